Background: an optimization exercise with open tools, aiming at small area. Do not read the settings as production practice. Function was checked by simulation only, so behaviour that the tests miss may differ from the original. Runs are listed by start time; runs that overlapped did not see each other's results, and the first one shown may already differ from the original design. The series may have gaps, and a smaller design here may also do less where the tests do not look. The flow treats the clock pin as an ideal source, which a real chip does not have. Power and IR drop assume default switching activity.

==> design/flow/design.v <==
`timescale 1ns/1ps
module latency #(
	parameter	LAT		= 2,
	parameter	DSIZE	= 1
)(
	input					clk,
	input					rst_n,
	input [DSIZE-1:0]		d,
	output[DSIZE-1:0]		q
);
reg	[DSIZE-1:0]		ltc		[LAT-1:0];
always@(posedge clk,negedge rst_n)begin:GEN_LAT
integer II;
	if(~rst_n)begin
		for(II=0;II<LAT;II=II+1)
			ltc[II]		<= {DSIZE{1'b0}};
	end else begin
		ltc[0]	<= d;
		for(II=1;II<LAT;II=II+1)
			ltc[II]		<= ltc[II-1];
end end
assign	q	= ltc[LAT-1];
endmodule
`timescale 1ns/1ps
module RGB_YCbCr #(
	parameter	DSIZE	= 16,
	parameter	MSIZE	= 12
)(
	input				clock  		,
	input				invsync     ,
	input				inhsync     ,
	input				inde        ,
	input [DSIZE-1:0]	inR         ,
	input [DSIZE-1:0]	inG         ,
	input [DSIZE-1:0]	inB         ,
	output				outvsync	,
	output				outhsync    ,
	output				outde       ,
	output[DSIZE-1:0]	outY        ,
	output[DSIZE-1:0]	outCb       ,
	output[DSIZE-1:0]	outCr
);
localparam [MSIZE-1:0]	  	M00p0_257		= 0.257 * 2**MSIZE,
							M10n0_148		= 0.148 * 2**MSIZE,
							M20p0_439       = 0.439 * 2**MSIZE;
localparam [MSIZE-1:0]		M01p0_504		= 0.504 * 2**MSIZE,
							M11n0_291		= 0.291 * 2**MSIZE,
							M21n0_368		= 0.368 * 2**MSIZE;
localparam [MSIZE-1:0]		M20p0_098		= 0.098 * 2**MSIZE,
							M21p0_439		= 0.439 * 2**MSIZE,
							M22n0_071		= 0.071 * 2**MSIZE;
reg [DSIZE+MSIZE-1:0]	Rxp0_257,Rxn0_148,Rxp0_439;
always@(posedge clock)begin
	Rxp0_257	<= inR * M00p0_257;
	Rxn0_148	<= inR * M10n0_148;
	Rxp0_439	<= inR * M20p0_439;
end
reg [DSIZE+MSIZE-1:0]	Gxp0_504,Gxn0_291,Gxn0_368;
always@(posedge clock)begin
	Gxp0_504	<= inG * M01p0_504;
	Gxn0_291	<= inG * M11n0_291;
	Gxn0_368	<= inG * M21n0_368;
end
reg [DSIZE+MSIZE-1:0]	Bxp0_098,Bxp0_439,Bxn0_071;
always@(posedge clock)begin
	Bxp0_098	<= inB * M20p0_098;
	Bxp0_439	<= inB * M21p0_439;
	Bxn0_071	<= inB * M22n0_071;
end
reg [DSIZE-1:0]	Rxp0_257__Gxp0_504;
reg [DSIZE-1:0]	Rxn0_148__Gxn0_291;
reg [DSIZE-1:0]	Gxn0_368__Bxn0_071;
reg [DSIZE-1:0]	Bxp0_098__16;
reg [DSIZE-1:0]	Bxp0_439__128;
reg [DSIZE-1:0]	Rxp0_439__128;
always@(posedge clock)begin
	Rxp0_257__Gxp0_504	<= Rxp0_257[DSIZE+MSIZE-1-:DSIZE] + Gxp0_504[DSIZE+MSIZE-1-:DSIZE];
	Rxn0_148__Gxn0_291	<= Rxn0_148[DSIZE+MSIZE-1-:DSIZE] + Gxn0_291[DSIZE+MSIZE-1-:DSIZE];
	Gxn0_368__Bxn0_071	<= Gxn0_368[DSIZE+MSIZE-1-:DSIZE] + Bxn0_071[DSIZE+MSIZE-1-:DSIZE];
	Bxp0_098__16		<= Bxp0_098[DSIZE+MSIZE-1-:DSIZE] + (2**DSIZE)/16;
	Bxp0_439__128		<= Bxp0_439[DSIZE+MSIZE-1-:DSIZE] + (2**DSIZE)/2;
	Rxp0_439__128		<= Rxp0_439[DSIZE+MSIZE-1-:DSIZE] + (2**DSIZE)/2;
end
reg [DSIZE-1:0]	Rxp0_257__Gxp0_504___Bxp0_098__16;
reg [DSIZE-1:0]	Rxn0_148__Gxn0_291___Bxp0_439__128;
reg [DSIZE-1:0]	Gxn0_368__Bxn0_071___Rxp0_439__128;
always@(posedge clock)begin
	Rxp0_257__Gxp0_504___Bxp0_098__16	<= Rxp0_257__Gxp0_504 	+ Bxp0_098__16;
	Rxn0_148__Gxn0_291___Bxp0_439__128	<= Bxp0_439__128		- Rxn0_148__Gxn0_291;
	Gxn0_368__Bxn0_071___Rxp0_439__128	<= Rxp0_439__128		- Gxn0_368__Bxn0_071;
end    
assign	outY  		=  Rxp0_257__Gxp0_504___Bxp0_098__16; 
assign	outCb       =  Rxn0_148__Gxn0_291___Bxp0_439__128;
assign	outCr       =  Gxn0_368__Bxn0_071___Rxp0_439__128; 
latency #(
	.LAT		(3),
	.DSIZE		(3)
)lat_sync(
	.clk		(clock						),
	.rst_n		(1'b1						),
	.d			({invsync,inhsync,inde}		),
	.q			({outvsync,outhsync,outde}	)
);
endmodule
==> design/flow/run.sh <==
#!/bin/bash
# synth_recipe.tcl (not shown) runs the flow's synth.tcl, then flattens the netlist and writes it again
# the make line also repeats each setting of config.mk as NAME=value (left out here)
make -C /OpenROAD-flow-scripts/flow DESIGN_CONFIG=/design/flow/config.mk WORK_HOME=/design/flow/orfs CLKGATE_MAP_FILE= SYNTH_SCRIPT=/design/flow/synth_recipe.tcl finish
==> design/flow/config.mk <==
export PLATFORM = sky130hd
export DESIGN_NAME = RGB_YCbCr
export DESIGN_NICKNAME = RGB_YCbCr
export VERILOG_FILES = /design/flow/design.v
export SDC_FILE = /design/flow/constraint.sdc
export NUM_CORES = 4
export LEC_CHECK = 0
export CAP_MARGIN = 20
export CORE_MARGIN = 2
export CORE_UTILIZATION = 40
export SLEW_MARGIN = 20
==> design/flow/constraint.sdc <==
create_clock -name core_clock -period 7.0 [get_ports {clock}]
set_input_delay 1.4000 -clock core_clock [delete_from_list [all_inputs] [get_ports {clock}]]
set_output_delay 1.4000 -clock core_clock [all_outputs]
set_load 0.01 [all_outputs]
==> results of run 1 <==
==> cell type report <==
class	instances	area, sq um	area share, %
Sequential cell	280	5610	18.5
Tap cell	864	1080	3.56
Inverter	549	2060	6.79
Multi-Input combinational cell	1854	19000	62.6
Timing Repair Buffer	150	1380	4.55
Clock inverter	18	293	0.964
Antenna cell	1	2.50	0.00824
Clock buffer	43	935	3.08
==> worst max-delay path by stage <==
stage,start,to,slack [ps],cells after the start
after global routing,inG[2],Gxn0_368[21],420,20
final,inG[0],Gxn0_368[26],700,19
after detailed placement,inG[2],Gxn0_368[21],160,20
after floorplan,inG[2],Gxn0_368[21],910,19
after global placement,inG[2],Gxn0_368[21],160,20
after CTS,inG[2],Gxn0_368[21],730,20
==> placed cells by master (no fill, tap or decap), types with 7 or more instances in the layout <==
master	instances
a211o_1	8
a211oi_1	13
a21boi_0	11
a21o_1	49
a21oi_1	103
a31oi_1	18
and2_1	12
and3_1	15
buf_4	48
clkbuf_16	34
clkdlybuf4s50_1	102
dfxtp_1	280
fa_1	244
ha_1	647
inv_1	549
nand2_1	73
nand2b_1	10
nand3_1	28
nand4_1	8
nor2_1	148
nor2b_1	32
nor3_1	51
o21a_1	29
o21ai_0	55
o21ai_1	11
o21bai_1	11
o31a_1	7
or3_1	16
xnor2_1	133
xor2_1	40
==> power groups by stage <==
stage / combinational, uW / sequential [uW] / clock (uW)
after floorplan: 6480 / 2780 / 0
after global placement: 8990 / 2840 / 0
after detailed placement: 9110 / 2840 / 0
after CTS: 9210 / 2820 / 1930
after global routing: 10300 / 2880 / 1990
final: 9090 / 2800 / 1870
==> layer usage <==
layer / track usage [%] / vias up / share of wire (%)
met5: 0 / - / 0
met4: 4.12 / 0 / 2.2
met3: 2.13 / 66 / 3.5
met2: 28.5 / 294 / 44
met1: 25.0 / 8677 / 50
li1: - / 9291 / -
==> per-stage QoR <==
step	total power, uW	area [sq um]	setup slack (ps)	utilization (%)
2_1_floorplan	9260	26700	911	-
3_3_place_gp	11800	29100	165	44.2
3_5_place_dp	11900	29100	156	44.2
4_1_cts	14000	30400	732	46.1
5_1_grt	15200	30400	419	46.1
6_report	13800	30400	704	46.1
==> cell families (layout without fill, tap and decap cells) <==
kind of cell | Yosys count | count (layout) | share of synthesized area, %
muxes | 1 | 1 | 0.0375
and+or+nand+nor | 414 | 414 | 7.36
adders and majority gates | 891 | 891 | 48.7
xor gates and xnor gates | 173 | 173 | 5.68
AOI/OAI and AO/OA | 375 | 375 | 9.49
DFF | 280 | 280 | 21.0
other | 0 | 1 | 0
buffers and inverters | 552 | 760 | 7.77
==> state kept, by name, summed over array words and instances (netlist names) <==
signal	flops
Rxp0_257__Gxp0_504___Bxp0_098__16	16
Rxn0_148__Gxn0_291	16
lat_sync.ltc	9
Bxn0_071	13
Rxp0_257	15
Rxn0_148__Gxn0_291___Bxp0_439__128	16
Bxp0_439__128	15
Bxp0_098	13
Bxp0_439	15
Rxp0_439	15
Rxp0_257__Gxp0_504	16
Rxn0_148	14
Gxn0_368	15
Rxp0_439__128	15
Gxn0_291	15
Bxp0_098__16	14
Gxn0_368__Bxn0_071___Rxp0_439__128	16
Gxn0_368__Bxn0_071	16
Gxp0_504	16
==> worst reg2reg max path: cells and delay by family (launching register included) <==
| kind | cells | cell delay [ps] |
|---|---|---|
| xor gates and xnor gates | 1 | 460 |
| buffers and inverters | 1 | 50 |
| AOI/OAI and AO/OA | 6 | 1460 |
| and+or+nand+nor | 2 | 240 |
| DFF | 1 | 320 |
| adders and majority gates | 2 | 560 |
==> Yosys cell counts (all sizes together), types with 13 or more instances <==
library cell / n
xnor2: 133
a21o: 49
a21oi: 105
dfxtp: 280
ha: 647
and3: 15
o21a: 29
a31oi: 18
nor2b: 32
inv: 549
a21boi: 13
nand3: 28
o21ai: 66
nand2: 73
nor2: 148
fa: 244
a211oi: 14
xor2: 40
or3: 16
nor3: 51
==> impl_metrics.csv, run 1 <==
group,metric,value,unit
finish,stdcell_count,3759,
critical_path,rr_startpoint,"Rxp0_257[12]",
place,gp_congestion,0.900,
logic_synthesis,netlist_area,26700,sq um
detailed_routing,drc,0,
place,port_buffers,102,
detailed_routing,first_pass_iters,5,
sta,fmax,0.159,GHz
min_path,min-delay-path-class,"register to register",
grt,grt_pass1_wl,98.9,mm
clocking,cts_resized,0,
clocking,cts_tree,"yes",
logic_synthesis,ys_seq_area_share,21.0,%
power_and_ir_drop,p_switching,6090,uW
critical_path,crit_type,"primary input to register",
power_and_ir_drop,power_frac_seq,20.3,%
die,initial_utilization,40.5,%
power_and_ir_drop,leakagePower,0.0158,uW
sta,maxSlewViolCount,0,
critical_path,critPathTopFamily,"adder cells",
detailed_routing,wire_per_inst,15.7,microns
critical_path,reg2reg_slack,3730,ps
die,die-width,262,microns
sta,period_needed,6300,ps
clocking,cts.sinks,280,
clocking,cts_setup_buffers,0,
logic_synthesis,synth_top_area_share,30.3,%
critical_path,crit_slowest_cell,"clkdlybuf4s50_1",
die,core_area,65900,sq um
sta,holdWs,303,ps
grt,grt_max_degree,15,
run,max_cap_viol_count,0,
outcome,status,"timing/DRC/antenna clean",
die,ios,103,
power_and_ir_drop,internal-power,7670,uW
clocking,clock_latency,560,ps
min_path,min_to,"lat_sync.ltc[1][2]",
detailed_routing,vias,18300,
critical_path,worst-path-max-fanout,8,
clocking,clockBufferDepth,3,
die,row_count,94,
sta,tightest_slew,728,ps
min_path,worstHoldPathCells,0,
logic_synthesis,synthArstFlopShare,0,%
finish,fill_cells,6137,
critical_path,rr_endpoint,"Rxp0_257__Gxp0_504[14]",
detailed_routing,wl,59.0,mm
sta,rsz0062_at_grt,"false",
sta,finalClockSkew,28.9,ps
logic_synthesis,syn_nets,3629,
power_and_ir_drop,swShare,44.3,%
logic_synthesis,synthTopCellsByArea,"ha_1, dfxtp_1, fa_1",
clocking,cts-root-buf,"clkbuf_16",
detailed_routing,ant_nets,0,
grt,antenna_found_initial,2,
die,die_h,262,microns
grt,grt_pass1_vias,19400,
critical_path,crit_path_end_kind,"register",
critical_path,cp.buffers_inverters,3,
logic_synthesis,synth_top_area_cell,"ha_1",
grt,grt_overflow,0,
logic_synthesis,yosysWarnings,12,
place,place_hpwl,51.0,mm
critical_path,worstSetupStartpointType,"primary input",
detailed_routing,via_per_inst,4.88,
clocking,cts_hold_buf,0,
logic_synthesis,synth_cell_types,70,
logic_synthesis,netlist_instances,2686,
power_and_ir_drop,power_frac_clock,13.6,%
clocking,path_clk_slew,60,ps
finish,area_growth,13.8,%
critical_path,arrival,6760,ps
detailed_routing,drt-initial-drc-count,788,
clocking,cts_max_level,2,
grt,grtUsageTotal,17.6,%
sta,period_share,89.9,%
sta,slew_headroom,51.2,%
logic_synthesis,avgSynthCellArea,9.93,sq um
logic_synthesis,synth_ff_type,"dfxtp_1",
critical_path,worst_r2r_path_depth,12,
place,placedCellCount,3697,
finish,num-nets-final,3812,
sta,setup_tns,0,ps
clocking,numCtsBuffers,34,
sta,hold_violations,0,
logic_synthesis,synth_edf_count,0,
critical_path,slowest_delay,630,ps
die,die_area,68800,sq um
sta,setup_violations,0,
logic_synthesis,ys_seq_elements,280,
critical_path,crit_chain,"clkdlybuf4s50_1 -> ha_1 -> xor2_1 -> ha_1 -> fa_1 -> inv_1 -> fa_1 -> fa_1 -> inv_1 -> ha_1 -> o21ai_0 -> a32o_2 -> a311oi_2 -> a311o_2 -> a221oi_4 -> o41ai_2 -> nor4_1 -> nor3_1 -> xnor2_1",
finish,drive_above_1_share,4.53,%
min_path,min_from,"lat_sync.ltc[0][2]",
power_and_ir_drop,peakVddDrop,0.242,mV
critical_path,worstPathRequired,7470,ps
power_and_ir_drop,power_density,453,nW/um^2
power_and_ir_drop,power_frac_comb,66.1,%
==> inputs of run 2 (changes only) <==
==> design/flow/design.v (replaced) <==
`timescale 1ns/1ps
module latency #(
	parameter	LAT		= 2,
	parameter	DSIZE	= 1
)(
	input					clk,
	input					rst_n,
	input [DSIZE-1:0]		d,
	output[DSIZE-1:0]		q
);
reg	[DSIZE-1:0]		ltc		[LAT-1:0];
always@(posedge clk,negedge rst_n)begin:GEN_LAT
integer II;
	if(~rst_n)begin
		for(II=0;II<LAT;II=II+1)
			ltc[II]		<= {DSIZE{1'b0}};
	end else begin
		ltc[0]	<= d;
		for(II=1;II<LAT;II=II+1)
			ltc[II]		<= ltc[II-1];
end end
assign	q	= ltc[LAT-1];
endmodule
`timescale 1ns/1ps
module RGB_YCbCr #(
	parameter	DSIZE	= 16,
	parameter	MSIZE	= 12
)(
	input				clock,
	input				invsync,
	input				inhsync,
	input				inde,
	input [DSIZE-1:0]	inR,
	input [DSIZE-1:0]	inG,
	input [DSIZE-1:0]	inB,
	output				outvsync,
	output				outhsync,
	output				outde,
	output[DSIZE-1:0]	outY,
	output[DSIZE-1:0]	outCb,
	output[DSIZE-1:0]	outCr
);
reg [15:0] q1R, q1G, q1B;
reg r1_1;
reg r1_2;
reg r1_3;
reg r1_4;
reg r1_5;
reg r1_6;
reg r1_7;
reg r1_8;
reg r1_9;
reg r1_10;
reg r1_11;
reg r1_12;
reg r2_13;
reg r2_14;
reg r2_15;
reg r2_16;
reg r2_17;
reg r2_18;
reg r2_19;
reg r2_20;
reg r2_21;
reg r2_22;
reg r2_23;
reg r2_24;
reg r2_25;
reg r2_26;
reg r2_27;
reg r2_28;
reg r2_29;
reg r2_30;
reg r2_31;
reg r2_32;
reg r2_33;
reg r2_34;
reg r2_35;
reg r2_36;
reg r2_37;
reg r2_38;
reg r2_39;
reg r2_40;
reg r2_41;
reg r2_42;
reg r2_43;
reg r2_44;
reg r2_45;
reg r2_46;
reg r2_47;
reg r2_48;
reg r2_49;
reg r2_50;
reg r2_51;
reg r2_52;
reg r2_53;
reg r2_54;
reg r2_55;
reg r2_56;
reg r2_57;
reg r2_58;
reg r2_59;
reg r2_60;
reg r2_61;
reg r2_62;
reg r2_63;
reg r2_64;
reg r2_65;
reg r2_66;
reg r2_67;
reg r2_68;
reg r2_69;
reg r2_70;
reg r2_71;
reg r2_72;
reg r2_73;
reg r2_74;
reg r2_75;
reg r2_76;
reg r2_77;
reg r2_78;
reg r2_79;
reg r3_80;
reg r3_81;
reg r3_82;
reg r3_83;
reg r3_84;
reg r3_85;
reg r3_86;
reg r3_87;
reg r3_88;
reg r3_89;
reg r3_90;
reg r3_91;
reg r3_92;
reg r3_93;
reg r3_94;
reg r3_95;
reg r3_96;
reg r3_97;
reg r3_98;
reg r3_99;
reg r3_100;
reg r3_101;
reg r3_102;
reg r3_103;
reg r3_104;
reg r3_105;
reg r3_106;
reg r3_107;
reg r3_108;
reg r3_109;
reg r3_110;
reg r3_111;
reg r3_112;
reg r3_113;
reg r3_114;
reg r3_115;
reg r3_116;
reg r3_117;
reg r3_118;
reg r3_119;
reg r3_120;
reg r3_121;
reg r3_122;
reg r3_123;
reg r3_124;
reg r3_125;
reg r3_126;
reg r3_127;
wire c1;
wire c2;
wire c3;
wire s4;
wire c5;
wire c6;
wire s7;
wire c8;
wire c9;
wire s10;
wire c11;
wire c12;
wire s13;
wire c14;
wire c15;
wire s16;
wire c17;
wire c18;
wire s19;
wire c20;
wire s21;
wire c22;
wire c23;
wire s24;
wire c25;
wire s26;
wire c27;
wire c28;
wire c29;
wire c30;
wire c31;
wire c32;
wire s33;
wire c34;
wire c35;
wire s36;
wire c37;
wire c38;
wire s39;
wire c40;
wire s41;
wire c42;
wire c43;
wire s44;
wire c45;
wire s46;
wire c47;
wire c48;
wire s49;
wire c50;
wire s51;
wire c52;
wire c53;
wire c54;
wire c55;
wire c56;
wire c57;
wire c58;
wire c59;
wire c60;
wire s61;
wire c62;
wire c63;
wire s64;
wire c65;
wire c66;
wire s67;
wire c68;
wire c69;
wire s70;
wire c71;
wire s72;
wire c73;
wire c74;
wire c75;
wire c76;
wire c77;
wire c78;
wire s79;
wire c80;
wire c81;
wire s82;
wire c83;
wire c84;
wire s85;
wire c86;
wire c87;
wire s88;
wire c89;
wire c90;
wire s91;
wire c92;
wire s93;
wire c94;
wire c95;
wire s96;
wire c97;
wire s98;
wire c99;
wire c100;
wire s101;
wire c102;
wire s103;
wire c104;
wire c105;
wire c106;
wire c107;
wire s108;
wire c109;
wire c110;
wire s111;
wire c112;
wire c113;
wire s114;
wire c115;
wire c116;
wire s117;
wire c118;
wire s119;
wire c120;
wire c121;
wire s122;
wire c123;
wire s124;
wire c125;
wire c126;
wire c127;
wire c128;
wire c129;
wire c130;
wire c131;
wire c132;
wire c133;
wire s134;
wire c135;
wire c136;
wire s137;
wire c138;
wire c139;
wire s140;
wire c141;
wire c142;
wire s143;
wire c144;
wire s145;
wire c146;
wire c147;
wire c148;
wire c149;
wire c150;
wire c151;
wire c152;
wire s153;
wire c154;
wire c155;
wire s156;
wire c157;
wire c158;
wire s159;
wire c160;
wire c161;
wire s162;
wire c163;
wire c164;
wire s165;
wire c166;
wire s167;
wire c168;
wire c169;
wire s170;
wire c171;
wire s172;
wire c173;
wire c174;
wire s175;
wire c176;
wire s177;
wire c178;
wire s179;
wire c180;
wire c181;
wire c182;
wire c183;
wire c184;
wire c185;
wire c186;
wire s187;
wire c188;
wire c189;
wire s190;
wire c191;
wire c192;
wire s193;
wire c194;
wire c195;
wire s196;
wire c197;
wire s198;
wire c199;
wire c200;
wire s201;
wire c202;
wire s203;
wire c204;
wire c205;
wire s206;
wire c207;
wire s208;
wire c209;
wire c210;
wire s211;
wire c212;
wire s213;
wire c214;
wire c215;
wire s216;
wire c217;
wire s218;
wire c219;
wire s220;
wire c221;
wire s222;
wire c223;
wire s224;
wire c225;
wire s226;
wire c227;
wire s228;
wire c229;
wire s230;
wire c231;
wire s232;
wire c233;
wire s234;
wire c235;
wire s236;
wire c237;
wire s238;
wire c239;
wire s240;
wire c241;
wire s242;
wire c243;
wire s244;
wire c245;
wire s246;
wire c247;
wire s248;
wire c249;
wire s250;
wire c251;
wire s252;
wire c253;
wire s254;
wire c255;
wire s256;
wire c257;
wire s258;
wire c259;
wire s260;
wire c261;
wire s262;
wire c263;
wire s264;
wire c265;
wire s266;
wire c267;
wire s268;
wire c269;
wire s270;
wire c271;
wire s272;
wire c273;
wire s274;
wire c275;
wire s276;
wire c277;
wire s278;
wire c279;
wire s280;
wire c281;
wire s282;
wire c283;
wire s284;
wire c285;
wire s286;
wire c287;
wire s288;
wire c289;
wire s290;
wire c291;
wire s292;
wire c293;
wire s294;
wire c295;
wire s296;
wire c297;
wire s298;
wire c299;
wire s300;
wire c301;
wire s302;
wire c303;
wire s304;
wire c305;
wire s306;
wire c307;
wire s308;
wire c309;
wire s310;
wire c311;
wire s312;
wire c313;
wire s314;
wire c315;
wire s316;
wire c317;
wire s318;
wire c319;
wire s320;
wire c321;
wire s322;
wire c323;
wire s324;
wire c325;
wire s326;
wire c327;
wire s328;
wire c329;
wire s330;
wire c331;
wire s332;
wire c333;
wire s334;
wire c335;
wire s336;
wire c337;
wire s338;
wire c339;
wire s340;
wire c341;
wire s342;
wire c343;
wire s344;
wire c345;
wire s346;
wire c347;
wire s348;
wire c349;
wire s350;
wire c351;
wire s352;
wire c353;
wire s354;
wire c355;
wire s356;
wire c357;
wire s358;
wire c359;
wire s360;
wire c361;
wire s362;
wire c363;
wire s364;
wire c365;
wire s366;
wire c367;
wire s368;
wire c369;
wire s370;
wire c371;
wire s372;
wire c373;
wire s374;
wire c375;
wire s376;
wire c377;
wire s378;
wire c379;
wire s380;
wire c381;
wire s382;
wire c383;
wire s384;
wire c385;
wire s386;
wire c387;
wire s388;
wire c389;
wire s390;
wire c391;
wire s392;
wire c393;
wire s394;
wire c395;
wire s396;
wire c397;
wire s398;
wire c399;
wire s400;
wire c401;
wire s402;
wire c403;
wire s404;
wire c405;
wire s406;
wire c407;
wire s408;
wire c409;
wire s410;
wire c411;
wire s412;
wire c413;
wire s414;
wire c415;
wire s416;
wire c417;
wire s418;
wire c419;
wire s420;
wire c421;
wire s422;
wire c423;
wire s424;
wire c425;
wire s426;
wire c427;
wire s428;
wire c429;
wire s430;
wire c431;
wire s432;
wire c433;
wire s434;
wire c435;
wire s436;
wire c437;
wire s438;
wire c439;
wire s440;
wire c441;
wire s442;
wire c443;
wire s444;
wire c445;
wire s446;
wire c447;
wire s448;
wire c449;
wire s450;
wire c451;
wire s452;
wire c453;
wire s454;
wire c455;
wire s456;
wire c457;
wire s458;
wire c459;
wire s460;
wire c461;
wire s462;
wire c463;
wire s464;
wire c465;
wire s466;
wire c467;
wire s468;
wire c469;
wire s470;
wire c471;
wire s472;
wire c473;
wire s474;
wire c475;
wire s476;
wire c477;
wire s478;
wire c479;
wire s480;
wire c481;
wire s482;
wire c483;
wire s484;
wire c485;
wire s486;
wire c487;
wire s488;
wire c489;
wire s490;
wire c491;
wire s492;
wire c493;
wire s494;
wire c495;
wire s496;
wire c497;
wire s498;
wire c499;
wire s500;
wire c501;
wire s502;
wire c503;
wire s504;
wire c505;
wire s506;
wire c507;
wire s508;
wire c509;
wire s510;
wire c511;
wire s512;
wire c513;
wire s514;
wire c515;
wire s516;
wire c517;
wire s518;
wire c519;
wire s520;
wire c521;
wire s522;
wire c523;
wire s524;
wire c525;
wire s526;
wire c527;
wire s528;
wire c529;
wire s530;
wire c531;
wire s532;
wire c533;
wire s534;
wire c535;
wire s536;
wire c537;
wire s538;
wire c539;
wire s540;
wire c541;
wire s542;
wire c543;
wire s544;
wire c545;
wire s546;
wire c547;
wire s548;
wire c549;
wire s550;
wire c551;
wire s552;
wire c553;
wire s554;
wire c555;
wire s556;
wire c557;
wire s558;
wire c559;
wire s560;
wire c561;
wire s562;
wire c563;
wire s564;
wire c565;
wire s566;
wire c567;
wire s568;
wire c569;
wire s570;
wire c571;
wire s572;
wire c573;
wire s574;
wire c575;
wire s576;
wire c577;
wire s578;
wire c579;
wire s580;
wire c581;
wire s582;
wire c583;
wire s584;
wire c585;
wire s586;
wire c587;
wire s588;
wire c589;
wire s590;
wire c591;
wire s592;
wire c593;
wire s594;
wire c595;
wire s596;
wire c597;
wire s598;
wire c599;
wire s600;
wire c601;
wire s602;
wire c603;
wire s604;
wire c605;
wire s606;
wire c607;
wire s608;
wire c609;
wire s610;
wire c611;
wire s612;
wire c613;
wire s614;
wire c615;
wire s616;
wire c617;
wire s618;
wire c619;
wire s620;
wire c621;
wire s622;
wire c623;
wire s624;
wire c625;
wire s626;
wire c627;
wire s628;
wire c629;
wire s630;
wire c631;
wire s632;
wire c633;
wire s634;
wire c635;
wire s636;
wire c637;
wire s638;
wire c639;
wire s640;
wire c641;
wire s642;
wire c643;
wire s644;
wire c645;
wire s646;
wire c647;
wire s648;
wire c649;
wire s650;
wire c651;
wire s652;
wire c653;
wire s654;
wire c655;
wire s656;
wire c657;
wire s658;
wire c659;
wire s660;
wire c661;
wire s662;
wire c663;
wire s664;
wire c665;
wire s666;
wire c667;
wire s668;
wire c669;
wire s670;
wire c671;
wire s672;
wire c673;
wire s674;
wire c675;
wire s676;
wire c677;
wire s678;
wire c679;
wire s680;
wire c681;
wire s682;
wire c683;
wire s684;
wire c685;
wire s686;
wire c687;
wire s688;
wire c689;
wire s690;
wire c691;
wire s692;
wire c693;
wire s694;
wire c695;
wire s696;
wire c697;
wire s698;
wire c699;
wire s700;
wire c701;
wire s702;
wire c703;
wire s704;
wire c705;
wire s706;
wire c707;
wire s708;
wire c709;
wire s710;
wire c711;
wire s712;
wire c713;
wire s714;
wire c715;
wire s716;
wire c717;
wire s718;
wire c719;
wire s720;
wire c721;
wire s722;
wire c723;
wire s724;
wire c725;
wire s726;
wire c727;
wire s728;
wire c729;
wire s730;
wire c731;
wire s732;
wire c733;
wire s734;
wire c735;
wire s736;
wire c737;
wire s738;
wire c739;
wire s740;
wire c741;
wire s742;
wire c743;
wire s744;
wire c745;
wire s746;
wire c747;
wire s748;
wire c749;
wire s750;
wire c751;
wire s752;
wire c753;
wire s754;
wire c755;
wire s756;
wire c757;
wire s758;
wire c759;
wire s760;
wire c761;
wire s762;
wire c763;
wire s764;
wire c765;
wire s766;
wire c767;
wire s768;
wire c769;
wire s770;
wire c771;
wire s772;
wire c773;
wire s774;
wire c775;
wire s776;
wire c777;
wire s778;
wire c779;
wire s780;
wire c781;
wire s782;
wire c783;
wire s784;
wire c785;
wire s786;
wire c787;
wire s788;
wire c789;
wire s790;
wire c791;
wire s792;
wire c793;
wire s794;
wire c795;
wire s796;
wire c797;
wire s798;
wire c799;
wire s800;
wire c801;
wire s802;
wire c803;
wire s804;
wire c805;
wire s806;
wire c807;
wire s808;
wire c809;
wire s810;
wire c811;
wire s812;
wire c813;
wire s814;
wire c815;
wire s816;
wire c817;
wire s818;
wire c819;
wire s820;
wire c821;
wire s822;
wire c823;
wire s824;
wire c825;
wire s826;
wire c827;
wire s828;
wire c829;
wire s830;
wire c831;
wire s832;
wire c833;
wire s834;
wire c835;
wire s836;
wire c837;
wire s838;
wire c839;
wire s840;
wire c841;
wire s842;
wire c843;
wire s844;
wire c845;
wire s846;
wire c847;
wire s848;
wire c849;
wire s850;
wire c851;
wire s852;
wire c853;
wire s854;
wire c855;
wire s856;
wire c857;
wire s858;
wire c859;
wire s860;
wire c861;
wire s862;
wire c863;
wire s864;
wire c865;
wire s866;
wire c867;
wire s868;
wire c869;
wire s870;
wire c871;
wire s872;
wire c873;
wire s874;
wire c875;
wire s876;
wire c877;
wire s878;
wire c879;
wire s880;
wire c881;
wire s882;
wire c883;
wire s884;
wire c885;
wire s886;
wire c887;
wire s888;
wire c889;
wire s890;
wire c891;
wire s892;
wire c893;
wire s894;
wire c895;
wire s896;
wire c897;
wire s898;
wire c899;
wire s900;
wire c901;
wire s902;
wire s903;
wire c904;
wire s905;
wire c906;
wire s907;
wire c908;
wire s909;
wire c910;
wire s911;
wire c912;
wire s913;
wire c914;
wire s915;
assign c1 = (1'b1 & inR[2]) | (1'b1 & ~inR[0]) | (inR[2] & ~inR[0]);
assign c2 = (inR[3] & ~inR[1]) | (inR[3] & c1) | (~inR[1] & c1);
assign c3 = (inR[4] & ~inR[2]) | (inR[4] & c2) | (~inR[2] & c2);
assign s4 = inR[5] ^ inR[0] ^ ~inR[3];
assign c5 = (inR[5] & inR[0]) | (inR[5] & ~inR[3]) | (inR[0] & ~inR[3]);
assign c6 = s4 & c3;
assign s7 = inR[6] ^ inR[1] ^ ~inR[4];
assign c8 = (inR[6] & inR[1]) | (inR[6] & ~inR[4]) | (inR[1] & ~inR[4]);
assign c9 = (c5 & s7) | (c5 & c6) | (s7 & c6);
assign s10 = inR[7] ^ inR[2] ^ ~inR[5];
assign c11 = (inR[7] & inR[2]) | (inR[7] & ~inR[5]) | (inR[2] & ~inR[5]);
assign c12 = (c8 & s10) | (c8 & c9) | (s10 & c9);
assign s13 = inR[8] ^ inR[3] ^ ~inR[6];
assign c14 = (inR[8] & inR[3]) | (inR[8] & ~inR[6]) | (inR[3] & ~inR[6]);
assign c15 = (c11 & s13) | (c11 & c12) | (s13 & c12);
assign s16 = inR[9] ^ inR[4] ^ ~inR[7];
assign c17 = (inR[9] & inR[4]) | (inR[9] & ~inR[7]) | (inR[4] & ~inR[7]);
assign c18 = (c14 & s16) | (c14 & c15) | (s16 & c15);
assign s19 = inR[10] ^ inR[5] ^ inR[0];
assign c20 = (inR[10] & inR[5]) | (inR[10] & inR[0]) | (inR[5] & inR[0]);
assign s21 = ~inR[8] ^ c17 ^ s19;
assign c22 = (~inR[8] & c17) | (~inR[8] & s19) | (c17 & s19);
assign c23 = s21 & c18;
assign s24 = inR[11] ^ inR[6] ^ inR[1];
assign c25 = (inR[11] & inR[6]) | (inR[11] & inR[1]) | (inR[6] & inR[1]);
assign s26 = ~inR[9] ^ c20 ^ s24;
assign c27 = (~inR[9] & c20) | (~inR[9] & s24) | (c20 & s24);
assign c28 = (c22 & s26) | (c22 & c23) | (s26 & c23);
assign c29 = inG[7] & inG[0];
assign c30 = inB[4] & inB[0];
assign c31 = (inB[5] & inB[1]) | (inB[5] & c30) | (inB[1] & c30);
assign c32 = (inB[6] & inB[2]) | (inB[6] & c31) | (inB[2] & c31);
assign s33 = 1'b1 ^ inB[7] ^ inB[3];
assign c34 = (1'b1 & inB[7]) | (1'b1 & inB[3]) | (inB[7] & inB[3]);
assign c35 = (~inB[0] & s33) | (~inB[0] & c32) | (s33 & c32);
assign s36 = inB[8] ^ inB[4] ^ ~inB[1];
assign c37 = (inB[8] & inB[4]) | (inB[8] & ~inB[1]) | (inB[4] & ~inB[1]);
assign c38 = (c34 & s36) | (c34 & c35) | (s36 & c35);
assign s39 = inB[9] ^ inB[5] ^ inB[0];
assign c40 = (inB[9] & inB[5]) | (inB[9] & inB[0]) | (inB[5] & inB[0]);
assign s41 = ~inB[2] ^ c37 ^ s39;
assign c42 = (~inB[2] & c37) | (~inB[2] & s39) | (c37 & s39);
assign c43 = s41 & c38;
assign s44 = inB[10] ^ inB[6] ^ inB[1];
assign c45 = (inB[10] & inB[6]) | (inB[10] & inB[1]) | (inB[6] & inB[1]);
assign s46 = ~inB[3] ^ c40 ^ s44;
assign c47 = (~inB[3] & c40) | (~inB[3] & s44) | (c40 & s44);
assign c48 = (c42 & s46) | (c42 & c43) | (s46 & c43);
assign s49 = inB[11] ^ inB[7] ^ inB[2];
assign c50 = (inB[11] & inB[7]) | (inB[11] & inB[2]) | (inB[7] & inB[2]);
assign s51 = ~inB[4] ^ c45 ^ s49;
assign c52 = (~inB[4] & c45) | (~inB[4] & s49) | (c45 & s49);
assign c53 = (c47 & s51) | (c47 & c48) | (s51 & c48);
assign c54 = 1'b1 & ~inB[0];
assign c55 = ~inB[1] & c54;
assign c56 = (inB[0] & ~inB[2]) | (inB[0] & c55) | (~inB[2] & c55);
assign c57 = (inB[1] & ~inB[3]) | (inB[1] & c56) | (~inB[3] & c56);
assign c58 = (inB[2] & ~inB[4]) | (inB[2] & c57) | (~inB[4] & c57);
assign c59 = (inB[3] & ~inB[5]) | (inB[3] & c58) | (~inB[5] & c58);
assign c60 = (inB[4] & ~inB[6]) | (inB[4] & c59) | (~inB[6] & c59);
assign s61 = 1'b1 ^ inB[5] ^ ~inB[7];
assign c62 = (1'b1 & inB[5]) | (1'b1 & ~inB[7]) | (inB[5] & ~inB[7]);
assign c63 = (~inB[0] & s61) | (~inB[0] & c60) | (s61 & c60);
assign s64 = ~inB[6] ^ inB[8] ^ inB[1];
assign c65 = (~inB[6] & inB[8]) | (~inB[6] & inB[1]) | (inB[8] & inB[1]);
assign c66 = (c62 & ~s64) | (c62 & c63) | (~s64 & c63);
assign s67 = ~inB[7] ^ inB[9] ^ inB[2];
assign c68 = (~inB[7] & inB[9]) | (~inB[7] & inB[2]) | (inB[9] & inB[2]);
assign c69 = (c65 & s67) | (c65 & ~c66) | (s67 & ~c66);
assign s70 = inB[8] ^ inB[0] ^ ~inB[10];
assign c71 = (inB[8] & inB[0]) | (inB[8] & ~inB[10]) | (inB[0] & ~inB[10]);
assign s72 = inB[3] ^ c68 ^ ~s70;
assign c73 = (inB[3] & c68) | (inB[3] & ~s70) | (c68 & ~s70);
assign c74 = ~s72 & ~c69;
assign c75 = 1'b1 & inR[0];
assign c76 = (1'b1 & inR[1]) | (1'b1 & c75) | (inR[1] & c75);
assign c77 = (1'b1 & inR[2]) | (1'b1 & c76) | (inR[2] & c76);
assign c78 = (1'b1 & inR[3]) | (1'b1 & c77) | (inR[3] & c77);
assign s79 = 1'b1 ^ inR[4] ^ inR[0];
assign c80 = (1'b1 & inR[4]) | (1'b1 & inR[0]) | (inR[4] & inR[0]);
assign c81 = s79 & c78;
assign s82 = 1'b1 ^ inR[5] ^ inR[1];
assign c83 = (1'b1 & inR[5]) | (1'b1 & inR[1]) | (inR[5] & inR[1]);
assign c84 = (c80 & s82) | (c80 & c81) | (s82 & c81);
assign s85 = inR[6] ^ inR[2] ^ ~inR[0];
assign c86 = (inR[6] & inR[2]) | (inR[6] & ~inR[0]) | (inR[2] & ~inR[0]);
assign c87 = (c83 & s85) | (c83 & c84) | (s85 & c84);
assign s88 = inR[7] ^ inR[3] ^ ~inR[1];
assign c89 = (inR[7] & inR[3]) | (inR[7] & ~inR[1]) | (inR[3] & ~inR[1]);
assign c90 = (c86 & s88) | (c86 & c87) | (s88 & c87);
assign s91 = 1'b1 ^ inR[8] ^ inR[4];
assign c92 = (1'b1 & inR[8]) | (1'b1 & inR[4]) | (inR[8] & inR[4]);
assign s93 = inR[2] ^ inR[0] ^ ~c89;
assign c94 = (inR[2] & inR[0]) | (inR[2] & ~c89) | (inR[0] & ~c89);
assign c95 = (s91 & ~s93) | (s91 & c90) | (~s93 & c90);
assign s96 = inR[9] ^ inR[5] ^ ~inR[3];
assign c97 = (inR[9] & inR[5]) | (inR[9] & ~inR[3]) | (inR[5] & ~inR[3]);
assign s98 = ~inR[1] ^ c92 ^ s96;
assign c99 = (~inR[1] & c92) | (~inR[1] & s96) | (c92 & s96);
assign c100 = (~c94 & s98) | (~c94 & c95) | (s98 & c95);
assign s101 = inR[10] ^ inR[6] ^ ~inR[4];
assign c102 = (inR[10] & inR[6]) | (inR[10] & ~inR[4]) | (inR[6] & ~inR[4]);
assign s103 = ~inR[2] ^ c97 ^ s101;
assign c104 = (~inR[2] & c97) | (~inR[2] & s101) | (c97 & s101);
assign c105 = (c99 & s103) | (c99 & c100) | (s103 & c100);
assign c106 = (1'b0 & inG[2]) | (1'b0 & inG[0]) | (inG[2] & inG[0]);
assign c107 = (inG[3] & inG[1]) | (inG[3] & c106) | (inG[1] & c106);
assign s108 = 1'b0 ^ inG[4] ^ inG[2];
assign c109 = (1'b0 & inG[4]) | (1'b0 & inG[2]) | (inG[4] & inG[2]);
assign c110 = (inG[0] & s108) | (inG[0] & c107) | (s108 & c107);
assign s111 = inG[5] ^ inG[3] ^ inG[1];
assign c112 = (inG[5] & inG[3]) | (inG[5] & inG[1]) | (inG[3] & inG[1]);
assign c113 = (c109 & s111) | (c109 & c110) | (s111 & c110);
assign s114 = inG[6] ^ inG[4] ^ inG[2];
assign c115 = (inG[6] & inG[4]) | (inG[6] & inG[2]) | (inG[4] & inG[2]);
assign c116 = (c112 & s114) | (c112 & c113) | (s114 & c113);
assign s117 = 1'b0 ^ inG[7] ^ inG[5];
assign c118 = (1'b0 & inG[7]) | (1'b0 & inG[5]) | (inG[7] & inG[5]);
assign s119 = inG[3] ^ inG[0] ^ c115;
assign c120 = (inG[3] & inG[0]) | (inG[3] & c115) | (inG[0] & c115);
assign c121 = (s117 & s119) | (s117 & c116) | (s119 & c116);
assign s122 = inG[8] ^ inG[6] ^ inG[4];
assign c123 = (inG[8] & inG[6]) | (inG[8] & inG[4]) | (inG[6] & inG[4]);
assign s124 = inG[1] ^ c118 ^ s122;
assign c125 = (inG[1] & c118) | (inG[1] & s122) | (c118 & s122);
assign c126 = (c120 & s124) | (c120 & c121) | (s124 & c121);
assign c127 = 1'b1 & ~inR[0];
assign c128 = ~inR[1] & c127;
assign c129 = (inR[0] & ~inR[2]) | (inR[0] & c128) | (~inR[2] & c128);
assign c130 = (inR[1] & ~inR[3]) | (inR[1] & c129) | (~inR[3] & c129);
assign c131 = (inR[2] & ~inR[4]) | (inR[2] & c130) | (~inR[4] & c130);
assign c132 = (inR[3] & ~inR[5]) | (inR[3] & c131) | (~inR[5] & c131);
assign c133 = (inR[4] & ~inR[6]) | (inR[4] & c132) | (~inR[6] & c132);
assign s134 = 1'b1 ^ inR[5] ^ ~inR[7];
assign c135 = (1'b1 & inR[5]) | (1'b1 & ~inR[7]) | (inR[5] & ~inR[7]);
assign c136 = (~inR[0] & s134) | (~inR[0] & c133) | (s134 & c133);
assign s137 = ~inR[6] ^ inR[8] ^ inR[1];
assign c138 = (~inR[6] & inR[8]) | (~inR[6] & inR[1]) | (inR[8] & inR[1]);
assign c139 = (c135 & ~s137) | (c135 & c136) | (~s137 & c136);
assign s140 = ~inR[7] ^ inR[9] ^ inR[2];
assign c141 = (~inR[7] & inR[9]) | (~inR[7] & inR[2]) | (inR[9] & inR[2]);
assign c142 = (c138 & s140) | (c138 & ~c139) | (s140 & ~c139);
assign s143 = inR[8] ^ inR[0] ^ ~inR[10];
assign c144 = (inR[8] & inR[0]) | (inR[8] & ~inR[10]) | (inR[0] & ~inR[10]);
assign s145 = inR[3] ^ c141 ^ ~s143;
assign c146 = (inR[3] & c141) | (inR[3] & ~s143) | (c141 & ~s143);
assign c147 = ~s145 & ~c142;
assign c148 = 1'b1 & inG[0];
assign c149 = (1'b1 & inG[1]) | (1'b1 & c148) | (inG[1] & c148);
assign c150 = (inG[2] & ~inG[0]) | (inG[2] & c149) | (~inG[0] & c149);
assign c151 = (inG[3] & ~inG[1]) | (inG[3] & c150) | (~inG[1] & c150);
assign c152 = (inG[4] & ~inG[2]) | (inG[4] & c151) | (~inG[2] & c151);
assign s153 = inG[5] ^ inG[0] ^ ~inG[3];
assign c154 = (inG[5] & inG[0]) | (inG[5] & ~inG[3]) | (inG[0] & ~inG[3]);
assign c155 = s153 & c152;
assign s156 = inG[6] ^ inG[1] ^ ~inG[4];
assign c157 = (inG[6] & inG[1]) | (inG[6] & ~inG[4]) | (inG[1] & ~inG[4]);
assign c158 = (c154 & s156) | (c154 & c155) | (s156 & c155);
assign s159 = inG[7] ^ inG[2] ^ ~inG[5];
assign c160 = (inG[7] & inG[2]) | (inG[7] & ~inG[5]) | (inG[2] & ~inG[5]);
assign c161 = (c157 & s159) | (c157 & c158) | (s159 & c158);
assign s162 = inG[8] ^ inG[3] ^ ~inG[6];
assign c163 = (inG[8] & inG[3]) | (inG[8] & ~inG[6]) | (inG[3] & ~inG[6]);
assign c164 = (c160 & s162) | (c160 & c161) | (s162 & c161);
assign s165 = inG[9] ^ inG[4] ^ inG[0];
assign c166 = (inG[9] & inG[4]) | (inG[9] & inG[0]) | (inG[4] & inG[0]);
assign s167 = ~inG[7] ^ c163 ^ s165;
assign c168 = (~inG[7] & c163) | (~inG[7] & s165) | (c163 & s165);
assign c169 = s167 & c164;
assign s170 = inG[10] ^ inG[5] ^ inG[1];
assign c171 = (inG[10] & inG[5]) | (inG[10] & inG[1]) | (inG[5] & inG[1]);
assign s172 = ~inG[8] ^ c166 ^ s170;
assign c173 = (~inG[8] & c166) | (~inG[8] & s170) | (c166 & s170);
assign c174 = (c168 & s172) | (c168 & c169) | (s172 & c169);
assign s175 = 1'b1 ^ inG[11] ^ inG[6];
assign c176 = (1'b1 & inG[11]) | (1'b1 & inG[6]) | (inG[11] & inG[6]);
assign s177 = ~inG[2] ^ inG[9] ^ inG[0];
assign c178 = (~inG[2] & inG[9]) | (~inG[2] & inG[0]) | (inG[9] & inG[0]);
assign s179 = c171 ^ s175 ^ ~s177;
assign c180 = (c171 & s175) | (c171 & ~s177) | (s175 & ~s177);
assign c181 = (c173 & s179) | (c173 & c174) | (s179 & c174);
assign c182 = 1'b1 & inB[0];
assign c183 = (1'b1 & inB[1]) | (1'b1 & c182) | (inB[1] & c182);
assign c184 = (inB[2] & ~inB[0]) | (inB[2] & c183) | (~inB[0] & c183);
assign c185 = (inB[3] & ~inB[1]) | (inB[3] & c184) | (~inB[1] & c184);
assign c186 = (inB[4] & ~inB[2]) | (inB[4] & c185) | (~inB[2] & c185);
assign s187 = 1'b1 ^ inB[5] ^ ~inB[3];
assign c188 = (1'b1 & inB[5]) | (1'b1 & ~inB[3]) | (inB[5] & ~inB[3]);
assign c189 = (~inB[0] & s187) | (~inB[0] & c186) | (s187 & c186);
assign s190 = ~inB[6] ^ inB[4] ^ inB[1];
assign c191 = (~inB[6] & inB[4]) | (~inB[6] & inB[1]) | (inB[4] & inB[1]);
assign c192 = (c188 & ~s190) | (c188 & c189) | (~s190 & c189);
assign s193 = ~inB[7] ^ inB[5] ^ inB[2];
assign c194 = (~inB[7] & inB[5]) | (~inB[7] & inB[2]) | (inB[5] & inB[2]);
assign c195 = (c191 & s193) | (c191 & ~c192) | (s193 & ~c192);
assign s196 = 1'b1 ^ inB[8] ^ ~inB[6];
assign c197 = (1'b1 & inB[8]) | (1'b1 & ~inB[6]) | (inB[8] & ~inB[6]);
assign s198 = inB[3] ^ inB[0] ^ c194;
assign c199 = (inB[3] & inB[0]) | (inB[3] & c194) | (inB[0] & c194);
assign c200 = (~s196 & s198) | (~s196 & c195) | (s198 & c195);
assign s201 = ~inB[9] ^ inB[7] ^ inB[4];
assign c202 = (~inB[9] & inB[7]) | (~inB[9] & inB[4]) | (inB[7] & inB[4]);
assign s203 = inB[1] ^ ~c197 ^ s201;
assign c204 = (inB[1] & ~c197) | (inB[1] & s201) | (~c197 & s201);
assign c205 = (c199 & s203) | (c199 & c200) | (s203 & c200);
assign s206 = ~inB[10] ^ inB[8] ^ inB[5];
assign c207 = (~inB[10] & inB[8]) | (~inB[10] & inB[5]) | (inB[8] & inB[5]);
assign s208 = inB[2] ^ c202 ^ s206;
assign c209 = (inB[2] & c202) | (inB[2] & s206) | (c202 & s206);
assign c210 = (c204 & s208) | (c204 & c205) | (s208 & c205);
assign s211 = ~inB[11] ^ inB[9] ^ inB[6];
assign c212 = (~inB[11] & inB[9]) | (~inB[11] & inB[6]) | (inB[9] & inB[6]);
assign s213 = inB[3] ^ c207 ^ s211;
assign c214 = (inB[3] & c207) | (inB[3] & s211) | (c207 & s211);
assign c215 = (c209 & s213) | (c209 & c210) | (s213 & c210);
assign s216 = c29 ^ c25 ^ c50;
assign c217 = (c29 & c25) | (c29 & c50) | (c25 & c50);
assign s218 = c27 ^ c52 ^ s216;
assign c219 = (c27 & c52) | (c27 & s216) | (c52 & s216);
assign s220 = s218 ^ c53 ^ c28;
assign c221 = (s218 & c53) | (s218 & c28) | (c53 & c28);
assign s222 = c217 ^ c219 ^ c221;
assign c223 = (c217 & c219) | (c217 & c221) | (c219 & c221);
assign s224 = c71 ^ c102 ^ ~c123;
assign c225 = (c71 & c102) | (c71 & ~c123) | (c102 & ~c123);
assign s226 = c104 ^ s224 ^ ~c73;
assign c227 = (c104 & s224) | (c104 & ~c73) | (s224 & ~c73);
assign s228 = c125 ^ ~s226 ^ c126;
assign c229 = (c125 & ~s226) | (c125 & c126) | (~s226 & c126);
assign s230 = ~s228 ^ c74 ^ c105;
assign c231 = (~s228 & c74) | (~s228 & c105) | (c74 & c105);
assign s232 = c225 ^ c227 ^ ~c229;
assign c233 = (c225 & c227) | (c225 & ~c229) | (c227 & ~c229);
assign s234 = c144 ^ c176 ^ ~c178;
assign c235 = (c144 & c176) | (c144 & ~c178) | (c176 & ~c178);
assign s236 = ~c212 ^ c180 ^ s234;
assign c237 = (~c212 & c180) | (~c212 & s234) | (c180 & s234);
assign s238 = c146 ^ c214 ^ ~s236;
assign c239 = (c146 & c214) | (c146 & ~s236) | (c214 & ~s236);
assign s240 = ~s238 ^ c147 ^ c181;
assign c241 = (~s238 & c147) | (~s238 & c181) | (c147 & c181);
assign s242 = c235 ^ c237 ^ ~c239;
assign c243 = (c235 & c237) | (c235 & ~c239) | (c237 & ~c239);
assign s244 = r1_1 ^ q1R[12] ^ q1R[7];
assign c245 = (r1_1 & q1R[12]) | (r1_1 & q1R[7]) | (q1R[12] & q1R[7]);
assign s246 = q1R[2] ^ q1G[8] ^ q1G[1];
assign c247 = (q1R[2] & q1G[8]) | (q1R[2] & q1G[1]) | (q1G[8] & q1G[1]);
assign s248 = q1B[12] ^ q1B[8] ^ q1B[3];
assign c249 = (q1B[12] & q1B[8]) | (q1B[12] & q1B[3]) | (q1B[8] & q1B[3]);
assign s250 = q1R[10] ^ q1B[5] ^ ~s244;
assign c251 = (q1R[10] & q1B[5]) | (q1R[10] & ~s244) | (q1B[5] & ~s244);
assign s252 = s246 ^ s248 ^ ~s250;
assign c253 = (s246 & s248) | (s246 & ~s250) | (s248 & ~s250);
assign s254 = r1_2 ^ q1R[13] ^ q1R[8];
assign c255 = (r1_2 & q1R[13]) | (r1_2 & q1R[8]) | (q1R[13] & q1R[8]);
assign s256 = q1R[3] ^ q1G[9] ^ q1G[2];
assign c257 = (q1R[3] & q1G[9]) | (q1R[3] & q1G[2]) | (q1G[9] & q1G[2]);
assign s258 = q1B[13] ^ q1B[9] ^ q1B[4];
assign c259 = (q1B[13] & q1B[9]) | (q1B[13] & q1B[4]) | (q1B[9] & q1B[4]);
assign s260 = q1R[11] ^ q1B[6] ^ ~c245;
assign c261 = (q1R[11] & q1B[6]) | (q1R[11] & ~c245) | (q1B[6] & ~c245);
assign s262 = c247 ^ c249 ^ s254;
assign c263 = (c247 & c249) | (c247 & s254) | (c249 & s254);
assign s264 = s256 ^ s258 ^ ~c251;
assign c265 = (s256 & s258) | (s256 & ~c251) | (s258 & ~c251);
assign s266 = ~s260 ^ s262 ^ c253;
assign c267 = (~s260 & s262) | (~s260 & c253) | (s262 & c253);
assign s268 = s264 ^ s266;
assign c269 = s264 & s266;
assign s270 = r1_3 ^ q1R[14] ^ q1R[9];
assign c271 = (r1_3 & q1R[14]) | (r1_3 & q1R[9]) | (q1R[14] & q1R[9]);
assign s272 = q1R[4] ^ q1G[10] ^ q1G[3];
assign c273 = (q1R[4] & q1G[10]) | (q1R[4] & q1G[3]) | (q1G[10] & q1G[3]);
assign s274 = q1B[14] ^ q1B[10] ^ q1B[5];
assign c275 = (q1B[14] & q1B[10]) | (q1B[14] & q1B[5]) | (q1B[10] & q1B[5]);
assign s276 = q1R[12] ^ q1B[7] ^ ~c255;
assign c277 = (q1R[12] & q1B[7]) | (q1R[12] & ~c255) | (q1B[7] & ~c255);
assign s278 = c257 ^ c259 ^ s270;
assign c279 = (c257 & c259) | (c257 & s270) | (c259 & s270);
assign s280 = s272 ^ s274 ^ ~c261;
assign c281 = (s272 & s274) | (s272 & ~c261) | (s274 & ~c261);
assign s282 = c263 ^ ~s276 ^ s278;
assign c283 = (c263 & ~s276) | (c263 & s278) | (~s276 & s278);
assign s284 = c265 ^ s280 ^ s282;
assign c285 = (c265 & s280) | (c265 & s282) | (s280 & s282);
assign s286 = c267 ^ s284 ^ c269;
assign c287 = (c267 & s284) | (c267 & c269) | (s284 & c269);
assign s288 = q1R[15] ^ q1R[10] ^ q1R[5];
assign c289 = (q1R[15] & q1R[10]) | (q1R[15] & q1R[5]) | (q1R[10] & q1R[5]);
assign s290 = q1G[11] ^ q1G[4] ^ q1B[15];
assign c291 = (q1G[11] & q1G[4]) | (q1G[11] & q1B[15]) | (q1G[4] & q1B[15]);
assign s292 = q1B[11] ^ q1B[6] ^ ~q1R[13];
assign c293 = (q1B[11] & q1B[6]) | (q1B[11] & ~q1R[13]) | (q1B[6] & ~q1R[13]);
assign s294 = ~q1B[8] ^ c271 ^ c273;
assign c295 = (~q1B[8] & c271) | (~q1B[8] & c273) | (c271 & c273);
assign s296 = c275 ^ s288 ^ s290;
assign c297 = (c275 & s288) | (c275 & s290) | (s288 & s290);
assign s298 = s292 ^ ~c277 ^ c279;
assign c299 = (s292 & ~c277) | (s292 & c279) | (~c277 & c279);
assign s300 = s294 ^ s296 ^ c281;
assign c301 = (s294 & s296) | (s294 & c281) | (s296 & c281);
assign s302 = c283 ^ s298 ^ s300;
assign c303 = (c283 & s298) | (c283 & s300) | (s298 & s300);
assign s304 = c285 ^ s302 ^ c287;
assign c305 = (c285 & s302) | (c285 & c287) | (s302 & c287);
assign s306 = q1R[11] ^ q1R[6] ^ q1G[12];
assign c307 = (q1R[11] & q1R[6]) | (q1R[11] & q1G[12]) | (q1R[6] & q1G[12]);
assign s308 = q1G[5] ^ q1B[12] ^ q1B[7];
assign c309 = (q1G[5] & q1B[12]) | (q1G[5] & q1B[7]) | (q1B[12] & q1B[7]);
assign s310 = q1R[14] ^ q1B[9] ^ ~c289;
assign c311 = (q1R[14] & q1B[9]) | (q1R[14] & ~c289) | (q1B[9] & ~c289);
assign s312 = c291 ^ c293 ^ s306;
assign c313 = (c291 & c293) | (c291 & s306) | (c293 & s306);
assign s314 = s308 ^ c295 ^ c297;
assign c315 = (s308 & c295) | (s308 & c297) | (c295 & c297);
assign s316 = ~s310 ^ s312 ^ c299;
assign c317 = (~s310 & s312) | (~s310 & c299) | (s312 & c299);
assign s318 = s314 ^ c301 ^ s316;
assign c319 = (s314 & c301) | (s314 & s316) | (c301 & s316);
assign s320 = c303 ^ s318 ^ c305;
assign c321 = (c303 & s318) | (c303 & c305) | (s318 & c305);
assign s322 = q1R[12] ^ q1R[7] ^ q1G[13];
assign c323 = (q1R[12] & q1R[7]) | (q1R[12] & q1G[13]) | (q1R[7] & q1G[13]);
assign s324 = q1G[6] ^ q1B[13] ^ q1B[8];
assign c325 = (q1G[6] & q1B[13]) | (q1G[6] & q1B[8]) | (q1B[13] & q1B[8]);
assign s326 = q1R[15] ^ q1B[10] ^ ~c307;
assign c327 = (q1R[15] & q1B[10]) | (q1R[15] & ~c307) | (q1B[10] & ~c307);
assign s328 = c309 ^ s322 ^ s324;
assign c329 = (c309 & s322) | (c309 & s324) | (s322 & s324);
assign s330 = c311 ^ ~c313 ^ s326;
assign c331 = (c311 & ~c313) | (c311 & s326) | (~c313 & s326);
assign s332 = s328 ^ c315 ^ ~s330;
assign c333 = (s328 & c315) | (s328 & ~s330) | (c315 & ~s330);
assign s334 = c317 ^ s332 ^ c319;
assign c335 = (c317 & s332) | (c317 & c319) | (s332 & c319);
assign s336 = s334 ^ c321;
assign c337 = s334 & c321;
assign s338 = 1'b1 ^ q1R[13] ^ q1R[8];
assign c339 = (1'b1 & q1R[13]) | (1'b1 & q1R[8]) | (q1R[13] & q1R[8]);
assign s340 = q1G[14] ^ q1G[7] ^ q1B[14];
assign c341 = (q1G[14] & q1G[7]) | (q1G[14] & q1B[14]) | (q1G[7] & q1B[14]);
assign s342 = q1B[9] ^ ~q1B[11] ^ c323;
assign c343 = (q1B[9] & ~q1B[11]) | (q1B[9] & c323) | (~q1B[11] & c323);
assign s344 = c325 ^ s338 ^ s340;
assign c345 = (c325 & s338) | (c325 & s340) | (s338 & s340);
assign s346 = ~c327 ^ c329 ^ s342;
assign c347 = (~c327 & c329) | (~c327 & s342) | (c329 & s342);
assign s348 = s344 ^ ~c331 ^ s346;
assign c349 = (s344 & ~c331) | (s344 & s346) | (~c331 & s346);
assign s350 = c333 ^ s348 ^ c335;
assign c351 = (c333 & s348) | (c333 & c335) | (s348 & c335);
assign s352 = s350 ^ c337;
assign c353 = s350 & c337;
assign s354 = 1'b1 ^ q1R[14] ^ q1R[9];
assign c355 = (1'b1 & q1R[14]) | (1'b1 & q1R[9]) | (q1R[14] & q1R[9]);
assign s356 = q1G[15] ^ q1G[8] ^ q1B[15];
assign c357 = (q1G[15] & q1G[8]) | (q1G[15] & q1B[15]) | (q1G[8] & q1B[15]);
assign s358 = q1B[10] ^ ~q1B[12] ^ c339;
assign c359 = (q1B[10] & ~q1B[12]) | (q1B[10] & c339) | (~q1B[12] & c339);
assign s360 = c341 ^ s354 ^ s356;
assign c361 = (c341 & s354) | (c341 & s356) | (s354 & s356);
assign s362 = c343 ^ c345 ^ s358;
assign c363 = (c343 & c345) | (c343 & s358) | (c345 & s358);
assign s364 = s360 ^ c347 ^ s362;
assign c365 = (s360 & c347) | (s360 & s362) | (c347 & s362);
assign s366 = c349 ^ s364 ^ c351;
assign c367 = (c349 & s364) | (c349 & c351) | (s364 & c351);
assign s368 = s366 ^ c353;
assign c369 = s366 & c353;
assign s370 = 1'b1 ^ q1R[15] ^ q1R[10];
assign c371 = (1'b1 & q1R[15]) | (1'b1 & q1R[10]) | (q1R[15] & q1R[10]);
assign s372 = q1G[9] ^ q1B[11] ^ ~q1B[13];
assign c373 = (q1G[9] & q1B[11]) | (q1G[9] & ~q1B[13]) | (q1B[11] & ~q1B[13]);
assign s374 = c355 ^ c357 ^ s370;
assign c375 = (c355 & c357) | (c355 & s370) | (c357 & s370);
assign s376 = s372 ^ c359 ^ c361;
assign c377 = (s372 & c359) | (s372 & c361) | (c359 & c361);
assign s378 = s374 ^ c363 ^ s376;
assign c379 = (s374 & c363) | (s374 & s376) | (c363 & s376);
assign s380 = c365 ^ s378 ^ c367;
assign c381 = (c365 & s378) | (c365 & c367) | (s378 & c367);
assign s382 = s380 ^ c369;
assign c383 = s380 & c369;
assign s384 = 1'b1 ^ q1R[11] ^ q1G[10];
assign c385 = (1'b1 & q1R[11]) | (1'b1 & q1G[10]) | (q1R[11] & q1G[10]);
assign s386 = q1B[12] ^ ~q1B[14] ^ c371;
assign c387 = (q1B[12] & ~q1B[14]) | (q1B[12] & c371) | (~q1B[14] & c371);
assign s388 = c373 ^ s384 ^ c375;
assign c389 = (c373 & s384) | (c373 & c375) | (s384 & c375);
assign s390 = s386 ^ c377 ^ s388;
assign c391 = (s386 & c377) | (s386 & s388) | (c377 & s388);
assign s392 = c379 ^ s390 ^ c381;
assign c393 = (c379 & s390) | (c379 & c381) | (s390 & c381);
assign s394 = 1'b1 ^ q1R[12] ^ q1G[11];
assign c395 = (1'b1 & q1R[12]) | (1'b1 & q1G[11]) | (q1R[12] & q1G[11]);
assign s396 = q1B[13] ^ ~q1B[15] ^ c385;
assign c397 = (q1B[13] & ~q1B[15]) | (q1B[13] & c385) | (~q1B[15] & c385);
assign s398 = s394 ^ c387 ^ s396;
assign c399 = (s394 & c387) | (s394 & s396) | (c387 & s396);
assign s400 = c389 ^ s398 ^ c391;
assign c401 = (c389 & s398) | (c389 & c391) | (s398 & c391);
assign s402 = q1R[13] ^ q1G[12] ^ q1B[14];
assign c403 = (q1R[13] & q1G[12]) | (q1R[13] & q1B[14]) | (q1G[12] & q1B[14]);
assign s404 = c395 ^ s402 ^ c397;
assign c405 = (c395 & s402) | (c395 & c397) | (s402 & c397);
assign s406 = c399 ^ s404;
assign c407 = c399 & s404;
assign s408 = q1R[14] ^ q1G[13] ^ q1B[15];
assign c409 = (q1R[14] & q1G[13]) | (q1R[14] & q1B[15]) | (q1G[13] & q1B[15]);
assign s410 = c403 ^ s408 ^ c405;
assign c411 = (c403 & s408) | (c403 & c405) | (s408 & c405);
assign s412 = q1R[15] ^ q1G[14] ^ c409;
assign c413 = (q1R[15] & q1G[14]) | (q1R[15] & c409) | (q1G[14] & c409);
assign s414 = r1_4 ^ q1B[9] ^ q1B[1];
assign c415 = (r1_4 & q1B[9]) | (r1_4 & q1B[1]) | (q1B[9] & q1B[1]);
assign s416 = q1R[11] ^ q1R[7] ^ ~q1B[11];
assign c417 = (q1R[11] & q1R[7]) | (q1R[11] & ~q1B[11]) | (q1R[7] & ~q1B[11]);
assign s418 = q1B[4] ^ q1R[5] ^ q1R[3];
assign c419 = (q1B[4] & q1R[5]) | (q1B[4] & q1R[3]) | (q1R[5] & q1R[3]);
assign s420 = q1G[9] ^ q1G[7] ^ q1G[5];
assign c421 = (q1G[9] & q1G[7]) | (q1G[9] & q1G[5]) | (q1G[7] & q1G[5]);
assign s422 = ~q1G[2] ^ s414 ^ s416;
assign c423 = (~q1G[2] & s414) | (~q1G[2] & s416) | (s414 & s416);
assign s424 = s418 ^ s420 ^ ~s422;
assign c425 = (s418 & s420) | (s418 & ~s422) | (s420 & ~s422);
assign s426 = 1'b1 ^ r1_5 ^ r1_6;
assign c427 = (1'b1 & r1_5) | (1'b1 & r1_6) | (r1_5 & r1_6);
assign s428 = q1B[10] ^ q1B[2] ^ q1R[12];
assign c429 = (q1B[10] & q1B[2]) | (q1B[10] & q1R[12]) | (q1B[2] & q1R[12]);
assign s430 = ~q1R[8] ^ q1B[12] ^ q1B[5];
assign c431 = (~q1R[8] & q1B[12]) | (~q1R[8] & q1B[5]) | (q1B[12] & q1B[5]);
assign s432 = q1R[6] ^ q1R[4] ^ q1G[10];
assign c433 = (q1R[6] & q1R[4]) | (q1R[6] & q1G[10]) | (q1R[4] & q1G[10]);
assign s434 = q1G[8] ^ q1G[6] ^ q1G[3];
assign c435 = (q1G[8] & q1G[6]) | (q1G[8] & q1G[3]) | (q1G[6] & q1G[3]);
assign s436 = c415 ^ c417 ^ ~c419;
assign c437 = (c415 & c417) | (c415 & ~c419) | (c417 & ~c419);
assign s438 = ~c421 ^ s426 ^ s428;
assign c439 = (~c421 & s426) | (~c421 & s428) | (s426 & s428);
assign s440 = s430 ^ s432 ^ s434;
assign c441 = (s430 & s432) | (s430 & s434) | (s432 & s434);
assign s442 = c423 ^ s436 ^ s438;
assign c443 = (c423 & s436) | (c423 & s438) | (s436 & s438);
assign s444 = s440 ^ c425 ^ ~s442;
assign c445 = (s440 & c425) | (s440 & ~s442) | (c425 & ~s442);
assign s446 = r1_7 ^ q1B[11] ^ q1B[3];
assign c447 = (r1_7 & q1B[11]) | (r1_7 & q1B[3]) | (q1B[11] & q1B[3]);
assign s448 = q1R[13] ^ q1R[9] ^ ~q1B[13];
assign c449 = (q1R[13] & q1R[9]) | (q1R[13] & ~q1B[13]) | (q1R[9] & ~q1B[13]);
assign s450 = q1B[6] ^ q1R[7] ^ q1R[5];
assign c451 = (q1B[6] & q1R[7]) | (q1B[6] & q1R[5]) | (q1R[7] & q1R[5]);
assign s452 = q1G[11] ^ q1G[9] ^ q1G[7];
assign c453 = (q1G[11] & q1G[9]) | (q1G[11] & q1G[7]) | (q1G[9] & q1G[7]);
assign s454 = ~q1G[4] ^ c427 ^ c429;
assign c455 = (~q1G[4] & c427) | (~q1G[4] & c429) | (c427 & c429);
assign s456 = c431 ^ c433 ^ c435;
assign c457 = (c431 & c433) | (c431 & c435) | (c433 & c435);
assign s458 = s446 ^ s448 ^ ~s450;
assign c459 = (s446 & s448) | (s446 & ~s450) | (s448 & ~s450);
assign s460 = ~s452 ^ c437 ^ c439;
assign c461 = (~s452 & c437) | (~s452 & c439) | (c437 & c439);
assign s462 = ~s454 ^ c441 ^ s456;
assign c463 = (~s454 & c441) | (~s454 & s456) | (c441 & s456);
assign s464 = s458 ^ c443 ^ s460;
assign c465 = (s458 & c443) | (s458 & s460) | (c443 & s460);
assign s466 = s462 ^ ~s464 ^ c445;
assign c467 = (s462 & ~s464) | (s462 & c445) | (~s464 & c445);
assign s468 = q1B[12] ^ q1B[4] ^ q1R[14];
assign c469 = (q1B[12] & q1B[4]) | (q1B[12] & q1R[14]) | (q1B[4] & q1R[14]);
assign s470 = ~q1R[10] ^ q1B[14] ^ q1B[7];
assign c471 = (~q1R[10] & q1B[14]) | (~q1R[10] & q1B[7]) | (q1B[14] & q1B[7]);
assign s472 = q1R[8] ^ q1R[6] ^ q1G[12];
assign c473 = (q1R[8] & q1R[6]) | (q1R[8] & q1G[12]) | (q1R[6] & q1G[12]);
assign s474 = q1G[10] ^ q1G[8] ^ q1G[5];
assign c475 = (q1G[10] & q1G[8]) | (q1G[10] & q1G[5]) | (q1G[8] & q1G[5]);
assign s476 = c447 ^ c449 ^ ~c451;
assign c477 = (c447 & c449) | (c447 & ~c451) | (c449 & ~c451);
assign s478 = c453 ^ ~s468 ^ s470;
assign c479 = (c453 & ~s468) | (c453 & s470) | (~s468 & s470);
assign s480 = s472 ^ s474 ^ ~c455;
assign c481 = (s472 & s474) | (s472 & ~c455) | (s474 & ~c455);
assign s482 = ~c457 ^ c459 ^ s476;
assign c483 = (~c457 & c459) | (~c457 & s476) | (c459 & s476);
assign s484 = s478 ^ ~c461 ^ c463;
assign c485 = (s478 & ~c461) | (s478 & c463) | (~c461 & c463);
assign s486 = s480 ^ ~s482 ^ s484;
assign c487 = (s480 & ~s482) | (s480 & s484) | (~s482 & s484);
assign s488 = ~c465 ^ c467 ^ s486;
assign c489 = (~c465 & c467) | (~c465 & s486) | (c467 & s486);
assign s490 = q1B[13] ^ q1B[5] ^ q1R[15];
assign c491 = (q1B[13] & q1B[5]) | (q1B[13] & q1R[15]) | (q1B[5] & q1R[15]);
assign s492 = ~q1R[11] ^ q1B[15] ^ q1B[8];
assign c493 = (~q1R[11] & q1B[15]) | (~q1R[11] & q1B[8]) | (q1B[15] & q1B[8]);
assign s494 = q1R[9] ^ q1R[7] ^ q1G[13];
assign c495 = (q1R[9] & q1R[7]) | (q1R[9] & q1G[13]) | (q1R[7] & q1G[13]);
assign s496 = q1G[11] ^ q1G[9] ^ q1G[6];
assign c497 = (q1G[11] & q1G[9]) | (q1G[11] & q1G[6]) | (q1G[9] & q1G[6]);
assign s498 = ~c469 ^ c471 ^ c473;
assign c499 = (~c469 & c471) | (~c469 & c473) | (c471 & c473);
assign s500 = c475 ^ ~s490 ^ s492;
assign c501 = (c475 & ~s490) | (c475 & s492) | (~s490 & s492);
assign s502 = s494 ^ s496 ^ ~c477;
assign c503 = (s494 & s496) | (s494 & ~c477) | (s496 & ~c477);
assign s504 = c479 ^ s498 ^ s500;
assign c505 = (c479 & s498) | (c479 & s500) | (s498 & s500);
assign s506 = c481 ^ ~c483 ^ s502;
assign c507 = (c481 & ~c483) | (c481 & s502) | (~c483 & s502);
assign s508 = s504 ^ c485 ^ s506;
assign c509 = (s504 & c485) | (s504 & s506) | (c485 & s506);
assign s510 = c487 ^ s508 ^ c489;
assign c511 = (c487 & s508) | (c487 & c489) | (s508 & c489);
assign s512 = 1'b1 ^ q1B[14] ^ q1B[6];
assign c513 = (1'b1 & q1B[14]) | (1'b1 & q1B[6]) | (q1B[14] & q1B[6]);
assign s514 = ~q1R[12] ^ q1B[9] ^ q1R[10];
assign c515 = (~q1R[12] & q1B[9]) | (~q1R[12] & q1R[10]) | (q1B[9] & q1R[10]);
assign s516 = q1R[8] ^ q1G[14] ^ q1G[12];
assign c517 = (q1R[8] & q1G[14]) | (q1R[8] & q1G[12]) | (q1G[14] & q1G[12]);
assign s518 = q1G[10] ^ q1G[7] ^ ~c491;
assign c519 = (q1G[10] & q1G[7]) | (q1G[10] & ~c491) | (q1G[7] & ~c491);
assign s520 = c493 ^ c495 ^ c497;
assign c521 = (c493 & c495) | (c493 & c497) | (c495 & c497);
assign s522 = ~s512 ^ s514 ^ s516;
assign c523 = (~s512 & s514) | (~s512 & s516) | (s514 & s516);
assign s524 = c499 ^ c501 ^ s518;
assign c525 = (c499 & c501) | (c499 & s518) | (c501 & s518);
assign s526 = s520 ^ s522 ^ c503;
assign c527 = (s520 & s522) | (s520 & c503) | (s522 & c503);
assign s528 = c505 ^ s524 ^ c507;
assign c529 = (c505 & s524) | (c505 & c507) | (s524 & c507);
assign s530 = s526 ^ c509 ^ s528;
assign c531 = (s526 & c509) | (s526 & s528) | (c509 & s528);
assign s532 = ~s530 ^ ~c511;
assign c533 = ~s530 & ~c511;
assign s534 = 1'b1 ^ q1B[15] ^ q1B[7];
assign c535 = (1'b1 & q1B[15]) | (1'b1 & q1B[7]) | (q1B[15] & q1B[7]);
assign s536 = ~q1R[13] ^ q1B[10] ^ q1R[11];
assign c537 = (~q1R[13] & q1B[10]) | (~q1R[13] & q1R[11]) | (q1B[10] & q1R[11]);
assign s538 = q1R[9] ^ q1G[15] ^ q1G[13];
assign c539 = (q1R[9] & q1G[15]) | (q1R[9] & q1G[13]) | (q1G[15] & q1G[13]);
assign s540 = q1G[11] ^ q1G[8] ^ ~c513;
assign c541 = (q1G[11] & q1G[8]) | (q1G[11] & ~c513) | (q1G[8] & ~c513);
assign s542 = c515 ^ c517 ^ ~s534;
assign c543 = (c515 & c517) | (c515 & ~s534) | (c517 & ~s534);
assign s544 = s536 ^ s538 ^ c519;
assign c545 = (s536 & s538) | (s536 & c519) | (s538 & c519);
assign s546 = c521 ^ c523 ^ s540;
assign c547 = (c521 & c523) | (c521 & s540) | (c523 & s540);
assign s548 = s542 ^ c525 ^ s544;
assign c549 = (s542 & c525) | (s542 & s544) | (c525 & s544);
assign s550 = s546 ^ c527 ^ s548;
assign c551 = (s546 & c527) | (s546 & s548) | (c527 & s548);
assign s552 = c529 ^ s550 ^ c531;
assign c553 = (c529 & s550) | (c529 & c531) | (s550 & c531);
assign s554 = ~s552 ^ c533;
assign c555 = ~s552 & c533;
assign s556 = q1B[8] ^ q1R[14] ^ ~q1B[11];
assign c557 = (q1B[8] & q1R[14]) | (q1B[8] & ~q1B[11]) | (q1R[14] & ~q1B[11]);
assign s558 = q1R[12] ^ q1R[10] ^ q1G[14];
assign c559 = (q1R[12] & q1R[10]) | (q1R[12] & q1G[14]) | (q1R[10] & q1G[14]);
assign s560 = q1G[12] ^ q1G[9] ^ ~c535;
assign c561 = (q1G[12] & q1G[9]) | (q1G[12] & ~c535) | (q1G[9] & ~c535);
assign s562 = c537 ^ c539 ^ ~s556;
assign c563 = (c537 & c539) | (c537 & ~s556) | (c539 & ~s556);
assign s564 = s558 ^ c541 ^ c543;
assign c565 = (s558 & c541) | (s558 & c543) | (c541 & c543);
assign s566 = s560 ^ s562 ^ c545;
assign c567 = (s560 & s562) | (s560 & c545) | (s562 & c545);
assign s568 = c547 ^ s564 ^ c549;
assign c569 = (c547 & s564) | (c547 & c549) | (s564 & c549);
assign s570 = s566 ^ c551 ^ s568;
assign c571 = (s566 & c551) | (s566 & s568) | (c551 & s568);
assign s572 = s570 ^ c553 ^ ~c555;
assign c573 = (s570 & c553) | (s570 & ~c555) | (c553 & ~c555);
assign s574 = 1'b1 ^ q1B[9] ^ q1R[15];
assign c575 = (1'b1 & q1B[9]) | (1'b1 & q1R[15]) | (q1B[9] & q1R[15]);
assign s576 = q1B[12] ^ q1R[13] ^ q1R[11];
assign c577 = (q1B[12] & q1R[13]) | (q1B[12] & q1R[11]) | (q1R[13] & q1R[11]);
assign s578 = q1G[15] ^ q1G[13] ^ q1G[10];
assign c579 = (q1G[15] & q1G[13]) | (q1G[15] & q1G[10]) | (q1G[13] & q1G[10]);
assign s580 = c557 ^ ~c559 ^ s574;
assign c581 = (c557 & ~c559) | (c557 & s574) | (~c559 & s574);
assign s582 = s576 ^ s578 ^ c561;
assign c583 = (s576 & s578) | (s576 & c561) | (s578 & c561);
assign s584 = c563 ^ ~s580 ^ c565;
assign c585 = (c563 & ~s580) | (c563 & c565) | (~s580 & c565);
assign s586 = s582 ^ c567 ^ s584;
assign c587 = (s582 & c567) | (s582 & s584) | (c567 & s584);
assign s588 = c569 ^ s586 ^ c571;
assign c589 = (c569 & s586) | (c569 & c571) | (s586 & c571);
assign s590 = ~s588 ^ ~c573;
assign c591 = ~s588 & ~c573;
assign s592 = ~q1B[10] ^ q1B[13] ^ q1R[14];
assign c593 = (~q1B[10] & q1B[13]) | (~q1B[10] & q1R[14]) | (q1B[13] & q1R[14]);
assign s594 = q1R[12] ^ q1G[14] ^ q1G[11];
assign c595 = (q1R[12] & q1G[14]) | (q1R[12] & q1G[11]) | (q1G[14] & q1G[11]);
assign s596 = ~c575 ^ c577 ^ c579;
assign c597 = (~c575 & c577) | (~c575 & c579) | (c577 & c579);
assign s598 = s592 ^ s594 ^ ~c581;
assign c599 = (s592 & s594) | (s592 & ~c581) | (s594 & ~c581);
assign s600 = s596 ^ c583 ^ s598;
assign c601 = (s596 & c583) | (s596 & s598) | (c583 & s598);
assign s602 = c585 ^ s600 ^ c587;
assign c603 = (c585 & s600) | (c585 & c587) | (s600 & c587);
assign s604 = ~s602 ^ ~c589;
assign c605 = ~s602 & ~c589;
assign s606 = 1'b1 ^ q1B[11] ^ ~q1B[14];
assign c607 = (1'b1 & q1B[11]) | (1'b1 & ~q1B[14]) | (q1B[11] & ~q1B[14]);
assign s608 = q1R[15] ^ q1R[13] ^ q1G[15];
assign c609 = (q1R[15] & q1R[13]) | (q1R[15] & q1G[15]) | (q1R[13] & q1G[15]);
assign s610 = q1G[12] ^ c593 ^ c595;
assign c611 = (q1G[12] & c593) | (q1G[12] & c595) | (c593 & c595);
assign s612 = ~s606 ^ s608 ^ c597;
assign c613 = (~s606 & s608) | (~s606 & c597) | (s608 & c597);
assign s614 = s610 ^ c599 ^ s612;
assign c615 = (s610 & c599) | (s610 & s612) | (c599 & s612);
assign s616 = s614 ^ c601 ^ c603;
assign c617 = (s614 & c601) | (s614 & c603) | (c601 & c603);
assign s618 = 1'b1 ^ q1B[12] ^ ~q1B[15];
assign c619 = (1'b1 & q1B[12]) | (1'b1 & ~q1B[15]) | (q1B[12] & ~q1B[15]);
assign s620 = q1R[14] ^ q1G[13] ^ ~c607;
assign c621 = (q1R[14] & q1G[13]) | (q1R[14] & ~c607) | (q1G[13] & ~c607);
assign s622 = c609 ^ ~s618 ^ c611;
assign c623 = (c609 & ~s618) | (c609 & c611) | (~s618 & c611);
assign s624 = s620 ^ c613 ^ s622;
assign c625 = (s620 & c613) | (s620 & s622) | (c613 & s622);
assign s626 = ~c615 ^ ~s624;
assign c627 = ~c615 & ~s624;
assign s628 = 1'b1 ^ q1B[13] ^ ~q1R[15];
assign c629 = (1'b1 & q1B[13]) | (1'b1 & ~q1R[15]) | (q1B[13] & ~q1R[15]);
assign s630 = ~q1G[14] ^ c619 ^ s628;
assign c631 = (~q1G[14] & c619) | (~q1G[14] & s628) | (c619 & s628);
assign s632 = c621 ^ ~s630 ^ c623;
assign c633 = (c621 & ~s630) | (c621 & c623) | (~s630 & c623);
assign s634 = ~c625 ^ ~s632;
assign c635 = ~c625 & ~s632;
assign s636 = 1'b1 ^ q1B[14] ^ ~q1G[15];
assign c637 = (1'b1 & q1B[14]) | (1'b1 & ~q1G[15]) | (q1B[14] & ~q1G[15]);
assign s638 = c629 ^ s636 ^ c631;
assign c639 = (c629 & s636) | (c629 & c631) | (s636 & c631);
assign s640 = s638 ^ ~c633;
assign c641 = s638 & ~c633;
assign s642 = 1'b1 ^ q1B[15] ^ c637;
assign c643 = (1'b1 & q1B[15]) | (1'b1 & c637) | (q1B[15] & c637);
assign s644 = s642 ^ c639;
assign c645 = s642 & c639;
assign s646 = 1'b1 ^ c643;
assign c647 = 1'b1 & c643;
assign s648 = r1_9 ^ q1R[9] ^ q1R[1];
assign c649 = (r1_9 & q1R[9]) | (r1_9 & q1R[1]) | (q1R[9] & q1R[1]);
assign s650 = q1G[12] ^ q1G[7] ^ q1G[3];
assign c651 = (q1G[12] & q1G[7]) | (q1G[12] & q1G[3]) | (q1G[7] & q1G[3]);
assign s652 = ~q1B[12] ^ r1_8 ^ q1R[11];
assign c653 = (~q1B[12] & r1_8) | (~q1B[12] & q1R[11]) | (r1_8 & q1R[11]);
assign s654 = q1R[4] ^ q1G[10] ^ q1G[1];
assign c655 = (q1R[4] & q1G[10]) | (q1R[4] & q1G[1]) | (q1G[10] & q1G[1]);
assign s656 = q1B[10] ^ q1B[7] ^ q1B[4];
assign c657 = (q1B[10] & q1B[7]) | (q1B[10] & q1B[4]) | (q1B[7] & q1B[4]);
assign s658 = s648 ^ s650 ^ ~s652;
assign c659 = (s648 & s650) | (s648 & ~s652) | (s650 & ~s652);
assign s660 = s654 ^ s656 ^ ~s658;
assign c661 = (s654 & s656) | (s654 & ~s658) | (s656 & ~s658);
assign s662 = 1'b1 ^ r1_10 ^ r1_11;
assign c663 = (1'b1 & r1_10) | (1'b1 & r1_11) | (r1_10 & r1_11);
assign s664 = q1R[10] ^ q1R[2] ^ q1G[13];
assign c665 = (q1R[10] & q1R[2]) | (q1R[10] & q1G[13]) | (q1R[2] & q1G[13]);
assign s666 = q1G[8] ^ q1G[4] ^ q1B[13];
assign c667 = (q1G[8] & q1G[4]) | (q1G[8] & q1B[13]) | (q1G[4] & q1B[13]);
assign s668 = q1R[12] ^ q1R[5] ^ q1G[11];
assign c669 = (q1R[12] & q1R[5]) | (q1R[12] & q1G[11]) | (q1R[5] & q1G[11]);
assign s670 = q1G[2] ^ q1B[11] ^ q1B[8];
assign c671 = (q1G[2] & q1B[11]) | (q1G[2] & q1B[8]) | (q1B[11] & q1B[8]);
assign s672 = ~q1B[5] ^ c649 ^ c651;
assign c673 = (~q1B[5] & c649) | (~q1B[5] & c651) | (c649 & c651);
assign s674 = c653 ^ c655 ^ c657;
assign c675 = (c653 & c655) | (c653 & c657) | (c655 & c657);
assign s676 = s662 ^ s664 ^ s666;
assign c677 = (s662 & s664) | (s662 & s666) | (s664 & s666);
assign s678 = s668 ^ s670 ^ ~c659;
assign c679 = (s668 & s670) | (s668 & ~c659) | (s670 & ~c659);
assign s680 = s672 ^ ~s674 ^ s676;
assign c681 = (s672 & ~s674) | (s672 & s676) | (~s674 & s676);
assign s682 = c661 ^ s678 ^ ~s680;
assign c683 = (c661 & s678) | (c661 & ~s680) | (s678 & ~s680);
assign s684 = r1_12 ^ q1R[11] ^ q1R[3];
assign c685 = (r1_12 & q1R[11]) | (r1_12 & q1R[3]) | (q1R[11] & q1R[3]);
assign s686 = q1G[14] ^ q1G[9] ^ q1G[5];
assign c687 = (q1G[14] & q1G[9]) | (q1G[14] & q1G[5]) | (q1G[9] & q1G[5]);
assign s688 = ~q1B[14] ^ q1R[13] ^ q1R[6];
assign c689 = (~q1B[14] & q1R[13]) | (~q1B[14] & q1R[6]) | (q1R[13] & q1R[6]);
assign s690 = q1G[12] ^ q1G[3] ^ q1B[12];
assign c691 = (q1G[12] & q1G[3]) | (q1G[12] & q1B[12]) | (q1G[3] & q1B[12]);
assign s692 = q1B[9] ^ q1B[6] ^ ~c663;
assign c693 = (q1B[9] & q1B[6]) | (q1B[9] & ~c663) | (q1B[6] & ~c663);
assign s694 = c665 ^ c667 ^ ~c669;
assign c695 = (c665 & c667) | (c665 & ~c669) | (c667 & ~c669);
assign s696 = ~c671 ^ s684 ^ s686;
assign c697 = (~c671 & s684) | (~c671 & s686) | (s684 & s686);
assign s698 = s688 ^ s690 ^ ~c673;
assign c699 = (s688 & s690) | (s688 & ~c673) | (s690 & ~c673);
assign s700 = ~c675 ^ c677 ^ s694;
assign c701 = (~c675 & c677) | (~c675 & s694) | (c677 & s694);
assign s702 = s692 ^ ~s696 ^ c679;
assign c703 = (s692 & ~s696) | (s692 & c679) | (~s696 & c679);
assign s704 = ~s698 ^ c681 ^ s700;
assign c705 = (~s698 & c681) | (~s698 & s700) | (c681 & s700);
assign s706 = s702 ^ ~s704 ^ c683;
assign c707 = (s702 & ~s704) | (s702 & c683) | (~s704 & c683);
assign s708 = q1R[12] ^ q1R[4] ^ q1G[15];
assign c709 = (q1R[12] & q1R[4]) | (q1R[12] & q1G[15]) | (q1R[4] & q1G[15]);
assign s710 = q1G[10] ^ q1G[6] ^ q1B[15];
assign c711 = (q1G[10] & q1G[6]) | (q1G[10] & q1B[15]) | (q1G[6] & q1B[15]);
assign s712 = q1R[14] ^ q1R[7] ^ q1G[13];
assign c713 = (q1R[14] & q1R[7]) | (q1R[14] & q1G[13]) | (q1R[7] & q1G[13]);
assign s714 = q1G[4] ^ q1B[13] ^ q1B[10];
assign c715 = (q1G[4] & q1B[13]) | (q1G[4] & q1B[10]) | (q1B[13] & q1B[10]);
assign s716 = ~q1B[7] ^ c685 ^ c687;
assign c717 = (~q1B[7] & c685) | (~q1B[7] & c687) | (c685 & c687);
assign s718 = c689 ^ c691 ^ ~s708;
assign c719 = (c689 & c691) | (c689 & ~s708) | (c691 & ~s708);
assign s720 = ~s710 ^ s712 ^ s714;
assign c721 = (~s710 & s712) | (~s710 & s714) | (s712 & s714);
assign s722 = c695 ^ ~c693 ^ c697;
assign c723 = (c695 & ~c693) | (c695 & c697) | (~c693 & c697);
assign s724 = ~s716 ^ s718 ^ s720;
assign c725 = (~s716 & s718) | (~s716 & s720) | (s718 & s720);
assign s726 = ~c699 ^ c701 ^ s722;
assign c727 = (~c699 & c701) | (~c699 & s722) | (c701 & s722);
assign s728 = s724 ^ c703 ^ ~c705;
assign c729 = (s724 & c703) | (s724 & ~c705) | (c703 & ~c705);
assign s730 = ~s726 ^ c707 ^ s728;
assign c731 = (~s726 & c707) | (~s726 & s728) | (c707 & s728);
assign s732 = q1R[13] ^ q1R[5] ^ q1G[11];
assign c733 = (q1R[13] & q1R[5]) | (q1R[13] & q1G[11]) | (q1R[5] & q1G[11]);
assign s734 = ~q1G[7] ^ q1R[15] ^ q1R[8];
assign c735 = (~q1G[7] & q1R[15]) | (~q1G[7] & q1R[8]) | (q1R[15] & q1R[8]);
assign s736 = q1G[14] ^ q1G[5] ^ q1B[14];
assign c737 = (q1G[14] & q1G[5]) | (q1G[14] & q1B[14]) | (q1G[5] & q1B[14]);
assign s738 = q1B[11] ^ q1B[8] ^ ~c709;
assign c739 = (q1B[11] & q1B[8]) | (q1B[11] & ~c709) | (q1B[8] & ~c709);
assign s740 = ~c711 ^ c713 ^ c715;
assign c741 = (~c711 & c713) | (~c711 & c715) | (c713 & c715);
assign s742 = ~s732 ^ s734 ^ s736;
assign c743 = (~s732 & s734) | (~s732 & s736) | (s734 & s736);
assign s744 = ~c717 ^ c719 ^ c721;
assign c745 = (~c717 & c719) | (~c717 & c721) | (c719 & c721);
assign s746 = s738 ^ s740 ^ s742;
assign c747 = (s738 & s740) | (s738 & s742) | (s740 & s742);
assign s748 = ~c723 ^ c725 ^ s744;
assign c749 = (~c723 & c725) | (~c723 & s744) | (c725 & s744);
assign s750 = s746 ^ ~c727 ^ s748;
assign c751 = (s746 & ~c727) | (s746 & s748) | (~c727 & s748);
assign s752 = c729 ^ s750 ^ c731;
assign c753 = (c729 & s750) | (c729 & c731) | (s750 & c731);
assign s754 = 1'b1 ^ q1R[14] ^ q1R[6];
assign c755 = (1'b1 & q1R[14]) | (1'b1 & q1R[6]) | (q1R[14] & q1R[6]);
assign s756 = q1G[12] ^ q1G[8] ^ ~q1R[9];
assign c757 = (q1G[12] & q1G[8]) | (q1G[12] & ~q1R[9]) | (q1G[8] & ~q1R[9]);
assign s758 = q1G[15] ^ q1G[6] ^ q1B[15];
assign c759 = (q1G[15] & q1G[6]) | (q1G[15] & q1B[15]) | (q1G[6] & q1B[15]);
assign s760 = q1B[12] ^ q1B[9] ^ ~c733;
assign c761 = (q1B[12] & q1B[9]) | (q1B[12] & ~c733) | (q1B[9] & ~c733);
assign s762 = c735 ^ c737 ^ ~s754;
assign c763 = (c735 & c737) | (c735 & ~s754) | (c737 & ~s754);
assign s764 = ~s756 ^ s758 ^ c739;
assign c765 = (~s756 & s758) | (~s756 & c739) | (s758 & c739);
assign s766 = c741 ^ c743 ^ s760;
assign c767 = (c741 & c743) | (c741 & s760) | (c743 & s760);
assign s768 = s762 ^ c745 ^ s764;
assign c769 = (s762 & c745) | (s762 & s764) | (c745 & s764);
assign s770 = c747 ^ s766 ^ s768;
assign c771 = (c747 & s766) | (c747 & s768) | (s766 & s768);
assign s772 = c749 ^ c751 ^ s770;
assign c773 = (c749 & c751) | (c749 & s770) | (c751 & s770);
assign s774 = ~s772 ^ ~c753;
assign c775 = ~s772 & ~c753;
assign s776 = 1'b1 ^ q1R[15] ^ q1R[7];
assign c777 = (1'b1 & q1R[15]) | (1'b1 & q1R[7]) | (q1R[15] & q1R[7]);
assign s778 = q1G[13] ^ q1G[9] ^ ~q1R[10];
assign c779 = (q1G[13] & q1G[9]) | (q1G[13] & ~q1R[10]) | (q1G[9] & ~q1R[10]);
assign s780 = q1G[7] ^ q1B[13] ^ q1B[10];
assign c781 = (q1G[7] & q1B[13]) | (q1G[7] & q1B[10]) | (q1B[13] & q1B[10]);
assign s782 = c755 ^ c757 ^ ~c759;
assign c783 = (c755 & c757) | (c755 & ~c759) | (c757 & ~c759);
assign s784 = s776 ^ s778 ^ ~s780;
assign c785 = (s776 & s778) | (s776 & ~s780) | (s778 & ~s780);
assign s786 = c761 ^ ~s782 ^ c763;
assign c787 = (c761 & ~s782) | (c761 & c763) | (~s782 & c763);
assign s788 = ~s784 ^ c765 ^ c767;
assign c789 = (~s784 & c765) | (~s784 & c767) | (c765 & c767);
assign s790 = s786 ^ c769 ^ s788;
assign c791 = (s786 & c769) | (s786 & s788) | (c769 & s788);
assign s792 = c771 ^ s790 ^ c773;
assign c793 = (c771 & s790) | (c771 & c773) | (s790 & c773);
assign s794 = ~s792 ^ c775;
assign c795 = ~s792 & c775;
assign s796 = q1R[8] ^ q1G[14] ^ q1G[10];
assign c797 = (q1R[8] & q1G[14]) | (q1R[8] & q1G[10]) | (q1G[14] & q1G[10]);
assign s798 = q1R[11] ^ q1G[8] ^ q1B[14];
assign c799 = (q1R[11] & q1G[8]) | (q1R[11] & q1B[14]) | (q1G[8] & q1B[14]);
assign s800 = ~q1B[11] ^ c777 ^ c779;
assign c801 = (~q1B[11] & c777) | (~q1B[11] & c779) | (c777 & c779);
assign s802 = c781 ^ ~s796 ^ s798;
assign c803 = (c781 & ~s796) | (c781 & s798) | (~s796 & s798);
assign s804 = c783 ^ c785 ^ s800;
assign c805 = (c783 & c785) | (c783 & s800) | (c785 & s800);
assign s806 = s802 ^ c787 ^ ~s804;
assign c807 = (s802 & c787) | (s802 & ~s804) | (c787 & ~s804);
assign s808 = c789 ^ s806 ^ c791;
assign c809 = (c789 & s806) | (c789 & c791) | (s806 & c791);
assign s810 = s808 ^ c793 ^ ~c795;
assign c811 = (s808 & c793) | (s808 & ~c795) | (c793 & ~c795);
assign s812 = 1'b1 ^ q1R[9] ^ q1G[15];
assign c813 = (1'b1 & q1R[9]) | (1'b1 & q1G[15]) | (q1R[9] & q1G[15]);
assign s814 = ~q1G[11] ^ q1R[12] ^ q1G[9];
assign c815 = (~q1G[11] & q1R[12]) | (~q1G[11] & q1G[9]) | (q1R[12] & q1G[9]);
assign s816 = q1B[15] ^ q1B[12] ^ ~c797;
assign c817 = (q1B[15] & q1B[12]) | (q1B[15] & ~c797) | (q1B[12] & ~c797);
assign s818 = c799 ^ ~s812 ^ s814;
assign c819 = (c799 & ~s812) | (c799 & s814) | (~s812 & s814);
assign s820 = ~c801 ^ c803 ^ s816;
assign c821 = (~c801 & c803) | (~c801 & s816) | (c803 & s816);
assign s822 = s818 ^ ~c805 ^ s820;
assign c823 = (s818 & ~c805) | (s818 & s820) | (~c805 & s820);
assign s824 = c807 ^ s822 ^ c809;
assign c825 = (c807 & s822) | (c807 & c809) | (s822 & c809);
assign s826 = ~s824 ^ ~c811;
assign c827 = ~s824 & ~c811;
assign s828 = q1R[10] ^ q1G[12] ^ ~q1R[13];
assign c829 = (q1R[10] & q1G[12]) | (q1R[10] & ~q1R[13]) | (q1G[12] & ~q1R[13]);
assign s830 = q1G[10] ^ q1B[13] ^ ~c813;
assign c831 = (q1G[10] & q1B[13]) | (q1G[10] & ~c813) | (q1B[13] & ~c813);
assign s832 = c815 ^ ~s828 ^ c817;
assign c833 = (c815 & ~s828) | (c815 & c817) | (~s828 & c817);
assign s834 = c819 ^ s830 ^ c821;
assign c835 = (c819 & s830) | (c819 & c821) | (s830 & c821);
assign s836 = s832 ^ s834 ^ c823;
assign c837 = (s832 & s834) | (s832 & c823) | (s834 & c823);
assign s838 = ~s836 ^ ~c825;
assign c839 = ~s836 & ~c825;
assign s840 = 1'b1 ^ q1R[11] ^ q1G[13];
assign c841 = (1'b1 & q1R[11]) | (1'b1 & q1G[13]) | (q1R[11] & q1G[13]);
assign s842 = q1R[14] ^ q1G[11] ^ q1B[14];
assign c843 = (q1R[14] & q1G[11]) | (q1R[14] & q1B[14]) | (q1G[11] & q1B[14]);
assign s844 = c829 ^ s840 ^ ~s842;
assign c845 = (c829 & s840) | (c829 & ~s842) | (s840 & ~s842);
assign s846 = c831 ^ ~s844 ^ c833;
assign c847 = (c831 & ~s844) | (c831 & c833) | (~s844 & c833);
assign s848 = c835 ^ s846 ^ c837;
assign c849 = (c835 & s846) | (c835 & c837) | (s846 & c837);
assign s850 = 1'b1 ^ q1R[12] ^ q1G[14];
assign c851 = (1'b1 & q1R[12]) | (1'b1 & q1G[14]) | (q1R[12] & q1G[14]);
assign s852 = q1R[15] ^ q1G[12] ^ q1B[15];
assign c853 = (q1R[15] & q1G[12]) | (q1R[15] & q1B[15]) | (q1G[12] & q1B[15]);
assign s854 = c841 ^ ~c843 ^ s850;
assign c855 = (c841 & ~c843) | (c841 & s850) | (~c843 & s850);
assign s856 = ~s852 ^ c845 ^ s854;
assign c857 = (~s852 & c845) | (~s852 & s854) | (c845 & s854);
assign s858 = s856 ^ ~c847;
assign c859 = s856 & ~c847;
assign s860 = 1'b1 ^ q1R[13] ^ q1G[15];
assign c861 = (1'b1 & q1R[13]) | (1'b1 & q1G[15]) | (q1R[13] & q1G[15]);
assign s862 = q1G[13] ^ ~c851 ^ c853;
assign c863 = (q1G[13] & ~c851) | (q1G[13] & c853) | (~c851 & c853);
assign s864 = s860 ^ c855 ^ ~s862;
assign c865 = (s860 & c855) | (s860 & ~s862) | (c855 & ~s862);
assign s866 = c857 ^ s864;
assign c867 = c857 & s864;
assign s868 = q1R[14] ^ ~q1G[14] ^ c861;
assign c869 = (q1R[14] & ~q1G[14]) | (q1R[14] & c861) | (~q1G[14] & c861);
assign s870 = ~c863 ^ s868 ^ c865;
assign c871 = (~c863 & s868) | (~c863 & c865) | (s868 & c865);
assign s872 = 1'b1 ^ q1R[15] ^ ~q1G[15];
assign c873 = (1'b1 & q1R[15]) | (1'b1 & ~q1G[15]) | (q1R[15] & ~q1G[15]);
assign s874 = s872 ^ c869;
assign c875 = s872 & c869;
assign s876 = 1'b1 ^ c873;
assign c877 = 1'b1 & c873;
assign s878 = r2_22 ^ r2_23;
assign c879 = r2_22 & r2_23;
assign s880 = r2_24 ^ r2_25 ^ c879;
assign c881 = (r2_24 & r2_25) | (r2_24 & c879) | (r2_25 & c879);
assign s882 = r2_26 ^ r2_27 ^ c881;
assign c883 = (r2_26 & r2_27) | (r2_26 & c881) | (r2_27 & c881);
assign s884 = r2_28 ^ r2_29 ^ c883;
assign c885 = (r2_28 & r2_29) | (r2_28 & c883) | (r2_29 & c883);
assign s886 = r2_30 ^ r2_31 ^ c885;
assign c887 = (r2_30 & r2_31) | (r2_30 & c885) | (r2_31 & c885);
assign s888 = r2_32 ^ r2_33 ^ c887;
assign c889 = (r2_32 & r2_33) | (r2_32 & c887) | (r2_33 & c887);
assign s890 = r2_43 ^ r2_44;
assign c891 = r2_43 & r2_44;
assign s892 = r2_45 ^ ~r2_46 ^ c891;
assign c893 = (r2_45 & ~r2_46) | (r2_45 & c891) | (~r2_46 & c891);
assign s894 = r2_48 ^ ~r2_47 ^ c893;
assign c895 = (r2_48 & ~r2_47) | (r2_48 & c893) | (~r2_47 & c893);
assign s896 = r2_49 ^ r2_50 ^ c895;
assign c897 = (r2_49 & r2_50) | (r2_49 & c895) | (r2_50 & c895);
assign s898 = r2_51 ^ r2_52 ^ c897;
assign c899 = (r2_51 & r2_52) | (r2_51 & c897) | (r2_52 & c897);
assign s900 = r2_53 ^ r2_54 ^ c899;
assign c901 = (r2_53 & r2_54) | (r2_53 & c899) | (r2_54 & c899);
assign s902 = r2_55 ^ r2_56 ^ c901;
assign s903 = r2_66 ^ r2_67;
assign c904 = r2_66 & r2_67;
assign s905 = r2_68 ^ ~r2_69 ^ c904;
assign c906 = (r2_68 & ~r2_69) | (r2_68 & c904) | (~r2_69 & c904);
assign s907 = r2_71 ^ ~r2_70 ^ c906;
assign c908 = (r2_71 & ~r2_70) | (r2_71 & c906) | (~r2_70 & c906);
assign s909 = r2_72 ^ r2_73 ^ c908;
assign c910 = (r2_72 & r2_73) | (r2_72 & c908) | (r2_73 & c908);
assign s911 = r2_74 ^ r2_75 ^ c910;
assign c912 = (r2_74 & r2_75) | (r2_74 & c910) | (r2_75 & c910);
assign s913 = r2_76 ^ r2_77 ^ c912;
assign c914 = (r2_76 & r2_77) | (r2_76 & c912) | (r2_77 & c912);
assign s915 = r2_78 ^ r2_79 ^ c914;
always @(posedge clock) begin
	q1R <= inR;
	q1G <= inG;
	q1B <= inB;
	r1_1 <= s220;
	r1_2 <= s222;
	r1_3 <= c223;
	r1_4 <= s230;
	r1_5 <= c231;
	r1_6 <= s232;
	r1_7 <= c233;
	r1_8 <= c215;
	r1_9 <= s240;
	r1_10 <= c241;
	r1_11 <= s242;
	r1_12 <= c243;
	r2_13 <= s252;
	r2_14 <= s268;
	r2_15 <= s286;
	r2_16 <= s304;
	r2_17 <= s320;
	r2_18 <= s336;
	r2_19 <= s352;
	r2_20 <= s368;
	r2_21 <= s382;
	r2_22 <= c383;
	r2_23 <= s392;
	r2_24 <= c393;
	r2_25 <= s400;
	r2_26 <= c401;
	r2_27 <= s406;
	r2_28 <= c407;
	r2_29 <= s410;
	r2_30 <= c411;
	r2_31 <= s412;
	r2_32 <= q1G[15];
	r2_33 <= c413;
	r2_34 <= s424;
	r2_35 <= s444;
	r2_36 <= s466;
	r2_37 <= s488;
	r2_38 <= s510;
	r2_39 <= s532;
	r2_40 <= s554;
	r2_41 <= s572;
	r2_42 <= s590;
	r2_43 <= c591;
	r2_44 <= s604;
	r2_45 <= c605;
	r2_46 <= s616;
	r2_47 <= c617;
	r2_48 <= s626;
	r2_49 <= c627;
	r2_50 <= s634;
	r2_51 <= c635;
	r2_52 <= s640;
	r2_53 <= c641;
	r2_54 <= s644;
	r2_55 <= c645;
	r2_56 <= s646;
	r2_57 <= s660;
	r2_58 <= s682;
	r2_59 <= s706;
	r2_60 <= s730;
	r2_61 <= s752;
	r2_62 <= s774;
	r2_63 <= s794;
	r2_64 <= s810;
	r2_65 <= s826;
	r2_66 <= c827;
	r2_67 <= s838;
	r2_68 <= c839;
	r2_69 <= s848;
	r2_70 <= c849;
	r2_71 <= s858;
	r2_72 <= c859;
	r2_73 <= s866;
	r2_74 <= c867;
	r2_75 <= s870;
	r2_76 <= c871;
	r2_77 <= s874;
	r2_78 <= c875;
	r2_79 <= s876;
	r3_80 <= r2_13;
	r3_81 <= r2_14;
	r3_82 <= r2_15;
	r3_83 <= r2_16;
	r3_84 <= r2_17;
	r3_85 <= r2_18;
	r3_86 <= r2_19;
	r3_87 <= r2_20;
	r3_88 <= r2_21;
	r3_89 <= s878;
	r3_90 <= s880;
	r3_91 <= s882;
	r3_92 <= s884;
	r3_93 <= s886;
	r3_94 <= s888;
	r3_95 <= c889;
	r3_96 <= ~r2_34;
	r3_97 <= ~r2_35;
	r3_98 <= ~r2_36;
	r3_99 <= ~r2_37;
	r3_100 <= ~r2_38;
	r3_101 <= r2_39;
	r3_102 <= r2_40;
	r3_103 <= ~r2_41;
	r3_104 <= r2_42;
	r3_105 <= s890;
	r3_106 <= s892;
	r3_107 <= s894;
	r3_108 <= s896;
	r3_109 <= s898;
	r3_110 <= s900;
	r3_111 <= s902;
	r3_112 <= ~r2_57;
	r3_113 <= ~r2_58;
	r3_114 <= ~r2_59;
	r3_115 <= ~r2_60;
	r3_116 <= ~r2_61;
	r3_117 <= r2_62;
	r3_118 <= r2_63;
	r3_119 <= ~r2_64;
	r3_120 <= r2_65;
	r3_121 <= s903;
	r3_122 <= s905;
	r3_123 <= s907;
	r3_124 <= s909;
	r3_125 <= s911;
	r3_126 <= s913;
	r3_127 <= s915;
end
assign outY = {r3_95, r3_94, r3_93, r3_92, r3_91, r3_90, r3_89, r3_88, r3_87, r3_86, r3_85, r3_84, r3_83, r3_82, r3_81, r3_80};
assign outCb = {r3_111, r3_110, r3_109, r3_108, r3_107, r3_106, r3_105, r3_104, r3_103, r3_102, r3_101, r3_100, r3_99, r3_98, r3_97, r3_96};
assign outCr = {r3_127, r3_126, r3_125, r3_124, r3_123, r3_122, r3_121, r3_120, r3_119, r3_118, r3_117, r3_116, r3_115, r3_114, r3_113, r3_112};
latency #(
	.LAT		(3),
	.DSIZE		(3)
)lat_sync(
	.clk		(clock),
	.rst_n		(1'b1),
	.d			({invsync,inhsync,inde}),
	.q			({outvsync,outhsync,outde})
);
endmodule
==> run 2 against run 1 <==
Effect of this change: clock power down 47%; cell count down 53%; highest routed layer unchanged; still clean on timing, DRC and antenna; count of clock-buffer cells in the layout down 23; die area down 45%; global-route usage up 0.35 points; sequential power down about 40%; non-clock buffer count down 45; critical path depth down 5; total power down 52%.
==> impl_metrics.csv, run 2 <==
group,metric,value,unit
finish,seq_area,3620,sq um
grt,grt_pass1_wl,51.4,mm
logic_synthesis,synth_edf_count,0,
grt,grtUsageTotal,18.0,%
detailed_routing,wl,30.9,mm
clocking,cts_tree,"yes",
finish,area_growth,12.8,%
die,die_area,37600,sq um
critical_path,rr_startpoint,"q1R[12]",
clocking,cts.sinks,181,
finish,fin_util,45.8,%
finish,diodes,0,
detailed_routing,drt-initial-drc-count,371,
grt,grt_max_degree,17,
detailed_routing,wire_per_inst,17.4,microns
sta,maxSlewViolCount,0,
detailed_routing,vias,7966,
sta,setup_slack,1530,ps
critical_path,worstSetupStartpointType,"register",
finish,fill_cells,3296,
place,port_buffers,102,
finish,num-nets-final,1773,
logic_synthesis,synthArstFlopShare,0,%
grt,grt_overflow,0,
detailed_routing,first_pass_iters,7,
logic_synthesis,yosysMostFrequentCell,"inv_1",
run,max_cap_viol_count,0,
logic_synthesis,syn_nets,1698,
clocking,cts_resized,0,
power_and_ir_drop,leakagePower,0.00796,uW
sta,finalClockSkew,12.5,ps
sta,rsz0062_at_grt,"false",
detailed_routing,ant_nets,0,
sta,period_needed,5470,ps
critical_path,crit_chain,"inv_1 -> fa_1 -> inv_1 -> fa_1 -> fa_1 -> fa_1 -> inv_1 -> fa_1 -> fa_1 -> fa_1 -> inv_1 -> ha_1 -> fa_1 -> ha_1",
clocking,clockBufferDepth,2,
power_and_ir_drop,peakVddDrop,0.242,mV
clocking,cts_setup_buffers,0,
die,initial_utilization,40.6,%
die,ios,103,
logic_synthesis,avgSynthCellArea,11.8,sq um
logic_synthesis,synth_ff_type,"dfxtp_1",
critical_path,reg2reg_slack,1530,ps
logic_synthesis,ys_seq_area_share,25.1,%
outcome,status,"timing/DRC/antenna clean",
logic_synthesis,synthTopCellsByArea,"fa_1, dfxtp_1, inv_1",
clocking,numCtsBuffers,17,
finish,multi_input_area,8740,sq um
sta,tightest_slew,925,ps
die,die_h,194,microns
critical_path,critPathTopFamily,"adder cells",
logic_synthesis,netlist_area,14400,sq um
grt,antenna_found_initial,0,
critical_path,crit_slowest_cell,"dfxtp_1",
grt,grt_pass1_vias,9186,
critical_path,arrival,5810,ps
critical_path,cp.buffers_inverters,4,
critical_path,critPathLaunch,"q1R[12]",
sta,hold_violations,0,
critical_path,worst-path-max-fanout,7,
sta,period_share,78.2,%
finish,reg_top3,"q1B (15), q1G (15), q1R (15)",
critical_path,worst_r2r_path_depth,14,
critical_path,worstPathRequired,7330,ps
logic_synthesis,synth_top_area_cell,"fa_1",
critical_path,worst-path-stages,14,
sta,setup_tns,0,ps
critical_path,crit_path_end_kind,"register",
place,gp_congestion,0.938,
clocking,cts-root-buf,"clkbuf_16",
sta,slew_headroom,38.2,%
clocking,clock_latency,440,ps
detailed_routing,via_per_inst,4.49,
power_and_ir_drop,power_density,404,nW/um^2
logic_synthesis,netlist_instances,1227,
sta,setup_violations,0,
sta,holdWs,322,ps
logic_synthesis,yosysWarnings,3,
die,row_count,69,
sta,fmax,0.183,GHz
place,place_hpwl,25.5,mm
logic_synthesis,netlist_top_cells_count,"inv_1, fa_1, dfxtp_1",
die,die-width,194,microns
clocking,cts_hold_buf,0,
logic_synthesis,synth_cell_types,49,
logic_synthesis,ys_seq_elements,181,
finish,layout_common_cells,"inv_1, fa_1, dfxtp_1, clkdlybuf4s50_1, ha_1",
clocking,cts_max_level,4,
min_path,min-delay-path-class,"register to register",
finish,mostFrequentLayoutCell,"inv_1",
critical_path,critical_path.most_common_cell,"fa_1",
critical_path,crit_type,"register to register",
clocking,path_clk_slew,70,ps
place,pre_cts_slack,1440,ps
critical_path,critPathCapture,"r2_65",
critical_path,rr_endpoint,"r2_65",
logic_synthesis,synth_top_area_share,49.4,%
critical_path,slowest_delay,710,ps
detailed_routing,drc,0,
finish,drive_above_1_share,3.27,%
die,core_area,35600,sq um
==> run 2: cell count changes in the layout (fill, tap and decap cells not counted), moves of 28 or more <==
cell     change
a21oi_1     -93
dfxtp_1     -99
nor3_1      -46
buf_4       -45
a21o_1      -48
xnor2_1    -129
o21ai_0     -50
xor2_1      -40
o21a_1      -28
ha_1       -584
nor2_1     -137
fa_1       +112
nand2_1     -62
inv_1       -95
==> run 2: worst min-delay path by stage <==
stage | cells after the start | slack, ps | to | start
finish | 0 | 320 | lat_sync.ltc[2][1] | lat_sync.ltc[1][1]
global route | 0 | 330 | r3_87 | r2_20
CTS | 0 | 320 | lat_sync.ltc[2][1] | lat_sync.ltc[1][1]
detailed placement | 0 | 310 | r3_117 | r2_62
global placement | 0 | 310 | lat_sync.ltc[1][0] | lat_sync.ltc[0][0]
floorplan | 0 | 310 | lat_sync.ltc[1][0] | lat_sync.ltc[0][0]
==> run 2: stage by stage <==
step | total power, uW | area [sq um] | cells
2_1_floorplan | 4410 | 14400 | 1227
3_3_place_gp | 5640 | 15700 | 1744
3_5_place_dp | 5680 | 15700 | 1744
4_1_cts | 6750 | 16300 | 1776
5_1_grt | 7480 | 16300 | 1776
6_report | 6580 | 16300 | 1776
==> run 2: worst register-to-register path, delay by kind of cell (launching register included) <==
| kind | cells | cell delay [ps] |
|---|---|---|
| fa+ha+maj | 10 | 4160 |
| flops | 1 | 710 |
| buf+inv | 4 | 510 |
==> run 2: kinds of logic (layout without fill, tap and decap cells) <==
kind of cell	count (synthesis)	after routing	share of synthesized area (%)
fa+ha+maj	429	429	55.6
flops	181	181	25.1
simple gates	51	51	1.80
xor+xnor	4	4	0.243
compound gates	58	58	2.90
buf+inv	504	592	14.4
==> run 2: layout make-up <==
class	instances	area share, %
Clock inverter	12	0.876
Inverter	455	10.5
Multi-Input combinational cell	542	53.6
Sequential cell	181	22.2
Clock buffer	20	2.80
Tap cell	461	3.54
Timing Repair Buffer	105	6.41
==> run 2: report_power, final <==
group / switching (uW) / internal, uW
logic: 2100 / 1820
clock network: 436 / 551
registers: 163 / 1520
total: 2690 / 3880
==> run 2: per-layer routing <==
layer | vias to the layer above | GRT usage (%) | part of all wire [%]
li1 | 3540 | - | -
met1 | 4159 | 23.9 | 44
met2 | 208 | 30.1 | 49
met3 | 59 | 3.10 | 4.8
met4 | 0 | 5.61 | 2.5
met5 | - | 0 | 0
--- run 3: outline of the changes from run 2 ---
design/flow/design.v: 2145 -> 1744 lines; modules unchanged: 0
  latency: edited, 22 -> 17 lines
  RGB_YCbCr: edited, 2121 -> 1694 lines, shown in part
  rgb_fa: new, 4 lines
  rgb_maj: new, 3 lines
  rgb_g2_1: new, 3 lines
  rgb_g2_2: new, 3 lines
  rgb_g2_4: new, 3 lines
  rgb_g2_6: new, 3 lines
  rgb_g2_8: new, 3 lines
  rgb_g2_9: new, 3 lines
  rgb_g2_b: new, 3 lines
  rgb_g2_e: new, 3 lines
==> module latency as of run 3 <==
module latency #(
	parameter	LAT		= 2,
	parameter	DSIZE	= 1
)(
	input					clk,
	input [DSIZE-1:0]		d,
	output[DSIZE-1:0]		q
);
reg	[DSIZE-1:0]		ltc		[LAT-1:0];
always@(posedge clk)begin:GEN_LAT
integer II;
	ltc[0]	<= d;
	for(II=1;II<LAT;II=II+1)
		ltc[II]		<= ltc[II-1];
end
assign	q	= ltc[LAT-1];
endmodule
==> module RGB_YCbCr, changes in run 3, first 151 of 3238 lines <==
@@ -18,4 +18,5 @@
 );
 reg [15:0] q1R, q1G, q1B;
+reg r1_0;
 reg r1_1;
 reg r1_2;
@@ -29,5 +30,5 @@
 reg r1_10;
 reg r1_11;
-reg r1_12;
+reg r2_12;
 reg r2_13;
 reg r2_14;
@@ -88,2026 +89,1599 @@
 reg r2_69;
 reg r2_70;
-reg r2_71;
-reg r2_72;
-reg r2_73;
-reg r2_74;
-reg r2_75;
-reg r2_76;
-reg r2_77;
-reg r2_78;
-reg r2_79;
-reg r3_80;
-reg r3_81;
-reg r3_82;
-reg r3_83;
-reg r3_84;
-reg r3_85;
-reg r3_86;
-reg r3_87;
-reg r3_88;
-reg r3_89;
-reg r3_90;
-reg r3_91;
-reg r3_92;
-reg r3_93;
-reg r3_94;
-reg r3_95;
-reg r3_96;
-reg r3_97;
-reg r3_98;
-reg r3_99;
-reg r3_100;
-reg r3_101;
-reg r3_102;
-reg r3_103;
-reg r3_104;
-reg r3_105;
-reg r3_106;
-reg r3_107;
-reg r3_108;
-reg r3_109;
-reg r3_110;
-reg r3_111;
-reg r3_112;
-reg r3_113;
-reg r3_114;
-reg r3_115;
-reg r3_116;
-reg r3_117;
-reg r3_118;
-reg r3_119;
-reg r3_120;
-reg r3_121;
-reg r3_122;
-reg r3_123;
-reg r3_124;
-reg r3_125;
-reg r3_126;
-reg r3_127;
-wire c1;
-wire c2;
-wire c3;
-wire s4;
-wire c5;
-wire c6;
-wire s7;
-wire c8;
-wire c9;
-wire s10;
-wire c11;
-wire c12;
-wire s13;
-wire c14;
-wire c15;
-wire s16;
-wire c17;
-wire c18;
-wire s19;
-wire c20;
-wire s21;
-wire c22;
-wire c23;
-wire s24;
-wire c25;
-wire s26;
-wire c27;
-wire c28;
-wire c29;
-wire c30;
-wire c31;
-wire c32;
-wire s33;
-wire c34;
-wire c35;
-wire s36;
-wire c37;
+reg [15:0] Y_q, Cb_q, Cr_q;
+wire y37;
 wire c38;
-wire s39;
+wire c39;
+wire s40;
 wire c40;
-wire s41;
+wire y41;
+wire s42;
 wire c42;
 wire c43;
 wire s44;
+wire c44;
 wire c45;
 wire s46;
+wire c46;
 wire c47;
+wire s48;
 wire c48;
-wire s49;
+wire c49;
+wire s50;
 wire c50;
 wire s51;
-wire c52;
+wire c51;
+wire y52;
+wire s53;
 wire c53;
+wire s54;
 wire c54;
 wire c55;
-wire c56;
-wire c57;
+wire y56;
+wire y57;
 wire c58;
 wire c59;
-wire c60;
-wire s61;
==> module rgb_fa as of run 3 <==
module rgb_fa(input a, input b, input c, output s, output co);
assign s = a ^ b ^ c;
assign co = (a & b) | (a & c) | (b & c);
endmodule
==> module rgb_maj as of run 3 <==
module rgb_maj(input a, input b, input c, output co);
assign co = (a & b) | (a & c) | (b & c);
endmodule
==> module rgb_g2_1 as of run 3 <==
module rgb_g2_1(input a0, input a1, output y);
assign y = (~a0 & ~a1);
endmodule
==> module rgb_g2_2 as of run 3 <==
module rgb_g2_2(input a0, input a1, output y);
assign y = (a0 & ~a1);
endmodule
==> module rgb_g2_4 as of run 3 <==
module rgb_g2_4(input a0, input a1, output y);
assign y = (~a0 & a1);
endmodule
==> module rgb_g2_6 as of run 3 <==
module rgb_g2_6(input a0, input a1, output y);
assign y = (a0 & ~a1) | (~a0 & a1);
endmodule
==> module rgb_g2_8 as of run 3 <==
module rgb_g2_8(input a0, input a1, output y);
assign y = (a0 & a1);
endmodule
==> module rgb_g2_9 as of run 3 <==
module rgb_g2_9(input a0, input a1, output y);
assign y = (~a0 & ~a1) | (a0 & a1);
endmodule
==> module rgb_g2_b as of run 3 <==
module rgb_g2_b(input a0, input a1, output y);
assign y = (~a0 & ~a1) | (a0 & ~a1) | (a0 & a1);
endmodule
==> module rgb_g2_e as of run 3 <==
module rgb_g2_e(input a0, input a1, output y);
assign y = (a0 & ~a1) | (~a0 & a1) | (a0 & a1);
endmodule
--- a/design/flow/config.mk
+++ b/design/flow/config.mk
@@ -10,2 +10,4 @@
 export CORE_UTILIZATION = 40
 export SLEW_MARGIN = 20
+export SYNTH_HIERARCHICAL = 1
+export SYNTH_MINIMUM_KEEP_SIZE = 0
==> run 3 against run 2 <==
Effect of this change: still clean; via count decreased by 20%; combinational power is 15% higher; register-to-register slack got worse by 310 ps; final area down 7.9%; non-clock buffer count up 16; largest power group unchanged.
==> impl_metrics.csv, run 3 <==
group,metric,value,unit
sta,finalClockSkew,14.8,ps
critical_path,worst-path-max-fanout,6,
sta,period_share,82.6,%
outcome,status,"timing/DRC/antenna clean",
critical_path,critPathTopFamily,"adder cells",
critical_path,slowest_delay,590,ps
power_and_ir_drop,power_frac_comb,63.5,%
detailed_routing,via_per_inst,4.60,
clocking,cts_tree,"yes",
critical_path,crit_path_end_kind,"register",
place,gp_congestion,0.899,
logic_synthesis,ys_seq_area_share,27.2,%
detailed_routing,vias,6411,
clocking,numCtsBuffers,17,
logic_synthesis,netlist_area,12700,sq um
grt,grtUsageTotal,19.0,%
logic_synthesis,synth_cell_types,11,
die,ios,103,
place,place_hpwl,23.1,mm
critical_path,crit_type,"register to register",
die,core_area,31500,sq um
sta,fmax,0.173,GHz
logic_synthesis,ys_seq_elements,173,
critical_path,cp.buffers_inverters,1,
clocking,cts.sinks,173,
clocking,cts_max_level,4,
logic_synthesis,netlist_instances,839,
finish,seq_area,3460,sq um
logic_synthesis,synthTopCellsByArea,"fa_1, dfxtp_1, maj3_2",
finish,area_growth,17.7,%
die,row_count,65,
logic_synthesis,synth_edf_count,0,
finish,diodes,0,
power_and_ir_drop,power_density,470,nW/um^2
finish,mostFrequentLayoutCell,"fa_1",
detailed_routing,drc,0,
power_and_ir_drop,internal-power,4240,uW
critical_path,crit_chain,"inv_1 -> fa_1 -> fa_1 -> fa_1 -> fa_1 -> fa_1 -> fa_1 -> fa_1 -> nor2_1 -> nand2b_1 -> fa_1 -> or2_1 -> fa_1 -> nor2_1 -> nor2b_4",
finish,stdcell_count,1394,
finish,layout_common_cells,"fa_1, dfxtp_1, inv_1, clkdlybuf4s50_1, maj3_2",
sta,maxSlewViolCount,0,
logic_synthesis,yosysWarnings,9,
detailed_routing,wire_per_inst,20.0,microns
die,die-width,182,microns
die,die_area,33300,sq um
finish,fill_cells,2737,
grt,grt_max_degree,18,
logic_synthesis,synth_top_family_by_area,"adder cells",
run,max_cap_viol_count,0,
place,dpl-instance-area,14400,sq um
sta,rsz0062_at_grt,"false",
grt,grt_pass1_wl,45.8,mm
power_and_ir_drop,swShare,39.8,%
logic_synthesis,synth_ff_type,"dfxtp_1",
logic_synthesis,avgSynthCellArea,15.2,sq um
finish,num-nets-final,1386,
finish,reg_top3,"Cb_q (16), Cr_q (16), Y_q (16)",
place,port_buffers,102,
power_and_ir_drop,peakVddDrop,0.358,mV
power_and_ir_drop,leakagePower,0.00605,uW
die,die_h,182,microns
logic_synthesis,synthMuxAreaShare,0,%
sta,tightest_slew,858,ps
die,initial_utilization,40.5,%
detailed_routing,first_pass_iters,5,
power_and_ir_drop,power_frac_clock,13.4,%
clocking,cts_hold_buf,0,
sta,hold_violations,0,
place,placedCellCount,1362,
detailed_routing,ant_nets,0,
logic_synthesis,netlist_top_cells_count,"fa_1, dfxtp_1, inv_1",
sta,setup_violations,0,
clocking,cts_setup_buffers,0,
logic_synthesis,synthArstFlopShare,0,%
clocking,clock_latency,450,ps
detailed_routing,wl,27.9,mm
clocking,cts-root-buf,"clkbuf_16",
sta,slew_headroom,42.7,%
critical_path,worstSetupStartpointType,"register",
grt,antenna_found_initial,0,
critical_path,arrival,6170,ps
power_and_ir_drop,power_frac_seq,23.1,%
logic_synthesis,synth_top_area_share,55.8,%
grt,grt_pass1_vias,7928,
logic_synthesis,yosys.area_share.adder,61.0,%
finish,final_area,15000,sq um
finish,fin_util,47.6,%
finish,multi_input_area,8860,sq um
critical_path,crit_slowest_cell,"dfxtp_1",
detailed_routing,drt-initial-drc-count,338,
power_and_ir_drop,p_switching,2800,uW
sta,period_needed,5780,ps
logic_synthesis,syn_nets,1246,
sta,setup_tns,0,ps
clocking,path_clk_slew,80,ps
min_path,min-delay-path-class,"register to register",
logic_synthesis,synth_xor_area_share,4.40,%
grt,grt_overflow,0,
finish,drive_above_1_share,12.2,%
critical_path,worstPathRequired,7380,ps
clocking,clockBufferDepth,2,
logic_synthesis,synth-compound-area-share,0,%
logic_synthesis,synth_top_area_cell,"fa_1",
clocking,cts_resized,0,
logic_synthesis,synth_simple_gate_area_share,4.18,%
critical_path,critical_path.most_common_cell,"fa_1",
logic_synthesis,yosysMostFrequentCell,"fa_1",
run 3: power by group through the flow:
stage	clock (uW)	combinational, uW	sequential, uW
2_1_floorplan	0	3020	1690
3_3_place_gp	0	4540	1650
3_5_place_dp	0	4600	1650
4_1_cts	975	4630	1630
5_1_grt	1020	5180	1660
6_report	943	4480	1620
run 3: worst reg2reg max path, cell delays in order, from the launching register on:
cell and delay [ps]:
dfxtp_1 590, inv_1 270, fa_1 460, fa_1 470
fa_1 560, fa_1 440, fa_1 430, fa_1 400
fa_1 410, nor2_1 210, nand2b_1 100, fa_1 400
or2_1 260, fa_1 400, nor2_1 180, nor2b_4 160
run 3: path summary, 6_finish.rpt:
kind                              start       to  slack, ps  cells past startpoint
worst min-delay path              r2_52  Cr_q[1]        330                      0
worst max register to register  q1B[10]    r2_43       1220                     15
worst min register to register    r2_52  Cr_q[1]        330                      0
worst max-delay path            q1B[10]    r2_43       1220                     15
run 3: metrics by stage:
step,total power (uW),worst slack [ps],hold slack [ps]
2_1_floorplan,4710,1310,310
3_3_place_gp,6190,1190,310
3_5_place_dp,6250,1150,312
4_1_cts,7230,1170,328
5_1_grt,7870,877,330
6_report,7040,1220,327
run 3: cells by family (layout without fill, tap and decap cells):
family | count (synthesis) | after routing
adder cells (fa/ha/maj) | 414 | 414
XOR/XNOR | 64 | 64
buffers and inverters | 110 | 263
AND/OR/NAND/NOR | 78 | 78
flip-flops | 173 | 173
run 3: final cells by class:
type / instances / share of cell area [%]
multi-input combinational: 556 / 59.1
sequential: 173 / 23.1
timing repair buffer: 121 / 7.76
tap: 402 / 3.35
clock buffer: 18 / 2.93
inverter: 110 / 2.75
clock inverter: 14 / 0.985
run 3: layer usage:
metal	routed length (microns)	GRT usage (%)	vias to the layer above
met3	1700	4.73	35
met5	0	0	-
li1	-	-	2771
met2	14000	31.5	155
met4	526	5.74	0
met1	11700	24.8	3450
run 3: per-module statistics from Yosys (local to each module, per instance), excerpt:
module,flip-flops and latches,cell area [sq um]
rgb_maj,0,11.3
rgb_fa,0,20.0
rgb_g2_6,0,8.76
rgb_g2_8,0,6.26
rgb_g2_b,0,6.26
rgb_g2_1,0,3.75
rgb_g2_9,0,8.76
==> inputs of run 4 (changes only) <==
--- a/design/flow/design.v
+++ b/design/flow/design.v
@@ -105,7 +105,4 @@
 reg r2_66;
 reg r2_67;
-reg r2_68;
-reg r2_69;
-reg r2_70;
 reg [15:0] Y_q, Cb_q, Cr_q;
 wire y37;
@@ -521,12 +518,14 @@
 wire s349;
 wire c349;
-wire y350;
-wire y351;
-wire s352;
-wire c352;
+wire s350;
+wire c350;
+wire s351;
+wire c351;
+wire y352;
 wire y353;
 wire y354;
 wire y355;
-wire y356;
+wire s356;
+wire c356;
 wire s357;
 wire c357;
@@ -539,8 +538,8 @@
 wire s361;
 wire c361;
-wire s362;
-wire c362;
+wire y362;
 wire y363;
-wire y364;
+wire s364;
+wire c364;
 wire s365;
 wire c365;
@@ -625,8 +624,8 @@
 wire s405;
 wire c405;
-wire s406;
-wire c406;
+wire y406;
 wire y407;
-wire y408;
+wire s408;
+wire c408;
 wire s409;
 wire c409;
@@ -645,10 +644,10 @@
 wire s416;
 wire c416;
-wire s417;
-wire c417;
+wire y417;
 wire y418;
 wire y419;
 wire y420;
-wire y421;
+wire s421;
+wire c421;
 wire s422;
 wire c422;
@@ -667,8 +666,8 @@
 wire s429;
 wire c429;
-wire s430;
-wire c430;
+wire y430;
 wire y431;
-wire y432;
+wire s432;
+wire c432;
 wire s433;
 wire c433;
@@ -687,8 +686,8 @@
 wire s440;
 wire c440;
-wire s441;
-wire c441;
+wire y441;
 wire y442;
-wire y443;
+wire s443;
+wire c443;
 wire s444;
 wire c444;
@@ -703,8 +702,8 @@
 wire s449;
 wire c449;
-wire s450;
-wire c450;
+wire y450;
 wire y451;
-wire y452;
+wire s452;
+wire c452;
 wire s453;
 wire c453;
@@ -719,8 +718,8 @@
 wire s458;
 wire c458;
-wire s459;
-wire c459;
+wire y459;
 wire y460;
-wire y461;
+wire s461;
+wire c461;
 wire s462;
 wire c462;
@@ -731,10 +730,10 @@
 wire s465;
 wire c465;
-wire s466;
-wire c466;
+wire y466;
 wire y467;
 wire y468;
 wire y469;
-wire y470;
+wire s470;
+wire c470;
 wire s471;
 wire c471;
@@ -743,22 +742,22 @@
 wire s473;
 wire c473;
-wire s474;
-wire c474;
+wire y474;
 wire y475;
 wire y476;
 wire y477;
-wire y478;
+wire s478;
+wire c478;
 wire s479;
 wire c479;
 wire s480;
 wire c480;
-wire s481;
-wire c481;
+wire y481;
 wire y482;
 wire y483;
-wire s484;
-wire c484;
-wire y485;
-wire y486;
+wire y484;
+wire s485;
+wire c485;
+wire s486;
+wire c486;
 wire y487;
 wire y488;
@@ -989,10 +988,10 @@
 wire s614;
 wire c614;
-wire s615;
-wire c615;
-wire s616;
-wire c616;
-wire y617;
-wire y618;
+wire y615;
+wire y616;
+wire s617;
+wire c617;
+wire s618;
+wire c618;
 wire y619;
 wire y620;
@@ -1001,19 +1000,17 @@
 wire s623;
 wire c623;
-wire s624;
-wire c624;
+wire y624;
 wire y625;
-wire y626;
+wire s626;
+wire c626;
 wire y627;
-wire s628;
-wire c628;
-wire s629;
-wire c629;
-wire y630;
+wire y628;
+wire y629;
+wire s630;
+wire c630;
 wire y631;
 wire y632;
 wire y633;
-wire s634;
-wire c634;
+wire y634;
 wire s635;
 wire c635;
@@ -1288,145 +1285,145 @@
 rgb_fa u348 (.a(q1R[14]), .b(q1G[13]), .c(q1B[15]), .s(s348), .co(c348));
 rgb_fa u349 (.a(c343), .b(s348), .c(c344), .s(s349), .co(c349));
-rgb_g2_6 u350 (s349, c345, y350);
-rgb_g2_8 u351 (s349, c345, y351);
-rgb_fa u352 (.a(q1R[15]), .b(q1G[14]), .c(c348), .s(s352), .co(c352));
-rgb_g2_6 u353 (s352, c349, y353);
-rgb_g2_8 u354 (s352, c349, y354);
-rgb_g2_6 u355 (q1G[15], c352, y355);
-rgb_g2_8 u356 (q1G[15], c352, y356);
-rgb_fa u357 (.a(r1_3), .b(q1B[9]), .c(q1B[1]), .s(s357), .co(c357));
-rgb_fa u358 (.a(~q1R[11]), .b(~q1R[7]), .c(q1B[11]), .s(s358), .co(c358));
-rgb_fa u359 (.a(q1B[4]), .b(q1R[5]), .c(q1R[3]), .s(s359), .co(c359));
-rgb_fa u360 (.a(q1G[9]), .b(q1G[7]), .c(q1G[5]), .s(s360), .co(c360));
-rgb_fa u361 (.a(q1G[2]), .b(~s357), .c(s358), .s(s361), .co(c361));
-rgb_fa u362 (.a(s359), .b(s360), .c(s361), .s(s362), .co(c362));
-rgb_g2_9 u363 (r1_4, r1_5, y363);
-rgb_g2_b u364 (r1_4, r1_5, y364);
-rgb_fa u365 (.a(y363), .b(~q1B[10]), .c(~q1B[2]), .s(s365), .co(c365));
-rgb_fa u366 (.a(~q1R[12]), .b(~q1R[8]), .c(q1B[12]), .s(s366), .co(c366));
-rgb_fa u367 (.a(q1B[5]), .b(q1R[6]), .c(q1R[4]), .s(s367), .co(c367));
-rgb_fa u368 (.a(q1G[10]), .b(q1G[8]), .c(q1G[6]), .s(s368), .co(c368));
-rgb_fa u369 (.a(q1G[3]), .b(~c357), .c(c358), .s(s369), .co(c369));
-rgb_fa u370 (.a(c359), .b(c360), .c(s365), .s(s370), .co(c370));
-rgb_fa u371 (.a(s366), .b(s367), .c(s368), .s(s371), .co(c371));
-rgb_fa u372 (.a(c361), .b(s369), .c(s370), .s(s372), .co(c372));
-rgb_fa u373 (.a(s371), .b(c362), .c(s372), .s(s373), .co(c373));
-rgb_fa u374 (.a(~r1_6), .b(y364), .c(q1B[11]), .s(s374), .co(c374));
-rgb_fa u375 (.a(q1B[3]), .b(q1R[13]), .c(q1R[9]), .s(s375), .co(c375));
-rgb_fa u376 (.a(~q1B[13]), .b(~q1B[6]), .c(~q1R[7]), .s(s376), .co(c376));
-rgb_fa u377 (.a(q1R[5]), .b(q1G[11]), .c(q1G[9]), .s(s377), .co(c377));
-rgb_fa u378 (.a(q1G[7]), .b(q1G[4]), .c(c365), .s(s378), .co(c378));
-rgb_fa u379 (.a(c366), .b(c367), .c(c368), .s(s379), .co(c379));
-rgb_fa u380 (.a(s374), .b(s375), .c(s376), .s(s380), .co(c380));
-rgb_fa u381 (.a(s377), .b(c369), .c(c370), .s(s381), .co(c381));
-rgb_fa u382 (.a(c371), .b(s378), .c(s379), .s(s382), .co(c382));
-rgb_fa u383 (.a(~s380), .b(s381), .c(s382), .s(s383), .co(c383));
-rgb_fa u384 (.a(c372), .b(s383), .c(c373), .s(s384), .co(c384));
-rgb_fa u385 (.a(~q1B[12]), .b(~q1B[4]), .c(~q1R[14]), .s(s385), .co(c385));
-rgb_fa u386 (.a(~q1R[10]), .b(q1B[14]), .c(q1B[7]), .s(s386), .co(c386));
-rgb_fa u387 (.a(q1R[8]), .b(q1R[6]), .c(q1G[12]), .s(s387), .co(c387));
-rgb_fa u388 (.a(q1G[10]), .b(q1G[8]), .c(q1G[5]), .s(s388), .co(c388));
-rgb_fa u389 (.a(c374), .b(c375), .c(c376), .s(s389), .co(c389));
-rgb_fa u390 (.a(c377), .b(s385), .c(s386), .s(s390), .co(c390));
-rgb_fa u391 (.a(s387), .b(s388), .c(c378), .s(s391), .co(c391));
-rgb_fa u392 (.a(c379), .b(~c380), .c(~s389), .s(s392), .co(c392));
-rgb_fa u393 (.a(s390), .b(c381), .c(c382), .s(s393), .co(c393));
-rgb_fa u394 (.a(s391), .b(s392), .c(c383), .s(s394), .co(c394));
-rgb_fa u395 (.a(s393), .b(s394), .c(c384), .s(s395), .co(c395));
-rgb_fa u396 (.a(~q1B[13]), .b(~q1B[5]), .c(~q1R[15]), .s(s396), .co(c396));
-rgb_fa u397 (.a(~q1R[11]), .b(q1B[15]), .c(q1B[8]), .s(s397), .co(c397));
-rgb_fa u398 (.a(q1R[9]), .b(q1R[7]), .c(q1G[13]), .s(s398), .co(c398));
-rgb_fa u399 (.a(q1G[11]), .b(q1G[9]), .c(q1G[6]), .s(s399), .co(c399));
-rgb_fa u400 (.a(c385), .b(c386), .c(c387), .s(s400), .co(c400));
-rgb_fa u401 (.a(c388), .b(s396), .c(s397), .s(s401), .co(c401));
-rgb_fa u402 (.a(s398), .b(s399), .c(~c389), .s(s402), .co(c402));
-rgb_fa u403 (.a(c390), .b(s400), .c(s401), .s(s403), .co(c403));
-rgb_fa u404 (.a(c391), .b(c392), .c(s402), .s(s404), .co(c404));
-rgb_fa u405 (.a(s403), .b(c393), .c(s404), .s(s405), .co(c405));
-rgb_fa u406 (.a(c394), .b(s405), .c(c395), .s(s406), .co(c406));
-rgb_g2_6 u407 (q1B[14], q1B[6], y407);
-rgb_g2_1 u408 (q1B[14], q1B[6], y408);
-rgb_fa u409 (.a(~q1R[12]), .b(q1B[9]), .c(q1R[10]), .s(s409), .co(c409));
-rgb_fa u410 (.a(q1R[8]), .b(q1G[14]), .c(q1G[12]), .s(s410), .co(c410));
-rgb_fa u411 (.a(q1G[10]), .b(q1G[7]), .c(y407), .s(s411), .co(c411));
-rgb_fa u412 (.a(c396), .b(c397), .c(c398), .s(s412), .co(c412));
-rgb_fa u413 (.a(c399), .b(s409), .c(s410), .s(s413), .co(c413));
-rgb_fa u414 (.a(s411), .b(c400), .c(c401), .s(s414), .co(c414));
-rgb_fa u415 (.a(s412), .b(s413), .c(c402), .s(s415), .co(c415));
-rgb_fa u416 (.a(s414), .b(c403), .c(c404), .s(s416), .co(c416));
-rgb_fa u417 (.a(s415), .b(c405), .c(s416), .s(s417), .co(c417));
-rgb_g2_6 u418 (s417, c406, y418);
-rgb_g2_1 u419 (s417, c406, y419);
-rgb_g2_6 u420 (q1B[15], q1B[7], y420);
-rgb_g2_1 u421 (q1B[15], q1B[7], y421);
-rgb_fa u422 (.a(~q1R[13]), .b(q1B[10]), .c(q1R[11]), .s(s422), .co(c422));
-rgb_fa u423 (.a(q1R[9]), .b(q1G[15]), .c(q1G[13]), .s(s423), .co(c423));
-rgb_fa u424 (.a(q1G[11]), .b(q1G[8]), .c(y408), .s(s424), .co(c424));
-rgb_fa u425 (.a(y420), .b(c409), .c(c410), .s(s425), .co(c425));
-rgb_fa u426 (.a(s422), .b(s423), .c(c411), .s(s426), .co(c426));
-rgb_fa u427 (.a(s424), .b(c412), .c(c413), .s(s427), .co(c427));
-rgb_fa u428 (.a(s425), .b(s426), .c(c414), .s(s428), .co(c428));
-rgb_fa u429 (.a(s427), .b(c415), .c(s428), .s(s429), .co(c429));
-rgb_fa u430 (.a(c416), .b(s429), .c(c417), .s(s430), .co(c430));
-rgb_g2_9 u431 (s430, y419, y431);
-rgb_g2_b u432 (s430, y419, y432);
-rgb_fa u433 (.a(~q1B[8]), .b(~q1R[14]), .c(q1B[11]), .s(s433), .co(c433));
-rgb_fa u434 (.a(q1R[12]), .b(q1R[10]), .c(q1G[14]), .s(s434), .co(c434));
-rgb_fa u435 (.a(q1G[12]), .b(q1G[9]), .c(y421), .s(s435), .co(c435));
-rgb_fa u436 (.a(c422), .b(c423), .c(s433), .s(s436), .co(c436));
-rgb_fa u437 (.a(s434), .b(c424), .c(s435), .s(s437), .co(c437));
-rgb_fa u438 (.a(c425), .b(s436), .c(c426), .s(s438), .co(c438));
-rgb_fa u439 (.a(s437), .b(c427), .c(s438), .s(s439), .co(c439));
-rgb_fa u440 (.a(c428), .b(s439), .c(c429), .s(s440), .co(c440));
-rgb_fa u441 (.a(s440), .b(c430), .c(y432), .s(s441), .co(c441));
-rgb_g2_6 u442 (q1B[9], q1R[15], y442);
-rgb_g2_1 u443 (q1B[9], q1R[15], y443);
-rgb_fa u444 (.a(q1B[12]), .b(q1R[13]), .c(q1R[11]), .s(s444), .co(c444));
-rgb_fa u445 (.a(q1G[15]), .b(q1G[13]), .c(q1G[10]), .s(s445), .co(c445));
-rgb_fa u446 (.a(y442), .b(c433), .c(c434), .s(s446), .co(c446));
-rgb_fa u447 (.a(s444), .b(s445), .c(c435), .s(s447), .co(c447));
-rgb_fa u448 (.a(c436), .b(s446), .c(s447), .s(s448), .co(c448));
-rgb_fa u449 (.a(c437), .b(c438), .c(s448), .s(s449), .co(c449));
-rgb_fa u450 (.a(c439), .b(s449), .c(c440), .s(s450), .co(c450));
-rgb_g2_6 u451 (s450, c441, y451);
-rgb_g2_e u452 (s450, c441, y452);
-rgb_fa u453 (.a(~q1B[10]), .b(q1B[13]), .c(q1R[14]), .s(s453), .co(c453));
-rgb_fa u454 (.a(q1R[12]), .b(q1G[14]), .c(q1G[11]), .s(s454), .co(c454));
-rgb_fa u455 (.a(y443), .b(c444), .c(c445), .s(s455), .co(c455));
-rgb_fa u456 (.a(s453), .b(s454), .c(c446), .s(s456), .co(c456));
-rgb_fa u457 (.a(s455), .b(c447), .c(s456), .s(s457), .co(c457));
-rgb_fa u458 (.a(c448), .b(s457), .c(c449), .s(s458), .co(c458));
-rgb_fa u459 (.a(s458), .b(c450), .c(y452), .s(s459), .co(c459));
-rgb_g2_9 u460 (q1B[11], q1B[14], y460);
-rgb_g2_4 u461 (q1B[11], q1B[14], y461);
-rgb_fa u462 (.a(q1R[15]), .b(q1R[13]), .c(q1G[15]), .s(s462), .co(c462));
-rgb_fa u463 (.a(q1G[12]), .b(y460), .c(c453), .s(s463), .co(c463));
-rgb_fa u464 (.a(c454), .b(s462), .c(c455), .s(s464), .co(c464));
-rgb_fa u465 (.a(s463), .b(c456), .c(s464), .s(s465), .co(c465));
-rgb_fa u466 (.a(c457), .b(s465), .c(c458), .s(s466), .co(c466));
-rgb_g2_6 u467 (s466, c459, y467);
-rgb_g2_1 u468 (s466, c459, y468);
-rgb_g2_9 u469 (q1B[12], q1B[15], y469);
-rgb_g2_b u470 (q1B[12], q1B[15], y470);
-rgb_fa u471 (.a(q1R[14]), .b(q1G[13]), .c(y461), .s(s471), .co(c471));
-rgb_fa u472 (.a(y469), .b(c462), .c(s471), .s(s472), .co(c472));
-rgb_fa u473 (.a(c463), .b(s472), .c(c464), .s(s473), .co(c473));
-rgb_fa u474 (.a(c465), .b(s473), .c(c466), .s(s474), .co(c474));
-rgb_g2_9 u475 (s474, y468, y475);
-rgb_g2_4 u476 (s474, y468, y476);
-rgb_g2_6 u477 (q1B[13], q1R[15], y477);
-rgb_g2_b u478 (q1B[13], q1R[15], y478);
-rgb_fa u479 (.a(~q1G[14]), .b(y470), .c(y477), .s(s479), .co(c479));
-rgb_fa u480 (.a(c471), .b(~s479), .c(c472), .s(s480), .co(c480));
-rgb_fa u481 (.a(s480), .b(c473), .c(c474), .s(s481), .co(c481));
-rgb_g2_6 u482 (q1B[14], q1G[15], y482);
-rgb_g2_b u483 (q1B[14], q1G[15], y483);
-rgb_fa u484 (.a(y478), .b(y482), .c(c479), .s(s484), .co(c484));
-rgb_g2_9 u485 (s484, c480, y485);
-rgb_g2_2 u486 (s484, c480, y486);
-rgb_g2_9 u487 (q1B[15], y483, y487);
-rgb_g2_1 u488 (q1B[15], y483, y488);
-rgb_g2_6 u489 (y487, c484, y489);
-rgb_g2_8 u490 (y487, c484, y490);
+rgb_fa u350 (.a(s349), .b(c345), .c(y347), .s(s350), .co(c350));
+rgb_fa u351 (.a(q1R[15]), .b(q1G[14]), .c(c348), .s(s351), .co(c351));
+rgb_g2_6 u352 (s351, c349, y352);
+rgb_g2_8 u353 (s351, c349, y353);
+rgb_g2_6 u354 (q1G[15], c351, y354);
+rgb_g2_8 u355 (q1G[15], c351, y355);
+rgb_fa u356 (.a(r1_3), .b(q1B[9]), .c(q1B[1]), .s(s356), .co(c356));
+rgb_fa u357 (.a(~q1R[11]), .b(~q1R[7]), .c(q1B[11]), .s(s357), .co(c357));
+rgb_fa u358 (.a(q1B[4]), .b(q1R[5]), .c(q1R[3]), .s(s358), .co(c358));
+rgb_fa u359 (.a(q1G[9]), .b(q1G[7]), .c(q1G[5]), .s(s359), .co(c359));
+rgb_fa u360 (.a(q1G[2]), .b(~s356), .c(s357), .s(s360), .co(c360));
+rgb_fa u361 (.a(s358), .b(s359), .c(s360), .s(s361), .co(c361));
+rgb_g2_9 u362 (r1_4, r1_5, y362);
+rgb_g2_b u363 (r1_4, r1_5, y363);
+rgb_fa u364 (.a(y362), .b(~q1B[10]), .c(~q1B[2]), .s(s364), .co(c364));
+rgb_fa u365 (.a(~q1R[12]), .b(~q1R[8]), .c(q1B[12]), .s(s365), .co(c365));
+rgb_fa u366 (.a(q1B[5]), .b(q1R[6]), .c(q1R[4]), .s(s366), .co(c366));
+rgb_fa u367 (.a(q1G[10]), .b(q1G[8]), .c(q1G[6]), .s(s367), .co(c367));
+rgb_fa u368 (.a(q1G[3]), .b(~c356), .c(c357), .s(s368), .co(c368));
+rgb_fa u369 (.a(c358), .b(c359), .c(s364), .s(s369), .co(c369));
+rgb_fa u370 (.a(s365), .b(s366), .c(s367), .s(s370), .co(c370));
+rgb_fa u371 (.a(c360), .b(s368), .c(s369), .s(s371), .co(c371));
+rgb_fa u372 (.a(s370), .b(c361), .c(s371), .s(s372), .co(c372));
+rgb_fa u373 (.a(~r1_6), .b(y363), .c(q1B[11]), .s(s373), .co(c373));
+rgb_fa u374 (.a(q1B[3]), .b(q1R[13]), .c(q1R[9]), .s(s374), .co(c374));
+rgb_fa u375 (.a(~q1B[13]), .b(~q1B[6]), .c(~q1R[7]), .s(s375), .co(c375));
+rgb_fa u376 (.a(q1R[5]), .b(q1G[11]), .c(q1G[9]), .s(s376), .co(c376));
+rgb_fa u377 (.a(q1G[7]), .b(q1G[4]), .c(c364), .s(s377), .co(c377));
+rgb_fa u378 (.a(c365), .b(c366), .c(c367), .s(s378), .co(c378));
+rgb_fa u379 (.a(s373), .b(s374), .c(s375), .s(s379), .co(c379));
+rgb_fa u380 (.a(s376), .b(c368), .c(c369), .s(s380), .co(c380));
+rgb_fa u381 (.a(c370), .b(s377), .c(s378), .s(s381), .co(c381));
+rgb_fa u382 (.a(~s379), .b(s380), .c(s381), .s(s382), .co(c382));
+rgb_fa u383 (.a(c371), .b(s382), .c(c372), .s(s383), .co(c383));
+rgb_fa u384 (.a(~q1B[12]), .b(~q1B[4]), .c(~q1R[14]), .s(s384), .co(c384));
+rgb_fa u385 (.a(~q1R[10]), .b(q1B[14]), .c(q1B[7]), .s(s385), .co(c385));
+rgb_fa u386 (.a(q1R[8]), .b(q1R[6]), .c(q1G[12]), .s(s386), .co(c386));
+rgb_fa u387 (.a(q1G[10]), .b(q1G[8]), .c(q1G[5]), .s(s387), .co(c387));
+rgb_fa u388 (.a(c373), .b(c374), .c(c375), .s(s388), .co(c388));
+rgb_fa u389 (.a(c376), .b(s384), .c(s385), .s(s389), .co(c389));
+rgb_fa u390 (.a(s386), .b(s387), .c(c377), .s(s390), .co(c390));
+rgb_fa u391 (.a(c378), .b(~c379), .c(~s388), .s(s391), .co(c391));
+rgb_fa u392 (.a(s389), .b(c380), .c(c381), .s(s392), .co(c392));
+rgb_fa u393 (.a(s390), .b(s391), .c(c382), .s(s393), .co(c393));
+rgb_fa u394 (.a(s392), .b(s393), .c(c383), .s(s394), .co(c394));
+rgb_fa u395 (.a(~q1B[13]), .b(~q1B[5]), .c(~q1R[15]), .s(s395), .co(c395));
+rgb_fa u396 (.a(~q1R[11]), .b(q1B[15]), .c(q1B[8]), .s(s396), .co(c396));
+rgb_fa u397 (.a(q1R[9]), .b(q1R[7]), .c(q1G[13]), .s(s397), .co(c397));
+rgb_fa u398 (.a(q1G[11]), .b(q1G[9]), .c(q1G[6]), .s(s398), .co(c398));
+rgb_fa u399 (.a(c384), .b(c385), .c(c386), .s(s399), .co(c399));
+rgb_fa u400 (.a(c387), .b(s395), .c(s396), .s(s400), .co(c400));
+rgb_fa u401 (.a(s397), .b(s398), .c(~c388), .s(s401), .co(c401));
+rgb_fa u402 (.a(c389), .b(s399), .c(s400), .s(s402), .co(c402));
+rgb_fa u403 (.a(c390), .b(c391), .c(s401), .s(s403), .co(c403));
+rgb_fa u404 (.a(s402), .b(c392), .c(s403), .s(s404), .co(c404));
+rgb_fa u405 (.a(c393), .b(s404), .c(c394), .s(s405), .co(c405));
+rgb_g2_6 u406 (q1B[14], q1B[6], y406);
+rgb_g2_1 u407 (q1B[14], q1B[6], y407);
+rgb_fa u408 (.a(~q1R[12]), .b(q1B[9]), .c(q1R[10]), .s(s408), .co(c408));
+rgb_fa u409 (.a(q1R[8]), .b(q1G[14]), .c(q1G[12]), .s(s409), .co(c409));
+rgb_fa u410 (.a(q1G[10]), .b(q1G[7]), .c(y406), .s(s410), .co(c410));
+rgb_fa u411 (.a(c395), .b(c396), .c(c397), .s(s411), .co(c411));
+rgb_fa u412 (.a(c398), .b(s408), .c(s409), .s(s412), .co(c412));
+rgb_fa u413 (.a(s410), .b(c399), .c(c400), .s(s413), .co(c413));
+rgb_fa u414 (.a(s411), .b(s412), .c(c401), .s(s414), .co(c414));
+rgb_fa u415 (.a(s413), .b(c402), .c(c403), .s(s415), .co(c415));
+rgb_fa u416 (.a(s414), .b(c404), .c(s415), .s(s416), .co(c416));
+rgb_g2_6 u417 (s416, c405, y417);
+rgb_g2_1 u418 (s416, c405, y418);
+rgb_g2_6 u419 (q1B[15], q1B[7], y419);
+rgb_g2_1 u420 (q1B[15], q1B[7], y420);
+rgb_fa u421 (.a(~q1R[13]), .b(q1B[10]), .c(q1R[11]), .s(s421), .co(c421));
+rgb_fa u422 (.a(q1R[9]), .b(q1G[15]), .c(q1G[13]), .s(s422), .co(c422));
+rgb_fa u423 (.a(q1G[11]), .b(q1G[8]), .c(y407), .s(s423), .co(c423));
+rgb_fa u424 (.a(y419), .b(c408), .c(c409), .s(s424), .co(c424));
+rgb_fa u425 (.a(s421), .b(s422), .c(c410), .s(s425), .co(c425));
+rgb_fa u426 (.a(s423), .b(c411), .c(c412), .s(s426), .co(c426));
+rgb_fa u427 (.a(s424), .b(s425), .c(c413), .s(s427), .co(c427));
+rgb_fa u428 (.a(s426), .b(c414), .c(s427), .s(s428), .co(c428));
+rgb_fa u429 (.a(c415), .b(s428), .c(c416), .s(s429), .co(c429));
+rgb_g2_9 u430 (s429, y418, y430);
+rgb_g2_b u431 (s429, y418, y431);
+rgb_fa u432 (.a(~q1B[8]), .b(~q1R[14]), .c(q1B[11]), .s(s432), .co(c432));
+rgb_fa u433 (.a(q1R[12]), .b(q1R[10]), .c(q1G[14]), .s(s433), .co(c433));
+rgb_fa u434 (.a(q1G[12]), .b(q1G[9]), .c(y420), .s(s434), .co(c434));
+rgb_fa u435 (.a(c421), .b(c422), .c(s432), .s(s435), .co(c435));
+rgb_fa u436 (.a(s433), .b(c423), .c(s434), .s(s436), .co(c436));
+rgb_fa u437 (.a(c424), .b(s435), .c(c425), .s(s437), .co(c437));
+rgb_fa u438 (.a(s436), .b(c426), .c(s437), .s(s438), .co(c438));
+rgb_fa u439 (.a(c427), .b(s438), .c(c428), .s(s439), .co(c439));
+rgb_fa u440 (.a(s439), .b(c429), .c(y431), .s(s440), .co(c440));
+rgb_g2_6 u441 (q1B[9], q1R[15], y441);
+rgb_g2_1 u442 (q1B[9], q1R[15], y442);
+rgb_fa u443 (.a(q1B[12]), .b(q1R[13]), .c(q1R[11]), .s(s443), .co(c443));
+rgb_fa u444 (.a(q1G[15]), .b(q1G[13]), .c(q1G[10]), .s(s444), .co(c444));
+rgb_fa u445 (.a(y441), .b(c432), .c(c433), .s(s445), .co(c445));
+rgb_fa u446 (.a(s443), .b(s444), .c(c434), .s(s446), .co(c446));
+rgb_fa u447 (.a(c435), .b(s445), .c(s446), .s(s447), .co(c447));
+rgb_fa u448 (.a(c436), .b(c437), .c(s447), .s(s448), .co(c448));
+rgb_fa u449 (.a(c438), .b(s448), .c(c439), .s(s449), .co(c449));
+rgb_g2_6 u450 (s449, c440, y450);
+rgb_g2_e u451 (s449, c440, y451);
+rgb_fa u452 (.a(~q1B[10]), .b(q1B[13]), .c(q1R[14]), .s(s452), .co(c452));
+rgb_fa u453 (.a(q1R[12]), .b(q1G[14]), .c(q1G[11]), .s(s453), .co(c453));
+rgb_fa u454 (.a(y442), .b(c443), .c(c444), .s(s454), .co(c454));
+rgb_fa u455 (.a(s452), .b(s453), .c(c445), .s(s455), .co(c455));
+rgb_fa u456 (.a(s454), .b(c446), .c(s455), .s(s456), .co(c456));
+rgb_fa u457 (.a(c447), .b(s456), .c(c448), .s(s457), .co(c457));
+rgb_fa u458 (.a(s457), .b(c449), .c(y451), .s(s458), .co(c458));
+rgb_g2_9 u459 (q1B[11], q1B[14], y459);
+rgb_g2_4 u460 (q1B[11], q1B[14], y460);
+rgb_fa u461 (.a(q1R[15]), .b(q1R[13]), .c(q1G[15]), .s(s461), .co(c461));
+rgb_fa u462 (.a(q1G[12]), .b(y459), .c(c452), .s(s462), .co(c462));
+rgb_fa u463 (.a(c453), .b(s461), .c(c454), .s(s463), .co(c463));
+rgb_fa u464 (.a(s462), .b(c455), .c(s463), .s(s464), .co(c464));
+rgb_fa u465 (.a(c456), .b(s464), .c(c457), .s(s465), .co(c465));
+rgb_g2_6 u466 (s465, c458, y466);
+rgb_g2_1 u467 (s465, c458, y467);
+rgb_g2_9 u468 (q1B[12], q1B[15], y468);
+rgb_g2_b u469 (q1B[12], q1B[15], y469);
+rgb_fa u470 (.a(q1R[14]), .b(q1G[13]), .c(y460), .s(s470), .co(c470));
+rgb_fa u471 (.a(y468), .b(c461), .c(s470), .s(s471), .co(c471));
+rgb_fa u472 (.a(c462), .b(s471), .c(c463), .s(s472), .co(c472));
+rgb_fa u473 (.a(c464), .b(s472), .c(c465), .s(s473), .co(c473));
+rgb_g2_9 u474 (s473, y467, y474);
+rgb_g2_4 u475 (s473, y467, y475);
+rgb_g2_6 u476 (q1B[13], q1R[15], y476);
+rgb_g2_b u477 (q1B[13], q1R[15], y477);
+rgb_fa u478 (.a(~q1G[14]), .b(y469), .c(y476), .s(s478), .co(c478));
+rgb_fa u479 (.a(c470), .b(~s478), .c(c471), .s(s479), .co(c479));
+rgb_fa u480 (.a(s479), .b(c472), .c(c473), .s(s480), .co(c480));
+rgb_g2_9 u481 (s480, y475, y481);
+rgb_g2_4 u482 (s480, y475, y482);
+rgb_g2_6 u483 (q1B[14], q1G[15], y483);
+rgb_g2_b u484 (q1B[14], q1G[15], y484);
+rgb_fa u485 (.a(y477), .b(y483), .c(c478), .s(s485), .co(c485));
+rgb_fa u486 (.a(~s485), .b(c479), .c(c480), .s(s486), .co(c486));
+rgb_g2_9 u487 (q1B[15], y484, y487);
+rgb_g2_1 u488 (q1B[15], y484, y488);
+rgb_g2_6 u489 (y487, c485, y489);
+rgb_g2_8 u490 (y487, c485, y490);
 rgb_fa u491 (.a(~r1_7), .b(r1_8), .c(q1R[9]), .s(s491), .co(c491));
 rgb_fa u492 (.a(q1R[1]), .b(q1G[12]), .c(q1G[7]), .s(s492), .co(c492));
@@ -1553,26 +1550,26 @@
 rgb_fa u613 (.a(c604), .b(s612), .c(c605), .s(s613), .co(c613));
 rgb_fa u614 (.a(c606), .b(s613), .c(~c607), .s(s614), .co(c614));
-rgb_fa u615 (.a(q1R[14]), .b(~q1G[14]), .c(y611), .s(s615), .co(c615));
-rgb_fa u616 (.a(c612), .b(s615), .c(c613), .s(s616), .co(c616));
-rgb_g2_6 u617 (q1R[15], q1G[15], y617);
-rgb_g2_4 u618 (q1R[15], q1G[15], y618);
-rgb_g2_6 u619 (y617, c615, y619);
-rgb_g2_8 u620 (y617, c615, y620);
-rgb_g2_6 u621 (r2_24, r2_25, y621);
-rgb_g2_8 u622 (r2_24, r2_25, y622);
-rgb_fa u623 (.a(r2_26), .b(r2_27), .c(y622), .s(s623), .co(c623));
-rgb_fa u624 (.a(r2_28), .b(r2_29), .c(c623), .s(s624), .co(c624));
-rgb_g2_6 u625 (r2_30, c624, y625);
-rgb_g2_9 u626 (r2_43, r2_44, y626);
-rgb_g2_2 u627 (r2_43, r2_44, y627);
-rgb_fa u628 (.a(~r2_45), .b(r2_46), .c(y627), .s(s628), .co(c628));
-rgb_fa u629 (.a(r2_47), .b(r2_48), .c(c628), .s(s629), .co(c629));
-rgb_g2_6 u630 (r2_49, r2_50, y630);
-rgb_g2_6 u631 (y630, c629, y631);
-rgb_g2_6 u632 (r2_63, r2_64, y632);
-rgb_g2_8 u633 (r2_63, r2_64, y633);
-rgb_fa u634 (.a(r2_65), .b(r2_66), .c(y633), .s(s634), .co(c634));
-rgb_fa u635 (.a(r2_67), .b(r2_68), .c(c634), .s(s635), .co(c635));
-rgb_g2_6 u636 (r2_69, r2_70, y636);
+rgb_g2_6 u615 (s614, y609, y615);
+rgb_g2_8 u616 (s614, y609, y616);
+rgb_fa u617 (.a(q1R[14]), .b(~q1G[14]), .c(y611), .s(s617), .co(c617));
+rgb_fa u618 (.a(c612), .b(s617), .c(c613), .s(s618), .co(c618));
+rgb_g2_6 u619 (s618, c614, y619);
+rgb_g2_8 u620 (s618, c614, y620);
+rgb_g2_6 u621 (q1R[15], q1G[15], y621);
+rgb_g2_4 u622 (q1R[15], q1G[15], y622);
+rgb_fa u623 (.a(y621), .b(c617), .c(c618), .s(s623), .co(c623));
+rgb_g2_6 u624 (r2_25, r2_26, y624);
+rgb_g2_8 u625 (r2_25, r2_26, y625);
+rgb_fa u626 (.a(r2_27), .b(r2_28), .c(y625), .s(s626), .co(c626));
+rgb_g2_6 u627 (r2_29, c626, y627);
+rgb_g2_9 u628 (r2_43, r2_44, y628);
+rgb_g2_2 u629 (r2_43, r2_44, y629);
+rgb_fa u630 (.a(~r2_45), .b(r2_46), .c(y629), .s(s630), .co(c630));
+rgb_g2_6 u631 (r2_47, r2_48, y631);
+rgb_g2_6 u632 (y631, c630, y632);
+rgb_g2_6 u633 (r2_62, r2_63, y633);
+rgb_g2_8 u634 (r2_62, r2_63, y634);
+rgb_fa u635 (.a(r2_64), .b(r2_65), .c(y634), .s(s635), .co(c635));
+rgb_g2_6 u636 (r2_66, r2_67, y636);
 rgb_g2_6 u637 (y636, c635, y637);
 always @(posedge clock) begin
@@ -1604,51 +1601,48 @@
 	r2_22 <= s342;
 	r2_23 <= y346;
-	r2_24 <= y347;
-	r2_25 <= y350;
-	r2_26 <= y351;
+	r2_24 <= s350;
+	r2_25 <= c350;
+	r2_26 <= y352;
 	r2_27 <= y353;
 	r2_28 <= y354;
 	r2_29 <= y355;
-	r2_30 <= y356;
-	r2_31 <= s362;
-	r2_32 <= s373;
-	r2_33 <= s384;
-	r2_34 <= s395;
-	r2_35 <= s406;
-	r2_36 <= y418;
-	r2_37 <= y431;
-	r2_38 <= s441;
-	r2_39 <= y451;
-	r2_40 <= s459;
-	r2_41 <= y467;
-	r2_42 <= y475;
-	r2_43 <= y476;
-	r2_44 <= s481;
-	r2_45 <= c481;
-	r2_46 <= y485;
-	r2_47 <= y486;
-	r2_48 <= y489;
-	r2_49 <= y490;
-	r2_50 <= y488;
-	r2_51 <= s497;
-	r2_52 <= s509;
-	r2_53 <= s521;
-	r2_54 <= s533;
-	r2_55 <= s544;
-	r2_56 <= y556;
-	r2_57 <= y568;
-	r2_58 <= s577;
-	r2_59 <= y586;
-	r2_60 <= s593;
-	r2_61 <= y600;
-	r2_62 <= y608;
-	r2_63 <= y609;
-	r2_64 <= s614;
-	r2_65 <= c614;
-	r2_66 <= s616;
-	r2_67 <= c616;
-	r2_68 <= y619;
-	r2_69 <= y620;
-	r2_70 <= y618;
+	r2_30 <= s361;
+	r2_31 <= s372;
+	r2_32 <= s383;
+	r2_33 <= s394;
+	r2_34 <= s405;
+	r2_35 <= y417;
+	r2_36 <= y430;
+	r2_37 <= s440;
+	r2_38 <= y450;
+	r2_39 <= s458;
+	r2_40 <= y466;
+	r2_41 <= y474;
+	r2_42 <= y481;
+	r2_43 <= y482;
+	r2_44 <= s486;
+	r2_45 <= c486;
+	r2_46 <= y489;
+	r2_47 <= y490;
+	r2_48 <= y488;
+	r2_49 <= s497;
+	r2_50 <= s509;
+	r2_51 <= s521;
+	r2_52 <= s533;
+	r2_53 <= s544;
+	r2_54 <= y556;
+	r2_55 <= y568;
+	r2_56 <= s577;
+	r2_57 <= y586;
+	r2_58 <= s593;
+	r2_59 <= y600;
+	r2_60 <= y608;
+	r2_61 <= y615;
+	r2_62 <= y616;
+	r2_63 <= y619;
+	r2_64 <= y620;
+	r2_65 <= s623;
+	r2_66 <= c623;
+	r2_67 <= y622;
 	Y_q[0] <= r2_12;
 	Y_q[1] <= r2_13;
@@ -1663,38 +1657,38 @@
 	Y_q[10] <= r2_22;
 	Y_q[11] <= r2_23;
-	Y_q[12] <= y621;
-	Y_q[13] <= s623;
-	Y_q[14] <= s624;
-	Y_q[15] <= y625;
-	Cb_q[0] <= ~r2_31;
-	Cb_q[1] <= ~r2_32;
-	Cb_q[2] <= ~r2_33;
-	Cb_q[3] <= ~r2_34;
-	Cb_q[4] <= ~r2_35;
-	Cb_q[5] <= r2_36;
-	Cb_q[6] <= r2_37;
-	Cb_q[7] <= ~r2_38;
-	Cb_q[8] <= r2_39;
-	Cb_q[9] <= ~r2_40;
-	Cb_q[10] <= r2_41;
-	Cb_q[11] <= r2_42;
-	Cb_q[12] <= y626;
-	Cb_q[13] <= s628;
-	Cb_q[14] <= s629;
-	Cb_q[15] <= y631;
-	Cr_q[0] <= r2_51;
-	Cr_q[1] <= r2_52;
-	Cr_q[2] <= r2_53;
-	Cr_q[3] <= r2_54;
-	Cr_q[4] <= r2_55;
-	Cr_q[5] <= r2_56;
-	Cr_q[6] <= r2_57;
-	Cr_q[7] <= ~r2_58;
-	Cr_q[8] <= r2_59;
-	Cr_q[9] <= ~r2_60;
-	Cr_q[10] <= r2_61;
-	Cr_q[11] <= r2_62;
-	Cr_q[12] <= y632;
-	Cr_q[13] <= s634;
+	Y_q[12] <= r2_24;
+	Y_q[13] <= y624;
+	Y_q[14] <= s626;
+	Y_q[15] <= y627;
+	Cb_q[0] <= ~r2_30;
+	Cb_q[1] <= ~r2_31;
+	Cb_q[2] <= ~r2_32;
+	Cb_q[3] <= ~r2_33;
+	Cb_q[4] <= ~r2_34;
+	Cb_q[5] <= r2_35;
+	Cb_q[6] <= r2_36;
+	Cb_q[7] <= ~r2_37;
+	Cb_q[8] <= r2_38;
+	Cb_q[9] <= ~r2_39;
+	Cb_q[10] <= r2_40;
+	Cb_q[11] <= r2_41;
+	Cb_q[12] <= r2_42;
+	Cb_q[13] <= y628;
+	Cb_q[14] <= s630;
+	Cb_q[15] <= y632;
+	Cr_q[0] <= r2_49;
+	Cr_q[1] <= r2_50;
+	Cr_q[2] <= r2_51;
+	Cr_q[3] <= r2_52;
+	Cr_q[4] <= r2_53;
+	Cr_q[5] <= r2_54;
+	Cr_q[6] <= r2_55;
+	Cr_q[7] <= ~r2_56;
+	Cr_q[8] <= r2_57;
+	Cr_q[9] <= ~r2_58;
+	Cr_q[10] <= r2_59;
+	Cr_q[11] <= r2_60;
+	Cr_q[12] <= r2_61;
+	Cr_q[13] <= y633;
 	Cr_q[14] <= s635;
 	Cr_q[15] <= y637;
==> run 4 against run 3 <==
Effect of this change: still clean on timing, DRC and antenna; register-to-register slack worse by 270 ps; combinational power is 2% higher; total power increased by 2.0%; clock power up 9%; critical path depth fell by 1; largest power group unchanged; highest routed layer unchanged.
==> impl_metrics.csv, run 4 <==
group,metric,value,unit
outcome,status,"timing/DRC/antenna clean",
grt,busiest_layer,"met2",
logic_synthesis,ys_seq_area_share,26.8,%
logic_synthesis,synth_cell_types,11,
die,die_h,182,microns
place,gp_congestion,0.917,
sta,period_needed,6060,ps
sta,setup_violations,0,
clocking,cts_hold_buf,0,
die,core_area,31400,sq um
finish,stdcell_count,1394,
min_path,min-delay-path-class,"register to register",
die,die_area,33200,sq um
sta,tightest_slew,906,ps
sta,rsz0062_at_grt,"false",
critical_path,crit_path_end_kind,"register",
finish,seq_area,3400,sq um
detailed_routing,vias,6410,
finish,drive_above_1_share,12.3,%
grt,grt_use_met2,30.9,%
grt,grt_pass1_vias,7733,
finish,layout_common_cells,"fa_1, dfxtp_1, inv_1, clkdlybuf4s50_1, maj3_2",
clocking,clock_latency,440,ps
logic_synthesis,netlist_top_cells_count,"fa_1, dfxtp_1, inv_1",
logic_synthesis,synth_edf_count,0,
sta,setup_tns,0,ps
logic_synthesis,yosysMostFrequentCell,"fa_1",
critical_path,crit_type,"register to register",
power_and_ir_drop,power_density,478,nW/um^2
sta,period_share,86.5,%
sta,hold_violations,0,
grt,grt_overflow,0,
logic_synthesis,syn_nets,1244,
detailed_routing,wire_per_inst,20.1,microns
run,max_cap_viol_count,0,
clocking,clockBufferDepth,2,
clocking,cts_setup_buffers,0,
logic_synthesis,yosysWarnings,9,
power_and_ir_drop,power,7180,uW
logic_synthesis,avgSynthCellArea,15.2,sq um
grt,grtUsageTotal,19.2,%
sta,slew_headroom,39.5,%
critical_path,worst-path-max-fanout,8,
logic_synthesis,netlist_area,12700,sq um
detailed_routing,first_pass_iters,4,
critical_path,arrival,6370,ps
die,ios,103,
finish,mostFrequentLayoutCell,"fa_1",
grt,grt_pass1_wl,46.1,mm
grt,grt_max_degree,17,
clocking,path_clk_slew,70,ps
place,placedCellCount,1362,
power_and_ir_drop,peakVddDrop,0.352,mV
die,row_count,65,
clocking,cts_tree,"yes",
clocking,numCtsBuffers,17,
detailed_routing,wl,28.1,mm
grt,antenna_found_initial,0,
clocking,cts-root-buf,"clkbuf_16",
finish,area_growth,18.3,%
logic_synthesis,synth_top_area_cell,"fa_1",
finish,fin_util,47.8,%
finish,multi_input_area,8860,sq um
finish,reg_top3,"Cb_q (16), Cr_q (16), Y_q (16)",
logic_synthesis,netlist_instances,837,
place,port_buffers,102,
die,initial_utilization,40.4,%
critical_path,worstSetupStartpointType,"register",
critical_path,worstPathRequired,7310,ps
logic_synthesis,ys_seq_elements,170,
clocking,cts_resized,0,
logic_synthesis,synthArstFlopShare,0,%
power_and_ir_drop,leakagePower,0.00606,uW
grt,grt.met1_usage,26.4,%
finish,diodes,0,
sta,maxSlewViolCount,0,
detailed_routing,ant_nets,0,
logic_synthesis,synth_ff_type,"dfxtp_1",
detailed_routing,drt-initial-drc-count,239,
sta,fmax,0.165,GHz
logic_synthesis,synth_top_area_share,56.0,%
sta,finalClockSkew,14.3,ps
clocking,cts.sinks,170,
die,die-width,182,microns
clocking,cts_max_level,4,
place,place_hpwl,23.3,mm
finish,fill_cells,2744,
logic_synthesis,synthTopCellsByArea,"fa_1, dfxtp_1, maj3_2",
grt,gr-usage-met3,3.87,%
detailed_routing,via_per_inst,4.60,
finish,num-nets-final,1386,
detailed_routing,drc,0,
## run 4: cell count changes in the layout (fill, tap and decap cells not counted)
cell | previous run | this run
inv_6 | 6 | 2
bufinv_16 | 1 | 4
dfxtp_1 | 173 | 170
buf_4 | 19 | 21
inv_8 | 3 | 1
clkbuf_1 | 0 | 1
clkbuf_8 | 1 | 2
clkinvlp_4 | 3 | 4
inv_1 | 110 | 111
## run 4: where the power goes
part / switching, uW / internal, uW / total, uW
Clock: 408 / 621 / 1030
Combinational: 2290 / 2280 / 4560
Sequential: 141 / 1450 / 1590
Total: 2840 / 4340 / 7180
## run 4: critical path: stages (launching register included)
cell and delay [ps]:
dfxtp_1 510, fa_1 520, fa_1 420, fa_1 440
fa_1 460, fa_1 400, fa_1 390, fa_1 390
fa_1 390, fa_1 390, fa_1 470, and2_1 170
fa_1 390, and2_1 170, fa_1 440
## run 4: through the flow
stage                     hold slack [ps]  cell area (sq um)  worst slack [ps]
after global placement                311              14400               983
after CTS                             328              15000               906
final                                 326              15000               942
after global routing                  331              15000               694
after detailed placement              312              14400               933
after floorplan                       310              12700              1070
## run 4: cell families (layout without fill, tap and decap cells)
logic type,count (synthesis),count (layout),synth area share (%)
flops,170,170,26.8
fa+ha+maj,414,414,61.3
simple gates,78,78,4.20
xor+xnor,64,64,4.42
buf+inv,111,266,3.28
## run 4: modules after synthesis (local to each module, per instance), excerpt
module    cells  cell area (sq um)
rgb_g2_6      1               8.76
rgb_g2_b      1               6.26
rgb_fa        1               20.0
rgb_maj       1               11.3
rgb_g2_e      1               6.26
rgb_g2_4      1               13.8
rgb_g2_1      1               3.75
rgb_g2_2      1               13.8
rgb_g2_9      1               8.76
## run 4: final timing paths
kind | start | endpoint | slack [ps] | cells after the start
setup / recovery | q1B[13] | r2_24 | 940 | 14
hold / removal | r2_12 | Y_q[0] | 330 | 0
setup reg to reg | q1B[13] | r2_24 | 940 | 14
hold reg to reg | r2_12 | Y_q[0] | 330 | 0
## run 4: routing by layer
metal  routed length [microns]  share of wire (%)
met1                     12200                 44
met2                     13700                 49
met3                      1560                5.6
met4                       570                2.0
met5                         0                  0
## run 4: final cells by class
| type | count | area share (%) |
|---|---|---|
| Clock buffer | 20 | 3.04 |
| Sequential cell | 170 | 22.7 |
| Clock inverter | 12 | 1.25 |
| Multi-Input combinational cell | 556 | 59.1 |
| Tap cell | 402 | 3.35 |
| Timing Repair Buffer | 123 | 7.85 |
| Inverter | 111 | 2.78 |
==> inputs of run 5 (changes only) <==
--- a/design/flow/design.v
+++ b/design/flow/design.v
@@ -101,8 +101,4 @@
 reg r2_62;
 reg r2_63;
-reg r2_64;
-reg r2_65;
-reg r2_66;
-reg r2_67;
 reg [15:0] Y_q, Cb_q, Cr_q;
 wire y37;
@@ -522,22 +518,26 @@
 wire s351;
 wire c351;
-wire y352;
-wire y353;
-wire y354;
-wire y355;
+wire s352;
+wire c352;
+wire s353;
+wire c353;
+wire s354;
+wire c354;
+wire s355;
+wire c355;
 wire s356;
 wire c356;
 wire s357;
 wire c357;
-wire s358;
-wire c358;
-wire s359;
-wire c359;
+wire y358;
+wire y359;
 wire s360;
 wire c360;
 wire s361;
 wire c361;
-wire y362;
-wire y363;
+wire s362;
+wire c362;
+wire s363;
+wire c363;
 wire s364;
 wire c364;
@@ -616,14 +616,14 @@
 wire s401;
 wire c401;
-wire s402;
-wire c402;
-wire s403;
-wire c403;
+wire y402;
+wire y403;
 wire s404;
 wire c404;
 wire s405;
 wire c405;
-wire y406;
-wire y407;
+wire s406;
+wire c406;
+wire s407;
+wire c407;
 wire s408;
 wire c408;
@@ -636,16 +636,16 @@
 wire s412;
 wire c412;
-wire s413;
-wire c413;
-wire s414;
-wire c414;
-wire s415;
-wire c415;
-wire s416;
-wire c416;
-wire y417;
-wire y418;
-wire y419;
-wire y420;
+wire y413;
+wire y414;
+wire y415;
+wire y416;
+wire s417;
+wire c417;
+wire s418;
+wire c418;
+wire s419;
+wire c419;
+wire s420;
+wire c420;
 wire s421;
 wire c421;
@@ -658,14 +658,14 @@
 wire s425;
 wire c425;
-wire s426;
-wire c426;
-wire s427;
-wire c427;
+wire y426;
+wire y427;
 wire s428;
 wire c428;
 wire s429;
 wire c429;
-wire y430;
-wire y431;
+wire s430;
+wire c430;
+wire s431;
+wire c431;
 wire s432;
 wire c432;
@@ -678,14 +678,14 @@
 wire s436;
 wire c436;
-wire s437;
-wire c437;
-wire s438;
-wire c438;
+wire y437;
+wire y438;
 wire s439;
 wire c439;
 wire s440;
 wire c440;
-wire y441;
-wire y442;
+wire s441;
+wire c441;
+wire s442;
+wire c442;
 wire s443;
 wire c443;
@@ -694,14 +694,14 @@
 wire s445;
 wire c445;
-wire s446;
-wire c446;
-wire s447;
-wire c447;
+wire y446;
+wire y447;
 wire s448;
 wire c448;
 wire s449;
 wire c449;
-wire y450;
-wire y451;
+wire s450;
+wire c450;
+wire s451;
+wire c451;
 wire s452;
 wire c452;
@@ -710,60 +710,56 @@
 wire s454;
 wire c454;
-wire s455;
-wire c455;
-wire s456;
-wire c456;
+wire y455;
+wire y456;
 wire s457;
 wire c457;
 wire s458;
 wire c458;
-wire y459;
-wire y460;
+wire s459;
+wire c459;
+wire s460;
+wire c460;
 wire s461;
 wire c461;
-wire s462;
-wire c462;
-wire s463;
-wire c463;
-wire s464;
-wire c464;
-wire s465;
-wire c465;
-wire y466;
-wire y467;
-wire y468;
-wire y469;
-wire s470;
-wire c470;
-wire s471;
-wire c471;
-wire s472;
-wire c472;
-wire s473;
-wire c473;
-wire y474;
-wire y475;
-wire y476;
+wire y462;
+wire y463;
+wire y464;
+wire y465;
+wire s466;
+wire c466;
+wire s467;
+wire c467;
+wire s468;
+wire c468;
+wire s469;
+wire c469;
+wire y470;
+wire y471;
+wire y472;
+wire y473;
+wire s474;
+wire c474;
+wire s475;
+wire c475;
+wire s476;
+wire c476;
 wire y477;
-wire s478;
-wire c478;
-wire s479;
-wire c479;
-wire s480;
-wire c480;
-wire y481;
-wire y482;
+wire y478;
+wire y479;
+wire y480;
+wire s481;
+wire c481;
+wire s482;
+wire c482;
 wire y483;
 wire y484;
-wire s485;
-wire c485;
-wire s486;
-wire c486;
-wire y487;
+wire y485;
+wire y486;
+wire s487;
+wire c487;
 wire y488;
 wire y489;
 wire y490;
-wire s491;
-wire c491;
+wire y491;
 wire s492;
 wire c492;
@@ -778,8 +774,8 @@
 wire s497;
 wire c497;
-wire y498;
+wire s498;
+wire c498;
 wire y499;
-wire s500;
-wire c500;
+wire y500;
 wire s501;
 wire c501;
@@ -870,8 +866,8 @@
 wire s544;
 wire c544;
-wire y545;
+wire s545;
+wire c545;
 wire y546;
-wire s547;
-wire c547;
+wire y547;
 wire s548;
 wire c548;
@@ -890,10 +886,10 @@
 wire s555;
 wire c555;
-wire y556;
+wire s556;
+wire c556;
 wire y557;
 wire y558;
 wire y559;
-wire s560;
-wire c560;
+wire y560;
 wire s561;
 wire c561;
@@ -910,8 +906,8 @@
 wire s567;
 wire c567;
-wire y568;
+wire s568;
+wire c568;
 wire y569;
-wire s570;
-wire c570;
+wire y570;
 wire s571;
 wire c571;
@@ -928,8 +924,8 @@
 wire s577;
 wire c577;
-wire y578;
+wire s578;
+wire c578;
 wire y579;
-wire s580;
-wire c580;
+wire y580;
 wire s581;
 wire c581;
@@ -942,8 +938,8 @@
 wire s585;
 wire c585;
-wire y586;
+wire s586;
+wire c586;
 wire y587;
-wire s588;
-wire c588;
+wire y588;
 wire s589;
 wire c589;
@@ -956,8 +952,8 @@
 wire s593;
 wire c593;
-wire y594;
+wire s594;
+wire c594;
 wire y595;
-wire s596;
-wire c596;
+wire y596;
 wire s597;
 wire c597;
@@ -966,10 +962,10 @@
 wire s599;
 wire c599;
-wire y600;
+wire s600;
+wire c600;
 wire y601;
 wire y602;
 wire y603;
-wire s604;
-wire c604;
+wire y604;
 wire s605;
 wire c605;
@@ -978,22 +974,24 @@
 wire s607;
 wire c607;
-wire y608;
+wire s608;
+wire c608;
 wire y609;
 wire y610;
 wire y611;
-wire s612;
-wire c612;
+wire y612;
 wire s613;
 wire c613;
 wire s614;
 wire c614;
-wire y615;
+wire s615;
+wire c615;
 wire y616;
-wire s617;
-wire c617;
+wire y617;
 wire s618;
 wire c618;
-wire y619;
-wire y620;
+wire s619;
+wire c619;
+wire s620;
+wire c620;
 wire y621;
 wire y622;
@@ -1002,19 +1000,12 @@
 wire y624;
 wire y625;
-wire s626;
-wire c626;
+wire y626;
 wire y627;
-wire y628;
-wire y629;
-wire s630;
-wire c630;
+wire s628;
+wire c628;
+wire s629;
+wire c629;
+wire y630;
 wire y631;
-wire y632;
-wire y633;
-wire y634;
-wire s635;
-wire c635;
-wire y636;
-wire y637;
 rgb_g2_b u37 (inR[2], inR[0], y37);
 rgb_maj u38 (.a(inR[3]), .b(~inR[1]), .c(y37), .co(c38));
@@ -1287,290 +1278,284 @@
 rgb_fa u350 (.a(s349), .b(c345), .c(y347), .s(s350), .co(c350));
 rgb_fa u351 (.a(q1R[15]), .b(q1G[14]), .c(c348), .s(s351), .co(c351));
-rgb_g2_6 u352 (s351, c349, y352);
-rgb_g2_8 u353 (s351, c349, y353);
-rgb_g2_6 u354 (q1G[15], c351, y354);
-rgb_g2_8 u355 (q1G[15], c351, y355);
-rgb_fa u356 (.a(r1_3), .b(q1B[9]), .c(q1B[1]), .s(s356), .co(c356));
-rgb_fa u357 (.a(~q1R[11]), .b(~q1R[7]), .c(q1B[11]), .s(s357), .co(c357));
-rgb_fa u358 (.a(q1B[4]), .b(q1R[5]), .c(q1R[3]), .s(s358), .co(c358));
-rgb_fa u359 (.a(q1G[9]), .b(q1G[7]), .c(q1G[5]), .s(s359), .co(c359));
-rgb_fa u360 (.a(q1G[2]), .b(~s356), .c(s357), .s(s360), .co(c360));
-rgb_fa u361 (.a(s358), .b(s359), .c(s360), .s(s361), .co(c361));
-rgb_g2_9 u362 (r1_4, r1_5, y362);
-rgb_g2_b u363 (r1_4, r1_5, y363);
-rgb_fa u364 (.a(y362), .b(~q1B[10]), .c(~q1B[2]), .s(s364), .co(c364));
-rgb_fa u365 (.a(~q1R[12]), .b(~q1R[8]), .c(q1B[12]), .s(s365), .co(c365));
-rgb_fa u366 (.a(q1B[5]), .b(q1R[6]), .c(q1R[4]), .s(s366), .co(c366));
-rgb_fa u367 (.a(q1G[10]), .b(q1G[8]), .c(q1G[6]), .s(s367), .co(c367));
-rgb_fa u368 (.a(q1G[3]), .b(~c356), .c(c357), .s(s368), .co(c368));
-rgb_fa u369 (.a(c358), .b(c359), .c(s364), .s(s369), .co(c369));
-rgb_fa u370 (.a(s365), .b(s366), .c(s367), .s(s370), .co(c370));
-rgb_fa u371 (.a(c360), .b(s368), .c(s369), .s(s371), .co(c371));
-rgb_fa u372 (.a(s370), .b(c361), .c(s371), .s(s372), .co(c372));
-rgb_fa u373 (.a(~r1_6), .b(y363), .c(q1B[11]), .s(s373), .co(c373));
-rgb_fa u374 (.a(q1B[3]), .b(q1R[13]), .c(q1R[9]), .s(s374), .co(c374));
-rgb_fa u375 (.a(~q1B[13]), .b(~q1B[6]), .c(~q1R[7]), .s(s375), .co(c375));
-rgb_fa u376 (.a(q1R[5]), .b(q1G[11]), .c(q1G[9]), .s(s376), .co(c376));
-rgb_fa u377 (.a(q1G[7]), .b(q1G[4]), .c(c364), .s(s377), .co(c377));
-rgb_fa u378 (.a(c365), .b(c366), .c(c367), .s(s378), .co(c378));
-rgb_fa u379 (.a(s373), .b(s374), .c(s375), .s(s379), .co(c379));
-rgb_fa u380 (.a(s376), .b(c368), .c(c369), .s(s380), .co(c380));
-rgb_fa u381 (.a(c370), .b(s377), .c(s378), .s(s381), .co(c381));
-rgb_fa u382 (.a(~s379), .b(s380), .c(s381), .s(s382), .co(c382));
-rgb_fa u383 (.a(c371), .b(s382), .c(c372), .s(s383), .co(c383));
-rgb_fa u384 (.a(~q1B[12]), .b(~q1B[4]), .c(~q1R[14]), .s(s384), .co(c384));
-rgb_fa u385 (.a(~q1R[10]), .b(q1B[14]), .c(q1B[7]), .s(s385), .co(c385));
-rgb_fa u386 (.a(q1R[8]), .b(q1R[6]), .c(q1G[12]), .s(s386), .co(c386));
-rgb_fa u387 (.a(q1G[10]), .b(q1G[8]), .c(q1G[5]), .s(s387), .co(c387));
-rgb_fa u388 (.a(c373), .b(c374), .c(c375), .s(s388), .co(c388));
-rgb_fa u389 (.a(c376), .b(s384), .c(s385), .s(s389), .co(c389));
-rgb_fa u390 (.a(s386), .b(s387), .c(c377), .s(s390), .co(c390));
-rgb_fa u391 (.a(c378), .b(~c379), .c(~s388), .s(s391), .co(c391));
-rgb_fa u392 (.a(s389), .b(c380), .c(c381), .s(s392), .co(c392));
-rgb_fa u393 (.a(s390), .b(s391), .c(c382), .s(s393), .co(c393));
-rgb_fa u394 (.a(s392), .b(s393), .c(c383), .s(s394), .co(c394));
-rgb_fa u395 (.a(~q1B[13]), .b(~q1B[5]), .c(~q1R[15]), .s(s395), .co(c395));
-rgb_fa u396 (.a(~q1R[11]), .b(q1B[15]), .c(q1B[8]), .s(s396), .co(c396));
-rgb_fa u397 (.a(q1R[9]), .b(q1R[7]), .c(q1G[13]), .s(s397), .co(c397));
-rgb_fa u398 (.a(q1G[11]), .b(q1G[9]), .c(q1G[6]), .s(s398), .co(c398));
-rgb_fa u399 (.a(c384), .b(c385), .c(c386), .s(s399), .co(c399));
-rgb_fa u400 (.a(c387), .b(s395), .c(s396), .s(s400), .co(c400));
-rgb_fa u401 (.a(s397), .b(s398), .c(~c388), .s(s401), .co(c401));
-rgb_fa u402 (.a(c389), .b(s399), .c(s400), .s(s402), .co(c402));
-rgb_fa u403 (.a(c390), .b(c391), .c(s401), .s(s403), .co(c403));
-rgb_fa u404 (.a(s402), .b(c392), .c(s403), .s(s404), .co(c404));
-rgb_fa u405 (.a(c393), .b(s404), .c(c394), .s(s405), .co(c405));
-rgb_g2_6 u406 (q1B[14], q1B[6], y406);
-rgb_g2_1 u407 (q1B[14], q1B[6], y407);
-rgb_fa u408 (.a(~q1R[12]), .b(q1B[9]), .c(q1R[10]), .s(s408), .co(c408));
-rgb_fa u409 (.a(q1R[8]), .b(q1G[14]), .c(q1G[12]), .s(s409), .co(c409));
-rgb_fa u410 (.a(q1G[10]), .b(q1G[7]), .c(y406), .s(s410), .co(c410));
-rgb_fa u411 (.a(c395), .b(c396), .c(c397), .s(s411), .co(c411));
-rgb_fa u412 (.a(c398), .b(s408), .c(s409), .s(s412), .co(c412));
-rgb_fa u413 (.a(s410), .b(c399), .c(c400), .s(s413), .co(c413));
-rgb_fa u414 (.a(s411), .b(s412), .c(c401), .s(s414), .co(c414));
-rgb_fa u415 (.a(s413), .b(c402), .c(c403), .s(s415), .co(c415));
-rgb_fa u416 (.a(s414), .b(c404), .c(s415), .s(s416), .co(c416));
-rgb_g2_6 u417 (s416, c405, y417);
-rgb_g2_1 u418 (s416, c405, y418);
-rgb_g2_6 u419 (q1B[15], q1B[7], y419);
-rgb_g2_1 u420 (q1B[15], q1B[7], y420);
-rgb_fa u421 (.a(~q1R[13]), .b(q1B[10]), .c(q1R[11]), .s(s421), .co(c421));
-rgb_fa u422 (.a(q1R[9]), .b(q1G[15]), .c(q1G[13]), .s(s422), .co(c422));
-rgb_fa u423 (.a(q1G[11]), .b(q1G[8]), .c(y407), .s(s423), .co(c423));
-rgb_fa u424 (.a(y419), .b(c408), .c(c409), .s(s424), .co(c424));
-rgb_fa u425 (.a(s421), .b(s422), .c(c410), .s(s425), .co(c425));
-rgb_fa u426 (.a(s423), .b(c411), .c(c412), .s(s426), .co(c426));
-rgb_fa u427 (.a(s424), .b(s425), .c(c413), .s(s427), .co(c427));
-rgb_fa u428 (.a(s426), .b(c414), .c(s427), .s(s428), .co(c428));
-rgb_fa u429 (.a(c415), .b(s428), .c(c416), .s(s429), .co(c429));
-rgb_g2_9 u430 (s429, y418, y430);
-rgb_g2_b u431 (s429, y418, y431);
-rgb_fa u432 (.a(~q1B[8]), .b(~q1R[14]), .c(q1B[11]), .s(s432), .co(c432));
-rgb_fa u433 (.a(q1R[12]), .b(q1R[10]), .c(q1G[14]), .s(s433), .co(c433));
-rgb_fa u434 (.a(q1G[12]), .b(q1G[9]), .c(y420), .s(s434), .co(c434));
-rgb_fa u435 (.a(c421), .b(c422), .c(s432), .s(s435), .co(c435));
-rgb_fa u436 (.a(s433), .b(c423), .c(s434), .s(s436), .co(c436));
-rgb_fa u437 (.a(c424), .b(s435), .c(c425), .s(s437), .co(c437));
-rgb_fa u438 (.a(s436), .b(c426), .c(s437), .s(s438), .co(c438));
-rgb_fa u439 (.a(c427), .b(s438), .c(c428), .s(s439), .co(c439));
-rgb_fa u440 (.a(s439), .b(c429), .c(y431), .s(s440), .co(c440));
-rgb_g2_6 u441 (q1B[9], q1R[15], y441);
-rgb_g2_1 u442 (q1B[9], q1R[15], y442);
-rgb_fa u443 (.a(q1B[12]), .b(q1R[13]), .c(q1R[11]), .s(s443), .co(c443));
-rgb_fa u444 (.a(q1G[15]), .b(q1G[13]), .c(q1G[10]), .s(s444), .co(c444));
-rgb_fa u445 (.a(y441), .b(c432), .c(c433), .s(s445), .co(c445));
-rgb_fa u446 (.a(s443), .b(s444), .c(c434), .s(s446), .co(c446));
-rgb_fa u447 (.a(c435), .b(s445), .c(s446), .s(s447), .co(c447));
-rgb_fa u448 (.a(c436), .b(c437), .c(s447), .s(s448), .co(c448));
-rgb_fa u449 (.a(c438), .b(s448), .c(c439), .s(s449), .co(c449));
-rgb_g2_6 u450 (s449, c440, y450);
-rgb_g2_e u451 (s449, c440, y451);
-rgb_fa u452 (.a(~q1B[10]), .b(q1B[13]), .c(q1R[14]), .s(s452), .co(c452));
-rgb_fa u453 (.a(q1R[12]), .b(q1G[14]), .c(q1G[11]), .s(s453), .co(c453));
-rgb_fa u454 (.a(y442), .b(c443), .c(c444), .s(s454), .co(c454));
-rgb_fa u455 (.a(s452), .b(s453), .c(c445), .s(s455), .co(c455));
-rgb_fa u456 (.a(s454), .b(c446), .c(s455), .s(s456), .co(c456));
-rgb_fa u457 (.a(c447), .b(s456), .c(c448), .s(s457), .co(c457));
-rgb_fa u458 (.a(s457), .b(c449), .c(y451), .s(s458), .co(c458));
-rgb_g2_9 u459 (q1B[11], q1B[14], y459);
-rgb_g2_4 u460 (q1B[11], q1B[14], y460);
-rgb_fa u461 (.a(q1R[15]), .b(q1R[13]), .c(q1G[15]), .s(s461), .co(c461));
-rgb_fa u462 (.a(q1G[12]), .b(y459), .c(c452), .s(s462), .co(c462));
-rgb_fa u463 (.a(c453), .b(s461), .c(c454), .s(s463), .co(c463));
-rgb_fa u464 (.a(s462), .b(c455), .c(s463), .s(s464), .co(c464));
-rgb_fa u465 (.a(c456), .b(s464), .c(c457), .s(s465), .co(c465));
-rgb_g2_6 u466 (s465, c458, y466);
-rgb_g2_1 u467 (s465, c458, y467);
-rgb_g2_9 u468 (q1B[12], q1B[15], y468);
-rgb_g2_b u469 (q1B[12], q1B[15], y469);
-rgb_fa u470 (.a(q1R[14]), .b(q1G[13]), .c(y460), .s(s470), .co(c470));
-rgb_fa u471 (.a(y468), .b(c461), .c(s470), .s(s471), .co(c471));
-rgb_fa u472 (.a(c462), .b(s471), .c(c463), .s(s472), .co(c472));
-rgb_fa u473 (.a(c464), .b(s472), .c(c465), .s(s473), .co(c473));
-rgb_g2_9 u474 (s473, y467, y474);
-rgb_g2_4 u475 (s473, y467, y475);
-rgb_g2_6 u476 (q1B[13], q1R[15], y476);
-rgb_g2_b u477 (q1B[13], q1R[15], y477);
-rgb_fa u478 (.a(~q1G[14]), .b(y469), .c(y476), .s(s478), .co(c478));
-rgb_fa u479 (.a(c470), .b(~s478), .c(c471), .s(s479), .co(c479));
-rgb_fa u480 (.a(s479), .b(c472), .c(c473), .s(s480), .co(c480));
-rgb_g2_9 u481 (s480, y475, y481);
-rgb_g2_4 u482 (s480, y475, y482);
-rgb_g2_6 u483 (q1B[14], q1G[15], y483);
-rgb_g2_b u484 (q1B[14], q1G[15], y484);
-rgb_fa u485 (.a(y477), .b(y483), .c(c478), .s(s485), .co(c485));
-rgb_fa u486 (.a(~s485), .b(c479), .c(c480), .s(s486), .co(c486));
-rgb_g2_9 u487 (q1B[15], y484, y487);
-rgb_g2_1 u488 (q1B[15], y484, y488);
-rgb_g2_6 u489 (y487, c485, y489);
-rgb_g2_8 u490 (y487, c485, y490);
-rgb_fa u491 (.a(~r1_7), .b(r1_8), .c(q1R[9]), .s(s491), .co(c491));
-rgb_fa u492 (.a(q1R[1]), .b(q1G[12]), .c(q1G[7]), .s(s492), .co(c492));
-rgb_fa u493 (.a(q1G[3]), .b(q1B[12]), .c(~q1R[11]), .s(s493), .co(c493));
-rgb_fa u494 (.a(q1R[4]), .b(q1G[10]), .c(q1G[1]), .s(s494), .co(c494));
-rgb_fa u495 (.a(~q1B[10]), .b(~q1B[7]), .c(~q1B[4]), .s(s495), .co(c495));
-rgb_fa u496 (.a(s491), .b(s492), .c(s493), .s(s496), .co(c496));
-rgb_fa u497 (.a(~s494), .b(s495), .c(s496), .s(s497), .co(c497));
-rgb_g2_6 u498 (r1_9, r1_10, y498);
-rgb_g2_b u499 (r1_9, r1_10, y499);
-rgb_fa u500 (.a(y498), .b(q1R[10]), .c(q1R[2]), .s(s500), .co(c500));
-rgb_fa u501 (.a(q1G[13]), .b(q1G[8]), .c(q1G[4]), .s(s501), .co(c501));
-rgb_fa u502 (.a(q1B[13]), .b(~q1R[12]), .c(~q1R[5]), .s(s502), .co(c502));
-rgb_fa u503 (.a(~q1G[11]), .b(~q1G[2]), .c(~q1B[11]), .s(s503), .co(c503));
-rgb_fa u504 (.a(~q1B[8]), .b(~q1B[5]), .c(c491), .s(s504), .co(c504));
-rgb_fa u505 (.a(c492), .b(c493), .c(~c494), .s(s505), .co(c505));
-rgb_fa u506 (.a(c495), .b(s500), .c(s501), .s(s506), .co(c506));
-rgb_fa u507 (.a(s502), .b(s503), .c(c496), .s(s507), .co(c507));
-rgb_fa u508 (.a(s504), .b(s505), .c(s506), .s(s508), .co(c508));
-rgb_fa u509 (.a(s507), .b(c497), .c(s508), .s(s509), .co(c509));
-rgb_fa u510 (.a(~r1_11), .b(y499), .c(q1R[11]), .s(s510), .co(c510));
-rgb_fa u511 (.a(q1R[3]), .b(q1G[14]), .c(q1G[9]), .s(s511), .co(c511));
-rgb_fa u512 (.a(~q1G[5]), .b(~q1B[14]), .c(q1R[13]), .s(s512), .co(c512));
-rgb_fa u513 (.a(q1R[6]), .b(q1G[12]), .c(q1G[3]), .s(s513), .co(c513));
-rgb_fa u514 (.a(q1B[12]), .b(q1B[9]), .c(q1B[6]), .s(s514), .co(c514));
-rgb_fa u515 (.a(c500), .b(c501), .c(c502), .s(s515), .co(c515));
-rgb_fa u516 (.a(c503), .b(s510), .c(s511), .s(s516), .co(c516));
-rgb_fa u517 (.a(s512), .b(s513), .c(s514), .s(s517), .co(c517));
-rgb_fa u518 (.a(c504), .b(c505), .c(c506), .s(s518), .co(c518));
-rgb_fa u519 (.a(s515), .b(s516), .c(~s517), .s(s519), .co(c519));
-rgb_fa u520 (.a(c507), .b(s518), .c(c508), .s(s520), .co(c520));
-rgb_fa u521 (.a(s519), .b(c509), .c(s520), .s(s521), .co(c521));
-rgb_fa u522 (.a(q1R[12]), .b(q1R[4]), .c(q1G[15]), .s(s522), .co(c522));
-rgb_fa u523 (.a(q1G[10]), .b(q1G[6]), .c(q1B[15]), .s(s523), .co(c523));
-rgb_fa u524 (.a(q1R[14]), .b(q1R[7]), .c(q1G[13]), .s(s524), .co(c524));
-rgb_fa u525 (.a(q1G[4]), .b(q1B[13]), .c(q1B[10]), .s(s525), .co(c525));
-rgb_fa u526 (.a(~q1B[7]), .b(c510), .c(c511), .s(s526), .co(c526));
-rgb_fa u527 (.a(c512), .b(c513), .c(c514), .s(s527), .co(c527));
-rgb_fa u528 (.a(s522), .b(s523), .c(~s524), .s(s528), .co(c528));
-rgb_fa u529 (.a(~s525), .b(c515), .c(c516), .s(s529), .co(c529));
-rgb_fa u530 (.a(~c517), .b(s526), .c(~s527), .s(s530), .co(c530));
-rgb_fa u531 (.a(s528), .b(c518), .c(s529), .s(s531), .co(c531));
-rgb_fa u532 (.a(s530), .b(c519), .c(c520), .s(s532), .co(c532));
-rgb_fa u533 (.a(s531), .b(c521), .c(s532), .s(s533), .co(c533));
-rgb_fa u534 (.a(~q1R[13]), .b(~q1R[5]), .c(~q1G[11]), .s(s534), .co(c534));
-rgb_fa u535 (.a(~q1G[7]), .b(q1R[15]), .c(q1R[8]), .s(s535), .co(c535));
-rgb_fa u536 (.a(q1G[14]), .b(q1G[5]), .c(q1B[14]), .s(s536), .co(c536));
-rgb_fa u537 (.a(q1B[11]), .b(q1B[8]), .c(~c522), .s(s537), .co(c537));
-rgb_fa u538 (.a(~c523), .b(c524), .c(c525), .s(s538), .co(c538));
-rgb_fa u539 (.a(s534), .b(s535), .c(s536), .s(s539), .co(c539));
-rgb_fa u540 (.a(c526), .b(~c527), .c(c528), .s(s540), .co(c540));
-rgb_fa u541 (.a(s537), .b(s538), .c(s539), .s(s541), .co(c541));
-rgb_fa u542 (.a(c529), .b(c530), .c(s540), .s(s542), .co(c542));
-rgb_fa u543 (.a(~s541), .b(c531), .c(s542), .s(s543), .co(c543));
-rgb_fa u544 (.a(c532), .b(s543), .c(c533), .s(s544), .co(c544));
-rgb_g2_6 u545 (q1R[14], q1R[6], y545);
-rgb_g2_1 u546 (q1R[14], q1R[6], y546);
-rgb_fa u547 (.a(~q1G[12]), .b(~q1G[8]), .c(q1R[9]), .s(s547), .co(c547));
-rgb_fa u548 (.a(q1G[15]), .b(q1G[6]), .c(q1B[15]), .s(s548), .co(c548));
-rgb_fa u549 (.a(q1B[12]), .b(q1B[9]), .c(y545), .s(s549), .co(c549));
-rgb_fa u550 (.a(c534), .b(c535), .c(c536), .s(s550), .co(c550));
-rgb_fa u551 (.a(s547), .b(s548), .c(s549), .s(s551), .co(c551));
-rgb_fa u552 (.a(c537), .b(c538), .c(c539), .s(s552), .co(c552));
-rgb_fa u553 (.a(s550), .b(s551), .c(~c540), .s(s553), .co(c553));
-rgb_fa u554 (.a(s552), .b(c541), .c(~c542), .s(s554), .co(c554));
-rgb_fa u555 (.a(s553), .b(~c543), .c(s554), .s(s555), .co(c555));
-rgb_g2_9 u556 (s555, c544, y556);
-rgb_g2_4 u557 (s555, c544, y557);
-rgb_g2_6 u558 (q1R[15], q1R[7], y558);
-rgb_g2_1 u559 (q1R[15], q1R[7], y559);
-rgb_fa u560 (.a(~q1G[13]), .b(~q1G[9]), .c(q1R[10]), .s(s560), .co(c560));
-rgb_fa u561 (.a(q1G[7]), .b(q1B[13]), .c(q1B[10]), .s(s561), .co(c561));
-rgb_fa u562 (.a(y546), .b(y558), .c(c547), .s(s562), .co(c562));
-rgb_fa u563 (.a(c548), .b(s560), .c(s561), .s(s563), .co(c563));
-rgb_fa u564 (.a(c549), .b(c550), .c(s562), .s(s564), .co(c564));
-rgb_fa u565 (.a(s563), .b(c551), .c(c552), .s(s565), .co(c565));
-rgb_fa u566 (.a(s564), .b(c553), .c(s565), .s(s566), .co(c566));
-rgb_fa u567 (.a(c554), .b(s566), .c(c555), .s(s567), .co(c567));
-rgb_g2_9 u568 (s567, y557, y568);
-rgb_g2_b u569 (s567, y557, y569);
-rgb_fa u570 (.a(~q1R[8]), .b(~q1G[14]), .c(~q1G[10]), .s(s570), .co(c570));
-rgb_fa u571 (.a(q1R[11]), .b(q1G[8]), .c(q1B[14]), .s(s571), .co(c571));
-rgb_fa u572 (.a(q1B[11]), .b(y559), .c(c560), .s(s572), .co(c572));
-rgb_fa u573 (.a(c561), .b(s570), .c(s571), .s(s573), .co(c573));
-rgb_fa u574 (.a(c562), .b(c563), .c(s572), .s(s574), .co(c574));
-rgb_fa u575 (.a(s573), .b(c564), .c(s574), .s(s575), .co(c575));
-rgb_fa u576 (.a(c565), .b(s575), .c(c566), .s(s576), .co(c576));
-rgb_fa u577 (.a(s576), .b(c567), .c(y569), .s(s577), .co(c577));
-rgb_g2_6 u578 (q1R[9], q1G[15], y578);
-rgb_g2_1 u579 (q1R[9], q1G[15], y579);
-rgb_fa u580 (.a(~q1G[11]), .b(q1R[12]), .c(q1G[9]), .s(s580), .co(c580));
-rgb_fa u581 (.a(q1B[15]), .b(q1B[12]), .c(y578), .s(s581), .co(c581));
-rgb_fa u582 (.a(c570), .b(c571), .c(s580), .s(s582), .co(c582));
-rgb_fa u583 (.a(s581), .b(c572), .c(c573), .s(s583), .co(c583));
-rgb_fa u584 (.a(s582), .b(c574), .c(s583), .s(s584), .co(c584));
-rgb_fa u585 (.a(c575), .b(s584), .c(c576), .s(s585), .co(c585));
-rgb_g2_6 u586 (s585, c577, y586);
-rgb_g2_e u587 (s585, c577, y587);
-rgb_fa u588 (.a(q1R[10]), .b(q1G[12]), .c(~q1R[13]), .s(s588), .co(c588));
-rgb_fa u589 (.a(q1G[10]), .b(q1B[13]), .c(y579), .s(s589), .co(c589));
-rgb_fa u590 (.a(c580), .b(~s588), .c(c581), .s(s590), .co(c590));
-rgb_fa u591 (.a(s589), .b(c582), .c(s590), .s(s591), .co(c591));
-rgb_fa u592 (.a(c583), .b(s591), .c(c584), .s(s592), .co(c592));
-rgb_fa u593 (.a(s592), .b(c585), .c(y587), .s(s593), .co(c593));
-rgb_g2_9 u594 (q1R[11], q1G[13], y594);
-rgb_g2_e u595 (q1R[11], q1G[13], y595);
-rgb_fa u596 (.a(~q1R[14]), .b(~q1G[11]), .c(~q1B[14]), .s(s596), .co(c596));
-rgb_fa u597 (.a(y594), .b(c588), .c(s596), .s(s597), .co(c597));
-rgb_fa u598 (.a(c589), .b(~s597), .c(c590), .s(s598), .co(c598));
-rgb_fa u599 (.a(c591), .b(s598), .c(c592), .s(s599), .co(c599));
-rgb_g2_6 u600 (s599, c593, y600);
-rgb_g2_1 u601 (s599, c593, y601);
-rgb_g2_9 u602 (q1R[12], q1G[14], y602);
-rgb_g2_e u603 (q1R[12], q1G[14], y603);
-rgb_fa u604 (.a(~q1R[15]), .b(~q1G[12]), .c(~q1B[15]), .s(s604), .co(c604));
-rgb_fa u605 (.a(y595), .b(y602), .c(c596), .s(s605), .co(c605));
-rgb_fa u606 (.a(s604), .b(c597), .c(s605), .s(s606), .co(c606));
-rgb_fa u607 (.a(~s606), .b(c598), .c(c599), .s(s607), .co(c607));
-rgb_g2_9 u608 (s607, y601, y608);
-rgb_g2_4 u609 (s607, y601, y609);
-rgb_g2_9 u610 (q1R[13], q1G[15], y610);
-rgb_g2_e u611 (q1R[13], q1G[15], y611);
-rgb_fa u612 (.a(~q1G[13]), .b(y603), .c(y610), .s(s612), .co(c612));
-rgb_fa u613 (.a(c604), .b(s612), .c(c605), .s(s613), .co(c613));
-rgb_fa u614 (.a(c606), .b(s613), .c(~c607), .s(s614), .co(c614));
-rgb_g2_6 u615 (s614, y609, y615);
-rgb_g2_8 u616 (s614, y609, y616);
-rgb_fa u617 (.a(q1R[14]), .b(~q1G[14]), .c(y611), .s(s617), .co(c617));
-rgb_fa u618 (.a(c612), .b(s617), .c(c613), .s(s618), .co(c618));
-rgb_g2_6 u619 (s618, c614, y619);
-rgb_g2_8 u620 (s618, c614, y620);
+rgb_fa u352 (.a(r1_3), .b(q1B[9]), .c(q1B[1]), .s(s352), .co(c352));
+rgb_fa u353 (.a(~q1R[11]), .b(~q1R[7]), .c(q1B[11]), .s(s353), .co(c353));
+rgb_fa u354 (.a(q1B[4]), .b(q1R[5]), .c(q1R[3]), .s(s354), .co(c354));
+rgb_fa u355 (.a(q1G[9]), .b(q1G[7]), .c(q1G[5]), .s(s355), .co(c355));
+rgb_fa u356 (.a(q1G[2]), .b(~s352), .c(s353), .s(s356), .co(c356));
+rgb_fa u357 (.a(s354), .b(s355), .c(s356), .s(s357), .co(c357));
+rgb_g2_9 u358 (r1_4, r1_5, y358);
+rgb_g2_b u359 (r1_4, r1_5, y359);
+rgb_fa u360 (.a(y358), .b(~q1B[10]), .c(~q1B[2]), .s(s360), .co(c360));
+rgb_fa u361 (.a(~q1R[12]), .b(~q1R[8]), .c(q1B[12]), .s(s361), .co(c361));
+rgb_fa u362 (.a(q1B[5]), .b(q1R[6]), .c(q1R[4]), .s(s362), .co(c362));
+rgb_fa u363 (.a(q1G[10]), .b(q1G[8]), .c(q1G[6]), .s(s363), .co(c363));
+rgb_fa u364 (.a(q1G[3]), .b(~c352), .c(c353), .s(s364), .co(c364));
+rgb_fa u365 (.a(c354), .b(c355), .c(s360), .s(s365), .co(c365));
+rgb_fa u366 (.a(s361), .b(s362), .c(s363), .s(s366), .co(c366));
+rgb_fa u367 (.a(c356), .b(s364), .c(s365), .s(s367), .co(c367));
+rgb_fa u368 (.a(s366), .b(c357), .c(s367), .s(s368), .co(c368));
+rgb_fa u369 (.a(~r1_6), .b(y359), .c(q1B[11]), .s(s369), .co(c369));
+rgb_fa u370 (.a(q1B[3]), .b(q1R[13]), .c(q1R[9]), .s(s370), .co(c370));
+rgb_fa u371 (.a(~q1B[13]), .b(~q1B[6]), .c(~q1R[7]), .s(s371), .co(c371));
+rgb_fa u372 (.a(q1R[5]), .b(q1G[11]), .c(q1G[9]), .s(s372), .co(c372));
+rgb_fa u373 (.a(q1G[7]), .b(q1G[4]), .c(c360), .s(s373), .co(c373));
+rgb_fa u374 (.a(c361), .b(c362), .c(c363), .s(s374), .co(c374));
+rgb_fa u375 (.a(s369), .b(s370), .c(s371), .s(s375), .co(c375));
+rgb_fa u376 (.a(s372), .b(c364), .c(c365), .s(s376), .co(c376));
+rgb_fa u377 (.a(c366), .b(s373), .c(s374), .s(s377), .co(c377));
+rgb_fa u378 (.a(~s375), .b(s376), .c(s377), .s(s378), .co(c378));
+rgb_fa u379 (.a(c367), .b(s378), .c(c368), .s(s379), .co(c379));
+rgb_fa u380 (.a(~q1B[12]), .b(~q1B[4]), .c(~q1R[14]), .s(s380), .co(c380));
+rgb_fa u381 (.a(~q1R[10]), .b(q1B[14]), .c(q1B[7]), .s(s381), .co(c381));
+rgb_fa u382 (.a(q1R[8]), .b(q1R[6]), .c(q1G[12]), .s(s382), .co(c382));
+rgb_fa u383 (.a(q1G[10]), .b(q1G[8]), .c(q1G[5]), .s(s383), .co(c383));
+rgb_fa u384 (.a(c369), .b(c370), .c(c371), .s(s384), .co(c384));
+rgb_fa u385 (.a(c372), .b(s380), .c(s381), .s(s385), .co(c385));
+rgb_fa u386 (.a(s382), .b(s383), .c(c373), .s(s386), .co(c386));
+rgb_fa u387 (.a(c374), .b(~c375), .c(~s384), .s(s387), .co(c387));
+rgb_fa u388 (.a(s385), .b(c376), .c(c377), .s(s388), .co(c388));
+rgb_fa u389 (.a(s386), .b(s387), .c(c378), .s(s389), .co(c389));
+rgb_fa u390 (.a(s388), .b(s389), .c(c379), .s(s390), .co(c390));
+rgb_fa u391 (.a(~q1B[13]), .b(~q1B[5]), .c(~q1R[15]), .s(s391), .co(c391));
+rgb_fa u392 (.a(~q1R[11]), .b(q1B[15]), .c(q1B[8]), .s(s392), .co(c392));
+rgb_fa u393 (.a(q1R[9]), .b(q1R[7]), .c(q1G[13]), .s(s393), .co(c393));
+rgb_fa u394 (.a(q1G[11]), .b(q1G[9]), .c(q1G[6]), .s(s394), .co(c394));
+rgb_fa u395 (.a(c380), .b(c381), .c(c382), .s(s395), .co(c395));
+rgb_fa u396 (.a(c383), .b(s391), .c(s392), .s(s396), .co(c396));
+rgb_fa u397 (.a(s393), .b(s394), .c(~c384), .s(s397), .co(c397));
+rgb_fa u398 (.a(c385), .b(s395), .c(s396), .s(s398), .co(c398));
+rgb_fa u399 (.a(c386), .b(c387), .c(s397), .s(s399), .co(c399));
+rgb_fa u400 (.a(s398), .b(c388), .c(s399), .s(s400), .co(c400));
+rgb_fa u401 (.a(c389), .b(s400), .c(c390), .s(s401), .co(c401));
+rgb_g2_6 u402 (q1B[14], q1B[6], y402);
+rgb_g2_1 u403 (q1B[14], q1B[6], y403);
+rgb_fa u404 (.a(~q1R[12]), .b(q1B[9]), .c(q1R[10]), .s(s404), .co(c404));
+rgb_fa u405 (.a(q1R[8]), .b(q1G[14]), .c(q1G[12]), .s(s405), .co(c405));
+rgb_fa u406 (.a(q1G[10]), .b(q1G[7]), .c(y402), .s(s406), .co(c406));
+rgb_fa u407 (.a(c391), .b(c392), .c(c393), .s(s407), .co(c407));
+rgb_fa u408 (.a(c394), .b(s404), .c(s405), .s(s408), .co(c408));
+rgb_fa u409 (.a(s406), .b(c395), .c(c396), .s(s409), .co(c409));
+rgb_fa u410 (.a(s407), .b(s408), .c(c397), .s(s410), .co(c410));
+rgb_fa u411 (.a(s409), .b(c398), .c(c399), .s(s411), .co(c411));
+rgb_fa u412 (.a(s410), .b(c400), .c(s411), .s(s412), .co(c412));
+rgb_g2_6 u413 (s412, c401, y413);
+rgb_g2_1 u414 (s412, c401, y414);
+rgb_g2_6 u415 (q1B[15], q1B[7], y415);
+rgb_g2_1 u416 (q1B[15], q1B[7], y416);
+rgb_fa u417 (.a(~q1R[13]), .b(q1B[10]), .c(q1R[11]), .s(s417), .co(c417));
+rgb_fa u418 (.a(q1R[9]), .b(q1G[15]), .c(q1G[13]), .s(s418), .co(c418));
+rgb_fa u419 (.a(q1G[11]), .b(q1G[8]), .c(y403), .s(s419), .co(c419));
+rgb_fa u420 (.a(y415), .b(c404), .c(c405), .s(s420), .co(c420));
+rgb_fa u421 (.a(s417), .b(s418), .c(c406), .s(s421), .co(c421));
+rgb_fa u422 (.a(s419), .b(c407), .c(c408), .s(s422), .co(c422));
+rgb_fa u423 (.a(s420), .b(s421), .c(c409), .s(s423), .co(c423));
+rgb_fa u424 (.a(s422), .b(c410), .c(s423), .s(s424), .co(c424));
+rgb_fa u425 (.a(c411), .b(s424), .c(c412), .s(s425), .co(c425));
+rgb_g2_9 u426 (s425, y414, y426);
+rgb_g2_b u427 (s425, y414, y427);
+rgb_fa u428 (.a(~q1B[8]), .b(~q1R[14]), .c(q1B[11]), .s(s428), .co(c428));
+rgb_fa u429 (.a(q1R[12]), .b(q1R[10]), .c(q1G[14]), .s(s429), .co(c429));
+rgb_fa u430 (.a(q1G[12]), .b(q1G[9]), .c(y416), .s(s430), .co(c430));
+rgb_fa u431 (.a(c417), .b(c418), .c(s428), .s(s431), .co(c431));
+rgb_fa u432 (.a(s429), .b(c419), .c(s430), .s(s432), .co(c432));
+rgb_fa u433 (.a(c420), .b(s431), .c(c421), .s(s433), .co(c433));
+rgb_fa u434 (.a(s432), .b(c422), .c(s433), .s(s434), .co(c434));
+rgb_fa u435 (.a(c423), .b(s434), .c(c424), .s(s435), .co(c435));
+rgb_fa u436 (.a(s435), .b(c425), .c(y427), .s(s436), .co(c436));
+rgb_g2_6 u437 (q1B[9], q1R[15], y437);
+rgb_g2_1 u438 (q1B[9], q1R[15], y438);
+rgb_fa u439 (.a(q1B[12]), .b(q1R[13]), .c(q1R[11]), .s(s439), .co(c439));
+rgb_fa u440 (.a(q1G[15]), .b(q1G[13]), .c(q1G[10]), .s(s440), .co(c440));
+rgb_fa u441 (.a(y437), .b(c428), .c(c429), .s(s441), .co(c441));
+rgb_fa u442 (.a(s439), .b(s440), .c(c430), .s(s442), .co(c442));
+rgb_fa u443 (.a(c431), .b(s441), .c(s442), .s(s443), .co(c443));
+rgb_fa u444 (.a(c432), .b(c433), .c(s443), .s(s444), .co(c444));
+rgb_fa u445 (.a(c434), .b(s444), .c(c435), .s(s445), .co(c445));
+rgb_g2_6 u446 (s445, c436, y446);
+rgb_g2_e u447 (s445, c436, y447);
+rgb_fa u448 (.a(~q1B[10]), .b(q1B[13]), .c(q1R[14]), .s(s448), .co(c448));
+rgb_fa u449 (.a(q1R[12]), .b(q1G[14]), .c(q1G[11]), .s(s449), .co(c449));
+rgb_fa u450 (.a(y438), .b(c439), .c(c440), .s(s450), .co(c450));
+rgb_fa u451 (.a(s448), .b(s449), .c(c441), .s(s451), .co(c451));
+rgb_fa u452 (.a(s450), .b(c442), .c(s451), .s(s452), .co(c452));
+rgb_fa u453 (.a(c443), .b(s452), .c(c444), .s(s453), .co(c453));
+rgb_fa u454 (.a(s453), .b(c445), .c(y447), .s(s454), .co(c454));
+rgb_g2_9 u455 (q1B[11], q1B[14], y455);
+rgb_g2_4 u456 (q1B[11], q1B[14], y456);
+rgb_fa u457 (.a(q1R[15]), .b(q1R[13]), .c(q1G[15]), .s(s457), .co(c457));
+rgb_fa u458 (.a(q1G[12]), .b(y455), .c(c448), .s(s458), .co(c458));
+rgb_fa u459 (.a(c449), .b(s457), .c(c450), .s(s459), .co(c459));
+rgb_fa u460 (.a(s458), .b(c451), .c(s459), .s(s460), .co(c460));
+rgb_fa u461 (.a(c452), .b(s460), .c(c453), .s(s461), .co(c461));
+rgb_g2_6 u462 (s461, c454, y462);
+rgb_g2_1 u463 (s461, c454, y463);
+rgb_g2_9 u464 (q1B[12], q1B[15], y464);
+rgb_g2_b u465 (q1B[12], q1B[15], y465);
+rgb_fa u466 (.a(q1R[14]), .b(q1G[13]), .c(y456), .s(s466), .co(c466));
+rgb_fa u467 (.a(y464), .b(c457), .c(s466), .s(s467), .co(c467));
+rgb_fa u468 (.a(c458), .b(s467), .c(c459), .s(s468), .co(c468));
+rgb_fa u469 (.a(c460), .b(s468), .c(c461), .s(s469), .co(c469));
+rgb_g2_9 u470 (s469, y463, y470);
+rgb_g2_4 u471 (s469, y463, y471);
+rgb_g2_6 u472 (q1B[13], q1R[15], y472);
+rgb_g2_b u473 (q1B[13], q1R[15], y473);
+rgb_fa u474 (.a(~q1G[14]), .b(y465), .c(y472), .s(s474), .co(c474));
+rgb_fa u475 (.a(c466), .b(~s474), .c(c467), .s(s475), .co(c475));
+rgb_fa u476 (.a(s475), .b(c468), .c(c469), .s(s476), .co(c476));
+rgb_g2_9 u477 (s476, y471, y477);
+rgb_g2_4 u478 (s476, y471, y478);
+rgb_g2_6 u479 (q1B[14], q1G[15], y479);
+rgb_g2_b u480 (q1B[14], q1G[15], y480);
+rgb_fa u481 (.a(y473), .b(y479), .c(c474), .s(s481), .co(c481));
+rgb_fa u482 (.a(~s481), .b(c475), .c(c476), .s(s482), .co(c482));
+rgb_g2_9 u483 (s482, y478, y483);
+rgb_g2_4 u484 (s482, y478, y484);
+rgb_g2_9 u485 (q1B[15], y480, y485);
+rgb_g2_e u486 (q1B[15], y480, y486);
+rgb_fa u487 (.a(y485), .b(c481), .c(~c482), .s(s487), .co(c487));
+rgb_g2_6 u488 (s487, y484, y488);
+rgb_g2_8 u489 (s487, y484, y489);
+rgb_g2_9 u490 (y486, c487, y490);
+rgb_g2_e u491 (y486, c487, y491);
+rgb_fa u492 (.a(~r1_7), .b(r1_8), .c(q1R[9]), .s(s492), .co(c492));
+rgb_fa u493 (.a(q1R[1]), .b(q1G[12]), .c(q1G[7]), .s(s493), .co(c493));
+rgb_fa u494 (.a(q1G[3]), .b(q1B[12]), .c(~q1R[11]), .s(s494), .co(c494));
+rgb_fa u495 (.a(q1R[4]), .b(q1G[10]), .c(q1G[1]), .s(s495), .co(c495));
+rgb_fa u496 (.a(~q1B[10]), .b(~q1B[7]), .c(~q1B[4]), .s(s496), .co(c496));
+rgb_fa u497 (.a(s492), .b(s493), .c(s494), .s(s497), .co(c497));
+rgb_fa u498 (.a(~s495), .b(s496), .c(s497), .s(s498), .co(c498));
+rgb_g2_6 u499 (r1_9, r1_10, y499);
+rgb_g2_b u500 (r1_9, r1_10, y500);
+rgb_fa u501 (.a(y499), .b(q1R[10]), .c(q1R[2]), .s(s501), .co(c501));
+rgb_fa u502 (.a(q1G[13]), .b(q1G[8]), .c(q1G[4]), .s(s502), .co(c502));
+rgb_fa u503 (.a(q1B[13]), .b(~q1R[12]), .c(~q1R[5]), .s(s503), .co(c503));
+rgb_fa u504 (.a(~q1G[11]), .b(~q1G[2]), .c(~q1B[11]), .s(s504), .co(c504));
+rgb_fa u505 (.a(~q1B[8]), .b(~q1B[5]), .c(c492), .s(s505), .co(c505));
+rgb_fa u506 (.a(c493), .b(c494), .c(~c495), .s(s506), .co(c506));
+rgb_fa u507 (.a(c496), .b(s501), .c(s502), .s(s507), .co(c507));
+rgb_fa u508 (.a(s503), .b(s504), .c(c497), .s(s508), .co(c508));
+rgb_fa u509 (.a(s505), .b(s506), .c(s507), .s(s509), .co(c509));
+rgb_fa u510 (.a(s508), .b(c498), .c(s509), .s(s510), .co(c510));
+rgb_fa u511 (.a(~r1_11), .b(y500), .c(q1R[11]), .s(s511), .co(c511));
+rgb_fa u512 (.a(q1R[3]), .b(q1G[14]), .c(q1G[9]), .s(s512), .co(c512));
+rgb_fa u513 (.a(~q1G[5]), .b(~q1B[14]), .c(q1R[13]), .s(s513), .co(c513));
+rgb_fa u514 (.a(q1R[6]), .b(q1G[12]), .c(q1G[3]), .s(s514), .co(c514));
+rgb_fa u515 (.a(q1B[12]), .b(q1B[9]), .c(q1B[6]), .s(s515), .co(c515));
+rgb_fa u516 (.a(c501), .b(c502), .c(c503), .s(s516), .co(c516));
+rgb_fa u517 (.a(c504), .b(s511), .c(s512), .s(s517), .co(c517));
+rgb_fa u518 (.a(s513), .b(s514), .c(s515), .s(s518), .co(c518));
+rgb_fa u519 (.a(c505), .b(c506), .c(c507), .s(s519), .co(c519));
+rgb_fa u520 (.a(s516), .b(s517), .c(~s518), .s(s520), .co(c520));
+rgb_fa u521 (.a(c508), .b(s519), .c(c509), .s(s521), .co(c521));
+rgb_fa u522 (.a(s520), .b(c510), .c(s521), .s(s522), .co(c522));
+rgb_fa u523 (.a(q1R[12]), .b(q1R[4]), .c(q1G[15]), .s(s523), .co(c523));
+rgb_fa u524 (.a(q1G[10]), .b(q1G[6]), .c(q1B[15]), .s(s524), .co(c524));
+rgb_fa u525 (.a(q1R[14]), .b(q1R[7]), .c(q1G[13]), .s(s525), .co(c525));
+rgb_fa u526 (.a(q1G[4]), .b(q1B[13]), .c(q1B[10]), .s(s526), .co(c526));
+rgb_fa u527 (.a(~q1B[7]), .b(c511), .c(c512), .s(s527), .co(c527));
+rgb_fa u528 (.a(c513), .b(c514), .c(c515), .s(s528), .co(c528));
+rgb_fa u529 (.a(s523), .b(s524), .c(~s525), .s(s529), .co(c529));
+rgb_fa u530 (.a(~s526), .b(c516), .c(c517), .s(s530), .co(c530));
+rgb_fa u531 (.a(~c518), .b(s527), .c(~s528), .s(s531), .co(c531));
+rgb_fa u532 (.a(s529), .b(c519), .c(s530), .s(s532), .co(c532));
+rgb_fa u533 (.a(s531), .b(c520), .c(c521), .s(s533), .co(c533));
+rgb_fa u534 (.a(s532), .b(c522), .c(s533), .s(s534), .co(c534));
+rgb_fa u535 (.a(~q1R[13]), .b(~q1R[5]), .c(~q1G[11]), .s(s535), .co(c535));
+rgb_fa u536 (.a(~q1G[7]), .b(q1R[15]), .c(q1R[8]), .s(s536), .co(c536));
+rgb_fa u537 (.a(q1G[14]), .b(q1G[5]), .c(q1B[14]), .s(s537), .co(c537));
+rgb_fa u538 (.a(q1B[11]), .b(q1B[8]), .c(~c523), .s(s538), .co(c538));
+rgb_fa u539 (.a(~c524), .b(c525), .c(c526), .s(s539), .co(c539));
+rgb_fa u540 (.a(s535), .b(s536), .c(s537), .s(s540), .co(c540));
+rgb_fa u541 (.a(c527), .b(~c528), .c(c529), .s(s541), .co(c541));
+rgb_fa u542 (.a(s538), .b(s539), .c(s540), .s(s542), .co(c542));
+rgb_fa u543 (.a(c530), .b(c531), .c(s541), .s(s543), .co(c543));
+rgb_fa u544 (.a(~s542), .b(c532), .c(s543), .s(s544), .co(c544));
+rgb_fa u545 (.a(c533), .b(s544), .c(c534), .s(s545), .co(c545));
+rgb_g2_6 u546 (q1R[14], q1R[6], y546);
+rgb_g2_1 u547 (q1R[14], q1R[6], y547);
+rgb_fa u548 (.a(~q1G[12]), .b(~q1G[8]), .c(q1R[9]), .s(s548), .co(c548));
+rgb_fa u549 (.a(q1G[15]), .b(q1G[6]), .c(q1B[15]), .s(s549), .co(c549));
+rgb_fa u550 (.a(q1B[12]), .b(q1B[9]), .c(y546), .s(s550), .co(c550));
+rgb_fa u551 (.a(c535), .b(c536), .c(c537), .s(s551), .co(c551));
+rgb_fa u552 (.a(s548), .b(s549), .c(s550), .s(s552), .co(c552));
+rgb_fa u553 (.a(c538), .b(c539), .c(c540), .s(s553), .co(c553));
+rgb_fa u554 (.a(s551), .b(s552), .c(~c541), .s(s554), .co(c554));
+rgb_fa u555 (.a(s553), .b(c542), .c(~c543), .s(s555), .co(c555));
+rgb_fa u556 (.a(s554), .b(~c544), .c(s555), .s(s556), .co(c556));
+rgb_g2_9 u557 (s556, c545, y557);
+rgb_g2_4 u558 (s556, c545, y558);
+rgb_g2_6 u559 (q1R[15], q1R[7], y559);
+rgb_g2_1 u560 (q1R[15], q1R[7], y560);
+rgb_fa u561 (.a(~q1G[13]), .b(~q1G[9]), .c(q1R[10]), .s(s561), .co(c561));
+rgb_fa u562 (.a(q1G[7]), .b(q1B[13]), .c(q1B[10]), .s(s562), .co(c562));
+rgb_fa u563 (.a(y547), .b(y559), .c(c548), .s(s563), .co(c563));
+rgb_fa u564 (.a(c549), .b(s561), .c(s562), .s(s564), .co(c564));
+rgb_fa u565 (.a(c550), .b(c551), .c(s563), .s(s565), .co(c565));
+rgb_fa u566 (.a(s564), .b(c552), .c(c553), .s(s566), .co(c566));
+rgb_fa u567 (.a(s565), .b(c554), .c(s566), .s(s567), .co(c567));
+rgb_fa u568 (.a(c555), .b(s567), .c(c556), .s(s568), .co(c568));
+rgb_g2_9 u569 (s568, y558, y569);
+rgb_g2_b u570 (s568, y558, y570);
+rgb_fa u571 (.a(~q1R[8]), .b(~q1G[14]), .c(~q1G[10]), .s(s571), .co(c571));
+rgb_fa u572 (.a(q1R[11]), .b(q1G[8]), .c(q1B[14]), .s(s572), .co(c572));
+rgb_fa u573 (.a(q1B[11]), .b(y560), .c(c561), .s(s573), .co(c573));
+rgb_fa u574 (.a(c562), .b(s571), .c(s572), .s(s574), .co(c574));
+rgb_fa u575 (.a(c563), .b(c564), .c(s573), .s(s575), .co(c575));
+rgb_fa u576 (.a(s574), .b(c565), .c(s575), .s(s576), .co(c576));
+rgb_fa u577 (.a(c566), .b(s576), .c(c567), .s(s577), .co(c577));
+rgb_fa u578 (.a(s577), .b(c568), .c(y570), .s(s578), .co(c578));
+rgb_g2_6 u579 (q1R[9], q1G[15], y579);
+rgb_g2_1 u580 (q1R[9], q1G[15], y580);
+rgb_fa u581 (.a(~q1G[11]), .b(q1R[12]), .c(q1G[9]), .s(s581), .co(c581));
+rgb_fa u582 (.a(q1B[15]), .b(q1B[12]), .c(y579), .s(s582), .co(c582));
+rgb_fa u583 (.a(c571), .b(c572), .c(s581), .s(s583), .co(c583));
+rgb_fa u584 (.a(s582), .b(c573), .c(c574), .s(s584), .co(c584));
+rgb_fa u585 (.a(s583), .b(c575), .c(s584), .s(s585), .co(c585));
+rgb_fa u586 (.a(c576), .b(s585), .c(c577), .s(s586), .co(c586));
+rgb_g2_6 u587 (s586, c578, y587);
+rgb_g2_e u588 (s586, c578, y588);
+rgb_fa u589 (.a(q1R[10]), .b(q1G[12]), .c(~q1R[13]), .s(s589), .co(c589));
+rgb_fa u590 (.a(q1G[10]), .b(q1B[13]), .c(y580), .s(s590), .co(c590));
+rgb_fa u591 (.a(c581), .b(~s589), .c(c582), .s(s591), .co(c591));
+rgb_fa u592 (.a(s590), .b(c583), .c(s591), .s(s592), .co(c592));
+rgb_fa u593 (.a(c584), .b(s592), .c(c585), .s(s593), .co(c593));
+rgb_fa u594 (.a(s593), .b(c586), .c(y588), .s(s594), .co(c594));
+rgb_g2_9 u595 (q1R[11], q1G[13], y595);
+rgb_g2_e u596 (q1R[11], q1G[13], y596);
+rgb_fa u597 (.a(~q1R[14]), .b(~q1G[11]), .c(~q1B[14]), .s(s597), .co(c597));
+rgb_fa u598 (.a(y595), .b(c589), .c(s597), .s(s598), .co(c598));
+rgb_fa u599 (.a(c590), .b(~s598), .c(c591), .s(s599), .co(c599));
+rgb_fa u600 (.a(c592), .b(s599), .c(c593), .s(s600), .co(c600));
+rgb_g2_6 u601 (s600, c594, y601);
+rgb_g2_1 u602 (s600, c594, y602);
+rgb_g2_9 u603 (q1R[12], q1G[14], y603);
+rgb_g2_e u604 (q1R[12], q1G[14], y604);
+rgb_fa u605 (.a(~q1R[15]), .b(~q1G[12]), .c(~q1B[15]), .s(s605), .co(c605));
+rgb_fa u606 (.a(y596), .b(y603), .c(c597), .s(s606), .co(c606));
+rgb_fa u607 (.a(s605), .b(c598), .c(s606), .s(s607), .co(c607));
+rgb_fa u608 (.a(~s607), .b(c599), .c(c600), .s(s608), .co(c608));
+rgb_g2_9 u609 (s608, y602, y609);
+rgb_g2_4 u610 (s608, y602, y610);
+rgb_g2_9 u611 (q1R[13], q1G[15], y611);
+rgb_g2_e u612 (q1R[13], q1G[15], y612);
+rgb_fa u613 (.a(~q1G[13]), .b(y604), .c(y611), .s(s613), .co(c613));
+rgb_fa u614 (.a(c605), .b(s613), .c(c606), .s(s614), .co(c614));
+rgb_fa u615 (.a(c607), .b(s614), .c(~c608), .s(s615), .co(c615));
+rgb_g2_6 u616 (s615, y610, y616);
+rgb_g2_8 u617 (s615, y610, y617);
+rgb_fa u618 (.a(q1R[14]), .b(~q1G[14]), .c(y612), .s(s618), .co(c618));
+rgb_fa u619 (.a(c613), .b(s618), .c(c614), .s(s619), .co(c619));
+rgb_fa u620 (.a(s619), .b(c615), .c(y617), .s(s620), .co(c620));
 rgb_g2_6 u621 (q1R[15], q1G[15], y621);
-rgb_g2_4 u622 (q1R[15], q1G[15], y622);
-rgb_fa u623 (.a(y621), .b(c617), .c(c618), .s(s623), .co(c623));
-rgb_g2_6 u624 (r2_25, r2_26, y624);
-rgb_g2_8 u625 (r2_25, r2_26, y625);
-rgb_fa u626 (.a(r2_27), .b(r2_28), .c(y625), .s(s626), .co(c626));
-rgb_g2_6 u627 (r2_29, c626, y627);
-rgb_g2_9 u628 (r2_43, r2_44, y628);
-rgb_g2_2 u629 (r2_43, r2_44, y629);
-rgb_fa u630 (.a(~r2_45), .b(r2_46), .c(y629), .s(s630), .co(c630));
-rgb_g2_6 u631 (r2_47, r2_48, y631);
-rgb_g2_6 u632 (y631, c630, y632);
-rgb_g2_6 u633 (r2_62, r2_63, y633);
-rgb_g2_8 u634 (r2_62, r2_63, y634);
-rgb_fa u635 (.a(r2_64), .b(r2_65), .c(y634), .s(s635), .co(c635));
-rgb_g2_6 u636 (r2_66, r2_67, y636);
-rgb_g2_6 u637 (y636, c635, y637);
+rgb_g2_b u622 (q1R[15], q1G[15], y622);
+rgb_fa u623 (.a(y621), .b(c618), .c(c619), .s(s623), .co(c623));
+rgb_g2_6 u624 (s623, c620, y624);
+rgb_g2_8 u625 (s623, c620, y625);
+rgb_g2_9 u626 (y622, c623, y626);
+rgb_g2_e u627 (y622, c623, y627);
+rgb_fa u628 (.a(r2_25), .b(r2_26), .c(r2_27), .s(s628), .co(c628));
+rgb_fa u629 (.a(r2_28), .b(r2_29), .c(c628), .s(s629), .co(c629));
+rgb_g2_6 u630 (r2_45, r2_46, y630);
+rgb_g2_6 u631 (r2_62, r2_63, y631);
 always @(posedge clock) begin
 	q1R <= inR;
@@ -1602,47 +1587,43 @@
 	r2_23 <= y346;
 	r2_24 <= s350;
-	r2_25 <= c350;
-	r2_26 <= y352;
-	r2_27 <= y353;
-	r2_28 <= y354;
-	r2_29 <= y355;
-	r2_30 <= s361;
-	r2_31 <= s372;
-	r2_32 <= s383;
-	r2_33 <= s394;
-	r2_34 <= s405;
-	r2_35 <= y417;
-	r2_36 <= y430;
-	r2_37 <= s440;
-	r2_38 <= y450;
-	r2_39 <= s458;
-	r2_40 <= y466;
-	r2_41 <= y474;
-	r2_42 <= y481;
-	r2_43 <= y482;
-	r2_44 <= s486;
-	r2_45 <= c486;
+	r2_25 <= s351;
+	r2_26 <= c349;
+	r2_27 <= c350;
+	r2_28 <= q1G[15];
+	r2_29 <= c351;
+	r2_30 <= s357;
+	r2_31 <= s368;
+	r2_32 <= s379;
+	r2_33 <= s390;
+	r2_34 <= s401;
+	r2_35 <= y413;
+	r2_36 <= y426;
+	r2_37 <= s436;
+	r2_38 <= y446;
+	r2_39 <= s454;
+	r2_40 <= y462;
+	r2_41 <= y470;
+	r2_42 <= y477;
+	r2_43 <= y483;
+	r2_44 <= y488;
+	r2_45 <= y490;
 	r2_46 <= y489;
-	r2_47 <= y490;
-	r2_48 <= y488;
-	r2_49 <= s497;
-	r2_50 <= s509;
-	r2_51 <= s521;
-	r2_52 <= s533;
-	r2_53 <= s544;
-	r2_54 <= y556;
-	r2_55 <= y568;
-	r2_56 <= s577;
-	r2_57 <= y586;
-	r2_58 <= s593;
-	r2_59 <= y600;
-	r2_60 <= y608;
-	r2_61 <= y615;
-	r2_62 <= y616;
-	r2_63 <= y619;
-	r2_64 <= y620;
-	r2_65 <= s623;
-	r2_66 <= c623;
-	r2_67 <= y622;
+	r2_47 <= s498;
+	r2_48 <= s510;
+	r2_49 <= s522;
+	r2_50 <= s534;
+	r2_51 <= s545;
+	r2_52 <= y557;
+	r2_53 <= y569;
+	r2_54 <= s578;
+	r2_55 <= y587;
+	r2_56 <= s594;
+	r2_57 <= y601;
+	r2_58 <= y609;
+	r2_59 <= y616;
+	r2_60 <= s620;
+	r2_61 <= y624;
+	r2_62 <= y626;
+	r2_63 <= y625;
 	Y_q[0] <= r2_12;
 	Y_q[1] <= r2_13;
@@ -1658,7 +1639,7 @@
 	Y_q[11] <= r2_23;
 	Y_q[12] <= r2_24;
-	Y_q[13] <= y624;
-	Y_q[14] <= s626;
-	Y_q[15] <= y627;
+	Y_q[13] <= s628;
+	Y_q[14] <= s629;
+	Y_q[15] <= c629;
 	Cb_q[0] <= ~r2_30;
 	Cb_q[1] <= ~r2_31;
@@ -1674,23 +1655,23 @@
 	Cb_q[11] <= r2_41;
 	Cb_q[12] <= r2_42;
-	Cb_q[13] <= y628;
-	Cb_q[14] <= s630;
-	Cb_q[15] <= y632;
-	Cr_q[0] <= r2_49;
-	Cr_q[1] <= r2_50;
-	Cr_q[2] <= r2_51;
-	Cr_q[3] <= r2_52;
-	Cr_q[4] <= r2_53;
-	Cr_q[5] <= r2_54;
-	Cr_q[6] <= r2_55;
-	Cr_q[7] <= ~r2_56;
-	Cr_q[8] <= r2_57;
-	Cr_q[9] <= ~r2_58;
-	Cr_q[10] <= r2_59;
-	Cr_q[11] <= r2_60;
-	Cr_q[12] <= r2_61;
-	Cr_q[13] <= y633;
-	Cr_q[14] <= s635;
-	Cr_q[15] <= y637;
+	Cb_q[13] <= r2_43;
+	Cb_q[14] <= r2_44;
+	Cb_q[15] <= y630;
+	Cr_q[0] <= r2_47;
+	Cr_q[1] <= r2_48;
+	Cr_q[2] <= r2_49;
+	Cr_q[3] <= r2_50;
+	Cr_q[4] <= r2_51;
+	Cr_q[5] <= r2_52;
+	Cr_q[6] <= r2_53;
+	Cr_q[7] <= ~r2_54;
+	Cr_q[8] <= r2_55;
+	Cr_q[9] <= ~r2_56;
+	Cr_q[10] <= r2_57;
+	Cr_q[11] <= r2_58;
+	Cr_q[12] <= r2_59;
+	Cr_q[13] <= r2_60;
+	Cr_q[14] <= r2_61;
+	Cr_q[15] <= y631;
 end
 assign outY = Y_q;
@@ -1716,7 +1697,4 @@
 assign y = (~a0 & ~a1);
 endmodule
-module rgb_g2_2(input a0, input a1, output y);
-assign y = (a0 & ~a1);
-endmodule
 module rgb_g2_4(input a0, input a1, output y);
 assign y = (~a0 & a1);
==> run 5 against run 4 <==
Effect of this change: still clean on timing, DRC and antenna; sequential power hardly changed; total power down 2.3%; combinational power decreased by 2%; highest routed layer unchanged.
==> impl_metrics.csv, run 5 <==
group,metric,value,unit
place,port_buffers,102,
critical_path,worstPathRequired,7360,ps
grt,grt_pass1_wl,46.5,mm
clocking,cts.sinks,166,
sta,period_needed,6330,ps
logic_synthesis,syn_nets,1233,
critical_path,worst_r2r_path_depth,18,
sta,slew_headroom,49.8,%
logic_synthesis,yosysWarnings,9,
clocking,cts_tree,"yes",
sta,maxSlewViolCount,0,
critical_path,worstSetupStartpointType,"register",
logic_synthesis,synth_top_area_cell,"fa_1",
power_and_ir_drop,power_density,471,nW/um^2
clocking,cts_max_level,4,
sta,setup_violations,0,
clocking,cts_resized,0,
detailed_routing,first_pass_iters,4,
sta,tightest_slew,752,ps
clocking,cts-root-buf,"clkbuf_16",
finish,mostFrequentLayoutCell,"fa_1",
die,ios,103,
detailed_routing,ant_nets,0,
logic_synthesis,synth_cell_types,11,
sta,rsz0062_at_grt,"false",
detailed_routing,via_per_inst,4.63,
critical_path,arrival,6690,ps
finish,diodes,0,
clocking,cts_setup_buffers,0,
logic_synthesis,ys_seq_area_share,26.5,%
logic_synthesis,synth_top_area_share,56.8,%
detailed_routing,drc,0,
die,die_h,181,microns
logic_synthesis,netlist_area,12600,sq um
logic_synthesis,synthArstFlopShare,0,%
detailed_routing,wl,28.4,mm
clocking,numCtsBuffers,17,
finish,reg_top3,"Cb_q (16), Cr_q (16), Y_q (16)",
place,place_hpwl,23.7,mm
grt,grt_pass1_vias,8056,
logic_synthesis,synth_edf_count,0,
min_path,min-delay-path-class,"register to register",
clocking,clock_latency,430,ps
grt,antenna_found_initial,0,
grt,grtUsageTotal,19.4,%
min_path,worstHoldPathCells,0,
critical_path,crit_path_end_kind,"register",
sta,hold_violations,0,
finish,multi_input_area,8810,sq um
finish,drive_above_1_share,13.0,%
sta,holdWs,324,ps
power_and_ir_drop,leakagePower,0.00602,uW
grt,grt_max_degree,17,
die,row_count,64,
clocking,clockBufferDepth,2,
critical_path,crit_type,"register to register",
place,gp_congestion,0.912,
logic_synthesis,netlist_top_cells_count,"fa_1, dfxtp_1, inv_1",
logic_synthesis,netlist_instances,825,
finish,seq_area,3320,sq um
logic_synthesis,synthTopCellsByArea,"fa_1, dfxtp_1, maj3_2",
finish,area_growth,18.6,%
grt,grt_overflow,0,
power_and_ir_drop,peakVddDrop,0.343,mV
run,max_cap_viol_count,0,
clocking,cts_hold_buf,0,
die,initial_utilization,40.8,%
finish,num-nets-final,1381,
logic_synthesis,synth_ff_type,"dfxtp_1",
clocking,path_clk_slew,70,ps
detailed_routing,drt-initial-drc-count,323,
logic_synthesis,ys_seq_elements,166,
sta,period_share,90.4,%
logic_synthesis,yosysMostFrequentCell,"fa_1",
logic_synthesis,avgSynthCellArea,15.2,sq um
detailed_routing,wire_per_inst,20.5,microns
sta,setup_tns,0,ps
finish,layout_common_cells,"fa_1, dfxtp_1, inv_1, clkdlybuf4s50_1, maj3_2",
sta,fmax,0.158,GHz
sta,finalClockSkew,10.3,ps
finish,fill_cells,2707,
outcome,status,"timing/DRC/antenna clean",
detailed_routing,vias,6397,
die,die_area,32800,sq um
die,die-width,181,microns
die,core_area,30700,sq um
critical_path,worst-path-max-fanout,10,
## run 5: changes by cell type after synthesis
cell / previous run / this run
and2_1: 25 / 21
dfxtp_1: 170 / 166
fa_1: 355 / 356
nand2b_1: 8 / 9
nor2_1: 15 / 14
nor2b_4: 11 / 10
or2_1: 19 / 20
xnor2_1: 25 / 27
xor2_1: 39 / 32
## run 5: kinds of logic (layout without fill, tap and decap cells)
family                   after synthesis  after routing  synth area share, %
buffers and inverters                111            272                 3.32
AND/OR/NAND/NOR                       74             74                 4.01
flip-flops                           166            166                 26.5
XOR/XNOR                              59             59                 4.12
adder cells (fa/ha/maj)              415            415                 62.1
## run 5: path summary, 6_finish.rpt
check           from       to  slack, ps
max          q1R[11]    r2_44        670
min            r2_53  Cr_q[6]        320
max reg2reg  q1R[11]    r2_44        670
min reg2reg    r2_53  Cr_q[6]        320
## run 5: layer usage
layer	routed length [microns]	track usage [%]
met2	14100	32.2
met5	0	0
met3	1760	4.25
met1	11700	25.1
met4	850	7.06
## run 5: power by group
| part | internal [uW] | leakage, uW | total [uW] | switching [uW] |
|---|---|---|---|---|
| registers | 1420 | 0.00140 | 1560 | 134 |
| logic | 2270 | 0.00431 | 4480 | 2220 |
| clock network | 558 | 0.000305 | 978 | 420 |
| total | 4250 | 0.00602 | 7020 | 2770 |
## run 5: worst max-delay path, cell delays in order, from the launching register on
cell      delay [ps]
dfxtp_1          690
inv_1            320
fa_1             490
fa_1             400
fa_1             540
fa_1             450
fa_1             420
fa_1             390
fa_1             420
nor2_1           190
nand2b_1         110
fa_1             400
or2_1            260
fa_1             390
nor2_1           180
nor2b_4          180
nor2b_4          150
nor2b_4          150
xor2_1           130
## run 5: layout make-up
class / instances / area share (%)
clock buffer: 19 / 3.04
sequential: 166 / 22.3
timing repair buffer: 129 / 8.22
tap: 396 / 3.33
multi-input combinational: 548 / 59.2
inverter: 111 / 2.80
clock inverter: 13 / 1.08
## run 5: per-stage QoR
step | utilization [%] | area [sq um] | power [uW] | setup WS (ps) | cells
final | 48.4 | 14900 | 7020 | 673 | 1382
after global routing | 48.4 | 14900 | 7870 | 264 | 1382
after detailed placement | 46.4 | 14300 | 6160 | 668 | 1350
after global placement | 46.4 | 14300 | 6130 | 760 | 1350
after CTS | 48.4 | 14900 | 7200 | 654 | 1382
after floorplan | - | 12600 | 4750 | 863 | 825
## run 5: modules after synthesis (local to each module, per instance), excerpt
module / cells / cell area [sq um]
rgb_maj: 1 / 11.3
rgb_fa: 1 / 20.0
RGB_YCbCr: 268 / 3560
rgb_g2_4: 1 / 13.8
rgb_g2_b: 1 / 6.26
rgb_g2_1: 1 / 3.75
rgb_g2_6: 1 / 8.76
rgb_g2_9: 1 / 8.76
rgb_g2_8: 1 / 6.26
rgb_g2_e: 1 / 6.26
==> inputs of run 6 (changes only) <==
==> design/flow/flow/run.sh (new file) <==
#!/bin/bash
# Own layout flow: the standard layout (standard.sh) with two changes:
#  - ports are buffered with the smallest buffer (buf_1) instead of clkdlybuf4s50_1;
#  - clock tree synthesis uses small clock buffers and inserts no dummy loads.
# Every tool's output goes to the ORFS logs under orfs/logs; make's own output to flow.log.
set -euo pipefail
cd "$(dirname "$0")/.."
export BUFFER_PORTS_ARGS="-buffer_cell sky130_fd_sc_hd__buf_1"
export CTS_ARGS="-sink_clustering_enable -repair_clock_nets -dont_use_dummy_load -buf_list {sky130_fd_sc_hd__clkbuf_4 sky130_fd_sc_hd__clkbuf_8}"
bash standard.sh > flow.log 2>&1
==> design/flow/standard.sh (new file) <==
#!/bin/bash
# synth_recipe.tcl (not shown) runs the flow's synth.tcl, then flattens the netlist and writes it again
# the make line also repeats each setting of config.mk as NAME=value (left out here)
make -C /OpenROAD-flow-scripts/flow DESIGN_CONFIG=/design/flow/config.mk WORK_HOME=/design/flow/orfs CLKGATE_MAP_FILE= SYNTH_SCRIPT=/design/flow/synth_recipe.tcl "${@:-finish}"
removed: design/flow/run.sh
==> run 6 against run 5 <==
Effect of this change: critical endpoint unchanged; largest cell class unchanged; largest power group unchanged; non-clock buffer count decreased by 3; fmax increased by 1.5%; still clean; via count decreased by 0.80%; flip-flop and latch count unchanged; critical path type unchanged; area after synthesis unchanged; global-route usage decreased by 0.31 points.
==> impl_metrics.csv, run 6 <==
group,metric,value,unit
outcome,status,"timing/DRC/antenna clean",
power_and_ir_drop,p_switching,2690,uW
min_path,worstHoldPathCells,0,
grt,grt_overflow,0,
critical_path,rr_startpoint,"q1B[10]",
clocking,cts_resized,0,
finish,num-nets-final,1378,
min_path,min_from,"lat_sync.ltc[1][1]",
sta,rsz0062_at_grt,"false",
power_and_ir_drop,peakVddDrop,0.345,mV
critical_path,worstPathRequired,7380,ps
detailed_routing,drc,0,
clocking,numCtsBuffers,17,
power_and_ir_drop,power,6420,uW
power_and_ir_drop,swShare,41.9,%
critical_path,worstSetupStartpointType,"register",
die,die-width,181,microns
sta,slew_headroom,47.9,%
power_and_ir_drop,power_frac_seq,24.2,%
clocking,cts.sinks,166,
detailed_routing,vias,6346,
critical_path,crit_slowest_cell,"dfxtp_1",
grt,antenna_found_initial,0,
die,initial_utilization,40.8,%
logic_synthesis,netlist_area,12600,sq um
critical_path,crit_type,"register to register",
power_and_ir_drop,power_frac_comb,67.5,%
critical_path,arrival,6610,ps
critical_path,worst-path-max-fanout,6,
logic_synthesis,synth_cell_types,11,
power_and_ir_drop,power_density,464,nW/um^2
critical_path,cp.buffers_inverters,1,
logic_synthesis,netlist_top_cells_count,"fa_1, dfxtp_1, inv_1",
critical_path,reg2reg_slack,770,ps
power_and_ir_drop,power_frac_clock,8.2,%
sta,fmax,0.160,GHz
finish,diodes,0,
grt,grt_pass1_wl,45.5,mm
power_and_ir_drop,leakagePower,0.00554,uW
finish,drive_above_1_share,11.4,%
logic_synthesis,synthTopCellsByArea,"fa_1, dfxtp_1, maj3_2",
logic_synthesis,synth_top_area_share,56.8,%
critical_path,rr_endpoint,"r2_44",
detailed_routing,wire_per_inst,20.5,microns
clocking,cts_max_level,4,
critical_path,slowest_delay,560,ps
die,die_h,181,microns
place,gp_congestion,0.922,
critical_path,crit_path_end_kind,"register",
clocking,cts-root-buf,"clkbuf_8",
critical_path,worst_r2r_path_depth,18,
logic_synthesis,ys_seq_elements,166,
place,placedCellCount,1347,
place,place_hpwl,23.8,mm
sta,setup_violations,0,
logic_synthesis,ys_seq_area_share,26.5,%
grt,grtUsageTotal,19.1,%
finish,reg_top3,"Cb_q (16), Cr_q (16), Y_q (16)",
critical_path,crit_chain,"inv_1 -> fa_1 -> fa_1 -> fa_1 -> fa_1 -> fa_1 -> fa_1 -> fa_1 -> nor2_1 -> nand2b_1 -> fa_1 -> or2_1 -> fa_1 -> nor2_1 -> nor2b_4 -> nor2b_4 -> nor2b_4 -> xor2_1",
sta,finalClockSkew,33.0,ps
logic_synthesis,netlist_instances,825,
finish,layout_common_cells,"fa_1, dfxtp_1, inv_1, buf_1, maj3_2",
min_path,min-delay-path-class,"register to register",
place,port_buffers,102,
critical_path,critical_path.most_common_cell,"fa_1",
grt,grt_pass1_vias,7831,
run,max_cap_viol_count,0,
detailed_routing,ant_nets,0,
logic_synthesis,syn_nets,1233,
detailed_routing,drt-initial-drc-count,315,
power_and_ir_drop,internal-power,3730,uW
clocking,clockBufferDepth,2,
clocking,clock_latency,470,ps
finish,area_growth,10.3,%
detailed_routing,first_pass_iters,4,
detailed_routing,wl,28.0,mm
detailed_routing,via_per_inst,4.65,
die,ios,103,
logic_synthesis,yosysWarnings,9,
clocking,cts_setup_buffers,0,
sta,period_share,89.1,%
die,row_count,64,
sta,period_needed,6230,ps
min_path,min_to,"lat_sync.ltc[2][1]",
sta,tightest_slew,782,ps
clocking,cts_hold_buf,0,
die,die_area,32800,sq um
finish,fin_util,45.0,%
sta,holdWs,323,ps
logic_synthesis,synth_top_area_cell,"fa_1",
logic_synthesis,yosysMostFrequentCell,"fa_1",
finish,mostFrequentLayoutCell,"fa_1",
logic_synthesis,synth_edf_count,0,
sta,maxSlewViolCount,0,
logic_synthesis,synth_ff_type,"dfxtp_1",
critical_path,critPathTopFamily,"adder cells",
finish,stdcell_count,1364,
sta,setup_tns,0,ps
clocking,cts_tree,"yes",
die,core_area,30700,sq um
clocking,path_clk_slew,80,ps
grt,grt_max_degree,18,
sta,hold_violations,0,
logic_synthesis,avgSynthCellArea,15.2,sq um
logic_synthesis,synthArstFlopShare,0,%
run 6: cell counts after synthesis:
No cell type changed its count.
run 6: cell families after synthesis:
| kind of cell | Yosys count | share of synthesized area (%) |
|---|---|---|
| xor+xnor | 59 | 4.12 |
| fa+ha+maj | 415 | 62.1 |
| buf+inv | 111 | 3.32 |
| flops | 166 | 26.5 |
| simple gates | 74 | 4.01 |
run 6: how the worst max path moves through the flow:
stage                 start    end  cells past startpoint
floorplan           q1R[12]  r2_44                     18
global route        q1B[10]  r2_44                     18
finish              q1B[10]  r2_44                     18
global placement    q1B[10]  r2_44                     18
detailed placement  q1B[10]  r2_44                     18
CTS                 q1B[10]  r2_44                     18
run 6: modules after synthesis, one instance, submodules excluded, excerpt:
module	area [sq um]	flops+latches	times used
rgb_g2_b	6.26	0	9
rgb_g2_1	3.75	0	14
rgb_g2_9	8.76	0	27
rgb_g2_e	6.26	0	20
RGB_YCbCr	3560	157	1
rgb_g2_6	8.76	0	32
rgb_g2_4	13.8	0	10
rgb_g2_8	6.26	0	21
rgb_maj	11.3	0	59
rgb_fa	20.0	0	356
run 6: area by class of cell:
class                      count  area, sq um
tap                          396          495
inverter                     111          417
multi-input combinational    548         8810
fill                        2839        16900
clock buffer                  17          234
sequential                   166         3320
timing repair buffer         126          563
run 6: power by group through the flow:
stage | logic [uW] | registers (uW) | clock network (uW)
finish | 4330 | 1560 | 529
global route | 5030 | 1590 | 587
CTS | 4480 | 1560 | 554
detailed placement | 4450 | 1580 | 0
global placement | 4360 | 1590 | 0
floorplan | 3120 | 1630 | 0
run 6: per-layer routing:
layer | up-vias | track usage [%] | wire [microns]
li1 | 2714 | - | -
met1 | 3421 | 24.8 | 11200
met2 | 189 | 32.6 | 14300
met3 | 22 | 4.37 | 2140
met4 | 0 | 4.36 | 387
met5 | - | 0 | 0
run 6: metrics by stage:
stage	setup WS, ps	area (sq um)
after global routing	419	13800
after CTS	690	13800
after floorplan	863	12600
after global placement	923	13600
after detailed placement	715	13600
final	766	13800
--- run 7: outline of the changes from run 6 ---
design/flow/design.v: 1716 -> 1709 lines; modules unchanged: 9
  RGB_YCbCr: edited, 1669 -> 1659 lines, shown in part
  rgb_g2_7: new, 3 lines
  rgb_g2_d: new, 3 lines
  removed: rgb_g2_4
==> module RGB_YCbCr, changes in run 7, first 147 of 1468 lines <==
@@ -159,60 +159,61 @@
 wire y91;
 wire y92;
-wire y93;
+wire c93;
 wire y94;
 wire y95;
-wire y96;
-wire y97;
+wire c96;
+wire s97;
+wire c97;
 wire c98;
 wire s99;
 wire c99;
 wire c100;
-wire s101;
-wire c101;
-wire c102;
-wire y103;
-wire y104;
+wire y101;
+wire y102;
+wire s103;
+wire c103;
+wire c104;
 wire s105;
 wire c105;
+wire s106;
 wire c106;
-wire s107;
 wire c107;
 wire s108;
 wire c108;
+wire s109;
 wire c109;
-wire s110;
 wire c110;
-wire s111;
-wire c111;
+wire y111;
 wire c112;
 wire y113;
-wire c114;
-wire y115;
-wire y116;
+wire y114;
+wire c115;
+wire s116;
+wire c116;
 wire c117;
 wire s118;
 wire c118;
 wire c119;
-wire s120;
-wire c120;
-wire c121;
-wire y122;
-wire y123;
+wire y120;
+wire y121;
+wire s122;
+wire c122;
+wire c123;
 wire s124;
 wire c124;
+wire s125;
 wire c125;
-wire s126;
 wire c126;
-wire s127;
-wire c127;
+wire y127;
 wire c128;
-wire y129;
+wire c129;
 wire c130;
 wire c131;
 wire c132;
-wire c133;
-wire c134;
-wire y135;
-wire y136;
+wire y133;
+wire y134;
+wire c135;
+wire s136;
+wire c136;
 wire c137;
 wire s138;
@@ -221,17 +222,17 @@
 wire s140;
 wire c140;
+wire s141;
 wire c141;
-wire s142;
-wire c142;
-wire s143;
-wire c143;
-wire y144;
-wire y145;
+wire y142;
+wire y143;
+wire c144;
+wire c145;
 wire c146;
+wire s147;
 wire c147;
-wire c148;
+wire y148;
 wire s149;
 wire c149;
-wire y150;
+wire c150;
 wire s151;
 wire c151;
@@ -240,19 +241,18 @@
 wire c153;
 wire c154;
-wire s155;
-wire c155;
-wire c156;
+wire y155;
+wire y156;
 wire s157;
 wire c157;
-wire s158;
 wire c158;
 wire y159;
-wire s160;
-wire c160;
+wire y160;
 wire s161;
 wire c161;
+wire s162;
 wire c162;
-wire y163;
-wire y164;
+wire c163;
+wire s164;
+wire c164;
 wire s165;
 wire c165;
@@ -597,6 +597,8 @@
 wire s401;
 wire c401;
-wire y402;
==> module rgb_g2_7 as of run 7 <==
module rgb_g2_7(input a0, input a1, output y);
assign y = (~a0 & ~a1) | (a0 & ~a1) | (~a0 & a1);
endmodule
==> module rgb_g2_d as of run 7 <==
module rgb_g2_d(input a0, input a1, output y);
assign y = (~a0 & ~a1) | (~a0 & a1) | (a0 & a1);
endmodule
--- a/design/flow/config.mk
+++ b/design/flow/config.mk
@@ -9,4 +9,5 @@
 export CORE_MARGIN = 2
 export CORE_UTILIZATION = 40
+export GPL_TIMING_DRIVEN = 0
 export SLEW_MARGIN = 20
 export SYNTH_HIERARCHICAL = 1
==> run 7 against run 6 <==
Effect of this change: critical path depth decreased by 2; worst setup slack worse by 490 ps; fmax is 7.3% lower; via count shrank 3.5%; flip-flop and latch count unchanged; sequential power about the same; global-route usage shrank 1.6 points.
==> impl_metrics.csv, run 7 <==
group,metric,value,unit
clocking,cts_tree,"yes",
sta,setup_tns,0,ps
finish,drive_above_1_share,9.40,%
logic_synthesis,synth_ff_type,"dfxtp_1",
logic_synthesis,yosysWarnings,9,
logic_synthesis,synthArstFlopShare,0,%
logic_synthesis,netlist_instances,807,
logic_synthesis,netlist_top_cells_count,"fa_1, dfxtp_1, inv_1",
logic_synthesis,synth_cell_types,11,
logic_synthesis,synthTopCellsByArea,"fa_1, dfxtp_1, maj3_2",
finish,fill_cells,2803,
sta,maxSlewViolCount,0,
finish,num-nets-final,1330,
sta,setup_violations,0,
power_and_ir_drop,power_frac_clock,8.4,%
clocking,cts_max_level,4,
finish,diodes,0,
critical_path,worstPathRequired,7350,ps
finish,area_growth,9.16,%
logic_synthesis,netlist_area,12300,sq um
die,die_area,32200,sq um
grt,grt_pass1_wl,42.1,mm
die,die-width,180,microns
critical_path,rr_endpoint,"r2_44",
place,gp_congestion,0.883,
detailed_routing,vias,6122,
sta,finalClockSkew,37.7,ps
grt,antenna_found_initial,0,
clocking,numCtsBuffers,17,
detailed_routing,first_pass_iters,4,
logic_synthesis,avgSynthCellArea,15.3,sq um
sta,tightest_slew,987,ps
logic_synthesis,synth_top_area_share,56.8,%
outcome,status,"timing/DRC/antenna clean",
sta,period_needed,6730,ps
sta,rsz0062_at_grt,"false",
finish,reg_top3,"Cb_q (16), Cr_q (16), Y_q (16)",
clocking,clock_latency,460,ps
grt,grt_pass1_vias,7371,
power_and_ir_drop,swShare,42.0,%
critical_path,reg2reg_slack,270,ps
power_and_ir_drop,leakagePower,0.00529,uW
detailed_routing,drt-initial-drc-count,205,
critical_path,crit_type,"register to register",
min_path,min-delay-path-class,"register to register",
power_and_ir_drop,internal-power,3570,uW
critical_path,rr_startpoint,"q1B[13]",
logic_synthesis,yosysMostFrequentCell,"fa_1",
grt,grt_overflow,0,
finish,mostFrequentLayoutCell,"fa_1",
min_path,worstHoldPathCells,0,
sta,period_share,96.1,%
detailed_routing,wl,25.4,mm
sta,slew_headroom,34.1,%
critical_path,worst_r2r_path_depth,16,
grt,grt_max_degree,17,
critical_path,critPathLaunch,"q1B[13]",
sta,fmax,0.149,GHz
critical_path,slowest_delay,660,ps
finish,final_area,13500,sq um
logic_synthesis,syn_nets,1209,
min_path,min_to,"lat_sync.ltc[1][1]",
run,max_cap_viol_count,0,
power_and_ir_drop,power_density,457,nW/um^2
power_and_ir_drop,p_switching,2590,uW
power_and_ir_drop,power_frac_comb,66.0,%
detailed_routing,wire_per_inst,19.2,microns
detailed_routing,drc,0,
critical_path,critical_path.most_common_cell,"fa_1",
clocking,path_clk_slew,100,ps
critical_path,worstSetupStartpointType,"register",
sta,hold_violations,0,
die,initial_utilization,40.5,%
critical_path,crit_path_end_kind,"register",
grt,grtUsageTotal,17.4,%
logic_synthesis,synth_edf_count,0,
die,row_count,64,
logic_synthesis,ys_seq_elements,166,
place,port_buffers,102,
die,ios,103,
clocking,clockBufferDepth,2,
logic_synthesis,synth_top_area_cell,"fa_1",
detailed_routing,ant_nets,0,
power_and_ir_drop,power_frac_seq,25.6,%
power_and_ir_drop,peakVddDrop,0.325,mV
critical_path,crit_slowest_cell,"dfxtp_2",
detailed_routing,via_per_inst,4.63,
finish,layout_common_cells,"fa_1, dfxtp_1, buf_1, inv_1, maj3_2",
min_path,min_from,"lat_sync.ltc[0][1]",
place,place_hpwl,20.5,mm
place,dpl-instance-area,13200,sq um
die,die_h,180,microns
clocking,cts-root-buf,"clkbuf_8",
finish,fin_util,44.2,%
critical_path,arrival,7080,ps
logic_synthesis,ys_seq_area_share,27.0,%
die,core_area,30400,sq um
critical_path,worst-path-max-fanout,12,
critical_path,crit_chain,"inv_1 -> fa_1 -> fa_1 -> fa_1 -> fa_1 -> fa_1 -> fa_1 -> fa_1 -> fa_1 -> fa_1 -> fa_1 -> fa_1 -> fa_1 -> inv_1 -> fa_1 -> xor2_1",
clocking,cts.sinks,166,
run 7: worst max path at each step:
| stage | cells past startpoint | slack, ps | endpoint |
|---|---|---|---|
| floorplan | 16 | 440 | r2_44 |
| CTS | 16 | 170 | r2_44 |
| finish | 16 | 270 | r2_44 |
| global route | 16 | 30 | r2_44 |
| global placement | 16 | -200 | r2_44 |
| detailed placement | 16 | -260 | r2_44 |
run 7: cell families (layout without fill, tap and decap cells):
logic type / after synthesis / count (layout) / share of synthesized area, %
xor gates and xnor gates: 61 / 61 / 4.33
adders and majority gates: 411 / 411 / 62.4
buffers and inverters: 95 / 214 / 2.89
DFF: 166 / 166 / 27.0
and+or+nand+nor: 74 / 74 / 3.39
run 7: Yosys stat by module (local to each module, per instance), excerpt:
module     flip-flops and latches  copies in the design  cell area (sq um)  cells
RGB_YCbCr                     157                     1               3500    252
rgb_maj                         0                    61               11.3      1
rgb_g2_1                        0                    13               3.75      1
rgb_fa                          0                   350               20.0      1
rgb_g2_e                        0                    11               6.26      1
rgb_g2_6                        0                    36               8.76      1
rgb_g2_8                        0                    23               6.26      1
run 7: per-stage QoR:
step	total power, uW	instances	hold WS (ps)	setup slack [ps]
2_1_floorplan	4460	807	310	435
3_3_place_gp	5740	1305	310	-196
3_5_place_dp	5760	1305	312	-256
4_1_cts	6330	1322	295	173
5_1_grt	6960	1322	296	28.1
6_report	6160	1322	295	271
run 7: area by class of cell:
| type | instances | area [sq um] | area share, % |
|---|---|---|---|
| tap | 396 | 495 | 3.68 |
| clock buffer | 17 | 234 | 1.74 |
| timing repair buffer | 102 | 383 | 2.85 |
| multi-input combinational | 546 | 8650 | 64.3 |
| inverter | 95 | 357 | 2.65 |
| sequential | 166 | 3340 | 24.8 |
run 7: what timing repair did:
item	in CTS	in global routing
hold buffers	0	0
buffers inserted	0	0
endpoints found under the hold margin	0	0
resized for setup	7	4
setup endpoints to repair	2	4
run 7: power groups by stage:
stage | combinational, uW | sequential [uW] | clock [uW]
CTS | 4200 | 1590 | 547
floorplan | 2830 | 1630 | 0
detailed placement | 4160 | 1610 | 0
global placement | 4130 | 1610 | 0
global route | 4760 | 1620 | 578
finish | 4060 | 1580 | 514
run 7: per-layer routing:
layer / vias to the layer above / routed length [microns] / global-route usage (%)
met1: 3327 / 10900 / 22.9
li1: 2629 / - / -
met2: 141 / 12900 / 29.5
met5: - / 0 / 0
met3: 25 / 1220 / 3.42
met4: 0 / 419 / 5.07
run 7: worst max-delay path: cells and delay by family, from the launching register on:
| kind | cells | cell delay (ps) |
|---|---|---|
| xor+xnor | 1 | 190 |
| fa+ha+maj | 13 | 5390 |
| buf+inv | 2 | 350 |
| flops | 1 | 660 |
==> inputs of run 8 (changes only) <==
--- a/design/flow/design.v
+++ b/design/flow/design.v
@@ -97,8 +97,4 @@
 reg r2_58;
 reg r2_59;
-reg r2_60;
-reg r2_61;
-reg r2_62;
-reg r2_63;
 reg [15:0] Y_q, Cb_q, Cr_q;
 wire y37;
@@ -530,10 +526,10 @@
 wire s357;
 wire c357;
-wire y358;
-wire y359;
-wire s360;
-wire c360;
-wire s361;
-wire c361;
+wire s358;
+wire c358;
+wire s359;
+wire c359;
+wire y360;
+wire y361;
 wire s362;
 wire c362;
@@ -654,10 +650,10 @@
 wire s420;
 wire c420;
-wire y421;
-wire y422;
-wire s423;
-wire c423;
-wire s424;
-wire c424;
+wire s421;
+wire c421;
+wire s422;
+wire c422;
+wire y423;
+wire y424;
 wire s425;
 wire c425;
@@ -670,12 +666,12 @@
 wire s429;
 wire c429;
-wire y430;
-wire y431;
+wire s430;
+wire c430;
+wire s431;
+wire c431;
 wire y432;
 wire y433;
-wire s434;
-wire c434;
-wire s435;
-wire c435;
+wire y434;
+wire y435;
 wire s436;
 wire c436;
@@ -688,12 +684,12 @@
 wire s440;
 wire c440;
-wire y441;
-wire y442;
+wire s441;
+wire c441;
+wire s442;
+wire c442;
 wire y443;
 wire y444;
-wire s445;
-wire c445;
-wire s446;
-wire c446;
+wire y445;
+wire y446;
 wire s447;
 wire c447;
@@ -704,12 +700,12 @@
 wire s450;
 wire c450;
-wire y451;
-wire y452;
+wire s451;
+wire c451;
+wire s452;
+wire c452;
 wire y453;
 wire y454;
-wire s455;
-wire c455;
-wire s456;
-wire c456;
+wire y455;
+wire y456;
 wire s457;
 wire c457;
@@ -718,50 +714,49 @@
 wire s459;
 wire c459;
-wire y460;
-wire y461;
+wire s460;
+wire c460;
+wire s461;
+wire c461;
 wire y462;
 wire y463;
-wire s464;
-wire c464;
-wire s465;
-wire c465;
+wire y464;
+wire y465;
 wire s466;
 wire c466;
 wire s467;
 wire c467;
-wire y468;
-wire y469;
+wire s468;
+wire c468;
+wire s469;
+wire c469;
 wire y470;
 wire y471;
-wire s472;
-wire c472;
-wire s473;
-wire c473;
+wire y472;
+wire y473;
 wire s474;
 wire c474;
-wire y475;
-wire y476;
+wire s475;
+wire c475;
+wire s476;
+wire c476;
 wire y477;
 wire y478;
-wire s479;
-wire c479;
-wire s480;
-wire c480;
-wire y481;
-wire y482;
+wire y479;
+wire y480;
+wire s481;
+wire c481;
+wire s482;
+wire c482;
 wire y483;
 wire y484;
-wire s485;
-wire c485;
+wire y485;
 wire y486;
-wire y487;
+wire s487;
+wire c487;
 wire y488;
 wire y489;
-wire s490;
-wire c490;
-wire s491;
-wire c491;
-wire s492;
-wire c492;
+wire y490;
+wire y491;
+wire y492;
 wire s493;
 wire c493;
@@ -772,12 +767,12 @@
 wire s496;
 wire c496;
-wire y497;
-wire y498;
+wire s497;
+wire c497;
+wire s498;
+wire c498;
 wire s499;
 wire c499;
-wire s500;
-wire c500;
-wire s501;
-wire c501;
+wire y500;
+wire y501;
 wire s502;
 wire c502;
@@ -864,12 +859,12 @@
 wire s543;
 wire c543;
-wire y544;
-wire y545;
+wire s544;
+wire c544;
+wire s545;
+wire c545;
 wire s546;
 wire c546;
-wire s547;
-wire c547;
-wire s548;
-wire c548;
+wire y547;
+wire y548;
 wire s549;
 wire c549;
@@ -882,12 +877,12 @@
 wire s553;
 wire c553;
-wire y554;
-wire y555;
+wire s554;
+wire c554;
+wire s555;
+wire c555;
 wire s556;
 wire c556;
-wire s557;
-wire c557;
-wire s558;
-wire c558;
+wire y557;
+wire y558;
 wire s559;
 wire c559;
@@ -900,12 +895,12 @@
 wire s563;
 wire c563;
-wire y564;
-wire y565;
+wire s564;
+wire c564;
+wire s565;
+wire c565;
 wire s566;
 wire c566;
-wire s567;
-wire c567;
-wire s568;
-wire c568;
+wire y567;
+wire y568;
 wire s569;
 wire c569;
@@ -914,14 +909,14 @@
 wire s571;
 wire c571;
-wire y572;
-wire y573;
-wire y574;
+wire s572;
+wire c572;
+wire s573;
+wire c573;
+wire s574;
+wire c574;
 wire y575;
-wire s576;
-wire c576;
-wire s577;
-wire c577;
-wire s578;
-wire c578;
+wire y576;
+wire y577;
+wire y578;
 wire s579;
 wire c579;
@@ -930,12 +925,12 @@
 wire s581;
 wire c581;
-wire y582;
-wire y583;
+wire s582;
+wire c582;
+wire s583;
+wire c583;
 wire s584;
 wire c584;
-wire s585;
-wire c585;
-wire s586;
-wire c586;
+wire y585;
+wire y586;
 wire s587;
 wire c587;
@@ -944,58 +939,59 @@
 wire s589;
 wire c589;
-wire y590;
-wire y591;
+wire s590;
+wire c590;
+wire s591;
+wire c591;
 wire s592;
 wire c592;
-wire s593;
-wire c593;
-wire s594;
-wire c594;
+wire y593;
+wire y594;
 wire s595;
 wire c595;
-wire y596;
-wire y597;
-wire y598;
+wire s596;
+wire c596;
+wire s597;
+wire c597;
+wire s598;
+wire c598;
 wire y599;
-wire s600;
-wire c600;
-wire s601;
-wire c601;
-wire s602;
-wire c602;
+wire y600;
+wire y601;
+wire y602;
 wire s603;
 wire c603;
-wire y604;
-wire y605;
-wire y606;
+wire s604;
+wire c604;
+wire s605;
+wire c605;
+wire s606;
+wire c606;
 wire y607;
-wire s608;
-wire c608;
-wire s609;
-wire c609;
-wire s610;
-wire c610;
-wire y611;
-wire y612;
-wire y613;
+wire y608;
+wire y609;
+wire y610;
+wire s611;
+wire c611;
+wire s612;
+wire c612;
+wire s613;
+wire c613;
 wire y614;
-wire s615;
-wire c615;
-wire s616;
-wire c616;
+wire y615;
+wire y616;
 wire y617;
-wire y618;
-wire y619;
+wire s618;
+wire c618;
+wire s619;
+wire c619;
 wire y620;
-wire s621;
-wire c621;
+wire y621;
 wire y622;
 wire y623;
-wire y624;
+wire s624;
+wire c624;
 wire y625;
-wire s626;
-wire c626;
-wire s627;
-wire c627;
+wire y626;
+wire y627;
 wire y628;
 wire y629;
@@ -1270,282 +1266,282 @@
 rgb_fa u350 (.a(s349), .b(c345), .c(y347), .s(s350), .co(c350));
 rgb_fa u351 (.a(q1R[15]), .b(q1G[14]), .c(c348), .s(s351), .co(c351));
-rgb_fa u352 (.a(r1_3), .b(~q1B[11]), .c(~q1B[10]), .s(s352), .co(c352));
-rgb_fa u353 (.a(~q1B[1]), .b(~q1R[11]), .c(q1B[4]), .s(s353), .co(c353));
-rgb_fa u354 (.a(q1R[7]), .b(q1R[6]), .c(q1R[3]), .s(s354), .co(c354));
-rgb_fa u355 (.a(q1G[9]), .b(q1G[7]), .c(q1G[5]), .s(s355), .co(c355));
-rgb_fa u356 (.a(q1G[2]), .b(s352), .c(s353), .s(s356), .co(c356));
-rgb_fa u357 (.a(s354), .b(s355), .c(s356), .s(s357), .co(c357));
-rgb_g2_6 u358 (r1_4, r1_5, y358);
-rgb_g2_8 u359 (r1_4, r1_5, y359);
-rgb_fa u360 (.a(y358), .b(~q1B[12]), .c(~q1B[11]), .s(s360), .co(c360));
-rgb_fa u361 (.a(~q1B[2]), .b(~q1R[12]), .c(q1B[5]), .s(s361), .co(c361));
-rgb_fa u362 (.a(q1R[8]), .b(q1R[7]), .c(q1R[4]), .s(s362), .co(c362));
-rgb_fa u363 (.a(q1G[10]), .b(q1G[8]), .c(q1G[6]), .s(s363), .co(c363));
-rgb_fa u364 (.a(q1G[3]), .b(c352), .c(c353), .s(s364), .co(c364));
-rgb_fa u365 (.a(c354), .b(c355), .c(s360), .s(s365), .co(c365));
-rgb_fa u366 (.a(s361), .b(s362), .c(s363), .s(s366), .co(c366));
-rgb_fa u367 (.a(c356), .b(s364), .c(s365), .s(s367), .co(c367));
-rgb_fa u368 (.a(s366), .b(c357), .c(s367), .s(s368), .co(c368));
-rgb_fa u369 (.a(r1_6), .b(y359), .c(~q1B[13]), .s(s369), .co(c369));
-rgb_fa u370 (.a(~q1B[12]), .b(~q1B[3]), .c(~q1R[13]), .s(s370), .co(c370));
-rgb_fa u371 (.a(q1B[6]), .b(q1R[9]), .c(q1R[8]), .s(s371), .co(c371));
-rgb_fa u372 (.a(q1R[5]), .b(q1G[11]), .c(q1G[9]), .s(s372), .co(c372));
-rgb_fa u373 (.a(q1G[7]), .b(q1G[4]), .c(c360), .s(s373), .co(c373));
-rgb_fa u374 (.a(c361), .b(c362), .c(c363), .s(s374), .co(c374));
-rgb_fa u375 (.a(s369), .b(s370), .c(s371), .s(s375), .co(c375));
-rgb_fa u376 (.a(s372), .b(c364), .c(c365), .s(s376), .co(c376));
-rgb_fa u377 (.a(c366), .b(s373), .c(s374), .s(s377), .co(c377));
-rgb_fa u378 (.a(s375), .b(s376), .c(s377), .s(s378), .co(c378));
-rgb_fa u379 (.a(c367), .b(s378), .c(c368), .s(s379), .co(c379));
-rgb_fa u380 (.a(~q1B[14]), .b(~q1B[13]), .c(~q1B[4]), .s(s380), .co(c380));
-rgb_fa u381 (.a(~q1R[14]), .b(q1B[7]), .c(q1R[10]), .s(s381), .co(c381));
-rgb_fa u382 (.a(q1R[9]), .b(q1R[6]), .c(q1G[12]), .s(s382), .co(c382));
-rgb_fa u383 (.a(q1G[10]), .b(q1G[8]), .c(q1G[5]), .s(s383), .co(c383));
-rgb_fa u384 (.a(c369), .b(c370), .c(c371), .s(s384), .co(c384));
-rgb_fa u385 (.a(c372), .b(s380), .c(s381), .s(s385), .co(c385));
-rgb_fa u386 (.a(s382), .b(s383), .c(c373), .s(s386), .co(c386));
-rgb_fa u387 (.a(c374), .b(c375), .c(s384), .s(s387), .co(c387));
-rgb_fa u388 (.a(s385), .b(c376), .c(c377), .s(s388), .co(c388));
-rgb_fa u389 (.a(s386), .b(s387), .c(c378), .s(s389), .co(c389));
-rgb_fa u390 (.a(s388), .b(s389), .c(c379), .s(s390), .co(c390));
-rgb_fa u391 (.a(~q1B[15]), .b(~q1B[14]), .c(~q1B[5]), .s(s391), .co(c391));
-rgb_fa u392 (.a(~q1R[15]), .b(q1B[8]), .c(q1R[11]), .s(s392), .co(c392));
-rgb_fa u393 (.a(q1R[10]), .b(q1R[7]), .c(q1G[13]), .s(s393), .co(c393));
-rgb_fa u394 (.a(q1G[11]), .b(q1G[9]), .c(q1G[6]), .s(s394), .co(c394));
-rgb_fa u395 (.a(c380), .b(c381), .c(c382), .s(s395), .co(c395));
-rgb_fa u396 (.a(c383), .b(s391), .c(s392), .s(s396), .co(c396));
-rgb_fa u397 (.a(s393), .b(s394), .c(c384), .s(s397), .co(c397));
-rgb_fa u398 (.a(c385), .b(s395), .c(s396), .s(s398), .co(c398));
-rgb_fa u399 (.a(c386), .b(c387), .c(s397), .s(s399), .co(c399));
-rgb_fa u400 (.a(s398), .b(c388), .c(s399), .s(s400), .co(c400));
-rgb_fa u401 (.a(c389), .b(s400), .c(c390), .s(s401), .co(c401));
-rgb_fa u402 (.a(~q1B[15]), .b(~q1B[6]), .c(q1B[9]), .s(s402), .co(c402));
-rgb_fa u403 (.a(q1R[12]), .b(q1R[11]), .c(q1R[8]), .s(s403), .co(c403));
-rgb_fa u404 (.a(q1G[14]), .b(q1G[12]), .c(q1G[10]), .s(s404), .co(c404));
-rgb_fa u405 (.a(q1G[7]), .b(c391), .c(c392), .s(s405), .co(c405));
-rgb_fa u406 (.a(c393), .b(c394), .c(s402), .s(s406), .co(c406));
-rgb_fa u407 (.a(s403), .b(s404), .c(c395), .s(s407), .co(c407));
-rgb_fa u408 (.a(c396), .b(s405), .c(s406), .s(s408), .co(c408));
-rgb_fa u409 (.a(c397), .b(s407), .c(c398), .s(s409), .co(c409));
-rgb_fa u410 (.a(s408), .b(c399), .c(s409), .s(s410), .co(c410));
-rgb_fa u411 (.a(c400), .b(s410), .c(c401), .s(s411), .co(c411));
-rgb_fa u412 (.a(~q1B[7]), .b(q1B[10]), .c(q1R[13]), .s(s412), .co(c412));
-rgb_fa u413 (.a(q1R[12]), .b(q1R[9]), .c(q1G[15]), .s(s413), .co(c413));
-rgb_fa u414 (.a(q1G[13]), .b(q1G[11]), .c(q1G[8]), .s(s414), .co(c414));
-rgb_fa u415 (.a(c402), .b(c403), .c(c404), .s(s415), .co(c415));
-rgb_fa u416 (.a(s412), .b(s413), .c(s414), .s(s416), .co(c416));
-rgb_fa u417 (.a(c405), .b(c406), .c(s415), .s(s417), .co(c417));
-rgb_fa u418 (.a(s416), .b(c407), .c(s417), .s(s418), .co(c418));
-rgb_fa u419 (.a(c408), .b(c409), .c(s418), .s(s419), .co(c419));
-rgb_fa u420 (.a(c410), .b(s419), .c(c411), .s(s420), .co(c420));
-rgb_g2_9 u421 (q1B[8], q1B[11], y421);
-rgb_g2_b u422 (q1B[8], q1B[11], y422);
-rgb_fa u423 (.a(q1R[14]), .b(q1R[13]), .c(q1R[10]), .s(s423), .co(c423));
-rgb_fa u424 (.a(q1G[14]), .b(q1G[12]), .c(q1G[9]), .s(s424), .co(c424));
-rgb_fa u425 (.a(y421), .b(c412), .c(c413), .s(s425), .co(c425));
-rgb_fa u426 (.a(c414), .b(s423), .c(s424), .s(s426), .co(c426));
-rgb_fa u427 (.a(c415), .b(c416), .c(s425), .s(s427), .co(c427));
-rgb_fa u428 (.a(s426), .b(c417), .c(s427), .s(s428), .co(c428));
-rgb_fa u429 (.a(c418), .b(s428), .c(c419), .s(s429), .co(c429));
-rgb_g2_6 u430 (s429, c420, y430);
-rgb_g2_1 u431 (s429, c420, y431);
-rgb_g2_9 u432 (q1B[9], q1B[12], y432);
-rgb_g2_b u433 (q1B[9], q1B[12], y433);
-rgb_fa u434 (.a(q1R[15]), .b(q1R[14]), .c(q1R[11]), .s(s434), .co(c434));
-rgb_fa u435 (.a(q1G[15]), .b(q1G[13]), .c(q1G[10]), .s(s435), .co(c435));
-rgb_fa u436 (.a(~y422), .b(y432), .c(c423), .s(s436), .co(c436));
-rgb_fa u437 (.a(c424), .b(s434), .c(s435), .s(s437), .co(c437));
-rgb_fa u438 (.a(c425), .b(c426), .c(s436), .s(s438), .co(c438));
-rgb_fa u439 (.a(s437), .b(c427), .c(s438), .s(s439), .co(c439));
-rgb_fa u440 (.a(c428), .b(s439), .c(c429), .s(s440), .co(c440));
-rgb_g2_9 u441 (s440, y431, y441);
-rgb_g2_b u442 (s440, y431, y442);
-rgb_g2_6 u443 (q1B[10], q1B[13], y443);
-rgb_g2_b u444 (q1B[10], q1B[13], y444);
-rgb_fa u445 (.a(q1R[15]), .b(q1R[12]), .c(q1G[14]), .s(s445), .co(c445));
-rgb_fa u446 (.a(~q1G[11]), .b(y433), .c(y443), .s(s446), .co(c446));
-rgb_fa u447 (.a(c434), .b(c435), .c(s445), .s(s447), .co(c447));
-rgb_fa u448 (.a(~s446), .b(c436), .c(c437), .s(s448), .co(c448));
-rgb_fa u449 (.a(s447), .b(c438), .c(s448), .s(s449), .co(c449));
-rgb_fa u450 (.a(c439), .b(s449), .c(c440), .s(s450), .co(c450));
-rgb_g2_6 u451 (s450, y442, y451);
-rgb_g2_1 u452 (s450, y442, y452);
-rgb_g2_9 u453 (q1B[11], q1B[14], y453);
-rgb_g2_b u454 (q1B[11], q1B[14], y454);
-rgb_fa u455 (.a(q1R[13]), .b(q1G[15]), .c(q1G[12]), .s(s455), .co(c455));
-rgb_fa u456 (.a(~y444), .b(y453), .c(c445), .s(s456), .co(c456));
-rgb_fa u457 (.a(s455), .b(~c446), .c(c447), .s(s457), .co(c457));
-rgb_fa u458 (.a(s456), .b(c448), .c(s457), .s(s458), .co(c458));
-rgb_fa u459 (.a(c449), .b(s458), .c(c450), .s(s459), .co(c459));
-rgb_g2_9 u460 (s459, y452, y460);
-rgb_g2_b u461 (s459, y452, y461);
-rgb_g2_9 u462 (q1B[12], q1B[15], y462);
-rgb_g2_b u463 (q1B[12], q1B[15], y463);
-rgb_fa u464 (.a(q1R[14]), .b(q1G[13]), .c(~y454), .s(s464), .co(c464));
-rgb_fa u465 (.a(y462), .b(c455), .c(s464), .s(s465), .co(c465));
-rgb_fa u466 (.a(c456), .b(s465), .c(c457), .s(s466), .co(c466));
-rgb_fa u467 (.a(c458), .b(s466), .c(c459), .s(s467), .co(c467));
-rgb_g2_6 u468 (s467, y461, y468);
-rgb_g2_1 u469 (s467, y461, y469);
-rgb_g2_6 u470 (q1B[13], q1R[15], y470);
-rgb_g2_b u471 (q1B[13], q1R[15], y471);
-rgb_fa u472 (.a(~q1G[14]), .b(y463), .c(y470), .s(s472), .co(c472));
-rgb_fa u473 (.a(c464), .b(~s472), .c(c465), .s(s473), .co(c473));
-rgb_fa u474 (.a(s473), .b(c466), .c(c467), .s(s474), .co(c474));
-rgb_g2_9 u475 (s474, y469, y475);
-rgb_g2_b u476 (s474, y469, y476);
-rgb_g2_6 u477 (q1B[14], q1G[15], y477);
-rgb_g2_b u478 (q1B[14], q1G[15], y478);
-rgb_fa u479 (.a(y471), .b(y477), .c(c472), .s(s479), .co(c479));
-rgb_fa u480 (.a(~s479), .b(c473), .c(c474), .s(s480), .co(c480));
-rgb_g2_6 u481 (s480, y476, y481);
-rgb_g2_1 u482 (s480, y476, y482);
-rgb_g2_9 u483 (q1B[15], y478, y483);
-rgb_g2_1 u484 (q1B[15], y478, y484);
-rgb_fa u485 (.a(y483), .b(c479), .c(~c480), .s(s485), .co(c485));
-rgb_g2_6 u486 (y482, s485, y486);
-rgb_g2_7 u487 (y482, s485, y487);
-rgb_g2_6 u488 (y484, c485, y488);
-rgb_g2_d u489 (y484, c485, y489);
-rgb_fa u490 (.a(r1_7), .b(r1_8), .c(~q1R[11]), .s(s490), .co(c490));
-rgb_fa u491 (.a(q1R[10]), .b(q1R[1]), .c(q1G[7]), .s(s491), .co(c491));
-rgb_fa u492 (.a(q1R[4]), .b(q1G[12]), .c(q1G[11]), .s(s492), .co(c492));
-rgb_fa u493 (.a(q1G[3]), .b(q1G[2]), .c(q1B[12]), .s(s493), .co(c493));
-rgb_fa u494 (.a(q1B[11]), .b(q1B[7]), .c(q1B[4]), .s(s494), .co(c494));
-rgb_fa u495 (.a(s490), .b(~s491), .c(s492), .s(s495), .co(c495));
-rgb_fa u496 (.a(s493), .b(s494), .c(s495), .s(s496), .co(c496));
-rgb_g2_6 u497 (r1_9, r1_10, y497);
-rgb_g2_7 u498 (r1_9, r1_10, y498);
-rgb_fa u499 (.a(y497), .b(~q1R[12]), .c(~q1R[11]), .s(s499), .co(c499));
-rgb_fa u500 (.a(q1R[2]), .b(q1G[8]), .c(~q1R[5]), .s(s500), .co(c500));
-rgb_fa u501 (.a(q1G[13]), .b(q1G[12]), .c(q1G[4]), .s(s501), .co(c501));
-rgb_fa u502 (.a(q1G[3]), .b(q1B[13]), .c(q1B[12]), .s(s502), .co(c502));
-rgb_fa u503 (.a(q1B[8]), .b(q1B[5]), .c(c490), .s(s503), .co(c503));
-rgb_fa u504 (.a(~c491), .b(c492), .c(c493), .s(s504), .co(c504));
-rgb_fa u505 (.a(c494), .b(s499), .c(~s500), .s(s505), .co(c505));
-rgb_fa u506 (.a(s501), .b(s502), .c(c495), .s(s506), .co(c506));
-rgb_fa u507 (.a(s503), .b(s504), .c(s505), .s(s507), .co(c507));
-rgb_fa u508 (.a(s506), .b(c496), .c(s507), .s(s508), .co(c508));
-rgb_fa u509 (.a(~r1_11), .b(y498), .c(q1R[13]), .s(s509), .co(c509));
-rgb_fa u510 (.a(q1R[12]), .b(q1R[3]), .c(q1G[9]), .s(s510), .co(c510));
-rgb_fa u511 (.a(q1R[6]), .b(q1G[14]), .c(q1G[13]), .s(s511), .co(c511));
-rgb_fa u512 (.a(q1G[5]), .b(q1G[4]), .c(q1B[14]), .s(s512), .co(c512));
-rgb_fa u513 (.a(q1B[13]), .b(q1B[9]), .c(q1B[6]), .s(s513), .co(c513));
-rgb_fa u514 (.a(c499), .b(~c500), .c(c501), .s(s514), .co(c514));
-rgb_fa u515 (.a(c502), .b(~s509), .c(~s510), .s(s515), .co(c515));
-rgb_fa u516 (.a(s511), .b(s512), .c(s513), .s(s516), .co(c516));
-rgb_fa u517 (.a(c503), .b(c504), .c(c505), .s(s517), .co(c517));
-rgb_fa u518 (.a(s514), .b(s515), .c(s516), .s(s518), .co(c518));
-rgb_fa u519 (.a(c506), .b(s517), .c(c507), .s(s519), .co(c519));
-rgb_fa u520 (.a(s518), .b(c508), .c(s519), .s(s520), .co(c520));
-rgb_fa u521 (.a(~q1R[14]), .b(~q1R[13]), .c(~q1R[4]), .s(s521), .co(c521));
-rgb_fa u522 (.a(~q1G[10]), .b(q1R[7]), .c(q1G[15]), .s(s522), .co(c522));
-rgb_fa u523 (.a(q1G[14]), .b(q1G[6]), .c(q1G[5]), .s(s523), .co(c523));
-rgb_fa u524 (.a(q1B[15]), .b(q1B[14]), .c(q1B[10]), .s(s524), .co(c524));
-rgb_fa u525 (.a(~q1B[7]), .b(c509), .c(c510), .s(s525), .co(c525));
-rgb_fa u526 (.a(c511), .b(c512), .c(c513), .s(s526), .co(c526));
-rgb_fa u527 (.a(s521), .b(s522), .c(s523), .s(s527), .co(c527));
-rgb_fa u528 (.a(s524), .b(c514), .c(c515), .s(s528), .co(c528));
-rgb_fa u529 (.a(c516), .b(~s525), .c(s526), .s(s529), .co(c529));
-rgb_fa u530 (.a(s527), .b(c517), .c(s528), .s(s530), .co(c530));
-rgb_fa u531 (.a(s529), .b(c518), .c(c519), .s(s531), .co(c531));
-rgb_fa u532 (.a(s530), .b(c520), .c(s531), .s(s532), .co(c532));
-rgb_fa u533 (.a(~q1R[15]), .b(~q1R[14]), .c(~q1R[5]), .s(s533), .co(c533));
-rgb_fa u534 (.a(~q1G[11]), .b(q1R[8]), .c(q1G[15]), .s(s534), .co(c534));
-rgb_fa u535 (.a(q1G[7]), .b(q1G[6]), .c(q1B[15]), .s(s535), .co(c535));
-rgb_fa u536 (.a(q1B[11]), .b(q1B[8]), .c(c521), .s(s536), .co(c536));
-rgb_fa u537 (.a(c522), .b(c523), .c(c524), .s(s537), .co(c537));
-rgb_fa u538 (.a(s533), .b(s534), .c(s535), .s(s538), .co(c538));
-rgb_fa u539 (.a(~c525), .b(c526), .c(c527), .s(s539), .co(c539));
-rgb_fa u540 (.a(s536), .b(s537), .c(s538), .s(s540), .co(c540));
-rgb_fa u541 (.a(c528), .b(c529), .c(s539), .s(s541), .co(c541));
-rgb_fa u542 (.a(s540), .b(c530), .c(s541), .s(s542), .co(c542));
-rgb_fa u543 (.a(c531), .b(s542), .c(c532), .s(s543), .co(c543));
-rgb_g2_6 u544 (q1R[15], q1R[6], y544);
-rgb_g2_1 u545 (q1R[15], q1R[6], y545);
-rgb_fa u546 (.a(~q1G[12]), .b(q1R[9]), .c(q1G[8]), .s(s546), .co(c546));
-rgb_fa u547 (.a(q1G[7]), .b(q1B[12]), .c(q1B[9]), .s(s547), .co(c547));
-rgb_fa u548 (.a(y544), .b(c533), .c(c534), .s(s548), .co(c548));
-rgb_fa u549 (.a(c535), .b(s546), .c(s547), .s(s549), .co(c549));
-rgb_fa u550 (.a(c536), .b(c537), .c(c538), .s(s550), .co(c550));
-rgb_fa u551 (.a(s548), .b(s549), .c(c539), .s(s551), .co(c551));
-rgb_fa u552 (.a(s550), .b(c540), .c(c541), .s(s552), .co(c552));
-rgb_fa u553 (.a(s551), .b(c542), .c(s552), .s(s553), .co(c553));
-rgb_g2_6 u554 (s553, c543, y554);
-rgb_g2_e u555 (s553, c543, y555);
-rgb_fa u556 (.a(q1R[7]), .b(q1G[13]), .c(~q1R[10]), .s(s556), .co(c556));
-rgb_fa u557 (.a(q1G[9]), .b(q1G[8]), .c(q1B[13]), .s(s557), .co(c557));
-rgb_fa u558 (.a(q1B[10]), .b(y545), .c(c546), .s(s558), .co(c558));
-rgb_fa u559 (.a(c547), .b(~s556), .c(s557), .s(s559), .co(c559));
-rgb_fa u560 (.a(c548), .b(c549), .c(s558), .s(s560), .co(c560));
-rgb_fa u561 (.a(s559), .b(c550), .c(s560), .s(s561), .co(c561));
-rgb_fa u562 (.a(c551), .b(s561), .c(c552), .s(s562), .co(c562));
-rgb_fa u563 (.a(c553), .b(s562), .c(y555), .s(s563), .co(c563));
-rgb_g2_6 u564 (q1R[8], q1G[14], y564);
-rgb_g2_1 u565 (q1R[8], q1G[14], y565);
-rgb_fa u566 (.a(q1R[11]), .b(q1G[10]), .c(q1G[9]), .s(s566), .co(c566));
-rgb_fa u567 (.a(q1B[14]), .b(q1B[11]), .c(y564), .s(s567), .co(c567));
-rgb_fa u568 (.a(~c556), .b(c557), .c(s566), .s(s568), .co(c568));
-rgb_fa u569 (.a(s567), .b(c558), .c(c559), .s(s569), .co(c569));
-rgb_fa u570 (.a(s568), .b(c560), .c(s569), .s(s570), .co(c570));
-rgb_fa u571 (.a(c561), .b(s570), .c(c562), .s(s571), .co(c571));
-rgb_g2_6 u572 (s571, c563, y572);
-rgb_g2_1 u573 (s571, c563, y573);
-rgb_g2_6 u574 (q1R[9], q1G[15], y574);
-rgb_g2_1 u575 (q1R[9], q1G[15], y575);
-rgb_fa u576 (.a(q1R[12]), .b(q1G[11]), .c(q1G[10]), .s(s576), .co(c576));
-rgb_fa u577 (.a(q1B[15]), .b(q1B[12]), .c(y565), .s(s577), .co(c577));
-rgb_fa u578 (.a(y574), .b(c566), .c(s576), .s(s578), .co(c578));
-rgb_fa u579 (.a(c567), .b(s577), .c(c568), .s(s579), .co(c579));
-rgb_fa u580 (.a(s578), .b(c569), .c(s579), .s(s580), .co(c580));
-rgb_fa u581 (.a(c570), .b(s580), .c(c571), .s(s581), .co(c581));
-rgb_g2_9 u582 (s581, y573, y582);
-rgb_g2_b u583 (s581, y573, y583);
-rgb_fa u584 (.a(~q1R[10]), .b(q1R[13]), .c(q1G[12]), .s(s584), .co(c584));
-rgb_fa u585 (.a(q1G[11]), .b(q1B[13]), .c(y575), .s(s585), .co(c585));
-rgb_fa u586 (.a(c576), .b(s584), .c(c577), .s(s586), .co(c586));
-rgb_fa u587 (.a(s585), .b(c578), .c(s586), .s(s587), .co(c587));
-rgb_fa u588 (.a(c579), .b(s587), .c(c580), .s(s588), .co(c588));
-rgb_fa u589 (.a(s588), .b(c581), .c(y583), .s(s589), .co(c589));
-rgb_g2_9 u590 (q1R[11], q1R[14], y590);
-rgb_g2_b u591 (q1R[11], q1R[14], y591);
-rgb_fa u592 (.a(q1G[13]), .b(q1G[12]), .c(q1B[14]), .s(s592), .co(c592));
-rgb_fa u593 (.a(y590), .b(c584), .c(s592), .s(s593), .co(c593));
-rgb_fa u594 (.a(c585), .b(s593), .c(c586), .s(s594), .co(c594));
-rgb_fa u595 (.a(c587), .b(s594), .c(c588), .s(s595), .co(c595));
-rgb_g2_6 u596 (s595, c589, y596);
-rgb_g2_1 u597 (s595, c589, y597);
-rgb_g2_6 u598 (q1R[12], q1R[15], y598);
-rgb_g2_b u599 (q1R[12], q1R[15], y599);
-rgb_fa u600 (.a(q1G[14]), .b(q1G[13]), .c(q1B[15]), .s(s600), .co(c600));
-rgb_fa u601 (.a(y591), .b(y598), .c(~c592), .s(s601), .co(c601));
-rgb_fa u602 (.a(s600), .b(c593), .c(~s601), .s(s602), .co(c602));
-rgb_fa u603 (.a(s602), .b(c594), .c(c595), .s(s603), .co(c603));
-rgb_g2_9 u604 (s603, y597, y604);
-rgb_g2_b u605 (s603, y597, y605);
-rgb_g2_6 u606 (q1R[13], q1G[15], y606);
-rgb_g2_b u607 (q1R[13], q1G[15], y607);
-rgb_fa u608 (.a(~q1G[14]), .b(y599), .c(y606), .s(s608), .co(c608));
-rgb_fa u609 (.a(~c600), .b(s608), .c(c601), .s(s609), .co(c609));
-rgb_fa u610 (.a(c602), .b(~s609), .c(c603), .s(s610), .co(c610));
-rgb_g2_6 u611 (s610, y605, y611);
-rgb_g2_1 u612 (s610, y605, y612);
-rgb_g2_6 u613 (q1R[14], q1G[15], y613);
-rgb_g2_b u614 (q1R[14], q1G[15], y614);
-rgb_fa u615 (.a(y607), .b(y613), .c(c608), .s(s615), .co(c615));
-rgb_fa u616 (.a(s615), .b(c609), .c(~c610), .s(s616), .co(c616));
-rgb_g2_6 u617 (s616, y612, y617);
-rgb_g2_8 u618 (s616, y612, y618);
-rgb_g2_9 u619 (q1R[15], y614, y619);
-rgb_g2_1 u620 (q1R[15], y614, y620);
-rgb_fa u621 (.a(y619), .b(c615), .c(c616), .s(s621), .co(c621));
-rgb_g2_6 u622 (s621, y618, y622);
-rgb_g2_7 u623 (s621, y618, y623);
-rgb_g2_6 u624 (y620, c621, y624);
-rgb_g2_d u625 (y620, c621, y625);
-rgb_fa u626 (.a(r2_25), .b(r2_26), .c(r2_27), .s(s626), .co(c626));
-rgb_fa u627 (.a(r2_28), .b(r2_29), .c(c626), .s(s627), .co(c627));
-rgb_g2_9 u628 (r2_45, r2_46, y628);
-rgb_g2_9 u629 (r2_62, r2_63, y629);
+rgb_fa u352 (.a(s351), .b(c349), .c(c350), .s(s352), .co(c352));
+rgb_fa u353 (.a(q1G[15]), .b(c351), .c(c352), .s(s353), .co(c353));
+rgb_fa u354 (.a(r1_3), .b(~q1B[11]), .c(~q1B[10]), .s(s354), .co(c354));
+rgb_fa u355 (.a(~q1B[1]), .b(~q1R[11]), .c(q1B[4]), .s(s355), .co(c355));
+rgb_fa u356 (.a(q1R[7]), .b(q1R[6]), .c(q1R[3]), .s(s356), .co(c356));
+rgb_fa u357 (.a(q1G[9]), .b(q1G[7]), .c(q1G[5]), .s(s357), .co(c357));
+rgb_fa u358 (.a(q1G[2]), .b(s354), .c(s355), .s(s358), .co(c358));
+rgb_fa u359 (.a(s356), .b(s357), .c(s358), .s(s359), .co(c359));
+rgb_g2_6 u360 (r1_4, r1_5, y360);
+rgb_g2_8 u361 (r1_4, r1_5, y361);
+rgb_fa u362 (.a(y360), .b(~q1B[12]), .c(~q1B[11]), .s(s362), .co(c362));
+rgb_fa u363 (.a(~q1B[2]), .b(~q1R[12]), .c(q1B[5]), .s(s363), .co(c363));
+rgb_fa u364 (.a(q1R[8]), .b(q1R[7]), .c(q1R[4]), .s(s364), .co(c364));
+rgb_fa u365 (.a(q1G[10]), .b(q1G[8]), .c(q1G[6]), .s(s365), .co(c365));
+rgb_fa u366 (.a(q1G[3]), .b(c354), .c(c355), .s(s366), .co(c366));
+rgb_fa u367 (.a(c356), .b(c357), .c(s362), .s(s367), .co(c367));
+rgb_fa u368 (.a(s363), .b(s364), .c(s365), .s(s368), .co(c368));
+rgb_fa u369 (.a(c358), .b(s366), .c(s367), .s(s369), .co(c369));
+rgb_fa u370 (.a(s368), .b(c359), .c(s369), .s(s370), .co(c370));
+rgb_fa u371 (.a(r1_6), .b(y361), .c(~q1B[13]), .s(s371), .co(c371));
+rgb_fa u372 (.a(~q1B[12]), .b(~q1B[3]), .c(~q1R[13]), .s(s372), .co(c372));
+rgb_fa u373 (.a(q1B[6]), .b(q1R[9]), .c(q1R[8]), .s(s373), .co(c373));
+rgb_fa u374 (.a(q1R[5]), .b(q1G[11]), .c(q1G[9]), .s(s374), .co(c374));
+rgb_fa u375 (.a(q1G[7]), .b(q1G[4]), .c(c362), .s(s375), .co(c375));
+rgb_fa u376 (.a(c363), .b(c364), .c(c365), .s(s376), .co(c376));
+rgb_fa u377 (.a(s371), .b(s372), .c(s373), .s(s377), .co(c377));
+rgb_fa u378 (.a(s374), .b(c366), .c(c367), .s(s378), .co(c378));
+rgb_fa u379 (.a(c368), .b(s375), .c(s376), .s(s379), .co(c379));
+rgb_fa u380 (.a(s377), .b(s378), .c(s379), .s(s380), .co(c380));
+rgb_fa u381 (.a(c369), .b(s380), .c(c370), .s(s381), .co(c381));
+rgb_fa u382 (.a(~q1B[14]), .b(~q1B[13]), .c(~q1B[4]), .s(s382), .co(c382));
+rgb_fa u383 (.a(~q1R[14]), .b(q1B[7]), .c(q1R[10]), .s(s383), .co(c383));
+rgb_fa u384 (.a(q1R[9]), .b(q1R[6]), .c(q1G[12]), .s(s384), .co(c384));
+rgb_fa u385 (.a(q1G[10]), .b(q1G[8]), .c(q1G[5]), .s(s385), .co(c385));
+rgb_fa u386 (.a(c371), .b(c372), .c(c373), .s(s386), .co(c386));
+rgb_fa u387 (.a(c374), .b(s382), .c(s383), .s(s387), .co(c387));
+rgb_fa u388 (.a(s384), .b(s385), .c(c375), .s(s388), .co(c388));
+rgb_fa u389 (.a(c376), .b(c377), .c(s386), .s(s389), .co(c389));
+rgb_fa u390 (.a(s387), .b(c378), .c(c379), .s(s390), .co(c390));
+rgb_fa u391 (.a(s388), .b(s389), .c(c380), .s(s391), .co(c391));
+rgb_fa u392 (.a(s390), .b(s391), .c(c381), .s(s392), .co(c392));
+rgb_fa u393 (.a(~q1B[15]), .b(~q1B[14]), .c(~q1B[5]), .s(s393), .co(c393));
+rgb_fa u394 (.a(~q1R[15]), .b(q1B[8]), .c(q1R[11]), .s(s394), .co(c394));
+rgb_fa u395 (.a(q1R[10]), .b(q1R[7]), .c(q1G[13]), .s(s395), .co(c395));
+rgb_fa u396 (.a(q1G[11]), .b(q1G[9]), .c(q1G[6]), .s(s396), .co(c396));
+rgb_fa u397 (.a(c382), .b(c383), .c(c384), .s(s397), .co(c397));
+rgb_fa u398 (.a(c385), .b(s393), .c(s394), .s(s398), .co(c398));
+rgb_fa u399 (.a(s395), .b(s396), .c(c386), .s(s399), .co(c399));
+rgb_fa u400 (.a(c387), .b(s397), .c(s398), .s(s400), .co(c400));
+rgb_fa u401 (.a(c388), .b(c389), .c(s399), .s(s401), .co(c401));
+rgb_fa u402 (.a(s400), .b(c390), .c(s401), .s(s402), .co(c402));
+rgb_fa u403 (.a(c391), .b(s402), .c(c392), .s(s403), .co(c403));
+rgb_fa u404 (.a(~q1B[15]), .b(~q1B[6]), .c(q1B[9]), .s(s404), .co(c404));
+rgb_fa u405 (.a(q1R[12]), .b(q1R[11]), .c(q1R[8]), .s(s405), .co(c405));
+rgb_fa u406 (.a(q1G[14]), .b(q1G[12]), .c(q1G[10]), .s(s406), .co(c406));
+rgb_fa u407 (.a(q1G[7]), .b(c393), .c(c394), .s(s407), .co(c407));
+rgb_fa u408 (.a(c395), .b(c396), .c(s404), .s(s408), .co(c408));
+rgb_fa u409 (.a(s405), .b(s406), .c(c397), .s(s409), .co(c409));
+rgb_fa u410 (.a(c398), .b(s407), .c(s408), .s(s410), .co(c410));
+rgb_fa u411 (.a(c399), .b(s409), .c(c400), .s(s411), .co(c411));
+rgb_fa u412 (.a(s410), .b(c401), .c(s411), .s(s412), .co(c412));
+rgb_fa u413 (.a(c402), .b(s412), .c(c403), .s(s413), .co(c413));
+rgb_fa u414 (.a(~q1B[7]), .b(q1B[10]), .c(q1R[13]), .s(s414), .co(c414));
+rgb_fa u415 (.a(q1R[12]), .b(q1R[9]), .c(q1G[15]), .s(s415), .co(c415));
+rgb_fa u416 (.a(q1G[13]), .b(q1G[11]), .c(q1G[8]), .s(s416), .co(c416));
+rgb_fa u417 (.a(c404), .b(c405), .c(c406), .s(s417), .co(c417));
+rgb_fa u418 (.a(s414), .b(s415), .c(s416), .s(s418), .co(c418));
+rgb_fa u419 (.a(c407), .b(c408), .c(s417), .s(s419), .co(c419));
+rgb_fa u420 (.a(s418), .b(c409), .c(s419), .s(s420), .co(c420));
+rgb_fa u421 (.a(c410), .b(c411), .c(s420), .s(s421), .co(c421));
+rgb_fa u422 (.a(c412), .b(s421), .c(c413), .s(s422), .co(c422));
+rgb_g2_9 u423 (q1B[8], q1B[11], y423);
+rgb_g2_b u424 (q1B[8], q1B[11], y424);
+rgb_fa u425 (.a(q1R[14]), .b(q1R[13]), .c(q1R[10]), .s(s425), .co(c425));
+rgb_fa u426 (.a(q1G[14]), .b(q1G[12]), .c(q1G[9]), .s(s426), .co(c426));
+rgb_fa u427 (.a(y423), .b(c414), .c(c415), .s(s427), .co(c427));
+rgb_fa u428 (.a(c416), .b(s425), .c(s426), .s(s428), .co(c428));
+rgb_fa u429 (.a(c417), .b(c418), .c(s427), .s(s429), .co(c429));
+rgb_fa u430 (.a(s428), .b(c419), .c(s429), .s(s430), .co(c430));
+rgb_fa u431 (.a(c420), .b(s430), .c(c421), .s(s431), .co(c431));
+rgb_g2_6 u432 (s431, c422, y432);
+rgb_g2_1 u433 (s431, c422, y433);
+rgb_g2_9 u434 (q1B[9], q1B[12], y434);
+rgb_g2_b u435 (q1B[9], q1B[12], y435);
+rgb_fa u436 (.a(q1R[15]), .b(q1R[14]), .c(q1R[11]), .s(s436), .co(c436));
+rgb_fa u437 (.a(q1G[15]), .b(q1G[13]), .c(q1G[10]), .s(s437), .co(c437));
+rgb_fa u438 (.a(~y424), .b(y434), .c(c425), .s(s438), .co(c438));
+rgb_fa u439 (.a(c426), .b(s436), .c(s437), .s(s439), .co(c439));
+rgb_fa u440 (.a(c427), .b(c428), .c(s438), .s(s440), .co(c440));
+rgb_fa u441 (.a(s439), .b(c429), .c(s440), .s(s441), .co(c441));
+rgb_fa u442 (.a(c430), .b(s441), .c(c431), .s(s442), .co(c442));
+rgb_g2_9 u443 (s442, y433, y443);
+rgb_g2_b u444 (s442, y433, y444);
+rgb_g2_6 u445 (q1B[10], q1B[13], y445);
+rgb_g2_b u446 (q1B[10], q1B[13], y446);
+rgb_fa u447 (.a(q1R[15]), .b(q1R[12]), .c(q1G[14]), .s(s447), .co(c447));
+rgb_fa u448 (.a(~q1G[11]), .b(y435), .c(y445), .s(s448), .co(c448));
+rgb_fa u449 (.a(c436), .b(c437), .c(s447), .s(s449), .co(c449));
+rgb_fa u450 (.a(~s448), .b(c438), .c(c439), .s(s450), .co(c450));
+rgb_fa u451 (.a(s449), .b(c440), .c(s450), .s(s451), .co(c451));
+rgb_fa u452 (.a(c441), .b(s451), .c(c442), .s(s452), .co(c452));
+rgb_g2_6 u453 (s452, y444, y453);
+rgb_g2_1 u454 (s452, y444, y454);
+rgb_g2_9 u455 (q1B[11], q1B[14], y455);
+rgb_g2_b u456 (q1B[11], q1B[14], y456);
+rgb_fa u457 (.a(q1R[13]), .b(q1G[15]), .c(q1G[12]), .s(s457), .co(c457));
+rgb_fa u458 (.a(~y446), .b(y455), .c(c447), .s(s458), .co(c458));
+rgb_fa u459 (.a(s457), .b(~c448), .c(c449), .s(s459), .co(c459));
+rgb_fa u460 (.a(s458), .b(c450), .c(s459), .s(s460), .co(c460));
+rgb_fa u461 (.a(c451), .b(s460), .c(c452), .s(s461), .co(c461));
+rgb_g2_9 u462 (s461, y454, y462);
+rgb_g2_b u463 (s461, y454, y463);
+rgb_g2_9 u464 (q1B[12], q1B[15], y464);
+rgb_g2_b u465 (q1B[12], q1B[15], y465);
+rgb_fa u466 (.a(q1R[14]), .b(q1G[13]), .c(~y456), .s(s466), .co(c466));
+rgb_fa u467 (.a(y464), .b(c457), .c(s466), .s(s467), .co(c467));
+rgb_fa u468 (.a(c458), .b(s467), .c(c459), .s(s468), .co(c468));
+rgb_fa u469 (.a(c460), .b(s468), .c(c461), .s(s469), .co(c469));
+rgb_g2_6 u470 (s469, y463, y470);
+rgb_g2_1 u471 (s469, y463, y471);
+rgb_g2_6 u472 (q1B[13], q1R[15], y472);
+rgb_g2_b u473 (q1B[13], q1R[15], y473);
+rgb_fa u474 (.a(~q1G[14]), .b(y465), .c(y472), .s(s474), .co(c474));
+rgb_fa u475 (.a(c466), .b(~s474), .c(c467), .s(s475), .co(c475));
+rgb_fa u476 (.a(s475), .b(c468), .c(c469), .s(s476), .co(c476));
+rgb_g2_9 u477 (s476, y471, y477);
+rgb_g2_b u478 (s476, y471, y478);
+rgb_g2_6 u479 (q1B[14], q1G[15], y479);
+rgb_g2_b u480 (q1B[14], q1G[15], y480);
+rgb_fa u481 (.a(y473), .b(y479), .c(c474), .s(s481), .co(c481));
+rgb_fa u482 (.a(~s481), .b(c475), .c(c476), .s(s482), .co(c482));
+rgb_g2_6 u483 (s482, y478, y483);
+rgb_g2_1 u484 (s482, y478, y484);
+rgb_g2_9 u485 (q1B[15], y480, y485);
+rgb_g2_1 u486 (q1B[15], y480, y486);
+rgb_fa u487 (.a(y485), .b(c481), .c(~c482), .s(s487), .co(c487));
+rgb_g2_6 u488 (y484, s487, y488);
+rgb_g2_7 u489 (y484, s487, y489);
+rgb_g2_6 u490 (y486, c487, y490);
+rgb_g2_d u491 (y486, c487, y491);
+rgb_g2_9 u492 (y490, y489, y492);
+rgb_fa u493 (.a(r1_7), .b(r1_8), .c(~q1R[11]), .s(s493), .co(c493));
+rgb_fa u494 (.a(q1R[10]), .b(q1R[1]), .c(q1G[7]), .s(s494), .co(c494));
+rgb_fa u495 (.a(q1R[4]), .b(q1G[12]), .c(q1G[11]), .s(s495), .co(c495));
+rgb_fa u496 (.a(q1G[3]), .b(q1G[2]), .c(q1B[12]), .s(s496), .co(c496));
+rgb_fa u497 (.a(q1B[11]), .b(q1B[7]), .c(q1B[4]), .s(s497), .co(c497));
+rgb_fa u498 (.a(s493), .b(~s494), .c(s495), .s(s498), .co(c498));
+rgb_fa u499 (.a(s496), .b(s497), .c(s498), .s(s499), .co(c499));
+rgb_g2_6 u500 (r1_9, r1_10, y500);
+rgb_g2_7 u501 (r1_9, r1_10, y501);
+rgb_fa u502 (.a(y500), .b(~q1R[12]), .c(~q1R[11]), .s(s502), .co(c502));
+rgb_fa u503 (.a(q1R[2]), .b(q1G[8]), .c(~q1R[5]), .s(s503), .co(c503));
+rgb_fa u504 (.a(q1G[13]), .b(q1G[12]), .c(q1G[4]), .s(s504), .co(c504));
+rgb_fa u505 (.a(q1G[3]), .b(q1B[13]), .c(q1B[12]), .s(s505), .co(c505));
+rgb_fa u506 (.a(q1B[8]), .b(q1B[5]), .c(c493), .s(s506), .co(c506));
+rgb_fa u507 (.a(~c494), .b(c495), .c(c496), .s(s507), .co(c507));
+rgb_fa u508 (.a(c497), .b(s502), .c(~s503), .s(s508), .co(c508));
+rgb_fa u509 (.a(s504), .b(s505), .c(c498), .s(s509), .co(c509));
+rgb_fa u510 (.a(s506), .b(s507), .c(s508), .s(s510), .co(c510));
+rgb_fa u511 (.a(s509), .b(c499), .c(s510), .s(s511), .co(c511));
+rgb_fa u512 (.a(~r1_11), .b(y501), .c(q1R[13]), .s(s512), .co(c512));
+rgb_fa u513 (.a(q1R[12]), .b(q1R[3]), .c(q1G[9]), .s(s513), .co(c513));
+rgb_fa u514 (.a(q1R[6]), .b(q1G[14]), .c(q1G[13]), .s(s514), .co(c514));
+rgb_fa u515 (.a(q1G[5]), .b(q1G[4]), .c(q1B[14]), .s(s515), .co(c515));
+rgb_fa u516 (.a(q1B[13]), .b(q1B[9]), .c(q1B[6]), .s(s516), .co(c516));
+rgb_fa u517 (.a(c502), .b(~c503), .c(c504), .s(s517), .co(c517));
+rgb_fa u518 (.a(c505), .b(~s512), .c(~s513), .s(s518), .co(c518));
+rgb_fa u519 (.a(s514), .b(s515), .c(s516), .s(s519), .co(c519));
+rgb_fa u520 (.a(c506), .b(c507), .c(c508), .s(s520), .co(c520));
+rgb_fa u521 (.a(s517), .b(s518), .c(s519), .s(s521), .co(c521));
+rgb_fa u522 (.a(c509), .b(s520), .c(c510), .s(s522), .co(c522));
+rgb_fa u523 (.a(s521), .b(c511), .c(s522), .s(s523), .co(c523));
+rgb_fa u524 (.a(~q1R[14]), .b(~q1R[13]), .c(~q1R[4]), .s(s524), .co(c524));
+rgb_fa u525 (.a(~q1G[10]), .b(q1R[7]), .c(q1G[15]), .s(s525), .co(c525));
+rgb_fa u526 (.a(q1G[14]), .b(q1G[6]), .c(q1G[5]), .s(s526), .co(c526));
+rgb_fa u527 (.a(q1B[15]), .b(q1B[14]), .c(q1B[10]), .s(s527), .co(c527));
+rgb_fa u528 (.a(~q1B[7]), .b(c512), .c(c513), .s(s528), .co(c528));
+rgb_fa u529 (.a(c514), .b(c515), .c(c516), .s(s529), .co(c529));
+rgb_fa u530 (.a(s524), .b(s525), .c(s526), .s(s530), .co(c530));
+rgb_fa u531 (.a(s527), .b(c517), .c(c518), .s(s531), .co(c531));
+rgb_fa u532 (.a(c519), .b(~s528), .c(s529), .s(s532), .co(c532));
+rgb_fa u533 (.a(s530), .b(c520), .c(s531), .s(s533), .co(c533));
+rgb_fa u534 (.a(s532), .b(c521), .c(c522), .s(s534), .co(c534));
+rgb_fa u535 (.a(s533), .b(c523), .c(s534), .s(s535), .co(c535));
+rgb_fa u536 (.a(~q1R[15]), .b(~q1R[14]), .c(~q1R[5]), .s(s536), .co(c536));
+rgb_fa u537 (.a(~q1G[11]), .b(q1R[8]), .c(q1G[15]), .s(s537), .co(c537));
+rgb_fa u538 (.a(q1G[7]), .b(q1G[6]), .c(q1B[15]), .s(s538), .co(c538));
+rgb_fa u539 (.a(q1B[11]), .b(q1B[8]), .c(c524), .s(s539), .co(c539));
+rgb_fa u540 (.a(c525), .b(c526), .c(c527), .s(s540), .co(c540));
+rgb_fa u541 (.a(s536), .b(s537), .c(s538), .s(s541), .co(c541));
+rgb_fa u542 (.a(~c528), .b(c529), .c(c530), .s(s542), .co(c542));
+rgb_fa u543 (.a(s539), .b(s540), .c(s541), .s(s543), .co(c543));
+rgb_fa u544 (.a(c531), .b(c532), .c(s542), .s(s544), .co(c544));
+rgb_fa u545 (.a(s543), .b(c533), .c(s544), .s(s545), .co(c545));
+rgb_fa u546 (.a(c534), .b(s545), .c(c535), .s(s546), .co(c546));
+rgb_g2_6 u547 (q1R[15], q1R[6], y547);
+rgb_g2_1 u548 (q1R[15], q1R[6], y548);
+rgb_fa u549 (.a(~q1G[12]), .b(q1R[9]), .c(q1G[8]), .s(s549), .co(c549));
+rgb_fa u550 (.a(q1G[7]), .b(q1B[12]), .c(q1B[9]), .s(s550), .co(c550));
+rgb_fa u551 (.a(y547), .b(c536), .c(c537), .s(s551), .co(c551));
+rgb_fa u552 (.a(c538), .b(s549), .c(s550), .s(s552), .co(c552));
+rgb_fa u553 (.a(c539), .b(c540), .c(c541), .s(s553), .co(c553));
+rgb_fa u554 (.a(s551), .b(s552), .c(c542), .s(s554), .co(c554));
+rgb_fa u555 (.a(s553), .b(c543), .c(c544), .s(s555), .co(c555));
+rgb_fa u556 (.a(s554), .b(c545), .c(s555), .s(s556), .co(c556));
+rgb_g2_6 u557 (s556, c546, y557);
+rgb_g2_e u558 (s556, c546, y558);
+rgb_fa u559 (.a(q1R[7]), .b(q1G[13]), .c(~q1R[10]), .s(s559), .co(c559));
+rgb_fa u560 (.a(q1G[9]), .b(q1G[8]), .c(q1B[13]), .s(s560), .co(c560));
+rgb_fa u561 (.a(q1B[10]), .b(y548), .c(c549), .s(s561), .co(c561));
+rgb_fa u562 (.a(c550), .b(~s559), .c(s560), .s(s562), .co(c562));
+rgb_fa u563 (.a(c551), .b(c552), .c(s561), .s(s563), .co(c563));
+rgb_fa u564 (.a(s562), .b(c553), .c(s563), .s(s564), .co(c564));
+rgb_fa u565 (.a(c554), .b(s564), .c(c555), .s(s565), .co(c565));
+rgb_fa u566 (.a(c556), .b(s565), .c(y558), .s(s566), .co(c566));
+rgb_g2_6 u567 (q1R[8], q1G[14], y567);
+rgb_g2_1 u568 (q1R[8], q1G[14], y568);
+rgb_fa u569 (.a(q1R[11]), .b(q1G[10]), .c(q1G[9]), .s(s569), .co(c569));
+rgb_fa u570 (.a(q1B[14]), .b(q1B[11]), .c(y567), .s(s570), .co(c570));
+rgb_fa u571 (.a(~c559), .b(c560), .c(s569), .s(s571), .co(c571));
+rgb_fa u572 (.a(s570), .b(c561), .c(c562), .s(s572), .co(c572));
+rgb_fa u573 (.a(s571), .b(c563), .c(s572), .s(s573), .co(c573));
+rgb_fa u574 (.a(c564), .b(s573), .c(c565), .s(s574), .co(c574));
+rgb_g2_6 u575 (s574, c566, y575);
+rgb_g2_1 u576 (s574, c566, y576);
+rgb_g2_6 u577 (q1R[9], q1G[15], y577);
+rgb_g2_1 u578 (q1R[9], q1G[15], y578);
+rgb_fa u579 (.a(q1R[12]), .b(q1G[11]), .c(q1G[10]), .s(s579), .co(c579));
+rgb_fa u580 (.a(q1B[15]), .b(q1B[12]), .c(y568), .s(s580), .co(c580));
+rgb_fa u581 (.a(y577), .b(c569), .c(s579), .s(s581), .co(c581));
+rgb_fa u582 (.a(c570), .b(s580), .c(c571), .s(s582), .co(c582));
+rgb_fa u583 (.a(s581), .b(c572), .c(s582), .s(s583), .co(c583));
+rgb_fa u584 (.a(c573), .b(s583), .c(c574), .s(s584), .co(c584));
+rgb_g2_9 u585 (s584, y576, y585);
+rgb_g2_b u586 (s584, y576, y586);
+rgb_fa u587 (.a(~q1R[10]), .b(q1R[13]), .c(q1G[12]), .s(s587), .co(c587));
+rgb_fa u588 (.a(q1G[11]), .b(q1B[13]), .c(y578), .s(s588), .co(c588));
+rgb_fa u589 (.a(c579), .b(s587), .c(c580), .s(s589), .co(c589));
+rgb_fa u590 (.a(s588), .b(c581), .c(s589), .s(s590), .co(c590));
+rgb_fa u591 (.a(c582), .b(s590), .c(c583), .s(s591), .co(c591));
+rgb_fa u592 (.a(s591), .b(c584), .c(y586), .s(s592), .co(c592));
+rgb_g2_9 u593 (q1R[11], q1R[14], y593);
+rgb_g2_b u594 (q1R[11], q1R[14], y594);
+rgb_fa u595 (.a(q1G[13]), .b(q1G[12]), .c(q1B[14]), .s(s595), .co(c595));
+rgb_fa u596 (.a(y593), .b(c587), .c(s595), .s(s596), .co(c596));
+rgb_fa u597 (.a(c588), .b(s596), .c(c589), .s(s597), .co(c597));
+rgb_fa u598 (.a(c590), .b(s597), .c(c591), .s(s598), .co(c598));
+rgb_g2_6 u599 (s598, c592, y599);
+rgb_g2_1 u600 (s598, c592, y600);
+rgb_g2_6 u601 (q1R[12], q1R[15], y601);
+rgb_g2_b u602 (q1R[12], q1R[15], y602);
+rgb_fa u603 (.a(q1G[14]), .b(q1G[13]), .c(q1B[15]), .s(s603), .co(c603));
+rgb_fa u604 (.a(y594), .b(y601), .c(~c595), .s(s604), .co(c604));
+rgb_fa u605 (.a(s603), .b(c596), .c(~s604), .s(s605), .co(c605));
+rgb_fa u606 (.a(s605), .b(c597), .c(c598), .s(s606), .co(c606));
+rgb_g2_9 u607 (s606, y600, y607);
+rgb_g2_b u608 (s606, y600, y608);
+rgb_g2_6 u609 (q1R[13], q1G[15], y609);
+rgb_g2_b u610 (q1R[13], q1G[15], y610);
+rgb_fa u611 (.a(~q1G[14]), .b(y602), .c(y609), .s(s611), .co(c611));
+rgb_fa u612 (.a(~c603), .b(s611), .c(c604), .s(s612), .co(c612));
+rgb_fa u613 (.a(c605), .b(~s612), .c(c606), .s(s613), .co(c613));
+rgb_g2_6 u614 (s613, y608, y614);
+rgb_g2_1 u615 (s613, y608, y615);
+rgb_g2_6 u616 (q1R[14], q1G[15], y616);
+rgb_g2_b u617 (q1R[14], q1G[15], y617);
+rgb_fa u618 (.a(y610), .b(y616), .c(c611), .s(s618), .co(c618));
+rgb_fa u619 (.a(s618), .b(c612), .c(~c613), .s(s619), .co(c619));
+rgb_g2_6 u620 (s619, y615, y620);
+rgb_g2_8 u621 (s619, y615, y621);
+rgb_g2_9 u622 (q1R[15], y617, y622);
+rgb_g2_1 u623 (q1R[15], y617, y623);
+rgb_fa u624 (.a(y622), .b(c618), .c(c619), .s(s624), .co(c624));
+rgb_g2_6 u625 (s624, y621, y625);
+rgb_g2_7 u626 (s624, y621, y626);
+rgb_g2_6 u627 (y623, c624, y627);
+rgb_g2_d u628 (y623, c624, y628);
+rgb_g2_9 u629 (y627, y626, y629);
 always @(posedge clock) begin
 	q1R <= inR;
@@ -1577,43 +1573,39 @@
 	r2_23 <= y346;
 	r2_24 <= s350;
-	r2_25 <= s351;
-	r2_26 <= c349;
-	r2_27 <= c350;
-	r2_28 <= q1G[15];
-	r2_29 <= c351;
-	r2_30 <= s357;
-	r2_31 <= s368;
-	r2_32 <= s379;
-	r2_33 <= s390;
-	r2_34 <= s401;
-	r2_35 <= s411;
-	r2_36 <= s420;
-	r2_37 <= y430;
-	r2_38 <= y441;
-	r2_39 <= y451;
-	r2_40 <= y460;
-	r2_41 <= y468;
-	r2_42 <= y475;
-	r2_43 <= y481;
-	r2_44 <= y486;
-	r2_45 <= y488;
-	r2_46 <= y487;
-	r2_47 <= s496;
-	r2_48 <= s508;
-	r2_49 <= s520;
-	r2_50 <= s532;
-	r2_51 <= s543;
-	r2_52 <= y554;
-	r2_53 <= s563;
-	r2_54 <= y572;
-	r2_55 <= y582;
-	r2_56 <= s589;
-	r2_57 <= y596;
-	r2_58 <= y604;
-	r2_59 <= y611;
-	r2_60 <= y617;
-	r2_61 <= y622;
-	r2_62 <= y624;
-	r2_63 <= y623;
+	r2_25 <= s352;
+	r2_26 <= s353;
+	r2_27 <= c353;
+	r2_28 <= s359;
+	r2_29 <= s370;
+	r2_30 <= s381;
+	r2_31 <= s392;
+	r2_32 <= s403;
+	r2_33 <= s413;
+	r2_34 <= s422;
+	r2_35 <= y432;
+	r2_36 <= y443;
+	r2_37 <= y453;
+	r2_38 <= y462;
+	r2_39 <= y470;
+	r2_40 <= y477;
+	r2_41 <= y483;
+	r2_42 <= y488;
+	r2_43 <= y492;
+	r2_44 <= s499;
+	r2_45 <= s511;
+	r2_46 <= s523;
+	r2_47 <= s535;
+	r2_48 <= s546;
+	r2_49 <= y557;
+	r2_50 <= s566;
+	r2_51 <= y575;
+	r2_52 <= y585;
+	r2_53 <= s592;
+	r2_54 <= y599;
+	r2_55 <= y607;
+	r2_56 <= y614;
+	r2_57 <= y620;
+	r2_58 <= y625;
+	r2_59 <= y629;
 	Y_q[0] <= r2_12;
 	Y_q[1] <= r2_13;
@@ -1629,39 +1621,39 @@
 	Y_q[11] <= r2_23;
 	Y_q[12] <= r2_24;
-	Y_q[13] <= s626;
-	Y_q[14] <= s627;
-	Y_q[15] <= c627;
-	Cb_q[0] <= ~r2_30;
-	Cb_q[1] <= ~r2_31;
-	Cb_q[2] <= ~r2_32;
-	Cb_q[3] <= ~r2_33;
-	Cb_q[4] <= ~r2_34;
-	Cb_q[5] <= ~r2_35;
-	Cb_q[6] <= ~r2_36;
-	Cb_q[7] <= r2_37;
-	Cb_q[8] <= r2_38;
-	Cb_q[9] <= r2_39;
-	Cb_q[10] <= r2_40;
-	Cb_q[11] <= r2_41;
-	Cb_q[12] <= r2_42;
-	Cb_q[13] <= r2_43;
-	Cb_q[14] <= r2_44;
-	Cb_q[15] <= y628;
-	Cr_q[0] <= ~r2_47;
-	Cr_q[1] <= ~r2_48;
-	Cr_q[2] <= ~r2_49;
-	Cr_q[3] <= ~r2_50;
-	Cr_q[4] <= ~r2_51;
-	Cr_q[5] <= r2_52;
-	Cr_q[6] <= ~r2_53;
-	Cr_q[7] <= r2_54;
-	Cr_q[8] <= r2_55;
-	Cr_q[9] <= ~r2_56;
-	Cr_q[10] <= r2_57;
-	Cr_q[11] <= r2_58;
-	Cr_q[12] <= r2_59;
-	Cr_q[13] <= r2_60;
-	Cr_q[14] <= r2_61;
-	Cr_q[15] <= y629;
+	Y_q[13] <= r2_25;
+	Y_q[14] <= r2_26;
+	Y_q[15] <= r2_27;
+	Cb_q[0] <= ~r2_28;
+	Cb_q[1] <= ~r2_29;
+	Cb_q[2] <= ~r2_30;
+	Cb_q[3] <= ~r2_31;
+	Cb_q[4] <= ~r2_32;
+	Cb_q[5] <= ~r2_33;
+	Cb_q[6] <= ~r2_34;
+	Cb_q[7] <= r2_35;
+	Cb_q[8] <= r2_36;
+	Cb_q[9] <= r2_37;
+	Cb_q[10] <= r2_38;
+	Cb_q[11] <= r2_39;
+	Cb_q[12] <= r2_40;
+	Cb_q[13] <= r2_41;
+	Cb_q[14] <= r2_42;
+	Cb_q[15] <= r2_43;
+	Cr_q[0] <= ~r2_44;
+	Cr_q[1] <= ~r2_45;
+	Cr_q[2] <= ~r2_46;
+	Cr_q[3] <= ~r2_47;
+	Cr_q[4] <= ~r2_48;
+	Cr_q[5] <= r2_49;
+	Cr_q[6] <= ~r2_50;
+	Cr_q[7] <= r2_51;
+	Cr_q[8] <= r2_52;
+	Cr_q[9] <= ~r2_53;
+	Cr_q[10] <= r2_54;
+	Cr_q[11] <= r2_55;
+	Cr_q[12] <= r2_56;
+	Cr_q[13] <= r2_57;
+	Cr_q[14] <= r2_58;
+	Cr_q[15] <= r2_59;
 end
 assign outY = Y_q;
==> run 8 against run 7 <==
Effect of this change: largest cell class unchanged; worst setup slack got worse by 7.2 ps; critical endpoint is now r2_26; combinational power about the same; synthesized cell count fell by 0.50%.
==> impl_metrics.csv, run 8 <==
group,metric,value,unit
outcome,status,"timing/DRC/antenna clean",
min_path,worstHoldPathCells,0,
critical_path,worstPathRequired,7350,ps
critical_path,worst-path-max-fanout,9,
sta,fmax,0.148,GHz
logic_synthesis,ys_seq_area_share,26.5,%
sta,rsz0062_at_grt,"false",
logic_synthesis,synth_edf_count,0,
critical_path,crit_path_end_kind,"register",
die,core_area,30300,sq um
sta,hold_violations,0,
finish,drive_above_1_share,9.98,%
detailed_routing,via_per_inst,4.64,
finish,mostFrequentLayoutCell,"fa_1",
critical_path,critPathLaunch,"q1G[9]",
die,die-width,179,microns
finish,area_growth,9.35,%
place,place_hpwl,20.4,mm
grt,antenna_found_initial,0,
grt,grt_pass1_wl,41.6,mm
clocking,cts_tree,"yes",
finish,seq_area,3280,sq um
critical_path,crit_slowest_cell,"fa_1",
die,die_area,32000,sq um
logic_synthesis,yosysWarnings,9,
critical_path,worstSetupStartpointType,"register",
logic_synthesis,netlist_area,12200,sq um
finish,reg_top3,"Cb_q (16), Cr_q (16), Y_q (16)",
min_path,min_from,"r2_51",
place,gp_congestion,0.881,
logic_synthesis,syn_nets,1205,
clocking,cts_max_level,4,
finish,final_area,13400,sq um
clocking,numCtsBuffers,17,
min_path,min_to,"Cr_q[7]",
sta,setup_violations,0,
detailed_routing,vias,6117,
critical_path,cp.buffers_inverters,0,
grt,grt.met1_usage,23.4,%
finish,fin_util,44.1,%
logic_synthesis,avgSynthCellArea,15.2,sq um
detailed_routing,ant_nets,0,
critical_path,slowest_delay,500,ps
grt,grt_overflow,0,
finish,diodes,0,
place,port_buffers,102,
logic_synthesis,synthTopCellsByArea,"fa_1, dfxtp_1, maj3_2",
finish,num-nets-final,1326,
die,row_count,64,
clocking,path_clk_slew,90,ps
grt,gr-usage-met3,3.73,%
sta,period_needed,6740,ps
logic_synthesis,ys_seq_elements,162,
clocking,clockBufferDepth,2,
critical_path,critPathTopFamily,"adder cells",
sta,slew_headroom,31.0,%
detailed_routing,drc,0,
die,die_h,179,microns
critical_path,rr_startpoint,"q1G[9]",
sta,period_share,96.2,%
detailed_routing,wire_per_inst,19.2,microns
power_and_ir_drop,leakagePower,0.00526,uW
logic_synthesis,yosysMostFrequentCell,"fa_1",
min_path,min-delay-path-class,"register to register",
place,pre_cts_slack,-272,ps
detailed_routing,drt-initial-drc-count,288,
grt,grt_pass1_vias,7330,
grt,grt_use_met2,30.9,%
run,max_cap_viol_count,0,
sta,maxSlewViolCount,0,
finish,fill_cells,2734,
critical_path,rr_endpoint,"r2_26",
finish,layout_common_cells,"fa_1, dfxtp_1, buf_1, inv_1, maj3_2",
logic_synthesis,netlist_top_cells_count,"fa_1, dfxtp_1, inv_1",
grt,busiest_layer,"met2",
critical_path,arrival,7090,ps
power_and_ir_drop,power_density,456,nW/um^2
sta,setup_slack,264,ps
logic_synthesis,synth_ff_type,"dfxtp_1",
logic_synthesis,synth_top_area_cell,"fa_1",
logic_synthesis,synth_cell_types,11,
detailed_routing,wl,25.4,mm
sta,holdWs,307,ps
critical_path,worst_r2r_path_depth,16,
grt,grt_max_degree,17,
logic_synthesis,netlist_instances,803,
critical_path,reg2reg_slack,260,ps
logic_synthesis,synth_top_area_share,57.2,%
critical_path,crit_chain,"fa_1 -> fa_1 -> fa_1 -> fa_1 -> fa_1 -> fa_1 -> fa_1 -> fa_1 -> fa_1 -> fa_1 -> and2_1 -> fa_1 -> and2_1 -> fa_1 -> fa_1 -> fa_1",
critical_path,critical_path.most_common_cell,"fa_1",
clocking,cts.sinks,162,
clocking,cts_hold_buf,0,
place,dpl-instance-area,13100,sq um
grt,grtUsageTotal,18.0,%
clocking,clock_latency,460,ps
detailed_routing,first_pass_iters,4,
sta,finalClockSkew,28.3,ps
sta,tightest_slew,1030,ps
critical_path,crit_type,"register to register",
clocking,cts-root-buf,"clkbuf_8",
logic_synthesis,synthArstFlopShare,0,%
finish,multi_input_area,8650,sq um
die,initial_utilization,40.3,%
power_and_ir_drop,peakVddDrop,0.304,mV
die,ios,103,
-- run 8: changes by cell type in the layout (fill, tap and decap cells not counted) --
cell	delta
dfxtp_4	+4
dfxtp_2	+1
dfxtp_1	-9
-- run 8: cells by family after synthesis --
group,count (synthesis),synth area share [%]
xor gates and xnor gates,61,4.36
adders and majority gates,411,62.8
buffers and inverters,95,2.91
DFF,162,26.5
and+or+nand+nor,74,3.41
-- run 8: layer usage --
| metal | vias up | wire [microns] |
|---|---|---|
| met2 | 148 | 13200 |
| met4 | 0 | 341 |
| li1 | 2617 | - |
| met5 | - | 0 |
| met3 | 21 | 1360 |
| met1 | 3331 | 10400 |
-- run 8: layout make-up --
type / instances / area share [%]
tap: 396 / 3.70
inverter: 95 / 2.66
multi-input combinational: 546 / 64.6
clock buffer: 17 / 1.75
timing repair buffer: 102 / 2.86
sequential: 162 / 24.5
-- run 8: how the worst max path moves through the flow --
stage / endpoint / slack [ps] / cells past startpoint
after floorplan: r2_26 / 310 / 16
after global placement: r2_26 / -220 / 16
after detailed placement: r2_42 / -270 / 16
after CTS: r2_26 / 20 / 16
after global routing: r2_26 / 2 / 16
final: r2_26 / 260 / 16
-- run 8: per-stage QoR --
| step | total power, uW | TNS [ps] | std cells |
|---|---|---|---|
| finish | 6100 | 0 | 1318 |
| global route | 6840 | 0 | 1318 |
| CTS | 6250 | 0 | 1318 |
| detailed placement | 5700 | -930 | 1301 |
| global placement | 5650 | -779 | 1301 |
| floorplan | 4440 | 0 | 803 |
-- run 8: timing repair --
| action | CTS | global route |
|---|---|---|
| resized for setup | 10 | 10 |
| setup buffers | 0 | 0 |
| endpoints found under the setup margin | 5 | 5 |
| pin swaps | 0 | 0 |
-- run 8: per-module statistics from Yosys, one instance, submodules excluded, excerpt --
module | cells | copies in the design | flops+latches | cell area (sq um)
rgb_g2_b | 1 | 22 | 0 | 6.26
rgb_fa | 1 | 350 | 0 | 20.0
rgb_g2_e | 1 | 11 | 0 | 6.26
rgb_maj | 1 | 61 | 0 | 11.3
rgb_g2_7 | 1 | 5 | 0 | 3.75
rgb_g2_1 | 1 | 13 | 0 | 3.75
rgb_g2_8 | 1 | 23 | 0 | 6.26
RGB_YCbCr | 248 | 1 | 153 | 3420
rgb_g2_9 | 1 | 25 | 0 | 8.76
rgb_g2_6 | 1 | 36 | 0 | 8.76
-- run 8: where the power goes --
part / switching, uW / internal [uW]
registers: 163 / 1390
logic: 2110 / 1930
clock network: 293 / 214
total: 2560 / 3540
==> run 9: too many edits to list; what changed since run 8 <==
design/flow/design.v: 1701 -> 1715 lines; modules unchanged: 11
  RGB_YCbCr: edited, 1651 -> 1665 lines, shown in part
==> module RGB_YCbCr, changes in run 9, first 145 of 1708 lines <==
@@ -30,11 +30,11 @@
 reg r1_10;
 reg r1_11;
-reg r2_12;
-reg r2_13;
-reg r2_14;
-reg r2_15;
-reg r2_16;
-reg r2_17;
-reg r2_18;
+reg r1_12;
+reg r1_13;
+reg r1_14;
+reg r1_15;
+reg r1_16;
+reg r1_17;
+reg r1_18;
 reg r2_19;
 reg r2_20;
@@ -78,4 +78,11 @@
 reg r2_58;
 reg r2_59;
+reg r2_60;
+reg r2_61;
+reg r2_62;
+reg r2_63;
+reg r2_64;
+reg r2_65;
+reg r2_66;
 reg [15:0] Y_q, Cb_q, Cr_q;
 wire y37;
@@ -317,30 +324,56 @@
 wire s205;
 wire c205;
-wire s251;
-wire c251;
-wire s252;
-wire c252;
-wire s253;
-wire c253;
-wire s254;
-wire c254;
-wire s255;
-wire c255;
-wire s256;
-wire c256;
-wire s257;
-wire c257;
-wire s258;
-wire c258;
-wire s259;
-wire c259;
-wire s260;
-wire c260;
-wire s261;
-wire c261;
+wire s206;
+wire c206;
+wire s207;
+wire c207;
+wire s208;
+wire c208;
+wire s209;
+wire c209;
+wire s210;
+wire c210;
+wire s211;
+wire c211;
+wire s212;
+wire c212;
+wire s213;
+wire c213;
+wire s214;
+wire c214;
+wire s215;
+wire c215;
+wire s216;
+wire c216;
+wire s217;
+wire c217;
+wire s218;
+wire c218;
+wire s219;
+wire c219;
+wire s220;
+wire c220;
+wire s221;
+wire c221;
+wire s222;
+wire c222;
+wire s223;
+wire c223;
+wire s224;
+wire c224;
+wire s225;
+wire c225;
+wire s226;
+wire c226;
+wire s227;
+wire c227;
+wire s228;
+wire c228;
 wire s262;
 wire c262;
-wire y263;
-wire y264;
+wire s263;
+wire c263;
+wire s264;
+wire c264;
 wire s265;
 wire c265;
@@ -355,8 +388,6 @@
 wire s270;
 wire c270;
-wire s271;
-wire c271;
-wire s272;
-wire c272;
+wire y271;
+wire y272;
 wire s273;
 wire c273;
@@ -409,82 +440,84 @@
 wire s297;
 wire c297;
-wire y298;
-wire y299;
-wire y300;
-wire y301;
+wire s298;
+wire c298;
+wire s299;
+wire c299;
+wire s300;
+wire c300;
+wire s301;
+wire c301;
 wire s302;
 wire c302;
-wire s303;
-wire c303;
-wire s304;
-wire c304;
-wire s305;
==> design/flow/flow/run.sh (replaced) <==
#!/bin/bash
# Own layout flow: the standard layout (standard.sh), unchanged synthesis, with:
#  - after synthesis, each maj3_2 cell is swapped for maj3_1 (same function, smaller);
#  - ports are buffered with the smallest buffer (buf_1) instead of clkdlybuf4s50_1;
#  - clock tree synthesis uses small clock buffers and inserts no dummy loads.
# Tool logs go to orfs/logs as in the standard flow; make's output to synth.log / flow.log.
set -euo pipefail
cd "$(dirname "$0")/.."
export BUFFER_PORTS_ARGS="-buffer_cell sky130_fd_sc_hd__buf_1"
export CTS_ARGS="-sink_clustering_enable -repair_clock_nets -dont_use_dummy_load -buf_list {sky130_fd_sc_hd__clkbuf_4 sky130_fd_sc_hd__clkbuf_8}"
bash standard.sh synth > synth.log 2>&1
R=orfs/results/${FLOW_PLATFORM:-sky130hd}/RGB_YCbCr/base
sed -i 's/sky130_fd_sc_hd__maj3_2 /sky130_fd_sc_hd__maj3_1 /' $R/1_2_yosys.v
rm -f $R/1_synth.odb $R/1_synth.sdc
bash standard.sh > flow.log 2>&1
==> run 9 against run 8 <==
Effect of this change: still clean; total power decreased by 0.71%; flip-flop and latch count decreased by 5; core utilization increased by 0.27 points; die area decreased by 1.7%; routed wire length decreased by 2.3%; critical path type unchanged.
==> impl_metrics.csv, run 9 <==
group,metric,value,unit
finish,diodes,0,
detailed_routing,route.met3.wl,1.19,mm
critical_path,crit_type,"register to register",
logic_synthesis,syn_nets,1189,
sta,setup_slack,259,ps
logic_synthesis,netlist_instances,787,
logic_synthesis,synthArstFlopShare,0,%
clocking,cts_setup_buffers,0,
clocking,path_clk_slew,80,ps
critical_path,worst_r2r_path_depth,15,
die,row_count,63,
clocking,cts.sinks,157,
sta,period_share,96.3,%
critical_path,crit_path_end_kind,"register",
sta,setup_violations,0,
place,gp_congestion,0.842,
finish,layout_common_cells,"fa_1, dfxtp_1, buf_1, inv_1, maj3_1",
sta,hold_violations,0,
clocking,cts-root-buf,"clkbuf_8",
die,die-width,177,microns
place,place_hpwl,19.8,mm
grt,grt_max_degree,17,
run,max_cap_viol_count,0,
logic_synthesis,avgSynthCellArea,15.3,sq um
finish,fin_util,44.4,%
logic_synthesis,synthTopCellsByArea,"fa_1, dfxtp_1, maj3_2",
sta,fmax,0.148,GHz
finish,seq_area,3160,sq um
logic_synthesis,yosysMostFrequentCell,"fa_1",
outcome,status,"timing/DRC/antenna clean",
logic_synthesis,synth_cell_types,11,
grt,grt_overflow,0,
logic_synthesis,synth_edf_count,0,
grt,grt_pass1_wl,40.7,mm
place,port_buffers,102,
critical_path,worstSetupStartpointType,"register",
clocking,cts_tree,"yes",
power_and_ir_drop,leakagePower,0.00509,uW
power_and_ir_drop,power_density,460,nW/um^2
grt,grt_pass1_vias,7179,
sta,rsz0062_at_grt,"false",
finish,reg_top3,"Cb_q (16), Cr_q (16), Y_q (16)",
logic_synthesis,ys_seq_elements,157,
clocking,cts_max_level,4,
detailed_routing,wire_per_inst,19.1,microns
detailed_routing,first_pass_iters,4,
logic_synthesis,netlist_top_cells_count,"fa_1, dfxtp_1, inv_1",
finish,multi_input_area,8570,sq um
detailed_routing,vias,5955,
place,placedCellCount,1279,
logic_synthesis,netlist_area,12000,sq um
clocking,clock_latency,450,ps
logic_synthesis,synth_top_area_cell,"fa_1",
finish,stdcell_count,1296,
finish,num-nets-final,1310,
die,die_h,177,microns
min_path,min-delay-path-class,"register to register",
sta,finalClockSkew,35.7,ps
detailed_routing,drc,0,
critical_path,arrival,7070,ps
grt,grtUsageTotal,17.8,%
place,dpl-instance-area,12900,sq um
finish,area_growth,9.36,%
place,pre_cts_slack,-361,ps
logic_synthesis,ys_chip_area,12100,sq um
critical_path,worstPathRequired,7330,ps
detailed_routing,topRoutingLayerUsed,"met4",
sta,period_needed,6740,ps
detailed_routing,wirelength_met1,10.6,mm
sta,slew_headroom,30.4,%
detailed_routing,ant_nets,0,
detailed_routing,via_per_inst,4.59,
sta,maxSlewViolCount,0,
clocking,clockBufferDepth,2,
detailed_routing,drt-initial-drc-count,242,
logic_synthesis,yosysWarnings,9,
finish,mostFrequentLayoutCell,"fa_1",
min_path,worstHoldPathCells,0,
die,ios,103,
die,initial_utilization,40.6,%
logic_synthesis,synth_top_area_share,57.9,%
detailed_routing,route.met2.wl,12.6,mm
clocking,numCtsBuffers,17,
sta,tightest_slew,1040,ps
power_and_ir_drop,peakVddDrop,0.328,mV
grt,antenna_found_initial,0,
finish,final_area,13200,sq um
logic_synthesis,synth_ff_type,"dfxtp_1",
die,die_area,31500,sq um
detailed_routing,wl,24.8,mm
power_and_ir_drop,power,6060,uW
critical_path,worst-path-max-fanout,9,
finish,drive_above_1_share,3.09,%
logic_synthesis,ys_seq_area_share,26.0,%
die,core_area,29600,sq um
finish,fill_cells,2753,
==> run 9: kinds of logic (layout without fill, tap and decap cells) <==
family | count (synthesis) | in the layout | synth area share (%)
xor gates and xnor gates | 61 | 61 | 4.41
adders and majority gates | 411 | 411 | 63.5
and+or+nand+nor | 74 | 74 | 3.47
DFF | 157 | 157 | 26.0
buffers and inverters | 84 | 203 | 2.60
==> run 9: critical path: stages (launching register included) <==
cell	delay, ps
dfxtp_1	780
fa_1	560
fa_1	400
fa_1	430
fa_1	440
fa_1	410
fa_1	380
fa_1	390
fa_1	400
fa_1	480
and2_1	190
fa_1	390
and2_1	170
fa_1	370
fa_1	380
fa_1	440
==> run 9: final timing paths <==
check / endpoint / slack (ps) / start
setup / recovery: r2_33 / 260 / q1R[9]
hold / removal: Cr_q[8] / 300 / r2_59
setup reg to reg: r2_33 / 260 / q1R[9]
hold reg to reg: Cr_q[8] / 300 / r2_59
==> run 9: stage by stage <==
| stage | TNS, ps | hold slack (ps) |
|---|---|---|
| after global placement | -1040 | 310 |
| after global routing | 0 | 303 |
| after detailed placement | -1350 | 312 |
| final | 0 | 303 |
| after floorplan | 0 | 310 |
| after CTS | 0 | 304 |
==> run 9: area by class of cell <==
type,instances,share of cell area (%)
multi-input cells,546,65.2
flip-flops and latches,157,24.1
well taps,390,3.71
repair buffers,102,2.91
inverters,84,2.40
clock buffers,17,1.78
==> run 9: per-layer routing <==
layer / track usage [%] / vias up
met4: 4.82 / 0
met2: 29.8 / 131
met3: 3.26 / 17
met5: 0 / -
met1: 23.8 / 3225
li1: - / 2582
==> run 9: Yosys stat by module, one instance, submodules excluded, a selection <==
module | flip-flops and latches | cells inside
RGB_YCbCr | 148 | 232
rgb_fa | 0 | 1
rgb_g2_1 | 0 | 1
rgb_g2_6 | 0 | 1
rgb_g2_7 | 0 | 1
rgb_g2_8 | 0 | 1
rgb_g2_9 | 0 | 1
rgb_g2_b | 0 | 1
rgb_g2_d | 0 | 1
rgb_g2_e | 0 | 1
rgb_maj | 0 | 1
==> run 9: what timing repair did <==
action / in CTS / in global routing
endpoints found under the setup margin: 4 / 5
hold buffers: 0 / 0
pin swaps: 0 / 0
cloned: 0 / 0
resized for setup: 8 / 6
==> run 9: report_power, final <==
group          switching (uW)  internal (uW)
sequential                173           1380
clock                     280            214
combinational            2100           1910
## Run 10: large edit since run 9, in outline
design/flow/design.v: 1715 -> 1663 lines; modules unchanged: 11
  RGB_YCbCr: edited, 1665 -> 1613 lines, shown in part
==> module RGB_YCbCr, changes in run 10, first 150 of 1895 lines <==
@@ -163,126 +163,138 @@
 wire y92;
 wire c93;
-wire y94;
+wire s94;
+wire c94;
 wire y95;
+wire s96;
 wire c96;
-wire s97;
 wire c97;
+wire s98;
 wire c98;
-wire s99;
 wire c99;
+wire s100;
 wire c100;
-wire y101;
+wire s101;
+wire c101;
 wire y102;
 wire s103;
 wire c103;
+wire s104;
 wire c104;
-wire s105;
 wire c105;
 wire s106;
 wire c106;
+wire s107;
 wire c107;
-wire s108;
 wire c108;
-wire s109;
-wire c109;
+wire y109;
 wire c110;
-wire y111;
-wire c112;
-wire y113;
-wire y114;
+wire s111;
+wire c111;
+wire y112;
+wire s113;
+wire c113;
+wire c114;
+wire s115;
 wire c115;
-wire s116;
 wire c116;
+wire s117;
 wire c117;
 wire s118;
 wire c118;
-wire c119;
-wire y120;
-wire y121;
-wire s122;
+wire y119;
+wire s120;
+wire c120;
+wire s121;
+wire c121;
 wire c122;
-wire c123;
-wire s124;
+wire y123;
 wire c124;
-wire s125;
 wire c125;
 wire c126;
-wire y127;
+wire c127;
 wire c128;
-wire c129;
-wire c130;
+wire y129;
+wire y130;
 wire c131;
+wire s132;
 wire c132;
-wire y133;
-wire y134;
+wire c133;
+wire s134;
+wire c134;
 wire c135;
 wire s136;
 wire c136;
+wire s137;
 wire c137;
-wire s138;
-wire c138;
-wire c139;
-wire s140;
+wire y138;
+wire y139;
 wire c140;
-wire s141;
 wire c141;
-wire y142;
+wire c142;
 wire y143;
-wire c144;
+wire y144;
 wire c145;
+wire s146;
 wire c146;
-wire s147;
 wire c147;
-wire y148;
-wire s149;
+wire s148;
+wire c148;
 wire c149;
+wire s150;
 wire c150;
-wire s151;
 wire c151;
+wire s152;
 wire c152;
 wire s153;
 wire c153;
-wire c154;
-wire y155;
-wire y156;
+wire y154;
+wire s155;
+wire c155;
+wire s156;
+wire c156;
 wire s157;
 wire c157;
-wire c158;
-wire y159;
-wire y160;
+wire y158;
+wire s159;
+wire c159;
+wire s160;
+wire c160;
 wire s161;
 wire c161;
-wire s162;
 wire c162;
-wire c163;
-wire s164;
+wire y163;
 wire c164;
==> run 10 against run 9 <==
Effect of this change: sequential power about the same; first-iteration DRC count up 8.7%; flip-flop and latch count unchanged; area after synthesis down 0.90%; worst hold slack better by 12 ps; sequential share of layout area about the same; critical path depth up 2; clock skew down 11 ps; largest power group unchanged; highest routed layer unchanged.
==> impl_metrics.csv, run 10 <==
group,metric,value,unit
run,max_cap_viol_count,0,
finish,num-nets-final,1316,
sta,period_needed,6750,ps
finish,mostFrequentLayoutCell,"fa_1",
detailed_routing,drc,0,
finish,reg_top3,"Cb_q (16), Cr_q (16), Y_q (16)",
grt,antenna_found_initial,0,
clocking,cts.sinks,157,
logic_synthesis,syn_nets,1163,
critical_path,worst-path-max-fanout,7,
die,ios,103,
critical_path,crit_chain,"fa_1 -> fa_1 -> fa_1 -> fa_1 -> fa_1 -> fa_1 -> fa_1 -> and2_1 -> fa_1 -> fa_1 -> and2_1 -> and2_1 -> fa_1 -> and2_1 -> fa_1 -> fa_1 -> fa_1",
critical_path,worstPathRequired,7330,ps
critical_path,crit_slowest_cell,"dfxtp_2",
logic_synthesis,synthTopCellsByArea,"fa_1, dfxtp_1, maj3_2",
grt,grt_pass1_wl,40.7,mm
finish,diodes,0,
logic_synthesis,netlist_area,11900,sq um
logic_synthesis,synth_edf_count,0,
die,die_h,177,microns
power_and_ir_drop,leakagePower,0.00518,uW
logic_synthesis,synth_top_area_cell,"fa_1",
logic_synthesis,netlist_instances,745,
power_and_ir_drop,power_density,438,nW/um^2
clocking,cts_tree,"yes",
critical_path,crit_type,"register to register",
clocking,clock_latency,460,ps
sta,fmax,0.148,GHz
place,place_hpwl,19.8,mm
critical_path,cp.buffers_inverters,0,
critical_path,worstSetupStartpointType,"register",
critical_path,arrival,7080,ps
finish,fin_util,45.3,%
die,initial_utilization,40.4,%
sta,setup_violations,0,
finish,multi_input_area,8500,sq um
logic_synthesis,yosysMostFrequentCell,"fa_1",
detailed_routing,ant_nets,0,
sta,setup_tns,0,ps
die,row_count,63,
finish,seq_area,3210,sq um
place,port_buffers,102,
detailed_routing,wire_per_inst,19.1,microns
power_and_ir_drop,power,5850,uW
sta,period_share,96.4,%
place,gp_congestion,0.875,
min_path,min-delay-path-class,"register to register",
finish,fill_cells,2684,
critical_path,critPathTopFamily,"adder cells",
die,die-width,177,microns
logic_synthesis,synth_ff_type,"dfxtp_1",
grt,grt_pass1_vias,7258,
sta,tightest_slew,851,ps
logic_synthesis,netlist_top_cells_count,"fa_1, dfxtp_1, inv_1",
logic_synthesis,ys_seq_area_share,26.2,%
grt,grt_max_degree,17,
logic_synthesis,yosysWarnings,9,
sta,rsz0062_at_grt,"true",
detailed_routing,via_per_inst,4.57,
logic_synthesis,ys_chip_area,12000,sq um
clocking,cts_hold_buf,0,
critical_path,critical_path.most_common_cell,"fa_1",
finish,layout_common_cells,"fa_1, dfxtp_1, buf_1, inv_1, maj3_1",
sta,finalClockSkew,25.1,ps
sta,maxSlewViolCount,0,
critical_path,crit_path_end_kind,"register",
detailed_routing,vias,5874,
logic_synthesis,synthArstFlopShare,0,%
sta,slew_headroom,43.2,%
grt,grtUsageTotal,17.8,%
clocking,cts-root-buf,"clkbuf_8",
clocking,path_clk_slew,70,ps
finish,area_growth,12.1,%
outcome,status,"timing/DRC/antenna clean",
logic_synthesis,synth_cell_types,11,
die,core_area,29500,sq um
logic_synthesis,synth_top_area_share,61.1,%
detailed_routing,wl,24.5,mm
critical_path,slowest_delay,550,ps
logic_synthesis,ys_seq_elements,157,
finish,drive_above_1_share,8.93,%
power_and_ir_drop,peakVddDrop,0.261,mV
grt,grt_overflow,0,
die,die_area,31200,sq um
clocking,numCtsBuffers,17,
clocking,cts_max_level,4,
detailed_routing,drt-initial-drc-count,263,
logic_synthesis,avgSynthCellArea,16.0,sq um
place,placedCellCount,1237,
detailed_routing,first_pass_iters,4,
finish,stdcell_count,1286,
clocking,clockBufferDepth,2,
sta,hold_violations,0,
[run 10: cell types whose count changed after synthesis, moves of 2 or more]
cell	delta
maj3_2	-7
xnor2_1	-14
xor2_1	-11
fa_1	+16
nand2b_1	-17
nand2_1	-2
inv_1	-8
[run 10: worst paths after layout]
path                              from  endpoint  slack (ps)  cells after the start
worst max-delay path            q1R[7]     r2_33         250                     17
worst min-delay path             r2_45  Cb_q[10]         320                      0
worst max register to register  q1R[7]     r2_33         250                     17
worst min register to register   r2_45  Cb_q[10]         320                      0
[run 10: cell type report]
cell class / instances / area share [%]
Clock buffer: 17 / 1.75
Inverter: 76 / 2.22
Multi-Input combinational cell: 512 / 63.6
Sequential cell: 157 / 24.0
Tap cell: 390 / 3.65
Timing Repair Buffer: 134 / 4.76
[run 10: Yosys stat by module (local to each module, per instance), a selection]
module,copies in the design,cells
rgb_maj,54,1
rgb_g2_7,2,1
rgb_g2_8,24,1
RGB_YCbCr,1,224
rgb_g2_6,23,1
rgb_g2_9,13,1
rgb_g2_e,10,1
rgb_g2_1,14,1
rgb_g2_b,5,1
[run 10: routing by layer]
layer	global-route usage [%]	part of all wire [%]	vias to the layer above
met5	0	0	-
met3	4.34	5.5	20
met1	23.6	43	3192
li1	-	-	2521
met4	4.55	1.4	0
met2	29.8	50	141
[run 10: cell families after synthesis]
group                    after synthesis  synth area share, %
buffers and inverters                 76                 2.38
flip-flops                           157                 26.2
AND/OR/NAND/NOR                       56                 2.59
XOR/XNOR                              36                 2.63
adder cells (fa/ha/maj)              420                 66.2
[run 10: timing repair]
| action | in CTS | in global routing |
|---|---|---|
| resized for setup | 30 | 14 |
| pin swaps | 0 | 0 |
| endpoints found under the setup margin | 8 | 6 |
| hold endpoints to repair | 0 | 0 |
| setup buffers | 4 | 28 |
[run 10: power breakdown]
| group | leakage [uW] | internal (uW) | switching [uW] |
|---|---|---|---|
| logic | 0.00372 | 1840 | 1980 |
| registers | 0.00133 | 1380 | 164 |
| clock network | 0.000122 | 214 | 279 |
| total | 0.00518 | 3430 | 2420 |
[run 10: metrics by stage]
| step | cell area [sq um] | setup slack (ps) | hold WS [ps] |
|---|---|---|---|
| finish | 13400 | 250 | 315 |
| global route | 13400 | -49.3 | 326 |
| CTS | 13100 | 16.1 | 320 |
| detailed placement | 12800 | -585 | 312 |
| global placement | 12800 | -534 | 310 |
| floorplan | 11900 | 156 | 310 |
--- run 11: outline of the changes from run 10 ---
design/flow/design.v: 1663 -> 1719 lines; modules unchanged: 11
  RGB_YCbCr: edited, 1613 -> 1669 lines, shown in part
==> module RGB_YCbCr, changes in run 11, first 145 of 1228 lines <==
@@ -452,8 +452,6 @@
 wire y296;
 wire y297;
-wire s298;
-wire c298;
-wire s299;
-wire c299;
+wire y298;
+wire y299;
 wire s300;
 wire c300;
@@ -468,60 +466,56 @@
 wire s305;
 wire c305;
-wire s306;
-wire c306;
-wire s307;
-wire c307;
-wire s308;
-wire c308;
-wire s309;
-wire c309;
+wire y306;
+wire y307;
+wire y308;
+wire y309;
 wire s310;
 wire c310;
 wire s311;
 wire c311;
-wire y312;
-wire y313;
+wire s312;
+wire c312;
+wire s313;
+wire c313;
 wire s314;
 wire c314;
 wire s315;
 wire c315;
-wire s316;
-wire c316;
-wire s317;
-wire c317;
-wire s318;
-wire c318;
+wire y316;
+wire y317;
+wire y318;
 wire y319;
-wire y320;
-wire y321;
-wire y322;
+wire s320;
+wire c320;
+wire s321;
+wire c321;
+wire s322;
+wire c322;
 wire s323;
 wire c323;
 wire s324;
 wire c324;
-wire s325;
-wire c325;
-wire s326;
-wire c326;
+wire y325;
+wire y326;
 wire y327;
 wire y328;
-wire y329;
-wire y330;
+wire s329;
+wire c329;
+wire s330;
+wire c330;
 wire s331;
 wire c331;
 wire s332;
 wire c332;
-wire s333;
-wire c333;
-wire s334;
-wire c334;
-wire s335;
-wire c335;
-wire s336;
-wire c336;
+wire y333;
+wire y334;
+wire y335;
+wire y336;
 wire s337;
 wire c337;
-wire y338;
-wire y339;
+wire s338;
+wire c338;
+wire s339;
+wire c339;
 wire s340;
 wire c340;
@@ -532,8 +526,6 @@
 wire s343;
 wire c343;
-wire s344;
-wire c344;
-wire s345;
-wire c345;
+wire y344;
+wire y345;
 wire s346;
 wire c346;
@@ -544,6 +536,8 @@
 wire s349;
 wire c349;
-wire y350;
-wire y351;
+wire s350;
+wire c350;
+wire s351;
+wire c351;
 wire s352;
 wire c352;
@@ -554,8 +548,6 @@
 wire s355;
 wire c355;
-wire s356;
-wire c356;
-wire s357;
-wire c357;
+wire y356;
+wire y357;
 wire s358;
 wire c358;
@@ -668,10 +660,10 @@
 wire s412;
 wire c412;
-wire s413;
-wire c413;
-wire s414;
-wire c414;
-wire y415;
-wire y416;
==> run 11 against run 10 <==
Effect of this change: still clean on timing, DRC and antenna; critical endpoint unchanged; via count grew 1.4%; routed wire length grew 2.6%; critical path type unchanged; flip-flop and latch count is the same; cell count shrank 0.78%; synthesized cell count grew 2.0%.
==> impl_metrics.csv, run 11 <==
group,metric,value,unit
logic_synthesis,synth_xor_area_share,3.49,%
logic_synthesis,synth_top_area_share,59.9,%
detailed_routing,via_per_inst,4.67,
finish,diodes,0,
clocking,cts_hold_buf,0,
sta,tightest_slew,1050,ps
critical_path,worstSetupStartpointType,"register",
sta,slew_headroom,30.1,%
sta,period_needed,6730,ps
sta,fmax,0.149,GHz
die,row_count,63,
power_and_ir_drop,power_frac_seq,25.8,%
logic_synthesis,ys_seq_elements,157,
logic_synthesis,yosysMostFrequentCell,"fa_1",
logic_synthesis,avgSynthCellArea,15.7,sq um
power_and_ir_drop,power_frac_comb,66.0,%
grt,grt_overflow,0,
critical_path,crit_path_end_kind,"register",
clocking,cts_tree,"yes",
clocking,clockBufferDepth,2,
finish,area_growth,10.0,%
detailed_routing,wl,25.1,mm
power_and_ir_drop,peakVddDrop,0.424,mV
detailed_routing,drc,0,
logic_synthesis,synth-compound-area-share,0,%
logic_synthesis,synth_cell_types,11,
sta,finalClockSkew,35.5,ps
logic_synthesis,yosysWarnings,9,
detailed_routing,first_pass_iters,4,
die,initial_utilization,40.5,%
sta,hold_violations,0,
logic_synthesis,ys_chip_area,12000,sq um
logic_synthesis,synth_simple_gate_area_share,3.14,%
power_and_ir_drop,power_density,458,nW/um^2
logic_synthesis,syn_nets,1172,
grt,grt_pass1_vias,7343,
power_and_ir_drop,p_switching,2540,uW
grt,antenna_found_initial,0,
finish,drive_above_1_share,4.85,%
logic_synthesis,netlist_area,12000,sq um
die,die_h,177,microns
place,place_hpwl,20.3,mm
power_and_ir_drop,internal-power,3490,uW
finish,fill_cells,2684,
critical_path,worst-path-max-fanout,6,
grt,grt_pass1_wl,41.2,mm
clocking,path_clk_slew,80,ps
logic_synthesis,netlist_instances,760,
min_path,min-delay-path-class,"register to register",
grt,grt_max_degree,17,
power_and_ir_drop,leakagePower,0.00506,uW
clocking,clock_latency,470,ps
sta,setup_violations,0,
logic_synthesis,synth_edf_count,0,
sta,period_share,96.2,%
logic_synthesis,synthMuxAreaShare,0,%
finish,num-nets-final,1300,
sta,rsz0062_at_grt,"false",
logic_synthesis,synth_top_family_by_area,"adder cells",
place,gp_congestion,0.830,
logic_synthesis,ys_seq_area_share,26.1,%
power_and_ir_drop,power,6030,uW
clocking,cts.sinks,157,
detailed_routing,ant_nets,0,
die,die-width,177,microns
finish,reg_top3,"Cb_q (16), Cr_q (16), Y_q (16)",
detailed_routing,vias,5954,
finish,layout_common_cells,"fa_1, dfxtp_1, buf_1, inv_1, maj3_1",
detailed_routing,drt-initial-drc-count,266,
sta,maxSlewViolCount,0,
logic_synthesis,synth_ff_type,"dfxtp_1",
clocking,cts-root-buf,"clkbuf_8",
clocking,numCtsBuffers,17,
place,port_buffers,102,
run,max_cap_viol_count,0,
die,ios,103,
logic_synthesis,netlist_top_cells_count,"fa_1, dfxtp_1, inv_1",
logic_synthesis,synthTopCellsByArea,"fa_1, dfxtp_1, maj3_2",
critical_path,worstPathRequired,7330,ps
critical_path,crit_type,"register to register",
logic_synthesis,synth_top_area_cell,"fa_1",
die,core_area,29600,sq um
outcome,status,"timing/DRC/antenna clean",
sta,holdWs,310,ps
detailed_routing,wire_per_inst,19.7,microns
grt,grtUsageTotal,18.4,%
finish,mostFrequentLayoutCell,"fa_1",
power_and_ir_drop,power_frac_clock,8.2,%
clocking,cts_max_level,4,
logic_synthesis,yosys.area_share.adder,65.0,%
critical_path,arrival,7070,ps
power_and_ir_drop,swShare,42.1,%
logic_synthesis,synthArstFlopShare,0,%
die,die_area,31300,sq um
## run 11: cell count changes in the layout (fill, tap and decap cells not counted), moves of 4 or more
cell,change
and2_1,+5
buf_4,-24
dfxtp_1,+10
dfxtp_4,-7
fa_1,-6
nand2b_1,+4
xor2_1,+11
## run 11: repair_timing
item / in CTS / in global routing
endpoints found under the setup margin: 5 / 5
buffers inserted: 1 / 6
gates resized for setup: 9 / 16
## run 11: final timing paths
kind            from     end  slack (ps)  cells after the start
max          q1R[10]   r2_33         270                     16
min            r2_21  Y_q[2]         310                      0
max reg2reg  q1R[10]   r2_33         270                     16
min reg2reg    r2_21  Y_q[2]         310                      0
## run 11: per-module statistics from Yosys (local to each module, per instance), a selection
module	cell area [sq um]	times used
rgb_g2_9	8.76	14
rgb_g2_7	3.75	3
rgb_fa	20.0	360
rgb_g2_8	6.26	29
rgb_g2_b	6.26	9
RGB_YCbCr	3240	1
rgb_g2_6	8.76	34
rgb_g2_1	3.75	16
rgb_g2_d	6.26	1
rgb_g2_e	6.26	10
rgb_maj	11.3	54
## run 11: layout make-up
cell class              instances  area [sq um]  area share, %
multi-input cells             530          8550           64.9
flip-flops and latches        157          3180           24.2
well taps                     390           488           3.71
repair buffers                109           435           3.31
inverters                      73           282           2.14
clock buffers                  17           234           1.78
## run 11: routing by layer
metal,vias to the layer above,wire (microns),global-route usage (%),share of wire (%)
li1,2524,-,-,-
met1,3233,10500,24.2,42
met2,165,12500,30.2,50
met3,32,1630,4.88,6.5
met4,0,488,5.20,1.9
met5,-,0,0,0
## run 11: logic make-up after synthesis
| group | count (synthesis) |
|---|---|
| buffers and inverters | 73 |
| AND/OR/NAND/NOR | 68 |
| flip-flops | 157 |
| XOR/XNOR | 48 |
| adder cells (fa/ha/maj) | 414 |
## run 11: power by group through the flow
stage / clock network [uW] / registers [uW] / logic [uW]
after floorplan: 0 / 1600 / 2780
after global placement: 0 / 1580 / 4040
after detailed placement: 0 / 1590 / 4070
after CTS: 530 / 1570 / 4100
after global routing: 561 / 1590 / 4640
final: 497 / 1550 / 3980
## run 11: worst max-delay path, cell delays in order (launching register included)
cell and delay [ps]:
dfxtp_4 410, inv_1 300, fa_1 510, fa_1 440, fa_1 530, fa_1 420
fa_1 420, fa_1 390, fa_1 390, fa_1 390, fa_1 460, and2_1 180
fa_1 390, and2_1 170, fa_1 380, fa_1 390, fa_1 430
## run 11: through the flow
step                cells  utilization [%]  TNS [ps]  setup slack, ps  cell area [sq um]
floorplan             760                -         0              371              12000
global placement     1252             43.4     -1030             -477              12800
detailed placement   1252             43.4      -967             -434              12800
CTS                  1270             44.3     -33.4            -33.4              13100
global route         1276             44.5         0             28.0              13200
finish               1276             44.5         0              269              13200
--- run 12: outline of the changes from run 11 ---
design/flow/design.v: 1719 -> 1687 lines; modules unchanged: 11
  RGB_YCbCr: edited, 1669 -> 1637 lines, shown in part
==> module RGB_YCbCr, changes in run 12, first 158 of 2170 lines <==
@@ -37,5 +37,5 @@
 reg r1_17;
 reg r1_18;
-reg r2_19;
+reg r1_19;
 reg r2_20;
 reg r2_21;
@@ -85,153 +85,147 @@
 reg r2_65;
 reg r2_66;
+reg r2_67;
 reg [15:0] Y_q, Cb_q, Cr_q;
-wire y37;
-wire c38;
-wire c39;
-wire s40;
-wire c40;
-wire y41;
-wire s42;
-wire c42;
-wire c43;
-wire s44;
-wire c44;
-wire c45;
-wire s46;
-wire c46;
-wire c47;
-wire s48;
-wire c48;
-wire c49;
-wire s50;
-wire c50;
-wire s51;
-wire c51;
-wire y52;
-wire s53;
-wire c53;
-wire s54;
+wire s4;
+wire c4;
+wire s8;
+wire c8;
+wire s12;
+wire c12;
+wire s15;
+wire c15;
+wire s19;
+wire c19;
+wire s23;
+wire c23;
+wire s27;
+wire c27;
+wire y53;
 wire c54;
 wire c55;
-wire y56;
+wire s56;
+wire c56;
 wire y57;
+wire s58;
 wire c58;
 wire c59;
-wire y60;
-wire y61;
+wire s60;
+wire c60;
+wire c61;
+wire s62;
 wire c62;
-wire s63;
 wire c63;
+wire s64;
 wire c64;
-wire s65;
 wire c65;
 wire s66;
 wire c66;
-wire y67;
-wire s68;
-wire c68;
+wire s67;
+wire c67;
+wire y68;
 wire s69;
 wire c69;
+wire s70;
 wire c70;
-wire s71;
 wire c71;
-wire s72;
-wire c72;
-wire c73;
-wire y74;
+wire y72;
+wire y73;
+wire c74;
 wire c75;
-wire c76;
+wire y76;
+wire s77;
 wire c77;
-wire c78;
+wire y78;
+wire s79;
 wire c79;
-wire y80;
-wire y81;
+wire c80;
+wire s81;
+wire c81;
 wire c82;
 wire s83;
 wire c83;
+wire s84;
 wire c84;
-wire s85;
 wire c85;
-wire c86;
-wire s87;
+wire y86;
 wire c87;
-wire s88;
 wire c88;
-wire y89;
-wire y90;
-wire y91;
+wire c89;
+wire c90;
+wire c91;
 wire y92;
-wire c93;
-wire s94;
+wire y93;
 wire c94;
-wire y95;
-wire s96;
+wire s95;
+wire c95;
 wire c96;
+wire s97;
 wire c97;
-wire s98;
 wire c98;
+wire s99;
 wire c99;
 wire s100;
 wire c100;
-wire s101;
-wire c101;
+wire y101;
 wire y102;
-wire s103;
-wire c103;
-wire s104;
-wire c104;
+wire y103;
+wire y104;
 wire c105;
==> run 12 against run 11 <==
Effect of this change: register-to-register slack hardly changed; count of clock-buffer cells in the layout unchanged; die area shrank 1.3%; critical endpoint is now r2_51.
==> impl_metrics.csv, run 12 <==
group,metric,value,unit
outcome,status,"timing/DRC/antenna clean",
place,place_hpwl,19.4,mm
sta,maxSlewViolCount,0,
logic_synthesis,synthMuxAreaShare,0,%
critical_path,crit_type,"register to register",
place,gp_congestion,0.832,
die,initial_utilization,40.9,%
power_and_ir_drop,power,5890,uW
grt,antenna_found_initial,0,
critical_path,worstSetupStartpointType,"register",
detailed_routing,vias,5705,
logic_synthesis,synth_top_area_cell,"fa_1",
critical_path,crit_chain,"fa_1 -> fa_1 -> fa_1 -> fa_1 -> fa_1 -> fa_1 -> fa_1 -> fa_1 -> fa_1 -> nor2_1 -> nand2b_1 -> or2_1 -> fa_1 -> fa_1 -> or2_1 -> nor2_1 -> xnor2_1",
logic_synthesis,synthArstFlopShare,0,%
sta,tightest_slew,923,ps
die,die_area,30900,sq um
sta,setup_slack,271,ps
finish,reg_top3,"Cb_q (16), Cr_q (16), Y_q (16)",
grt,grt_pass1_vias,7000,
clocking,clockBufferDepth,2,
logic_synthesis,synth_edf_count,0,
finish,num-nets-final,1283,
logic_synthesis,synth_xor_area_share,3.10,%
place,port_buffers,102,
place,placedCellCount,1233,
detailed_routing,wl,23.6,mm
finish,layout_common_cells,"fa_1, dfxtp_1, buf_1, inv_1, maj3_1",
critical_path,critical_path.most_common_cell,"fa_1",
finish,mostFrequentLayoutCell,"fa_1",
logic_synthesis,synth_ff_type,"dfxtp_1",
detailed_routing,drc,0,
clocking,cts-root-buf,"clkbuf_8",
logic_synthesis,netlist_instances,747,
logic_synthesis,ys_chip_area,11900,sq um
critical_path,cp.buffers_inverters,0,
sta,setup_violations,0,
min_path,min-delay-path-class,"register to register",
detailed_routing,first_pass_iters,4,
critical_path,worst_r2r_path_depth,17,
die,row_count,62,
critical_path,worst-path-stages,17,
logic_synthesis,yosysMostFrequentCell,"fa_1",
power_and_ir_drop,peakVddDrop,0.359,mV
logic_synthesis,synth_simple_gate_area_share,2.86,%
die,die-width,176,microns
clocking,clock_latency,460,ps
clocking,cts_tree,"yes",
detailed_routing,via_per_inst,4.54,
detailed_routing,ant_nets,0,
die,core_area,28900,sq um
run,max_cap_viol_count,0,
finish,drive_above_1_share,5.05,%
logic_synthesis,synth_cell_types,11,
detailed_routing,drt-initial-drc-count,202,
critical_path,worstPathRequired,7370,ps
critical_path,crit_path_end_kind,"register",
logic_synthesis,synth-compound-area-share,0,%
sta,period_share,96.1,%
grt,grt_max_degree,17,
clocking,path_clk_slew,70,ps
logic_synthesis,avgSynthCellArea,15.8,sq um
grt,grt_overflow,0,
logic_synthesis,netlist_top_cells_count,"fa_1, dfxtp_1, inv_1",
min_path,worstHoldPathCells,0,
critical_path,worst-path-max-fanout,8,
place,pre_cts_slack,-424,ps
critical_path,rr_endpoint,"r2_51",
sta,setup_tns,0,ps
grt,grt_pass1_wl,39.0,mm
logic_synthesis,ys_seq_area_share,26.5,%
logic_synthesis,synthTopCellsByArea,"fa_1, dfxtp_1, maj3_2",
power_and_ir_drop,power_density,454,nW/um^2
sta,slew_headroom,38.5,%
logic_synthesis,yosys.area_share.adder,65.2,%
sta,finalClockSkew,30.0,ps
logic_synthesis,synth_top_family_by_area,"adder cells",
die,ios,103,
sta,holdWs,306,ps
critical_path,critPathTopFamily,"adder cells",
die,die_h,176,microns
critical_path,slowest_delay,770,ps
power_and_ir_drop,leakagePower,0.00500,uW
finish,diodes,0,
sta,hold_violations,0,
sta,rsz0062_at_grt,"true",
critical_path,crit_slowest_cell,"dfxtp_1",
clocking,cts_max_level,4,
clocking,cts.sinks,157,
finish,area_growth,10.0,%
logic_synthesis,synth_top_area_share,60.2,%
detailed_routing,wire_per_inst,18.8,microns
logic_synthesis,netlist_area,11800,sq um
min_path,min_to,"Cr_q[8]",
logic_synthesis,ys_seq_elements,157,
critical_path,rr_startpoint,"q1R[8]",
finish,stdcell_count,1256,
clocking,numCtsBuffers,17,
grt,grtUsageTotal,17.3,%
critical_path,reg2reg_slack,270,ps
logic_synthesis,syn_nets,1156,
sta,period_needed,6730,ps
sta,fmax,0.149,GHz
min_path,min_from,"r2_60",
finish,fill_cells,2632,
critical_path,arrival,7100,ps
logic_synthesis,yosysWarnings,9,
[run 12: cell count changes in the layout (fill, tap and decap cells not counted), sizes merged]
cell | previous run | this run
inv | 71 | 73
nor2 | 16 | 18
maj3 | 54 | 53
xnor2 | 14 | 11
or2 | 10 | 13
xor2 | 34 | 31
nand2 | 3 | 4
buf | 109 | 108
fa | 360 | 357
nand2b | 10 | 8
and2 | 29 | 20
[run 12: layer usage]
metal / track usage (%) / vias up / part of all wire, %
li1: - / 2477 / -
met1: 24.2 / 3103 / 45
met2: 28.7 / 111 / 50
met3: 3.05 / 14 / 4.5
met4: 3.03 / 0 / 0.81
met5: 0 / - / 0
[run 12: stage by stage]
step                instance area (sq um)  util, %
global placement                    12700     43.9
finish                              13000     45.0
floorplan                           11800        -
detailed placement                  12700     43.9
global route                        13000     45.0
CTS                                 12900     44.8
[run 12: worst max-delay path by stage]
stage / end / start
after floorplan: r2_51 / q1B[12]
after global placement: r2_51 / q1B[12]
after detailed placement: r2_51 / q1B[12]
after CTS: r2_51 / q1B[12]
after global routing: r2_51 / q1B[12]
final: r2_51 / q1R[8]
[run 12: kinds of logic (layout without fill, tap and decap cells)]
kind of cell / Yosys count / count (layout)
adders and majority gates: 410 / 410
DFF: 157 / 157
buffers and inverters: 75 / 200
and+or+nand+nor: 63 / 63
xor gates and xnor gates: 42 / 42
[run 12: timing repair]
item / 4_1_cts / 5_1_grt
hold endpoints to repair: 0 / 0
resized for setup: 7 / 19
setup endpoints to repair: 5 / 6
setup buffers: 2 / 4
hold buffers: 0 / 0
[run 12: area by class of cell]
type,instances,area (sq um),area share [%]
Clock buffer,17,234,1.80
Inverter,75,289,2.22
Multi-Input combinational cell,515,8380,64.5
Sequential cell,157,3180,24.5
Tap cell,384,480,3.70
Timing Repair Buffer,108,428,3.29
[run 12: worst register-to-register path: cells and delay by family, from the launching register on]
family,cells,cell delay (ps)
adder cells (fa/ha/maj),11,4810
AND/OR/NAND/NOR,5,950
flip-flops,1,770
XOR/XNOR,1,140
[run 12: report_power, final]
group | total [uW] | switching (uW) | internal, uW | leakage (uW)
registers | 1550 | 167 | 1380 | 0.00133
logic | 3850 | 2020 | 1830 | 0.00355
clock network | 494 | 280 | 214 | 0.000122
[run 12: modules after synthesis (local to each module, per instance), excerpt]
module | cell area [sq um] | copies in the design
RGB_YCbCr | 3240 | 1
rgb_fa | 20.0 | 357
rgb_maj | 11.3 | 53
rgb_g2_9 | 8.76 | 11
rgb_g2_8 | 6.26 | 20
rgb_g2_b | 6.26 | 7
rgb_g2_e | 6.26 | 13
rgb_g2_d | 6.26 | 1
rgb_g2_7 | 3.75 | 4
rgb_g2_1 | 3.75 | 18
==> inputs of run 13 (changes only) <==
==> design/flow/design.v: back to that of run 11 <==
--- a/design/flow/flow/run.sh
+++ b/design/flow/flow/run.sh
@@ -8,5 +8,5 @@
 cd "$(dirname "$0")/.."
 export BUFFER_PORTS_ARGS="-buffer_cell sky130_fd_sc_hd__buf_1"
-export CTS_ARGS="-sink_clustering_enable -repair_clock_nets -dont_use_dummy_load -buf_list {sky130_fd_sc_hd__clkbuf_4 sky130_fd_sc_hd__clkbuf_8}"
+export CTS_ARGS="-sink_clustering_enable -repair_clock_nets -dont_use_dummy_load -buf_list {sky130_fd_sc_hd__clkbuf_8 sky130_fd_sc_hd__clkbuf_16} -sink_clustering_size 30 -sink_clustering_max_diameter 100"
 bash standard.sh synth > synth.log 2>&1
 R=orfs/results/${FLOW_PLATFORM:-sky130hd}/RGB_YCbCr/base
==> run 13 against run 12 <==
Effect of this change: routed wire length increased by 6.9%; clock power rose by 48%; core utilization increased by 0.23 points; still clean; global-route usage is 1.2 points higher; highest routed layer unchanged; area after synthesis increased by 1.3%; cell count grew 1.8%; clock skew fell by 7.5 ps; final area up 3.0%; combinational power increased by 3%; synthesized cell count up 1.7%; via count is 4.8% higher; flip-flop and latch count did not move.
==> impl_metrics.csv, run 13 <==
group,metric,value,unit
die,die-width,177,microns
sta,finalClockSkew,22.5,ps
critical_path,crit_type,"register to register",
grt,antenna_found_initial,0,
critical_path,worst-path-max-fanout,12,
logic_synthesis,ys_chip_area,12000,sq um
finish,num-nets-final,1303,
grt,grt_pass1_wl,41.4,mm
sta,fmax,0.150,GHz
clocking,cts.sinks,157,
logic_synthesis,netlist_top_cells_count,"fa_1, dfxtp_1, inv_1",
critical_path,critical_path.most_common_cell,"fa_1",
die,initial_utilization,40.5,%
clocking,cts-root-buf,"clkbuf_16",
grt,grt_max_degree,17,
grt,grt_overflow,0,
critical_path,worstSetupStartpointType,"register",
logic_synthesis,yosysWarnings,9,
detailed_routing,first_pass_iters,4,
critical_path,crit_path_end_kind,"register",
finish,reg_top3,"Cb_q (16), Cr_q (16), Y_q (16)",
power_and_ir_drop,peakVddDrop,0.416,mV
finish,fin_util,45.3,%
finish,drive_above_1_share,5.17,%
detailed_routing,drt-initial-drc-count,227,
logic_synthesis,avgSynthCellArea,15.7,sq um
logic_synthesis,synthArstFlopShare,0,%
sta,slew_headroom,30.0,%
detailed_routing,wl,25.2,mm
sta,setup_violations,0,
power_and_ir_drop,power_density,467,nW/um^2
place,port_buffers,102,
logic_synthesis,synth_edf_count,0,
die,die_h,177,microns
finish,fill_cells,2665,
clocking,path_clk_slew,70,ps
clocking,numCtsBuffers,17,
critical_path,critPathTopFamily,"adder cells",
detailed_routing,via_per_inst,4.68,
grt,grt_pass1_vias,7349,
place,place_hpwl,20.3,mm
sta,hold_violations,0,
logic_synthesis,synth_top_area_share,59.9,%
finish,final_area,13400,sq um
logic_synthesis,netlist_area,12000,sq um
sta,tightest_slew,1050,ps
clocking,clockBufferDepth,2,
logic_synthesis,syn_nets,1172,
logic_synthesis,yosysMostFrequentCell,"fa_1",
place,dpl-instance-area,12800,sq um
clocking,clock_latency,430,ps
finish,layout_common_cells,"fa_1, dfxtp_1, buf_1, inv_1, maj3_1",
finish,area_growth,11.8,%
clocking,cts_hold_buf,0,
die,die_area,31300,sq um
critical_path,crit_slowest_cell,"dfxtp_4",
sta,period_needed,6680,ps
place,pre_cts_slack,-434,ps
clocking,cts_tree,"yes",
logic_synthesis,synthTopCellsByArea,"fa_1, dfxtp_1, maj3_2",
logic_synthesis,synth_ff_type,"dfxtp_1",
detailed_routing,drc,0,
critical_path,worstPathRequired,7300,ps
sta,setup_slack,320,ps
logic_synthesis,synth_cell_types,11,
run,max_cap_viol_count,0,
sta,setup_tns,0,ps
sta,period_share,95.4,%
power_and_ir_drop,power,6250,uW
critical_path,cp.buffers_inverters,1,
clocking,cts_max_level,4,
die,core_area,29600,sq um
sta,rsz0062_at_grt,"false",
detailed_routing,vias,5980,
power_and_ir_drop,leakagePower,0.00516,uW
logic_synthesis,synth_top_area_cell,"fa_1",
die,row_count,63,
critical_path,crit_chain,"inv_1 -> fa_1 -> fa_1 -> fa_1 -> fa_1 -> fa_1 -> fa_1 -> fa_1 -> fa_1 -> fa_1 -> and2_1 -> fa_1 -> and2_1 -> fa_1 -> fa_1 -> fa_1",
logic_synthesis,ys_seq_elements,157,
logic_synthesis,netlist_instances,760,
detailed_routing,ant_nets,0,
critical_path,slowest_delay,530,ps
place,gp_congestion,0.830,
critical_path,arrival,6980,ps
finish,mostFrequentLayoutCell,"fa_1",
outcome,status,"timing/DRC/antenna clean",
min_path,min-delay-path-class,"register to register",
die,ios,103,
finish,diodes,0,
logic_synthesis,ys_seq_area_share,26.1,%
detailed_routing,wire_per_inst,19.7,microns
sta,maxSlewViolCount,0,
grt,grtUsageTotal,18.5,%
run 13: metrics by stage:
step                      std cells  hold WS, ps
after floorplan                 760          310
after global placement         1252          310
after detailed placement       1252          312
after CTS                      1270          314
after global routing           1279          318
final                          1279          314
run 13: worst reg2reg max path, cell delays in order (launching register included):
cell     delay, ps
dfxtp_4        530
inv_1          230
fa_1           420
fa_1           510
fa_1           460
fa_1           430
fa_1           420
fa_1           390
fa_1           390
fa_1           390
fa_1           460
and2_1         190
fa_1           400
and2_1         170
fa_1           380
fa_1           390
fa_1           430
run 13: kinds of logic after synthesis:
| group | after synthesis | synth area share [%] |
|---|---|---|
| XOR/XNOR | 48 | 3.49 |
| buffers and inverters | 73 | 2.28 |
| AND/OR/NAND/NOR | 68 | 3.14 |
| flip-flops | 157 | 26.1 |
| adder cells (fa/ha/maj) | 414 | 65.0 |
run 13: final timing paths:
kind	slack, ps	depth (start not counted)	from	to
setup / recovery	320	16	q1R[13]	r2_33
hold / removal	310	0	r2_24	Y_q[5]
setup reg to reg	320	16	q1R[13]	r2_33
hold reg to reg	310	0	r2_24	Y_q[5]
run 13: metal layers:
layer	vias up	global-route usage [%]	wire, microns
li1	2531	-	-
met1	3241	24.2	10200
met2	173	30.2	12500
met3	35	4.88	1870
met4	0	5.75	552
met5	-	0	0
run 13: layout make-up:
| type | count | area [sq um] | share of cell area (%) |
|---|---|---|---|
| Tap cell | 390 | 488 | 3.65 |
| Inverter | 73 | 285 | 2.13 |
| Clock buffer | 17 | 425 | 3.18 |
| Sequential cell | 157 | 3180 | 23.8 |
| Multi-Input combinational cell | 530 | 8550 | 63.9 |
| Timing Repair Buffer | 112 | 458 | 3.42 |
run 13: per-module statistics from Yosys (local to each module, per instance), a selection:
module     flops+latches  cell area (sq um)  cells  copies in the design
RGB_YCbCr            148               3240    221                     1
rgb_g2_d               0               6.26      1                     1
rgb_g2_6               0               8.76      1                    34
rgb_g2_1               0               3.75      1                    16
rgb_fa                 0               20.0      1                   360
rgb_g2_e               0               6.26      1                    10
rgb_g2_8               0               6.26      1                    29
rgb_maj                0               11.3      1                    54
rgb_g2_9               0               8.76      1                    14
rgb_g2_b               0               6.26      1                     9
rgb_g2_7               0               3.75      1                     3
run 13: timing repair:
action,in CTS,in global routing
pin swaps,0,0
resized for setup,9,16
endpoints found under the setup margin,5,6
setup buffers,1,9
run 13: power by group:
part	switching [uW]	internal, uW	leakage, uW
Combinational	2070	1890	0.00362
Sequential	173	1380	0.00133
Clock	311	420	0.000209
==> inputs of run 14 (changes only) <==
==> design/flow/design.v: back to that of run 12 <==
--- a/design/flow/flow/run.sh
+++ b/design/flow/flow/run.sh
@@ -8,5 +8,5 @@
 cd "$(dirname "$0")/.."
 export BUFFER_PORTS_ARGS="-buffer_cell sky130_fd_sc_hd__buf_1"
-export CTS_ARGS="-sink_clustering_enable -repair_clock_nets -dont_use_dummy_load -buf_list {sky130_fd_sc_hd__clkbuf_8 sky130_fd_sc_hd__clkbuf_16} -sink_clustering_size 30 -sink_clustering_max_diameter 100"
+export CTS_ARGS="-sink_clustering_enable -repair_clock_nets -dont_use_dummy_load -buf_list {sky130_fd_sc_hd__clkbuf_4 sky130_fd_sc_hd__clkbuf_8}"
 bash standard.sh synth > synth.log 2>&1
 R=orfs/results/${FLOW_PLATFORM:-sky130hd}/RGB_YCbCr/base
--- a/design/flow/config.mk
+++ b/design/flow/config.mk
@@ -10,4 +10,5 @@
 export CORE_UTILIZATION = 40
 export GPL_TIMING_DRIVEN = 0
+export SETUP_SLACK_MARGIN = -0.15
 export SLEW_MARGIN = 20
 export SYNTH_HIERARCHICAL = 1
==> run 14 against run 13 <==
Effect of this change: flip-flop and latch count unchanged; register-to-register slack got worse by 170 ps; non-clock buffer count is 3 lower; clock power down 33%.
==> impl_metrics.csv, run 14 <==
group,metric,value,unit
logic_synthesis,yosysMostFrequentCell,"fa_1",
critical_path,worst-path-max-fanout,12,
logic_synthesis,ys_seq_elements,157,
die,core_area,28900,sq um
logic_synthesis,ys_chip_area,11900,sq um
clocking,cts_hold_buf,0,
grt,busiest_layer,"met2",
logic_synthesis,synth-compound-area-share,0,%
critical_path,crit_type,"register to register",
logic_synthesis,synth_xor_area_share,3.10,%
logic_synthesis,synthTopCellsByArea,"fa_1, dfxtp_1, maj3_2",
sta,finalClockSkew,29.6,ps
finish,seq_area,3160,sq um
sta,holdWs,306,ps
clocking,clock_latency,460,ps
critical_path,reg2reg_slack,140,ps
min_path,min-delay-path-class,"register to register",
clocking,cts_max_level,4,
detailed_routing,drt-initial-drc-count,210,
critical_path,slowest_delay,620,ps
place,gp_congestion,0.832,
detailed_routing,drc,0,
logic_synthesis,syn_nets,1156,
clocking,path_clk_slew,70,ps
sta,slew_headroom,34.2,%
grt,grt.met1_usage,24.2,%
die,row_count,62,
sta,period_share,97.9,%
clocking,cts.sinks,157,
logic_synthesis,synth_edf_count,0,
critical_path,arrival,7220,ps
sta,fmax,0.146,GHz
detailed_routing,vias,5738,
logic_synthesis,yosys.area_share.adder,65.2,%
finish,multi_input_area,8380,sq um
finish,fill_cells,2638,
clocking,numCtsBuffers,17,
die,die-width,176,microns
sta,tightest_slew,986,ps
critical_path,critPathTopFamily,"adder cells",
critical_path,worstPathRequired,7370,ps
detailed_routing,via_per_inst,4.56,
grt,grt_max_degree,17,
outcome,status,"timing/DRC/antenna clean",
power_and_ir_drop,power_density,453,nW/um^2
clocking,clockBufferDepth,2,
sta,maxSlewViolCount,0,
finish,area_growth,9.94,%
grt,grt_overflow,0,
logic_synthesis,synth_simple_gate_area_share,2.86,%
finish,num-nets-final,1284,
logic_synthesis,netlist_area,11800,sq um
finish,layout_common_cells,"fa_1, dfxtp_1, buf_1, inv_1, maj3_1",
detailed_routing,ant_nets,0,
critical_path,critical_path.most_common_cell,"fa_1",
logic_synthesis,synth_ff_type,"dfxtp_1",
die,die_h,176,microns
finish,reg_top3,"Cb_q (16), Cr_q (16), Y_q (16)",
power_and_ir_drop,peakVddDrop,0.360,mV
die,die_area,30900,sq um
critical_path,crit_slowest_cell,"dfxtp_2",
detailed_routing,wl,23.5,mm
critical_path,cp.buffers_inverters,1,
grt,gr-usage-met3,2.77,%
logic_synthesis,netlist_instances,747,
place,port_buffers,102,
logic_synthesis,synth_cell_types,11,
grt,grt_pass1_vias,6978,
sta,setup_violations,0,
power_and_ir_drop,leakagePower,0.00501,uW
run,max_cap_viol_count,0,
die,initial_utilization,40.9,%
logic_synthesis,avgSynthCellArea,15.8,sq um
logic_synthesis,synth_top_family_by_area,"adder cells",
critical_path,worstSetupStartpointType,"register",
sta,hold_violations,0,
detailed_routing,first_pass_iters,4,
grt,grt_pass1_wl,38.9,mm
logic_synthesis,synth_top_area_share,60.2,%
logic_synthesis,ys_seq_area_share,26.5,%
place,place_hpwl,19.4,mm
grt,grt_use_met2,28.7,%
clocking,cts-root-buf,"clkbuf_8",
logic_synthesis,yosysWarnings,9,
place,pre_cts_slack,-424,ps
logic_synthesis,netlist_top_cells_count,"fa_1, dfxtp_1, inv_1",
grt,antenna_found_initial,0,
finish,diodes,0,
critical_path,crit_path_end_kind,"register",
grt,grtUsageTotal,17.2,%
sta,setup_slack,145,ps
die,ios,103,
clocking,cts_tree,"yes",
sta,period_needed,6860,ps
logic_synthesis,synthArstFlopShare,0,%
logic_synthesis,synth_top_area_cell,"fa_1",
critical_path,crit_chain,"inv_1 -> fa_1 -> fa_1 -> fa_1 -> fa_1 -> fa_1 -> fa_1 -> fa_1 -> fa_1 -> fa_1 -> nor2_1 -> nand2b_1 -> or2_1 -> fa_1 -> fa_1 -> or2_1 -> nor2_1 -> xnor2_1",
finish,drive_above_1_share,4.24,%
logic_synthesis,synthMuxAreaShare,0,%
detailed_routing,wire_per_inst,18.7,microns
finish,mostFrequentLayoutCell,"fa_1",
## run 14: changes by cell type in the layout (fill, tap and decap cells not counted), moves of 4 or more
cell,delta
and2_1,-9
clkbuf_16,-17
clkbuf_8,+17
dfxtp_1,+4
dfxtp_4,-4
inv_1,+4
## run 14: final cells by class
type                       count  share of cell area, %
multi-input combinational    515                   64.6
sequential                   157                   24.4
tap                          384                   3.70
timing repair buffer         109                   3.35
inverter                      75                   2.20
clock buffer                  17                   1.80
## run 14: modules after synthesis, one instance, submodules excluded, excerpt
module / flip-flops and latches / copies in the design / cells inside
rgb_g2_9: 0 / 11 / 1
rgb_g2_8: 0 / 20 / 1
rgb_g2_1: 0 / 18 / 1
rgb_g2_e: 0 / 13 / 1
RGB_YCbCr: 148 / 1 / 223
rgb_fa: 0 / 357 / 1
rgb_g2_7: 0 / 4 / 1
rgb_g2_b: 0 / 7 / 1
rgb_g2_6: 0 / 31 / 1
rgb_g2_d: 0 / 1 / 1
rgb_maj: 0 / 53 / 1
## run 14: logic make-up (layout without fill, tap and decap cells)
family / count (synthesis) / after routing
flip-flops: 157 / 157
adder cells (fa/ha/maj): 410 / 410
XOR/XNOR: 42 / 42
buffers and inverters: 75 / 201
AND/OR/NAND/NOR: 63 / 63
## run 14: report_power, final
group	switching (uW)	internal [uW]
combinational	2010	1830
clock	279	214
sequential	167	1380
## run 14: stage by stage
step                      TNS (ps)  total power (uW)  instance area (sq um)  util, %  std cells
after detailed placement     -1520              5510                  12700     43.9       1233
after global placement       -1210              5480                  12700     43.9       1233
final                            0              5880                  13000     45.0       1257
after floorplan                  0              4240                  11800        -        747
after CTS                     -227              6050                  12900     44.7       1250
after global routing          -624              6640                  13000     45.0       1257
## run 14: what timing repair did
action / in CTS / in global routing
resized for setup: 4 / 11
buffers inserted: 0 / 7
gates cloned: 0 / 0
setup endpoints to repair: 4 / 5
## run 14: final timing paths
path              endpoint  cells after the start  startpoint
hold reg to reg    Cr_q[8]                      0       r2_60
hold / removal     Cr_q[8]                      0       r2_60
setup reg to reg     r2_51                     18     q1R[13]
setup / recovery     r2_51                     18     q1R[13]
## run 14: routing by layer
metal | part of all wire [%] | vias up
li1 | - | 2477
met1 | 45 | 3142
met2 | 50 | 105
met3 | 4.0 | 14
met4 | 0.82 | 0
met5 | 0 | -
==> inputs of run 15 (changes only) <==
--- a/design/flow/config.mk
+++ b/design/flow/config.mk
@@ -8,7 +8,7 @@
 export CAP_MARGIN = 20
 export CORE_MARGIN = 2
-export CORE_UTILIZATION = 40
+export CORE_UTILIZATION = 60
 export GPL_TIMING_DRIVEN = 0
-export SETUP_SLACK_MARGIN = -0.15
+export PLACE_DENSITY = 0.75
 export SLEW_MARGIN = 20
 export SYNTH_HIERARCHICAL = 1
==> run 15 against run 14 <==
Effect of this change: area after synthesis unchanged; total power down 2.3%; critical endpoint is now r2_67; final area down 0.78%; synthesized cell count unchanged.
==> impl_metrics.csv, run 15 <==
group,metric,value,unit
logic_synthesis,ys_seq_elements,157,
detailed_routing,first_pass_iters,4,
critical_path,critPathTopFamily,"adder cells",
logic_synthesis,yosysMostFrequentCell,"fa_1",
critical_path,worst-path-stages,17,
logic_synthesis,synth_cell_types,11,
logic_synthesis,ys_seq_area_share,26.5,%
power_and_ir_drop,power_frac_comb,64.4,%
detailed_routing,drc,0,
finish,seq_area,3180,sq um
die,die_h,144,microns
critical_path,rr_endpoint,"r2_67",
finish,num-nets-final,1287,
sta,tightest_slew,964,ps
critical_path,crit_chain,"fa_1 -> fa_1 -> fa_1 -> fa_1 -> fa_1 -> fa_1 -> or2_1 -> fa_1 -> nor2_1 -> nand2b_1 -> fa_1 -> fa_1 -> or2_1 -> fa_1 -> or2_1 -> nor2_1 -> xor2_1",
detailed_routing,vias,5917,
place,placedCellCount,1114,
critical_path,critPathCapture,"r2_67",
grt,grt_overflow,0,
sta,slew_headroom,35.6,%
finish,drive_above_1_share,5.48,%
run,max_cap_viol_count,0,
logic_synthesis,netlist_area,11800,sq um
die,initial_utilization,60.9,%
power_and_ir_drop,peakVddDrop,0.368,mV
outcome,status,"timing/DRC/antenna clean",
critical_path,worstPathRequired,7370,ps
detailed_routing,ant_nets,0,
logic_synthesis,synth_top_area_share,60.2,%
clocking,cts_hold_buf,0,
place,place_hpwl,19.6,mm
sta,period_needed,6730,ps
clocking,clockBufferDepth,2,
logic_synthesis,synthArstFlopShare,0,%
critical_path,slowest_delay,950,ps
power_and_ir_drop,power_frac_seq,27.2,%
clocking,cts.sinks,157,
finish,diodes,0,
logic_synthesis,synthTopCellsByArea,"fa_1, dfxtp_1, maj3_2",
logic_synthesis,netlist_top_cells_count,"fa_1, dfxtp_1, inv_1",
sta,setup_violations,0,
critical_path,arrival,7100,ps
die,ios,103,
critical_path,rr_startpoint,"q1G[11]",
grt,grt_pass1_vias,7246,
critical_path,critPathLaunch,"q1G[11]",
finish,mostFrequentLayoutCell,"fa_1",
logic_synthesis,yosysWarnings,9,
clocking,numCtsBuffers,17,
detailed_routing,via_per_inst,5.19,
sta,hold_violations,0,
power_and_ir_drop,power_density,446,nW/um^2
logic_synthesis,syn_nets,1156,
clocking,path_clk_slew,80,ps
logic_synthesis,ys_chip_area,11900,sq um
critical_path,crit_path_end_kind,"register",
die,core_area,19400,sq um
critical_path,cp.buffers_inverters,0,
place,dpl-instance-area,12500,sq um
clocking,cts-root-buf,"clkbuf_8",
finish,area_growth,9.08,%
logic_synthesis,netlist_instances,747,
finish,final_area,12900,sq um
critical_path,worst-path-max-fanout,11,
sta,maxSlewViolCount,0,
logic_synthesis,synth_ff_type,"dfxtp_1",
sta,setup_tns,0,ps
critical_path,worstSetupStartpointType,"register",
power_and_ir_drop,internal-power,3380,uW
grt,grtUsageTotal,26.5,%
sta,setup_slack,274,ps
grt,grt_max_degree,17,
critical_path,critical_path.most_common_cell,"fa_1",
logic_synthesis,synth_top_area_cell,"fa_1",
critical_path,crit_type,"register to register",
clocking,cts_tree,"yes",
place,gp_congestion,0.916,
power_and_ir_drop,swShare,41.3,%
grt,grt_pass1_wl,38.8,mm
finish,reg_top3,"Cb_q (16), Cr_q (16), Y_q (16)",
grt,antenna_found_initial,0,
power_and_ir_drop,power,5750,uW
sta,period_share,96.1,%
power_and_ir_drop,leakagePower,0.00501,uW
finish,multi_input_area,8380,sq um
sta,rsz0062_at_grt,"false",
finish,fill_cells,1430,
finish,layout_common_cells,"fa_1, dfxtp_1, buf_1, inv_1, maj3_1",
place,pre_cts_slack,-307,ps
die,row_count,51,
critical_path,worst_r2r_path_depth,17,
die,die_area,20800,sq um
sta,fmax,0.149,GHz
detailed_routing,drt-initial-drc-count,278,
clocking,clock_latency,450,ps
die,die-width,144,microns
logic_synthesis,avgSynthCellArea,15.8,sq um
logic_synthesis,synth_edf_count,0,
clocking,cts_max_level,4,
detailed_routing,wire_per_inst,21.0,microns
detailed_routing,wl,23.9,mm
finish,stdcell_count,1141,
min_path,min-delay-path-class,"register to register",
sta,finalClockSkew,18.4,ps
power_and_ir_drop,power_frac_clock,8.4,%
place,port_buffers,102,
critical_path,crit_slowest_cell,"dfxtp_1",
power_and_ir_drop,p_switching,2370,uW
critical_path,reg2reg_slack,270,ps
-- run 15: cell counts after synthesis --
Identical to the previous run, type by type.
-- run 15: area by class of cell --
type                       count  share of cell area (%)
inverter                      75                    2.30
timing repair buffer         112                    3.56
clock buffer                  17                    1.82
tap                          265                    2.57
multi-input combinational    515                    65.1
sequential                   157                    24.7
-- run 15: stage by stage --
| stage | hold slack (ps) | util, % |
|---|---|---|
| final | 309 | 66.4 |
| after floorplan | 310 | - |
| after CTS | 309 | 66.0 |
| after global placement | 310 | 64.6 |
| after global routing | 310 | 66.4 |
| after detailed placement | 312 | 64.6 |
-- run 15: how the worst min path moves through the flow --
stage               startpoint        to  slack (ps)  cells after the start
detailed placement       r2_23    Y_q[3]         310                      0
CTS                      r2_57   Cr_q[5]         310                      0
global route             r2_57   Cr_q[5]         310                      0
global placement         r2_59   Cr_q[7]         310                      0
floorplan                r2_46  Cb_q[10]         310                      0
finish                   r2_57   Cr_q[5]         310                      0
-- run 15: modules after synthesis, one instance, submodules excluded, excerpt --
module     area, sq um  flip-flops and latches  cells inside  copies in the design
RGB_YCbCr         3240                     148           223                     1
rgb_fa            20.0                       0             1                   357
rgb_g2_6          8.76                       0             1                    31
rgb_g2_8          6.26                       0             1                    20
rgb_maj           11.3                       0             1                    53
rgb_g2_b          6.26                       0             1                     7
-- run 15: per-layer routing --
metal  wire length, microns  part of all wire [%]  vias up  track usage (%)
met2                  12400                    52      183             43.1
met5                      0                     0        -                0
li1                       -                     -     2487                -
met3                   1840                   7.7       29             9.50
met4                    396                   1.7        0             6.49
met1                   9340                    39     3218             34.8
-- run 15: timing repair --
| item | in CTS | in global routing |
|---|---|---|
| endpoints found under the setup margin | 6 | 6 |
| endpoints found under the hold margin | 0 | 0 |
| resized for setup | 7 | 19 |
| buffers inserted | 4 | 6 |
-- run 15: power by group through the flow --
| stage | sequential, uW | combinational (uW) | clock [uW] |
|---|---|---|---|
| floorplan | 1600 | 2650 | 0 |
| global placement | 1570 | 3610 | 0 |
| detailed placement | 1590 | 3750 | 0 |
| CTS | 1570 | 3780 | 501 |
| global route | 1600 | 4320 | 533 |
| finish | 1560 | 3700 | 484 |
-- run 15: logic make-up (layout without fill, tap and decap cells) --
group,after synthesis,count (layout),synth area share (%)
buf+inv,75,204,2.37
fa+ha+maj,410,410,65.2
xor+xnor,42,42,3.10
flops,157,157,26.5
simple gates,63,63,2.86
==> inputs of run 16 (changes only) <==
--- a/design/flow/flow/run.sh
+++ b/design/flow/flow/run.sh
@@ -8,5 +8,5 @@
 cd "$(dirname "$0")/.."
 export BUFFER_PORTS_ARGS="-buffer_cell sky130_fd_sc_hd__buf_1"
-export CTS_ARGS="-sink_clustering_enable -repair_clock_nets -dont_use_dummy_load -buf_list {sky130_fd_sc_hd__clkbuf_4 sky130_fd_sc_hd__clkbuf_8}"
+export CTS_ARGS="-sink_clustering_enable -repair_clock_nets -dont_use_dummy_load -buf_list {sky130_fd_sc_hd__clkbuf_4} -sink_clustering_size 8 -sink_clustering_max_diameter 40"
 bash standard.sh synth > synth.log 2>&1
 R=orfs/results/${FLOW_PLATFORM:-sky130hd}/RGB_YCbCr/base
==> run 16 against run 15 <==
Effect of this change: still clean; count of clock-buffer cells in the layout unchanged; core utilization is 0.74 points lower; die area unchanged; combinational power barely moved; synthesized cell count is the same; largest power group unchanged.
==> impl_metrics.csv, run 16 <==
group,metric,value,unit
outcome,status,"timing/DRC/antenna clean",
detailed_routing,first_pass_iters,6,
die,ios,103,
power_and_ir_drop,power_frac_comb,65.9,%
die,core_area,19400,sq um
finish,num-nets-final,1283,
logic_synthesis,synth_top_area_cell,"fa_1",
logic_synthesis,ys_seq_area_share,26.5,%
critical_path,reg2reg_slack,300,ps
power_and_ir_drop,power_frac_clock,6.5,%
logic_synthesis,synthTopCellsByArea,"fa_1, dfxtp_1, maj3_2",
die,die_h,144,microns
logic_synthesis,synth_ff_type,"dfxtp_1",
min_path,min-delay-path-class,"register to register",
power_and_ir_drop,peakVddDrop,0.389,mV
logic_synthesis,ys_seq_elements,157,
critical_path,worst-path-max-fanout,7,
power_and_ir_drop,swShare,41.9,%
sta,hold_violations,0,
finish,fin_util,65.7,%
clocking,clockBufferDepth,2,
logic_synthesis,synth_cell_types,11,
critical_path,rr_endpoint,"r2_34",
detailed_routing,wirelength_met1,9.33,mm
critical_path,worstSetupStartpointType,"register",
finish,layout_common_cells,"fa_1, dfxtp_1, buf_1, inv_1, maj3_1",
detailed_routing,drt-initial-drc-count,275,
detailed_routing,route.met2.wl,12.3,mm
logic_synthesis,netlist_area,11800,sq um
detailed_routing,ant_nets,0,
detailed_routing,wire_per_inst,20.9,microns
critical_path,crit_path_end_kind,"register",
critical_path,critPathLaunch,"q1B[14]",
sta,setup_violations,0,
detailed_routing,wl,23.8,mm
power_and_ir_drop,power_frac_seq,27.7,%
detailed_routing,drc,0,
die,die_area,20800,sq um
critical_path,arrival,7110,ps
clocking,cts.sinks,157,
power_and_ir_drop,leakagePower,0.00496,uW
critical_path,rr_startpoint,"q1B[14]",
sta,period_share,95.7,%
sta,period_needed,6700,ps
sta,rsz0062_at_grt,"false",
logic_synthesis,yosysMostFrequentCell,"fa_1",
detailed_routing,vias,5897,
detailed_routing,topRoutingLayerUsed,"met4",
clocking,path_clk_slew,120,ps
sta,slew_headroom,38.3,%
power_and_ir_drop,p_switching,2360,uW
die,row_count,51,
place,gp_congestion,0.916,
logic_synthesis,netlist_instances,747,
place,place_hpwl,19.6,mm
die,initial_utilization,60.9,%
sta,holdWs,306,ps
clocking,clock_latency,540,ps
run,max_cap_viol_count,0,
finish,drive_above_1_share,4.93,%
clocking,cts-root-buf,"clkbuf_4",
finish,fill_cells,1444,
sta,tightest_slew,925,ps
critical_path,worst_r2r_path_depth,18,
sta,maxSlewViolCount,0,
power_and_ir_drop,power_density,443,nW/um^2
grt,grtUsageTotal,26.4,%
logic_synthesis,syn_nets,1156,
grt,antenna_found_initial,0,
logic_synthesis,avgSynthCellArea,15.8,sq um
critical_path,critPathCapture,"r2_34",
grt,grt_pass1_wl,38.8,mm
finish,diodes,0,
finish,area_growth,7.87,%
detailed_routing,route.met3.wl,1.75,mm
clocking,cts_max_level,4,
finish,reg_top3,"Cb_q (16), Cr_q (16), Y_q (16)",
logic_synthesis,synthArstFlopShare,0,%
logic_synthesis,netlist_top_cells_count,"fa_1, dfxtp_1, inv_1",
grt,grt_overflow,0,
finish,mostFrequentLayoutCell,"fa_1",
logic_synthesis,synth_top_area_share,60.2,%
logic_synthesis,yosysWarnings,9,
logic_synthesis,ys_chip_area,11900,sq um
power_and_ir_drop,internal-power,3280,uW
clocking,cts_hold_buf,0,
critical_path,crit_type,"register to register",
clocking,numCtsBuffers,17,
sta,fmax,0.149,GHz
place,port_buffers,102,
grt,grt_pass1_vias,7255,
clocking,cts_tree,"yes",
die,die-width,144,microns
critical_path,worstPathRequired,7400,ps
logic_synthesis,synth_edf_count,0,
grt,grt_max_degree,17,
sta,finalClockSkew,34.3,ps
detailed_routing,via_per_inst,5.19,
-- run 16: layer usage --
metal  global-route usage [%]  up-vias
met1                     34.8     3218
li1                         -     2477
met3                     9.17       27
met2                     43.1      175
met5                        0        -
met4                     6.39        0
-- run 16: cell type report --
| cell class | count | area (sq um) | share of cell area, % |
|---|---|---|---|
| Inverter | 75 | 289 | 2.27 |
| Tap cell | 265 | 332 | 2.60 |
| Timing Repair Buffer | 108 | 428 | 3.36 |
| Clock buffer | 17 | 128 | 1.00 |
| Multi-Input combinational cell | 515 | 8380 | 65.8 |
| Sequential cell | 157 | 3180 | 24.9 |
-- run 16: cell families (layout without fill, tap and decap cells) --
group         Yosys count  after routing  share of synthesized area, %
xor+xnor               42             42                          3.10
buf+inv                75            200                          2.37
flops                 157            157                          26.5
fa+ha+maj             410            410                          65.2
simple gates           63             63                          2.86
-- run 16: worst max-delay path, cell delays in order, from the launching register on --
cell and delay, ps:
dfxtp_2 520, clkinvlp_4 140, buf_4 180, fa_1 580
fa_1 460, fa_1 520, fa_1 440, fa_1 430
fa_1 420, and2_1 180, fa_1 400, and2_1 180
and2_1 160, and2_1 150, fa_1 400, fa_1 420
and2_1 170, fa_1 380, fa_1 440
-- run 16: per-stage QoR --
stage	instances	power (uW)	instance area, sq um	worst slack [ps]	setup TNS [ps]
3_5_place_dp	1114	5340	12500	-307	-990
3_3_place_gp	1114	5180	12500	-202	-503
6_report	1137	5640	12700	298	0
4_1_cts	1135	5750	12700	46.0	0
2_1_floorplan	747	4240	11800	442	0
5_1_grt	1137	6350	12700	12.2	0
-- run 16: worst min path at each step --
| stage | start | end | slack, ps | cells after the start |
|---|---|---|---|---|
| 2_1_floorplan | r2_46 | Cb_q[10] | 310 | 0 |
| 3_3_place_gp | r2_59 | Cr_q[7] | 310 | 0 |
| 3_5_place_dp | r2_23 | Y_q[3] | 310 | 0 |
| 4_1_cts | r2_57 | Cr_q[5] | 300 | 0 |
| 5_1_grt | r2_57 | Cr_q[5] | 310 | 0 |
| 6_report | r2_57 | Cr_q[5] | 310 | 0 |
-- run 16: timing repair --
action | in CTS | in global routing
resized for setup | 7 | 18
buffers inserted | 4 | 2
endpoints found under the setup margin | 6 | 6
-- run 16: Yosys stat by module, one instance, submodules excluded, excerpt --
module    copies in the design  cells inside
rgb_g2_e                    13             1
rgb_g2_1                    18             1
rgb_maj                     53             1
rgb_fa                     357             1
rgb_g2_7                     4             1
rgb_g2_6                    31             1
-- run 16: power by group through the flow --
stage	sequential [uW]	clock (uW)	combinational, uW
6_report	1560	364	3720
5_1_grt	1590	415	4340
4_1_cts	1570	382	3800
3_5_place_dp	1590	0	3750
3_3_place_gp	1570	0	3610
2_1_floorplan	1600	0	2650
==> inputs of run 17 (changes only) <==
==> design/flow/flow/run.sh (replaced) <==
#!/bin/bash
# Own layout flow: the standard layout (standard.sh), unchanged synthesis, with:
#  - after synthesis, each maj3_2 cell is swapped for maj3_1 (same function, smaller);
#  - ports are buffered with the smallest buffer (buf_1) instead of clkdlybuf4s50_1;
#  - clock tree synthesis uses clkbuf_4 and inserts no dummy loads; after it, clock buffers
#    that drive a slow edge are upsized (flow/post_cts.tcl).
# Tool logs go to orfs/logs as in the standard flow; make's output to synth.log / flow.log.
set -euo pipefail
cd "$(dirname "$0")/.."
export BUFFER_PORTS_ARGS="-buffer_cell sky130_fd_sc_hd__buf_1"
export CTS_ARGS="-sink_clustering_enable -repair_clock_nets -dont_use_dummy_load -buf_list {sky130_fd_sc_hd__clkbuf_4}"
export POST_CTS_TCL="$(pwd)/flow/post_cts.tcl"
bash standard.sh synth > synth.log 2>&1
R=orfs/results/${FLOW_PLATFORM:-sky130hd}/RGB_YCbCr/base
sed -i 's/sky130_fd_sc_hd__maj3_2 /sky130_fd_sc_hd__maj3_1 /' $R/1_2_yosys.v
rm -f $R/1_synth.odb $R/1_synth.sdc
bash standard.sh > flow.log 2>&1
==> design/flow/flow/post_cts.tcl (new file) <==
# Sourced by ORFS at the end of clock tree synthesis (POST_CTS_TCL): a clock buffer whose
# sinks see a slow clock edge is swapped for the next larger clock buffer, then the
# placement is legalised again.
estimate_parasitics -placement
set upsized 0
foreach net [get_nets clknet_*] {
  set maxs 0
  set drv ""
  foreach pin [get_pins -of_objects $net] {
    if {[get_property $pin direction] == "output"} {
      set drv [get_property $pin instance]
      continue
    }
    set s [get_property $pin slew_max]
    if {$s > $maxs} { set maxs $s }
  }
  if {$drv != "" && $maxs > 0.095 && [get_property $drv ref_name] == "sky130_fd_sc_hd__clkbuf_4"} {
    replace_cell $drv sky130_fd_sc_hd__clkbuf_8
    incr upsized
  }
}
puts "post_cts: upsized $upsized clock buffers"
if {$upsized > 0} {
  detailed_placement
  check_placement -verbose
  estimate_parasitics -placement
}
--- a/design/flow/config.mk
+++ b/design/flow/config.mk
@@ -8,7 +8,6 @@
 export CAP_MARGIN = 20
 export CORE_MARGIN = 2
-export CORE_UTILIZATION = 60
+export CORE_UTILIZATION = 40
 export GPL_TIMING_DRIVEN = 0
-export PLACE_DENSITY = 0.75
 export SLEW_MARGIN = 20
 export SYNTH_HIERARCHICAL = 1
==> run 17 against run 16 <==
Effect of this change: the run now fails in clock tree synthesis; synthesized cell count stayed put; area after synthesis stayed put.
==> impl_metrics.csv, run 17 <==
group,metric,value,unit
logic_synthesis,synth_cell_types,11,
die,die-width,176,microns
place,gp_congestion,0.832,
die,die_h,176,microns
logic_synthesis,netlist_top_cells_count,"fa_1, dfxtp_1, inv_1",
logic_synthesis,synth_ff_type,"dfxtp_1",
place,port_buffers,102,
logic_synthesis,synth_edf_count,0,
place,place_hpwl,19.4,mm
clocking,cts.sinks,157,
outcome,error,"Error: cts.tcl, 90 pin objects do not have a instance property.",
logic_synthesis,synth_top_area_cell,"fa_1",
logic_synthesis,synth_top_area_share,60.2,%
die,ios,103,
logic_synthesis,netlist_area,11800,sq um
place,placedCellCount,1233,
logic_synthesis,avgSynthCellArea,15.8,sq um
logic_synthesis,synthTopCellsByArea,"fa_1, dfxtp_1, maj3_2",
logic_synthesis,yosysWarnings,9,
logic_synthesis,ys_seq_elements,157,
logic_synthesis,netlist_instances,747,
outcome,status,"did not finish",
die,initial_utilization,40.9,%
logic_synthesis,yosysMostFrequentCell,"fa_1",
outcome,haltStage,"clock tree synthesis",
logic_synthesis,ys_seq_area_share,26.5,%
logic_synthesis,ys_chip_area,11900,sq um
logic_synthesis,synthArstFlopShare,0,%
die,row_count,62,
logic_synthesis,syn_nets,1156,
==> run 17: cells by family after synthesis <==
kind of cell	share of synthesized area, %
flip-flops	26.5
AND/OR/NAND/NOR	2.86
adder cells (fa/ha/maj)	65.2
buffers and inverters	2.37
XOR/XNOR	3.10
==> run 17: power groups by stage <==
stage          Clock, uW  Sequential (uW)  Combinational (uW)
2_1_floorplan          0             1600                2650
3_3_place_gp           0             1570                3910
3_5_place_dp           0             1580                3940
==> run 17: worst min path at each step <==
stage | to | slack, ps | depth (start not counted)
floorplan | Cb_q[10] | 310 | 0
global placement | lat_sync.ltc[2][0] | 310 | 0
detailed placement | Y_q[1] | 310 | 0
==> run 17: per-stage QoR <==
| stage | area, sq um | setup WS [ps] |
|---|---|---|
| 2_1_floorplan | 11800 | 442 |
| 3_3_place_gp | 12700 | -339 |
| 3_5_place_dp | 12700 | -424 |
==> run 17: per-module statistics from Yosys (local to each module, per instance), a selection <==
module	flops+latches	times used	cells inside
RGB_YCbCr	148	1	223
rgb_g2_7	0	4	1
rgb_g2_b	0	7	1
rgb_g2_8	0	20	1
rgb_maj	0	53	1
rgb_g2_d	0	1	1
rgb_fa	0	357	1
rgb_g2_1	0	18	1
rgb_g2_e	0	13	1
rgb_g2_6	0	31	1
rgb_g2_9	0	11	1
==> inputs of run 18 (changes only) <==
==> design/flow/flow/post_cts.tcl (replaced) <==
# Sourced by ORFS at the end of clock tree synthesis (POST_CTS_TCL): a clkbuf_4 that
# drives 11 or more clock sinks is swapped for clkbuf_8, so that every flip-flop clock
# pin keeps a fast edge; the placement is then legalised again.
set upsized 0
foreach net [get_nets clknet_*] {
  set drv ""
  set n 0
  foreach pin [get_pins -of_objects $net] {
    set inst [get_cells -quiet -of_objects $pin]
    if {[llength $inst] == 0} { continue }
    if {[get_property $pin direction] == "output"} {
      set drv $inst
    } else {
      incr n
    }
  }
  if {$drv != "" && $n >= 11 && [get_property $drv ref_name] == "sky130_fd_sc_hd__clkbuf_4"} {
    replace_cell $drv sky130_fd_sc_hd__clkbuf_8
    puts "up [get_full_name $drv] $n"
    incr upsized
  }
}
puts "post_cts: upsized $upsized clock buffers"
if {$upsized > 0} {
  detailed_placement
  check_placement -verbose
  estimate_parasitics -placement
}
==> run 18 against run 17 <==
Effect of this change: the run now finishes clean; synthesized cell count unchanged; area after synthesis stayed put.
==> impl_metrics.csv, run 18 <==
group,metric,value,unit
logic_synthesis,ys_chip_area,11900,sq um
detailed_routing,wire_per_inst,18.7,microns
detailed_routing,vias,5686,
sta,maxSlewViolCount,0,
logic_synthesis,synth_top_area_cell,"fa_1",
run,max_cap_viol_count,0,
critical_path,crit_type,"register to register",
sta,slew_headroom,39.6,%
die,die_h,176,microns
clocking,clock_latency,450,ps
sta,finalClockSkew,39.2,ps
sta,hold_violations,0,
die,row_count,62,
logic_synthesis,netlist_area,11800,sq um
critical_path,cp.buffers_inverters,1,
logic_synthesis,ys_seq_elements,157,
logic_synthesis,synth_ff_type,"dfxtp_1",
grt,grt_overflow,0,
clocking,cts_tree,"yes",
logic_synthesis,avgSynthCellArea,15.8,sq um
power_and_ir_drop,p_switching,2450,uW
logic_synthesis,synth_cell_types,11,
logic_synthesis,yosysWarnings,9,
finish,reg_top3,"Cb_q (16), Cr_q (16), Y_q (16)",
power_and_ir_drop,swShare,42.1,%
die,die_area,30900,sq um
sta,tightest_slew,907,ps
finish,stdcell_count,1256,
detailed_routing,drt-initial-drc-count,215,
sta,period_needed,6720,ps
logic_synthesis,synth_top_area_share,60.2,%
logic_synthesis,synthTopCellsByArea,"fa_1, dfxtp_1, maj3_2",
logic_synthesis,synthArstFlopShare,0,%
power_and_ir_drop,peakVddDrop,0.372,mV
grt,antenna_found_initial,0,
finish,area_growth,9.50,%
sta,period_share,96.0,%
sta,setup_violations,0,
place,port_buffers,102,
place,gp_congestion,0.832,
logic_synthesis,syn_nets,1156,
die,initial_utilization,40.9,%
critical_path,arrival,7090,ps
die,die-width,176,microns
power_and_ir_drop,power_frac_comb,66.1,%
place,placedCellCount,1233,
die,core_area,28900,sq um
critical_path,slowest_delay,530,ps
detailed_routing,wl,23.5,mm
detailed_routing,first_pass_iters,4,
clocking,path_clk_slew,90,ps
power_and_ir_drop,power_frac_clock,7.3,%
detailed_routing,drc,0,
critical_path,crit_slowest_cell,"dfxtp_4",
detailed_routing,via_per_inst,4.53,
power_and_ir_drop,leakagePower,0.00498,uW
logic_synthesis,yosysMostFrequentCell,"fa_1",
finish,drive_above_1_share,4.93,%
finish,diodes,0,
sta,fmax,0.149,GHz
logic_synthesis,ys_seq_area_share,26.5,%
logic_synthesis,netlist_top_cells_count,"fa_1, dfxtp_1, inv_1",
critical_path,crit_chain,"inv_1 -> fa_1 -> fa_1 -> fa_1 -> fa_1 -> fa_1 -> fa_1 -> fa_1 -> fa_1 -> fa_1 -> nor2_1 -> nand2b_1 -> or2_1 -> fa_1 -> fa_1 -> or2_1 -> nor2_1 -> xnor2_1",
finish,num-nets-final,1283,
logic_synthesis,synth_edf_count,0,
clocking,cts.sinks,157,
finish,multi_input_area,8380,sq um
critical_path,crit_path_end_kind,"register",
finish,fill_cells,2639,
power_and_ir_drop,power_density,450,nW/um^2
place,place_hpwl,19.4,mm
die,ios,103,
power_and_ir_drop,power_frac_seq,26.6,%
power_and_ir_drop,power,5820,uW
grt,grtUsageTotal,17.2,%
critical_path,critPathTopFamily,"adder cells",
grt,grt_max_degree,17,
critical_path,worstPathRequired,7370,ps
power_and_ir_drop,internal-power,3370,uW
critical_path,worst-path-max-fanout,11,
detailed_routing,ant_nets,0,
critical_path,critical_path.most_common_cell,"fa_1",
min_path,min-delay-path-class,"register to register",
logic_synthesis,netlist_instances,747,
finish,mostFrequentLayoutCell,"fa_1",
grt,grt_pass1_wl,38.9,mm
critical_path,worstSetupStartpointType,"register",
sta,rsz0062_at_grt,"true",
outcome,status,"timing/DRC/antenna clean",
finish,layout_common_cells,"fa_1, dfxtp_1, buf_1, inv_1, maj3_1",
grt,grt_pass1_vias,7002,
sta,holdWs,328,ps
finish,seq_area,3180,sq um
run 18: path summary, 6_finish.rpt:
| path | start | endpoint | slack (ps) | cells after the start |
|---|---|---|---|---|
| hold / removal | r2_21 | Y_q[1] | 330 | 0 |
| setup reg to reg | q1B[12] | r2_51 | 280 | 18 |
| setup / recovery | q1B[12] | r2_51 | 280 | 18 |
| hold reg to reg | r2_21 | Y_q[1] | 330 | 0 |
run 18: layer usage:
metal	share of wire [%]	global-route usage, %	wire, microns
met1	46	24.3	10900
met2	50	28.6	11700
met3	3.0	3.01	711
met4	0.89	3.06	210
met5	0	0	0
run 18: stage by stage:
stage | cell area, sq um | setup TNS [ps] | setup WS [ps] | utilization (%)
6_report | 12900 | 0 | 278 | 44.8
5_1_grt | 12900 | -33.3 | -33.3 | 44.8
3_3_place_gp | 12700 | -1210 | -339 | 43.9
3_5_place_dp | 12700 | -1520 | -424 | 43.9
2_1_floorplan | 11800 | 0 | 442 | -
run 18: power by group through the flow:
stage               clock (uW)  sequential (uW)  combinational [uW]
floorplan                    0             1600                2650
finish                     422             1550                3850
global placement             0             1570                3910
global route               483             1590                4490
detailed placement           0             1580                3940
run 18: modules after synthesis, one instance, submodules excluded, excerpt:
module / flops+latches / cells inside
rgb_g2_e: 0 / 1
rgb_fa: 0 / 1
RGB_YCbCr: 148 / 223
rgb_maj: 0 / 1
rgb_g2_9: 0 / 1
rgb_g2_6: 0 / 1
rgb_g2_d: 0 / 1
rgb_g2_7: 0 / 1
rgb_g2_b: 0 / 1
rgb_g2_1: 0 / 1
rgb_g2_8: 0 / 1
run 18: area by class of cell:
class / instances / share of cell area [%]
Tap cell: 384 / 3.72
Inverter: 75 / 2.24
Clock buffer: 17 / 1.33
Sequential cell: 157 / 24.6
Multi-Input combinational cell: 515 / 64.8
Timing Repair Buffer: 108 / 3.31
run 18: worst reg2reg max path: cells and delay by family, from the launching register on:
kind | cells | cell delay [ps]
xor gates and xnor gates | 1 | 140
adders and majority gates | 11 | 4790
buffers and inverters | 1 | 250
DFF | 1 | 530
and+or+nand+nor | 5 | 960
run 18: kinds of logic after synthesis:
logic type    count (synthesis)  share of synthesized area, %
flops                       157                          26.5
xor+xnor                     42                          3.10
fa+ha+maj                   410                          65.2
buf+inv                      75                          2.37
simple gates                 63                          2.86

-- what the ideal ports hide --
No port has a modelled driver above. Below, the same layouts with a new extraction and two added sets of constraints. Step 1 (the two cells are an assumption about what drives the block):
set clk [get_ports {clock}]
set_driving_cell -lib_cell sky130_fd_sc_hd__clkbuf_16 $clk
set_driving_cell -lib_cell sky130_fd_sc_hd__buf_2 [delete_from_list [all_inputs] $clk]
Step 2 times the ports against the registers' clock, not the clock port: input delays grow and output delays shrink by t, the midpoint of the rising clock arrivals with the driver on. a / b / c = no drivers / after step 1 / after step 2; a / b = the first two.
| run | t (ns) | setup WS [ns] | latest minus earliest clock arrival (ns) |
|---|---|---|---|
| run 1 | 0.601 | 0.704 / 0.736 / 0.135 | 0.029 / 0.030 |
| run 2 | 0.483 | 1.525 / 1.525 / 1.511 | 0.013 / 0.012 |
| run 3 | 0.484 | 1.216 / 1.216 / 1.153 | 0.015 / 0.015 |
| run 4 | 0.485 | 0.942 / 0.942 / 0.942 | 0.017 / 0.017 |
| run 5 | 0.474 | 0.673 / 0.673 / 0.673 | 0.011 / 0.011 |
| run 6 | 0.496 | 0.766 / 0.766 / 0.766 | 0.033 / 0.033 |
| run 7 | 0.482 | 0.271 / 0.271 / 0.271 | 0.038 / 0.037 |
| run 8 | 0.490 | 0.264 / 0.264 / 0.264 | 0.028 / 0.029 |
| run 9 | 0.480 | 0.259 / 0.259 / 0.259 | 0.036 / 0.036 |
| run 10 | 0.487 | 0.250 / 0.250 / 0.250 | 0.025 / 0.025 |
| run 11 | 0.491 | 0.269 / 0.269 / 0.269 | 0.035 / 0.035 |
| run 12 | 0.485 | 0.271 / 0.271 / -0.177 | 0.031 / 0.031 |
| run 13 | 0.468 | 0.320 / 0.320 / 0.320 | 0.024 / 0.023 |
| run 14 | 0.484 | 0.145 / 0.145 / -0.177 | 0.030 / 0.030 |
| run 15 | 0.476 | 0.274 / 0.274 / -0.160 | 0.018 / 0.018 |
| run 16 | 0.557 | 0.298 / 0.298 / -0.156 | 0.035 / 0.035 |
| run 18 | 0.473 | 0.278 / 0.278 / -0.151 | 0.040 / 0.039 |
Met with ideal ports but missed after step 2: setup timing in 5 of these runs. The setup slack of run 1, which loses most, moves by +0.032 ns with the drivers and by -0.569 ns with both steps.
